Background: an optimization exercise with open tools, aiming at small area, a short achievable clock period and few clock cycles. Do not read the settings as production practice. At most, simulation tests tie the RTL to the original design; equivalence was not proved. The runs stand in the order in which they began. Some may have run side by side, so a run need not build on the results above it, and the first need not be the original design. The series may have gaps, and a smaller design here may also do less where the tests do not look. For runs 10, 13 to 16, 21, 22 and 27, only the layout was checked, not whether the RTL still works.

`flow/design.v`:
```
typedef enum logic [2:0] {
	S_IDLE,
	S_ENABLE_UART_RX,
	S_WAIT_UART_RX,
	S_M1,
	S_M2
} top_state_type;
typedef enum logic [1:0] {
	S_RXC_IDLE,
	S_RXC_SYNC,
	S_RXC_ASSEMBLE_DATA,
	S_RXC_STOP_BIT
} RX_Controller_state_type;
typedef enum logic [2:0] {
	S_US_IDLE,
	S_US_STRIP_FILE_HEADER_1,
	S_US_STRIP_FILE_HEADER_2,
	S_US_START_FIRST_BYTE_RECEIVE,
	S_US_WRITE_FIRST_BYTE,
	S_US_START_SECOND_BYTE_RECEIVE,
	S_US_WRITE_SECOND_BYTE
} UART_SRAM_state_type;
typedef enum logic [3:0] {
	S_VS_WAIT_NEW_PIXEL_ROW,
	S_VS_NEW_PIXEL_ROW_DELAY_1,
	S_VS_NEW_PIXEL_ROW_DELAY_2,
	S_VS_NEW_PIXEL_ROW_DELAY_3,
	S_VS_NEW_PIXEL_ROW_DELAY_4,
	S_VS_NEW_PIXEL_ROW_DELAY_5,
	S_VS_FETCH_PIXEL_DATA_0,
	S_VS_FETCH_PIXEL_DATA_1,
	S_VS_FETCH_PIXEL_DATA_2,
	S_VS_FETCH_PIXEL_DATA_3
} VGA_SRAM_state_type;
typedef enum logic [5:0] {
	STATE_IDLE,
	STATE_00,
	STATE_01,
	STATE_02,
	STATE_03,
	STATE_04,
	STATE_05,
	STATE_06,
	STATE_07,
	STATE_08,
	STATE_09,
	STATE_10,
	STATE_11,
	STATE_12,
	STATE_13,
	STATE_14,
	STATE_15,
	STATE_16,
	STATE_17,
	STATE_18,
	STATE_19,
	STATE_20,
	STATE_21,
	STATE_22
} M1_STATE_type;
typedef enum logic [5:0] {
	STATE_2_IDLE,
	S_INIT_00,
	S_INIT_01,
	S_INIT_02,
	S_FETCH_S,
	S_COMPUTE_T,
	S_COMMON_1,
	S_COMMON_2,
	S_COMPUTE_S,
	S_WRITE_S,
	S_PRE_IDLE,
	STATE_PRE_IDLE
} M2_STATE_type;
`timescale 1ns/100ps
`default_nettype none
module fundamental_milestone (
		input logic Clock_50,
		input logic Resetn,
		input logic m1_enable,
		input logic [15:0] SRAM_read_data,
		output logic [15:0] SRAM_write_data,
		output logic SRAM_we_n,
		output logic [17:0] SRAM_address,
		output logic m1_disable
		);
parameter OFFSET_U = 18'd38400,
		  OFFSET_V = 18'd57600,
		  OFFSET_RGB = 18'd146944;
logic [17:0] counter_uv;
logic [17:0] counter_y;
logic [17:0] counter_rgb; 
logic [9:0] counter_pixel;
logic [9:0] counter_row;
logic signed [31:0] operator_0a, operator_0b, operator_1a, operator_1b, operator_2a, operator_2b;
logic signed [63:0] product_generator0, product_generator1, product_generator2;
logic signed [31:0] interpolating_sum_compiler;
logic signed [31:0] convertable_red_even_sum_compiler, convertable_green_even_sum_compiler, convertable_blue_even_sum_compiler;
logic signed [31:0] convertable_red_odd_sum_compiler, convertable_green_odd_sum_compiler, convertable_blue_odd_sum_compiler;
M1_STATE_type M1_STATE;
logic [15:0] YVAL_sram_data[1:0];
logic [15:0] UVAL_sram_data[3:0];
logic [15:0] VVAL_sram_data[3:0];
logic [39:0] Uprimez;  
logic [39:0] Vprimez;  
logic [63:0] RGB_even_terms[4:0];
logic [7:0] RGB_even_data[2:0];
logic [63:0] RGB_odd_terms[4:0];
logic [7:0] RGB_odd_data[2:0];
always_ff @ (posedge Clock_50 or negedge Resetn) begin
    if (Resetn == 1'b0) begin
        M1_STATE <= STATE_IDLE;
		counter_uv <= 18'd0;
		counter_y <= 18'd0;
		counter_rgb <= 18'd0;
		counter_pixel <= 10'd0;
		counter_row <= 10'd0;
		SRAM_address <= 18'd0;
		SRAM_we_n <= 1'b1;
		SRAM_write_data <= 16'd0;
		m1_disable <= 1'b0;
		YVAL_sram_data[1] <= 16'd0;
		YVAL_sram_data[0] <= 16'd0;	
		UVAL_sram_data[3] <= 16'd0;
		UVAL_sram_data[2] <= 16'd0;
		UVAL_sram_data[1] <= 16'd0;
		UVAL_sram_data[0] <= 16'd0;
		VVAL_sram_data[3] <= 16'd0;
		VVAL_sram_data[2] <= 16'd0;
		VVAL_sram_data[1] <= 16'd0;
		VVAL_sram_data[0] <= 16'd0;
		Uprimez <= 40'd0;
		Vprimez <= 40'd0;
		RGB_even_terms[4] <= 64'd0;
		RGB_even_terms[3] <= 64'd0;
		RGB_even_terms[2] <= 64'd0;
		RGB_even_terms[1] <= 64'd0;
		RGB_even_terms[0] <= 64'd0;
		RGB_odd_terms[4] <= 64'd0;
		RGB_odd_terms[3] <= 64'd0;
		RGB_odd_terms[2] <= 64'd0;
		RGB_odd_terms[1] <= 64'd0;
		RGB_odd_terms[0] <= 64'd0;
    end else begin
        case (M1_STATE)
			STATE_IDLE: begin
			counter_uv <= 18'd0;
			counter_y <= 18'd0;
			counter_rgb <= 18'd0;
			counter_pixel <= 10'd0;
			counter_row <= 10'd0;
			SRAM_address <= 18'd0;
			SRAM_we_n <= 1'b1;
			SRAM_write_data <= 16'd0;
			m1_disable <= 1'b0;
			YVAL_sram_data[1] <= 16'd0;
			YVAL_sram_data[0] <= 16'd0;	
			UVAL_sram_data[3] <= 16'd0;
			UVAL_sram_data[2] <= 16'd0;
			UVAL_sram_data[1] <= 16'd0;
			UVAL_sram_data[0] <= 16'd0;
			VVAL_sram_data[3] <= 16'd0;
			VVAL_sram_data[2] <= 16'd0;
			VVAL_sram_data[1] <= 16'd0;
			VVAL_sram_data[0] <= 16'd0;
			Uprimez <= 40'd0;
			Vprimez <= 40'd0;
			RGB_even_terms[4] <= 64'd0;
			RGB_even_terms[3] <= 64'd0;
			RGB_even_terms[2] <= 64'd0;
			RGB_even_terms[1] <= 64'd0;
			RGB_even_terms[0] <= 64'd0;
			RGB_odd_terms[4] <= 64'd0;
			RGB_odd_terms[3] <= 64'd0;
			RGB_odd_terms[2] <= 64'd0;
			RGB_odd_terms[1] <= 64'd0;
			RGB_odd_terms[0] <= 64'd0;
               if (m1_enable == 1'b1) begin
					M1_STATE  <= STATE_00;
					m1_disable <= 1'b0;
					counter_row <= 10'd0;
				end  
			end
            STATE_00: begin
				SRAM_we_n <= 1'b1;  
                SRAM_address <= OFFSET_U + counter_uv;  
				counter_pixel <= 10'd0;
                M1_STATE <= STATE_01; 
            end
            STATE_01: begin
                SRAM_address <= OFFSET_U + counter_uv +  18'd1 ;  
				M1_STATE <= STATE_02; 
            end
            STATE_02: begin
                SRAM_address <= OFFSET_V + counter_uv;  
				counter_uv <= counter_uv + 18'd1;  
				M1_STATE <= STATE_03; 
            end
            STATE_03: begin
                SRAM_address <= OFFSET_V + counter_uv;  
				counter_uv <= counter_uv + 18'd1;  
				UVAL_sram_data[3] <= {SRAM_read_data[15:8], SRAM_read_data[15:8]};  
				UVAL_sram_data[2] <= SRAM_read_data;  
				Uprimez[39:32] <= SRAM_read_data[15:8];  
				M1_STATE <= STATE_04;
            end
            STATE_04: begin
                SRAM_address <= counter_y;  
				counter_y <= counter_y + 18'd1;  
				UVAL_sram_data[1] <= SRAM_read_data;  
				Uprimez[31:0] <= interpolating_sum_compiler >>> 8; 
				M1_STATE <= STATE_05;
            end
            STATE_05: begin
                SRAM_address <= OFFSET_U + counter_uv;  
				VVAL_sram_data[3] <= {SRAM_read_data[15:8], SRAM_read_data[15:8]};  
				VVAL_sram_data[2] <= SRAM_read_data;  
				Vprimez[39:32] <= SRAM_read_data[15:8];  
				M1_STATE <= STATE_06;
            end
            STATE_06: begin
                SRAM_address <= OFFSET_V + counter_uv;  
				counter_uv <= counter_uv + 18'd1;  
				VVAL_sram_data[1] <= SRAM_read_data;  
				Vprimez[31:0] <= interpolating_sum_compiler >>> 8; 
				M1_STATE <= STATE_07;
            end
            STATE_07: begin
				YVAL_sram_data[0] <= SRAM_read_data;  
				RGB_even_terms[0] <= product_generator0;
				RGB_even_terms[1] <= product_generator1;
				RGB_even_terms[2] <= product_generator2;				
				M1_STATE <= STATE_08;
            end
            STATE_08: begin
                SRAM_address <= counter_y;  
				counter_y <= counter_y + 18'd1;  
				UVAL_sram_data[0] <= SRAM_read_data;  
				RGB_even_terms[3] <= product_generator0;
				RGB_even_terms[4] <= product_generator1;
				M1_STATE <= STATE_09;
            end
            STATE_09: begin
				VVAL_sram_data[0] <= SRAM_read_data;  
				RGB_odd_terms[0] <= product_generator0;
				RGB_odd_terms[1] <= product_generator1;
				RGB_odd_terms[2] <= product_generator2;	
				M1_STATE <= STATE_10;
            end
            STATE_10: begin
				RGB_odd_terms[3] <= product_generator0;
				RGB_odd_terms[4] <= product_generator1;
				M1_STATE <= STATE_11;
            end
            STATE_11: begin  
				YVAL_sram_data[1] <= YVAL_sram_data[0];  
				YVAL_sram_data[0] <= SRAM_read_data;  
				SRAM_we_n <= 1'b0;  
                SRAM_address <= OFFSET_RGB + counter_rgb;  
				counter_rgb <= counter_rgb + 18'd1;  
				SRAM_write_data <= {RGB_even_data[0],RGB_even_data[1]};	
				counter_pixel <= counter_pixel+ 10'd1;  
				Uprimez <= {UVAL_sram_data[2][7:0], (interpolating_sum_compiler >>> 8)};  
				M1_STATE <= STATE_12;
            end
            STATE_12: begin
                SRAM_address <= OFFSET_RGB + counter_rgb;  
				counter_rgb <= counter_rgb + 18'd1;  
				SRAM_write_data <= {RGB_even_data[2],RGB_odd_data[0]};						
				Vprimez <= {VVAL_sram_data[2][7:0], (interpolating_sum_compiler >>> 8)};  
				M1_STATE <= STATE_13;
            end
            STATE_13: begin
                SRAM_address <= OFFSET_RGB + counter_rgb;  
				counter_rgb <= counter_rgb + 18'd1;  
				SRAM_write_data <= {RGB_odd_data[1],RGB_odd_data[2]};	
				counter_pixel <= counter_pixel+ 10'd1;	 
				RGB_even_terms[0] <= product_generator0;
				RGB_even_terms[1] <= product_generator1;
				RGB_even_terms[2] <= product_generator2;					
				M1_STATE <= STATE_14;
            end
            STATE_14: begin
				SRAM_we_n <= 1'b1;  
				SRAM_address <= counter_y;  
				if ( counter_pixel < 10'd316) counter_y <= counter_y + 18'd1;  
				RGB_even_terms[3] <= product_generator0;
				RGB_even_terms[4] <= product_generator1;
				M1_STATE <= STATE_15;
            end
            STATE_15: begin
                SRAM_address <= OFFSET_U + counter_uv;  
				RGB_odd_terms[0] <= product_generator0;
				RGB_odd_terms[1] <= product_generator1;
				RGB_odd_terms[2] <= product_generator2;		
				M1_STATE <= STATE_16;
            end
            STATE_16: begin
                SRAM_address <= OFFSET_V + counter_uv;  
				if(counter_pixel < 10'd308) counter_uv <= counter_uv + 18'd1;  
				RGB_odd_terms[3] <= product_generator0;
				RGB_odd_terms[4] <= product_generator1;
				M1_STATE <= STATE_17;
            end
            STATE_17: begin
				if (counter_pixel >= 10'd318) begin
					YVAL_sram_data[1] <= YVAL_sram_data[0];  
				end
				else begin
					YVAL_sram_data[1] <= YVAL_sram_data[0];  
					YVAL_sram_data[0] <= SRAM_read_data;  
				end
				SRAM_we_n <= 1'b0;  
                SRAM_address <= OFFSET_RGB + counter_rgb;  
				counter_rgb <= counter_rgb + 18'd1;  
				SRAM_write_data <= {RGB_even_data[0],RGB_even_data[1]};
				counter_pixel <= counter_pixel+ 10'd1;
				Uprimez <= {UVAL_sram_data[1][15:8], (interpolating_sum_compiler >>> 8)};  
				M1_STATE <= STATE_18;
			end
            STATE_18: begin
				if (counter_pixel >= 10'd308) begin
					UVAL_sram_data[3] <= UVAL_sram_data[2];  
					UVAL_sram_data[2] <= UVAL_sram_data[1];
					UVAL_sram_data[1] <= UVAL_sram_data[0];
					UVAL_sram_data[0] <= {UVAL_sram_data[0][7:0],UVAL_sram_data[0][7:0]};					
				end else begin 
					UVAL_sram_data[3] <= UVAL_sram_data[2];  
					UVAL_sram_data[2] <= UVAL_sram_data[1];
					UVAL_sram_data[1] <= UVAL_sram_data[0];
					UVAL_sram_data[0] <= SRAM_read_data;  
				end 
                SRAM_address <= OFFSET_RGB + counter_rgb;  
				counter_rgb <= counter_rgb + 18'd1;  
				SRAM_write_data <= {RGB_even_data[2],RGB_odd_data[0]};
				Vprimez <= {VVAL_sram_data[1][15:8], (interpolating_sum_compiler >>> 8)};  
				M1_STATE <= STATE_19;
            end
            STATE_19: begin
				if (counter_pixel >= 10'd308) begin
					VVAL_sram_data[3] <= VVAL_sram_data[2];  
					VVAL_sram_data[2] <= VVAL_sram_data[1];
					VVAL_sram_data[1] <= VVAL_sram_data[0];
					VVAL_sram_data[0] <= {VVAL_sram_data[0][7:0],VVAL_sram_data[0][7:0]};	
				end else begin 
					VVAL_sram_data[3] <= VVAL_sram_data[2];
					VVAL_sram_data[2] <= VVAL_sram_data[1];
					VVAL_sram_data[1] <= VVAL_sram_data[0];
					VVAL_sram_data[0] <= SRAM_read_data;  
				end 
                SRAM_address <= OFFSET_RGB + counter_rgb;  
				counter_rgb <= counter_rgb + 18'd1;  
				SRAM_write_data <= {RGB_odd_data[1],RGB_odd_data[2]};
				counter_pixel <= counter_pixel+ 10'd1;
				RGB_even_terms[0] <= product_generator0;
				RGB_even_terms[1] <= product_generator1;
				RGB_even_terms[2] <= product_generator2;
				M1_STATE <= STATE_20;
            end
			STATE_20: begin
				SRAM_we_n <= 1'b1;  
				SRAM_address <= counter_y;  
				if ( counter_pixel < 10'd318) counter_y <= counter_y + 18'd1;  
				RGB_even_terms[3] <= product_generator0;
				RGB_even_terms[4] <= product_generator1;
				M1_STATE <= STATE_21;
            end
            STATE_21: begin
				RGB_odd_terms[0] <= product_generator0;
				RGB_odd_terms[1] <= product_generator1;
				RGB_odd_terms[2] <= product_generator2;		
				M1_STATE <= STATE_22;
            end
            STATE_22: begin
				RGB_odd_terms[3] <= product_generator0;
				RGB_odd_terms[4] <= product_generator1;
				if(counter_pixel == 10'd320) begin
					if(counter_row == 10'd239)  begin
						m1_disable <= 1'b1;
						M1_STATE <= STATE_IDLE;					
					end
					else begin
						M1_STATE <= STATE_00;
						counter_row <=  counter_row + 10'd1;
					end
				end 
				else M1_STATE <= STATE_11;  
			end
			default: M1_STATE <= STATE_IDLE;
			endcase
		end
	end
always_comb begin
	if	(M1_STATE == STATE_14 || M1_STATE == STATE_20 || M1_STATE == STATE_16 || M1_STATE == STATE_22) begin  
		operator_0a = 32'd104595;
		operator_1a = 32'd53281;
		operator_2a = 32'd0;  
		operator_2b = 32'd0;	
		if(M1_STATE == STATE_14 || M1_STATE == STATE_20) begin  
			operator_0b = {24'd0,Vprimez[39:32]} - 32'd128;  
			operator_1b = {24'd0,Vprimez[39:32]} - 32'd128;  
		end else begin		
			operator_0b = Vprimez[31:0] - 32'd128;  
			operator_1b = Vprimez[31:0] - 32'd128;  
		end
	end else begin	
		if (M1_STATE == STATE_13 || M1_STATE == STATE_19 || M1_STATE == STATE_15 || M1_STATE == STATE_21) begin  
			operator_0a = 32'd76284;
			operator_1a = 32'd25624;
			operator_2a = 32'd132251;	
			if(M1_STATE == STATE_13 || M1_STATE == STATE_19) begin  
				operator_0b =  {24'd0,YVAL_sram_data[0][15:8]} - 32'd16  ;  
				operator_1b =  {24'd0,Uprimez[39:32]} - 32'd128;  
				operator_2b =  {24'd0,Uprimez[39:32]} - 32'd128;  
			end else begin  
				operator_0b =  {24'd0,YVAL_sram_data[0][7:0]} - 32'd16  ;  
				operator_1b =  Uprimez[31:0] - 32'd128;  
				operator_2b =  Uprimez[31:0] - 32'd128;  
			end
		end 
		else begin
			if (M1_STATE == STATE_11 || M1_STATE == STATE_17 || M1_STATE == STATE_12 || M1_STATE == STATE_18) begin  
				operator_0a = 32'd21;
				operator_1a = 32'd52;
				operator_2a = 32'd159;
				if(M1_STATE == STATE_11 || M1_STATE == STATE_17) begin  
				operator_0b = M1_STATE == STATE_11 ? {24'd0,UVAL_sram_data[3][7:0]}  + {24'd0,UVAL_sram_data[0][15:8]} : {24'd0,UVAL_sram_data[2][15:8]} + {24'd0,UVAL_sram_data[0][7:0]};
				operator_1b = M1_STATE == STATE_11 ? {24'd0,UVAL_sram_data[2][15:8]} + {24'd0,UVAL_sram_data[1][7:0]}  : {24'd0,UVAL_sram_data[2][7:0]}  + {24'd0,UVAL_sram_data[0][15:8]};
				operator_2b = M1_STATE == STATE_11 ? {24'd0,UVAL_sram_data[2][7:0]}  + {24'd0,UVAL_sram_data[1][15:8]} : {24'd0,UVAL_sram_data[1][15:8]} + {24'd0,UVAL_sram_data[1][7:0]};
				end else begin  
				operator_0b = M1_STATE == STATE_12 ? {24'd0,VVAL_sram_data[3][7:0]}  + {24'd0,VVAL_sram_data[0][15:8]} : {24'd0,VVAL_sram_data[2][15:8]} + {24'd0,VVAL_sram_data[0][7:0]};
				operator_1b = M1_STATE == STATE_12 ? {24'd0,VVAL_sram_data[2][15:8]} + {24'd0,VVAL_sram_data[1][7:0]}  : {24'd0,VVAL_sram_data[2][7:0]}  + {24'd0,VVAL_sram_data[0][15:8]};
				operator_2b = M1_STATE == STATE_12 ? {24'd0,VVAL_sram_data[2][7:0]}  + {24'd0,VVAL_sram_data[1][15:8]} : {24'd0,VVAL_sram_data[1][15:8]} + {24'd0,VVAL_sram_data[1][7:0]};		
				end
			end
			else begin
				if(M1_STATE == STATE_10) begin  
					operator_0a = Vprimez[31:0] - 32'd128;  
					operator_0b = 32'd104595;
					operator_1a = Vprimez[31:0] - 32'd128;  
					operator_1b = 32'd53281;
					operator_2a = 32'd0;  
					operator_2b = 32'd0;			
				end else begin
					if(M1_STATE == STATE_09) begin  
						operator_0a = {24'd0,YVAL_sram_data[0][7:0]} - 32'd16;  
						operator_0b = 32'd76284;
						operator_1a = Uprimez[31:0] - 32'd128;  
						operator_1b = 32'd25624;
						operator_2a = Uprimez[31:0] - 32'd128;  
						operator_2b = 32'd132251;	
					end
					else begin
						if (M1_STATE == STATE_08) begin  
							operator_0a = {24'd0,Vprimez[39:32]} - 32'd128;  
							operator_0b = 32'd104595;
							operator_1a = {24'd0,Vprimez[39:32]} - 32'd128;  
							operator_1b = 32'd53281;
							operator_2a = 32'd0;  
							operator_2b = 32'd0;
						end
						else begin
							if (M1_STATE == STATE_07) begin  
								operator_0a = {24'd0,SRAM_read_data[15:8]} - 32'd16;  
								operator_0b = 32'd76284;
								operator_1a = {24'd0,Uprimez[39:32]} - 32'd128;  
								operator_1b = 32'd25624;
								operator_2a = {24'd0,Uprimez[39:32]} - 32'd128;  
								operator_2b = 32'd132251;
							end
							else begin 
								if (M1_STATE == STATE_06) begin  
									operator_0a = 32'd21;
									operator_1a = 32'd52;
									operator_2a = 32'd159;
									operator_0b = {24'd0,SRAM_read_data[7:0]} + {24'd0,VVAL_sram_data[3][7:0]};
									operator_1b = {24'd0,SRAM_read_data[15:8]} + {24'd0,VVAL_sram_data[3][7:0]};
									operator_2b = {24'd0,VVAL_sram_data[3][7:0]} + {24'd0,VVAL_sram_data[2][7:0]};		
								end else begin
									if (M1_STATE == STATE_04) begin  
										operator_0a = 32'd21;
										operator_1a = 32'd52;
										operator_2a = 32'd159;
										operator_0b = {24'd0,SRAM_read_data[7:0]} + {24'd0,UVAL_sram_data[3][7:0]};
										operator_1b = {24'd0,SRAM_read_data[15:8]} + {24'd0,UVAL_sram_data[3][7:0]};
										operator_2b = {24'd0,UVAL_sram_data[3][7:0]} + {24'd0,UVAL_sram_data[2][7:0]};
									end
									else begin
										operator_0a = 32'd0;
										operator_1a = 32'd0;
										operator_2a = 32'd0;
										operator_0b = 32'd0;
										operator_1b = 32'd0;
										operator_2b = 32'd0;						
									end
								end
							end
						end
					end	
				end
			end
		end
	end
end
assign product_generator0 = operator_0a * operator_0b;
assign product_generator1 = operator_1a * operator_1b;
assign product_generator2 = operator_2a * operator_2b;
assign interpolating_sum_compiler = 32'd128 + product_generator0[31:0] - product_generator1[31:0] + product_generator2[31:0];
assign convertable_red_even_sum_compiler = RGB_even_terms[0] + RGB_even_terms[3];  
assign convertable_green_even_sum_compiler = RGB_even_terms[0] - RGB_even_terms[1] - RGB_even_terms[4];  
assign convertable_blue_even_sum_compiler = RGB_even_terms[0] + RGB_even_terms[2];  
assign convertable_red_odd_sum_compiler = RGB_odd_terms[0] + RGB_odd_terms[3];
assign convertable_green_odd_sum_compiler = RGB_odd_terms[0] - RGB_odd_terms[1] - RGB_odd_terms[4];
assign convertable_blue_odd_sum_compiler = RGB_odd_terms[0] + RGB_odd_terms[2];
assign RGB_even_data[0] = convertable_red_even_sum_compiler[31] == 1'b1 ? 8'd0 : |convertable_red_even_sum_compiler[30:24] ? 8'd255 : convertable_red_even_sum_compiler[23:16];  
assign RGB_even_data[1] = convertable_green_even_sum_compiler[31] == 1'b1 ? 8'd0 : |convertable_green_even_sum_compiler[30:24] ? 8'd255 : convertable_green_even_sum_compiler[23:16];  
assign RGB_even_data[2] = convertable_blue_even_sum_compiler[31] == 1'b1 ? 8'd0 : |convertable_blue_even_sum_compiler[30:24] ? 8'd255 : convertable_blue_even_sum_compiler[23:16];  
assign RGB_odd_data[0] = convertable_red_odd_sum_compiler[31] == 1'b1 ? 8'd0 : |convertable_red_odd_sum_compiler[30:24] ? 8'd255 : convertable_red_odd_sum_compiler[23:16];  
assign RGB_odd_data[1] = convertable_green_odd_sum_compiler[31] == 1'b1 ? 8'd0 : |convertable_green_odd_sum_compiler[30:24] ? 8'd255 : convertable_green_odd_sum_compiler[23:16];  
assign RGB_odd_data[2] = convertable_blue_odd_sum_compiler[31] == 1'b1 ? 8'd0 : |convertable_blue_odd_sum_compiler[30:24] ? 8'd255 : convertable_blue_odd_sum_compiler[23:16];  
endmodule
```
`flow/run.sh`:
```
#!/bin/bash
# synth_recipe.tcl (not shown) runs the flow's synth.tcl, then flattens the netlist and writes it again
# the make line also repeats each setting of config.mk as NAME=value (left out here)
make -C /OpenROAD-flow-scripts/flow DESIGN_CONFIG=/design/flow/config.mk WORK_HOME=/design/flow/orfs CLKGATE_MAP_FILE= SYNTH_SCRIPT=/design/flow/synth_recipe.tcl finish
```
`flow/config.mk`:
```
export PLATFORM = sky130hd
export DESIGN_NAME = fundamental_milestone
export DESIGN_NICKNAME = fundamental_milestone
export VERILOG_FILES = /design/flow/design.v
export SDC_FILE = /design/flow/constraint.sdc
export NUM_CORES = 4
export LEC_CHECK = 0
export CAP_MARGIN = 20
export CORE_MARGIN = 2
export CORE_UTILIZATION = 40
export PLACE_DENSITY = 0.6
export SLEW_MARGIN = 20
```
`flow/constraint.sdc`:
```
create_clock -name core_clock -period 16.0 [get_ports {Clock_50}]
set_input_delay 3.2000 -clock core_clock [delete_from_list [all_inputs] [get_ports {Clock_50}]]
set_output_delay 3.2000 -clock core_clock [all_outputs]
set_load 0.01 [all_outputs]
```
==> results by group, run 1 <==
Floorplanning
  – Initial Utilization: 40.2%
  – DIE HEIGHT: roughly 470 um
  – I/O pin count: 55
  – Die X-Extent: 473 um
  – Die footprint: 224000 sq um
  – Core Region: 219000 sq um
  – # rows: between 150 and 200

Flow run
  – Max Cap Violations: 0

Yosys
  – Most common cell in the netlist: inv_1
  – Avg Cell Area, Syn: 9.13 sq um
  – Cell Area, Synth: 88100 sq um
  – Dominant synthesized flop cell: dfrtp_1
  – Cells after Synth: 9650
  – Commonest cells in the synthesized netlist: inv_1, fa_1, ha_1, nor2_1, dfrtp_1
  – Area contributors post-synth: fa_1, dfrtp_1, ha_1
  – Post-synth EDFFs: 0
  – Top cell type's share of synthesized area: 30.2%
  – Yosys top cell by area: fa_1
  – #FFs+latches synth: about 630
  – Seq/Total Area, Yosys: 17.8%
  – Synth cell types: 124
  – Share of synthesized registers carrying an async set or reset: 100%
  – Yosys warns: 8

Timing
  – Worst-Margin Slew: 1.25 ns
  – Pins over their slew limit: 0
  – Fin crit period: 14.92 ns
  – Setup Skew: 0.0532 ns
  – Final setup vio count: 0
  – RSZ-0062 raised after global routing: no
  – Fmax: between 60 and 70 MHz
  – Final worst-path cycle share: 93.2%
  – Slew headroom: around 16%
  – Setup_tns: 0 ns
  – Count of final hold-check violations: 0

Clocking
  – Clock Pin Slew Worst Setup and Hold Paths: ~0.060 ns
  – CTS HTree Levels: 3
  – CTS Hold Bufs: 0
  – CTS root buf: clkbuf_16
  – Total CTS buffers: 75
  – TritonCTS clock tree: built
  – Clock Latency Late Sink: ~0.73 ns
  – Post-cts resize count: 0
  – Maximum clock path buffer count: 3
  – Setup bufs post-CTS: 0
  – Clock sink total: between 600 and 700

Global routing
  – Global Route met1 Usage: 39.3%
  – Initial antenna violation count: 11
  – First-pass GRT wire length: 473 mm
  – Vias in the first global route: 74239
  – GR Layer Usage met3: 6.75%
  – GR Util met2: 42.8%
  – GR Util All Layers: 28.3%
  – Busiest layer in global routing: met2
  – GRT overflow: 0
  – Largest net degree at the start of global routing: 176

Worst setup path
  – Critical path class: primary input to flop
  – Crit path top cell by count: fa_1
  – Crit path DAT: approximately 16 ns
  – Crit-path max cell delay: 0.67 ns
  – Worst Path Buf+Inv: 9
  – Worst Path Required: about 17 ns
  – Slowest CP cell: clkdlybuf4s50_1
  – CP Capture Type: flop
  – CP Max Fanout: 8
  – Type of origin of the critical path: primary input
  – Cell family with most CP delay: adder cells

Placement
  – GP Congestion: about 1.0
  – Detailed Place HPWL: 252 mm
  – Port Buffer Count: 54

Detailed routing
  – Routed WL: 315 mm
  – ANT nets after route: 0
  – Detailed-route via count: just over 70000
  – Wire length per cell: 24.2 um
  – DRC violations left: 0
  – Number of vias per cell: 5.53
  – Drt pass-1 iters: 7
  – Drt initial violations: 7631

Worst hold path
  – Min-Delay Path Class: flop to flop

Layout
  – P&R area growth vs syn: 10.5%
  – Nets@finish: 12279
  – Layout cells sized above 1: 6.29%

Outcome
  – Status: finished clean
==> stage by stage <==
stage	worst slack [ns]	utilization (%)	instances	instance area [sq um]	hold WS (ns)
after floorplan	1.90	-	10031	89500	0.456
after global placement	0.380	43.2	12885	94800	0.480
after detailed placement	0.446	43.2	12886	94800	0.489
after CTS	1.19	44.4	13021	97300	0.501
after global routing	0.390	44.4	13021	97300	0.523
final	1.08	44.4	13024	97300	0.495
==> final timing paths <==
| path | slack [ns] | endpoint | from | cells after the start |
|---|---|---|---|---|
| setup / recovery | 1.08 | Vprimez[30]$_DFFE_PN0P_ | SRAM_read_data[0] | 54 |
| hold / removal | 0.49 | RGB_even_terms[1][30]$_DFFE_PN0P_ | RGB_even_terms[1][30]$_DFFE_PN0P_ | 2 |
| setup reg to reg | 2.02 | Vprimez[30]$_DFFE_PN0P_ | M1_STATE[1]$_DFFE_PN0P_ | 54 |
| hold reg to reg | 0.49 | RGB_even_terms[1][30]$_DFFE_PN0P_ | RGB_even_terms[1][30]$_DFFE_PN0P_ | 2 |
| max in group asynchronous | 10.38 | RGB_even_terms[2][22]$_DFFE_PN0P_ | Resetn | 4 |
| min in group asynchronous | 2.61 | UVAL_sram_data[2][9]$_DFFE_PN0P_ | Resetn | 1 |
==> area by class of cell <==
cell class,instances,area [sq um]
Antenna cell,3,7.51
Clock buffer,111,2170
Clock inverter,24,338
Fill cell,21328,122000
Inverter,1912,7180
Multi-Input combinational cell,7113,65400
Sequential cell,627,15700
Tap cell,2871,3590
Timing Repair Buffer,363,2930
==> worst register-to-register path: cells and delay by family, from the launching register on <==
family / cells / cell delay (ns)
adders and majority gates: 13 / 5.41
buffers and inverters: 10 / 1.13
AOI/OAI and AO/OA: 20 / 4.43
xor gates and xnor gates: 3 / 0.63
and+or+nand+nor: 8 / 1.91
DFF: 1 / 0.36
==> cells by family (layout without fill, tap and decap cells) <==
group	count (synthesis)	after routing	share of synthesized area, %
flip-flops	627	627	17.8
AO/OA/AOI/OAI	1779	1779	13.0
multiplexers	31	31	0.362
adder cells (fa/ha/maj)	2169	2169	42.1
buffers and inverters	2291	2410	9.85
other	2	386	0.00853
XOR/XNOR	426	426	4.35
AND/OR/NAND/NOR	2325	2325	12.4
==> sequential cells by signal, indices dropped and copies added (netlist names), 16 cells and up <==
| register | flops |
|---|---|
| SRAM_write_data | 16 |
| RGB_even_terms | 160 |
| VVAL_sram_data | 56 |
| Vprimez | 32 |
| counter_y | 18 |
| Uprimez | 32 |
| YVAL_sram_data | 16 |
| RGB_odd_terms | 160 |
| UVAL_sram_data | 56 |
| SRAM_address | 18 |
| counter_uv | 18 |
| counter_rgb | 18 |
==> routing by layer <==
| layer | wire, um | vias up |
|---|---|---|
| met4 | 13500 | 8 |
| met2 | 135000 | 3175 |
| met3 | 31700 | 642 |
| li1 | - | 31792 |
| met1 | 135000 | 36441 |
| met5 | 54 | - |
==> cell usage in the layout, fill, tap and decap left out, types with 155 or more instances in the layout <==
master	n
xnor2_1	261
dfrtp_1	625
o21ai_0	605
nor2_1	757
fa_1	1329
a21oi_1	364
conb_1	383
nand2_1	510
xor2_1	155
ha_1	839
inv_1	1904
buf_4	303
nand3_1	441
Testbench counts, summed over its fixed seeds: cycles 1,864,336.
Power of run 1 is left out: the tool's default activity adds up to more than one toggle a clock period on the data nets, which glitch-free logic cannot reach.
==> run 2: changes to the inputs <==
==> flow/design.v (replaced) <==
typedef enum logic [2:0] {
	S_IDLE,
	S_ENABLE_UART_RX,
	S_WAIT_UART_RX,
	S_M1,
	S_M2
} top_state_type;
typedef enum logic [1:0] {
	S_RXC_IDLE,
	S_RXC_SYNC,
	S_RXC_ASSEMBLE_DATA,
	S_RXC_STOP_BIT
} RX_Controller_state_type;
typedef enum logic [2:0] {
	S_US_IDLE,
	S_US_STRIP_FILE_HEADER_1,
	S_US_STRIP_FILE_HEADER_2,
	S_US_START_FIRST_BYTE_RECEIVE,
	S_US_WRITE_FIRST_BYTE,
	S_US_START_SECOND_BYTE_RECEIVE,
	S_US_WRITE_SECOND_BYTE
} UART_SRAM_state_type;
typedef enum logic [3:0] {
	S_VS_WAIT_NEW_PIXEL_ROW,
	S_VS_NEW_PIXEL_ROW_DELAY_1,
	S_VS_NEW_PIXEL_ROW_DELAY_2,
	S_VS_NEW_PIXEL_ROW_DELAY_3,
	S_VS_NEW_PIXEL_ROW_DELAY_4,
	S_VS_NEW_PIXEL_ROW_DELAY_5,
	S_VS_FETCH_PIXEL_DATA_0,
	S_VS_FETCH_PIXEL_DATA_1,
	S_VS_FETCH_PIXEL_DATA_2,
	S_VS_FETCH_PIXEL_DATA_3
} VGA_SRAM_state_type;
typedef enum logic [5:0] {
	STATE_IDLE,
	STATE_00,
	STATE_01,
	STATE_02,
	STATE_03,
	STATE_04,
	STATE_05,
	STATE_06,
	STATE_07,
	STATE_08,
	STATE_09,
	STATE_10,
	STATE_11,
	STATE_12,
	STATE_13,
	STATE_14,
	STATE_15,
	STATE_16,
	STATE_17,
	STATE_18,
	STATE_19,
	STATE_20,
	STATE_21,
	STATE_22
} M1_STATE_type;
typedef enum logic [5:0] {
	STATE_2_IDLE,
	S_INIT_00,
	S_INIT_01,
	S_INIT_02,
	S_FETCH_S,
	S_COMPUTE_T,
	S_COMMON_1,
	S_COMMON_2,
	S_COMPUTE_S,
	S_WRITE_S,
	S_PRE_IDLE,
	STATE_PRE_IDLE
} M2_STATE_type;
`timescale 1ns/100ps
`default_nettype none
module fundamental_milestone (
		input logic Clock_50,
		input logic Resetn,
		input logic m1_enable,
		input logic [15:0] SRAM_read_data,
		output logic [15:0] SRAM_write_data,
		output logic SRAM_we_n,
		output logic [17:0] SRAM_address,
		output logic m1_disable
		);
localparam [17:0] OFFSET_U = 18'd38400,
                  OFFSET_V = 18'd57600,
                  OFFSET_RGB = 18'd146944;
localparam [16:0] LAST_RGB = 17'd115199;
logic        running;
logic [3:0]  ph;         
logic [1:0]  warm;       
logic [6:0]  col;        
logic [14:0] uvp;        
logic [15:0] yp;         
logic [16:0] wp;         
logic [7:0]  us [0:6];   
logic [7:0]  vs [0:6];   
logic [15:0] ybuf;
logic signed [9:0] fu, fv;
logic [7:0]  px_y;
logic signed [9:0] px_u, px_v;
logic [7:0]  q_r, q_g, q_b;
logic [15:0] hold;
logic        f_isv, f_pre;
logic [7:0]  t [0:5];
logic [7:0]  c [0:5];
logic        first_col, col78, last_col;
always_comb begin
	f_isv = (ph == 4'd2) || (ph == 4'd7);
	f_pre = (ph == 4'd6) || (ph == 4'd7);
	for (int i = 0; i < 6; i++) begin
		if (f_isv) t[i] = f_pre ? vs[i+1] : vs[i];
		else       t[i] = f_pre ? us[i+1] : us[i];
	end
	if (f_pre) begin
		first_col = (col == 7'd79);
		col78     = 1'b0;
		last_col  = (col == 7'd78);
	end else begin
		first_col = (col == 7'd0);
		col78     = (col == 7'd78);
		last_col  = (col == 7'd79);
	end
	for (int i = 0; i < 6; i++) c[i] = t[i];
	if (f_pre) begin
		if (first_col) begin c[0] = t[2]; c[1] = t[2]; end
		if (last_col)  begin c[4] = t[3]; c[5] = t[3]; end
	end else begin
		if (first_col) c[0] = t[1];
		if (col78)     c[5] = t[4];
		if (last_col)  begin c[3] = t[2]; c[4] = t[2]; c[5] = t[2]; end
	end
end
logic [8:0]  p1, p2, p3;
logic signed [18:0] fsum;
logic signed [9:0]  fout;
assign p1 = {1'b0, c[0]} + {1'b0, c[5]};
assign p2 = {1'b0, c[1]} + {1'b0, c[4]};
assign p3 = {1'b0, c[2]} + {1'b0, c[3]};
logic signed [18:0] sp1, sp2, sp3;
assign sp1 = {10'd0, p1};
assign sp2 = {10'd0, p2};
assign sp3 = {10'd0, p3};
assign fsum = sp1 * 19'sd21 - sp2 * 19'sd52 + sp3 * 19'sd159 + 19'sd128;
assign fout = fsum[17:8];
logic signed [8:0]  yd;
logic signed [9:0]  ud, vd;
logic signed [26:0] yt, sr, sg, sb;
assign yd = {1'b0, px_y} - 9'd16;
assign ud = px_u - 10'sd128;
assign vd = px_v - 10'sd128;
assign yt = yd * 27'sd76284;
assign sr = yt + vd * 27'sd104595;
assign sg = yt - ud * 27'sd25624 - vd * 27'sd53281;
assign sb = yt + ud * 27'sd132251;
function automatic [7:0] clip(input logic signed [26:0] x);
	clip = x[26] ? 8'd0 : (|x[25:24]) ? 8'd255 : x[23:16];
endfunction
logic wr_en;
assign wr_en = (warm == 2'd3);
always_ff @(posedge Clock_50 or negedge Resetn) begin
	if (!Resetn) begin
		running <= 1'b0;
		SRAM_we_n <= 1'b1;
		m1_disable <= 1'b0;
		ph <= 4'd0;
		warm <= 2'd0;
		col <= 7'd0;
	end else begin
		m1_disable <= 1'b0;
		if (!running) begin
			SRAM_we_n <= 1'b1;
			if (m1_enable) begin
				running <= 1'b1;
				ph <= 4'd6;
				warm <= 2'd0;
				col <= 7'd77;
			end
		end else begin
			ph <= (ph == 4'd9) ? 4'd0 : ph + 4'd1;
			if (ph == 4'd9) begin
				if (warm != 2'd3) warm <= warm + 2'd1;
				col <= (col == 7'd79) ? 7'd0 : col + 7'd1;
			end
			case (ph)
				4'd1, 4'd2, 4'd3, 4'd6, 4'd7, 4'd8: SRAM_we_n <= ~wr_en;
				default: SRAM_we_n <= 1'b1;
			endcase
			if (ph == 4'd8 && wr_en && wp == LAST_RGB) begin
				m1_disable <= 1'b1;
				running <= 1'b0;
			end
		end
	end
end
always_ff @(posedge Clock_50) begin
	if (!running) begin
		uvp <= 15'd0;
		yp <= 16'hFFFD;
		wp <= 17'd0;
		SRAM_address <= OFFSET_V;
	end else begin
		case (ph)
			4'd9, 4'd4: begin
				SRAM_address <= {2'b00, yp};
				yp <= yp + 16'd1;
			end
			4'd0: begin
				SRAM_address <= OFFSET_U + {3'b000, uvp};
				uvp <= uvp + 15'd1;
			end
			4'd5: SRAM_address <= OFFSET_V + {3'b000, uvp};
			default: begin
				SRAM_address <= OFFSET_RGB + {1'b0, wp};
				if (wr_en) wp <= wp + 17'd1;
			end
		endcase
	end
	if (ph == 4'd2 || ph == 4'd7) ybuf <= SRAM_read_data;
	if (ph == 4'd3) begin
		for (int i = 0; i < 5; i++) us[i] <= us[i+2];
		us[5] <= SRAM_read_data[15:8];
		us[6] <= SRAM_read_data[7:0];
	end
	if (ph == 4'd8) begin
		for (int i = 0; i < 5; i++) vs[i] <= vs[i+2];
		vs[5] <= SRAM_read_data[15:8];
		vs[6] <= SRAM_read_data[7:0];
	end
	if (ph == 4'd4 || ph == 4'd6) fu <= fout;
	if (ph == 4'd2 || ph == 4'd7) fv <= fout;
	case (ph)
		4'd9: begin px_y <= ybuf[15:8]; px_u <= {2'b00, us[3]}; px_v <= {2'b00, vs[1]}; end
		4'd0: begin px_y <= ybuf[7:0];  px_u <= fu;             px_v <= fv;             end
		4'd4: begin px_y <= ybuf[15:8]; px_u <= {2'b00, us[2]}; px_v <= {2'b00, vs[2]}; end
		default: begin px_y <= ybuf[7:0]; px_u <= fu;           px_v <= fv;             end
	endcase
	q_r <= clip(sr);
	q_g <= clip(sg);
	q_b <= clip(sb);
	case (ph)
		4'd1, 4'd6: begin SRAM_write_data <= {q_r, q_g}; hold <= {8'd0, q_b}; end
		4'd2, 4'd7: begin SRAM_write_data <= {hold[7:0], q_r}; hold <= {q_g, q_b}; end
		default:    SRAM_write_data <= hold;
	endcase
end
endmodule
==> run 2 against run 1 <==
  * Register-to-register slack better by 3.4 ns
  * Synthesized cell count decreased by 66%
  * Final cell count fell by 66%
  * Worst setup slack improved by 4.3 ns
  * First-iteration DRC count down 83%
  * Hold slack got worse by 0.10 ns
  * Via count is 69% lower
  * Critical path depth down 16
  * Largest cell class unchanged
  * Core utilization decreased by 0.56 points
  * Area after synthesis down 64%
  * Flip-flop and latch count is 313 lower
  * Clock-buffer cell count fell by 66
  * Critical endpoint is now fv[9]$_DFFE_PN_
==> results by group, run 2 <==
Detailed routing
  – Wire length per cell: 16.8 um
  – Number of vias per cell: 5.10
  – ANT nets after route: 0
  – Drt pass-1 iters: 5
  – Drt initial violations: 1293
  – Routed WL: approximately 74 mm
  – DRC violations left: 0
  – Detailed-route via count: 22325

Yosys
  – Yosys warns: 5
  – Post-synth EDFFs: 164
  – Commonest cells in the synthesized netlist: inv_1, ha_1, nand2_1, fa_1, edfxtp_1
  – Synth cell types: 80
  – Most common cell in the netlist: inv_1
  – Top cell type's share of synthesized area: 22.9%
  – Area contributors post-synth: ha_1, edfxtp_1, fa_1
  – Cells after Synth: 3263
  – Share of synthesized registers carrying an async set or reset: 5.10%
  – Seq/Total Area, Yosys: 25.4%
  – Dominant synthesized flop cell: edfxtp_1
  – #FFs+latches synth: roughly 310
  – Avg Cell Area, Syn: 9.68 sq um
  – Yosys top cell by area: ha_1
  – Cell Area, Synth: 31600 sq um

Layout
  – Layout cells sized above 1: 3.55%
  – Most frequent cells in the layout: inv_1, ha_1, nand2_1
  – P&R area growth vs syn: 9.10%
  – Largest regs: us: 56 flops, vs: 56 flops, SRAM_address: 18 flops
  – Commonest non-fill, non-tap cell in the layout: inv_1
  – Nets@finish: 4142

Timing
  – Setup Skew: 0.0290 ns
  – RSZ-0062 raised after global routing: no
  – Fin crit period: 10.62 ns
  – Slew headroom: 32.9%
  – Pins over their slew limit: 0
  – Final worst-path cycle share: 66.4%
  – Setup_tns: 0 ns
  – Fmax: 94.1 MHz
  – Count of final hold-check violations: 0
  – Worst-Margin Slew: about 1.0 ns
  – Final setup vio count: 0

Clocking
  – CTS root buf: clkbuf_16
  – CTS HTree Levels: 2
  – Setup bufs post-CTS: 0
  – Clock sink total: 314
  – Total CTS buffers: 34
  – Post-cts resize count: 0
  – Clock Latency Late Sink: 0.54 ns
  – Clock Pin Slew Worst Setup and Hold Paths: 0.08 ns
  – CTS Hold Bufs: 0
  – Maximum clock path buffer count: 3
  – TritonCTS clock tree: built

Worst setup path
  – Crit path DAT: approximately 11 ns
  – Type of origin of the critical path: flop
  – Worst Path Required: 16.26 ns
  – Worst Setup SP: ph[1]$_DFFE_PN0P_
  – Slowest CP cell: buf_4
  – CP Capture Type: flop
  – Critical path class: flop to flop
  – Reg-to-reg startpoint: ph[1]$_DFFE_PN0P_
  – Crit path top cell by count: ha_1
  – Crit-path max cell delay: 0.83 ns
  – CP Max Fanout: 80

Floorplanning
  – Initial Utilization: 40.2%
  – I/O pin count: 55
  – Die X-Extent: 285 um
  – Core Region: 78600 sq um
  – # rows: between 100 and 150
  – DIE HEIGHT: 285 um
  – Die footprint: 81200 sq um

Flow run
  – Max Cap Violations: 0

Global routing
  – Initial antenna violation count: 2
  – Vias in the first global route: 22122
  – First-pass GRT wire length: 118 mm
  – GRT overflow: 0
  – GR Util All Layers: 18.2%
  – Largest net degree at the start of global routing: 83

Placement
  – GP Congestion: 0.867
  – Detailed Place HPWL: 59.7 mm
  – Port Buffer Count: 54

Worst hold path
  – Min-Delay Path Class: flop to flop
  – Min-delay src: q_b[6]$_SDFF_PP0_

Outcome
  – Status: finished clean
-- run 2: worst paths after layout --
check / depth (start not counted) / endpoint / slack (ns)
max in group asynchronous: 1 / col[1]$_DFFE_PN0P_ / 12.31
max: 38 / fv[9]$_DFFE_PN_ / 5.38
min: 0 / hold[6]$_DFFE_PN_ / 0.39
max reg2reg: 38 / fv[9]$_DFFE_PN_ / 5.38
min in group asynchronous: 1 / m1_disable$_DFF_PN0_ / 3.15
min reg2reg: 0 / hold[6]$_DFFE_PN_ / 0.39
-- run 2: metal layers --
metal / wire length [um] / global-route usage (%) / part of all wire, % / vias to the layer above
li1: - / - / - / 11122
met1: 34900 / 25.5 / 47 / 10707
met2: 34100 / 29.9 / 46 / 407
met3: 3000 / 2.02 / 4.1 / 89
met4: 1770 / 4.84 / 2.4 / 0
met5: 0 / 0 / 0 / -
-- run 2: layout make-up --
class                   instances  area [sq um]
diodes                          2          5.00
clock buffers                  45           913
clock inverters                17           184
fillers                      7677         44200
inverters                     588          2210
multi-input cells            2287         21100
flip-flops and latches        314          8010
well taps                    1050          1310
repair buffers                 75           698
-- run 2: logic make-up (layout without fill, tap and decap cells) --
family                     count (synthesis)  after routing  share of synthesized area, %
xor gates and xnor gates                 172            172                          4.79
AOI/OAI and AO/OA                        570            570                          11.8
buffers and inverters                    662            725                          7.94
and+or+nand+nor                          687            687                          10.3
other                                      0              2                             0
DFF                                      314            314                          25.4
muxes                                     35             35                          1.47
adders and majority gates                823            823                          38.4
-- run 2: worst max-delay path, delay by kind of cell, from the launching register on --
kind            cells  cell delay (ns)
compound gates     11             2.37
simple gates        4             0.66
xor+xnor            4             0.62
mux                 1             0.46
flops               1             0.71
buf+inv             8             1.84
fa+ha+maj          10             3.62
-- run 2: metrics by stage --
stage / setup slack [ns] / hold WS [ns] / utilization (%) / std cells / area [sq um]
CTS: 5.35 / 0.398 / 43.8 / 4376 / 34400
global placement: 5.52 / 0.387 / 42.4 / 4314 / 33300
detailed placement: 5.41 / 0.391 / 42.4 / 4314 / 33300
floorplan: 6.99 / 0.386 / - / 3263 / 31600
finish: 5.38 / 0.394 / 43.8 / 4378 / 34500
global route: 4.57 / 0.410 / 43.8 / 4377 / 34500
Testbench counts for the RTL of run 2, summed over its fixed seeds: cycles 1,536,200.
Power of run 2 is left out for the same reason.
==> run 3: changes to the inputs <==
==> flow/design.v (replaced) <==
typedef enum logic [2:0] {
	S_IDLE,
	S_ENABLE_UART_RX,
	S_WAIT_UART_RX,
	S_M1,
	S_M2
} top_state_type;
typedef enum logic [1:0] {
	S_RXC_IDLE,
	S_RXC_SYNC,
	S_RXC_ASSEMBLE_DATA,
	S_RXC_STOP_BIT
} RX_Controller_state_type;
typedef enum logic [2:0] {
	S_US_IDLE,
	S_US_STRIP_FILE_HEADER_1,
	S_US_STRIP_FILE_HEADER_2,
	S_US_START_FIRST_BYTE_RECEIVE,
	S_US_WRITE_FIRST_BYTE,
	S_US_START_SECOND_BYTE_RECEIVE,
	S_US_WRITE_SECOND_BYTE
} UART_SRAM_state_type;
typedef enum logic [3:0] {
	S_VS_WAIT_NEW_PIXEL_ROW,
	S_VS_NEW_PIXEL_ROW_DELAY_1,
	S_VS_NEW_PIXEL_ROW_DELAY_2,
	S_VS_NEW_PIXEL_ROW_DELAY_3,
	S_VS_NEW_PIXEL_ROW_DELAY_4,
	S_VS_NEW_PIXEL_ROW_DELAY_5,
	S_VS_FETCH_PIXEL_DATA_0,
	S_VS_FETCH_PIXEL_DATA_1,
	S_VS_FETCH_PIXEL_DATA_2,
	S_VS_FETCH_PIXEL_DATA_3
} VGA_SRAM_state_type;
typedef enum logic [5:0] {
	STATE_IDLE,
	STATE_00,
	STATE_01,
	STATE_02,
	STATE_03,
	STATE_04,
	STATE_05,
	STATE_06,
	STATE_07,
	STATE_08,
	STATE_09,
	STATE_10,
	STATE_11,
	STATE_12,
	STATE_13,
	STATE_14,
	STATE_15,
	STATE_16,
	STATE_17,
	STATE_18,
	STATE_19,
	STATE_20,
	STATE_21,
	STATE_22
} M1_STATE_type;
typedef enum logic [5:0] {
	STATE_2_IDLE,
	S_INIT_00,
	S_INIT_01,
	S_INIT_02,
	S_FETCH_S,
	S_COMPUTE_T,
	S_COMMON_1,
	S_COMMON_2,
	S_COMPUTE_S,
	S_WRITE_S,
	S_PRE_IDLE,
	STATE_PRE_IDLE
} M2_STATE_type;
`timescale 1ns/100ps
`default_nettype none
module fundamental_milestone (
		input logic Clock_50,
		input logic Resetn,
		input logic m1_enable,
		input logic [15:0] SRAM_read_data,
		output logic [15:0] SRAM_write_data,
		output logic SRAM_we_n,
		output logic [17:0] SRAM_address,
		output logic m1_disable
		);
logic        running;
logic [3:0]  ph;         
logic [1:0]  warm;       
logic [6:0]  col;        
logic        wr_en;
assign wr_en = (warm == 2'd3);
logic [15:0] yp;
logic [16:0] up, vp;
logic [17:0] wp;
logic [17:0] inc;
logic [7:0]  us0, us1, us2, us3, us4, us5, us6;    
logic [7:0]  vs0, vs1, vs2, vs3, vs4, vs5, vs6;    
logic [15:0] ybuf;
logic [9:0]  fu, fv;            
logic [7:0]  px_y;
logic [9:0]  px_u, px_v;        
logic [10:0] r_a, r_b, g_a, g_b, b_a, b_b;
logic        r_c, g_c, b_c;
logic [9:0]  f_a, f_b;
logic        f_c;
logic [15:0] hold;
logic [17:0] icy;
always_comb begin
	icy[0] = 1'b1;
	for (int i = 1; i < 18; i++) icy[i] = icy[i-1] & SRAM_address[i-1];
	inc = SRAM_address ^ icy;
end
logic        f_isv, f_pre, first_col, col78, last_col;
logic [7:0]  t0, t1, t2, t3, t4, t5;
logic [7:0]  s0, s1, s2, s3, s4, s5;
always_comb begin
	f_isv = ph[0] & (ph[1] ~^ ph[2]);    
	f_pre = ph[2];                       
	if (f_isv) begin s0 = vs0; s1 = vs1; s2 = vs2; s3 = vs3; s4 = vs4; s5 = vs5; end
	else       begin s0 = us0; s1 = us1; s2 = us2; s3 = us3; s4 = us4; s5 = us5; end
	if (f_pre) begin
		first_col = (col == 7'd79);
		col78     = 1'b0;
		last_col  = (col == 7'd78);
	end else begin
		first_col = (col == 7'd0);
		col78     = (col == 7'd78);
		last_col  = (col == 7'd79);
	end
	t0 = s0; t1 = s1; t2 = s2; t3 = s3; t4 = s4; t5 = s5;
	if (f_pre) begin
		if (first_col) begin t0 = s2; t1 = s2; end
		if (last_col)  begin t4 = s3; t5 = s3; end
	end else begin
		if (first_col) t0 = s1;
		if (col78)     t5 = s4;
		if (last_col)  begin t3 = s2; t4 = s2; t5 = s2; end
	end
end
logic [9:0] f_a_d, f_b_d;
logic       f_c_d;
wire fi_0 = t0[5] ^ t0[3];
wire fi_1 = t0[5] & t0[3];
wire fi_2 = t0[6] ^ t0[4] ^ t0[2];
wire fi_3 = (t0[6] & t0[4]) | (t0[6] & t0[2]) | (t0[4] & t0[2]);
wire fi_4 = t5[6] ^ t5[4] ^ t5[2];
wire fi_5 = (t5[6] & t5[4]) | (t5[6] & t5[2]) | (t5[4] & t5[2]);
wire fi_6 = t0[7] ^ t0[5] ^ t0[3];
wire fi_7 = (t0[7] & t0[5]) | (t0[7] & t0[3]) | (t0[5] & t0[3]);
wire fi_8 = t5[7] ^ t5[5] ^ t5[3];
wire fi_9 = (t5[7] & t5[5]) | (t5[7] & t5[3]) | (t5[5] & t5[3]);
wire fi_10 = ~t1[5] ^ t1[3] ^ ~t1[1];
wire fi_11 = (~t1[5] & t1[3]) | (~t1[5] & ~t1[1]) | (t1[3] & ~t1[1]);
wire fi_12 = ~t4[5] ^ t4[3];
wire fi_13 = ~t4[5] & t4[3];
wire fi_14 = t0[6] ^ t0[4] ^ t5[6];
wire fi_15 = (t0[6] & t0[4]) | (t0[6] & t5[6]) | (t0[4] & t5[6]);
wire fi_16 = t5[4] ^ ~t1[6] ^ t1[4];
wire fi_17 = (t5[4] & ~t1[6]) | (t5[4] & t1[4]) | (~t1[6] & t1[4]);
wire fi_18 = ~t1[2] ^ ~t4[6] ^ t4[4];
wire fi_19 = (~t1[2] & ~t4[6]) | (~t1[2] & t4[4]) | (~t4[6] & t4[4]);
wire fi_20 = t0[7] ^ t0[5] ^ t5[7];
wire fi_21 = (t0[7] & t0[5]) | (t0[7] & t5[7]) | (t0[5] & t5[7]);
wire fi_22 = t5[5] ^ ~t1[7] ^ t1[5];
wire fi_23 = (t5[5] & ~t1[7]) | (t5[5] & t1[5]) | (~t1[7] & t1[5]);
wire fi_24 = ~t1[3] ^ ~t4[7];
wire fi_25 = ~t1[3] & ~t4[7];
wire fi_26 = t0[6] ^ t5[6];
wire fi_27 = t0[6] & t5[6];
wire fi_28 = t0[4] ^ t0[2] ^ t0[0];
wire fi_29 = (t0[4] & t0[2]) | (t0[4] & t0[0]) | (t0[2] & t0[0]);
wire fi_30 = t5[4] ^ t5[2];
wire fi_31 = t5[4] & t5[2];
wire fi_32 = fi_0 ^ t0[1] ^ t5[5];
wire fi_33 = (fi_0 & t0[1]) | (fi_0 & t5[5]) | (t0[1] & t5[5]);
wire fi_34 = t5[3] ^ t5[1] ^ ~t1[3];
wire fi_35 = (t5[3] & t5[1]) | (t5[3] & ~t1[3]) | (t5[1] & ~t1[3]);
wire fi_36 = t1[1] ^ ~t4[3] ^ t4[1];
wire fi_37 = (t1[1] & ~t4[3]) | (t1[1] & t4[1]) | (~t4[3] & t4[1]);
wire fi_38 = fi_1 ^ fi_2 ^ fi_4;
wire fi_39 = (fi_1 & fi_2) | (fi_1 & fi_4) | (fi_2 & fi_4);
wire fi_40 = ~t1[4] ^ t1[2] ^ ~t1[0];
wire fi_41 = (~t1[4] & t1[2]) | (~t1[4] & ~t1[0]) | (t1[2] & ~t1[0]);
wire fi_42 = ~t4[4] ^ t4[2] ^ ~t4[0];
wire fi_43 = (~t4[4] & t4[2]) | (~t4[4] & ~t4[0]) | (t4[2] & ~t4[0]);
wire fi_44 = ~t2[6] ^ t2[1];
wire fi_45 = ~t2[6] & t2[1];
wire fi_46 = fi_3 ^ fi_5 ^ fi_6;
wire fi_47 = (fi_3 & fi_5) | (fi_3 & fi_6) | (fi_5 & fi_6);
wire fi_48 = fi_8 ^ fi_10 ^ fi_12;
wire fi_49 = (fi_8 & fi_10) | (fi_8 & fi_12) | (fi_10 & fi_12);
wire fi_50 = ~t4[1] ^ ~t2[7] ^ t2[2];
wire fi_51 = (~t4[1] & ~t2[7]) | (~t4[1] & t2[2]) | (~t2[7] & t2[2]);
wire fi_52 = t2[0] ^ ~t3[7] ^ t3[2];
wire fi_53 = (t2[0] & ~t3[7]) | (t2[0] & t3[2]) | (~t3[7] & t3[2]);
wire fi_54 = fi_7 ^ fi_9 ^ fi_11;
wire fi_55 = (fi_7 & fi_9) | (fi_7 & fi_11) | (fi_9 & fi_11);
wire fi_56 = fi_13 ^ fi_14 ^ fi_16;
wire fi_57 = (fi_13 & fi_14) | (fi_13 & fi_16) | (fi_14 & fi_16);
wire fi_58 = fi_18 ^ ~t4[2] ^ t2[3];
wire fi_59 = (fi_18 & ~t4[2]) | (fi_18 & t2[3]) | (~t4[2] & t2[3]);
wire fi_60 = t2[1] ^ t3[3] ^ t3[1];
wire fi_61 = (t2[1] & t3[3]) | (t2[1] & t3[1]) | (t3[3] & t3[1]);
wire fi_62 = fi_15 ^ fi_17 ^ fi_19;
wire fi_63 = (fi_15 & fi_17) | (fi_15 & fi_19) | (fi_17 & fi_19);
wire fi_64 = fi_20 ^ fi_22 ^ fi_24;
wire fi_65 = (fi_20 & fi_22) | (fi_20 & fi_24) | (fi_22 & fi_24);
wire fi_66 = t4[5] ^ ~t4[3] ^ t2[4];
wire fi_67 = (t4[5] & ~t4[3]) | (t4[5] & t2[4]) | (~t4[3] & t2[4]);
wire fi_68 = t2[2] ^ t3[4] ^ t3[2];
wire fi_69 = (t2[2] & t3[4]) | (t2[2] & t3[2]) | (t3[4] & t3[2]);
wire fi_70 = fi_21 ^ fi_23 ^ fi_25;
wire fi_71 = (fi_21 & fi_23) | (fi_21 & fi_25) | (fi_23 & fi_25);
wire fi_72 = fi_26 ^ t1[6] ^ ~t1[4];
wire fi_73 = (fi_26 & t1[6]) | (fi_26 & ~t1[4]) | (t1[6] & ~t1[4]);
wire fi_74 = t4[6] ^ ~t4[4] ^ t2[5];
wire fi_75 = (t4[6] & ~t4[4]) | (t4[6] & t2[5]) | (~t4[4] & t2[5]);
wire fi_76 = t2[3] ^ t3[5] ^ t3[3];
wire fi_77 = (t2[3] & t3[5]) | (t2[3] & t3[3]) | (t3[5] & t3[3]);
wire fi_78 = fi_27 ^ t0[7] ^ t5[7];
wire fi_79 = (fi_27 & t0[7]) | (fi_27 & t5[7]) | (t0[7] & t5[7]);
wire fi_80 = t1[7] ^ ~t1[5] ^ t4[7];
wire fi_81 = (t1[7] & ~t1[5]) | (t1[7] & t4[7]) | (~t1[5] & t4[7]);
wire fi_82 = ~t4[5] ^ t2[6] ^ t2[4];
wire fi_83 = (~t4[5] & t2[6]) | (~t4[5] & t2[4]) | (t2[6] & t2[4]);
wire fi_84 = ~t1[6] ^ ~t4[6];
wire fi_85 = ~t1[6] & ~t4[6];
wire fi_86 = t0[2] ^ t0[0] ^ t5[2];
wire fi_87 = (t0[2] & t0[0]) | (t0[2] & t5[2]) | (t0[0] & t5[2]);
wire fi_88 = t0[3] ^ t0[1] ^ t5[3];
wire fi_89 = (t0[3] & t0[1]) | (t0[3] & t5[3]) | (t0[1] & t5[3]);
wire fi_90 = t5[1] ^ ~t1[1] ^ ~t4[1];
wire fi_91 = (t5[1] & ~t1[1]) | (t5[1] & ~t4[1]) | (~t1[1] & ~t4[1]);
wire fi_92 = fi_28 ^ fi_30 ^ t5[0];
wire fi_93 = (fi_28 & fi_30) | (fi_28 & t5[0]) | (fi_30 & t5[0]);
wire fi_94 = ~t1[2] ^ t1[0] ^ ~t4[2];
wire fi_95 = (~t1[2] & t1[0]) | (~t1[2] & ~t4[2]) | (t1[0] & ~t4[2]);
wire fi_96 = t4[0] ^ ~t2[4];
wire fi_97 = t4[0] & ~t2[4];
wire fi_98 = fi_29 ^ fi_31 ^ fi_32;
wire fi_99 = (fi_29 & fi_31) | (fi_29 & fi_32) | (fi_31 & fi_32);
wire fi_100 = fi_34 ^ fi_36 ^ ~t2[5];
wire fi_101 = (fi_34 & fi_36) | (fi_34 & ~t2[5]) | (fi_36 & ~t2[5]);
wire fi_102 = t2[0] ^ ~t3[5] ^ t3[0];
wire fi_103 = (t2[0] & ~t3[5]) | (t2[0] & t3[0]) | (~t3[5] & t3[0]);
wire fi_104 = fi_33 ^ fi_35 ^ fi_37;
wire fi_105 = (fi_33 & fi_35) | (fi_33 & fi_37) | (fi_35 & fi_37);
wire fi_106 = fi_38 ^ fi_40 ^ fi_42;
wire fi_107 = (fi_38 & fi_40) | (fi_38 & fi_42) | (fi_40 & fi_42);
wire fi_108 = fi_44 ^ ~t3[6] ^ t3[1];
wire fi_109 = (fi_44 & ~t3[6]) | (fi_44 & t3[1]) | (~t3[6] & t3[1]);
wire fi_110 = fi_39 ^ fi_41 ^ fi_43;
wire fi_111 = (fi_39 & fi_41) | (fi_39 & fi_43) | (fi_41 & fi_43);
wire fi_112 = fi_45 ^ fi_46 ^ fi_48;
wire fi_113 = (fi_45 & fi_46) | (fi_45 & fi_48) | (fi_46 & fi_48);
wire fi_114 = fi_50 ^ fi_52 ^ t3[0];
wire fi_115 = (fi_50 & fi_52) | (fi_50 & t3[0]) | (fi_52 & t3[0]);
wire fi_116 = fi_47 ^ fi_49 ^ fi_51;
wire fi_117 = (fi_47 & fi_49) | (fi_47 & fi_51) | (fi_49 & fi_51);
wire fi_118 = fi_53 ^ fi_54 ^ fi_56;
wire fi_119 = (fi_53 & fi_54) | (fi_53 & fi_56) | (fi_54 & fi_56);
wire fi_120 = ~(fi_58 ^ fi_60);
wire fi_121 = fi_58 | fi_60;
wire fi_122 = fi_55 ^ fi_57 ^ fi_59;
wire fi_123 = (fi_55 & fi_57) | (fi_55 & fi_59) | (fi_57 & fi_59);
wire fi_124 = fi_61 ^ fi_62 ^ fi_64;
wire fi_125 = (fi_61 & fi_62) | (fi_61 & fi_64) | (fi_62 & fi_64);
wire fi_126 = ~(fi_66 ^ fi_68);
wire fi_127 = fi_66 | fi_68;
wire fi_128 = fi_63 ^ fi_65 ^ fi_67;
wire fi_129 = (fi_63 & fi_65) | (fi_63 & fi_67) | (fi_65 & fi_67);
wire fi_130 = fi_69 ^ fi_70 ^ fi_72;
wire fi_131 = (fi_69 & fi_70) | (fi_69 & fi_72) | (fi_70 & fi_72);
wire fi_132 = ~(fi_74 ^ fi_76);
wire fi_133 = fi_74 | fi_76;
wire fi_134 = fi_71 ^ fi_73 ^ fi_75;
wire fi_135 = (fi_71 & fi_73) | (fi_71 & fi_75) | (fi_73 & fi_75);
wire fi_136 = fi_77 ^ fi_78 ^ fi_80;
wire fi_137 = (fi_77 & fi_78) | (fi_77 & fi_80) | (fi_78 & fi_80);
wire fi_138 = fi_82 ^ t3[6] ^ t3[4];
wire fi_139 = (fi_82 & t3[6]) | (fi_82 & t3[4]) | (t3[6] & t3[4]);
wire fi_140 = fi_79 ^ fi_81 ^ fi_83;
wire fi_141 = (fi_79 & fi_81) | (fi_79 & fi_83) | (fi_81 & fi_83);
wire fi_142 = fi_84 ^ t2[7] ^ t2[5];
wire fi_143 = (fi_84 & t2[7]) | (fi_84 & t2[5]) | (t2[7] & t2[5]);
wire fi_144 = ~(t3[7] ^ t3[5]);
wire fi_145 = t3[7] | t3[5];
wire fi_146 = fi_85 ^ ~t1[7] ^ ~t4[7];
wire fi_147 = (fi_85 & ~t1[7]) | (fi_85 & ~t4[7]) | (~t1[7] & ~t4[7]);
wire fi_148 = t2[6] ^ t3[6];
wire fi_149 = t2[6] & t3[6];
wire fi_150 = t0[1] ^ t5[1];
wire fi_151 = t0[1] & t5[1];
wire fi_152 = fi_86 ^ t5[0] ^ ~t1[0];
wire fi_153 = (fi_86 & t5[0]) | (fi_86 & ~t1[0]) | (t5[0] & ~t1[0]);
wire fi_154 = ~t4[0] ^ ~t2[2];
wire fi_155 = ~t4[0] & ~t2[2];
wire fi_156 = fi_87 ^ fi_88 ^ fi_90;
wire fi_157 = (fi_87 & fi_88) | (fi_87 & fi_90) | (fi_88 & fi_90);
wire fi_158 = ~(~t2[3] ^ ~t3[3]);
wire fi_159 = ~t2[3] | ~t3[3];
wire fi_160 = fi_89 ^ fi_91 ^ fi_92;
wire fi_161 = (fi_89 & fi_91) | (fi_89 & fi_92) | (fi_91 & fi_92);
wire fi_162 = fi_94 ^ fi_96 ^ ~t3[4];
wire fi_163 = (fi_94 & fi_96) | (fi_94 & ~t3[4]) | (fi_96 & ~t3[4]);
wire fi_164 = fi_93 ^ fi_95 ^ fi_97;
wire fi_165 = (fi_93 & fi_95) | (fi_93 & fi_97) | (fi_95 & fi_97);
wire fi_166 = fi_98 ^ fi_100 ^ fi_102;
wire fi_167 = (fi_98 & fi_100) | (fi_98 & fi_102) | (fi_100 & fi_102);
wire fi_168 = fi_99 ^ fi_101 ^ fi_103;
wire fi_169 = (fi_99 & fi_101) | (fi_99 & fi_103) | (fi_101 & fi_103);
wire fi_170 = fi_104 ^ fi_106 ^ fi_108;
wire fi_171 = (fi_104 & fi_106) | (fi_104 & fi_108) | (fi_106 & fi_108);
wire fi_172 = fi_105 ^ fi_107 ^ fi_109;
wire fi_173 = (fi_105 & fi_107) | (fi_105 & fi_109) | (fi_107 & fi_109);
wire fi_174 = fi_110 ^ fi_112 ^ fi_114;
wire fi_175 = (fi_110 & fi_112) | (fi_110 & fi_114) | (fi_112 & fi_114);
wire fi_176 = fi_111 ^ fi_113 ^ fi_115;
wire fi_177 = (fi_111 & fi_113) | (fi_111 & fi_115) | (fi_113 & fi_115);
wire fi_178 = fi_116 ^ fi_118 ^ fi_120;
wire fi_179 = (fi_116 & fi_118) | (fi_116 & fi_120) | (fi_118 & fi_120);
wire fi_180 = fi_117 ^ fi_119 ^ fi_121;
wire fi_181 = (fi_117 & fi_119) | (fi_117 & fi_121) | (fi_119 & fi_121);
wire fi_182 = fi_122 ^ fi_124 ^ fi_126;
wire fi_183 = (fi_122 & fi_124) | (fi_122 & fi_126) | (fi_124 & fi_126);
wire fi_184 = fi_123 ^ fi_125 ^ fi_127;
wire fi_185 = (fi_123 & fi_125) | (fi_123 & fi_127) | (fi_125 & fi_127);
wire fi_186 = fi_128 ^ fi_130 ^ fi_132;
wire fi_187 = (fi_128 & fi_130) | (fi_128 & fi_132) | (fi_130 & fi_132);
wire fi_188 = fi_129 ^ fi_131 ^ fi_133;
wire fi_189 = (fi_129 & fi_131) | (fi_129 & fi_133) | (fi_131 & fi_133);
wire fi_190 = fi_134 ^ fi_136 ^ fi_138;
wire fi_191 = (fi_134 & fi_136) | (fi_134 & fi_138) | (fi_136 & fi_138);
wire fi_192 = fi_135 ^ fi_137 ^ fi_139;
wire fi_193 = (fi_135 & fi_137) | (fi_135 & fi_139) | (fi_137 & fi_139);
wire fi_194 = fi_140 ^ fi_142 ^ fi_144;
wire fi_195 = (fi_140 & fi_142) | (fi_140 & fi_144) | (fi_142 & fi_144);
wire fi_196 = fi_141 ^ fi_143 ^ fi_145;
wire fi_197 = (fi_141 & fi_143) | (fi_141 & fi_145) | (fi_143 & fi_145);
wire fi_198 = ~(fi_146 ^ fi_148);
wire fi_199 = fi_146 | fi_148;
wire fi_200 = fi_147 ^ fi_149 ^ t2[7];
wire fi_201 = (fi_147 & fi_149) | (fi_147 & t2[7]) | (fi_149 & t2[7]);
wire fi_202 = ~t3[7];
wire fi_203 = t0[0] ^ t5[0];
wire fi_204 = t0[0] & t5[0];
wire fi_205 = fi_150 ^ ~t2[1] ^ ~t3[1];
wire fi_206 = (fi_150 & ~t2[1]) | (fi_150 & ~t3[1]) | (~t2[1] & ~t3[1]);
wire fi_207 = fi_151 ^ fi_152 ^ fi_154;
wire fi_208 = (fi_151 & fi_152) | (fi_151 & fi_154) | (fi_152 & fi_154);
wire fi_209 = fi_153 ^ fi_155 ^ fi_156;
wire fi_210 = (fi_153 & fi_155) | (fi_153 & fi_156) | (fi_155 & fi_156);
wire fi_211 = fi_157 ^ fi_159 ^ fi_160;
wire fi_212 = (fi_157 & fi_159) | (fi_157 & fi_160) | (fi_159 & fi_160);
wire fi_213 = fi_161 ^ fi_163 ^ fi_164;
wire fi_214 = (fi_161 & fi_163) | (fi_161 & fi_164) | (fi_163 & fi_164);
wire fi_215 = fi_165 ^ fi_167 ^ fi_168;
wire fi_216 = (fi_165 & fi_167) | (fi_165 & fi_168) | (fi_167 & fi_168);
wire fi_217 = fi_169 ^ fi_171 ^ fi_172;
wire fi_218 = (fi_169 & fi_171) | (fi_169 & fi_172) | (fi_171 & fi_172);
wire fi_219 = fi_173 ^ fi_175 ^ fi_176;
wire fi_220 = (fi_173 & fi_175) | (fi_173 & fi_176) | (fi_175 & fi_176);
wire fi_221 = fi_177 ^ fi_179 ^ fi_180;
wire fi_222 = (fi_177 & fi_179) | (fi_177 & fi_180) | (fi_179 & fi_180);
wire fi_223 = fi_181 ^ fi_183 ^ fi_184;
wire fi_224 = (fi_181 & fi_183) | (fi_181 & fi_184) | (fi_183 & fi_184);
wire fi_225 = fi_185 ^ fi_187 ^ fi_188;
wire fi_226 = (fi_185 & fi_187) | (fi_185 & fi_188) | (fi_187 & fi_188);
wire fi_227 = fi_189 ^ fi_191 ^ fi_192;
wire fi_228 = (fi_189 & fi_191) | (fi_189 & fi_192) | (fi_191 & fi_192);
wire fi_229 = fi_193 ^ fi_195 ^ fi_196;
wire fi_230 = (fi_193 & fi_195) | (fi_193 & fi_196) | (fi_195 & fi_196);
wire fi_231 = fi_197 ^ fi_199 ^ fi_200;
wire fi_232 = (fi_197 & fi_199) | (fi_197 & fi_200) | (fi_199 & fi_200);
wire fi_233 = fi_203 ^ ~t2[0];
wire fi_234 = fi_203 & ~t2[0];
wire fi_235 = ~(fi_204 ^ fi_205);
wire fi_236 = fi_204 | fi_205;
wire fi_237 = fi_206 ^ fi_207 ^ ~t3[2];
wire fi_238 = (fi_206 & fi_207) | (fi_206 & ~t3[2]) | (fi_207 & ~t3[2]);
wire fi_239 = fi_208 ^ fi_209 ^ fi_158;
wire fi_240 = (fi_208 & fi_209) | (fi_208 & fi_158) | (fi_209 & fi_158);
wire fi_241 = fi_210 ^ fi_211 ^ fi_162;
wire fi_242 = (fi_210 & fi_211) | (fi_210 & fi_162) | (fi_211 & fi_162);
wire fi_243 = fi_212 ^ fi_213 ^ fi_166;
wire fi_244 = (fi_212 & fi_213) | (fi_212 & fi_166) | (fi_213 & fi_166);
wire fi_245 = fi_214 ^ fi_215 ^ fi_170;
wire fi_246 = (fi_214 & fi_215) | (fi_214 & fi_170) | (fi_215 & fi_170);
wire fi_247 = fi_216 ^ fi_217 ^ fi_174;
wire fi_248 = (fi_216 & fi_217) | (fi_216 & fi_174) | (fi_217 & fi_174);
wire fi_249 = fi_218 ^ fi_219 ^ fi_178;
wire fi_250 = (fi_218 & fi_219) | (fi_218 & fi_178) | (fi_219 & fi_178);
wire fi_251 = fi_220 ^ fi_221 ^ fi_182;
wire fi_252 = (fi_220 & fi_221) | (fi_220 & fi_182) | (fi_221 & fi_182);
wire fi_253 = fi_222 ^ fi_223 ^ fi_186;
wire fi_254 = (fi_222 & fi_223) | (fi_222 & fi_186) | (fi_223 & fi_186);
wire fi_255 = fi_224 ^ fi_225 ^ fi_190;
wire fi_256 = (fi_224 & fi_225) | (fi_224 & fi_190) | (fi_225 & fi_190);
wire fi_257 = fi_226 ^ fi_227 ^ fi_194;
wire fi_258 = (fi_226 & fi_227) | (fi_226 & fi_194) | (fi_227 & fi_194);
wire fi_259 = fi_228 ^ fi_229 ^ fi_198;
wire fi_260 = (fi_228 & fi_229) | (fi_228 & fi_198) | (fi_229 & fi_198);
wire fi_261 = fi_230 ^ fi_231 ^ fi_202;
wire fi_262 = (fi_230 & fi_231) | (fi_230 & fi_202) | (fi_231 & fi_202);
wire fi_263 = fi_232 ^ fi_201 ^ t3[7];
wire fi_264 = (fi_232 & fi_201) | (fi_232 & t3[7]) | (fi_201 & t3[7]);
wire fi_265 = fi_233 & ~t3[0];
wire fi_266 = fi_233 | ~t3[0];
wire fi_267 = fi_234 & fi_235;
wire fi_268 = fi_234 | fi_235;
wire fi_269 = fi_236 & fi_237;
wire fi_270 = fi_236 | fi_237;
wire fi_271 = fi_238 & fi_239;
wire fi_272 = fi_238 | fi_239;
wire fi_273 = fi_240 & fi_241;
wire fi_274 = fi_240 | fi_241;
wire fi_275 = fi_242 & fi_243;
wire fi_276 = fi_242 | fi_243;
wire fi_277 = fi_244 & fi_245;
wire fi_278 = fi_244 | fi_245;
wire fi_279 = fi_246 & fi_247;
wire fi_280 = fi_246 | fi_247;
wire fi_281 = fi_267 | (fi_268 & fi_265);
wire fi_282 = fi_268 & fi_266;
wire fi_283 = fi_271 | (fi_272 & fi_269);
wire fi_284 = fi_272 & fi_270;
wire fi_285 = fi_283 | (fi_284 & fi_281);
wire fi_286 = fi_284 & fi_282;
wire fi_287 = fi_275 | (fi_276 & fi_273);
wire fi_288 = fi_276 & fi_274;
wire fi_289 = fi_279 | (fi_280 & fi_277);
wire fi_290 = fi_280 & fi_278;
wire fi_291 = fi_289 | (fi_290 & fi_287);
wire fi_292 = fi_290 & fi_288;
wire fi_293 = fi_291 | (fi_292 & fi_285);
wire fi_294 = fi_292 & fi_286;
assign f_a_d = {1'b1, fi_264, fi_262, fi_260, fi_258, fi_256, fi_254, fi_252, fi_250, fi_248};
assign f_b_d = {1'b0, 1'b1, fi_263, fi_261, fi_259, fi_257, fi_255, fi_253, fi_251, fi_249};
assign f_c_d = fi_293;
logic [9:0] fout;
wire fj_0 = f_a[0] ^ f_b[0];
wire fj_1 = f_a[0] & f_b[0];
wire fj_2 = f_a[0] | f_b[0];
wire fj_3 = f_a[1] ^ f_b[1];
wire fj_4 = f_a[1] & f_b[1];
wire fj_5 = f_a[1] | f_b[1];
wire fj_6 = f_a[2] ^ f_b[2];
wire fj_7 = f_a[2] & f_b[2];
wire fj_8 = f_a[2] | f_b[2];
wire fj_9 = f_a[3] ^ f_b[3];
wire fj_10 = f_a[3] & f_b[3];
wire fj_11 = f_a[3] | f_b[3];
wire fj_12 = f_a[4] ^ f_b[4];
wire fj_13 = f_a[4] & f_b[4];
wire fj_14 = f_a[4] | f_b[4];
wire fj_15 = f_a[5] ^ f_b[5];
wire fj_16 = f_a[5] & f_b[5];
wire fj_17 = f_a[5] | f_b[5];
wire fj_18 = f_a[6] ^ f_b[6];
wire fj_19 = f_a[6] & f_b[6];
wire fj_20 = f_a[6] | f_b[6];
wire fj_21 = f_a[7] ^ f_b[7];
wire fj_22 = f_a[7] & f_b[7];
wire fj_23 = f_a[7] | f_b[7];
wire fj_24 = f_a[8] ^ f_b[8];
wire fj_25 = f_a[8] & f_b[8];
wire fj_26 = f_a[8] | f_b[8];
wire fj_27 = f_a[9] ^ f_b[9];
wire fj_28 = f_a[9] & f_b[9];
wire fj_29 = f_a[9] | f_b[9];
wire fj_30 = fj_1 | (fj_2 & f_c);
wire fj_31 = fj_7 | (fj_8 & fj_4);
wire fj_32 = fj_8 & fj_5;
wire fj_33 = fj_13 | (fj_14 & fj_10);
wire fj_34 = fj_14 & fj_11;
wire fj_35 = fj_19 | (fj_20 & fj_16);
wire fj_36 = fj_20 & fj_17;
wire fj_37 = fj_25 | (fj_26 & fj_22);
wire fj_38 = fj_26 & fj_23;
wire fj_39 = fj_4 | (fj_5 & fj_30);
wire fj_40 = fj_31 | (fj_32 & fj_30);
wire fj_41 = fj_16 | (fj_17 & fj_33);
wire fj_42 = fj_17 & fj_34;
wire fj_43 = fj_35 | (fj_36 & fj_33);
wire fj_44 = fj_36 & fj_34;
wire fj_45 = fj_28 | (fj_29 & fj_37);
wire fj_46 = fj_29 & fj_38;
wire fj_47 = fj_10 | (fj_11 & fj_40);
wire fj_48 = fj_33 | (fj_34 & fj_40);
wire fj_49 = fj_41 | (fj_42 & fj_40);
wire fj_50 = fj_43 | (fj_44 & fj_40);
wire fj_51 = fj_22 | (fj_23 & fj_50);
wire fj_52 = fj_37 | (fj_38 & fj_50);
wire fj_53 = fj_45 | (fj_46 & fj_50);
wire fj_54 = fj_0 ^ f_c;
wire fj_55 = fj_3 ^ fj_30;
wire fj_56 = fj_6 ^ fj_39;
wire fj_57 = fj_9 ^ fj_40;
wire fj_58 = fj_12 ^ fj_47;
wire fj_59 = fj_15 ^ fj_48;
wire fj_60 = fj_18 ^ fj_49;
wire fj_61 = fj_21 ^ fj_50;
wire fj_62 = fj_24 ^ fj_51;
wire fj_63 = fj_27 ^ fj_52;
assign fout = {fj_63, fj_62, fj_61, fj_60, fj_59, fj_58, fj_57, fj_56, fj_55, fj_54};
logic [10:0] r_a_d, r_b_d, g_a_d, g_b_d, b_a_d, b_b_d;
logic        r_c_d, g_c_d, b_c_d;
wire cr_0 = px_y[4] ^ px_y[2] ^ px_y[0];
wire cr_1 = (px_y[4] & px_y[2]) | (px_y[4] & px_y[0]) | (px_y[2] & px_y[0]);
wire cr_2 = px_y[5] ^ px_y[3] ^ px_y[1];
wire cr_3 = (px_y[5] & px_y[3]) | (px_y[5] & px_y[1]) | (px_y[3] & px_y[1]);
wire cr_4 = px_y[6] ^ px_y[4] ^ px_y[2];
wire cr_5 = (px_y[6] & px_y[4]) | (px_y[6] & px_y[2]) | (px_y[4] & px_y[2]);
wire cr_6 = px_y[7] ^ px_y[5] ^ px_y[3];
wire cr_7 = (px_y[7] & px_y[5]) | (px_y[7] & px_y[3]) | (px_y[5] & px_y[3]);
wire cr_8 = px_y[0] ^ ~px_v[9];
wire cr_9 = px_y[0] & ~px_v[9];
wire cr_10 = px_y[6] ^ px_y[4] ^ px_y[1];
wire cr_11 = (px_y[6] & px_y[4]) | (px_y[6] & px_y[1]) | (px_y[4] & px_y[1]);
wire cr_12 = ~px_v[6] ^ px_v[4];
wire cr_13 = ~px_v[6] & px_v[4];
wire cr_14 = px_y[7] ^ px_y[5] ^ px_y[2];
wire cr_15 = (px_y[7] & px_y[5]) | (px_y[7] & px_y[2]) | (px_y[5] & px_y[2]);
wire cr_16 = ~px_v[7] ^ px_v[5];
wire cr_17 = ~px_v[7] & px_v[5];
wire cr_18 = px_y[6] ^ px_y[3] ^ ~px_v[8];
wire cr_19 = (px_y[6] & px_y[3]) | (px_y[6] & ~px_v[8]) | (px_y[3] & ~px_v[8]);
wire cr_20 = px_y[7] ^ px_y[4] ^ px_v[9];
wire cr_21 = (px_y[7] & px_y[4]) | (px_y[7] & px_v[9]) | (px_y[4] & px_v[9]);
wire cr_22 = ~px_y[4] ^ ~px_v[6];
wire cr_23 = ~px_y[4] & ~px_v[6];
wire cr_24 = ~px_y[5] ^ ~px_v[7] ^ px_v[5];
wire cr_25 = (~px_y[5] & ~px_v[7]) | (~px_y[5] & px_v[5]) | (~px_v[7] & px_v[5]);
wire cr_26 = px_v[3] ^ px_v[0];
wire cr_27 = px_v[3] & px_v[0];
wire cr_28 = ~px_y[6] ^ ~px_v[8] ^ px_v[6];
wire cr_29 = (~px_y[6] & ~px_v[8]) | (~px_y[6] & px_v[6]) | (~px_v[8] & px_v[6]);
wire cr_30 = px_v[4] ^ px_v[1];
wire cr_31 = px_v[4] & px_v[1];
wire cr_32 = ~px_y[7] ^ px_y[0] ^ px_v[9];
wire cr_33 = (~px_y[7] & px_y[0]) | (~px_y[7] & px_v[9]) | (px_y[0] & px_v[9]);
wire cr_34 = px_v[7] ^ px_v[5] ^ px_v[2];
wire cr_35 = (px_v[7] & px_v[5]) | (px_v[7] & px_v[2]) | (px_v[5] & px_v[2]);
wire cr_36 = px_y[1] ^ px_v[8] ^ px_v[6];
wire cr_37 = (px_y[1] & px_v[8]) | (px_y[1] & px_v[6]) | (px_v[8] & px_v[6]);
wire cr_38 = px_y[2] ^ px_y[0] ^ ~px_v[9];
wire cr_39 = (px_y[2] & px_y[0]) | (px_y[2] & ~px_v[9]) | (px_y[0] & ~px_v[9]);
wire cr_40 = px_v[7] ^ px_v[4];
wire cr_41 = px_v[7] & px_v[4];
wire cr_42 = px_y[3] ^ px_y[1] ^ px_v[8];
wire cr_43 = (px_y[3] & px_y[1]) | (px_y[3] & px_v[8]) | (px_y[1] & px_v[8]);
wire cr_44 = ~(px_v[5] ^ ~px_v[1]);
wire cr_45 = px_v[5] | ~px_v[1];
wire cr_46 = cr_0 ^ ~px_v[9] ^ px_v[6];
wire cr_47 = (cr_0 & ~px_v[9]) | (cr_0 & px_v[6]) | (~px_v[9] & px_v[6]);
wire cr_48 = ~(~px_v[2] ^ px_v[0]);
wire cr_49 = ~px_v[2] | px_v[0];
wire cr_50 = cr_1 ^ cr_2 ^ px_v[7];
wire cr_51 = (cr_1 & cr_2) | (cr_1 & px_v[7]) | (cr_2 & px_v[7]);
wire cr_52 = ~(~px_v[3] ^ px_v[1]);
wire cr_53 = ~px_v[3] | px_v[1];
wire cr_54 = cr_3 ^ cr_4 ^ px_v[8];
wire cr_55 = (cr_3 & cr_4) | (cr_3 & px_v[8]) | (cr_4 & px_v[8]);
wire cr_56 = ~px_v[4] ^ px_v[2] ^ ~px_v[0];
wire cr_57 = (~px_v[4] & px_v[2]) | (~px_v[4] & ~px_v[0]) | (px_v[2] & ~px_v[0]);
wire cr_58 = cr_5 ^ cr_6 ^ cr_8;
wire cr_59 = (cr_5 & cr_6) | (cr_5 & cr_8) | (cr_6 & cr_8);
wire cr_60 = ~px_v[5] ^ px_v[3] ^ ~px_v[1];
wire cr_61 = (~px_v[5] & px_v[3]) | (~px_v[5] & ~px_v[1]) | (px_v[3] & ~px_v[1]);
wire cr_62 = cr_7 ^ cr_9 ^ cr_10;
wire cr_63 = (cr_7 & cr_9) | (cr_7 & cr_10) | (cr_9 & cr_10);
wire cr_64 = cr_12 ^ ~px_v[2] ^ px_v[0];
wire cr_65 = (cr_12 & ~px_v[2]) | (cr_12 & px_v[0]) | (~px_v[2] & px_v[0]);
wire cr_66 = cr_11 ^ cr_13 ^ cr_14;
wire cr_67 = (cr_11 & cr_13) | (cr_11 & cr_14) | (cr_13 & cr_14);
wire cr_68 = cr_16 ^ ~px_v[3] ^ px_v[1];
wire cr_69 = (cr_16 & ~px_v[3]) | (cr_16 & px_v[1]) | (~px_v[3] & px_v[1]);
wire cr_70 = cr_15 ^ cr_17 ^ cr_18;
wire cr_71 = (cr_15 & cr_17) | (cr_15 & cr_18) | (cr_17 & cr_18);
wire cr_72 = px_v[6] ^ ~px_v[4] ^ px_v[2];
wire cr_73 = (px_v[6] & ~px_v[4]) | (px_v[6] & px_v[2]) | (~px_v[4] & px_v[2]);
wire cr_74 = cr_19 ^ cr_20 ^ px_v[7];
wire cr_75 = (cr_19 & cr_20) | (cr_19 & px_v[7]) | (cr_20 & px_v[7]);
wire cr_76 = ~(~px_v[5] ^ px_v[3]);
wire cr_77 = ~px_v[5] | px_v[3];
wire cr_78 = cr_21 ^ px_y[5] ^ px_v[8];
wire cr_79 = (cr_21 & px_y[5]) | (cr_21 & px_v[8]) | (px_y[5] & px_v[8]);
wire cr_80 = ~px_v[6] ^ px_v[4];
wire cr_81 = ~px_v[6] & px_v[4];
wire cr_82 = px_y[6] ^ ~px_v[9] ^ ~px_v[7];
wire cr_83 = (px_y[6] & ~px_v[9]) | (px_y[6] & ~px_v[7]) | (~px_v[9] & ~px_v[7]);
wire cr_84 = ~px_v[5];
wire cr_85 = px_y[7] ^ ~px_v[8] ^ px_v[6];
wire cr_86 = (px_y[7] & ~px_v[8]) | (px_y[7] & px_v[6]) | (~px_v[8] & px_v[6]);
wire cr_87 = ~px_y[0] ^ ~px_v[2];
wire cr_88 = ~px_y[0] & ~px_v[2];
wire cr_89 = ~px_y[1] ^ ~px_v[3];
wire cr_90 = ~px_y[1] & ~px_v[3];
wire cr_91 = ~px_y[2] ^ ~px_v[4] ^ px_v[2];
wire cr_92 = (~px_y[2] & ~px_v[4]) | (~px_y[2] & px_v[2]) | (~px_v[4] & px_v[2]);
wire cr_93 = ~px_y[3] ^ ~px_v[5] ^ px_v[3];
wire cr_94 = (~px_y[3] & ~px_v[5]) | (~px_y[3] & px_v[3]) | (~px_v[5] & px_v[3]);
wire cr_95 = cr_22 ^ px_v[4] ^ px_v[2];
wire cr_96 = (cr_22 & px_v[4]) | (cr_22 & px_v[2]) | (px_v[4] & px_v[2]);
wire cr_97 = cr_23 ^ cr_24 ^ cr_26;
wire cr_98 = (cr_23 & cr_24) | (cr_23 & cr_26) | (cr_24 & cr_26);
wire cr_99 = cr_25 ^ cr_27 ^ cr_28;
wire cr_100 = (cr_25 & cr_27) | (cr_25 & cr_28) | (cr_27 & cr_28);
wire cr_101 = cr_29 ^ cr_31 ^ cr_32;
wire cr_102 = (cr_29 & cr_31) | (cr_29 & cr_32) | (cr_31 & cr_32);
wire cr_103 = cr_33 ^ cr_35 ^ cr_36;
wire cr_104 = (cr_33 & cr_35) | (cr_33 & cr_36) | (cr_35 & cr_36);
wire cr_105 = cr_37 ^ cr_38 ^ cr_40;
wire cr_106 = (cr_37 & cr_38) | (cr_37 & cr_40) | (cr_38 & cr_40);
wire cr_107 = cr_39 ^ cr_41 ^ cr_42;
wire cr_108 = (cr_39 & cr_41) | (cr_39 & cr_42) | (cr_41 & cr_42);
wire cr_109 = cr_43 ^ cr_45 ^ cr_46;
wire cr_110 = (cr_43 & cr_45) | (cr_43 & cr_46) | (cr_45 & cr_46);
wire cr_111 = cr_47 ^ cr_49 ^ cr_50;
wire cr_112 = (cr_47 & cr_49) | (cr_47 & cr_50) | (cr_49 & cr_50);
wire cr_113 = cr_51 ^ cr_53 ^ cr_54;
wire cr_114 = (cr_51 & cr_53) | (cr_51 & cr_54) | (cr_53 & cr_54);
wire cr_115 = cr_55 ^ cr_57 ^ cr_58;
wire cr_116 = (cr_55 & cr_57) | (cr_55 & cr_58) | (cr_57 & cr_58);
wire cr_117 = cr_59 ^ cr_61 ^ cr_62;
wire cr_118 = (cr_59 & cr_61) | (cr_59 & cr_62) | (cr_61 & cr_62);
wire cr_119 = cr_63 ^ cr_65 ^ cr_66;
wire cr_120 = (cr_63 & cr_65) | (cr_63 & cr_66) | (cr_65 & cr_66);
wire cr_121 = cr_67 ^ cr_69 ^ cr_70;
wire cr_122 = (cr_67 & cr_69) | (cr_67 & cr_70) | (cr_69 & cr_70);
wire cr_123 = cr_71 ^ cr_73 ^ cr_74;
wire cr_124 = (cr_71 & cr_73) | (cr_71 & cr_74) | (cr_73 & cr_74);
wire cr_125 = cr_75 ^ cr_77 ^ cr_78;
wire cr_126 = (cr_75 & cr_77) | (cr_75 & cr_78) | (cr_77 & cr_78);
wire cr_127 = cr_79 ^ cr_81 ^ cr_82;
wire cr_128 = (cr_79 & cr_81) | (cr_79 & cr_82) | (cr_81 & cr_82);
wire cr_129 = cr_83 ^ px_v[5] ^ cr_85;
wire cr_130 = (cr_83 & px_v[5]) | (cr_83 & cr_85) | (px_v[5] & cr_85);
wire cr_131 = cr_86 ^ px_v[9] ^ px_v[7];
wire cr_132 = (cr_86 & px_v[9]) | (cr_86 & px_v[7]) | (px_v[9] & px_v[7]);
wire cr_133 = cr_87 ^ px_v[0];
wire cr_134 = cr_87 & px_v[0];
wire cr_135 = cr_88 ^ cr_89 ^ px_v[1];
wire cr_136 = (cr_88 & cr_89) | (cr_88 & px_v[1]) | (cr_89 & px_v[1]);
wire cr_137 = cr_90 ^ cr_91 ^ px_v[0];
wire cr_138 = (cr_90 & cr_91) | (cr_90 & px_v[0]) | (cr_91 & px_v[0]);
wire cr_139 = cr_92 ^ cr_93 ^ px_v[1];
wire cr_140 = (cr_92 & cr_93) | (cr_92 & px_v[1]) | (cr_93 & px_v[1]);
wire cr_141 = ~(cr_94 ^ cr_95);
wire cr_142 = cr_94 | cr_95;
wire cr_143 = ~(cr_96 ^ cr_97);
wire cr_144 = cr_96 | cr_97;
wire cr_145 = cr_98 ^ cr_99 ^ cr_30;
wire cr_146 = (cr_98 & cr_99) | (cr_98 & cr_30) | (cr_99 & cr_30);
wire cr_147 = cr_100 ^ cr_101 ^ cr_34;
wire cr_148 = (cr_100 & cr_101) | (cr_100 & cr_34) | (cr_101 & cr_34);
wire cr_149 = cr_102 ^ cr_103 ^ px_v[3];
wire cr_150 = (cr_102 & cr_103) | (cr_102 & px_v[3]) | (cr_103 & px_v[3]);
wire cr_151 = cr_104 ^ cr_105 ^ ~px_v[0];
wire cr_152 = (cr_104 & cr_105) | (cr_104 & ~px_v[0]) | (cr_105 & ~px_v[0]);
wire cr_153 = cr_106 ^ cr_107 ^ cr_44;
wire cr_154 = (cr_106 & cr_107) | (cr_106 & cr_44) | (cr_107 & cr_44);
wire cr_155 = cr_108 ^ cr_109 ^ cr_48;
wire cr_156 = (cr_108 & cr_109) | (cr_108 & cr_48) | (cr_109 & cr_48);
wire cr_157 = cr_110 ^ cr_111 ^ cr_52;
wire cr_158 = (cr_110 & cr_111) | (cr_110 & cr_52) | (cr_111 & cr_52);
wire cr_159 = cr_112 ^ cr_113 ^ cr_56;
wire cr_160 = (cr_112 & cr_113) | (cr_112 & cr_56) | (cr_113 & cr_56);
wire cr_161 = cr_114 ^ cr_115 ^ cr_60;
wire cr_162 = (cr_114 & cr_115) | (cr_114 & cr_60) | (cr_115 & cr_60);
wire cr_163 = cr_116 ^ cr_117 ^ cr_64;
wire cr_164 = (cr_116 & cr_117) | (cr_116 & cr_64) | (cr_117 & cr_64);
wire cr_165 = cr_118 ^ cr_119 ^ cr_68;
wire cr_166 = (cr_118 & cr_119) | (cr_118 & cr_68) | (cr_119 & cr_68);
wire cr_167 = cr_120 ^ cr_121 ^ cr_72;
wire cr_168 = (cr_120 & cr_121) | (cr_120 & cr_72) | (cr_121 & cr_72);
wire cr_169 = cr_122 ^ cr_123 ^ cr_76;
wire cr_170 = (cr_122 & cr_123) | (cr_122 & cr_76) | (cr_123 & cr_76);
wire cr_171 = cr_124 ^ cr_125 ^ cr_80;
wire cr_172 = (cr_124 & cr_125) | (cr_124 & cr_80) | (cr_125 & cr_80);
wire cr_173 = cr_126 ^ cr_127 ^ cr_84;
wire cr_174 = (cr_126 & cr_127) | (cr_126 & cr_84) | (cr_127 & cr_84);
wire cr_175 = ~(cr_128 ^ cr_129);
wire cr_176 = cr_128 | cr_129;
wire cr_177 = ~(cr_130 ^ cr_131);
wire cr_178 = cr_130 | cr_131;
wire cr_179 = cr_132 ^ px_v[8];
wire cr_180 = cr_132 & px_v[8];
wire cr_181 = ~px_v[0] & 1'b1;
wire cr_182 = ~px_v[0] | 1'b1;
wire cr_183 = cr_133 & 1'b1;
wire cr_184 = cr_133 | 1'b1;
wire cr_185 = cr_134 & cr_135;
wire cr_186 = cr_134 | cr_135;
wire cr_187 = cr_136 & cr_137;
wire cr_188 = cr_136 | cr_137;
wire cr_189 = cr_138 & cr_139;
wire cr_190 = cr_138 | cr_139;
wire cr_191 = cr_140 & cr_141;
wire cr_192 = cr_140 | cr_141;
wire cr_193 = cr_142 & cr_143;
wire cr_194 = cr_142 | cr_143;
wire cr_195 = cr_144 & cr_145;
wire cr_196 = cr_144 | cr_145;
wire cr_197 = cr_146 & cr_147;
wire cr_198 = cr_146 | cr_147;
wire cr_199 = cr_148 & cr_149;
wire cr_200 = cr_148 | cr_149;
wire cr_201 = cr_150 & cr_151;
wire cr_202 = cr_150 | cr_151;
wire cr_203 = cr_152 & cr_153;
wire cr_204 = cr_152 | cr_153;
wire cr_205 = cr_154 & cr_155;
wire cr_206 = cr_154 | cr_155;
wire cr_207 = cr_156 & cr_157;
wire cr_208 = cr_156 | cr_157;
wire cr_209 = cr_158 & cr_159;
wire cr_210 = cr_158 | cr_159;
wire cr_211 = ~px_v[1] & cr_181;
wire cr_212 = ~px_v[1] & cr_182;
wire cr_213 = cr_185 | (cr_186 & cr_183);
wire cr_214 = cr_186 & cr_184;
wire cr_215 = cr_213 | (cr_214 & cr_211);
wire cr_216 = cr_214 & cr_212;
wire cr_217 = cr_189 | (cr_190 & cr_187);
wire cr_218 = cr_190 & cr_188;
wire cr_219 = cr_193 | (cr_194 & cr_191);
wire cr_220 = cr_194 & cr_192;
wire cr_221 = cr_219 | (cr_220 & cr_217);
wire cr_222 = cr_220 & cr_218;
wire cr_223 = cr_221 | (cr_222 & cr_215);
wire cr_224 = cr_222 & cr_216;
wire cr_225 = cr_197 | (cr_198 & cr_195);
wire cr_226 = cr_198 & cr_196;
wire cr_227 = cr_201 | (cr_202 & cr_199);
wire cr_228 = cr_202 & cr_200;
wire cr_229 = cr_227 | (cr_228 & cr_225);
wire cr_230 = cr_228 & cr_226;
wire cr_231 = cr_205 | (cr_206 & cr_203);
wire cr_232 = cr_206 & cr_204;
wire cr_233 = cr_209 | (cr_210 & cr_207);
wire cr_234 = cr_210 & cr_208;
wire cr_235 = cr_233 | (cr_234 & cr_231);
wire cr_236 = cr_234 & cr_232;
wire cr_237 = cr_235 | (cr_236 & cr_229);
wire cr_238 = cr_236 & cr_230;
wire cr_239 = cr_237 | (cr_238 & cr_223);
wire cr_240 = cr_238 & cr_224;
assign r_a_d = {cr_180, cr_178, cr_176, cr_174, cr_172, cr_170, cr_168, cr_166, cr_164, cr_162, cr_160};
assign r_b_d = {~px_v[9], cr_179, cr_177, cr_175, cr_173, cr_171, cr_169, cr_167, cr_165, cr_163, cr_161};
assign r_c_d = cr_239;
wire cg_0 = px_y[5] ^ px_y[3];
wire cg_1 = px_y[5] & px_y[3];
wire cg_2 = px_y[7] ^ px_y[5];
wire cg_3 = px_y[7] & px_y[5];
wire cg_4 = px_y[6] ^ px_y[4];
wire cg_5 = px_y[6] & px_y[4];
wire cg_6 = px_y[7] ^ px_y[5];
wire cg_7 = px_y[7] & px_y[5];
wire cg_8 = ~px_y[7] ^ px_y[0];
wire cg_9 = ~px_y[7] & px_y[0];
wire cg_10 = px_y[2] ^ px_y[0];
wire cg_11 = px_y[2] & px_y[0];
wire cg_12 = px_y[3] ^ px_y[1] ^ ~px_u[9];
wire cg_13 = (px_y[3] & px_y[1]) | (px_y[3] & ~px_u[9]) | (px_y[1] & ~px_u[9]);
wire cg_14 = ~px_u[7] ^ ~px_u[2];
wire cg_15 = ~px_u[7] & ~px_u[2];
wire cg_16 = px_y[4] ^ px_y[2] ^ px_y[0];
wire cg_17 = (px_y[4] & px_y[2]) | (px_y[4] & px_y[0]) | (px_y[2] & px_y[0]);
wire cg_18 = ~px_u[8] ^ ~px_u[3] ^ px_u[0];
wire cg_19 = (~px_u[8] & ~px_u[3]) | (~px_u[8] & px_u[0]) | (~px_u[3] & px_u[0]);
wire cg_20 = ~px_v[8] ^ ~px_v[1];
wire cg_21 = ~px_v[8] & ~px_v[1];
wire cg_22 = cg_0 ^ px_y[1] ^ px_u[9];
wire cg_23 = (cg_0 & px_y[1]) | (cg_0 & px_u[9]) | (px_y[1] & px_u[9]);
wire cg_24 = ~px_u[4] ^ px_u[1] ^ px_v[9];
wire cg_25 = (~px_u[4] & px_u[1]) | (~px_u[4] & px_v[9]) | (px_u[1] & px_v[9]);
wire cg_26 = ~(~px_v[2] ^ px_v[0]);
wire cg_27 = ~px_v[2] | px_v[0];
wire cg_28 = cg_1 ^ px_y[6] ^ px_y[4];
wire cg_29 = (cg_1 & px_y[6]) | (cg_1 & px_y[4]) | (px_y[6] & px_y[4]);
wire cg_30 = px_y[2] ^ ~px_u[5] ^ px_u[2];
wire cg_31 = (px_y[2] & ~px_u[5]) | (px_y[2] & px_u[2]) | (~px_u[5] & px_u[2]);
wire cg_32 = ~px_u[0] ^ ~px_v[3] ^ px_v[1];
wire cg_33 = (~px_u[0] & ~px_v[3]) | (~px_u[0] & px_v[1]) | (~px_v[3] & px_v[1]);
wire cg_34 = cg_2 ^ px_y[3] ^ px_y[0];
wire cg_35 = (cg_2 & px_y[3]) | (cg_2 & px_y[0]) | (px_y[3] & px_y[0]);
wire cg_36 = ~px_u[6] ^ px_u[3] ^ ~px_u[1];
wire cg_37 = (~px_u[6] & px_u[3]) | (~px_u[6] & ~px_u[1]) | (px_u[3] & ~px_u[1]);
wire cg_38 = ~px_v[4] ^ px_v[2] ^ ~px_v[0];
wire cg_39 = (~px_v[4] & px_v[2]) | (~px_v[4] & ~px_v[0]) | (px_v[2] & ~px_v[0]);
wire cg_40 = cg_3 ^ cg_4 ^ px_y[1];
wire cg_41 = (cg_3 & cg_4) | (cg_3 & px_y[1]) | (cg_4 & px_y[1]);
wire cg_42 = ~px_u[7] ^ px_u[4] ^ ~px_u[2];
wire cg_43 = (~px_u[7] & px_u[4]) | (~px_u[7] & ~px_u[2]) | (px_u[4] & ~px_u[2]);
wire cg_44 = ~px_v[5] ^ px_v[3] ^ ~px_v[1];
wire cg_45 = (~px_v[5] & px_v[3]) | (~px_v[5] & ~px_v[1]) | (px_v[3] & ~px_v[1]);
wire cg_46 = cg_5 ^ cg_6 ^ px_y[2];
wire cg_47 = (cg_5 & cg_6) | (cg_5 & px_y[2]) | (cg_6 & px_y[2]);
wire cg_48 = ~px_u[8] ^ px_u[5] ^ ~px_u[3];
wire cg_49 = (~px_u[8] & px_u[5]) | (~px_u[8] & ~px_u[3]) | (px_u[5] & ~px_u[3]);
wire cg_50 = ~px_v[6] ^ px_v[4] ^ ~px_v[2];
wire cg_51 = (~px_v[6] & px_v[4]) | (~px_v[6] & ~px_v[2]) | (px_v[4] & ~px_v[2]);
wire cg_52 = cg_7 ^ px_y[6] ^ px_y[3];
wire cg_53 = (cg_7 & px_y[6]) | (cg_7 & px_y[3]) | (px_y[6] & px_y[3]);
wire cg_54 = px_u[9] ^ px_u[6] ^ ~px_u[4];
wire cg_55 = (px_u[9] & px_u[6]) | (px_u[9] & ~px_u[4]) | (px_u[6] & ~px_u[4]);
wire cg_56 = ~px_v[7] ^ px_v[5] ^ ~px_v[3];
wire cg_57 = (~px_v[7] & px_v[5]) | (~px_v[7] & ~px_v[3]) | (px_v[5] & ~px_v[3]);
wire cg_58 = px_y[7] ^ px_y[4] ^ px_u[7];
wire cg_59 = (px_y[7] & px_y[4]) | (px_y[7] & px_u[7]) | (px_y[4] & px_u[7]);
wire cg_60 = ~px_u[5] ^ ~px_v[8] ^ px_v[6];
wire cg_61 = (~px_u[5] & ~px_v[8]) | (~px_u[5] & px_v[6]) | (~px_v[8] & px_v[6]);
wire cg_62 = px_y[5] ^ px_u[8] ^ ~px_u[6];
wire cg_63 = (px_y[5] & px_u[8]) | (px_y[5] & ~px_u[6]) | (px_u[8] & ~px_u[6]);
wire cg_64 = px_v[9] ^ px_v[7];
wire cg_65 = px_v[9] & px_v[7];
wire cg_66 = px_y[6] ^ ~px_u[9];
wire cg_67 = px_y[6] & ~px_u[9];
wire cg_68 = ~px_y[3] ^ px_u[2];
wire cg_69 = ~px_y[3] & px_u[2];
wire cg_70 = ~px_y[4] ^ px_u[3] ^ ~px_u[1];
wire cg_71 = (~px_y[4] & px_u[3]) | (~px_y[4] & ~px_u[1]) | (px_u[3] & ~px_u[1]);
wire cg_72 = ~px_y[5] ^ px_u[4] ^ ~px_u[2];
wire cg_73 = (~px_y[5] & px_u[4]) | (~px_y[5] & ~px_u[2]) | (px_u[4] & ~px_u[2]);
wire cg_74 = ~px_y[6] ^ px_u[5] ^ ~px_u[3];
wire cg_75 = (~px_y[6] & px_u[5]) | (~px_y[6] & ~px_u[3]) | (px_u[5] & ~px_u[3]);
wire cg_76 = ~px_v[8] ^ ~px_v[3];
wire cg_77 = ~px_v[8] & ~px_v[3];
wire cg_78 = cg_8 ^ px_u[6] ^ ~px_u[4];
wire cg_79 = (cg_8 & px_u[6]) | (cg_8 & ~px_u[4]) | (px_u[6] & ~px_u[4]);
wire cg_80 = ~(px_v[9] ^ ~px_v[4]);
wire cg_81 = px_v[9] | ~px_v[4];
wire cg_82 = cg_9 ^ px_y[1] ^ px_u[7];
wire cg_83 = (cg_9 & px_y[1]) | (cg_9 & px_u[7]) | (px_y[1] & px_u[7]);
wire cg_84 = ~px_u[5] ^ ~px_u[0] ^ ~px_v[5];
wire cg_85 = (~px_u[5] & ~px_u[0]) | (~px_u[5] & ~px_v[5]) | (~px_u[0] & ~px_v[5]);
wire cg_86 = cg_10 ^ px_u[8] ^ ~px_u[6];
wire cg_87 = (cg_10 & px_u[8]) | (cg_10 & ~px_u[6]) | (px_u[8] & ~px_u[6]);
wire cg_88 = ~(~px_u[1] ^ ~px_v[6]);
wire cg_89 = ~px_u[1] | ~px_v[6];
wire cg_90 = cg_11 ^ cg_12 ^ cg_14;
wire cg_91 = (cg_11 & cg_12) | (cg_11 & cg_14) | (cg_12 & cg_14);
wire cg_92 = ~(~px_v[7] ^ ~px_v[0]);
wire cg_93 = ~px_v[7] | ~px_v[0];
wire cg_94 = cg_13 ^ cg_15 ^ cg_16;
wire cg_95 = (cg_13 & cg_15) | (cg_13 & cg_16) | (cg_15 & cg_16);
wire cg_96 = ~(cg_18 ^ cg_20);
wire cg_97 = cg_18 | cg_20;
wire cg_98 = cg_17 ^ cg_19 ^ cg_21;
wire cg_99 = (cg_17 & cg_19) | (cg_17 & cg_21) | (cg_19 & cg_21);
wire cg_100 = cg_22 ^ cg_24 ^ cg_26;
wire cg_101 = (cg_22 & cg_24) | (cg_22 & cg_26) | (cg_24 & cg_26);
wire cg_102 = cg_23 ^ cg_25 ^ cg_27;
wire cg_103 = (cg_23 & cg_25) | (cg_23 & cg_27) | (cg_25 & cg_27);
wire cg_104 = cg_28 ^ cg_30 ^ cg_32;
wire cg_105 = (cg_28 & cg_30) | (cg_28 & cg_32) | (cg_30 & cg_32);
wire cg_106 = cg_29 ^ cg_31 ^ cg_33;
wire cg_107 = (cg_29 & cg_31) | (cg_29 & cg_33) | (cg_31 & cg_33);
wire cg_108 = cg_34 ^ cg_36 ^ cg_38;
wire cg_109 = (cg_34 & cg_36) | (cg_34 & cg_38) | (cg_36 & cg_38);
wire cg_110 = cg_35 ^ cg_37 ^ cg_39;
wire cg_111 = (cg_35 & cg_37) | (cg_35 & cg_39) | (cg_37 & cg_39);
wire cg_112 = cg_40 ^ cg_42 ^ cg_44;
wire cg_113 = (cg_40 & cg_42) | (cg_40 & cg_44) | (cg_42 & cg_44);
wire cg_114 = cg_41 ^ cg_43 ^ cg_45;
wire cg_115 = (cg_41 & cg_43) | (cg_41 & cg_45) | (cg_43 & cg_45);
wire cg_116 = cg_46 ^ cg_48 ^ cg_50;
wire cg_117 = (cg_46 & cg_48) | (cg_46 & cg_50) | (cg_48 & cg_50);
wire cg_118 = cg_47 ^ cg_49 ^ cg_51;
wire cg_119 = (cg_47 & cg_49) | (cg_47 & cg_51) | (cg_49 & cg_51);
wire cg_120 = cg_52 ^ cg_54 ^ cg_56;
wire cg_121 = (cg_52 & cg_54) | (cg_52 & cg_56) | (cg_54 & cg_56);
wire cg_122 = cg_53 ^ cg_55 ^ cg_57;
wire cg_123 = (cg_53 & cg_55) | (cg_53 & cg_57) | (cg_55 & cg_57);
wire cg_124 = cg_58 ^ cg_60 ^ ~px_v[4];
wire cg_125 = (cg_58 & cg_60) | (cg_58 & ~px_v[4]) | (cg_60 & ~px_v[4]);
wire cg_126 = cg_59 ^ cg_61 ^ cg_62;
wire cg_127 = (cg_59 & cg_61) | (cg_59 & cg_62) | (cg_61 & cg_62);
wire cg_128 = ~(cg_64 ^ ~px_v[5]);
wire cg_129 = cg_64 | ~px_v[5];
wire cg_130 = cg_63 ^ cg_65 ^ cg_66;
wire cg_131 = (cg_63 & cg_65) | (cg_63 & cg_66) | (cg_65 & cg_66);
wire cg_132 = ~px_u[7] ^ px_v[8] ^ ~px_v[6];
wire cg_133 = (~px_u[7] & px_v[8]) | (~px_u[7] & ~px_v[6]) | (px_v[8] & ~px_v[6]);
wire cg_134 = cg_67 ^ px_y[7] ^ ~px_u[8];
wire cg_135 = (cg_67 & px_y[7]) | (cg_67 & ~px_u[8]) | (px_y[7] & ~px_u[8]);
wire cg_136 = ~(~px_v[9] ^ ~px_v[7]);
wire cg_137 = ~px_v[9] | ~px_v[7];
wire cg_138 = cg_68 ^ ~px_u[0];
wire cg_139 = cg_68 & ~px_u[0];
wire cg_140 = cg_69 ^ cg_70 ^ ~px_v[6];
wire cg_141 = (cg_69 & cg_70) | (cg_69 & ~px_v[6]) | (cg_70 & ~px_v[6]);
wire cg_142 = cg_71 ^ cg_72 ^ ~px_v[7];
wire cg_143 = (cg_71 & cg_72) | (cg_71 & ~px_v[7]) | (cg_72 & ~px_v[7]);
wire cg_144 = cg_73 ^ cg_74 ^ cg_76;
wire cg_145 = (cg_73 & cg_74) | (cg_73 & cg_76) | (cg_74 & cg_76);
wire cg_146 = cg_75 ^ cg_77 ^ cg_78;
wire cg_147 = (cg_75 & cg_77) | (cg_75 & cg_78) | (cg_77 & cg_78);
wire cg_148 = cg_79 ^ cg_81 ^ cg_82;
wire cg_149 = (cg_79 & cg_81) | (cg_79 & cg_82) | (cg_81 & cg_82);
wire cg_150 = cg_83 ^ cg_85 ^ cg_86;
wire cg_151 = (cg_83 & cg_85) | (cg_83 & cg_86) | (cg_85 & cg_86);
wire cg_152 = cg_87 ^ cg_89 ^ cg_90;
wire cg_153 = (cg_87 & cg_89) | (cg_87 & cg_90) | (cg_89 & cg_90);
wire cg_154 = cg_91 ^ cg_93 ^ cg_94;
wire cg_155 = (cg_91 & cg_93) | (cg_91 & cg_94) | (cg_93 & cg_94);
wire cg_156 = cg_95 ^ cg_97 ^ cg_98;
wire cg_157 = (cg_95 & cg_97) | (cg_95 & cg_98) | (cg_97 & cg_98);
wire cg_158 = cg_99 ^ cg_101 ^ cg_102;
wire cg_159 = (cg_99 & cg_101) | (cg_99 & cg_102) | (cg_101 & cg_102);
wire cg_160 = cg_103 ^ cg_105 ^ cg_106;
wire cg_161 = (cg_103 & cg_105) | (cg_103 & cg_106) | (cg_105 & cg_106);
wire cg_162 = cg_107 ^ cg_109 ^ cg_110;
wire cg_163 = (cg_107 & cg_109) | (cg_107 & cg_110) | (cg_109 & cg_110);
wire cg_164 = cg_111 ^ cg_113 ^ cg_114;
wire cg_165 = (cg_111 & cg_113) | (cg_111 & cg_114) | (cg_113 & cg_114);
wire cg_166 = cg_115 ^ cg_117 ^ cg_118;
wire cg_167 = (cg_115 & cg_117) | (cg_115 & cg_118) | (cg_117 & cg_118);
wire cg_168 = cg_119 ^ cg_121 ^ cg_122;
wire cg_169 = (cg_119 & cg_121) | (cg_119 & cg_122) | (cg_121 & cg_122);
wire cg_170 = cg_123 ^ cg_125 ^ cg_126;
wire cg_171 = (cg_123 & cg_125) | (cg_123 & cg_126) | (cg_125 & cg_126);
wire cg_172 = cg_127 ^ cg_129 ^ cg_130;
wire cg_173 = (cg_127 & cg_129) | (cg_127 & cg_130) | (cg_129 & cg_130);
wire cg_174 = cg_131 ^ cg_133 ^ cg_134;
wire cg_175 = (cg_131 & cg_133) | (cg_131 & cg_134) | (cg_133 & cg_134);
wire cg_176 = cg_135 ^ cg_137 ^ px_u[9];
wire cg_177 = (cg_135 & cg_137) | (cg_135 & px_u[9]) | (cg_137 & px_u[9]);
wire cg_178 = ~px_y[0] ^ ~px_v[2];
wire cg_179 = ~px_y[0] & ~px_v[2];
wire cg_180 = ~px_y[1] ^ px_u[0] ^ ~px_v[3];
wire cg_181 = (~px_y[1] & px_u[0]) | (~px_y[1] & ~px_v[3]) | (px_u[0] & ~px_v[3]);
wire cg_182 = ~px_y[2] ^ px_u[1] ^ ~px_v[4];
wire cg_183 = (~px_y[2] & px_u[1]) | (~px_y[2] & ~px_v[4]) | (px_u[1] & ~px_v[4]);
wire cg_184 = cg_138 ^ ~px_v[5] ^ ~px_v[0];
wire cg_185 = (cg_138 & ~px_v[5]) | (cg_138 & ~px_v[0]) | (~px_v[5] & ~px_v[0]);
wire cg_186 = cg_139 ^ cg_140 ^ ~px_v[1];
wire cg_187 = (cg_139 & cg_140) | (cg_139 & ~px_v[1]) | (cg_140 & ~px_v[1]);
wire cg_188 = cg_141 ^ cg_142 ^ ~px_v[2];
wire cg_189 = (cg_141 & cg_142) | (cg_141 & ~px_v[2]) | (cg_142 & ~px_v[2]);
wire cg_190 = ~(cg_143 ^ cg_144);
wire cg_191 = cg_143 | cg_144;
wire cg_192 = cg_145 ^ cg_146 ^ cg_80;
wire cg_193 = (cg_145 & cg_146) | (cg_145 & cg_80) | (cg_146 & cg_80);
wire cg_194 = cg_147 ^ cg_148 ^ cg_84;
wire cg_195 = (cg_147 & cg_148) | (cg_147 & cg_84) | (cg_148 & cg_84);
wire cg_196 = cg_149 ^ cg_150 ^ cg_88;
wire cg_197 = (cg_149 & cg_150) | (cg_149 & cg_88) | (cg_150 & cg_88);
wire cg_198 = cg_151 ^ cg_152 ^ cg_92;
wire cg_199 = (cg_151 & cg_152) | (cg_151 & cg_92) | (cg_152 & cg_92);
wire cg_200 = cg_153 ^ cg_154 ^ cg_96;
wire cg_201 = (cg_153 & cg_154) | (cg_153 & cg_96) | (cg_154 & cg_96);
wire cg_202 = cg_155 ^ cg_156 ^ cg_100;
wire cg_203 = (cg_155 & cg_156) | (cg_155 & cg_100) | (cg_156 & cg_100);
wire cg_204 = cg_157 ^ cg_158 ^ cg_104;
wire cg_205 = (cg_157 & cg_158) | (cg_157 & cg_104) | (cg_158 & cg_104);
wire cg_206 = cg_159 ^ cg_160 ^ cg_108;
wire cg_207 = (cg_159 & cg_160) | (cg_159 & cg_108) | (cg_160 & cg_108);
wire cg_208 = cg_161 ^ cg_162 ^ cg_112;
wire cg_209 = (cg_161 & cg_162) | (cg_161 & cg_112) | (cg_162 & cg_112);
wire cg_210 = cg_163 ^ cg_164 ^ cg_116;
wire cg_211 = (cg_163 & cg_164) | (cg_163 & cg_116) | (cg_164 & cg_116);
wire cg_212 = cg_165 ^ cg_166 ^ cg_120;
wire cg_213 = (cg_165 & cg_166) | (cg_165 & cg_120) | (cg_166 & cg_120);
wire cg_214 = cg_167 ^ cg_168 ^ cg_124;
wire cg_215 = (cg_167 & cg_168) | (cg_167 & cg_124) | (cg_168 & cg_124);
wire cg_216 = cg_169 ^ cg_170 ^ cg_128;
wire cg_217 = (cg_169 & cg_170) | (cg_169 & cg_128) | (cg_170 & cg_128);
wire cg_218 = cg_171 ^ cg_172 ^ cg_132;
wire cg_219 = (cg_171 & cg_172) | (cg_171 & cg_132) | (cg_172 & cg_132);
wire cg_220 = cg_173 ^ cg_174 ^ cg_136;
wire cg_221 = (cg_173 & cg_174) | (cg_173 & cg_136) | (cg_174 & cg_136);
wire cg_222 = cg_175 ^ cg_176 ^ ~px_v[8];
wire cg_223 = (cg_175 & cg_176) | (cg_175 & ~px_v[8]) | (cg_176 & ~px_v[8]);
wire cg_224 = cg_177 ^ px_v[9];
wire cg_225 = cg_177 & px_v[9];
wire cg_226 = ~px_v[0] & 1'b1;
wire cg_227 = ~px_v[0] | 1'b1;
wire cg_228 = cg_178 & 1'b1;
wire cg_229 = cg_178 | 1'b1;
wire cg_230 = cg_179 & cg_180;
wire cg_231 = cg_179 | cg_180;
wire cg_232 = cg_181 & cg_182;
wire cg_233 = cg_181 | cg_182;
wire cg_234 = cg_183 & cg_184;
wire cg_235 = cg_183 | cg_184;
wire cg_236 = cg_185 & cg_186;
wire cg_237 = cg_185 | cg_186;
wire cg_238 = cg_187 & cg_188;
wire cg_239 = cg_187 | cg_188;
wire cg_240 = cg_189 & cg_190;
wire cg_241 = cg_189 | cg_190;
wire cg_242 = cg_191 & cg_192;
wire cg_243 = cg_191 | cg_192;
wire cg_244 = cg_193 & cg_194;
wire cg_245 = cg_193 | cg_194;
wire cg_246 = cg_195 & cg_196;
wire cg_247 = cg_195 | cg_196;
wire cg_248 = cg_197 & cg_198;
wire cg_249 = cg_197 | cg_198;
wire cg_250 = cg_199 & cg_200;
wire cg_251 = cg_199 | cg_200;
wire cg_252 = cg_201 & cg_202;
wire cg_253 = cg_201 | cg_202;
wire cg_254 = cg_203 & cg_204;
wire cg_255 = cg_203 | cg_204;
wire cg_256 = ~px_v[1] & cg_226;
wire cg_257 = ~px_v[1] & cg_227;
wire cg_258 = cg_230 | (cg_231 & cg_228);
wire cg_259 = cg_231 & cg_229;
wire cg_260 = cg_258 | (cg_259 & cg_256);
wire cg_261 = cg_259 & cg_257;
wire cg_262 = cg_234 | (cg_235 & cg_232);
wire cg_263 = cg_235 & cg_233;
wire cg_264 = cg_238 | (cg_239 & cg_236);
wire cg_265 = cg_239 & cg_237;
wire cg_266 = cg_264 | (cg_265 & cg_262);
wire cg_267 = cg_265 & cg_263;
wire cg_268 = cg_266 | (cg_267 & cg_260);
wire cg_269 = cg_267 & cg_261;
wire cg_270 = cg_242 | (cg_243 & cg_240);
wire cg_271 = cg_243 & cg_241;
wire cg_272 = cg_246 | (cg_247 & cg_244);
wire cg_273 = cg_247 & cg_245;
wire cg_274 = cg_272 | (cg_273 & cg_270);
wire cg_275 = cg_273 & cg_271;
wire cg_276 = cg_250 | (cg_251 & cg_248);
wire cg_277 = cg_251 & cg_249;
wire cg_278 = cg_254 | (cg_255 & cg_252);
wire cg_279 = cg_255 & cg_253;
wire cg_280 = cg_278 | (cg_279 & cg_276);
wire cg_281 = cg_279 & cg_277;
wire cg_282 = cg_280 | (cg_281 & cg_274);
wire cg_283 = cg_281 & cg_275;
wire cg_284 = cg_282 | (cg_283 & cg_268);
wire cg_285 = cg_283 & cg_269;
assign g_a_d = {cg_225, cg_223, cg_221, cg_219, cg_217, cg_215, cg_213, cg_211, cg_209, cg_207, cg_205};
assign g_b_d = {1'b1, cg_224, cg_222, cg_220, cg_218, cg_216, cg_214, cg_212, cg_210, cg_208, cg_206};
assign g_c_d = cg_284;
wire cb_0 = px_y[5] ^ px_y[3];
wire cb_1 = px_y[5] & px_y[3];
wire cb_2 = px_y[6] ^ px_y[4];
wire cb_3 = px_y[6] & px_y[4];
wire cb_4 = px_y[7] ^ px_y[5] ^ px_y[3];
wire cb_5 = (px_y[7] & px_y[5]) | (px_y[7] & px_y[3]) | (px_y[5] & px_y[3]);
wire cb_6 = ~px_y[4] ^ ~px_u[6];
wire cb_7 = ~px_y[4] & ~px_u[6];
wire cb_8 = ~px_y[5] ^ ~px_u[7] ^ ~px_u[5];
wire cb_9 = (~px_y[5] & ~px_u[7]) | (~px_y[5] & ~px_u[5]) | (~px_u[7] & ~px_u[5]);
wire cb_10 = px_u[2] ^ px_u[0];
wire cb_11 = px_u[2] & px_u[0];
wire cb_12 = ~px_y[6] ^ ~px_u[8] ^ ~px_u[6];
wire cb_13 = (~px_y[6] & ~px_u[8]) | (~px_y[6] & ~px_u[6]) | (~px_u[8] & ~px_u[6]);
wire cb_14 = px_u[3] ^ px_u[1];
wire cb_15 = px_u[3] & px_u[1];
wire cb_16 = ~px_y[7] ^ px_y[0] ^ px_u[9];
wire cb_17 = (~px_y[7] & px_y[0]) | (~px_y[7] & px_u[9]) | (px_y[0] & px_u[9]);
wire cb_18 = ~px_u[7] ^ px_u[4] ^ px_u[2];
wire cb_19 = (~px_u[7] & px_u[4]) | (~px_u[7] & px_u[2]) | (px_u[4] & px_u[2]);
wire cb_20 = px_y[1] ^ ~px_u[8] ^ px_u[5];
wire cb_21 = (px_y[1] & ~px_u[8]) | (px_y[1] & px_u[5]) | (~px_u[8] & px_u[5]);
wire cb_22 = ~(px_u[3] ^ px_u[0]);
wire cb_23 = px_u[3] | px_u[0];
wire cb_24 = px_y[2] ^ px_y[0] ^ px_u[9];
wire cb_25 = (px_y[2] & px_y[0]) | (px_y[2] & px_u[9]) | (px_y[0] & px_u[9]);
wire cb_26 = px_u[6] ^ px_u[4] ^ px_u[1];
wire cb_27 = (px_u[6] & px_u[4]) | (px_u[6] & px_u[1]) | (px_u[4] & px_u[1]);
wire cb_28 = px_y[3] ^ px_y[1] ^ px_u[7];
wire cb_29 = (px_y[3] & px_y[1]) | (px_y[3] & px_u[7]) | (px_y[1] & px_u[7]);
wire cb_30 = px_u[5] ^ px_u[2];
wire cb_31 = px_u[5] & px_u[2];
wire cb_32 = px_y[4] ^ px_y[2] ^ px_y[0];
wire cb_33 = (px_y[4] & px_y[2]) | (px_y[4] & px_y[0]) | (px_y[2] & px_y[0]);
wire cb_34 = px_u[8] ^ px_u[6] ^ px_u[3];
wire cb_35 = (px_u[8] & px_u[6]) | (px_u[8] & px_u[3]) | (px_u[6] & px_u[3]);
wire cb_36 = cb_0 ^ px_y[1] ^ ~px_u[9];
wire cb_37 = (cb_0 & px_y[1]) | (cb_0 & ~px_u[9]) | (px_y[1] & ~px_u[9]);
wire cb_38 = ~(px_u[7] ^ px_u[4]);
wire cb_39 = px_u[7] | px_u[4];
wire cb_40 = cb_1 ^ cb_2 ^ px_y[2];
wire cb_41 = (cb_1 & cb_2) | (cb_1 & px_y[2]) | (cb_2 & px_y[2]);
wire cb_42 = ~(px_u[8] ^ px_u[5]);
wire cb_43 = px_u[8] | px_u[5];
wire cb_44 = cb_3 ^ cb_4 ^ px_y[0];
wire cb_45 = (cb_3 & cb_4) | (cb_3 & px_y[0]) | (cb_4 & px_y[0]);
wire cb_46 = ~(~px_u[9] ^ px_u[6]);
wire cb_47 = ~px_u[9] | px_u[6];
wire cb_48 = cb_5 ^ px_y[6] ^ px_y[4];
wire cb_49 = (cb_5 & px_y[6]) | (cb_5 & px_y[4]) | (px_y[6] & px_y[4]);
wire cb_50 = px_y[1] ^ px_u[7] ^ px_u[0];
wire cb_51 = (px_y[1] & px_u[7]) | (px_y[1] & px_u[0]) | (px_u[7] & px_u[0]);
wire cb_52 = px_y[7] ^ px_y[5] ^ px_y[2];
wire cb_53 = (px_y[7] & px_y[5]) | (px_y[7] & px_y[2]) | (px_y[5] & px_y[2]);
wire cb_54 = px_u[8] ^ px_u[1];
wire cb_55 = px_u[8] & px_u[1];
wire cb_56 = px_y[6] ^ px_y[3] ^ ~px_u[9];
wire cb_57 = (px_y[6] & px_y[3]) | (px_y[6] & ~px_u[9]) | (px_y[3] & ~px_u[9]);
wire cb_58 = ~px_y[1] ^ ~px_u[3];
wire cb_59 = ~px_y[1] & ~px_u[3];
wire cb_60 = ~px_y[2] ^ ~px_u[4];
wire cb_61 = ~px_y[2] & ~px_u[4];
wire cb_62 = ~px_y[3] ^ ~px_u[5] ^ ~px_u[3];
wire cb_63 = (~px_y[3] & ~px_u[5]) | (~px_y[3] & ~px_u[3]) | (~px_u[5] & ~px_u[3]);
wire cb_64 = cb_6 ^ ~px_u[4] ^ px_u[1];
wire cb_65 = (cb_6 & ~px_u[4]) | (cb_6 & px_u[1]) | (~px_u[4] & px_u[1]);
wire cb_66 = cb_7 ^ cb_8 ^ cb_10;
wire cb_67 = (cb_7 & cb_8) | (cb_7 & cb_10) | (cb_8 & cb_10);
wire cb_68 = cb_9 ^ cb_11 ^ cb_12;
wire cb_69 = (cb_9 & cb_11) | (cb_9 & cb_12) | (cb_11 & cb_12);
wire cb_70 = cb_13 ^ cb_15 ^ cb_16;
wire cb_71 = (cb_13 & cb_15) | (cb_13 & cb_16) | (cb_15 & cb_16);
wire cb_72 = cb_17 ^ cb_19 ^ cb_20;
wire cb_73 = (cb_17 & cb_19) | (cb_17 & cb_20) | (cb_19 & cb_20);
wire cb_74 = cb_21 ^ cb_23 ^ cb_24;
wire cb_75 = (cb_21 & cb_23) | (cb_21 & cb_24) | (cb_23 & cb_24);
wire cb_76 = cb_25 ^ cb_27 ^ cb_28;
wire cb_77 = (cb_25 & cb_27) | (cb_25 & cb_28) | (cb_27 & cb_28);
wire cb_78 = cb_29 ^ cb_31 ^ cb_32;
wire cb_79 = (cb_29 & cb_31) | (cb_29 & cb_32) | (cb_31 & cb_32);
wire cb_80 = cb_33 ^ cb_35 ^ cb_36;
wire cb_81 = (cb_33 & cb_35) | (cb_33 & cb_36) | (cb_35 & cb_36);
wire cb_82 = cb_37 ^ cb_39 ^ cb_40;
wire cb_83 = (cb_37 & cb_39) | (cb_37 & cb_40) | (cb_39 & cb_40);
wire cb_84 = cb_41 ^ cb_43 ^ cb_44;
wire cb_85 = (cb_41 & cb_43) | (cb_41 & cb_44) | (cb_43 & cb_44);
wire cb_86 = cb_45 ^ cb_47 ^ cb_48;
wire cb_87 = (cb_45 & cb_47) | (cb_45 & cb_48) | (cb_47 & cb_48);
wire cb_88 = cb_49 ^ cb_51 ^ cb_52;
wire cb_89 = (cb_49 & cb_51) | (cb_49 & cb_52) | (cb_51 & cb_52);
wire cb_90 = cb_53 ^ cb_55 ^ cb_56;
wire cb_91 = (cb_53 & cb_55) | (cb_53 & cb_56) | (cb_55 & cb_56);
wire cb_92 = cb_57 ^ px_y[7] ^ px_y[4];
wire cb_93 = (cb_57 & px_y[7]) | (cb_57 & px_y[4]) | (px_y[7] & px_y[4]);
wire cb_94 = px_y[5] ^ px_u[4];
wire cb_95 = px_y[5] & px_u[4];
wire cb_96 = px_y[6] ^ px_u[5];
wire cb_97 = px_y[6] & px_u[5];
wire cb_98 = px_y[7] ^ px_u[6];
wire cb_99 = px_y[7] & px_u[6];
wire cb_100 = ~px_y[0] ^ ~px_u[2];
wire cb_101 = ~px_y[0] & ~px_u[2];
wire cb_102 = ~(cb_58 ^ ~px_u[1]);
wire cb_103 = cb_58 | ~px_u[1];
wire cb_104 = cb_59 ^ cb_60 ^ ~px_u[2];
wire cb_105 = (cb_59 & cb_60) | (cb_59 & ~px_u[2]) | (cb_60 & ~px_u[2]);
wire cb_106 = cb_61 ^ cb_62 ^ px_u[0];
wire cb_107 = (cb_61 & cb_62) | (cb_61 & px_u[0]) | (cb_62 & px_u[0]);
wire cb_108 = ~(cb_63 ^ cb_64);
wire cb_109 = cb_63 | cb_64;
wire cb_110 = ~(cb_65 ^ cb_66);
wire cb_111 = cb_65 | cb_66;
wire cb_112 = cb_67 ^ cb_68 ^ cb_14;
wire cb_113 = (cb_67 & cb_68) | (cb_67 & cb_14) | (cb_68 & cb_14);
wire cb_114 = cb_69 ^ cb_70 ^ cb_18;
wire cb_115 = (cb_69 & cb_70) | (cb_69 & cb_18) | (cb_70 & cb_18);
wire cb_116 = cb_71 ^ cb_72 ^ cb_22;
wire cb_117 = (cb_71 & cb_72) | (cb_71 & cb_22) | (cb_72 & cb_22);
wire cb_118 = cb_73 ^ cb_74 ^ cb_26;
wire cb_119 = (cb_73 & cb_74) | (cb_73 & cb_26) | (cb_74 & cb_26);
wire cb_120 = cb_75 ^ cb_76 ^ cb_30;
wire cb_121 = (cb_75 & cb_76) | (cb_75 & cb_30) | (cb_76 & cb_30);
wire cb_122 = cb_77 ^ cb_78 ^ cb_34;
wire cb_123 = (cb_77 & cb_78) | (cb_77 & cb_34) | (cb_78 & cb_34);
wire cb_124 = cb_79 ^ cb_80 ^ cb_38;
wire cb_125 = (cb_79 & cb_80) | (cb_79 & cb_38) | (cb_80 & cb_38);
wire cb_126 = cb_81 ^ cb_82 ^ cb_42;
wire cb_127 = (cb_81 & cb_82) | (cb_81 & cb_42) | (cb_82 & cb_42);
wire cb_128 = cb_83 ^ cb_84 ^ cb_46;
wire cb_129 = (cb_83 & cb_84) | (cb_83 & cb_46) | (cb_84 & cb_46);
wire cb_130 = cb_85 ^ cb_86 ^ cb_50;
wire cb_131 = (cb_85 & cb_86) | (cb_85 & cb_50) | (cb_86 & cb_50);
wire cb_132 = cb_87 ^ cb_88 ^ cb_54;
wire cb_133 = (cb_87 & cb_88) | (cb_87 & cb_54) | (cb_88 & cb_54);
wire cb_134 = cb_89 ^ cb_90 ^ px_u[2];
wire cb_135 = (cb_89 & cb_90) | (cb_89 & px_u[2]) | (cb_90 & px_u[2]);
wire cb_136 = cb_91 ^ cb_92 ^ px_u[3];
wire cb_137 = (cb_91 & cb_92) | (cb_91 & px_u[3]) | (cb_92 & px_u[3]);
wire cb_138 = ~(cb_93 ^ cb_94);
wire cb_139 = cb_93 | cb_94;
wire cb_140 = ~(cb_95 ^ cb_96);
wire cb_141 = cb_95 | cb_96;
wire cb_142 = ~(cb_97 ^ cb_98);
wire cb_143 = cb_97 | cb_98;
wire cb_144 = cb_99 ^ px_u[7];
wire cb_145 = cb_99 & px_u[7];
wire cb_146 = ~px_u[8];
wire cb_147 = ~px_u[0] & 1'b1;
wire cb_148 = ~px_u[0] | 1'b1;
wire cb_149 = cb_100 & ~px_u[0];
wire cb_150 = cb_100 | ~px_u[0];
wire cb_151 = cb_101 & cb_102;
wire cb_152 = cb_101 | cb_102;
wire cb_153 = cb_103 & cb_104;
wire cb_154 = cb_103 | cb_104;
wire cb_155 = cb_105 & cb_106;
wire cb_156 = cb_105 | cb_106;
wire cb_157 = cb_107 & cb_108;
wire cb_158 = cb_107 | cb_108;
wire cb_159 = cb_109 & cb_110;
wire cb_160 = cb_109 | cb_110;
wire cb_161 = cb_111 & cb_112;
wire cb_162 = cb_111 | cb_112;
wire cb_163 = cb_113 & cb_114;
wire cb_164 = cb_113 | cb_114;
wire cb_165 = cb_115 & cb_116;
wire cb_166 = cb_115 | cb_116;
wire cb_167 = cb_117 & cb_118;
wire cb_168 = cb_117 | cb_118;
wire cb_169 = cb_119 & cb_120;
wire cb_170 = cb_119 | cb_120;
wire cb_171 = cb_121 & cb_122;
wire cb_172 = cb_121 | cb_122;
wire cb_173 = cb_123 & cb_124;
wire cb_174 = cb_123 | cb_124;
wire cb_175 = cb_125 & cb_126;
wire cb_176 = cb_125 | cb_126;
wire cb_177 = ~px_u[1] & cb_147;
wire cb_178 = ~px_u[1] & cb_148;
wire cb_179 = cb_151 | (cb_152 & cb_149);
wire cb_180 = cb_152 & cb_150;
wire cb_181 = cb_179 | (cb_180 & cb_177);
wire cb_182 = cb_180 & cb_178;
wire cb_183 = cb_155 | (cb_156 & cb_153);
wire cb_184 = cb_156 & cb_154;
wire cb_185 = cb_159 | (cb_160 & cb_157);
wire cb_186 = cb_160 & cb_158;
wire cb_187 = cb_185 | (cb_186 & cb_183);
wire cb_188 = cb_186 & cb_184;
wire cb_189 = cb_187 | (cb_188 & cb_181);
wire cb_190 = cb_188 & cb_182;
wire cb_191 = cb_163 | (cb_164 & cb_161);
wire cb_192 = cb_164 & cb_162;
wire cb_193 = cb_167 | (cb_168 & cb_165);
wire cb_194 = cb_168 & cb_166;
wire cb_195 = cb_193 | (cb_194 & cb_191);
wire cb_196 = cb_194 & cb_192;
wire cb_197 = cb_171 | (cb_172 & cb_169);
wire cb_198 = cb_172 & cb_170;
wire cb_199 = cb_175 | (cb_176 & cb_173);
wire cb_200 = cb_176 & cb_174;
wire cb_201 = cb_199 | (cb_200 & cb_197);
wire cb_202 = cb_200 & cb_198;
wire cb_203 = cb_201 | (cb_202 & cb_195);
wire cb_204 = cb_202 & cb_196;
wire cb_205 = cb_203 | (cb_204 & cb_189);
wire cb_206 = cb_204 & cb_190;
assign b_a_d = {px_u[8], cb_145, cb_143, cb_141, cb_139, cb_137, cb_135, cb_133, cb_131, cb_129, cb_127};
assign b_b_d = {~px_u[9], cb_146, cb_144, cb_142, cb_140, cb_138, cb_136, cb_134, cb_132, cb_130, cb_128};
assign b_c_d = cb_205;
logic [10:0] r_s, g_s, b_s;
wire dr_0 = r_a[0] ^ r_b[0];
wire dr_1 = r_a[0] & r_b[0];
wire dr_2 = r_a[0] | r_b[0];
wire dr_3 = r_a[1] ^ r_b[1];
wire dr_4 = r_a[1] & r_b[1];
wire dr_5 = r_a[1] | r_b[1];
wire dr_6 = r_a[2] ^ r_b[2];
wire dr_7 = r_a[2] & r_b[2];
wire dr_8 = r_a[2] | r_b[2];
wire dr_9 = r_a[3] ^ r_b[3];
wire dr_10 = r_a[3] & r_b[3];
wire dr_11 = r_a[3] | r_b[3];
wire dr_12 = r_a[4] ^ r_b[4];
wire dr_13 = r_a[4] & r_b[4];
wire dr_14 = r_a[4] | r_b[4];
wire dr_15 = r_a[5] ^ r_b[5];
wire dr_16 = r_a[5] & r_b[5];
wire dr_17 = r_a[5] | r_b[5];
wire dr_18 = r_a[6] ^ r_b[6];
wire dr_19 = r_a[6] & r_b[6];
wire dr_20 = r_a[6] | r_b[6];
wire dr_21 = r_a[7] ^ r_b[7];
wire dr_22 = r_a[7] & r_b[7];
wire dr_23 = r_a[7] | r_b[7];
wire dr_24 = r_a[8] ^ r_b[8];
wire dr_25 = r_a[8] & r_b[8];
wire dr_26 = r_a[8] | r_b[8];
wire dr_27 = r_a[9] ^ r_b[9];
wire dr_28 = r_a[9] & r_b[9];
wire dr_29 = r_a[9] | r_b[9];
wire dr_30 = r_a[10] ^ r_b[10];
wire dr_31 = r_a[10] & r_b[10];
wire dr_32 = r_a[10] | r_b[10];
wire dr_33 = dr_1 | (dr_2 & r_c);
wire dr_34 = dr_7 | (dr_8 & dr_4);
wire dr_35 = dr_8 & dr_5;
wire dr_36 = dr_13 | (dr_14 & dr_10);
wire dr_37 = dr_14 & dr_11;
wire dr_38 = dr_19 | (dr_20 & dr_16);
wire dr_39 = dr_20 & dr_17;
wire dr_40 = dr_25 | (dr_26 & dr_22);
wire dr_41 = dr_26 & dr_23;
wire dr_42 = dr_31 | (dr_32 & dr_28);
wire dr_43 = dr_32 & dr_29;
wire dr_44 = dr_4 | (dr_5 & dr_33);
wire dr_45 = dr_34 | (dr_35 & dr_33);
wire dr_46 = dr_16 | (dr_17 & dr_36);
wire dr_47 = dr_17 & dr_37;
wire dr_48 = dr_38 | (dr_39 & dr_36);
wire dr_49 = dr_39 & dr_37;
wire dr_50 = dr_28 | (dr_29 & dr_40);
wire dr_51 = dr_29 & dr_41;
wire dr_52 = dr_42 | (dr_43 & dr_40);
wire dr_53 = dr_43 & dr_41;
wire dr_54 = dr_10 | (dr_11 & dr_45);
wire dr_55 = dr_36 | (dr_37 & dr_45);
wire dr_56 = dr_46 | (dr_47 & dr_45);
wire dr_57 = dr_48 | (dr_49 & dr_45);
wire dr_58 = dr_22 | (dr_23 & dr_57);
wire dr_59 = dr_40 | (dr_41 & dr_57);
wire dr_60 = dr_50 | (dr_51 & dr_57);
wire dr_61 = dr_52 | (dr_53 & dr_57);
wire dr_62 = dr_0 ^ r_c;
wire dr_63 = dr_3 ^ dr_33;
wire dr_64 = dr_6 ^ dr_44;
wire dr_65 = dr_9 ^ dr_45;
wire dr_66 = dr_12 ^ dr_54;
wire dr_67 = dr_15 ^ dr_55;
wire dr_68 = dr_18 ^ dr_56;
wire dr_69 = dr_21 ^ dr_57;
wire dr_70 = dr_24 ^ dr_58;
wire dr_71 = dr_27 ^ dr_59;
wire dr_72 = dr_30 ^ dr_60;
assign r_s = {dr_72, dr_71, dr_70, dr_69, dr_68, dr_67, dr_66, dr_65, dr_64, dr_63, dr_62};
wire dg_0 = g_a[0] ^ g_b[0];
wire dg_1 = g_a[0] & g_b[0];
wire dg_2 = g_a[0] | g_b[0];
wire dg_3 = g_a[1] ^ g_b[1];
wire dg_4 = g_a[1] & g_b[1];
wire dg_5 = g_a[1] | g_b[1];
wire dg_6 = g_a[2] ^ g_b[2];
wire dg_7 = g_a[2] & g_b[2];
wire dg_8 = g_a[2] | g_b[2];
wire dg_9 = g_a[3] ^ g_b[3];
wire dg_10 = g_a[3] & g_b[3];
wire dg_11 = g_a[3] | g_b[3];
wire dg_12 = g_a[4] ^ g_b[4];
wire dg_13 = g_a[4] & g_b[4];
wire dg_14 = g_a[4] | g_b[4];
wire dg_15 = g_a[5] ^ g_b[5];
wire dg_16 = g_a[5] & g_b[5];
wire dg_17 = g_a[5] | g_b[5];
wire dg_18 = g_a[6] ^ g_b[6];
wire dg_19 = g_a[6] & g_b[6];
wire dg_20 = g_a[6] | g_b[6];
wire dg_21 = g_a[7] ^ g_b[7];
wire dg_22 = g_a[7] & g_b[7];
wire dg_23 = g_a[7] | g_b[7];
wire dg_24 = g_a[8] ^ g_b[8];
wire dg_25 = g_a[8] & g_b[8];
wire dg_26 = g_a[8] | g_b[8];
wire dg_27 = g_a[9] ^ g_b[9];
wire dg_28 = g_a[9] & g_b[9];
wire dg_29 = g_a[9] | g_b[9];
wire dg_30 = g_a[10] ^ g_b[10];
wire dg_31 = g_a[10] & g_b[10];
wire dg_32 = g_a[10] | g_b[10];
wire dg_33 = dg_1 | (dg_2 & g_c);
wire dg_34 = dg_7 | (dg_8 & dg_4);
wire dg_35 = dg_8 & dg_5;
wire dg_36 = dg_13 | (dg_14 & dg_10);
wire dg_37 = dg_14 & dg_11;
wire dg_38 = dg_19 | (dg_20 & dg_16);
wire dg_39 = dg_20 & dg_17;
wire dg_40 = dg_25 | (dg_26 & dg_22);
wire dg_41 = dg_26 & dg_23;
wire dg_42 = dg_31 | (dg_32 & dg_28);
wire dg_43 = dg_32 & dg_29;
wire dg_44 = dg_4 | (dg_5 & dg_33);
wire dg_45 = dg_34 | (dg_35 & dg_33);
wire dg_46 = dg_16 | (dg_17 & dg_36);
wire dg_47 = dg_17 & dg_37;
wire dg_48 = dg_38 | (dg_39 & dg_36);
wire dg_49 = dg_39 & dg_37;
wire dg_50 = dg_28 | (dg_29 & dg_40);
wire dg_51 = dg_29 & dg_41;
wire dg_52 = dg_42 | (dg_43 & dg_40);
wire dg_53 = dg_43 & dg_41;
wire dg_54 = dg_10 | (dg_11 & dg_45);
wire dg_55 = dg_36 | (dg_37 & dg_45);
wire dg_56 = dg_46 | (dg_47 & dg_45);
wire dg_57 = dg_48 | (dg_49 & dg_45);
wire dg_58 = dg_22 | (dg_23 & dg_57);
wire dg_59 = dg_40 | (dg_41 & dg_57);
wire dg_60 = dg_50 | (dg_51 & dg_57);
wire dg_61 = dg_52 | (dg_53 & dg_57);
wire dg_62 = dg_0 ^ g_c;
wire dg_63 = dg_3 ^ dg_33;
wire dg_64 = dg_6 ^ dg_44;
wire dg_65 = dg_9 ^ dg_45;
wire dg_66 = dg_12 ^ dg_54;
wire dg_67 = dg_15 ^ dg_55;
wire dg_68 = dg_18 ^ dg_56;
wire dg_69 = dg_21 ^ dg_57;
wire dg_70 = dg_24 ^ dg_58;
wire dg_71 = dg_27 ^ dg_59;
wire dg_72 = dg_30 ^ dg_60;
assign g_s = {dg_72, dg_71, dg_70, dg_69, dg_68, dg_67, dg_66, dg_65, dg_64, dg_63, dg_62};
wire db_0 = b_a[0] ^ b_b[0];
wire db_1 = b_a[0] & b_b[0];
wire db_2 = b_a[0] | b_b[0];
wire db_3 = b_a[1] ^ b_b[1];
wire db_4 = b_a[1] & b_b[1];
wire db_5 = b_a[1] | b_b[1];
wire db_6 = b_a[2] ^ b_b[2];
wire db_7 = b_a[2] & b_b[2];
wire db_8 = b_a[2] | b_b[2];
wire db_9 = b_a[3] ^ b_b[3];
wire db_10 = b_a[3] & b_b[3];
wire db_11 = b_a[3] | b_b[3];
wire db_12 = b_a[4] ^ b_b[4];
wire db_13 = b_a[4] & b_b[4];
wire db_14 = b_a[4] | b_b[4];
wire db_15 = b_a[5] ^ b_b[5];
wire db_16 = b_a[5] & b_b[5];
wire db_17 = b_a[5] | b_b[5];
wire db_18 = b_a[6] ^ b_b[6];
wire db_19 = b_a[6] & b_b[6];
wire db_20 = b_a[6] | b_b[6];
wire db_21 = b_a[7] ^ b_b[7];
wire db_22 = b_a[7] & b_b[7];
wire db_23 = b_a[7] | b_b[7];
wire db_24 = b_a[8] ^ b_b[8];
wire db_25 = b_a[8] & b_b[8];
wire db_26 = b_a[8] | b_b[8];
wire db_27 = b_a[9] ^ b_b[9];
wire db_28 = b_a[9] & b_b[9];
wire db_29 = b_a[9] | b_b[9];
wire db_30 = b_a[10] ^ b_b[10];
wire db_31 = b_a[10] & b_b[10];
wire db_32 = b_a[10] | b_b[10];
wire db_33 = db_1 | (db_2 & b_c);
wire db_34 = db_7 | (db_8 & db_4);
wire db_35 = db_8 & db_5;
wire db_36 = db_13 | (db_14 & db_10);
wire db_37 = db_14 & db_11;
wire db_38 = db_19 | (db_20 & db_16);
wire db_39 = db_20 & db_17;
wire db_40 = db_25 | (db_26 & db_22);
wire db_41 = db_26 & db_23;
wire db_42 = db_31 | (db_32 & db_28);
wire db_43 = db_32 & db_29;
wire db_44 = db_4 | (db_5 & db_33);
wire db_45 = db_34 | (db_35 & db_33);
wire db_46 = db_16 | (db_17 & db_36);
wire db_47 = db_17 & db_37;
wire db_48 = db_38 | (db_39 & db_36);
wire db_49 = db_39 & db_37;
wire db_50 = db_28 | (db_29 & db_40);
wire db_51 = db_29 & db_41;
wire db_52 = db_42 | (db_43 & db_40);
wire db_53 = db_43 & db_41;
wire db_54 = db_10 | (db_11 & db_45);
wire db_55 = db_36 | (db_37 & db_45);
wire db_56 = db_46 | (db_47 & db_45);
wire db_57 = db_48 | (db_49 & db_45);
wire db_58 = db_22 | (db_23 & db_57);
wire db_59 = db_40 | (db_41 & db_57);
wire db_60 = db_50 | (db_51 & db_57);
wire db_61 = db_52 | (db_53 & db_57);
wire db_62 = db_0 ^ b_c;
wire db_63 = db_3 ^ db_33;
wire db_64 = db_6 ^ db_44;
wire db_65 = db_9 ^ db_45;
wire db_66 = db_12 ^ db_54;
wire db_67 = db_15 ^ db_55;
wire db_68 = db_18 ^ db_56;
wire db_69 = db_21 ^ db_57;
wire db_70 = db_24 ^ db_58;
wire db_71 = db_27 ^ db_59;
wire db_72 = db_30 ^ db_60;
assign b_s = {db_72, db_71, db_70, db_69, db_68, db_67, db_66, db_65, db_64, db_63, db_62};
logic [7:0] q_r, q_g, q_b;
assign q_r = r_s[10] ? 8'd0 : (r_s[9] | r_s[8]) ? 8'd255 : r_s[7:0];
assign q_g = g_s[10] ? 8'd0 : (g_s[9] | g_s[8]) ? 8'd255 : g_s[7:0];
assign q_b = b_s[10] ? 8'd0 : (b_s[9] | b_s[8]) ? 8'd255 : b_s[7:0];
always_ff @(posedge Clock_50 or negedge Resetn) begin
	if (!Resetn) begin
		running <= 1'b0;
		SRAM_we_n <= 1'b1;
		m1_disable <= 1'b0;
		ph <= 4'd0;
		warm <= 2'd0;
		col <= 7'd0;
	end else begin
		m1_disable <= 1'b0;
		if (!running) begin
			SRAM_we_n <= 1'b1;
			if (m1_enable) begin
				running <= 1'b1;
				ph <= 4'd6;
				warm <= 2'd0;
				col <= 7'd77;
			end
		end else begin
			ph <= (ph == 4'd9) ? 4'd0 : ph + 4'd1;
			if (ph == 4'd9) begin
				if (!wr_en) warm <= warm + 2'd1;
				col <= (col == 7'd79) ? 7'd0 : col + 7'd1;
			end
			case (ph)
				4'd1, 4'd2, 4'd3, 4'd6, 4'd7, 4'd8: SRAM_we_n <= ~wr_en;
				default: SRAM_we_n <= 1'b1;
			endcase
			if (ph == 4'd8 && wr_en && (&inc)) begin
				m1_disable <= 1'b1;
				running <= 1'b0;
			end
		end
	end
end
always_ff @(posedge Clock_50) begin
	if (!running) begin
		yp <= 16'hFFFD;
		up <= 17'd38400;
		wp <= 18'd146944;
		SRAM_address <= 18'd57600;
	end else begin
		case (ph)
			4'd9: SRAM_address <= {1'b0, up};
			4'd0, 4'd4: SRAM_address <= {2'b00, yp};
			4'd5: SRAM_address <= {1'b0, vp};
			4'd1, 4'd6: SRAM_address <= wp;
			default: SRAM_address <= inc;
		endcase
		if (ph == 4'd0) up <= inc[16:0];
		if (ph == 4'd1 || ph == 4'd5) yp <= inc[15:0];
		if ((ph == 4'd4 || ph == 4'd9) && wr_en) wp <= inc;
	end
	if (running && ph == 4'd6) vp <= inc[16:0];
	else if (!running) vp <= 17'd57600;
	if (ph == 4'd3 || ph == 4'd7) ybuf <= SRAM_read_data;
	if (ph == 4'd2 || ph == 4'd3) begin
		us0 <= us1; us1 <= us2; us2 <= us3; us3 <= us4; us4 <= us5;
		us5 <= (ph == 4'd2) ? SRAM_read_data[15:8] : us6;
		us6 <= SRAM_read_data[7:0];
	end
	if (ph == 4'd1 || ph == 4'd8) begin
		vs0 <= vs1; vs1 <= vs2; vs2 <= vs3; vs3 <= vs4; vs4 <= vs5;
		vs5 <= (ph == 4'd8) ? SRAM_read_data[15:8] : vs6;
		vs6 <= SRAM_read_data[7:0];
	end
	f_a <= f_a_d; f_b <= f_b_d; f_c <= f_c_d;
	if (ph == 4'd4 || ph == 4'd6) fu <= fout;
	if (ph == 4'd2 || ph == 4'd8) fv <= fout;
	case (ph)
		4'd9: begin px_y <= ybuf[15:8]; px_u <= {2'b00, us2}; px_v <= {2'b00, vs1}; end
		4'd4: begin px_y <= ybuf[15:8]; px_u <= {2'b00, us1}; px_v <= {2'b00, vs1}; end
		default: begin px_y <= ybuf[7:0]; px_u <= fu; px_v <= fv; end
	endcase
	r_a <= r_a_d; r_b <= r_b_d; r_c <= r_c_d;
	g_a <= g_a_d; g_b <= g_b_d; g_c <= g_c_d;
	b_a <= b_a_d; b_b <= b_b_d; b_c <= b_c_d;
	case (ph)
		4'd1, 4'd6: begin SRAM_write_data <= {q_r, q_g}; hold[7:0] <= q_b; end
		4'd2, 4'd7: begin SRAM_write_data <= {hold[7:0], q_r}; hold <= {q_g, q_b}; end
		default:    SRAM_write_data <= hold;
	endcase
end
endmodule
==> run 3 against run 2 <==
  * Still clean
  * Worst setup slack improved by 3.9 ns
  * Largest cell class unchanged
  * Wire length fell by 11%
  * Via count fell by 24%
  * Area after synthesis fell by 16%
==> results by group, run 3 <==
Layout
  – Layout cells sized above 1: between 7 and 8%
  – Largest regs: SRAM_address: 18 flops, wp: 18 flops
  – Non-Filler Instances: approximately 3400
  – Commonest non-fill, non-tap cell in the layout: inv_1
  – Fillers: 6102
  – Most frequent cells in the layout: inv_1, fa_1, nand2_1
  – Nets@finish: 2988
  – P&R area growth vs syn: 11.9%

Timing
  – Fin crit period: 6.75 ns
  – Final setup vio count: 0
  – Worst-Margin Slew: 1.07 ns
  – Pins over their slew limit: 0
  – Slew headroom: 28.2%
  – Count of final hold-check violations: 0
  – Fmax: 148 MHz
  – Final worst-path cycle share: 42.2%
  – Setup_tns: 0 ns
  – RSZ-0062 raised after global routing: no
  – Setup Skew: 0.0408 ns

Flow run
  – Max Cap Violations: 0

Detailed routing
  – Drt initial violations: 1278
  – Wire length per cell: 19.5 um
  – ANT nets after route: 0
  – Detailed-route via count: 17061
  – Routed WL: 65.5 mm
  – DRC violations left: 0
  – Drt pass-1 iters: 7
  – Number of vias per cell: 5.07

Clocking
  – CTS Hold Bufs: 0
  – Post-cts resize count: 0
  – Total CTS buffers: 45
  – Clock sink total: between 300 and 400
  – Clock Latency Late Sink: a little over 0.6 ns
  – Maximum clock path buffer count: 3
  – TritonCTS clock tree: built
  – CTS root buf: clkbuf_16
  – CTS HTree Levels: 2
  – Setup bufs post-CTS: 0
  – Clock Pin Slew Worst Setup and Hold Paths: 0.07 ns

Floorplanning
  – Die footprint: just under 70000 sq um
  – DIE HEIGHT: 261 um
  – I/O pin count: between 50 and 60
  – Core Region: 65600 sq um
  – Die X-Extent: 261 um
  – # rows: 94
  – Initial Utilization: 40.3%

Worst setup path
  – Type of origin of the critical path: flop
  – Worst Path Required: 16.50 ns
  – Crit path DAT: 7.25 ns
  – Critical path class: flop to flop
  – CP Capture Type: flop
  – CP Max Fanout: 30

Yosys
  – Post-synth EDFFs: ~180
  – Yosys warns: 1
  – Dominant synthesized flop cell: dfxtp_1
  – Avg Cell Area, Syn: 11.0 sq um
  – Yosys top cell by area: fa_1
  – Synth cell types: 93
  – Commonest cells in the synthesized netlist: inv_1, fa_1, nand2_1, dfxtp_1, ha_1
  – Area contributors post-synth: fa_1, edfxtp_1, dfxtp_1
  – Cells after Synth: 2396
  – Share of synthesized registers carrying an async set or reset: approximately 4%
  – Cell Area, Synth: between 20000 and 30000 sq um
  – Top cell type's share of synthesized area: 24.3%
  – #FFs+latches synth: between 300 and 400
  – Most common cell in the netlist: inv_1
  – Seq/Total Area, Yosys: 37.1%

Outcome
  – Status: finished clean

Global routing
  – Largest net degree at the start of global routing: 57
  – First-pass GRT wire length: approximately 100 mm
  – GRT overflow: 0
  – Initial antenna violation count: 4
  – GR Util All Layers: 19.7%
  – Vias in the first global route: around 18000

Worst hold path
  – Min-Delay Path Class: flop to flop

Placement
  – Detailed Place HPWL: 50.0 mm
  – Port Buffer Count: 54
  – Placed instance count: 3281
  – GP Congestion: 0.915
==> run 3: area by class of cell <==
class,instances,area (sq um),area share [%]
multi-input combinational,1403,14400,48.6
tap,864,1080,3.65
timing repair buffer,79,728,2.46
clock inverter,24,299,1.01
sequential,396,9820,33.2
antenna,2,5.00,0.0169
inverter,539,2020,6.83
clock buffer,59,1270,4.29
==> run 3: metal layers <==
| layer | up-vias | track usage (%) | wire, um |
|---|---|---|---|
| met5 | - | 0 | 0 |
| met4 | 0 | 7.77 | 2380 |
| met3 | 128 | 2.66 | 3460 |
| met2 | 505 | 33.4 | 32100 |
| met1 | 8549 | 25.7 | 27600 |
| li1 | 7879 | - | - |
==> run 3: metrics by stage <==
step	instance area [sq um]	util (%)	setup slack, ns	hold WS (ns)
4_1_cts	29600	45.1	9.19	0.446
3_5_place_dp	28000	42.7	9.23	0.431
5_1_grt	29600	45.1	8.81	0.454
2_1_floorplan	26500	-	10.12	0.416
6_report	29600	45.1	9.25	0.442
3_3_place_gp	28000	42.7	9.28	0.431
==> run 3: logic make-up after synthesis <==
group                      after synthesis  share of synthesized area (%)
and+or+nand+nor                        443                           7.64
AOI/OAI and AO/OA                      329                           8.67
muxes                                   79                           3.31
DFF                                    396                           37.1
buffers and inverters                  597                           8.66
adders and majority gates              515                           33.4
xor gates and xnor gates                37                           1.22
==> run 3: path summary, 6_finish.rpt <==
check,endpoint,startpoint,slack [ns],cells after the start
hold reg to reg,px_u[9]$_DFF_P_,fu[9]$_DFFE_PP_,0.44,1
setup / recovery,f_c$_DFF_P_,ph[1]$_DFFE_PN0P_,9.25,19
min in group asynchronous,m1_disable$_DFF_PN0_,Resetn,3.08,1
max in group asynchronous,ph[2]$_DFFE_PN0P_,Resetn,12.40,1
hold / removal,px_u[9]$_DFF_P_,fu[9]$_DFFE_PP_,0.44,1
setup reg to reg,f_c$_DFF_P_,ph[1]$_DFFE_PN0P_,9.25,19
==> run 3: worst max-delay path, stage by stage, from the launching register on <==
cell,delay (ns)
dfrtp_1,0.59
ha_1,0.31
and2b_4,0.61
mux2i_1,0.84
mux2i_1,0.15
o21ai_0,0.42
inv_1,0.18
ha_1,0.31
inv_1,0.05
fa_1,0.55
fa_1,0.44
fa_1,0.45
fa_1,0.51
inv_1,0.05
fa_1,0.50
a31oi_1,0.19
o22ai_1,0.12
nor3b_1,0.19
nor3_1,0.07
o31a_1,0.10
Testbench counts for the RTL of run 3, summed over its fixed seeds: cycles 1,536,200.
Power of run 3 is left out for the same reason.
==> run 4: too many edits to list; what changed since run 3 <==
flow/design.v: 1562 -> 1582 lines; modules unchanged: 0
  fundamental_milestone: edited, 1486 -> 1498 lines, not shown
  m1_fa: new, 4 lines
  m1_ha: new, 4 lines
==> module m1_fa as of run 4 <==
module m1_fa (input logic a, input logic b, input logic c, output logic s, output logic co);
assign s = a ^ b ^ c;
assign co = (a & b) | (a & c) | (b & c);
endmodule
==> module m1_ha as of run 4 <==
module m1_ha (input logic a, input logic b, output logic s, output logic co);
assign s = a ^ b;
assign co = a & b;
endmodule
--- a/flow/config.mk
+++ b/flow/config.mk
@@ -10,3 +10,5 @@
 export CORE_UTILIZATION = 40
 export PLACE_DENSITY = 0.6
 export SLEW_MARGIN = 20
+export SYNTH_HIERARCHICAL = 1
+export SYNTH_MINIMUM_KEEP_SIZE = 0
==> run 4 against run 3 <==
  * Clock-buffer cell count up 6
  * Core utilization about the same
  * Die area down 8.6%
  * Hold slack better by 0.0030 ns
  * Global-route usage down 0.84 points
  * Clock skew down 0.015 ns
  * Non-clock buffer count up 2
  * Critical path depth down 7
==> results by group, run 4 <==
Outcome
  – Status: finished clean

Timing
  – Fin crit period: 5.64 ns
  – Worst-Margin Slew: 1.02 ns
  – Final setup vio count: 0
  – Final worst-path cycle share: 35.2%
  – RSZ-0062 raised after global routing: no
  – Pins over their slew limit: 0
  – Count of final hold-check violations: 0
  – Setup Skew: 0.0254 ns
  – Setup_tns: 0 ns
  – Fmax: 177 MHz
  – Slew headroom: 32.2%

Global routing
  – First-pass GRT wire length: between 90 and 100 mm
  – GRT overflow: 0
  – GR Util All Layers: 18.9%
  – Initial antenna violation count: 2
  – Vias in the first global route: between 15000 and 20000
  – Largest net degree at the start of global routing: 92

Clocking
  – TritonCTS clock tree: built
  – Clock Latency Late Sink: approximately 0.58 ns
  – Maximum clock path buffer count: 3
  – Post-cts resize count: 0
  – Setup bufs post-CTS: 0
  – CTS root buf: clkbuf_16
  – Clock sink total: 353
  – Total CTS buffers: 40
  – CTS Hold Bufs: 0
  – CTS HTree Levels: 2
  – Clock Pin Slew Worst Setup and Hold Paths: 0.06 ns

Yosys
  – Area contributors post-synth: fa_1, edfxtp_1, dfxtp_1
  – Synth cell types: 67
  – Yosys warns: 7
  – Top cell type's share of synthesized area: 23.6%
  – Yosys top cell by area: fa_1
  – Post-synth EDFFs: 156
  – #FFs+latches synth: 353
  – Avg Cell Area, Syn: 11.4 sq um
  – Cell Area, Synth: 24200 sq um
  – Most common cell in the netlist: inv_1
  – Commonest cells in the synthesized netlist: inv_1, fa_1, ha_1, nand2_1, dfxtp_1
  – Seq/Total Area, Yosys: 36.1%
  – Cells after Synth: ~2100
  – Dominant synthesized flop cell: dfxtp_1
  – Share of synthesized registers carrying an async set or reset: ~4.5%

Worst setup path
  – Slowest CP cell: dfxtp_2
  – Crit path to: r_c$_DFF_P_
  – Worst Path Buf+Inv: 1
  – CP Capture Type: flop
  – Crit-path max cell delay: 0.92 ns
  – CP Max Fanout: 36
  – Reg-to-reg startpoint: ev$_DFF_P_
  – Reg2Reg Depth: 12
  – Critical path depth: 12
  – Critical path class: flop to flop
  – Worst Setup SP: ev$_DFF_P_
  – Crit path DAT: 6.11 ns
  – Slack of the worst reg-to-reg path: 10.36 ns
  – Worst Path Required: 16.47 ns
  – RR Endpoint: r_c$_DFF_P_
  – Type of origin of the critical path: flop
  – Cell family with most CP delay: adder cells
  – Crit path top cell by count: fa_1
  – Critical-path cell list: mux2i_1 > inv_1 > fa_1 > fa_1 > fa_1 > fa_1 > a222oi_1 > o21ai_0 > a31oi_1 > a21oi_1 > maj3_1 > maj3_1

Floorplanning
  – Core Region: approximately 60000 sq um
  – I/O pin count: 55
  – Die footprint: about 62000 sq um
  – DIE HEIGHT: 250 um
  – Initial Utilization: 40.2%
  – # rows: 90
  – Die X-Extent: 250 um

Layout
  – Nets@finish: 2708
  – Commonest non-fill, non-tap cell in the layout: inv_1
  – Layout cells sized above 1: 6.26%
  – P&R area growth vs syn: 12.0%
  – Most frequent cells in the layout: inv_1, fa_1, ha_1
  – Multi-input gate area: 14000 sq um
  – Diodes inserted: 0
  – Fillers: 5521
  – Largest regs: SRAM_address: 18 flops, wp: 18 flops, up: 17 flops
  – Reg area: 8710 sq um

Worst hold path
  – Min-Delay Path Class: flop to flop

Detailed routing
  – Routed WL: about 58 mm
  – Detailed-route via count: 15367
  – ANT nets after route: 0
  – Number of vias per cell: 5.12
  – DRC violations left: 0
  – Drt initial violations: just under 900
  – Drt pass-1 iters: 5
  – Wire length per cell: approximately 19 um

Placement
  – Detailed Place HPWL: 43.7 mm
  – GP Congestion: 0.883
  – Port Buffer Count: 54

Flow run
  – Max Cap Violations: 0
==> run 4: area by class of cell <==
| type | count | share of cell area (%) |
|---|---|---|
| tap | 782 | 3.62 |
| timing repair buffer | 81 | 2.75 |
| sequential | 353 | 32.2 |
| clock inverter | 8 | 0.319 |
| inverter | 340 | 4.72 |
| multi-input combinational | 1374 | 51.6 |
| clock buffer | 65 | 4.77 |
==> run 4: Yosys stat by module (local to each module, per instance) <==
module                 area, sq um  times used  cells inside
fundamental_milestone        18600           1          1838
m1_fa                         20.0         260             1
m1_ha                         12.5          27             1
==> run 4: how the worst min path moves through the flow <==
| stage | start | end | slack (ns) | cells past startpoint |
|---|---|---|---|---|
| 2_1_floorplan | vs5[7]$_DFFE_PP_ | vs4[7]$_DFFE_PP_ | 0.42 | 0 |
| 3_3_place_gp | vs2[0]$_DFFE_PP_ | vs1[0]$_DFFE_PP_ | 0.43 | 0 |
| 3_5_place_dp | vs2[7]$_DFFE_PP_ | vs1[7]$_DFFE_PP_ | 0.43 | 0 |
| 4_1_cts | us3[5]$_DFFE_PN_ | us2[5]$_DFFE_PN_ | 0.44 | 0 |
| 5_1_grt | us4[0]$_DFFE_PN_ | us3[0]$_DFFE_PN_ | 0.45 | 0 |
| 6_report | vs3[5]$_DFFE_PP_ | vs2[5]$_DFFE_PP_ | 0.44 | 0 |
==> run 4: cells by family (layout without fill, tap and decap cells) <==
family | after synthesis | in the layout | synth area share, %
adders and majority gates | 514 | 514 | 35.4
buffers and inverters | 398 | 494 | 6.26
and+or+nand+nor | 392 | 392 | 6.87
DFF | 353 | 353 | 36.1
AOI/OAI and AO/OA | 298 | 298 | 8.43
muxes | 118 | 118 | 5.14
xor gates and xnor gates | 52 | 52 | 1.89
==> run 4: layer usage <==
metal / part of all wire, % / up-vias / track usage, % / routed length [um]
met5: 0 / - / 0 / 0
met4: 2.5 / 0 / 5.54 / 1430
met3: 5.0 / 84 / 2.91 / 2860
met2: 48 / 374 / 31.7 / 27700
met1: 44 / 7771 / 25.3 / 25500
li1: - / 7138 / - / -
==> run 4: through the flow <==
| step | cell area (sq um) | setup WS, ns | utilization [%] | cells | hold WS [ns] |
|---|---|---|---|---|---|
| detailed placement | 25700 | 10.36 | 42.8 | 2930 | 0.434 |
| global placement | 25700 | 10.40 | 42.8 | 2930 | 0.426 |
| CTS | 27100 | 10.34 | 45.1 | 3003 | 0.441 |
| global route | 27100 | 10.05 | 45.1 | 3003 | 0.452 |
| finish | 27100 | 10.36 | 45.1 | 3003 | 0.445 |
| floorplan | 24200 | 11.08 | - | 2125 | 0.419 |
Testbench counts for the RTL of run 4, summed over its fixed seeds: cycles 1,536,200.
Power of run 4 is left out for the same reason.
==> run 5: changes to the inputs <==
--- a/flow/design.v
+++ b/flow/design.v
@@ -100,7 +100,6 @@
 logic [9:0]  fu, fv;            
 logic [7:0]  px_y;
 logic [9:0]  px_u, px_v;        
-logic        ev, ev0;           
 logic [10:0] r_a, r_b, g_a, g_b, b_a, b_b;
 logic        r_c, g_c, b_c;
 logic [8:0]  p1, p2, p3;        
@@ -111,32 +110,46 @@
 	for (int i = 1; i < 18; i++) icy[i] = icy[i-1] & SRAM_address[i-1];
 	inc = SRAM_address ^ icy;
 end
-logic        f_isv, f_pre, first_col, col78, last_col;
+logic        f_isv, f_pre;
+logic        c01, c02, c12, c32, c43, c42, c54, c53, c52;    
+logic [3:0]  nph;
+logic        n_isv, n_pre, n_first, n_78, n_last;
 logic [7:0]  t0, t1, t2, t3, t4, t5;
 logic [7:0]  s0, s1, s2, s3, s4, s5;
 always_comb begin
-	f_isv = (ph == 4'd1) || (ph == 4'd7);
-	f_pre = (ph == 4'd6) || (ph == 4'd7);
-	if (f_isv) begin s0 = vs0; s1 = vs1; s2 = vs2; s3 = vs3; s4 = vs4; s5 = vs5; end
-	else       begin s0 = us0; s1 = us1; s2 = us2; s3 = us3; s4 = us4; s5 = us5; end
-	if (f_pre) begin
-		first_col = (col == 7'd79);
-		col78     = 1'b0;
-		last_col  = (col == 7'd78);
-	end else begin
-		first_col = (col == 7'd0);
-		col78     = (col == 7'd78);
-		last_col  = (col == 7'd79);
-	end
-	t0 = s0; t1 = s1; t2 = s2; t3 = s3; t4 = s4; t5 = s5;
-	if (f_pre) begin
-		if (first_col) begin t0 = s2; t1 = s2; end
-		if (last_col)  begin t4 = s3; t5 = s3; end
+	nph = ph + 4'd1;
+	n_isv = (nph == 4'd1) || (nph == 4'd7);
+	n_pre = (nph == 4'd5) || (nph == 4'd7);
+	if (n_pre) begin
+		n_first = (col == 7'd79);
+		n_78    = 1'b0;
+		n_last  = (col == 7'd78);
 	end else begin
-		if (first_col) t0 = s1;
-		if (col78)     t5 = s4;
-		if (last_col)  begin t3 = s2; t4 = s2; t5 = s2; end
+		n_first = (col == 7'd0);
+		n_78    = (col == 7'd78);
+		n_last  = (col == 7'd79);
 	end
+	if (f_isv) begin s0 = vs0; s1 = vs1; s2 = vs2; s3 = vs3; s4 = vs4; s5 = vs5; end
+	else       begin s0 = us0; s1 = us1; s2 = us2; s3 = us3; s4 = us4; s5 = us5; end
+	t0 = c02 ? s2 : c01 ? s1 : s0;
+	t1 = c12 ? s2 : s1;
+	t2 = s2;
+	t3 = c32 ? s2 : s3;
+	t4 = c42 ? s2 : c43 ? s3 : s4;
+	t5 = c52 ? s2 : c53 ? s3 : c54 ? s4 : s5;
+end
+always_ff @(posedge Clock_50) begin
+	f_isv <= n_isv;
+	f_pre <= n_pre;
+	c02 <= n_pre & n_first;
+	c12 <= n_pre & n_first;
+	c01 <= ~n_pre & n_first;
+	c43 <= n_pre & n_last;
+	c53 <= n_pre & n_last;
+	c54 <= ~n_pre & n_78;
+	c32 <= ~n_pre & n_last;
+	c42 <= ~n_pre & n_last;
+	c52 <= ~n_pre & n_last;
 end
 logic [8:0] p1_d, p2_d, p3_d;
 wire fp_0 = t0[0] ^ t5[0];
@@ -485,44 +498,56 @@
 wire fi_192 = fi_137 ^ 1'b1;
 wire fi_193 = fi_137 & 1'b1;
 wire fi_194 = fi_137 | 1'b1;
-wire fi_195 = fi_169 | (fi_170 & fi_166);
-wire fi_196 = fi_175 | (fi_176 & fi_172);
-wire fi_197 = fi_176 & fi_173;
-wire fi_198 = fi_181 | (fi_182 & fi_178);
-wire fi_199 = fi_182 & fi_179;
-wire fi_200 = fi_187 | (fi_188 & fi_184);
-wire fi_201 = fi_188 & fi_185;
-wire fi_202 = fi_193 | (fi_194 & fi_190);
-wire fi_203 = fi_194 & fi_191;
-wire fi_204 = fi_172 | (fi_173 & fi_195);
-wire fi_205 = fi_196 | (fi_197 & fi_195);
-wire fi_206 = fi_184 | (fi_185 & fi_198);
-wire fi_207 = fi_185 & fi_199;
-wire fi_208 = fi_200 | (fi_201 & fi_198);
-wire fi_209 = fi_201 & fi_199;
-wire fi_210 = 1'b1 & fi_202;
-wire fi_211 = 1'b1 & fi_203;
-wire fi_212 = fi_178 | (fi_179 & fi_205);
-wire fi_213 = fi_198 | (fi_199 & fi_205);
-wire fi_214 = fi_206 | (fi_207 & fi_205);
-wire fi_215 = fi_208 | (fi_209 & fi_205);
-wire fi_216 = fi_190 | (fi_191 & fi_215);
-wire fi_217 = fi_202 | (fi_203 & fi_215);
-wire fi_218 = fi_210 | (fi_211 & fi_215);
-wire fi_219 = fi_168 ^ fi_166;
-wire fi_220 = fi_171 ^ fi_195;
-wire fi_221 = fi_174 ^ fi_204;
-wire fi_222 = fi_177 ^ fi_205;
-wire fi_223 = fi_180 ^ fi_212;
-wire fi_224 = fi_183 ^ fi_213;
-wire fi_225 = fi_186 ^ fi_214;
-wire fi_226 = fi_189 ^ fi_215;
-wire fi_227 = fi_192 ^ fi_216;
-wire fi_228 = 1'b1 ^ fi_217;
-assign fout = {fi_228, fi_227, fi_226, fi_225, fi_224, fi_223, fi_222, fi_221, fi_220, fi_219};
-assign px_y = ev ? ybuf[15:8] : ybuf[7:0];
-assign px_u = ev ? {2'b00, (ev0 ? us2 : us1)} : fu;
-assign px_v = ev ? {2'b00, vs1} : fv;
+wire fi_195 = fi_172 | (fi_173 & fi_169);
+wire fi_196 = fi_173 & fi_170;
+wire fi_197 = fi_178 | (fi_179 & fi_175);
+wire fi_198 = fi_179 & fi_176;
+wire fi_199 = fi_184 | (fi_185 & fi_181);
+wire fi_200 = fi_185 & fi_182;
+wire fi_201 = fi_190 | (fi_191 & fi_187);
+wire fi_202 = fi_191 & fi_188;
+wire fi_203 = 1'b1 & fi_193;
+wire fi_204 = 1'b1 & fi_194;
+wire fi_205 = fi_175 | (fi_176 & fi_195);
+wire fi_206 = fi_176 & fi_196;
+wire fi_207 = fi_197 | (fi_198 & fi_195);
+wire fi_208 = fi_198 & fi_196;
+wire fi_209 = fi_187 | (fi_188 & fi_199);
+wire fi_210 = fi_188 & fi_200;
+wire fi_211 = fi_201 | (fi_202 & fi_199);
+wire fi_212 = fi_202 & fi_200;
+wire fi_213 = fi_181 | (fi_182 & fi_207);
+wire fi_214 = fi_182 & fi_208;
+wire fi_215 = fi_199 | (fi_200 & fi_207);
+wire fi_216 = fi_200 & fi_208;
+wire fi_217 = fi_209 | (fi_210 & fi_207);
+wire fi_218 = fi_210 & fi_208;
+wire fi_219 = fi_211 | (fi_212 & fi_207);
+wire fi_220 = fi_212 & fi_208;
+wire fi_221 = fi_193 | (fi_194 & fi_219);
+wire fi_222 = fi_194 & fi_220;
+wire fi_223 = fi_203 | (fi_204 & fi_219);
+wire fi_224 = fi_204 & fi_220;
+wire fi_225 = fi_168 ^ fi_166;
+wire fi_226 = fi_169 | (fi_170 & fi_166);
+wire fi_227 = fi_171 ^ fi_226;
+wire fi_228 = fi_195 | (fi_196 & fi_166);
+wire fi_229 = fi_174 ^ fi_228;
+wire fi_230 = fi_205 | (fi_206 & fi_166);
+wire fi_231 = fi_177 ^ fi_230;
+wire fi_232 = fi_207 | (fi_208 & fi_166);
+wire fi_233 = fi_180 ^ fi_232;
+wire fi_234 = fi_213 | (fi_214 & fi_166);
+wire fi_235 = fi_183 ^ fi_234;
+wire fi_236 = fi_215 | (fi_216 & fi_166);
+wire fi_237 = fi_186 ^ fi_236;
+wire fi_238 = fi_217 | (fi_218 & fi_166);
+wire fi_239 = fi_189 ^ fi_238;
+wire fi_240 = fi_219 | (fi_220 & fi_166);
+wire fi_241 = fi_192 ^ fi_240;
+wire fi_242 = fi_221 | (fi_222 & fi_166);
+wire fi_243 = 1'b1 ^ fi_242;
+assign fout = {fi_243, fi_241, fi_239, fi_237, fi_235, fi_233, fi_231, fi_229, fi_227, fi_225};
 logic [10:0] r_a_d, r_b_d, g_a_d, g_b_d, b_a_d, b_b_d;
 logic        r_c_d, g_c_d, b_c_d;
 wire cr_0, cr_1;
@@ -1521,7 +1546,7 @@
 				4'd1, 4'd2, 4'd3, 4'd6, 4'd7, 4'd8: SRAM_we_n <= ~wr_en;
 				default: SRAM_we_n <= 1'b1;
 			endcase
-			if (ph == 4'd8 && wr_en && (&inc)) begin
+			if (ph == 4'd8 && wr_en && SRAM_address == 18'h3FFFE) begin
 				m1_disable <= 1'b1;
 				running <= 1'b0;
 			end
@@ -1558,10 +1583,13 @@
 		vs6 <= SRAM_read_data[7:0];
 	end
 	p1 <= p1_d; p2 <= p2_d; p3 <= p3_d;
-	if (ph == 4'd4 || ph == 4'd7) fu <= fout;
+	if (ph == 4'd4 || ph == 4'd6) fu <= fout;
 	if (ph == 4'd2 || ph == 4'd8) fv <= fout;
-	ev <= (ph == 4'd9) || (ph == 4'd4);
-	ev0 <= (ph == 4'd9);
+	case (ph)
+		4'd9: begin px_y <= ybuf[15:8]; px_u <= {2'b00, us2}; px_v <= {2'b00, vs1}; end
+		4'd4: begin px_y <= ybuf[15:8]; px_u <= {2'b00, us1}; px_v <= {2'b00, vs1}; end
+		default: begin px_y <= ybuf[7:0]; px_u <= fu; px_v <= fv; end
+	endcase
 	r_a <= r_a_d; r_b <= r_b_d; r_c <= r_c_d;
 	g_a <= g_a_d; g_b <= g_b_d; g_c <= g_c_d;
 	b_a <= b_a_d; b_b <= b_b_d; b_c <= b_c_d;
==> run 5 against run 4 <==
  * Fmax increased by 13%
  * Global-route usage decreased by 0.89 points
  * Core utilization increased by 0.37 points
  * Flip-flop and latch count increased by 32
  * Register-to-register slack improved by 0.67 ns
==> results by group, run 5 <==
Yosys
  – Dominant synthesized flop cell: dfxtp_1
  – Seq/Total Area, Yosys: 37.7%
  – Area contributors post-synth: fa_1, edfxtp_1, dfxtp_1
  – Yosys top cell by area: fa_1
  – Commonest cells in the synthesized netlist: inv_1, fa_1, ha_1, dfxtp_1, nand2_1
  – Yosys warns: 7
  – Cell Area, Synth: between 20000 and 25000 sq um
  – Cells after Synth: 2155
  – Synth cell types: 67
  – Avg Cell Area, Syn: 11.5 sq um
  – #FFs+latches synth: 385
  – Top cell type's share of synthesized area: 22.7%
  – Post-synth EDFFs: 156
  – Share of synthesized registers carrying an async set or reset: 4.16%
  – Most common cell in the netlist: inv_1

Global routing
  – GR Layer Usage met3: 2.87%
  – Global Route met1 Usage: between 20% and 30%
  – GR Util met2: 30.8%
  – GRT overflow: 0
  – Largest net degree at the start of global routing: 57
  – Vias in the first global route: 16798
  – Busiest layer in global routing: met2
  – GR Util All Layers: 18.0%
  – First-pass GRT wire length: roughly 90 mm
  – Initial antenna violation count: 3

Timing
  – Final setup vio count: 0
  – Fin crit period: 4.97 ns
  – Count of final hold-check violations: 0
  – Setup_tns: 0 ns
  – RSZ-0062 raised after global routing: no
  – Slew headroom: 30.2%
  – Final worst-path cycle share: 31.1%
  – Worst-Margin Slew: 1.04 ns
  – Setup Skew: 0.0320 ns
  – Pins over their slew limit: 0
  – Fmax: about 200 MHz

Placement
  – Detailed Place HPWL: 41.7 mm
  – GP Congestion: between 0.8 and 0.9
  – Port Buffer Count: 54

Worst setup path
  – Crit path top cell by count: fa_1
  – CP Capture Type: flop
  – Critical path class: flop to flop
  – Critical-path cell list: ha_1 > fa_1 > fa_1 > fa_1 > fa_1 > o21a_1 > nor2_1 > o41ai_1 > a211o_1 > a21oi_2 > o21bai_1 > a221o_1 > a21oi_2 > xor2_1
  – Slowest CP cell: o41ai_1
  – Crit path DAT: around 5.3 ns
  – Crit-path max cell delay: 0.70 ns
  – Type of origin of the critical path: flop
  – CP Max Fanout: 3
  – Worst Path Required: ~16 ns

Clocking
  – CTS HTree Levels: 2
  – Clock Latency Late Sink: 0.59 ns
  – Total CTS buffers: 44
  – Maximum clock path buffer count: 3
  – CTS Hold Bufs: 0
  – Post-cts resize count: 0
  – Clock Pin Slew Worst Setup and Hold Paths: approximately 0.070 ns
  – Setup bufs post-CTS: 0
  – CTS root buf: clkbuf_16
  – TritonCTS clock tree: built
  – Clock sink total: around 390

Layout
  – P&R area growth vs syn: 12.6%
  – Commonest non-fill, non-tap cell in the layout: inv_1
  – Nets@finish: 2746
  – Layout cells sized above 1: 7.86%
  – Most frequent cells in the layout: inv_1, fa_1, ha_1
  – Largest regs: SRAM_address: 18 flops, wp: 18 flops, up: 17 flops
  – Diodes inserted: 0

Worst hold path
  – Min-Delay Path Class: flop to flop

Detailed routing
  – DRC violations left: 0
  – ANT nets after route: 0
  – Drt initial violations: 938
  – Routed WL: 55.7 mm
  – Number of vias per cell: between 5 and 6
  – Detailed-route via count: between 15000 and 20000
  – Drt pass-1 iters: 5
  – Wire length per cell: 18.2 um

Floorplanning
  – Initial Utilization: 40.4%
  – Core Region: roughly 60000 sq um
  – Die X-Extent: 253 um
  – DIE HEIGHT: 253 um
  – # rows: a little over 90
  – Die footprint: 64100 sq um
  – I/O pin count: 55

Outcome
  – Status: finished clean

Flow run
  – Max Cap Violations: 0
[run 5: changes by cell type in the layout (fill, tap and decap cells not counted), moves of 15 or more]
cell and delta:
a21boi_0 +29, a21boi_1 -38, dfxtp_1 +32, inv_1 +17
mux2_1 -15, mux2_2 +27, mux2i_1 -57, nor2_1 -27
nor3_1 +21, o21ai_0 +36, o21ai_1 -36, o311ai_0 +19
[run 5: cells by family after synthesis]
family / synth area share (%)
xor gates and xnor gates: 1.73
and+or+nand+nor: 7.44
buffers and inverters: 6.19
AOI/OAI and AO/OA: 8.94
DFF: 37.7
muxes: 4.13
adders and majority gates: 33.9
[run 5: Yosys stat by module, one instance, submodules excluded]
module | area (sq um) | flip-flops and latches
fundamental_milestone | 19300 | 385
m1_ha | 12.5 | 0
m1_fa | 20.0 | 0
[run 5: worst paths after layout]
| check | startpoint | endpoint | slack [ns] | depth (start not counted) |
|---|---|---|---|---|
| worst min register to register | fu[8]$_DFFE_PP_ | px_u[8]$_DFF_P_ | 0.43 | 1 |
| worst max-delay path | p1[7]$_DFF_P_ | fu[8]$_DFFE_PP_ | 11.03 | 14 |
| worst min-delay path | fu[8]$_DFFE_PP_ | px_u[8]$_DFF_P_ | 0.43 | 1 |
| worst max register to register | p1[7]$_DFF_P_ | fu[8]$_DFFE_PP_ | 11.03 | 14 |
| min in group asynchronous | Resetn | col[3]$_DFFE_PN0P_ | 3.06 | 1 |
| max in group asynchronous | Resetn | running$_DFF_PN0_ | 12.40 | 1 |
[run 5: through the flow]
stage	instance area, sq um	instances	worst slack, ns	utilization, %	hold slack (ns)
2_1_floorplan	24800	2155	11.48	-	0.416
3_3_place_gp	26400	2973	11.06	43.0	0.424
3_5_place_dp	26400	2973	10.99	43.0	0.426
4_1_cts	28000	3055	10.99	45.5	0.437
5_1_grt	28000	3055	10.72	45.5	0.453
6_report	28000	3055	11.03	45.5	0.430
[run 5: critical path, delay by kind of cell, from the launching register on]
| family | cells | cell delay [ns] |
|---|---|---|
| AOI/OAI and AO/OA | 7 | 1.81 |
| xor gates and xnor gates | 1 | 0.15 |
| adders and majority gates | 5 | 2.30 |
| DFF | 1 | 0.41 |
| and+or+nand+nor | 1 | 0.03 |
[run 5: final cells by class]
cell class | instances | area, sq um
well taps | 790 | 988
multi-input cells | 1362 | 14000
clock buffers | 57 | 1180
repair buffers | 87 | 788
fillers | 5688 | 33500
clock inverters | 25 | 332
flip-flops and latches | 385 | 9350
inverters | 349 | 1310
[run 5: metal layers]
metal	part of all wire (%)	vias to the layer above
met5	0.023	-
met4	2.4	2
met3	4.2	103
met2	49	303
met1	44	7965
li1	-	7335
Testbench counts for the RTL of run 5, summed over its fixed seeds: cycles 1,536,200.
Power of run 5 is left out for the same reason.
==> run 6: changes to the inputs <==
--- a/flow/config.mk
+++ b/flow/config.mk
@@ -8,6 +8,8 @@
 export CAP_MARGIN = 20
 export CORE_MARGIN = 2
 export CORE_UTILIZATION = 40
+export CTS_BUF_LIST = sky130_fd_sc_hd__clkbuf_4
+export CTS_CLUSTER_SIZE = 30
 export PLACE_DENSITY = 0.6
 export SLEW_MARGIN = 20
 export SYNTH_HIERARCHICAL = 1
==> run 6 against run 5 <==
  * Still clean
  * Clock-buffer cell count grew 94
  * Synthesized cell count is the same
  * Via count grew 2.3%
  * Flip-flop and latch count is the same
  * Critical endpoint is now SRAM_we_n
  * Largest cell class unchanged
  * Highest routed layer unchanged
==> results by group, run 6 <==
Outcome
  – Status: finished clean

Worst setup path
  – Slowest CP cell: dfstp_2
  – Crit-path max cell delay: 0.55 ns
  – CP Max Fanout: 1
  – Worst Path Required: 12.80 ns
  – Critical path depth: 1
  – Cell family with most CP delay: flip-flops
  – Slack of the worst reg-to-reg path: 10.99 ns
  – Crit path DAT: slightly below 2 ns
  – RR Endpoint: fu[8]$_DFFE_PP_
  – Type of origin of the critical path: flop
  – Reg2Reg Depth: 14
  – CP Capture Type: output pin
  – Critical path class: flop to output pin
  – Worst Setup SP: SRAM_we_n$_DFF_PN1_
  – Critical-path cell list: clkdlybuf4s50_1
  – Reg-to-reg startpoint: p1[7]$_DFF_P_
  – Worst Path Buf+Inv: 1

Global routing
  – GR Util All Layers: 18.3%
  – GRT overflow: 0
  – Largest net degree at the start of global routing: 57
  – Initial antenna violation count: 6
  – Vias in the first global route: 17274
  – First-pass GRT wire length: 91.0 mm

Clocking
  – TritonCTS clock tree: built
  – Clock Latency Late Sink: 0.88 ns
  – Maximum clock path buffer count: 3
  – CTS root buf: clkbuf_4
  – Clock Pin Slew Worst Setup and Hold Paths: ~0.070 ns
  – CTS HTree Levels: 3
  – Total CTS buffers: 102
  – CTS Hold Bufs: 0
  – Clock sink total: 385
  – Setup bufs post-CTS: 0
  – Post-cts resize count: 0

Placement
  – DP Area: 26400 sq um
  – GP Congestion: 0.836
  – Port Buffer Count: 54
  – Detailed Place HPWL: around 42 mm

Yosys
  – Avg Cell Area, Syn: 11.5 sq um
  – Cell Area, Synth: 24800 sq um
  – Seq/Total Area, Yosys: a little under two fifths
  – XOR/XNOR share of the synthesized area: approximately 1.7%
  – Cells after Synth: 2155
  – Top cell type's share of synthesized area: 22.7%
  – Compound-cell area share of the yosys netlist: 8.94%
  – Area contributors post-synth: fa_1, edfxtp_1, dfxtp_1
  – Mux cell area share after synthesis: 4.13%
  – Synth cell types: 67
  – Share of synthesized registers carrying an async set or reset: under 10%
  – Post-synth EDFFs: 156
  – Most common cell in the netlist: inv_1
  – Yosys top cell by area: fa_1
  – Yosys warns: 7
  – Dominant synthesized flop cell: dfxtp_1
  – #FFs+latches synth: about 390
  – Commonest cells in the synthesized netlist: inv_1, fa_1, ha_1, dfxtp_1, nand2_1
  – Adder-cell share of the synthesized area: 33.9%
  – Post-Synth Simple-Gate Area: under 10%
  – Largest family of logic cells by synthesized area: adder cells

Layout
  – Final instance area: 27800 sq um
  – Fillers: 5778
  – Largest regs: SRAM_address: 18 flops, wp: 18 flops, up: 17 flops
  – Reg area: 9350 sq um
  – Commonest non-fill, non-tap cell in the layout: inv_1
  – Final core utilization: 45.2%
  – Nets@finish: ~2800
  – Multi-input gate area: ~14000 sq um
  – Most frequent cells in the layout: inv_1, fa_1, ha_1
  – P&R area growth vs syn: 12.0%
  – Layout cells sized above 1: 11.7%

Timing
  – Setup_tns: 0 ns
  – Worst-Margin Slew: 1.04 ns
  – Setup Skew: between 0.06 and 0.07 ns
  – Final setup vio count: 0
  – Final worst-path cycle share: approximately 32%
  – Fin crit period: 5.13 ns
  – Fmax: between 150 and 200 MHz
  – Pins over their slew limit: 0
  – RSZ-0062 raised after global routing: no
  – Count of final hold-check violations: 0
  – Hold slack: between 0.4 and 0.5 ns
  – Slew headroom: 30.3%

Detailed routing
  – DRC violations left: 0
  – Detailed-route via count: 16071
  – Drt pass-1 iters: 6
  – Wire length per cell: 17.7 um
  – Routed WL: 56.0 mm
  – ANT nets after route: 0
  – Drt initial violations: slightly below 1000
  – Number of vias per cell: 5.08

Floorplanning
  – Die X-Extent: 253 um
  – DIE HEIGHT: 253 um
  – Initial Utilization: 40.4%
  – I/O pin count: 55
  – Die footprint: about 64000 sq um
  – Core Region: about 61000 sq um
  – # rows: 91

Worst hold path
  – Min-delay src: fu[8]$_DFFE_PP_
  – Min-Delay Path Class: flop to flop
  – Hold Path Stages: 1
  – Hold Crit Endpoint: px_u[8]$_DFF_P_

Flow run
  – Max Cap Violations: 0
-- run 6: cell counts after synthesis --
Identical to the previous run, type by type.
-- run 6: cell families (layout without fill, tap and decap cells) --
logic type,Yosys count,in the layout
mux,82,82
other cells,0,5
compound gates,313,313
buf+inv,408,621
simple gates,413,413
flops,385,385
xor+xnor,49,49
fa+ha+maj,505,505
-- run 6: routing by layer --
layer | vias up | share of wire, % | track usage, %
met4 | 2 | 2.3 | 6.09
met5 | - | 0.025 | 0
met2 | 348 | 50 | 31.0
met3 | 109 | 4.7 | 3.81
met1 | 8079 | 43 | 23.2
li1 | 7533 | - | -
-- run 6: worst max-delay path by stage --
stage | end | slack, ns
floorplan | fu[8]$_DFFE_PP_ | 11.48
global placement | fu[8]$_DFFE_PP_ | 11.06
detailed placement | fu[8]$_DFFE_PP_ | 10.99
CTS | SRAM_we_n | 10.77
global route | fu[8]$_DFFE_PP_ | 10.64
finish | SRAM_we_n | 10.87
-- run 6: metrics by stage --
step,instances,setup slack [ns]
2_1_floorplan,2155,11.48
3_3_place_gp,2973,11.06
3_5_place_dp,2973,10.99
4_1_cts,3158,10.77
5_1_grt,3162,10.64
6_report,3163,10.87
-- run 6: final cells by class --
cell class | instances | area share (%)
Clock inverter | 34 | 0.828
Inverter | 349 | 4.71
Sequential cell | 385 | 33.6
Multi-Input combinational cell | 1362 | 50.3
Tap cell | 790 | 3.55
Antenna cell | 5 | 0.0450
Clock buffer | 151 | 4.08
Timing Repair Buffer | 87 | 2.83
-- run 6: Yosys stat by module, one instance, submodules excluded --
module | cells inside | flops+latches | cell area (sq um) | times used
fundamental_milestone | 1868 | 385 | 19300 | 1
m1_fa | 1 | 0 | 20.0 | 260
m1_ha | 1 | 0 | 12.5 | 27
Power of run 6 is left out for the same reason.
==> run 7: changes to the inputs <==
==> flow/flow/run.sh (new file) <==
#!/bin/bash
set -euo pipefail
cat >> config.mk <<'EOC'
export SETUP_SLACK_MARGIN = 11.3
EOC
bash standard.sh > standard.log 2>&1
==> flow/standard.sh (new file) <==
#!/bin/bash
# synth_recipe.tcl (not shown) runs the flow's synth.tcl, then flattens the netlist and writes it again
# the make line also repeats each setting of config.mk as NAME=value (left out here)
make -C /OpenROAD-flow-scripts/flow DESIGN_CONFIG=/design/flow/config.mk WORK_HOME=/design/flow/orfs CLKGATE_MAP_FILE= SYNTH_SCRIPT=/design/flow/synth_recipe.tcl "${@:-finish}"
--- a/flow/config.mk
+++ b/flow/config.mk
@@ -8,9 +8,8 @@
 export CAP_MARGIN = 20
 export CORE_MARGIN = 2
 export CORE_UTILIZATION = 40
-export CTS_BUF_LIST = sky130_fd_sc_hd__clkbuf_4
-export CTS_CLUSTER_SIZE = 30
 export PLACE_DENSITY = 0.6
 export SLEW_MARGIN = 20
 export SYNTH_HIERARCHICAL = 1
 export SYNTH_MINIMUM_KEEP_SIZE = 0
+export SETUP_SLACK_MARGIN = 11.3
removed: flow/run.sh
==> run 7 against run 6 <==
  * Area after synthesis unchanged
  * Clock skew down 0.036 ns
  * Critical path type unchanged
  * Largest cell class unchanged
  * Die area unchanged
  * Sequential share of layout area down 0.24 points
  * Final cell count down 3.3%
  * Wire length down 0.43%
==> results by group, run 7 <==
Yosys
  – Commonest cells in the synthesized netlist: inv_1, fa_1, ha_1, dfxtp_1, nand2_1
  – Share of synthesized registers carrying an async set or reset: 4.16%
  – Avg Cell Area, Syn: 11.5 sq um
  – Seq/Total Area, Yosys: a little under two fifths
  – Yosys top cell by area: fa_1
  – Dominant synthesized flop cell: dfxtp_1
  – Mux cell area share after synthesis: 4.13%
  – Post-synth EDFFs: 156
  – XOR/XNOR share of the synthesized area: 1.73%
  – Adder-cell share of the synthesized area: 33.9%
  – Most common cell in the netlist: inv_1
  – Top cell type's share of synthesized area: between 20% and 30%
  – #FFs+latches synth: 385
  – Post-Synth Simple-Gate Area: 7.44%
  – Yosys warns: 7
  – Synth cell types: 67
  – Cell Area, Synth: 24800 sq um
  – Largest family of logic cells by synthesized area: adder cells
  – Compound-cell area share of the yosys netlist: 8.94%
  – Area contributors post-synth: fa_1, edfxtp_1, dfxtp_1
  – Cells after Synth: 2155

Detailed routing
  – Drt pass-1 iters: 5
  – DRC violations left: 0
  – Routed WL: 55.8 mm
  – Detailed-route via count: 15744
  – Drt initial violations: 947
  – ANT nets after route: 0
  – Wire length per cell: 18.2 um
  – Number of vias per cell: 5.15

Layout
  – Final instance area: 28100 sq um
  – Nets@finish: 2750
  – Commonest non-fill, non-tap cell in the layout: inv_1
  – Layout cells sized above 1: a little under a tenth
  – Largest regs: SRAM_address: 18 flops, wp: 18 flops, up: 17 flops
  – P&R area growth vs syn: 13.0%
  – Diodes inserted: 0
  – Most frequent cells in the layout: inv_1, fa_1, ha_1
  – Non-Filler Instances: 3059

Worst setup path
  – CP Capture Type: output pin
  – Critical-path cell list: clkdlybuf4s50_1
  – Type of origin of the critical path: flop
  – CP Max Fanout: 1
  – Cell family with most CP delay: buffers and inverters
  – Slowest CP cell: clkdlybuf4s50_1
  – Worst Path Required: ~13 ns
  – Crit path DAT: 1.41 ns
  – Worst Path Buf+Inv: 1
  – Slack of the worst reg-to-reg path: between 10 and 15 ns
  – Reg2Reg Depth: 14
  – Reg-to-reg startpoint: p1[7]$_DFF_P_
  – Critical path class: flop to output pin
  – Crit-path max cell delay: 0.54 ns
  – RR Endpoint: fu[8]$_DFFE_PP_

Floorplanning
  – # rows: 91
  – Initial Utilization: 40.4%
  – DIE HEIGHT: approximately 250 um
  – Die X-Extent: 253 um
  – Core Region: 61500 sq um
  – Die footprint: 64100 sq um
  – I/O pin count: 55

Timing
  – RSZ-0062 raised after global routing: no
  – Fmax: 217 MHz
  – Final worst-path cycle share: 28.8%
  – Fin crit period: 4.61 ns
  – Count of final hold-check violations: 0
  – Setup Skew: 0.0297 ns
  – Slew headroom: 29.2%
  – Setup_tns: 0 ns
  – Pins over their slew limit: 0
  – Worst-Margin Slew: about 1.1 ns
  – Final setup vio count: 0

Worst hold path
  – Min-Delay Path Class: flop to flop
  – Hold Path Stages: 1
  – Hold Crit Endpoint: px_u[8]$_DFF_P_
  – Min-delay src: fu[8]$_DFFE_PP_

Global routing
  – Initial antenna violation count: 3
  – GRT overflow: 0
  – Busiest layer in global routing: met2
  – Global Route met1 Usage: 23.7%
  – First-pass GRT wire length: 90.3 mm
  – GR Layer Usage met3: 2.87%
  – Largest net degree at the start of global routing: 57
  – GR Util All Layers: a little under a fifth
  – GR Util met2: 30.8%
  – Vias in the first global route: between 15000 and 20000

Outcome
  – Status: finished clean

Clocking
  – CTS Hold Bufs: 0
  – Clock Pin Slew Worst Setup and Hold Paths: 0.07 ns
  – Total CTS buffers: 44
  – CTS HTree Levels: 2
  – Clock Latency Late Sink: 0.59 ns
  – CTS root buf: clkbuf_16
  – TritonCTS clock tree: built
  – Maximum clock path buffer count: 3
  – Clock sink total: 385

Placement
  – GP Congestion: 0.836
  – Placed instance count: 2973
  – Port Buffer Count: 54
  – DP Area: 26400 sq um
  – Detailed Place HPWL: 41.7 mm

Flow run
  – Max Cap Violations: 0
==> run 7: kinds of logic after synthesis <==
| family | after synthesis |
|---|---|
| DFF | 385 |
| buffers and inverters | 408 |
| muxes | 82 |
| adders and majority gates | 505 |
| and+or+nand+nor | 413 |
| xor gates and xnor gates | 49 |
| AOI/OAI and AO/OA | 313 |
==> run 7: metrics by stage <==
stage                     utilization [%]  hold slack [ns]  setup slack (ns)
final                                45.6            0.430             11.39
after global placement               43.0            0.424             11.06
after detailed placement             43.0            0.426             10.99
after global routing                 45.6            0.453             11.29
after CTS                            45.5            0.437             11.33
after floorplan                         -            0.416             11.48
==> run 7: area by class of cell <==
class                   count  area, sq um
well taps                 790          988
clock inverters            25          332
repair buffers             91          793
multi-input cells        1362        14100
inverters                 349         1310
clock buffers              57         1180
fillers                  5677        33400
flip-flops and latches    385         9370
==> run 7: per-module statistics from Yosys, one instance, submodules excluded <==
module | times used | flops+latches | area [sq um] | cells inside
m1_fa | 260 | 0 | 20.0 | 1
m1_ha | 27 | 0 | 12.5 | 1
fundamental_milestone | 1 | 385 | 19300 | 1868
==> run 7: what timing repair did <==
item                       CTS  global route
pin swaps                    0            15
setup buffers                0             4
resized for setup           31            19
setup endpoints to repair   29             7
==> run 7: worst max-delay path by stage <==
stage,from,to,slack (ns),cells past startpoint
floorplan,p1[7]$_DFF_P_,fu[8]$_DFFE_PP_,11.48,14
global placement,p1[7]$_DFF_P_,fu[8]$_DFFE_PP_,11.06,14
detailed placement,p1[7]$_DFF_P_,fu[8]$_DFFE_PP_,10.99,14
CTS,p1[7]$_DFF_P_,fu[8]$_DFFE_PP_,11.33,16
global route,p1[7]$_DFF_P_,fu[8]$_DFFE_PP_,11.29,14
finish,SRAM_write_data[7]$_DFF_P_,SRAM_write_data[7],11.39,1
==> run 7: per-layer routing <==
metal / vias to the layer above / routed length (um)
li1: 7345 / -
met1: 8003 / 24600
met2: 298 / 27700
met3: 96 / 2240
met4: 2 / 1270
met5: - / 13
Power of run 7 is left out for the same reason.
==> run 8: changes to the inputs <==
==> flow/flow/run.sh (replaced) <==
#!/bin/bash
set -euo pipefail
cat >> config.mk <<'EOC'
export SETUP_SLACK_MARGIN = 11.8
EOC
bash standard.sh > standard.log 2>&1
--- a/flow/config.mk
+++ b/flow/config.mk
@@ -12,4 +12,4 @@
 export SLEW_MARGIN = 20
 export SYNTH_HIERARCHICAL = 1
 export SYNTH_MINIMUM_KEEP_SIZE = 0
-export SETUP_SLACK_MARGIN = 11.3
+export SETUP_SLACK_MARGIN = 11.8
==> run 8 against run 7 <==
  * Highest routed layer is now met4
  * Core utilization rose by 0.56 points
  * Die area did not move
  * Still clean
  * Largest cell class unchanged
  * Critical path depth rose by 13
==> results by group, run 8 <==
Clocking
  – Total CTS buffers: between 40 and 50
  – Maximum clock path buffer count: 3
  – Clock sink total: 385
  – TritonCTS clock tree: built
  – CTS HTree Levels: 2
  – CTS Hold Bufs: 0
  – Clock Latency Late Sink: between 0.5 and 0.6 ns
  – Clock Pin Slew Worst Setup and Hold Paths: roughly 0.060 ns
  – CTS root buf: clkbuf_16

Timing
  – Pins over their slew limit: 0
  – Count of final hold-check violations: 0
  – Fmax: 225 MHz
  – RSZ-0062 raised after global routing: yes
  – Final setup vio count: 0
  – PnR worst setup slack: 11.55 ns
  – Hold slack: 0.424 ns
  – Final worst-path cycle share: 27.8%
  – Setup_tns: 0 ns
  – Fin crit period: 4.45 ns
  – Slew headroom: about 29%
  – Setup Skew: around 0.026 ns
  – Worst-Margin Slew: 1.07 ns

Worst setup path
  – Crit path DAT: 4.78 ns
  – Slowest CP cell: fa_2
  – Critical path class: flop to flop
  – Critical-path cell list: ha_4 > fa_2 > fa_2 > fa_2 > fa_2 > ha_4 > a21oi_1 > nor2_1 > a211o_1 > a21oi_2 > o21bai_2 > a221o_1 > a21oi_2 > xor2_1
  – CP Capture Type: flop
  – Crit path top cell by count: fa_2
  – Worst Path Required: 16.33 ns
  – CP Max Fanout: 3
  – Type of origin of the critical path: flop
  – Crit-path max cell delay: 0.55 ns

Detailed routing
  – Number of vias per cell: ~5.1
  – Drt pass-1 iters: 8
  – DRC violations left: 0
  – Detailed-route via count: ~16000
  – Wire length per cell: between 15 and 20 um
  – Routed WL: approximately 56 mm
  – Drt initial violations: 1158
  – ANT nets after route: 0

Yosys
  – Yosys top cell by area: fa_1
  – Most common cell in the netlist: inv_1
  – Share of synthesized registers carrying an async set or reset: 4.16%
  – Commonest cells in the synthesized netlist: inv_1, fa_1, ha_1, dfxtp_1, nand2_1
  – Cells after Synth: 2155
  – Avg Cell Area, Syn: 11.5 sq um
  – Dominant synthesized flop cell: dfxtp_1
  – #FFs+latches synth: 385
  – Synth cell types: 67
  – Top cell type's share of synthesized area: 22.7%
  – Seq/Total Area, Yosys: 37.7%
  – Cell Area, Synth: 24800 sq um
  – Yosys warns: 7
  – Post-synth EDFFs: 156
  – Area contributors post-synth: fa_1, edfxtp_1, dfxtp_1

Layout
  – Nets@finish: 2773
  – Most frequent cells in the layout: inv_1, fa_1, ha_1
  – Final core utilization: 46.2%
  – Largest regs: SRAM_address: 18 flops, wp: 18 flops, up: 17 flops
  – Commonest non-fill, non-tap cell in the layout: inv_1
  – Diodes inserted: 0
  – P&R area growth vs syn: 14.4%
  – Layout cells sized above 1: 13.7%
  – Fillers: 5642

Placement
  – Detailed Place HPWL: 41.4 mm
  – Port Buffer Count: 54
  – Place WS: 11.38 ns
  – GP Congestion: slightly below 0.9

Flow run
  – Max Cap Violations: 0

Floorplanning
  – Initial Utilization: 40.4%
  – Die X-Extent: roughly 250 um
  – Die footprint: 64100 sq um
  – Core Region: 61500 sq um
  – DIE HEIGHT: 253 um
  – I/O pin count: 55
  – # rows: 91

Global routing
  – First-pass GRT wire length: about 90 mm
  – GR Util All Layers: 18.1%
  – Initial antenna violation count: 2
  – Vias in the first global route: 16757
  – Largest net degree at the start of global routing: 72
  – GRT overflow: 0

Outcome
  – Status: finished clean

Worst hold path
  – Min-Delay Path Class: flop to flop
run 8: per-stage QoR:
step	area (sq um)	cells
floorplan	24900	2155
global placement	26500	2971
detailed placement	26500	2971
CTS	28200	3072
global route	28400	3081
finish	28400	3081
run 8: final cells by class:
type	count	area (sq um)	share of cell area, %
inverters	349	1310	4.61
multi-input cells	1362	14100	49.8
repair buffers	115	982	3.46
well taps	790	988	3.48
clock inverters	21	352	1.24
clock buffers	59	1190	4.18
flip-flops and latches	385	9430	33.2
run 8: routing by layer:
| layer | share of wire [%] | routed length [um] | global-route usage (%) |
|---|---|---|---|
| met5 | 0 | 0 | 0 |
| met4 | 2.7 | 1510 | 5.39 |
| met3 | 4.5 | 2530 | 3.08 |
| met2 | 49 | 27600 | 30.8 |
| met1 | 43 | 24300 | 23.5 |
run 8: repair_timing:
item | 4_1_cts | 5_1_grt
buffers inserted | 21 | 9
endpoints found under the hold margin | 0 | 0
endpoints found under the setup margin | 48 | 53
pin swaps | 11 | 9
gates resized for setup | 211 | 29
run 8: cell families after synthesis:
kind of cell	after synthesis	share of synthesized area [%]
XOR/XNOR	49	1.73
adder cells (fa/ha/maj)	505	33.9
AO/OA/AOI/OAI	313	8.94
buffers and inverters	408	6.19
AND/OR/NAND/NOR	413	7.44
multiplexers	82	4.13
flip-flops	385	37.7
run 8: Yosys stat by module, one instance, submodules excluded:
module | flip-flops and latches | cell area (sq um) | cells | copies in the design
m1_fa | 0 | 20.0 | 1 | 260
m1_ha | 0 | 12.5 | 1 | 27
fundamental_milestone | 385 | 19300 | 1868 | 1
run 8: worst paths after layout:
kind / cells past startpoint / from / slack [ns] / end
min in group asynchronous: 1 / Resetn / 3.09 / col[4]$_DFFE_PN0P_
max in group asynchronous: 1 / Resetn / 12.35 / running$_DFF_PN0_
worst max-delay path: 14 / p1[6]$_DFF_P_ / 11.55 / fv[8]$_DFFE_PP_
worst min-delay path: 0 / us5[5]$_DFFE_PP_ / 0.42 / us4[5]$_DFFE_PP_
worst min register to register: 0 / us5[5]$_DFFE_PP_ / 0.42 / us4[5]$_DFFE_PP_
worst max register to register: 14 / p1[6]$_DFF_P_ / 11.55 / fv[8]$_DFFE_PP_
run 8: critical path: cells and delay by family (launching register included):
family / cells / cell delay, ns
adders and majority gates: 6 / 2.44
AOI/OAI and AO/OA: 6 / 1.22
DFF: 1 / 0.37
xor gates and xnor gates: 1 / 0.09
and+or+nand+nor: 1 / 0.06
Power of run 8 is left out for the same reason.
==> run 9: changes to the inputs <==
==> flow/flow/run.sh (replaced) <==
#!/bin/bash
set -euo pipefail
cat >> config.mk <<'EOC'
export SETUP_SLACK_MARGIN = 12.2
EOC
bash standard.sh > standard.log 2>&1
--- a/flow/config.mk
+++ b/flow/config.mk
@@ -12,4 +12,4 @@
 export SLEW_MARGIN = 20
 export SYNTH_HIERARCHICAL = 1
 export SYNTH_MINIMUM_KEEP_SIZE = 0
-export SETUP_SLACK_MARGIN = 11.8
+export SETUP_SLACK_MARGIN = 12.2
==> run 9 against run 8 <==
  * Wire length is 3.1% higher
  * Clock skew is 0.016 ns higher
  * Highest routed layer unchanged
  * Core utilization is 0.85 points higher
  * Sequential share of layout area is 0.43 points lower
  * Critical path depth is 13 lower
==> results by group, run 9 <==
Outcome
  – Status: finished clean

Clocking
  – Maximum clock path buffer count: 3
  – CTS HTree Levels: 2
  – Clock Pin Slew Worst Setup and Hold Paths: 0.06 ns
  – Clock Latency Late Sink: 0.59 ns
  – Clock sink total: 385
  – TritonCTS clock tree: built
  – CTS root buf: clkbuf_16
  – CTS Hold Bufs: 0
  – Total CTS buffers: 44

Detailed routing
  – Highest Signal Layer: met4
  – Wire length per cell: between 15 and 20 um
  – Detailed-route via count: 16048
  – DRC violations left: 0
  – Drt initial violations: 950
  – Number of vias per cell: 5.16
  – Met2 WL: just under 30 mm
  – Met3 WL post-DR: 2.66 mm
  – DRT met1 WL: approximately 25 mm
  – ANT nets after route: 0
  – Drt pass-1 iters: 8
  – Routed WL: 57.6 mm

Global routing
  – GR Util All Layers: 18.7%
  – GRT overflow: 0
  – Initial antenna violation count: 0
  – Largest net degree at the start of global routing: around 70
  – First-pass GRT wire length: 93.6 mm
  – Vias in the first global route: 17156

Layout
  – Fillers: approximately 5500
  – Nets@finish: roughly 2800
  – Layout cells sized above 1: 16.8%
  – Non-Filler Instances: 3112
  – Diodes inserted: 0
  – P&R area growth vs syn: 16.5%
  – Commonest non-fill, non-tap cell in the layout: inv_1
  – Largest regs: SRAM_address: 18 flops, wp: 18 flops, up: 17 flops
  – Most frequent cells in the layout: inv_1, fa_1, ha_1

Worst setup path
  – Type of origin of the critical path: flop
  – Worst Path Required: roughly 13 ns
  – Crit path DAT: around 1.3 ns
  – Critical-path cell list: buf_6
  – Critical path class: flop to output pin
  – Cell family with most CP delay: flip-flops
  – Reg2Reg Depth: 14
  – Slowest CP cell: dfstp_2
  – Crit-path max cell delay: ~0.57 ns
  – CP Capture Type: output pin
  – Worst Path Buf+Inv: 1
  – CP Max Fanout: 1
  – Critical path depth: 1

Timing
  – Final worst-path cycle share: 27.9%
  – Fmax: 224 MHz
  – Slew headroom: 24.2%
  – Count of final hold-check violations: 0
  – Setup_tns: 0 ns
  – Hold slack: about 0.44 ns
  – Fin crit period: 4.47 ns
  – Worst-Margin Slew: 1.13 ns
  – Final setup vio count: 0
  – RSZ-0062 raised after global routing: yes
  – PnR worst setup slack: 11.53 ns
  – Pins over their slew limit: 0
  – Setup Skew: 0.0420 ns

Floorplanning
  – Core Region: 61500 sq um
  – I/O pin count: 55
  – Die footprint: ~64000 sq um
  – Initial Utilization: approximately 40%
  – Die X-Extent: between 200 and 300 um
  – DIE HEIGHT: between 200 and 300 um
  – # rows: 91

Placement
  – Placed instance count: 2965
  – Port Buffer Count: 54
  – Place WS: 11.43 ns
  – GP Congestion: between 0.8 and 0.9
  – Detailed Place HPWL: 41.3 mm

Yosys
  – Avg Cell Area, Syn: 11.5 sq um
  – Post-synth EDFFs: approximately 160
  – Area contributors post-synth: fa_1, edfxtp_1, dfxtp_1
  – #FFs+latches synth: 385
  – Dominant synthesized flop cell: dfxtp_1
  – Cell Area, Synth: 24800 sq um
  – Seq/Total Area, Yosys: a little under two fifths
  – Yosys top cell by area: fa_1
  – Most common cell in the netlist: inv_1
  – Top cell type's share of synthesized area: 22.7%
  – Share of synthesized registers carrying an async set or reset: 4.16%
  – Commonest cells in the synthesized netlist: inv_1, fa_1, ha_1, dfxtp_1, nand2_1
  – Cells after Synth: 2155
  – Synth cell types: 67
  – Yosys warns: 7

Flow run
  – Max Cap Violations: 0

Worst hold path
  – Min-Delay Path Class: flop to flop
  – Hold Path Stages: 1
[run 9: cell counts after synthesis]
Identical to the previous run, type by type.
[run 9: per-stage QoR]
step	area, sq um	util [%]
floorplan	24900	-
global placement	26500	43.0
detailed placement	26500	43.0
CTS	28600	46.5
global route	28900	47.0
finish	28900	47.0
[run 9: cell type report]
type                       instances  area, sq um  area share (%)
clock buffer                      68         1350            4.67
timing repair buffer             145         1240            4.27
inverter                         349         1330            4.58
tap                              790          988            3.42
multi-input combinational       1362        14400            49.7
clock inverter                    13          156           0.541
sequential                       385         9480            32.8
[run 9: cell families (layout without fill, tap and decap cells)]
family | Yosys count | count (layout) | share of synthesized area (%)
AO/OA/AOI/OAI | 313 | 313 | 8.94
XOR/XNOR | 49 | 49 | 1.73
adder cells (fa/ha/maj) | 505 | 505 | 33.9
buffers and inverters | 408 | 575 | 6.19
flip-flops | 385 | 385 | 37.7
multiplexers | 82 | 82 | 4.13
AND/OR/NAND/NOR | 413 | 413 | 7.44
[run 9: per-layer routing]
metal	GRT usage, %	vias to the layer above
met2	32.6	351
met1	24.3	8143
met3	2.66	85
li1	-	7469
met5	0	-
met4	5.05	0
[run 9: path summary, 6_finish.rpt]
path                                      from            endpoint  slack [ns]
max                        SRAM_we_n$_DFF_PN1_           SRAM_we_n       11.53
max reg2reg                      p1[5]$_DFF_P_     fv[7]$_DFFE_PP_       11.56
min reg2reg                    fv[9]$_DFFE_PP_  px_v[9]$_SDFF_PN0_        0.44
min in group asynchronous               Resetn  col[5]$_DFFE_PN0P_        3.06
min                            fv[9]$_DFFE_PP_  px_v[9]$_SDFF_PN0_        0.44
max in group asynchronous               Resetn   running$_DFF_PN0_       12.41
[run 9: per-module statistics from Yosys, one instance, submodules excluded]
module                 flops+latches  area (sq um)  times used
fundamental_milestone            385         19300           1
m1_fa                              0          20.0         260
m1_ha                              0          12.5          27
[run 9: timing repair]
action                     4_1_cts  5_1_grt
resized for setup              255       49
hold endpoints to repair         0        0
buffers inserted                56       10
pin swaps                       38       24
setup endpoints to repair       68       79
Power of run 9 is left out for the same reason.
==> run 10: changes to the inputs <==
--- a/flow/design.v
+++ b/flow/design.v
@@ -154,154 +154,130 @@
 logic [8:0] p1_d, p2_d, p3_d;
 wire fp_0 = t0[0] ^ t5[0];
 wire fp_1 = t0[0] & t5[0];
-wire fp_2 = t0[0] | t5[0];
-wire fp_3 = t0[1] ^ t5[1];
-wire fp_4 = t0[1] & t5[1];
-wire fp_5 = t0[1] | t5[1];
-wire fp_6 = t0[2] ^ t5[2];
-wire fp_7 = t0[2] & t5[2];
-wire fp_8 = t0[2] | t5[2];
-wire fp_9 = t0[3] ^ t5[3];
-wire fp_10 = t0[3] & t5[3];
-wire fp_11 = t0[3] | t5[3];
-wire fp_12 = t0[4] ^ t5[4];
-wire fp_13 = t0[4] & t5[4];
-wire fp_14 = t0[4] | t5[4];
-wire fp_15 = t0[5] ^ t5[5];
-wire fp_16 = t0[5] & t5[5];
-wire fp_17 = t0[5] | t5[5];
-wire fp_18 = t0[6] ^ t5[6];
-wire fp_19 = t0[6] & t5[6];
-wire fp_20 = t0[6] | t5[6];
-wire fp_21 = t0[7] ^ t5[7];
-wire fp_22 = t0[7] & t5[7];
-wire fp_23 = t0[7] | t5[7];
-wire fp_24 = fp_7 | (fp_8 & fp_4);
-wire fp_25 = fp_8 & fp_5;
-wire fp_26 = fp_13 | (fp_14 & fp_10);
-wire fp_27 = fp_14 & fp_11;
-wire fp_28 = fp_19 | (fp_20 & fp_16);
-wire fp_29 = fp_20 & fp_17;
-wire fp_30 = fp_4 | (fp_5 & fp_1);
-wire fp_31 = fp_24 | (fp_25 & fp_1);
-wire fp_32 = fp_16 | (fp_17 & fp_26);
-wire fp_33 = fp_17 & fp_27;
-wire fp_34 = fp_28 | (fp_29 & fp_26);
-wire fp_35 = fp_29 & fp_27;
-wire fp_36 = fp_10 | (fp_11 & fp_31);
-wire fp_37 = fp_26 | (fp_27 & fp_31);
-wire fp_38 = fp_32 | (fp_33 & fp_31);
-wire fp_39 = fp_34 | (fp_35 & fp_31);
-wire fp_40 = fp_22 | (fp_23 & fp_39);
-wire fp_41 = fp_3 ^ fp_1;
-wire fp_42 = fp_6 ^ fp_30;
-wire fp_43 = fp_9 ^ fp_31;
-wire fp_44 = fp_12 ^ fp_36;
-wire fp_45 = fp_15 ^ fp_37;
-wire fp_46 = fp_18 ^ fp_38;
-wire fp_47 = fp_21 ^ fp_39;
-wire fp_48 = 1'b0 ^ fp_40;
-assign p1_d = {fp_48, fp_47, fp_46, fp_45, fp_44, fp_43, fp_42, fp_41, fp_0};
-wire fp_49 = t1[0] ^ t4[0];
-wire fp_50 = t1[0] & t4[0];
-wire fp_51 = t1[0] | t4[0];
-wire fp_52 = t1[1] ^ t4[1];
-wire fp_53 = t1[1] & t4[1];
-wire fp_54 = t1[1] | t4[1];
-wire fp_55 = t1[2] ^ t4[2];
-wire fp_56 = t1[2] & t4[2];
-wire fp_57 = t1[2] | t4[2];
-wire fp_58 = t1[3] ^ t4[3];
-wire fp_59 = t1[3] & t4[3];
-wire fp_60 = t1[3] | t4[3];
-wire fp_61 = t1[4] ^ t4[4];
-wire fp_62 = t1[4] & t4[4];
-wire fp_63 = t1[4] | t4[4];
-wire fp_64 = t1[5] ^ t4[5];
-wire fp_65 = t1[5] & t4[5];
-wire fp_66 = t1[5] | t4[5];
-wire fp_67 = t1[6] ^ t4[6];
-wire fp_68 = t1[6] & t4[6];
-wire fp_69 = t1[6] | t4[6];
-wire fp_70 = t1[7] ^ t4[7];
-wire fp_71 = t1[7] & t4[7];
-wire fp_72 = t1[7] | t4[7];
-wire fp_73 = fp_56 | (fp_57 & fp_53);
-wire fp_74 = fp_57 & fp_54;
-wire fp_75 = fp_62 | (fp_63 & fp_59);
-wire fp_76 = fp_63 & fp_60;
-wire fp_77 = fp_68 | (fp_69 & fp_65);
-wire fp_78 = fp_69 & fp_66;
-wire fp_79 = fp_53 | (fp_54 & fp_50);
-wire fp_80 = fp_73 | (fp_74 & fp_50);
-wire fp_81 = fp_65 | (fp_66 & fp_75);
-wire fp_82 = fp_66 & fp_76;
-wire fp_83 = fp_77 | (fp_78 & fp_75);
-wire fp_84 = fp_78 & fp_76;
-wire fp_85 = fp_59 | (fp_60 & fp_80);
-wire fp_86 = fp_75 | (fp_76 & fp_80);
-wire fp_87 = fp_81 | (fp_82 & fp_80);
-wire fp_88 = fp_83 | (fp_84 & fp_80);
-wire fp_89 = fp_71 | (fp_72 & fp_88);
-wire fp_90 = fp_52 ^ fp_50;
-wire fp_91 = fp_55 ^ fp_79;
-wire fp_92 = fp_58 ^ fp_80;
-wire fp_93 = fp_61 ^ fp_85;
-wire fp_94 = fp_64 ^ fp_86;
-wire fp_95 = fp_67 ^ fp_87;
-wire fp_96 = fp_70 ^ fp_88;
-wire fp_97 = 1'b0 ^ fp_89;
-assign p2_d = {fp_97, fp_96, fp_95, fp_94, fp_93, fp_92, fp_91, fp_90, fp_49};
-wire fp_98 = t2[0] ^ t3[0];
-wire fp_99 = t2[0] & t3[0];
-wire fp_100 = t2[0] | t3[0];
-wire fp_101 = t2[1] ^ t3[1];
-wire fp_102 = t2[1] & t3[1];
-wire fp_103 = t2[1] | t3[1];
-wire fp_104 = t2[2] ^ t3[2];
-wire fp_105 = t2[2] & t3[2];
-wire fp_106 = t2[2] | t3[2];
-wire fp_107 = t2[3] ^ t3[3];
-wire fp_108 = t2[3] & t3[3];
-wire fp_109 = t2[3] | t3[3];
-wire fp_110 = t2[4] ^ t3[4];
-wire fp_111 = t2[4] & t3[4];
-wire fp_112 = t2[4] | t3[4];
-wire fp_113 = t2[5] ^ t3[5];
-wire fp_114 = t2[5] & t3[5];
-wire fp_115 = t2[5] | t3[5];
-wire fp_116 = t2[6] ^ t3[6];
-wire fp_117 = t2[6] & t3[6];
-wire fp_118 = t2[6] | t3[6];
-wire fp_119 = t2[7] ^ t3[7];
-wire fp_120 = t2[7] & t3[7];
-wire fp_121 = t2[7] | t3[7];
-wire fp_122 = fp_105 | (fp_106 & fp_102);
-wire fp_123 = fp_106 & fp_103;
-wire fp_124 = fp_111 | (fp_112 & fp_108);
-wire fp_125 = fp_112 & fp_109;
-wire fp_126 = fp_117 | (fp_118 & fp_114);
-wire fp_127 = fp_118 & fp_115;
-wire fp_128 = fp_102 | (fp_103 & fp_99);
-wire fp_129 = fp_122 | (fp_123 & fp_99);
-wire fp_130 = fp_114 | (fp_115 & fp_124);
-wire fp_131 = fp_115 & fp_125;
-wire fp_132 = fp_126 | (fp_127 & fp_124);
-wire fp_133 = fp_127 & fp_125;
-wire fp_134 = fp_108 | (fp_109 & fp_129);
-wire fp_135 = fp_124 | (fp_125 & fp_129);
-wire fp_136 = fp_130 | (fp_131 & fp_129);
-wire fp_137 = fp_132 | (fp_133 & fp_129);
-wire fp_138 = fp_120 | (fp_121 & fp_137);
-wire fp_139 = fp_101 ^ fp_99;
-wire fp_140 = fp_104 ^ fp_128;
-wire fp_141 = fp_107 ^ fp_129;
-wire fp_142 = fp_110 ^ fp_134;
-wire fp_143 = fp_113 ^ fp_135;
-wire fp_144 = fp_116 ^ fp_136;
-wire fp_145 = fp_119 ^ fp_137;
-wire fp_146 = 1'b0 ^ fp_138;
-assign p3_d = {fp_146, fp_145, fp_144, fp_143, fp_142, fp_141, fp_140, fp_139, fp_98};
+wire fp_2 = t0[1] ^ t5[1];
+wire fp_3 = t0[1] & t5[1];
+wire fp_4 = t0[2] ^ t5[2];
+wire fp_5 = t0[2] & t5[2];
+wire fp_6 = t0[3] ^ t5[3];
+wire fp_7 = t0[3] & t5[3];
+wire fp_8 = t0[4] ^ t5[4];
+wire fp_9 = t0[4] & t5[4];
+wire fp_10 = t0[5] ^ t5[5];
+wire fp_11 = t0[5] & t5[5];
+wire fp_12 = t0[6] ^ t5[6];
+wire fp_13 = t0[6] & t5[6];
+wire fp_14 = t0[7] ^ t5[7];
+wire fp_15 = t0[7] & t5[7];
+wire fp_16 = fp_5 | (fp_4 & fp_3);
+wire fp_17 = fp_4 & fp_2;
+wire fp_18 = fp_9 | (fp_8 & fp_7);
+wire fp_19 = fp_8 & fp_6;
+wire fp_20 = fp_13 | (fp_12 & fp_11);
+wire fp_21 = fp_12 & fp_10;
+wire fp_22 = fp_3 | (fp_2 & fp_1);
+wire fp_23 = fp_16 | (fp_17 & fp_1);
+wire fp_24 = fp_11 | (fp_10 & fp_18);
+wire fp_25 = fp_10 & fp_19;
+wire fp_26 = fp_20 | (fp_21 & fp_18);
+wire fp_27 = fp_21 & fp_19;
+wire fp_28 = fp_7 | (fp_6 & fp_23);
+wire fp_29 = fp_18 | (fp_19 & fp_23);
+wire fp_30 = fp_24 | (fp_25 & fp_23);
+wire fp_31 = fp_26 | (fp_27 & fp_23);
+wire fp_32 = fp_15 | (fp_14 & fp_31);
+wire fp_33 = fp_2 ^ fp_1;
+wire fp_34 = fp_4 ^ fp_22;
+wire fp_35 = fp_6 ^ fp_23;
+wire fp_36 = fp_8 ^ fp_28;
+wire fp_37 = fp_10 ^ fp_29;
+wire fp_38 = fp_12 ^ fp_30;
+wire fp_39 = fp_14 ^ fp_31;
+wire fp_40 = 1'b0 ^ fp_32;
+assign p1_d = {fp_40, fp_39, fp_38, fp_37, fp_36, fp_35, fp_34, fp_33, fp_0};
+wire fp_41 = t1[0] ^ t4[0];
+wire fp_42 = t1[0] & t4[0];
+wire fp_43 = t1[1] ^ t4[1];
+wire fp_44 = t1[1] & t4[1];
+wire fp_45 = t1[2] ^ t4[2];
+wire fp_46 = t1[2] & t4[2];
+wire fp_47 = t1[3] ^ t4[3];
+wire fp_48 = t1[3] & t4[3];
+wire fp_49 = t1[4] ^ t4[4];
+wire fp_50 = t1[4] & t4[4];
+wire fp_51 = t1[5] ^ t4[5];
+wire fp_52 = t1[5] & t4[5];
+wire fp_53 = t1[6] ^ t4[6];
+wire fp_54 = t1[6] & t4[6];
+wire fp_55 = t1[7] ^ t4[7];
+wire fp_56 = t1[7] & t4[7];
+wire fp_57 = fp_46 | (fp_45 & fp_44);
+wire fp_58 = fp_45 & fp_43;
+wire fp_59 = fp_50 | (fp_49 & fp_48);
+wire fp_60 = fp_49 & fp_47;
+wire fp_61 = fp_54 | (fp_53 & fp_52);
+wire fp_62 = fp_53 & fp_51;
+wire fp_63 = fp_44 | (fp_43 & fp_42);
+wire fp_64 = fp_57 | (fp_58 & fp_42);
+wire fp_65 = fp_52 | (fp_51 & fp_59);
+wire fp_66 = fp_51 & fp_60;
+wire fp_67 = fp_61 | (fp_62 & fp_59);
+wire fp_68 = fp_62 & fp_60;
+wire fp_69 = fp_48 | (fp_47 & fp_64);
+wire fp_70 = fp_59 | (fp_60 & fp_64);
+wire fp_71 = fp_65 | (fp_66 & fp_64);
+wire fp_72 = fp_67 | (fp_68 & fp_64);
+wire fp_73 = fp_56 | (fp_55 & fp_72);
+wire fp_74 = fp_43 ^ fp_42;
+wire fp_75 = fp_45 ^ fp_63;
+wire fp_76 = fp_47 ^ fp_64;
+wire fp_77 = fp_49 ^ fp_69;
+wire fp_78 = fp_51 ^ fp_70;
+wire fp_79 = fp_53 ^ fp_71;
+wire fp_80 = fp_55 ^ fp_72;
+wire fp_81 = 1'b0 ^ fp_73;
+assign p2_d = {fp_81, fp_80, fp_79, fp_78, fp_77, fp_76, fp_75, fp_74, fp_41};
+wire fp_82 = t2[0] ^ t3[0];
+wire fp_83 = t2[0] & t3[0];
+wire fp_84 = t2[1] ^ t3[1];
+wire fp_85 = t2[1] & t3[1];
+wire fp_86 = t2[2] ^ t3[2];
+wire fp_87 = t2[2] & t3[2];
+wire fp_88 = t2[3] ^ t3[3];
+wire fp_89 = t2[3] & t3[3];
+wire fp_90 = t2[4] ^ t3[4];
+wire fp_91 = t2[4] & t3[4];
+wire fp_92 = t2[5] ^ t3[5];
+wire fp_93 = t2[5] & t3[5];
+wire fp_94 = t2[6] ^ t3[6];
+wire fp_95 = t2[6] & t3[6];
+wire fp_96 = t2[7] ^ t3[7];
+wire fp_97 = t2[7] & t3[7];
+wire fp_98 = fp_87 | (fp_86 & fp_85);
+wire fp_99 = fp_86 & fp_84;
+wire fp_100 = fp_91 | (fp_90 & fp_89);
+wire fp_101 = fp_90 & fp_88;
+wire fp_102 = fp_95 | (fp_94 & fp_93);
+wire fp_103 = fp_94 & fp_92;
+wire fp_104 = fp_85 | (fp_84 & fp_83);
+wire fp_105 = fp_98 | (fp_99 & fp_83);
+wire fp_106 = fp_93 | (fp_92 & fp_100);
+wire fp_107 = fp_92 & fp_101;
+wire fp_108 = fp_102 | (fp_103 & fp_100);
+wire fp_109 = fp_103 & fp_101;
+wire fp_110 = fp_89 | (fp_88 & fp_105);
+wire fp_111 = fp_100 | (fp_101 & fp_105);
+wire fp_112 = fp_106 | (fp_107 & fp_105);
+wire fp_113 = fp_108 | (fp_109 & fp_105);
+wire fp_114 = fp_97 | (fp_96 & fp_113);
+wire fp_115 = fp_84 ^ fp_83;
+wire fp_116 = fp_86 ^ fp_104;
+wire fp_117 = fp_88 ^ fp_105;
+wire fp_118 = fp_90 ^ fp_110;
+wire fp_119 = fp_92 ^ fp_111;
+wire fp_120 = fp_94 ^ fp_112;
+wire fp_121 = fp_96 ^ fp_113;
+wire fp_122 = 1'b0 ^ fp_114;
+assign p3_d = {fp_122, fp_121, fp_120, fp_119, fp_118, fp_117, fp_116, fp_115, fp_82};
 logic [9:0] fout;
 wire fi_0, fi_1;
 m1_ha u_fi_0 (.a(p1[7]), .b(p1[5]), .s(fi_0), .co(fi_1));
@@ -473,81 +449,72 @@
 wire fi_167 = fi_165 & fi_159;
 wire fi_168 = fi_121 ^ fi_122;
 wire fi_169 = fi_121 & fi_122;
-wire fi_170 = fi_121 | fi_122;
-wire fi_171 = fi_123 ^ fi_124;
-wire fi_172 = fi_123 & fi_124;
-wire fi_173 = fi_123 | fi_124;
-wire fi_174 = fi_125 ^ fi_126;
-wire fi_175 = fi_125 & fi_126;
-wire fi_176 = fi_125 | fi_126;
-wire fi_177 = fi_127 ^ fi_128;
-wire fi_178 = fi_127 & fi_128;
-wire fi_179 = fi_127 | fi_128;
-wire fi_180 = fi_129 ^ fi_130;
-wire fi_181 = fi_129 & fi_130;
-wire fi_182 = fi_129 | fi_130;
-wire fi_183 = fi_131 ^ fi_132;
-wire fi_184 = fi_131 & fi_132;
-wire fi_185 = fi_131 | fi_132;
-wire fi_186 = fi_133 ^ fi_134;
-wire fi_187 = fi_133 & fi_134;
-wire fi_188 = fi_133 | fi_134;
-wire fi_189 = fi_135 ^ fi_136;
-wire fi_190 = fi_135 & fi_136;
-wire fi_191 = fi_135 | fi_136;
-wire fi_192 = fi_137 ^ 1'b1;
-wire fi_193 = fi_137 & 1'b1;
-wire fi_194 = fi_137 | 1'b1;
-wire fi_195 = fi_172 | (fi_173 & fi_169);
-wire fi_196 = fi_173 & fi_170;
-wire fi_197 = fi_178 | (fi_179 & fi_175);
-wire fi_198 = fi_179 & fi_176;
-wire fi_199 = fi_184 | (fi_185 & fi_181);
-wire fi_200 = fi_185 & fi_182;
-wire fi_201 = fi_190 | (fi_191 & fi_187);
-wire fi_202 = fi_191 & fi_188;
-wire fi_203 = 1'b1 & fi_193;
-wire fi_204 = 1'b1 & fi_194;
-wire fi_205 = fi_175 | (fi_176 & fi_195);
-wire fi_206 = fi_176 & fi_196;
-wire fi_207 = fi_197 | (fi_198 & fi_195);
-wire fi_208 = fi_198 & fi_196;
-wire fi_209 = fi_187 | (fi_188 & fi_199);
-wire fi_210 = fi_188 & fi_200;
-wire fi_211 = fi_201 | (fi_202 & fi_199);
-wire fi_212 = fi_202 & fi_200;
-wire fi_213 = fi_181 | (fi_182 & fi_207);
-wire fi_214 = fi_182 & fi_208;
-wire fi_215 = fi_199 | (fi_200 & fi_207);
-wire fi_216 = fi_200 & fi_208;
-wire fi_217 = fi_209 | (fi_210 & fi_207);
-wire fi_218 = fi_210 & fi_208;
-wire fi_219 = fi_211 | (fi_212 & fi_207);
-wire fi_220 = fi_212 & fi_208;
-wire fi_221 = fi_193 | (fi_194 & fi_219);
-wire fi_222 = fi_194 & fi_220;
-wire fi_223 = fi_203 | (fi_204 & fi_219);
-wire fi_224 = fi_204 & fi_220;
-wire fi_225 = fi_168 ^ fi_166;
-wire fi_226 = fi_169 | (fi_170 & fi_166);
-wire fi_227 = fi_171 ^ fi_226;
-wire fi_228 = fi_195 | (fi_196 & fi_166);
-wire fi_229 = fi_174 ^ fi_228;
-wire fi_230 = fi_205 | (fi_206 & fi_166);
-wire fi_231 = fi_177 ^ fi_230;
-wire fi_232 = fi_207 | (fi_208 & fi_166);
-wire fi_233 = fi_180 ^ fi_232;
-wire fi_234 = fi_213 | (fi_214 & fi_166);
-wire fi_235 = fi_183 ^ fi_234;
-wire fi_236 = fi_215 | (fi_216 & fi_166);
-wire fi_237 = fi_186 ^ fi_236;
-wire fi_238 = fi_217 | (fi_218 & fi_166);
-wire fi_239 = fi_189 ^ fi_238;
-wire fi_240 = fi_219 | (fi_220 & fi_166);
-wire fi_241 = fi_192 ^ fi_240;
-wire fi_242 = fi_221 | (fi_222 & fi_166);
-wire fi_243 = 1'b1 ^ fi_242;
-assign fout = {fi_243, fi_241, fi_239, fi_237, fi_235, fi_233, fi_231, fi_229, fi_227, fi_225};
+wire fi_170 = fi_123 ^ fi_124;
+wire fi_171 = fi_123 & fi_124;
+wire fi_172 = fi_125 ^ fi_126;
+wire fi_173 = fi_125 & fi_126;
+wire fi_174 = fi_127 ^ fi_128;
+wire fi_175 = fi_127 & fi_128;
+wire fi_176 = fi_129 ^ fi_130;
+wire fi_177 = fi_129 & fi_130;
+wire fi_178 = fi_131 ^ fi_132;
+wire fi_179 = fi_131 & fi_132;
+wire fi_180 = fi_133 ^ fi_134;
+wire fi_181 = fi_133 & fi_134;
+wire fi_182 = fi_135 ^ fi_136;
+wire fi_183 = fi_135 & fi_136;
+wire fi_184 = fi_137 ^ 1'b1;
+wire fi_185 = fi_137 & 1'b1;
+wire fi_186 = fi_171 | (fi_170 & fi_169);
+wire fi_187 = fi_170 & fi_168;
+wire fi_188 = fi_175 | (fi_174 & fi_173);
+wire fi_189 = fi_174 & fi_172;
+wire fi_190 = fi_179 | (fi_178 & fi_177);
+wire fi_191 = fi_178 & fi_176;
+wire fi_192 = fi_183 | (fi_182 & fi_181);
+wire fi_193 = fi_182 & fi_180;
+wire fi_194 = 1'b1 & fi_185;
+wire fi_195 = 1'b1 & fi_184;
+wire fi_196 = fi_173 | (fi_172 & fi_186);
+wire fi_197 = fi_172 & fi_187;
+wire fi_198 = fi_188 | (fi_189 & fi_186);
+wire fi_199 = fi_189 & fi_187;
+wire fi_200 = fi_181 | (fi_180 & fi_190);
+wire fi_201 = fi_180 & fi_191;
+wire fi_202 = fi_192 | (fi_193 & fi_190);
+wire fi_203 = fi_193 & fi_191;
+wire fi_204 = fi_177 | (fi_176 & fi_198);
+wire fi_205 = fi_176 & fi_199;
+wire fi_206 = fi_190 | (fi_191 & fi_198);
+wire fi_207 = fi_191 & fi_199;
+wire fi_208 = fi_200 | (fi_201 & fi_198);
+wire fi_209 = fi_201 & fi_199;
+wire fi_210 = fi_202 | (fi_203 & fi_198);
+wire fi_211 = fi_203 & fi_199;
+wire fi_212 = fi_185 | (fi_184 & fi_210);
+wire fi_213 = fi_184 & fi_211;
+wire fi_214 = fi_194 | (fi_195 & fi_210);
+wire fi_215 = fi_195 & fi_211;
+wire fi_216 = fi_168 ^ fi_166;
+wire fi_217 = fi_169 | (fi_168 & fi_166);
+wire fi_218 = fi_170 ^ fi_217;
+wire fi_219 = fi_186 | (fi_187 & fi_166);
+wire fi_220 = fi_172 ^ fi_219;
+wire fi_221 = fi_196 | (fi_197 & fi_166);
+wire fi_222 = fi_174 ^ fi_221;
+wire fi_223 = fi_198 | (fi_199 & fi_166);
+wire fi_224 = fi_176 ^ fi_223;
+wire fi_225 = fi_204 | (fi_205 & fi_166);
+wire fi_226 = fi_178 ^ fi_225;
+wire fi_227 = fi_206 | (fi_207 & fi_166);
+wire fi_228 = fi_180 ^ fi_227;
+wire fi_229 = fi_208 | (fi_209 & fi_166);
+wire fi_230 = fi_182 ^ fi_229;
+wire fi_231 = fi_210 | (fi_211 & fi_166);
+wire fi_232 = fi_184 ^ fi_231;
+wire fi_233 = fi_212 | (fi_213 & fi_166);
+wire fi_234 = 1'b1 ^ fi_233;
+assign fout = {fi_234, fi_232, fi_230, fi_228, fi_226, fi_224, fi_222, fi_220, fi_218, fi_216};
 logic [10:0] r_a_d, r_b_d, g_a_d, g_b_d, b_a_d, b_b_d;
 logic        r_c_d, g_c_d, b_c_d;
 wire cr_0, cr_1;
@@ -1294,226 +1261,193 @@
 logic [10:0] r_s, g_s, b_s;
 wire dr_0 = r_a[0] ^ r_b[0];
 wire dr_1 = r_a[0] & r_b[0];
-wire dr_2 = r_a[0] | r_b[0];
-wire dr_3 = r_a[1] ^ r_b[1];
-wire dr_4 = r_a[1] & r_b[1];
-wire dr_5 = r_a[1] | r_b[1];
-wire dr_6 = r_a[2] ^ r_b[2];
-wire dr_7 = r_a[2] & r_b[2];
-wire dr_8 = r_a[2] | r_b[2];
-wire dr_9 = r_a[3] ^ r_b[3];
-wire dr_10 = r_a[3] & r_b[3];
-wire dr_11 = r_a[3] | r_b[3];
-wire dr_12 = r_a[4] ^ r_b[4];
-wire dr_13 = r_a[4] & r_b[4];
-wire dr_14 = r_a[4] | r_b[4];
-wire dr_15 = r_a[5] ^ r_b[5];
-wire dr_16 = r_a[5] & r_b[5];
-wire dr_17 = r_a[5] | r_b[5];
-wire dr_18 = r_a[6] ^ r_b[6];
-wire dr_19 = r_a[6] & r_b[6];
-wire dr_20 = r_a[6] | r_b[6];
-wire dr_21 = r_a[7] ^ ~r_b[7];
-wire dr_22 = r_a[7] & ~r_b[7];
-wire dr_23 = r_a[7] | ~r_b[7];
-wire dr_24 = r_a[8] ^ ~r_b[8];
-wire dr_25 = r_a[8] & ~r_b[8];
-wire dr_26 = r_a[8] | ~r_b[8];
-wire dr_27 = r_a[9] ^ r_b[9];
-wire dr_28 = r_a[9] & r_b[9];
-wire dr_29 = r_a[9] | r_b[9];
-wire dr_30 = r_a[10] ^ ~r_b[10];
-wire dr_31 = r_a[10] & ~r_b[10];
-wire dr_32 = r_a[10] | ~r_b[10];
-wire dr_33 = dr_1 | (dr_2 & r_c);
-wire dr_34 = dr_7 | (dr_8 & dr_4);
-wire dr_35 = dr_8 & dr_5;
-wire dr_36 = dr_13 | (dr_14 & dr_10);
-wire dr_37 = dr_14 & dr_11;
-wire dr_38 = dr_19 | (dr_20 & dr_16);
-wire dr_39 = dr_20 & dr_17;
-wire dr_40 = dr_25 | (dr_26 & dr_22);
-wire dr_41 = dr_26 & dr_23;
-wire dr_42 = dr_31 | (dr_32 & dr_28);
-wire dr_43 = dr_32 & dr_29;
-wire dr_44 = dr_4 | (dr_5 & dr_33);
-wire dr_45 = dr_34 | (dr_35 & dr_33);
-wire dr_46 = dr_16 | (dr_17 & dr_36);
-wire dr_47 = dr_17 & dr_37;
-wire dr_48 = dr_38 | (dr_39 & dr_36);
-wire dr_49 = dr_39 & dr_37;
-wire dr_50 = dr_28 | (dr_29 & dr_40);
-wire dr_51 = dr_29 & dr_41;
-wire dr_52 = dr_42 | (dr_43 & dr_40);
-wire dr_53 = dr_43 & dr_41;
-wire dr_54 = dr_10 | (dr_11 & dr_45);
-wire dr_55 = dr_36 | (dr_37 & dr_45);
-wire dr_56 = dr_46 | (dr_47 & dr_45);
-wire dr_57 = dr_48 | (dr_49 & dr_45);
-wire dr_58 = dr_22 | (dr_23 & dr_57);
-wire dr_59 = dr_40 | (dr_41 & dr_57);
-wire dr_60 = dr_50 | (dr_51 & dr_57);
-wire dr_61 = dr_52 | (dr_53 & dr_57);
-wire dr_62 = dr_0 ^ r_c;
-wire dr_63 = dr_3 ^ dr_33;
-wire dr_64 = dr_6 ^ dr_44;
-wire dr_65 = dr_9 ^ dr_45;
-wire dr_66 = dr_12 ^ dr_54;
-wire dr_67 = dr_15 ^ dr_55;
-wire dr_68 = dr_18 ^ dr_56;
-wire dr_69 = dr_21 ^ dr_57;
-wire dr_70 = dr_24 ^ dr_58;
-wire dr_71 = dr_27 ^ dr_59;
-wire dr_72 = dr_30 ^ dr_60;
-assign r_s = {dr_72, dr_71, dr_70, dr_69, dr_68, dr_67, dr_66, dr_65, dr_64, dr_63, dr_62};
+wire dr_2 = r_a[1] ^ r_b[1];
+wire dr_3 = r_a[1] & r_b[1];
+wire dr_4 = r_a[2] ^ r_b[2];
+wire dr_5 = r_a[2] & r_b[2];
+wire dr_6 = r_a[3] ^ r_b[3];
+wire dr_7 = r_a[3] & r_b[3];
+wire dr_8 = r_a[4] ^ r_b[4];
+wire dr_9 = r_a[4] & r_b[4];
+wire dr_10 = r_a[5] ^ r_b[5];
+wire dr_11 = r_a[5] & r_b[5];
+wire dr_12 = r_a[6] ^ r_b[6];
+wire dr_13 = r_a[6] & r_b[6];
+wire dr_14 = r_a[7] ^ ~r_b[7];
+wire dr_15 = r_a[7] & ~r_b[7];
+wire dr_16 = r_a[8] ^ ~r_b[8];
+wire dr_17 = r_a[8] & ~r_b[8];
+wire dr_18 = r_a[9] ^ r_b[9];
+wire dr_19 = r_a[9] & r_b[9];
+wire dr_20 = r_a[10] ^ ~r_b[10];
+wire dr_21 = r_a[10] & ~r_b[10];
+wire dr_22 = dr_1 | (dr_0 & r_c);
+wire dr_23 = dr_5 | (dr_4 & dr_3);
+wire dr_24 = dr_4 & dr_2;
+wire dr_25 = dr_9 | (dr_8 & dr_7);
+wire dr_26 = dr_8 & dr_6;
+wire dr_27 = dr_13 | (dr_12 & dr_11);
+wire dr_28 = dr_12 & dr_10;
+wire dr_29 = dr_17 | (dr_16 & dr_15);
+wire dr_30 = dr_16 & dr_14;
+wire dr_31 = dr_21 | (dr_20 & dr_19);
+wire dr_32 = dr_20 & dr_18;
+wire dr_33 = dr_3 | (dr_2 & dr_22);
+wire dr_34 = dr_23 | (dr_24 & dr_22);
+wire dr_35 = dr_11 | (dr_10 & dr_25);
+wire dr_36 = dr_10 & dr_26;
+wire dr_37 = dr_27 | (dr_28 & dr_25);
+wire dr_38 = dr_28 & dr_26;
+wire dr_39 = dr_19 | (dr_18 & dr_29);
+wire dr_40 = dr_18 & dr_30;
+wire dr_41 = dr_31 | (dr_32 & dr_29);
+wire dr_42 = dr_32 & dr_30;
+wire dr_43 = dr_7 | (dr_6 & dr_34);
+wire dr_44 = dr_25 | (dr_26 & dr_34);
+wire dr_45 = dr_35 | (dr_36 & dr_34);
+wire dr_46 = dr_37 | (dr_38 & dr_34);
+wire dr_47 = dr_15 | (dr_14 & dr_46);
+wire dr_48 = dr_29 | (dr_30 & dr_46);
+wire dr_49 = dr_39 | (dr_40 & dr_46);
+wire dr_50 = dr_41 | (dr_42 & dr_46);
+wire dr_51 = dr_0 ^ r_c;
+wire dr_52 = dr_2 ^ dr_22;
+wire dr_53 = dr_4 ^ dr_33;
+wire dr_54 = dr_6 ^ dr_34;
+wire dr_55 = dr_8 ^ dr_43;
+wire dr_56 = dr_10 ^ dr_44;
+wire dr_57 = dr_12 ^ dr_45;
+wire dr_58 = dr_14 ^ dr_46;
+wire dr_59 = dr_16 ^ dr_47;
+wire dr_60 = dr_18 ^ dr_48;
+wire dr_61 = dr_20 ^ dr_49;
+assign r_s = {dr_61, dr_60, dr_59, dr_58, dr_57, dr_56, dr_55, dr_54, dr_53, dr_52, dr_51};
 wire dg_0 = g_a[0] ^ g_b[0];
 wire dg_1 = g_a[0] & g_b[0];
-wire dg_2 = g_a[0] | g_b[0];
-wire dg_3 = g_a[1] ^ g_b[1];
-wire dg_4 = g_a[1] & g_b[1];
-wire dg_5 = g_a[1] | g_b[1];
-wire dg_6 = g_a[2] ^ g_b[2];
-wire dg_7 = g_a[2] & g_b[2];
-wire dg_8 = g_a[2] | g_b[2];
-wire dg_9 = g_a[3] ^ g_b[3];
-wire dg_10 = g_a[3] & g_b[3];
-wire dg_11 = g_a[3] | g_b[3];
-wire dg_12 = g_a[4] ^ g_b[4];
-wire dg_13 = g_a[4] & g_b[4];
-wire dg_14 = g_a[4] | g_b[4];
-wire dg_15 = g_a[5] ^ g_b[5];
-wire dg_16 = g_a[5] & g_b[5];
-wire dg_17 = g_a[5] | g_b[5];
-wire dg_18 = g_a[6] ^ g_b[6];
-wire dg_19 = g_a[6] & g_b[6];
-wire dg_20 = g_a[6] | g_b[6];
-wire dg_21 = g_a[7] ^ g_b[7];
-wire dg_22 = g_a[7] & g_b[7];
-wire dg_23 = g_a[7] | g_b[7];
-wire dg_24 = g_a[8] ^ g_b[8];
-wire dg_25 = g_a[8] & g_b[8];
-wire dg_26 = g_a[8] | g_b[8];
-wire dg_27 = g_a[9] ^ g_b[9];
-wire dg_28 = g_a[9] & g_b[9];
-wire dg_29 = g_a[9] | g_b[9];
-wire dg_30 = g_a[10] ^ 1'b1;
-wire dg_31 = g_a[10] & 1'b1;
-wire dg_32 = g_a[10] | 1'b1;
-wire dg_33 = dg_1 | (dg_2 & g_c);
-wire dg_34 = dg_7 | (dg_8 & dg_4);
-wire dg_35 = dg_8 & dg_5;
-wire dg_36 = dg_13 | (dg_14 & dg_10);
-wire dg_37 = dg_14 & dg_11;
-wire dg_38 = dg_19 | (dg_20 & dg_16);
-wire dg_39 = dg_20 & dg_17;
-wire dg_40 = dg_25 | (dg_26 & dg_22);
-wire dg_41 = dg_26 & dg_23;
-wire dg_42 = dg_31 | (dg_32 & dg_28);
-wire dg_43 = dg_32 & dg_29;
-wire dg_44 = dg_4 | (dg_5 & dg_33);
-wire dg_45 = dg_34 | (dg_35 & dg_33);
-wire dg_46 = dg_16 | (dg_17 & dg_36);
-wire dg_47 = dg_17 & dg_37;
-wire dg_48 = dg_38 | (dg_39 & dg_36);
-wire dg_49 = dg_39 & dg_37;
-wire dg_50 = dg_28 | (dg_29 & dg_40);
-wire dg_51 = dg_29 & dg_41;
-wire dg_52 = dg_42 | (dg_43 & dg_40);
-wire dg_53 = dg_43 & dg_41;
-wire dg_54 = dg_10 | (dg_11 & dg_45);
-wire dg_55 = dg_36 | (dg_37 & dg_45);
-wire dg_56 = dg_46 | (dg_47 & dg_45);
-wire dg_57 = dg_48 | (dg_49 & dg_45);
-wire dg_58 = dg_22 | (dg_23 & dg_57);
-wire dg_59 = dg_40 | (dg_41 & dg_57);
-wire dg_60 = dg_50 | (dg_51 & dg_57);
-wire dg_61 = dg_52 | (dg_53 & dg_57);
-wire dg_62 = dg_0 ^ g_c;
-wire dg_63 = dg_3 ^ dg_33;
-wire dg_64 = dg_6 ^ dg_44;
-wire dg_65 = dg_9 ^ dg_45;
-wire dg_66 = dg_12 ^ dg_54;
-wire dg_67 = dg_15 ^ dg_55;
-wire dg_68 = dg_18 ^ dg_56;
-wire dg_69 = dg_21 ^ dg_57;
-wire dg_70 = dg_24 ^ dg_58;
-wire dg_71 = dg_27 ^ dg_59;
-wire dg_72 = dg_30 ^ dg_60;
-assign g_s = {dg_72, dg_71, dg_70, dg_69, dg_68, dg_67, dg_66, dg_65, dg_64, dg_63, dg_62};
+wire dg_2 = g_a[1] ^ g_b[1];
+wire dg_3 = g_a[1] & g_b[1];
+wire dg_4 = g_a[2] ^ g_b[2];
+wire dg_5 = g_a[2] & g_b[2];
+wire dg_6 = g_a[3] ^ g_b[3];
+wire dg_7 = g_a[3] & g_b[3];
+wire dg_8 = g_a[4] ^ g_b[4];
+wire dg_9 = g_a[4] & g_b[4];
+wire dg_10 = g_a[5] ^ g_b[5];
+wire dg_11 = g_a[5] & g_b[5];
+wire dg_12 = g_a[6] ^ g_b[6];
+wire dg_13 = g_a[6] & g_b[6];
+wire dg_14 = g_a[7] ^ g_b[7];
+wire dg_15 = g_a[7] & g_b[7];
+wire dg_16 = g_a[8] ^ g_b[8];
+wire dg_17 = g_a[8] & g_b[8];
+wire dg_18 = g_a[9] ^ g_b[9];
+wire dg_19 = g_a[9] & g_b[9];
+wire dg_20 = g_a[10] ^ 1'b1;
+wire dg_21 = g_a[10] & 1'b1;
+wire dg_22 = dg_1 | (dg_0 & g_c);
+wire dg_23 = dg_5 | (dg_4 & dg_3);
+wire dg_24 = dg_4 & dg_2;
+wire dg_25 = dg_9 | (dg_8 & dg_7);
+wire dg_26 = dg_8 & dg_6;
+wire dg_27 = dg_13 | (dg_12 & dg_11);
+wire dg_28 = dg_12 & dg_10;
+wire dg_29 = dg_17 | (dg_16 & dg_15);
+wire dg_30 = dg_16 & dg_14;
+wire dg_31 = dg_21 | (dg_20 & dg_19);
+wire dg_32 = dg_20 & dg_18;
+wire dg_33 = dg_3 | (dg_2 & dg_22);
+wire dg_34 = dg_23 | (dg_24 & dg_22);
+wire dg_35 = dg_11 | (dg_10 & dg_25);
+wire dg_36 = dg_10 & dg_26;
+wire dg_37 = dg_27 | (dg_28 & dg_25);
+wire dg_38 = dg_28 & dg_26;
+wire dg_39 = dg_19 | (dg_18 & dg_29);
+wire dg_40 = dg_18 & dg_30;
+wire dg_41 = dg_31 | (dg_32 & dg_29);
+wire dg_42 = dg_32 & dg_30;
+wire dg_43 = dg_7 | (dg_6 & dg_34);
+wire dg_44 = dg_25 | (dg_26 & dg_34);
+wire dg_45 = dg_35 | (dg_36 & dg_34);
+wire dg_46 = dg_37 | (dg_38 & dg_34);
+wire dg_47 = dg_15 | (dg_14 & dg_46);
+wire dg_48 = dg_29 | (dg_30 & dg_46);
+wire dg_49 = dg_39 | (dg_40 & dg_46);
+wire dg_50 = dg_41 | (dg_42 & dg_46);
+wire dg_51 = dg_0 ^ g_c;
+wire dg_52 = dg_2 ^ dg_22;
+wire dg_53 = dg_4 ^ dg_33;
+wire dg_54 = dg_6 ^ dg_34;
+wire dg_55 = dg_8 ^ dg_43;
+wire dg_56 = dg_10 ^ dg_44;
+wire dg_57 = dg_12 ^ dg_45;
+wire dg_58 = dg_14 ^ dg_46;
+wire dg_59 = dg_16 ^ dg_47;
+wire dg_60 = dg_18 ^ dg_48;
+wire dg_61 = dg_20 ^ dg_49;
+assign g_s = {dg_61, dg_60, dg_59, dg_58, dg_57, dg_56, dg_55, dg_54, dg_53, dg_52, dg_51};
 wire db_0 = b_a[0] ^ b_b[0];
 wire db_1 = b_a[0] & b_b[0];
-wire db_2 = b_a[0] | b_b[0];
-wire db_3 = b_a[1] ^ b_b[1];
-wire db_4 = b_a[1] & b_b[1];
-wire db_5 = b_a[1] | b_b[1];
-wire db_6 = b_a[2] ^ b_b[2];
-wire db_7 = b_a[2] & b_b[2];
-wire db_8 = b_a[2] | b_b[2];
-wire db_9 = b_a[3] ^ b_b[3];
-wire db_10 = b_a[3] & b_b[3];
-wire db_11 = b_a[3] | b_b[3];
-wire db_12 = b_a[4] ^ b_b[4];
-wire db_13 = b_a[4] & b_b[4];
-wire db_14 = b_a[4] | b_b[4];
-wire db_15 = b_a[5] ^ ~b_b[5];
-wire db_16 = b_a[5] & ~b_b[5];
-wire db_17 = b_a[5] | ~b_b[5];
-wire db_18 = b_a[6] ^ ~b_b[6];
-wire db_19 = b_a[6] & ~b_b[6];
-wire db_20 = b_a[6] | ~b_b[6];
-wire db_21 = b_a[7] ^ ~b_b[7];
-wire db_22 = b_a[7] & ~b_b[7];
-wire db_23 = b_a[7] | ~b_b[7];
-wire db_24 = b_a[8] ^ b_b[8];
-wire db_25 = b_a[8] & b_b[8];
-wire db_26 = b_a[8] | b_b[8];
-wire db_27 = b_a[9] ^ ~b_b[9];
-wire db_28 = b_a[9] & ~b_b[9];
-wire db_29 = b_a[9] | ~b_b[9];
-wire db_30 = b_a[10] ^ ~b_b[10];
-wire db_31 = b_a[10] & ~b_b[10];
-wire db_32 = b_a[10] | ~b_b[10];
-wire db_33 = db_1 | (db_2 & b_c);
-wire db_34 = db_7 | (db_8 & db_4);
-wire db_35 = db_8 & db_5;
-wire db_36 = db_13 | (db_14 & db_10);
-wire db_37 = db_14 & db_11;
-wire db_38 = db_19 | (db_20 & db_16);
-wire db_39 = db_20 & db_17;
-wire db_40 = db_25 | (db_26 & db_22);
-wire db_41 = db_26 & db_23;
-wire db_42 = db_31 | (db_32 & db_28);
-wire db_43 = db_32 & db_29;
-wire db_44 = db_4 | (db_5 & db_33);
-wire db_45 = db_34 | (db_35 & db_33);
-wire db_46 = db_16 | (db_17 & db_36);
-wire db_47 = db_17 & db_37;
-wire db_48 = db_38 | (db_39 & db_36);
-wire db_49 = db_39 & db_37;
-wire db_50 = db_28 | (db_29 & db_40);
-wire db_51 = db_29 & db_41;
-wire db_52 = db_42 | (db_43 & db_40);
-wire db_53 = db_43 & db_41;
-wire db_54 = db_10 | (db_11 & db_45);
-wire db_55 = db_36 | (db_37 & db_45);
-wire db_56 = db_46 | (db_47 & db_45);
-wire db_57 = db_48 | (db_49 & db_45);
-wire db_58 = db_22 | (db_23 & db_57);
-wire db_59 = db_40 | (db_41 & db_57);
-wire db_60 = db_50 | (db_51 & db_57);
-wire db_61 = db_52 | (db_53 & db_57);
-wire db_62 = db_0 ^ b_c;
-wire db_63 = db_3 ^ db_33;
-wire db_64 = db_6 ^ db_44;
-wire db_65 = db_9 ^ db_45;
-wire db_66 = db_12 ^ db_54;
-wire db_67 = db_15 ^ db_55;
-wire db_68 = db_18 ^ db_56;
-wire db_69 = db_21 ^ db_57;
-wire db_70 = db_24 ^ db_58;
-wire db_71 = db_27 ^ db_59;
-wire db_72 = db_30 ^ db_60;
-assign b_s = {db_72, db_71, db_70, db_69, db_68, db_67, db_66, db_65, db_64, db_63, db_62};
+wire db_2 = b_a[1] ^ b_b[1];
+wire db_3 = b_a[1] & b_b[1];
+wire db_4 = b_a[2] ^ b_b[2];
+wire db_5 = b_a[2] & b_b[2];
+wire db_6 = b_a[3] ^ b_b[3];
+wire db_7 = b_a[3] & b_b[3];
+wire db_8 = b_a[4] ^ b_b[4];
+wire db_9 = b_a[4] & b_b[4];
+wire db_10 = b_a[5] ^ ~b_b[5];
+wire db_11 = b_a[5] & ~b_b[5];
+wire db_12 = b_a[6] ^ ~b_b[6];
+wire db_13 = b_a[6] & ~b_b[6];
+wire db_14 = b_a[7] ^ ~b_b[7];
+wire db_15 = b_a[7] & ~b_b[7];
+wire db_16 = b_a[8] ^ b_b[8];
+wire db_17 = b_a[8] & b_b[8];
+wire db_18 = b_a[9] ^ ~b_b[9];
+wire db_19 = b_a[9] & ~b_b[9];
+wire db_20 = b_a[10] ^ ~b_b[10];
+wire db_21 = b_a[10] & ~b_b[10];
+wire db_22 = db_1 | (db_0 & b_c);
+wire db_23 = db_5 | (db_4 & db_3);
+wire db_24 = db_4 & db_2;
+wire db_25 = db_9 | (db_8 & db_7);
+wire db_26 = db_8 & db_6;
+wire db_27 = db_13 | (db_12 & db_11);
+wire db_28 = db_12 & db_10;
+wire db_29 = db_17 | (db_16 & db_15);
+wire db_30 = db_16 & db_14;
+wire db_31 = db_21 | (db_20 & db_19);
+wire db_32 = db_20 & db_18;
+wire db_33 = db_3 | (db_2 & db_22);
+wire db_34 = db_23 | (db_24 & db_22);
+wire db_35 = db_11 | (db_10 & db_25);
+wire db_36 = db_10 & db_26;
+wire db_37 = db_27 | (db_28 & db_25);
+wire db_38 = db_28 & db_26;
+wire db_39 = db_19 | (db_18 & db_29);
+wire db_40 = db_18 & db_30;
+wire db_41 = db_31 | (db_32 & db_29);
+wire db_42 = db_32 & db_30;
+wire db_43 = db_7 | (db_6 & db_34);
+wire db_44 = db_25 | (db_26 & db_34);
+wire db_45 = db_35 | (db_36 & db_34);
+wire db_46 = db_37 | (db_38 & db_34);
+wire db_47 = db_15 | (db_14 & db_46);
+wire db_48 = db_29 | (db_30 & db_46);
+wire db_49 = db_39 | (db_40 & db_46);
+wire db_50 = db_41 | (db_42 & db_46);
+wire db_51 = db_0 ^ b_c;
+wire db_52 = db_2 ^ db_22;
+wire db_53 = db_4 ^ db_33;
+wire db_54 = db_6 ^ db_34;
+wire db_55 = db_8 ^ db_43;
+wire db_56 = db_10 ^ db_44;
+wire db_57 = db_12 ^ db_45;
+wire db_58 = db_14 ^ db_46;
+wire db_59 = db_16 ^ db_47;
+wire db_60 = db_18 ^ db_48;
+wire db_61 = db_20 ^ db_49;
+assign b_s = {db_61, db_60, db_59, db_58, db_57, db_56, db_55, db_54, db_53, db_52, db_51};
 logic [7:0] q_r, q_g, q_b;
 assign q_r = r_s[10] ? 8'd0 : (r_s[9] | r_s[8]) ? 8'd255 : r_s[7:0];
 assign q_g = g_s[10] ? 8'd0 : (g_s[9] | g_s[8]) ? 8'd255 : g_s[7:0];
==> flow/flow/run.sh (replaced) <==
#!/bin/bash
set -euo pipefail
cat >> config.mk <<'EOC'
export SETUP_SLACK_MARGIN = 11.8
EOC
bash standard.sh > standard.log 2>&1
--- a/flow/config.mk
+++ b/flow/config.mk
@@ -12,4 +12,4 @@
 export SLEW_MARGIN = 20
 export SYNTH_HIERARCHICAL = 1
 export SYNTH_MINIMUM_KEEP_SIZE = 0
-export SETUP_SLACK_MARGIN = 12.2
+export SETUP_SLACK_MARGIN = 11.8
==> run 10 against run 9 <==
  * Register-to-register slack about the same
  * Hold slack got worse by 0.0080 ns
  * Non-clock buffer count fell by 29
  * Core utilization shrank 0.79 points
  * Critical path depth grew 13
  * Clock skew shrank 0.023 ns
  * Clock-buffer cell count is 3 lower
  * Global-route usage down 0.35 points
  * Largest cell class unchanged
==> results by group, run 10 <==
Floorplanning
  – I/O pin count: 55
  – Initial Utilization: slightly above 40%
  – DIE HEIGHT: ~250 um
  – # rows: 89
  – Die footprint: between 60000 and 70000 sq um
  – Core Region: 59100 sq um
  – Die X-Extent: roughly 250 um

Clocking
  – CTS HTree Levels: 2
  – Clock Pin Slew Worst Setup and Hold Paths: 0.07 ns
  – Clock sink total: 385
  – CTS root buf: clkbuf_16
  – Maximum clock path buffer count: 3
  – Clock Latency Late Sink: 0.58 ns
  – TritonCTS clock tree: built
  – Total CTS buffers: 43

Yosys
  – Cell Area, Synth: approximately 24000 sq um
  – #FFs+latches synth: around 390
  – Most common cell in the netlist: fa_1
  – Area contributors post-synth: fa_1, edfxtp_1, dfxtp_1
  – Top cell type's share of synthesized area: a little under a quarter
  – Seq/Total Area, Yosys: 39.1%
  – Avg Cell Area, Syn: ~12 sq um
  – Yosys warns: 7
  – Post-synth EDFFs: roughly 160
  – Share of synthesized registers carrying an async set or reset: ~4.2%
  – Commonest cells in the synthesized netlist: fa_1, inv_1, dfxtp_1, nand2_1, ha_1
  – Synth cell types: 77
  – Cells after Synth: 2019
  – Dominant synthesized flop cell: dfxtp_1
  – Yosys top cell by area: fa_1

Detailed routing
  – Number of vias per cell: about 5.2
  – Drt initial violations: 1088
  – ANT nets after route: 0
  – Drt pass-1 iters: 17
  – Wire length per cell: 18.8 um
  – DRC violations left: 0
  – Routed WL: 55.1 mm
  – Detailed-route via count: 15393

Worst setup path
  – Slowest CP cell: fa_2
  – Crit path DAT: ~4.8 ns
  – Critical path class: flop to flop
  – Crit-path max cell delay: 0.54 ns
  – Type of origin of the critical path: flop
  – Critical-path cell list: ha_4 > fa_2 > fa_2 > fa_1 > fa_1 > ha_1 > and2_4 > a221o_1 > o21ai_4 > a31oi_4 > o21ai_2 > a21boi_4 > a31oi_2 > xor2_1
  – Worst Path Required: around 16 ns
  – CP Max Fanout: 4
  – Worst Setup SP: p1[6]$_DFF_P_
  – Slack of the worst reg-to-reg path: roughly 12 ns
  – Reg-to-reg startpoint: p1[6]$_DFF_P_
  – CP Capture Type: flop

Timing
  – Count of final hold-check violations: 0
  – Fmax: 224 MHz
  – Setup Skew: 0.0186 ns
  – RSZ-0062 raised after global routing: yes
  – Setup_tns: 0 ns
  – Worst-Margin Slew: 1.08 ns
  – Final worst-path cycle share: 27.8%
  – Slew headroom: 27.8%
  – Pins over their slew limit: 0
  – Fin crit period: between 4 and 5 ns
  – Final setup vio count: 0

Placement
  – Detailed Place HPWL: approximately 40 mm
  – Port Buffer Count: 54
  – GP Congestion: about 0.84

Worst hold path
  – Min-delay src: fu[5]$_DFFE_PP_
  – Min-Delay Path Class: flop to flop

Global routing
  – Vias in the first global route: between 15000 and 20000
  – First-pass GRT wire length: 89.6 mm
  – GRT overflow: 0
  – Largest net degree at the start of global routing: 57
  – GR Util All Layers: 18.3%
  – Initial antenna violation count: 1

Layout
  – Final core utilization: a little under half
  – Layout cells sized above 1: 13.7%
  – P&R area growth vs syn: 14.3%
  – Nets@finish: 2589
  – Most frequent cells in the layout: fa_1, inv_1, nand2_1
  – Commonest non-fill, non-tap cell in the layout: fa_1
  – Largest regs: SRAM_address: 18 flops, wp: 18 flops, up: 17 flops
  – Diodes inserted: 0

Outcome
  – Status: finished clean

Flow run
  – Max Cap Violations: 0
-- run 10: per-module statistics from Yosys, one instance, submodules excluded --
module                 copies in the design  cells
fundamental_milestone                     1   1732
m1_fa                                   260      1
m1_ha                                    27      1
-- run 10: path summary, 6_finish.rpt --
check                      cells after the start                   to
max                                           14      fu[8]$_DFFE_PP_
min                                            2      px_u[5]$_DFF_P_
max reg2reg                                   14      fu[8]$_DFFE_PP_
min reg2reg                                    2      px_u[5]$_DFF_P_
max in group asynchronous                      1  warm[1]$_DFFE_PN0P_
min in group asynchronous                      1    ph[0]$_DFFE_PN0P_
-- run 10: final cells by class --
cell class | instances | area, sq um
Multi-Input combinational cell | 1323 | 13700
Clock buffer | 65 | 1200
Tap cell | 773 | 967
Fill cell | 5338 | 31800
Inverter | 256 | 961
Sequential cell | 385 | 9410
Timing Repair Buffer | 116 | 987
Clock inverter | 15 | 165
-- run 10: logic make-up after synthesis --
family / Yosys count / synth area share (%)
AOI/OAI and AO/OA: 319 / 9.14
xor gates and xnor gates: 42 / 1.54
adders and majority gates: 456 / 32.6
buffers and inverters: 311 / 4.93
DFF: 385 / 39.1
muxes: 93 / 4.88
and+or+nand+nor: 413 / 7.86
-- run 10: per-layer routing --
layer  track usage (%)  up-vias  wire (um)
met5                 0        -          0
met2              31.9      362      27600
li1                  -     7116          -
met3              2.56       96       2300
met4              5.63        0       1380
met1              23.7     7819      23800
-- run 10: through the flow --
step / cells / hold slack, ns / worst slack [ns] / cell area [sq um]
detailed placement: 2820 / 0.424 / 11.39 / 25500
global route: 2933 / 0.440 / 11.40 / 27400
global placement: 2820 / 0.427 / 11.46 / 25500
finish: 2933 / 0.428 / 11.55 / 27400
floorplan: 2019 / 0.416 / 11.68 / 24000
CTS: 2927 / 0.426 / 11.46 / 27200
-- run 10: worst max-delay path: cells and delay by family (launching register included) --
family	cells	cell delay [ns]
AOI/OAI and AO/OA	6	1.10
xor gates and xnor gates	1	0.10
adders and majority gates	6	2.48
DFF	1	0.36
and+or+nand+nor	1	0.17
-- run 10: timing repair --
item | in CTS | in global routing
endpoints found under the setup margin | 54 | 62
buffers inserted | 27 | 6
pin swaps | 15 | 8
resized for setup | 209 | 39
hold buffers | 0 | 0
Power of run 10 is left out for the same reason.
==> run 11: changes to the inputs <==
--- a/flow/design.v
+++ b/flow/design.v
@@ -449,72 +449,81 @@
 wire fi_167 = fi_165 & fi_159;
 wire fi_168 = fi_121 ^ fi_122;
 wire fi_169 = fi_121 & fi_122;
-wire fi_170 = fi_123 ^ fi_124;
-wire fi_171 = fi_123 & fi_124;
-wire fi_172 = fi_125 ^ fi_126;
-wire fi_173 = fi_125 & fi_126;
-wire fi_174 = fi_127 ^ fi_128;
-wire fi_175 = fi_127 & fi_128;
-wire fi_176 = fi_129 ^ fi_130;
-wire fi_177 = fi_129 & fi_130;
-wire fi_178 = fi_131 ^ fi_132;
-wire fi_179 = fi_131 & fi_132;
-wire fi_180 = fi_133 ^ fi_134;
-wire fi_181 = fi_133 & fi_134;
-wire fi_182 = fi_135 ^ fi_136;
-wire fi_183 = fi_135 & fi_136;
-wire fi_184 = fi_137 ^ 1'b1;
-wire fi_185 = fi_137 & 1'b1;
-wire fi_186 = fi_171 | (fi_170 & fi_169);
-wire fi_187 = fi_170 & fi_168;
-wire fi_188 = fi_175 | (fi_174 & fi_173);
-wire fi_189 = fi_174 & fi_172;
-wire fi_190 = fi_179 | (fi_178 & fi_177);
-wire fi_191 = fi_178 & fi_176;
-wire fi_192 = fi_183 | (fi_182 & fi_181);
-wire fi_193 = fi_182 & fi_180;
-wire fi_194 = 1'b1 & fi_185;
-wire fi_195 = 1'b1 & fi_184;
-wire fi_196 = fi_173 | (fi_172 & fi_186);
-wire fi_197 = fi_172 & fi_187;
-wire fi_198 = fi_188 | (fi_189 & fi_186);
-wire fi_199 = fi_189 & fi_187;
-wire fi_200 = fi_181 | (fi_180 & fi_190);
-wire fi_201 = fi_180 & fi_191;
-wire fi_202 = fi_192 | (fi_193 & fi_190);
-wire fi_203 = fi_193 & fi_191;
-wire fi_204 = fi_177 | (fi_176 & fi_198);
-wire fi_205 = fi_176 & fi_199;
-wire fi_206 = fi_190 | (fi_191 & fi_198);
-wire fi_207 = fi_191 & fi_199;
-wire fi_208 = fi_200 | (fi_201 & fi_198);
-wire fi_209 = fi_201 & fi_199;
-wire fi_210 = fi_202 | (fi_203 & fi_198);
-wire fi_211 = fi_203 & fi_199;
-wire fi_212 = fi_185 | (fi_184 & fi_210);
-wire fi_213 = fi_184 & fi_211;
-wire fi_214 = fi_194 | (fi_195 & fi_210);
-wire fi_215 = fi_195 & fi_211;
-wire fi_216 = fi_168 ^ fi_166;
-wire fi_217 = fi_169 | (fi_168 & fi_166);
-wire fi_218 = fi_170 ^ fi_217;
-wire fi_219 = fi_186 | (fi_187 & fi_166);
-wire fi_220 = fi_172 ^ fi_219;
-wire fi_221 = fi_196 | (fi_197 & fi_166);
-wire fi_222 = fi_174 ^ fi_221;
-wire fi_223 = fi_198 | (fi_199 & fi_166);
-wire fi_224 = fi_176 ^ fi_223;
-wire fi_225 = fi_204 | (fi_205 & fi_166);
-wire fi_226 = fi_178 ^ fi_225;
-wire fi_227 = fi_206 | (fi_207 & fi_166);
-wire fi_228 = fi_180 ^ fi_227;
-wire fi_229 = fi_208 | (fi_209 & fi_166);
-wire fi_230 = fi_182 ^ fi_229;
-wire fi_231 = fi_210 | (fi_211 & fi_166);
-wire fi_232 = fi_184 ^ fi_231;
-wire fi_233 = fi_212 | (fi_213 & fi_166);
-wire fi_234 = 1'b1 ^ fi_233;
-assign fout = {fi_234, fi_232, fi_230, fi_228, fi_226, fi_224, fi_222, fi_220, fi_218, fi_216};
+wire fi_170 = fi_121 | fi_122;
+wire fi_171 = fi_123 ^ fi_124;
+wire fi_172 = fi_123 & fi_124;
+wire fi_173 = fi_123 | fi_124;
+wire fi_174 = fi_125 ^ fi_126;
+wire fi_175 = fi_125 & fi_126;
+wire fi_176 = fi_125 | fi_126;
+wire fi_177 = fi_127 ^ fi_128;
+wire fi_178 = fi_127 & fi_128;
+wire fi_179 = fi_127 | fi_128;
+wire fi_180 = fi_129 ^ fi_130;
+wire fi_181 = fi_129 & fi_130;
+wire fi_182 = fi_129 | fi_130;
+wire fi_183 = fi_131 ^ fi_132;
+wire fi_184 = fi_131 & fi_132;
+wire fi_185 = fi_131 | fi_132;
+wire fi_186 = fi_133 ^ fi_134;
+wire fi_187 = fi_133 & fi_134;
+wire fi_188 = fi_133 | fi_134;
+wire fi_189 = fi_135 ^ fi_136;
+wire fi_190 = fi_135 & fi_136;
+wire fi_191 = fi_135 | fi_136;
+wire fi_192 = fi_137 ^ 1'b1;
+wire fi_193 = fi_137 & 1'b1;
+wire fi_194 = fi_137 | 1'b1;
+wire fi_195 = fi_172 | (fi_173 & fi_169);
+wire fi_196 = fi_173 & fi_170;
+wire fi_197 = fi_178 | (fi_179 & fi_175);
+wire fi_198 = fi_179 & fi_176;
+wire fi_199 = fi_184 | (fi_185 & fi_181);
+wire fi_200 = fi_185 & fi_182;
+wire fi_201 = fi_190 | (fi_191 & fi_187);
+wire fi_202 = fi_191 & fi_188;
+wire fi_203 = 1'b1 & fi_193;
+wire fi_204 = 1'b1 & fi_194;
+wire fi_205 = fi_175 | (fi_176 & fi_195);
+wire fi_206 = fi_176 & fi_196;
+wire fi_207 = fi_197 | (fi_198 & fi_195);
+wire fi_208 = fi_198 & fi_196;
+wire fi_209 = fi_187 | (fi_188 & fi_199);
+wire fi_210 = fi_188 & fi_200;
+wire fi_211 = fi_201 | (fi_202 & fi_199);
+wire fi_212 = fi_202 & fi_200;
+wire fi_213 = fi_181 | (fi_182 & fi_207);
+wire fi_214 = fi_182 & fi_208;
+wire fi_215 = fi_199 | (fi_200 & fi_207);
+wire fi_216 = fi_200 & fi_208;
+wire fi_217 = fi_209 | (fi_210 & fi_207);
+wire fi_218 = fi_210 & fi_208;
+wire fi_219 = fi_211 | (fi_212 & fi_207);
+wire fi_220 = fi_212 & fi_208;
+wire fi_221 = fi_193 | (fi_194 & fi_219);
+wire fi_222 = fi_194 & fi_220;
+wire fi_223 = fi_203 | (fi_204 & fi_219);
+wire fi_224 = fi_204 & fi_220;
+wire fi_225 = fi_168 ^ fi_166;
+wire fi_226 = fi_169 | (fi_170 & fi_166);
+wire fi_227 = fi_171 ^ fi_226;
+wire fi_228 = fi_195 | (fi_196 & fi_166);
+wire fi_229 = fi_174 ^ fi_228;
+wire fi_230 = fi_205 | (fi_206 & fi_166);
+wire fi_231 = fi_177 ^ fi_230;
+wire fi_232 = fi_207 | (fi_208 & fi_166);
+wire fi_233 = fi_180 ^ fi_232;
+wire fi_234 = fi_213 | (fi_214 & fi_166);
+wire fi_235 = fi_183 ^ fi_234;
+wire fi_236 = fi_215 | (fi_216 & fi_166);
+wire fi_237 = fi_186 ^ fi_236;
+wire fi_238 = fi_217 | (fi_218 & fi_166);
+wire fi_239 = fi_189 ^ fi_238;
+wire fi_240 = fi_219 | (fi_220 & fi_166);
+wire fi_241 = fi_192 ^ fi_240;
+wire fi_242 = fi_221 | (fi_222 & fi_166);
+wire fi_243 = 1'b1 ^ fi_242;
+assign fout = {fi_243, fi_241, fi_239, fi_237, fi_235, fi_233, fi_231, fi_229, fi_227, fi_225};
 logic [10:0] r_a_d, r_b_d, g_a_d, g_b_d, b_a_d, b_b_d;
 logic        r_c_d, g_c_d, b_c_d;
 wire cr_0, cr_1;
==> run 11 against run 10 <==
  * Still clean on timing, DRC and antenna
  * Worst setup slack gained 0.037 ns
  * Sequential share of layout area is 0.56 points lower
  * Hold slack improved by 0.013 ns
  * Flip-flop and latch count did not move
  * Non-clock buffer count decreased by 9
  * Area after synthesis rose by 1.8%
==> results by group, run 11 <==
Outcome
  – Status: finished clean

Detailed routing
  – ANT nets after route: 0
  – Routed WL: 56.9 mm
  – Drt pass-1 iters: 5
  – DRC violations left: 0
  – Wire length per cell: 19.0 um
  – Number of vias per cell: between 5 and 6
  – Drt initial violations: 915
  – Detailed-route via count: 15790

Worst setup path
  – Worst Path Required: 12.80 ns
  – Cell family with most CP delay: flip-flops
  – CP Capture Type: output pin
  – Crit-path max cell delay: 0.54 ns
  – Slowest CP cell: dfstp_2
  – RR Endpoint: fv[8]$_DFFE_PP_
  – Critical path depth: 1
  – Worst Path Buf+Inv: 1
  – Critical-path cell list: buf_6
  – Critical path class: flop to output pin
  – Reg2Reg Depth: 14
  – Type of origin of the critical path: flop
  – Crit path DAT: roughly 1.2 ns
  – CP Max Fanout: 1
  – Slack of the worst reg-to-reg path: 11.78 ns
  – Reg-to-reg startpoint: p1[6]$_DFF_P_
  – Worst Setup SP: SRAM_we_n$_DFF_PN1_

Worst hold path
  – Hold Crit Endpoint: px_u[4]$_DFF_P_
  – Min-delay src: fu[4]$_DFFE_PP_
  – Min-Delay Path Class: flop to flop
  – Hold Path Stages: 2

Floorplanning
  – I/O pin count: 55
  – Die footprint: 62900 sq um
  – Die X-Extent: 251 um
  – # rows: 90
  – Initial Utilization: roughly 40%
  – Core Region: 60400 sq um
  – DIE HEIGHT: 251 um

Yosys
  – Cell Area, Synth: 24400 sq um
  – Commonest cells in the synthesized netlist: fa_1, inv_1, dfxtp_1, nand2_1, ha_1
  – Synth cell types: 70
  – Seq/Total Area, Yosys: 38.4%
  – Top cell type's share of synthesized area: between 20% and 30%
  – #FFs+latches synth: 385
  – Yosys warns: 7
  – Share of synthesized registers carrying an async set or reset: 4.16%
  – Cells after Synth: 2092
  – Post-synth EDFFs: 156
  – Area contributors post-synth: fa_1, edfxtp_1, dfxtp_1
  – Dominant synthesized flop cell: dfxtp_1
  – Most common cell in the netlist: fa_1
  – Avg Cell Area, Syn: 11.7 sq um
  – Yosys top cell by area: fa_1

Timing
  – Final setup vio count: 0
  – Slew headroom: 30.5%
  – Pins over their slew limit: 0
  – Fin crit period: 4.42 ns
  – Count of final hold-check violations: 0
  – Final worst-path cycle share: 27.6%
  – Worst-Margin Slew: a little over 1 ns
  – Fmax: between 200 and 250 MHz
  – Setup Skew: 0.0358 ns
  – RSZ-0062 raised after global routing: yes
  – Setup_tns: 0 ns

Placement
  – Detailed Place HPWL: 42.0 mm
  – Port Buffer Count: 54
  – GP Congestion: 0.867

Global routing
  – GRT overflow: 0
  – Initial antenna violation count: 0
  – First-pass GRT wire length: about 91 mm
  – Vias in the first global route: 16651
  – Largest net degree at the start of global routing: 57
  – GR Util All Layers: 18.4%

Layout
  – Commonest non-fill, non-tap cell in the layout: fa_1
  – Nets@finish: 2657
  – Layout cells sized above 1: 14.5%
  – Diodes inserted: 0
  – P&R area growth vs syn: 14.2%
  – Most frequent cells in the layout: fa_1, inv_1, nand2_1
  – Fillers: about 5500
  – Largest regs: SRAM_address: 18 flops, wp: 18 flops, up: 17 flops

Clocking
  – CTS root buf: clkbuf_16
  – Clock Pin Slew Worst Setup and Hold Paths: 0.06 ns
  – Clock sink total: 385
  – CTS HTree Levels: 2
  – CTS Hold Bufs: 0
  – TritonCTS clock tree: built
  – Clock Latency Late Sink: 0.58 ns
  – Maximum clock path buffer count: 3
  – Total CTS buffers: 43

Flow run
  – Max Cap Violations: 0
run 11: changes by cell type after synthesis, moves of 7 or more:
cell,before,now
ha_1,163,171
o211ai_1,14,25
inv_1,254,272
nand2b_1,18,11
a21boi_0,1,36
o21ai_0,65,81
a21oi_1,69,58
mux2_1,16,0
nor3_1,20,31
mux2_2,24,43
run 11: how the worst max path moves through the flow:
| stage | endpoint | slack, ns |
|---|---|---|
| after global routing | SRAM_we_n | 11.54 |
| after detailed placement | fv[7]$_DFFE_PP_ | 11.41 |
| after global placement | fu[7]$_DFFE_PP_ | 11.48 |
| after CTS | SRAM_we_n | 11.54 |
| after floorplan | b_c$_DFF_P_ | 11.81 |
| final | SRAM_we_n | 11.58 |
run 11: repair_timing:
| item | 4_1_cts | 5_1_grt |
|---|---|---|
| pin swaps | 5 | 8 |
| setup buffers | 21 | 4 |
| gates resized for setup | 227 | 46 |
| endpoints found under the setup margin | 56 | 56 |
run 11: kinds of logic after synthesis:
family	after synthesis	synth area share (%)
adders and majority gates	462	32.3
and+or+nand+nor	419	7.76
DFF	385	38.4
AOI/OAI and AO/OA	355	9.95
buffers and inverters	331	5.14
muxes	97	4.92
xor gates and xnor gates	43	1.54
run 11: metal layers:
layer,vias to the layer above,wire [um],global-route usage [%]
met1,8031,25100,24.7
met2,321,28400,31.5
met4,0,1220,5.07
met3,84,2210,2.23
li1,7354,-,-
met5,-,0,0
run 11: modules after synthesis, one instance, submodules excluded:
| module | area, sq um | copies in the design | cells inside | flip-flops and latches |
|---|---|---|---|---|
| fundamental_milestone | 18800 | 1 | 1805 | 385 |
| m1_fa | 20.0 | 260 | 1 | 0 |
| m1_ha | 12.5 | 27 | 1 | 0 |
run 11: per-stage QoR:
step / worst slack, ns / hold WS (ns) / cell area, sq um / std cells / util, %
global route: 11.54 / 0.452 / 27800 / 3002 / 46.1
floorplan: 11.81 / 0.416 / 24400 / 2092 / -
CTS: 11.54 / 0.439 / 27600 / 2998 / 45.8
global placement: 11.48 / 0.428 / 25900 / 2897 / 43.0
finish: 11.58 / 0.441 / 27800 / 3002 / 46.1
detailed placement: 11.41 / 0.427 / 25900 / 2897 / 43.0
run 11: cell type report:
cell class | count | area, sq um | area share [%]
Sequential cell | 385 | 9420 | 33.9
Clock inverter | 23 | 205 | 0.737
Tap cell | 782 | 978 | 3.52
Multi-Input combinational cell | 1376 | 14000 | 50.4
Clock buffer | 57 | 1200 | 4.31
Inverter | 272 | 1020 | 3.67
Timing Repair Buffer | 107 | 972 | 3.49
Testbench counts for the RTL of run 11, summed over its fixed seeds: cycles 1,536,200.
Power of run 11 is left out for the same reason.
==> run 12: changes to the inputs <==
--- a/flow/config.mk
+++ b/flow/config.mk
@@ -7,8 +7,8 @@
 export LEC_CHECK = 0
 export CAP_MARGIN = 20
 export CORE_MARGIN = 2
-export CORE_UTILIZATION = 40
-export PLACE_DENSITY = 0.6
+export CORE_UTILIZATION = 55
+export PLACE_DENSITY = 0.75
 export SLEW_MARGIN = 20
 export SYNTH_HIERARCHICAL = 1
 export SYNTH_MINIMUM_KEEP_SIZE = 0
==> run 12 against run 11 <==
  * Still clean on timing, DRC and antenna
  * Die area down 27%
  * Non-clock buffer count shrank 4
  * Register-to-register slack worse by 0.02 ns
  * Sequential share of layout area up 0.26 points
  * Final cell count down 6.5%
  * Global-route usage is 6.5 points higher
  * Area after synthesis stayed put
  * Hold slack about the same
  * Design area is 0.71% lower
  * Critical endpoint unchanged
==> results by group, run 12 <==
Clocking
  – Maximum clock path buffer count: 3
  – Total CTS buffers: 43
  – Clock sink total: 385
  – CTS root buf: clkbuf_16
  – Clock Latency Late Sink: 0.58 ns
  – TritonCTS clock tree: built
  – CTS HTree Levels: 2
  – Clock Pin Slew Worst Setup and Hold Paths: 0.07 ns

Detailed routing
  – ANT nets after route: 0
  – Drt pass-1 iters: 5
  – Wire length per cell: 20.0 um
  – DRC violations left: 0
  – Routed WL: 56.1 mm
  – Detailed-route via count: about 16000
  – Drt initial violations: 1129
  – Number of vias per cell: 5.74

Layout
  – Layout cells sized above 1: 14.7%
  – Fillers: 3305
  – Most frequent cells in the layout: fa_1, inv_1, nand2_1
  – P&R area growth vs syn: 13.4%
  – Nets@finish: 2653
  – Commonest non-fill, non-tap cell in the layout: fa_1
  – Diodes inserted: 0
  – Largest regs: SRAM_address: 18 flops, wp: 18 flops, up: 17 flops

Worst setup path
  – Worst Path Required: 12.80 ns
  – Reg-to-reg startpoint: p1[6]$_DFF_P_
  – Reg2Reg Depth: 14
  – Slowest CP cell: dfstp_2
  – Worst Path Buf+Inv: 1
  – CP Capture Type: output pin
  – Slack of the worst reg-to-reg path: between 10 and 15 ns
  – CP Max Fanout: 1
  – Critical path class: flop to output pin
  – Crit-path max cell delay: 0.56 ns
  – Critical-path cell list: buf_6
  – Type of origin of the critical path: flop
  – RR Endpoint: fu[8]$_DFFE_PP_
  – Cell family with most CP delay: flip-flops
  – Crit path DAT: 1.24 ns

Yosys
  – Yosys top cell by area: fa_1
  – Dominant synthesized flop cell: dfxtp_1
  – Commonest cells in the synthesized netlist: fa_1, inv_1, dfxtp_1, nand2_1, ha_1
  – Post-synth EDFFs: 156
  – #FFs+latches synth: 385
  – Most common cell in the netlist: fa_1
  – Synth cell types: 70
  – Share of synthesized registers carrying an async set or reset: 4.16%
  – Cells after Synth: 2092
  – Avg Cell Area, Syn: 11.7 sq um
  – Seq/Total Area, Yosys: a little under two fifths
  – Area contributors post-synth: fa_1, edfxtp_1, dfxtp_1
  – Yosys warns: 7
  – Cell Area, Synth: 24400 sq um
  – Top cell type's share of synthesized area: 23.2%

Timing
  – Final worst-path cycle share: between 20% and 30%
  – Fin crit period: between 4 and 5 ns
  – PnR worst setup slack: ~12 ns
  – Hold slack: 0.441 ns
  – RSZ-0062 raised after global routing: yes
  – Fmax: 225 MHz
  – Setup_tns: 0 ns
  – Count of final hold-check violations: 0
  – Slew headroom: roughly a third
  – Setup Skew: about 0.018 ns
  – Worst-Margin Slew: 1.02 ns
  – Final setup vio count: 0
  – Pins over their slew limit: 0

Floorplanning
  – I/O pin count: 55
  – Die footprint: 46000 sq um
  – Die X-Extent: 215 um
  – # rows: 77
  – Core Region: 44000 sq um
  – DIE HEIGHT: 215 um
  – Initial Utilization: 55.4%

Worst hold path
  – Hold Path Stages: 1
  – Hold Crit Endpoint: px_u[9]$_DFF_P_
  – Min-Delay Path Class: flop to flop
  – Min-delay src: fu[9]$_DFFE_PP_

Global routing
  – First-pass GRT wire length: 90.2 mm
  – GR Util All Layers: 24.9%
  – Largest net degree at the start of global routing: 57
  – Initial antenna violation count: 0
  – GRT overflow: 0
  – Vias in the first global route: 16880

Flow run
  – Max Cap Violations: 0

Placement
  – Detailed Place HPWL: 40.2 mm
  – Port Buffer Count: 54
  – GP Congestion: 0.889
  – Place WS: 11.44 ns

Outcome
  – Status: finished clean
[run 12: logic make-up after synthesis]
kind of cell,Yosys count,share of synthesized area [%]
AO/OA/AOI/OAI,355,9.95
AND/OR/NAND/NOR,419,7.76
multiplexers,97,4.92
adder cells (fa/ha/maj),462,32.3
buffers and inverters,331,5.14
flip-flops,385,38.4
XOR/XNOR,43,1.54
[run 12: how the worst max path moves through the flow]
stage / slack, ns / startpoint / depth (start not counted) / end
2_1_floorplan: 11.81 / px_y[6]$_DFF_P_ / 10 / b_c$_DFF_P_
3_3_place_gp: 11.51 / m1_enable / 4 / ph[2]$_DFFE_PN0P_
3_5_place_dp: 11.44 / p1[6]$_DFF_P_ / 14 / fu[8]$_DFFE_PP_
4_1_cts: 11.54 / SRAM_we_n$_DFF_PN1_ / 1 / SRAM_we_n
5_1_grt: 11.55 / SRAM_we_n$_DFF_PN1_ / 1 / SRAM_we_n
6_report: 11.56 / SRAM_we_n$_DFF_PN1_ / 1 / SRAM_we_n
[run 12: stage by stage]
step	area (sq um)	cells	util [%]
finish	27600	2808	62.8
global route	27600	2808	62.8
CTS	27400	2805	62.3
detailed placement	25700	2705	58.3
global placement	25700	2705	58.3
floorplan	24400	2092	-
[run 12: final cells by class]
type	instances	area, sq um	area share (%)
Timing Repair Buffer	103	923	3.34
Multi-Input combinational cell	1376	14000	50.8
Inverter	272	1020	3.69
Sequential cell	385	9430	34.1
Tap cell	592	741	2.68
Clock inverter	20	269	0.974
Clock buffer	60	1220	4.42
[run 12: layer usage]
metal	routed length [um]	track usage, %	vias up
met5	0	0	-
met4	1380	7.94	0
met3	3190	2.94	85
met2	27800	41.7	500
met1	23800	34.1	8158
li1	-	-	7366
[run 12: modules after synthesis, one instance, submodules excluded]
| module | cells inside | flops+latches | copies in the design |
|---|---|---|---|
| fundamental_milestone | 1805 | 385 | 1 |
| m1_ha | 1 | 0 | 27 |
| m1_fa | 1 | 0 | 260 |
[run 12: what timing repair did]
| item | CTS | global route |
|---|---|---|
| buffers inserted | 20 | 3 |
| endpoints found under the setup margin | 54 | 60 |
| hold buffers | 0 | 0 |
| pin swaps | 5 | 11 |
| resized for setup | 226 | 50 |
Power of run 12 is left out for the same reason.
## Run 13: large edit since run 12, in outline
flow/design.v: 1553 -> 1557 lines; modules unchanged: 2
  fundamental_milestone: edited, 1469 -> 1473 lines, not shown
--- a/flow/config.mk
+++ b/flow/config.mk
@@ -7,8 +7,8 @@
 export LEC_CHECK = 0
 export CAP_MARGIN = 20
 export CORE_MARGIN = 2
-export CORE_UTILIZATION = 55
-export PLACE_DENSITY = 0.75
+export CORE_UTILIZATION = 40
+export PLACE_DENSITY = 0.6
 export SLEW_MARGIN = 20
 export SYNTH_HIERARCHICAL = 1
 export SYNTH_MINIMUM_KEEP_SIZE = 0
==> run 13 against run 12 <==
  * Still clean on timing, DRC and antenna
  * Hold slack worse by 0.033 ns
  * Worst setup slack gained 0.0071 ns
  * Die area grew 33%
  * First-iteration DRC count fell by 18%
  * Global-route usage down 6.5 points
  * Core utilization shrank 16 points
  * Clock skew rose by 0.019 ns
  * Design area fell by 1.2%
  * Critical path depth unchanged
  * Critical path type unchanged
==> results by group, run 13 <==
Outcome
  – Status: finished clean

Worst setup path
  – Crit-path max cell delay: 0.54 ns
  – CP Max Fanout: 1
  – CP Capture Type: output pin
  – Cell family with most CP delay: flip-flops
  – Slack of the worst reg-to-reg path: 11.66 ns
  – Slowest CP cell: dfstp_2
  – Critical path class: flop to output pin
  – Crit path DAT: 1.23 ns
  – Worst Path Buf+Inv: 1
  – Critical-path cell list: buf_6
  – Type of origin of the critical path: flop
  – Worst Path Required: 12.80 ns

Layout
  – Diodes inserted: 0
  – Nets@finish: approximately 2600
  – Largest regs: SRAM_address: 18 flops, wp: 18 flops, up: 17 flops
  – Commonest non-fill, non-tap cell in the layout: fa_1
  – Most frequent cells in the layout: fa_1, inv_1, nand2_1
  – Fillers: about 5200
  – P&R area growth vs syn: 14.9%
  – Multi-input gate area: 13500 sq um
  – Reg area: around 9500 sq um
  – Final core utilization: 46.3%
  – Layout cells sized above 1: 16.7%

Clocking
  – Clock sink total: 386
  – CTS root buf: clkbuf_16
  – Clock Latency Late Sink: 0.59 ns
  – CTS Hold Bufs: 0
  – Total CTS buffers: 44
  – Clock Pin Slew Worst Setup and Hold Paths: 0.06 ns
  – TritonCTS clock tree: built
  – CTS HTree Levels: 2
  – Maximum clock path buffer count: 3

Timing
  – Pins over their slew limit: 0
  – Setup Skew: 0.0370 ns
  – Fmax: 226 MHz
  – RSZ-0062 raised after global routing: yes
  – Final setup vio count: 0
  – Fin crit period: 4.43 ns
  – Count of final hold-check violations: 0
  – Final worst-path cycle share: around 28%
  – Worst-Margin Slew: 1.04 ns
  – Hold slack: 0.408 ns
  – Setup_tns: 0 ns
  – Slew headroom: a little under a third

Detailed routing
  – Detailed-route via count: 15018
  – DRT met1 WL: ~24 mm
  – Routed WL: 54.7 mm
  – Met3 WL post-DR: roughly 1.9 mm
  – ANT nets after route: 0
  – Met2 WL: 27.3 mm
  – Highest Signal Layer: met4
  – Drt initial violations: 930
  – DRC violations left: 0
  – Drt pass-1 iters: 7
  – Number of vias per cell: 5.19
  – Wire length per cell: about 19 um

Flow run
  – Max Cap Violations: 0

Yosys
  – Commonest cells in the synthesized netlist: fa_1, inv_1, dfxtp_1, nand2_1, ha_1
  – Cells after Synth: a little under 2000
  – Dominant synthesized flop cell: dfxtp_1
  – Avg Cell Area, Syn: 12.1 sq um
  – Share of synthesized registers carrying an async set or reset: 4.15%
  – Yosys top cell by area: fa_1
  – Seq/Total Area, Yosys: 39.4%
  – Yosys warns: 7
  – #FFs+latches synth: 386
  – Cell Area, Synth: 23800 sq um
  – Synth cell types: 76
  – Post-synth EDFFs: about 160
  – Area contributors post-synth: fa_1, edfxtp_1, dfxtp_1
  – Top cell type's share of synthesized area: 23.8%
  – Most common cell in the netlist: fa_1

Floorplanning
  – Core Region: 58900 sq um
  – Die footprint: 61400 sq um
  – # rows: 89
  – DIE HEIGHT: between 200 and 250 um
  – I/O pin count: 55
  – Die X-Extent: 248 um
  – Initial Utilization: 40.3%

Placement
  – Detailed Place HPWL: 40.7 mm
  – Port Buffer Count: 54
  – GP Congestion: between 0.8 and 0.9

Global routing
  – GRT overflow: 0
  – First-pass GRT wire length: 87.6 mm
  – GR Util All Layers: a little under a fifth
  – Initial antenna violation count: 0
  – Largest net degree at the start of global routing: 57
  – Vias in the first global route: 15945

Worst hold path
  – Min-Delay Path Class: flop to flop
## run 13: cell count changes in the layout (fill, tap and decap cells not counted), moves of 8 or more
cell	before	now
clkbuf_1	10	21
buf_4	46	71
inv_1	271	206
dfxtp_2	43	35
o211ai_1	25	12
nor3_1	29	16
a21boi_0	36	3
clkinvlp_4	0	11
## run 13: path summary, 6_finish.rpt
kind | start | to | cells after the start
worst min-delay path | fv[9]$_DFFE_PP_ | px_v[9]$_SDFF_PN0_ | 1
min in group asynchronous | Resetn | col[6]$_DFFE_PN0P_ | 1
worst max register to register | p1[5]$_DFF_P_ | fv[8]$_DFFE_PP_ | 12
worst min register to register | fv[9]$_DFFE_PP_ | px_v[9]$_SDFF_PN0_ | 1
worst max-delay path | SRAM_we_n$_DFF_PN1_ | SRAM_we_n | 1
max in group asynchronous | Resetn | m1_disable$_DFF_PN0_ | 1
## run 13: stage by stage
stage / setup WS (ns) / std cells / cell area [sq um]
after floorplan: 11.80 / 1970 / 23800
after global placement: 11.47 / 2757 / 25200
after detailed placement: 11.42 / 2757 / 25200
after CTS: 11.52 / 2862 / 26900
after global routing: 11.52 / 2895 / 27300
final: 11.57 / 2895 / 27300
## run 13: per-layer routing
layer / up-vias / track usage (%)
li1: 6978 / -
met1: 7654 / 24.4
met2: 303 / 31.8
met3: 83 / 2.38
met4: 0 / 4.51
met5: - / 0
## run 13: final cells by class
class / instances / share of cell area (%)
multi-input combinational: 1305 / 49.5
sequential: 386 / 34.7
clock buffer: 71 / 4.63
timing repair buffer: 130 / 4.06
tap: 773 / 3.54
inverter: 219 / 3.15
clock inverter: 11 / 0.399
## run 13: repair_timing
item / 4_1_cts / 5_1_grt
setup endpoints to repair: 53 / 55
pin swaps: 19 / 10
buffers inserted: 23 / 33
resized for setup: 226 / 52
## run 13: cells by family after synthesis
kind of cell | after synthesis | share of synthesized area, %
fa+ha+maj | 467 | 33.4
simple gates | 397 | 7.41
xor+xnor | 45 | 1.69
mux | 94 | 4.91
buf+inv | 279 | 4.48
compound gates | 302 | 8.67
flops | 386 | 39.4
## run 13: Yosys stat by module, one instance, submodules excluded
module / flip-flops and latches / area, sq um / cells
fundamental_milestone: 386 / 17900 / 1657
m1_fa: 0 / 20.0 / 1
m1_ha: 0 / 12.5 / 1
Power of run 13 is left out for the same reason.
==> run 14: changes to the inputs <==
--- a/flow/design.v
+++ b/flow/design.v
@@ -90,13 +90,14 @@
 logic [6:0]  col;        
 logic        wr_en;
 assign wr_en = (warm == 2'd3);
-logic [15:0] yp;
 logic [16:0] up;
+logic [16:0] ya;       
 logic [17:0] wp;
 logic [17:0] inc;
 logic [7:0]  us0, us1, us2, us3, us4, us5, us6;    
 logic [7:0]  vs0, vs1, vs2, vs3, vs4, vs5, vs6;    
 logic [15:0] ybuf;
+logic        u_en, u_ld, v_en, v_ld;    
 logic [9:0]  fu, fv;            
 logic [7:0]  px_y;
 logic [9:0]  px_u, px_v;        
@@ -104,6 +105,94 @@
 logic        r_c, g_c, b_c;
 logic [8:0]  p1, p2, p3;        
 logic [7:0]  hold;
+wire ya_0 = up[1] ^ 1'b1;
+wire ya_1 = up[1] & 1'b1;
+wire ya_2 = up[2] ^ 1'b1;
+wire ya_3 = up[2] & 1'b1;
+wire ya_4 = up[3] ^ 1'b1;
+wire ya_5 = up[3] & 1'b1;
+wire ya_6 = up[4] ^ 1'b1;
+wire ya_7 = up[4] & 1'b1;
+wire ya_8 = up[5] ^ 1'b1;
+wire ya_9 = up[5] & 1'b1;
+wire ya_10 = up[6] ^ 1'b1;
+wire ya_11 = up[6] & 1'b1;
+wire ya_12 = up[7] ^ 1'b1;
+wire ya_13 = up[7] & 1'b1;
+wire ya_14 = up[8] ^ 1'b1;
+wire ya_15 = up[8] & 1'b1;
+wire ya_16 = up[11] ^ 1'b1;
+wire ya_17 = up[11] & 1'b1;
+wire ya_18 = up[13] ^ 1'b1;
+wire ya_19 = up[13] & 1'b1;
+wire ya_20 = up[14] ^ 1'b1;
+wire ya_21 = up[14] & 1'b1;
+wire ya_22 = up[16] ^ 1'b1;
+wire ya_23 = up[16] & 1'b1;
+wire ya_24 = ya_3 | (ya_2 & ya_1);
+wire ya_25 = ya_2 & ya_0;
+wire ya_26 = ya_7 | (ya_6 & ya_5);
+wire ya_27 = ya_6 & ya_4;
+wire ya_28 = ya_11 | (ya_10 & ya_9);
+wire ya_29 = ya_10 & ya_8;
+wire ya_30 = ya_15 | (ya_14 & ya_13);
+wire ya_31 = ya_14 & ya_12;
+wire ya_32 = up[10] & up[9];
+wire ya_33 = up[12] & ya_17;
+wire ya_34 = up[12] & ya_16;
+wire ya_35 = ya_21 | (ya_20 & ya_19);
+wire ya_36 = ya_20 & ya_18;
+wire ya_37 = ya_22 & up[15];
+wire ya_38 = ya_9 | (ya_8 & ya_26);
+wire ya_39 = ya_8 & ya_27;
+wire ya_40 = ya_28 | (ya_29 & ya_26);
+wire ya_41 = ya_29 & ya_27;
+wire ya_42 = up[9] & ya_30;
+wire ya_43 = up[9] & ya_31;
+wire ya_44 = ya_32 & ya_30;
+wire ya_45 = ya_32 & ya_31;
+wire ya_46 = ya_19 | (ya_18 & ya_33);
+wire ya_47 = ya_18 & ya_34;
+wire ya_48 = ya_35 | (ya_36 & ya_33);
+wire ya_49 = ya_36 & ya_34;
+wire ya_50 = ya_5 | (ya_4 & ya_24);
+wire ya_51 = ya_26 | (ya_27 & ya_24);
+wire ya_52 = ya_38 | (ya_39 & ya_24);
+wire ya_53 = ya_40 | (ya_41 & ya_24);
+wire ya_54 = ya_17 | (ya_16 & ya_44);
+wire ya_55 = ya_16 & ya_45;
+wire ya_56 = ya_33 | (ya_34 & ya_44);
+wire ya_57 = ya_34 & ya_45;
+wire ya_58 = ya_46 | (ya_47 & ya_44);
+wire ya_59 = ya_47 & ya_45;
+wire ya_60 = ya_48 | (ya_49 & ya_44);
+wire ya_61 = ya_49 & ya_45;
+wire ya_62 = ya_13 | (ya_12 & ya_53);
+wire ya_63 = ya_30 | (ya_31 & ya_53);
+wire ya_64 = ya_42 | (ya_43 & ya_53);
+wire ya_65 = ya_44 | (ya_45 & ya_53);
+wire ya_66 = ya_54 | (ya_55 & ya_53);
+wire ya_67 = ya_56 | (ya_57 & ya_53);
+wire ya_68 = ya_58 | (ya_59 & ya_53);
+wire ya_69 = ya_60 | (ya_61 & ya_53);
+wire ya_70 = up[15] & ya_69;
+wire ya_71 = ya_23 | (ya_37 & ya_69);
+wire ya_72 = ya_2 ^ ya_1;
+wire ya_73 = ya_4 ^ ya_24;
+wire ya_74 = ya_6 ^ ya_50;
+wire ya_75 = ya_8 ^ ya_51;
+wire ya_76 = ya_10 ^ ya_52;
+wire ya_77 = ya_12 ^ ya_53;
+wire ya_78 = ya_14 ^ ya_62;
+wire ya_79 = up[9] ^ ya_63;
+wire ya_80 = up[10] ^ ya_64;
+wire ya_81 = ya_16 ^ ya_65;
+wire ya_82 = up[12] ^ ya_66;
+wire ya_83 = ya_18 ^ ya_67;
+wire ya_84 = ya_20 ^ ya_68;
+wire ya_85 = up[15] ^ ya_69;
+wire ya_86 = ya_22 ^ ya_70;
+assign ya = {ya_86, ya_85, ya_84, ya_83, ya_82, ya_81, ya_80, ya_79, ya_78, ya_77, ya_76, ya_75, ya_74, ya_73, ya_72, ya_0, up[0]};
 logic [17:0] icy;
 always_comb begin
 	icy[0] = 1'b1;
@@ -1502,31 +1591,33 @@
 end
 always_ff @(posedge Clock_50) begin
 	if (!running) begin
-		yp <= 16'hFFFD;
 		up <= 17'd38400;
 		wp <= 18'd146944;
 		SRAM_address <= 18'd57600;
 	end else begin
 		case (ph)
 			4'd9: SRAM_address <= {1'b0, up};
-			4'd0, 4'd4: SRAM_address <= {2'b00, yp};
+			4'd0, 4'd4: SRAM_address <= {ya, (ph == 4'd0)};    
 			4'd5: SRAM_address <= {1'b0, up[16:8] + 9'h4B, up[7:0]};    
 			4'd1, 4'd6: SRAM_address <= wp;
 			default: SRAM_address <= inc;
 		endcase
 		if (ph == 4'd0) up <= inc[16:0];
-		if (ph == 4'd1 || ph == 4'd5) yp <= inc[15:0];
 		if ((ph == 4'd4 || ph == 4'd9) && wr_en) wp <= inc;
 	end
 	if (ph == 4'd3 || ph == 4'd7) ybuf <= SRAM_read_data;
-	if (ph == 4'd2 || ph == 4'd3) begin
+	u_en <= (ph == 4'd1) || (ph == 4'd2);
+	u_ld <= (ph == 4'd1);
+	v_en <= (ph == 4'd0) || (ph == 4'd7);
+	v_ld <= (ph == 4'd7);
+	if (u_en) begin
 		us0 <= us1; us1 <= us2; us2 <= us3; us3 <= us4; us4 <= us5;
-		us5 <= (ph == 4'd2) ? SRAM_read_data[15:8] : us6;
+		us5 <= u_ld ? SRAM_read_data[15:8] : us6;
 		us6 <= SRAM_read_data[7:0];
 	end
-	if (ph == 4'd1 || ph == 4'd8) begin
+	if (v_en) begin
 		vs0 <= vs1; vs1 <= vs2; vs2 <= vs3; vs3 <= vs4; vs4 <= vs5;
-		vs5 <= (ph == 4'd8) ? SRAM_read_data[15:8] : vs6;
+		vs5 <= v_ld ? SRAM_read_data[15:8] : vs6;
 		vs6 <= SRAM_read_data[7:0];
 	end
 	p1 <= p1_d; p2 <= p2_d; p3 <= p3_d;
==> run 14 against run 13 <==
  * Worst setup slack better by 0.018 ns
  * Non-clock buffer count is 12 higher
  * Synthesized cell count is 0.25% higher
  * First-iteration DRC count is 13% higher
  * Fmax is 0.40% higher
==> results by group, run 14 <==
Clocking
  – Total CTS buffers: 44
  – Maximum clock path buffer count: 3
  – Clock sink total: 374
  – TritonCTS clock tree: built
  – CTS root buf: clkbuf_16
  – Clock Pin Slew Worst Setup and Hold Paths: 0.06 ns
  – Clock Latency Late Sink: around 0.58 ns
  – CTS HTree Levels: 2

Yosys
  – Avg Cell Area, Syn: between 10 and 15 sq um
  – Share of synthesized registers carrying an async set or reset: 4.28%
  – Post-synth EDFFs: 156
  – Area contributors post-synth: fa_1, edfxtp_1, dfxtp_1
  – Commonest cells in the synthesized netlist: fa_1, inv_1, dfxtp_1, ha_1, nand2_1
  – Dominant synthesized flop cell: dfxtp_1
  – Yosys warns: 7
  – Cell Area, Synth: 23600 sq um
  – Seq/Total Area, Yosys: 38.8%
  – Yosys top cell by area: fa_1
  – #FFs+latches synth: 374
  – Most common cell in the netlist: fa_1
  – Top cell type's share of synthesized area: 24.0%
  – Cells after Synth: 1975
  – Synth cell types: 69

Floorplanning
  – I/O pin count: 55
  – Die X-Extent: ~250 um
  – Die footprint: 60800 sq um
  – # rows: 88
  – DIE HEIGHT: 247 um
  – Core Region: 57900 sq um
  – Initial Utilization: 40.7%

Timing
  – Fin crit period: 4.42 ns
  – Setup Skew: between 0.02 and 0.03 ns
  – Slew headroom: 30.4%
  – Pins over their slew limit: 0
  – Worst-Margin Slew: 1.04 ns
  – Final worst-path cycle share: 27.6%
  – Count of final hold-check violations: 0
  – RSZ-0062 raised after global routing: yes
  – Fmax: 226 MHz
  – Final setup vio count: 0
  – Setup_tns: 0 ns

Global routing
  – GRT overflow: 0
  – GR Util All Layers: 18.4%
  – Largest net degree at the start of global routing: 57
  – Vias in the first global route: 16045
  – Initial antenna violation count: 0
  – First-pass GRT wire length: approximately 87 mm

Worst setup path
  – Worst Path Buf+Inv: 1
  – Critical path class: flop to output pin
  – CP Capture Type: output pin
  – Worst Path Required: about 13 ns
  – Type of origin of the critical path: flop
  – Slack of the worst reg-to-reg path: 11.78 ns
  – Crit-path max cell delay: about 0.53 ns
  – Crit path DAT: 1.22 ns
  – Slowest CP cell: dfstp_2
  – CP Max Fanout: 1
  – Critical-path cell list: buf_6
  – Cell family with most CP delay: flip-flops

Layout
  – Nets@finish: 2581
  – Most frequent cells in the layout: fa_1, inv_1, ha_1
  – Reg area: 9250 sq um
  – P&R area growth vs syn: 15.4%
  – Layout cells sized above 1: 17.0%
  – Multi-input gate area: 13500 sq um
  – Commonest non-fill, non-tap cell in the layout: fa_1
  – Largest regs: SRAM_address: 18 flops, wp: 18 flops, up: 17 flops
  – Fillers: 5271

Placement
  – Port Buffer Count: 54
  – Detailed Place HPWL: around 41 mm
  – GP Congestion: just under 0.9

Worst hold path
  – Min-Delay Path Class: flop to flop

Detailed routing
  – Detailed-route via count: 15149
  – ANT nets after route: 0
  – Wire length per cell: 19.1 um
  – DRC violations left: 0
  – Drt pass-1 iters: 6
  – Drt initial violations: 1052
  – Routed WL: between 50 and 60 mm
  – Number of vias per cell: between 5 and 6

Flow run
  – Max Cap Violations: 0

Outcome
  – Status: finished clean
-- run 14: changes by cell type after synthesis, sizes merged, moves of 5 or more --
cell	delta
nand2	-24
a21oi	+16
dfxtp	-12
o211ai	+12
nand3	-11
xnor2	+10
inv	+9
o21ai	+9
o221ai	-8
a31oi	+6
buf	-6
a222oi	-5
-- run 14: per-stage QoR --
stage / worst slack, ns / instances / area (sq um) / util (%) / hold slack [ns]
floorplan: 11.82 / 1975 / 23600 / - / 0.416
global placement: 11.45 / 2755 / 25000 / 43.2 / 0.424
detailed placement: 11.39 / 2755 / 25000 / 43.2 / 0.425
CTS: 11.55 / 2864 / 26700 / 46.0 / 0.421
global route: 11.55 / 2905 / 27200 / 46.9 / 0.434
finish: 11.58 / 2906 / 27200 / 47.0 / 0.417
-- run 14: worst register-to-register path: cells and delay by family (launching register included) --
kind / cells / cell delay (ns)
adders and majority gates: 5 / 2.19
AOI/OAI and AO/OA: 5 / 1.01
DFF: 1 / 0.36
buffers and inverters: 2 / 0.28
xor gates and xnor gates: 1 / 0.14
-- run 14: cells by family after synthesis --
group                    Yosys count  share of synthesized area, %
AND/OR/NAND/NOR                  371                          7.03
adder cells (fa/ha/maj)          473                          34.0
buffers and inverters            285                          4.57
flip-flops                       374                          38.8
multiplexers                      94                          4.96
XOR/XNOR                          54                          2.01
AO/OA/AOI/OAI                    324                          8.72
-- run 14: cell type report --
class,count,area share [%]
repair buffers,142,4.44
inverters,228,3.23
clock inverters,30,0.819
well taps,765,3.52
diodes,1,0.00920
flip-flops and latches,374,34.0
clock buffers,50,4.21
multi-input cells,1316,49.8
-- run 14: what timing repair did --
item | in CTS | in global routing
pin swaps | 4 | 33
setup endpoints to repair | 53 | 64
setup buffers | 29 | 41
hold buffers | 0 | 0
hold endpoints to repair | 0 | 0
gates resized for setup | 219 | 64
gates cloned | 0 | 0
-- run 14: path summary, 6_finish.rpt --
check	startpoint	endpoint	cells after the start
setup / recovery	SRAM_we_n$_DFF_PN1_	SRAM_we_n	1
hold / removal	fv[9]$_DFFE_PP_	px_v[9]$_SDFF_PN0_	1
max in group asynchronous	Resetn	ph[3]$_DFFE_PN0P_	1
min in group asynchronous	Resetn	col[0]$_DFFE_PN0P_	1
hold reg to reg	fv[9]$_DFFE_PP_	px_v[9]$_SDFF_PN0_	1
setup reg to reg	p1[7]$_DFF_P_	fu[8]$_DFFE_PP_	13
-- run 14: layer usage --
metal | track usage, % | up-vias | part of all wire (%)
met1 | 23.9 | 7673 | 43
met3 | 3.02 | 87 | 4.3
met2 | 32.0 | 355 | 50
li1 | - | 7034 | -
met5 | 0 | - | 0
met4 | 4.71 | 0 | 2.1
-- run 14: per-module statistics from Yosys, one instance, submodules excluded --
module                 area [sq um]  flops+latches
m1_ha                          12.5              0
m1_fa                          20.0              0
fundamental_milestone         17700            374
Power of run 14 is left out for the same reason.
==> run 15: changes to the inputs <==
--- a/flow/config.mk
+++ b/flow/config.mk
@@ -8,6 +8,8 @@
 export CAP_MARGIN = 20
 export CORE_MARGIN = 2
 export CORE_UTILIZATION = 40
+export CTS_CLUSTER_DIAMETER = 50
+export CTS_CLUSTER_SIZE = 24
 export PLACE_DENSITY = 0.6
 export SLEW_MARGIN = 20
 export SYNTH_HIERARCHICAL = 1
==> run 15 against run 14 <==
  * Clock skew grew 0.021 ns
  * Wire length fell by 0.65%
  * Hold slack got worse by 0.011 ns
  * Synthesized cell count did not move
  * Still clean
  * First-iteration DRC count fell by 2.6%
  * Critical path depth unchanged
  * Design area barely moved
==> results by group, run 15 <==
Detailed routing
  – Number of vias per cell: 5.20
  – Wire length per cell: 19.0 um
  – Drt pass-1 iters: 6
  – DRC violations left: 0
  – Routed WL: 55.0 mm
  – ANT nets after route: 0
  – Drt initial violations: 1025
  – Detailed-route via count: ~15000

Clocking
  – Clock Pin Slew Worst Setup and Hold Paths: around 0.080 ns
  – CTS Hold Bufs: 0
  – CTS root buf: clkbuf_16
  – Maximum clock path buffer count: 3
  – Clock sink total: ~370
  – Clock Latency Late Sink: ~0.58 ns
  – TritonCTS clock tree: built
  – CTS HTree Levels: 2
  – Total CTS buffers: 41

Worst setup path
  – Cell family with most CP delay: flip-flops
  – Type of origin of the critical path: flop
  – Critical path class: flop to output pin
  – CP Max Fanout: 1
  – Critical-path cell list: buf_6
  – CP Capture Type: output pin
  – Crit-path max cell delay: 0.54 ns
  – Slowest CP cell: dfstp_2
  – Worst Path Buf+Inv: 1
  – Crit path DAT: between 1 and 1.5 ns
  – Worst Path Required: roughly 13 ns
  – Slack of the worst reg-to-reg path: 11.79 ns

Yosys
  – Post-synth EDFFs: ~160
  – Cells after Synth: 1975
  – Seq/Total Area, Yosys: 38.8%
  – Synth cell types: 69
  – Cell Area, Synth: 23600 sq um
  – #FFs+latches synth: 374
  – Commonest cells in the synthesized netlist: fa_1, inv_1, dfxtp_1, ha_1, nand2_1
  – Adder-cell share of the synthesized area: 34.0%
  – Compound-cell area share of the yosys netlist: 8.72%
  – Share of synthesized registers carrying an async set or reset: roughly 4.3%
  – Post-Synth Simple-Gate Area: approximately 7%
  – Largest family of logic cells by synthesized area: adder cells
  – Dominant synthesized flop cell: dfxtp_1
  – Most common cell in the netlist: fa_1
  – Avg Cell Area, Syn: 11.9 sq um
  – Yosys top cell by area: fa_1
  – Mux cell area share after synthesis: 4.96%
  – Top cell type's share of synthesized area: 24.0%
  – XOR/XNOR share of the synthesized area: 2.01%
  – Area contributors post-synth: fa_1, edfxtp_1, dfxtp_1
  – Yosys warns: 7

Floorplanning
  – # rows: between 80 and 90
  – Die footprint: 60800 sq um
  – Die X-Extent: 247 um
  – Initial Utilization: 40.7%
  – DIE HEIGHT: 247 um
  – Core Region: 57900 sq um
  – I/O pin count: 55

Global routing
  – Vias in the first global route: 15988
  – GR Util met2: 32.2%
  – GR Layer Usage met3: between 2 and 3%
  – GR Util All Layers: 18.4%
  – Busiest layer in global routing: met2
  – Largest net degree at the start of global routing: between 50 and 60
  – Initial antenna violation count: 0
  – First-pass GRT wire length: 87.5 mm
  – Global Route met1 Usage: 23.9%
  – GRT overflow: 0

Placement
  – Detailed Place HPWL: around 40 mm
  – Placed instance count: 2755
  – Port Buffer Count: between 50 and 60
  – GP Congestion: 0.871

Layout
  – Most frequent cells in the layout: fa_1, inv_1, ha_1
  – Nets@finish: 2574
  – Non-Filler Instances: slightly below 3000
  – Largest regs: SRAM_address: 18 flops, wp: 18 flops, up: 17 flops
  – Fillers: 5279
  – Commonest non-fill, non-tap cell in the layout: fa_1
  – P&R area growth vs syn: 15.5%
  – Layout cells sized above 1: between 15 and 20%

Timing
  – Setup Skew: 0.0463 ns
  – Final worst-path cycle share: 27.7%
  – RSZ-0062 raised after global routing: yes
  – Fin crit period: 4.42 ns
  – Slew headroom: about a third
  – Pins over their slew limit: 0
  – Final setup vio count: 0
  – Setup_tns: 0 ns
  – Worst-Margin Slew: 0.993 ns
  – Count of final hold-check violations: 0
  – Fmax: 226 MHz

Outcome
  – Status: finished clean

Worst hold path
  – Min-Delay Path Class: flop to flop

Flow run
  – Max Cap Violations: 0
-- run 15: cell families (layout without fill, tap and decap cells) --
kind of cell	Yosys count	count (layout)
flip-flops	374	374
multiplexers	94	94
adder cells (fa/ha/maj)	473	473
buffers and inverters	285	442
AO/OA/AOI/OAI	324	324
AND/OR/NAND/NOR	371	371
XOR/XNOR	54	54
other	0	1
-- run 15: final timing paths --
path                                         to                 from  depth (start not counted)
max in group asynchronous     ph[2]$_DFFE_PN0P_               Resetn                          1
hold / removal               px_v[9]$_SDFF_PN0_      fv[9]$_DFFE_PP_                          1
hold reg to reg              px_v[9]$_SDFF_PN0_      fv[9]$_DFFE_PP_                          1
setup reg to reg                fv[8]$_DFFE_PP_        p1[5]$_DFF_P_                         13
setup / recovery                      SRAM_we_n  SRAM_we_n$_DFF_PN1_                          1
min in group asynchronous  m1_disable$_DFF_PN0_               Resetn                          1
-- run 15: final cells by class --
type	count	area, sq um	area share (%)
antenna	1	2.50	0.00920
clock buffer	42	1050	3.86
sequential	374	9230	33.9
inverter	228	878	3.23
tap	765	957	3.52
clock inverter	34	423	1.55
timing repair buffer	138	1170	4.30
multi-input combinational	1316	13500	49.6
-- run 15: per-layer routing --
metal  vias to the layer above  routed length (um)
met5                         -                   0
met4                         0                1160
met3                        83                2450
met2                       320               28000
met1                      7630               23400
li1                       7031                   -
-- run 15: metrics by stage --
stage                     utilization, %  setup WS [ns]  instance area [sq um]  hold WS [ns]
after floorplan                        -          11.82                  23600         0.416
after global placement              43.2          11.45                  25000         0.424
after detailed placement            43.2          11.39                  25000         0.425
after CTS                           46.2          11.55                  26800         0.404
after global routing                47.0          11.56                  27200         0.431
final                               47.0          11.58                  27200         0.406
-- run 15: what timing repair did --
action,CTS,global route
gates resized for setup,221,44
setup buffers,29,37
pin swaps,10,20
endpoints found under the setup margin,51,62
-- run 15: per-module statistics from Yosys, one instance, submodules excluded --
module	cells	cell area [sq um]
m1_ha	1	12.5
fundamental_milestone	1662	17700
m1_fa	1	20.0
Power of run 15 is left out for the same reason.
==> run 16: changes to the inputs <==
--- a/flow/config.mk
+++ b/flow/config.mk
@@ -8,8 +8,8 @@
 export CAP_MARGIN = 20
 export CORE_MARGIN = 2
 export CORE_UTILIZATION = 40
-export CTS_CLUSTER_DIAMETER = 50
-export CTS_CLUSTER_SIZE = 24
+export CTS_CLUSTER_DIAMETER = 60
+export CTS_CLUSTER_SIZE = 30
 export PLACE_DENSITY = 0.6
 export SLEW_MARGIN = 20
 export SYNTH_HIERARCHICAL = 1
==> run 16 against run 15 <==
  * Via count is 0.36% lower
  * Synthesized cell count unchanged
  * Critical path type unchanged
  * Flip-flop and latch count is the same
  * Critical endpoint unchanged
  * Area after synthesis did not move
  * Clock skew decreased by 0.021 ns
  * Design area is 1.1% lower
  * Sequential share of layout area is 0.41 points higher
  * Worst setup slack gained 0.0079 ns
  * Non-clock buffer count shrank 4
  * First-iteration DRC count is 2.9% higher
==> results by group, run 16 <==
Layout
  – Largest regs: SRAM_address: 18 flops, wp: 18 flops, up: 17 flops
  – Fillers: 5298
  – Commonest non-fill, non-tap cell in the layout: fa_1
  – Most frequent cells in the layout: fa_1, inv_1, ha_1
  – P&R area growth vs syn: 14.3%
  – Nets@finish: 2563
  – Layout cells sized above 1: 16.0%

Worst setup path
  – Cell family with most CP delay: flip-flops
  – Critical path depth: 1
  – Critical path class: flop to output pin
  – Slowest CP cell: dfstp_2
  – Worst Path Buf+Inv: 1
  – Worst Setup SP: SRAM_we_n$_DFF_PN1_
  – RR Endpoint: fv[7]$_DFFE_PP_
  – Crit-path max cell delay: between 0.5 and 0.6 ns
  – Crit path to: SRAM_we_n
  – Worst Path Required: 12.80 ns
  – Reg2Reg Depth: 12
  – CP Max Fanout: 1
  – Reg-to-reg startpoint: p1[6]$_DFF_P_
  – Crit path DAT: 1.22 ns
  – Slack of the worst reg-to-reg path: between 10 and 15 ns
  – Type of origin of the critical path: flop
  – CP Capture Type: output pin
  – Critical-path cell list: buf_6

Yosys
  – Share of synthesized registers carrying an async set or reset: 4.28%
  – Dominant synthesized flop cell: dfxtp_1
  – Yosys warns: 7
  – Top cell type's share of synthesized area: 24.0%
  – Post-synth EDFFs: 156
  – Avg Cell Area, Syn: roughly 12 sq um
  – Area contributors post-synth: fa_1, edfxtp_1, dfxtp_1
  – #FFs+latches synth: 374
  – Most common cell in the netlist: fa_1
  – Seq/Total Area, Yosys: 38.8%
  – Synth cell types: 69
  – Cell Area, Synth: 23600 sq um
  – Yosys top cell by area: fa_1
  – Cells after Synth: 1975
  – Commonest cells in the synthesized netlist: fa_1, inv_1, dfxtp_1, ha_1, nand2_1

Placement
  – Place WS: roughly 11 ns
  – Detailed Place HPWL: 40.9 mm
  – Port Buffer Count: 54
  – GP Congestion: roughly 0.87

Floorplanning
  – Die X-Extent: approximately 250 um
  – I/O pin count: 55
  – Initial Utilization: 40.7%
  – Die footprint: 60800 sq um
  – Core Region: 57900 sq um
  – DIE HEIGHT: 247 um
  – # rows: 88

Timing
  – PnR worst setup slack: 11.58 ns
  – Final setup vio count: 0
  – Pins over their slew limit: 0
  – Worst-Margin Slew: 0.989 ns
  – Count of final hold-check violations: 0
  – Slew headroom: 33.8%
  – Final worst-path cycle share: 27.6%
  – RSZ-0062 raised after global routing: yes
  – Setup Skew: 0.0251 ns
  – Setup_tns: 0 ns
  – Fin crit period: 4.42 ns
  – Fmax: 226 MHz

Clocking
  – CTS HTree Levels: 2
  – Total CTS buffers: 34
  – TritonCTS clock tree: built
  – CTS Hold Bufs: 0
  – Clock sink total: approximately 370
  – Clock Latency Late Sink: 0.57 ns
  – Maximum clock path buffer count: 3
  – Clock Pin Slew Worst Setup and Hold Paths: ~0.09 ns
  – CTS root buf: clkbuf_16

Detailed routing
  – ANT nets after route: 0
  – Drt pass-1 iters: 6
  – DRC violations left: 0
  – Number of vias per cell: 5.21
  – Detailed-route via count: 15010
  – Routed WL: 55.1 mm
  – Wire length per cell: ~19 um
  – Drt initial violations: 1055

Outcome
  – Status: finished clean

Global routing
  – GRT overflow: 0
  – First-pass GRT wire length: 87.3 mm
  – GR Util met2: 32.3%
  – GR Layer Usage met3: 2.81%
  – Largest net degree at the start of global routing: 57
  – Vias in the first global route: approximately 16000
  – Global Route met1 Usage: 23.9%
  – Busiest layer in global routing: met2
  – GR Util All Layers: 18.4%
  – Initial antenna violation count: 1

Flow run
  – Max Cap Violations: 0

Worst hold path
  – Min-Delay Path Class: flop to flop
-- run 16: cell counts after synthesis --
No cell type changed its count.
-- run 16: through the flow --
step | std cells | hold slack (ns) | util, % | cell area [sq um]
finish | 2880 | 0.441 | 46.5 | 26900
global route | 2879 | 0.451 | 46.5 | 26900
CTS | 2846 | 0.442 | 45.7 | 26500
detailed placement | 2755 | 0.425 | 43.2 | 25000
global placement | 2755 | 0.424 | 43.2 | 25000
floorplan | 1975 | 0.416 | - | 23600
-- run 16: final cells by class --
| class | count | area, sq um | area share [%] |
|---|---|---|---|
| timing repair buffer | 134 | 1130 | 4.20 |
| inverter | 228 | 878 | 3.26 |
| sequential | 374 | 9250 | 34.3 |
| tap | 765 | 957 | 3.56 |
| multi-input combinational | 1316 | 13500 | 50.2 |
| clock buffer | 37 | 893 | 3.32 |
| clock inverter | 25 | 299 | 1.11 |
| antenna | 1 | 2.50 | 0.00930 |
-- run 16: how the worst min path moves through the flow --
stage                                start  cells past startpoint          endpoint  slack, ns
after floorplan            fu[7]$_DFFE_PP_                      2   px_u[7]$_DFF_P_       0.42
after global placement    vs3[7]$_DFFE_PP_                      0  vs2[7]$_DFFE_PP_       0.42
after detailed placement   fu[5]$_DFFE_PP_                      2   px_u[5]$_DFF_P_       0.43
after CTS                  fu[5]$_DFFE_PP_                      2   px_u[5]$_DFF_P_       0.44
after global routing      us3[2]$_DFFE_PP_                      0  us2[2]$_DFFE_PP_       0.45
final                      fu[5]$_DFFE_PP_                      2   px_u[5]$_DFF_P_       0.44
-- run 16: cells by family after synthesis --
| family | Yosys count | share of synthesized area (%) |
|---|---|---|
| compound gates | 324 | 8.72 |
| xor+xnor | 54 | 2.01 |
| fa+ha+maj | 473 | 34.0 |
| buf+inv | 285 | 4.57 |
| flops | 374 | 38.8 |
| mux | 94 | 4.96 |
| simple gates | 371 | 7.03 |
-- run 16: per-module statistics from Yosys (local to each module, per instance) --
module	flops+latches	cell area, sq um	cells inside
m1_ha	0	12.5	1
fundamental_milestone	374	17700	1662
m1_fa	0	20.0	1
-- run 16: routing by layer --
layer / routed length [um] / part of all wire [%]
met3: 2530 / 4.6
met4: 952 / 1.7
met1: 23500 / 43
met5: 0 / 0
met2: 28100 / 51
-- run 16: what timing repair did --
item                                   CTS  global route
endpoints found under the hold margin    0             0
setup endpoints to repair               53            63
resized for setup                      223            47
pin swaps                                4            19
buffers inserted                        29            33
gates cloned                             0             0
-- run 16: worst register-to-register path, stage by stage (launching register included) --
cell and delay [ns]:
dfxtp_4 0.38, ha_4 0.16, fa_1 0.44, fa_1 0.46, fa_1 0.51, fa_1 0.59
inv_1 0.06, ha_1 0.21, or3_4 0.42, o211ai_1 0.17, buf_4 0.17, a31oi_2 0.11
xnor2_2 0.17
Power of run 16 is left out for the same reason.
==> run 17: changes to the inputs <==
--- a/flow/design.v
+++ b/flow/design.v
@@ -98,7 +98,7 @@
 logic [7:0]  vs0, vs1, vs2, vs3, vs4, vs5, vs6;    
 logic [15:0] ybuf;
 logic        u_en, u_ld, v_en, v_ld;    
-logic [9:0]  fu, fv;            
+logic [9:0]  fv;                
 logic [7:0]  px_y;
 logic [9:0]  px_u, px_v;        
 logic [10:0] r_a, r_b, g_a, g_b, b_a, b_b;
@@ -208,7 +208,7 @@
 always_comb begin
 	nph = ph + 4'd1;
 	n_isv = (nph == 4'd1) || (nph == 4'd7);
-	n_pre = (nph == 4'd5) || (nph == 4'd7);
+	n_pre = (nph == 4'd7) || (nph == 4'd9);
 	if (n_pre) begin
 		n_first = (col == 7'd79);
 		n_78    = 1'b0;
@@ -1554,30 +1554,30 @@
 assign q_r = r_s[10] ? 8'd0 : (r_s[9] | r_s[8]) ? 8'd255 : r_s[7:0];
 assign q_g = g_s[10] ? 8'd0 : (g_s[9] | g_s[8]) ? 8'd255 : g_s[7:0];
 assign q_b = b_s[10] ? 8'd0 : (b_s[9] | b_s[8]) ? 8'd255 : b_s[7:0];
+always_ff @(posedge Clock_50) begin
+	if (!running) begin
+		ph <= 4'd6;
+		warm <= 2'd0;
+		col <= 7'd77;
+	end else begin
+		ph <= (ph == 4'd9) ? 4'd0 : ph + 4'd1;
+		if (ph == 4'd9) begin
+			if (!wr_en) warm <= warm + 2'd1;
+			col <= (col == 7'd79) ? 7'd0 : col + 7'd1;
+		end
+	end
+end
 always_ff @(posedge Clock_50 or negedge Resetn) begin
 	if (!Resetn) begin
 		running <= 1'b0;
 		SRAM_we_n <= 1'b1;
 		m1_disable <= 1'b0;
-		ph <= 4'd0;
-		warm <= 2'd0;
-		col <= 7'd0;
 	end else begin
 		m1_disable <= 1'b0;
 		if (!running) begin
 			SRAM_we_n <= 1'b1;
-			if (m1_enable) begin
-				running <= 1'b1;
-				ph <= 4'd6;
-				warm <= 2'd0;
-				col <= 7'd77;
-			end
+			if (m1_enable) running <= 1'b1;
 		end else begin
-			ph <= (ph == 4'd9) ? 4'd0 : ph + 4'd1;
-			if (ph == 4'd9) begin
-				if (!wr_en) warm <= warm + 2'd1;
-				col <= (col == 7'd79) ? 7'd0 : col + 7'd1;
-			end
 			case (ph)
 				4'd1, 4'd2, 4'd3, 4'd6, 4'd7, 4'd8: SRAM_we_n <= ~wr_en;
 				default: SRAM_we_n <= 1'b1;
@@ -1606,7 +1606,7 @@
 		if ((ph == 4'd4 || ph == 4'd9) && wr_en) wp <= inc;
 	end
 	if (ph == 4'd3 || ph == 4'd7) ybuf <= SRAM_read_data;
-	u_en <= (ph == 4'd1) || (ph == 4'd2);
+	u_en <= (ph == 4'd1) || (ph == 4'd3);
 	u_ld <= (ph == 4'd1);
 	v_en <= (ph == 4'd0) || (ph == 4'd7);
 	v_ld <= (ph == 4'd7);
@@ -1621,12 +1621,11 @@
 		vs6 <= SRAM_read_data[7:0];
 	end
 	p1 <= p1_d; p2 <= p2_d; p3 <= p3_d;
-	if (ph == 4'd4 || ph == 4'd6) fu <= fout;
 	if (ph == 4'd2 || ph == 4'd8) fv <= fout;
 	case (ph)
-		4'd9: begin px_y <= ybuf[15:8]; px_u <= {2'b00, us2}; px_v <= {2'b00, vs1}; end
-		4'd4: begin px_y <= ybuf[15:8]; px_u <= {2'b00, us1}; px_v <= {2'b00, vs1}; end
-		default: begin px_y <= ybuf[7:0]; px_u <= fu; px_v <= fv; end
+		4'd9, 4'd4: begin px_y <= ybuf[15:8]; px_u <= {2'b00, us2}; px_v <= {2'b00, vs1}; end
+		4'd0, 4'd5: begin px_y <= ybuf[7:0];  px_u <= fout;          px_v <= fv; end
+		default:    begin px_y <= ybuf[7:0];                          px_v <= fv; end
 	endcase
 	r_a <= r_a_d; r_b <= r_b_d; r_c <= r_c_d;
 	g_a <= g_a_d; g_b <= g_b_d; g_c <= g_c_d;
==> run 17 against run 16 <==
  * Design area shrank 0.95%
  * Wire length grew 3.5%
  * Critical endpoint unchanged
  * Non-clock buffer count shrank 11
  * Fmax grew 0.70%
  * Synthesized cell count shrank 1.5%
  * Still clean
  * Via count shrank 0.30%
  * Largest cell class unchanged
==> results by group, run 17 <==
Worst setup path
  – Type of origin of the critical path: flop
  – Cell family with most CP delay: flip-flops
  – Worst Path Required: 12.80 ns
  – CP Max Fanout: 1
  – Crit-path max cell delay: about 0.53 ns
  – CP Capture Type: output pin
  – Critical path class: flop to output pin
  – Worst Path Buf+Inv: 1
  – Slowest CP cell: dfstp_2
  – Crit path DAT: approximately 1.2 ns
  – Critical-path cell list: buf_6

Timing
  – Fin crit period: between 4 and 5 ns
  – Setup Skew: 0.0451 ns
  – Count of final hold-check violations: 0
  – Setup_tns: 0 ns
  – Pins over their slew limit: 0
  – Final worst-path cycle share: 27.4%
  – Final setup vio count: 0
  – Fmax: about 230 MHz
  – Worst-Margin Slew: ~1.0 ns
  – Slew headroom: 32.1%
  – RSZ-0062 raised after global routing: yes

Layout
  – Largest regs: SRAM_address: 18 flops, wp: 18 flops, up: 17 flops
  – Diodes inserted: 0
  – Most frequent cells in the layout: fa_1, inv_1, dfxtp_1
  – P&R area growth vs syn: 14.3%
  – Fillers: 5251
  – Commonest non-fill, non-tap cell in the layout: fa_1
  – Layout cells sized above 1: ~16%
  – Nets@finish: 2525

Detailed routing
  – Number of vias per cell: 5.27
  – DRC violations left: 0
  – Drt initial violations: 914
  – Routed WL: between 50 and 60 mm
  – Detailed-route via count: 14965
  – Drt pass-1 iters: 5
  – Wire length per cell: 20.1 um
  – ANT nets after route: 0

Yosys
  – Commonest cells in the synthesized netlist: fa_1, inv_1, dfxtp_1, ha_1, edfxtp_1
  – Yosys warns: 7
  – Cell Area, Synth: 23300 sq um
  – Yosys top cell by area: fa_1
  – Post-synth EDFFs: about 160
  – Adder-cell share of the synthesized area: 33.8%
  – Area contributors post-synth: fa_1, edfxtp_1, dfxtp_1
  – #FFs+latches synth: 364
  – Synth cell types: between 70 and 80
  – Mux cell area share after synthesis: between 5 and 6%
  – Compound-cell area share of the yosys netlist: under 10%
  – Post-Synth Simple-Gate Area: 7.25%
  – Most common cell in the netlist: fa_1
  – Cells after Synth: 1945
  – Share of synthesized registers carrying an async set or reset: 0.824%
  – XOR/XNOR share of the synthesized area: approximately 2%
  – Avg Cell Area, Syn: 12.0 sq um
  – Seq/Total Area, Yosys: about two fifths
  – Largest family of logic cells by synthesized area: adder cells
  – Top cell type's share of synthesized area: about a quarter
  – Dominant synthesized flop cell: dfxtp_1

Clocking
  – CTS HTree Levels: 2
  – TritonCTS clock tree: built
  – Maximum clock path buffer count: 3
  – CTS root buf: clkbuf_16
  – Clock sink total: 364
  – Clock Pin Slew Worst Setup and Hold Paths: 0.08 ns
  – CTS Hold Bufs: 0
  – Total CTS buffers: 34
  – Clock Latency Late Sink: 0.58 ns

Placement
  – Detailed Place HPWL: 42.2 mm
  – Port Buffer Count: 54
  – GP Congestion: 0.896

Global routing
  – GRT overflow: 0
  – Initial antenna violation count: 0
  – Largest net degree at the start of global routing: 57
  – Vias in the first global route: between 15000 and 20000
  – First-pass GRT wire length: between 90 and 100 mm
  – GR Util All Layers: 19.4%

Floorplanning
  – Core Region: 57700 sq um
  – I/O pin count: 55
  – Die X-Extent: 245 um
  – Initial Utilization: 40.4%
  – DIE HEIGHT: 245 um
  – # rows: 88
  – Die footprint: 60200 sq um

Flow run
  – Max Cap Violations: 0

Outcome
  – Status: finished clean

Worst hold path
  – Min-Delay Path Class: flop to flop
## run 17: modules after synthesis, one instance, submodules excluded
module / cell area [sq um] / times used / flip-flops and latches
fundamental_milestone: 17500 / 1 / 364
m1_fa: 20.0 / 260 / 0
m1_ha: 12.5 / 53 / 0
## run 17: area by class of cell
cell class	instances	area, sq um	share of cell area, %
clock buffer	37	915	3.43
clock inverter	24	288	1.08
inverter	227	866	3.25
multi-input combinational	1300	13700	51.3
sequential	364	8940	33.5
tap	765	957	3.59
timing repair buffer	123	1020	3.83
## run 17: cell families (layout without fill, tap and decap cells)
family | Yosys count | count (layout)
compound gates | 320 | 320
xor+xnor | 52 | 52
fa+ha+maj | 461 | 461
buf+inv | 281 | 411
flops | 364 | 364
mux | 102 | 102
simple gates | 365 | 365
## run 17: routing by layer
metal	part of all wire, %	global-route usage, %	vias to the layer above	wire length, um
met4	2.9	6.10	0	1650
met5	0	0	-	0
met1	44	25.5	7645	25100
li1	-	-	6897	-
met2	49	33.3	330	28200
met3	3.8	2.55	93	2190
## run 17: final timing paths
check                                     from  cells after the start             endpoint  slack, ns
setup / recovery           SRAM_we_n$_DFF_PN1_                      1            SRAM_we_n      11.61
hold / removal                us3[5]$_DFFE_PP_                      0     us2[5]$_DFFE_PP_       0.45
setup reg to reg                 p1[5]$_DFF_P_                     14    px_u[6]$_DFFE_PP_      11.62
hold reg to reg               us3[5]$_DFFE_PP_                      0     us2[5]$_DFFE_PP_       0.45
max in group asynchronous               Resetn                      1  SRAM_we_n$_DFF_PN1_      12.95
min in group asynchronous               Resetn                      1    running$_DFF_PN0_       2.82
## run 17: through the flow
step / setup WS, ns / hold WS [ns] / util, % / area (sq um) / instances
final: 11.61 / 0.448 / 46.2 / 26700 / 2840
after global routing: 11.52 / 0.459 / 46.2 / 26700 / 2840
after CTS: 11.58 / 0.444 / 45.7 / 26300 / 2819
after detailed placement: 11.48 / 0.429 / 43.0 / 24800 / 2726
after global placement: 11.52 / 0.433 / 43.0 / 24800 / 2726
after floorplan: 11.72 / 0.418 / - / 23400 / 1945
## run 17: what timing repair did
item | 4_1_cts | 5_1_grt
pin swaps | 15 | 13
gates resized for setup | 221 | 38
buffers inserted | 32 | 21
setup endpoints to repair | 50 | 55
Testbench counts for the RTL of run 17, summed over its fixed seeds: cycles 1,536,200.
Power of run 17 is left out for the same reason.
==> run 18: changes to the inputs <==
--- a/flow/config.mk
+++ b/flow/config.mk
@@ -8,8 +8,8 @@
 export CAP_MARGIN = 20
 export CORE_MARGIN = 2
 export CORE_UTILIZATION = 40
-export CTS_CLUSTER_DIAMETER = 60
-export CTS_CLUSTER_SIZE = 30
+export CTS_CLUSTER_DIAMETER = 70
+export CTS_CLUSTER_SIZE = 36
 export PLACE_DENSITY = 0.6
 export SLEW_MARGIN = 20
 export SYNTH_HIERARCHICAL = 1
==> run 18 against run 17 <==
  * Still clean on timing, DRC and antenna
  * Register-to-register slack gained 0.02 ns
  * Fmax down 0.34%
  * Die area unchanged
  * Wire length is 0.32% lower
  * Critical path depth unchanged
  * Area after synthesis unchanged
  * Global-route usage is 0.21 points lower
  * First-iteration DRC count increased by 18%
  * Critical path type unchanged
==> results by group, run 18 <==
Worst setup path
  – Cell family with most CP delay: flip-flops
  – Crit path DAT: between 1 and 1.5 ns
  – Worst Path Required: 12.80 ns
  – CP Max Fanout: 1
  – Crit-path max cell delay: 0.53 ns
  – Slowest CP cell: dfstp_2
  – Worst Path Buf+Inv: 1
  – Critical-path cell list: buf_6
  – CP Capture Type: output pin
  – Critical path class: flop to output pin
  – Type of origin of the critical path: flop

Floorplanning
  – Die footprint: between 60000 and 70000 sq um
  – Die X-Extent: 245 um
  – # rows: 88
  – DIE HEIGHT: ~250 um
  – I/O pin count: 55
  – Core Region: 57700 sq um
  – Initial Utilization: between 40% and 50%

Clocking
  – Clock Latency Late Sink: 0.59 ns
  – CTS root buf: clkbuf_16
  – Clock Pin Slew Worst Setup and Hold Paths: 0.09 ns
  – TritonCTS clock tree: built
  – CTS HTree Levels: 1
  – Clock sink total: 364
  – Total CTS buffers: 28
  – Maximum clock path buffer count: 3

Layout
  – Diodes inserted: 0
  – Largest regs: SRAM_address: 18 flops, wp: 18 flops, up: 17 flops
  – Nets@finish: 2518
  – Fillers: 5259
  – Most frequent cells in the layout: fa_1, inv_1, dfxtp_1
  – Commonest non-fill, non-tap cell in the layout: fa_1
  – Non-Filler Instances: 2830
  – P&R area growth vs syn: 13.8%
  – Final core utilization: between 40% and 50%
  – Layout cells sized above 1: 15.8%

Yosys
  – Dominant synthesized flop cell: dfxtp_1
  – Post-Synth Simple-Gate Area: 7.25%
  – Top cell type's share of synthesized area: 24.2%
  – Synth cell types: slightly below 80
  – Adder-cell share of the synthesized area: 33.8%
  – Area contributors post-synth: fa_1, edfxtp_1, dfxtp_1
  – Compound-cell area share of the yosys netlist: 9.07%
  – Cells after Synth: between 1500 and 2000
  – Commonest cells in the synthesized netlist: fa_1, inv_1, dfxtp_1, ha_1, edfxtp_1
  – XOR/XNOR share of the synthesized area: 1.95%
  – Cell Area, Synth: between 20000 and 25000 sq um
  – Most common cell in the netlist: fa_1
  – Mux cell area share after synthesis: around 5.4%
  – Seq/Total Area, Yosys: 38.0%
  – Yosys top cell by area: fa_1
  – Largest family of logic cells by synthesized area: adder cells
  – #FFs+latches synth: 364
  – Yosys warns: 7
  – Share of synthesized registers carrying an async set or reset: 0.824%
  – Avg Cell Area, Syn: 12.0 sq um
  – Post-synth EDFFs: 156

Timing
  – Final worst-path cycle share: 27.5%
  – Count of final hold-check violations: 0
  – Worst-Margin Slew: approximately 1.0 ns
  – Setup Skew: 0.0246 ns
  – RSZ-0062 raised after global routing: yes
  – Fmax: 227 MHz
  – Pins over their slew limit: 0
  – Slew headroom: 31.7%
  – Final setup vio count: 0
  – Fin crit period: around 4.4 ns
  – Setup_tns: 0 ns

Global routing
  – Largest net degree at the start of global routing: 57
  – First-pass GRT wire length: 89.7 mm
  – Vias in the first global route: 15949
  – Initial antenna violation count: 0
  – GRT overflow: 0
  – GR Util All Layers: 19.2%

Detailed routing
  – Routed WL: 56.9 mm
  – Drt pass-1 iters: 7
  – Number of vias per cell: roughly 5.3
  – Wire length per cell: between 20 and 25 um
  – Detailed-route via count: roughly 15000
  – Drt initial violations: 1081
  – DRC violations left: 0
  – ANT nets after route: 0

Placement
  – Detailed Place HPWL: 42.2 mm
  – Port Buffer Count: 54
  – Placed instance count: 2726
  – GP Congestion: 0.896

Worst hold path
  – Min-Delay Path Class: flop to flop

Flow run
  – Max Cap Violations: 0

Outcome
  – Status: finished clean
## run 18: Yosys stat by module (local to each module, per instance)
module	copies in the design	area, sq um	flops+latches
m1_fa	260	20.0	0
fundamental_milestone	1	17500	364
m1_ha	53	12.5	0
## run 18: area by class of cell
type,count,area [sq um],share of cell area [%]
clock buffer,29,726,2.74
clock inverter,23,362,1.36
inverter,227,860,3.24
multi-input combinational,1300,13700,51.5
sequential,364,8940,33.7
tap,765,957,3.61
timing repair buffer,122,1010,3.82
## run 18: per-stage QoR
step	hold slack (ns)	cell area, sq um	setup slack (ns)
floorplan	0.418	23400	11.72
global route	0.466	26500	11.54
CTS	0.451	26200	11.56
global placement	0.433	24800	11.52
detailed placement	0.429	24800	11.48
finish	0.456	26500	11.60
## run 18: cells by family after synthesis
logic type,count (synthesis)
xor gates and xnor gates,52
AOI/OAI and AO/OA,320
buffers and inverters,281
and+or+nand+nor,365
muxes,102
adders and majority gates,461
DFF,364
## run 18: layer usage
metal	up-vias	track usage, %	part of all wire (%)
met4	0	6.29	3.3
met3	103	2.22	4.2
met1	7555	25.7	44
met2	365	32.5	49
met5	-	0	0
li1	6880	-	-
## run 18: repair_timing
item,4_1_cts,5_1_grt
pin swaps,16,10
endpoints found under the hold margin,0,0
endpoints found under the setup margin,50,54
hold buffers,0,0
resized for setup,215,49
buffers inserted,33,19
## run 18: final timing paths
path                                     start  slack, ns             endpoint  depth (start not counted)
min reg2reg                   vs3[1]$_DFFE_PP_       0.46     vs2[1]$_DFFE_PP_                          0
max in group asynchronous               Resetn      12.96  SRAM_we_n$_DFF_PN1_                          1
max                        SRAM_we_n$_DFF_PN1_      11.60            SRAM_we_n                          1
max reg2reg                      p1[5]$_DFF_P_      11.64    px_u[6]$_DFFE_PP_                         14
min in group asynchronous               Resetn       2.81    running$_DFF_PN0_                          1
min                           vs3[1]$_DFFE_PP_       0.46     vs2[1]$_DFFE_PP_                          0
Power of run 18 is left out for the same reason.
==> run 19: changes to the inputs <==
==> flow/flow/run.sh (replaced) <==
#!/bin/bash
set -euo pipefail
cat >> config.mk <<'EOC'
export SETUP_SLACK_MARGIN = 12.0
EOC
bash standard.sh > standard.log 2>&1
--- a/flow/config.mk
+++ b/flow/config.mk
@@ -14,4 +14,4 @@
 export SLEW_MARGIN = 20
 export SYNTH_HIERARCHICAL = 1
 export SYNTH_MINIMUM_KEEP_SIZE = 0
-export SETUP_SLACK_MARGIN = 11.8
+export SETUP_SLACK_MARGIN = 12.0
==> run 19 against run 18 <==
  * Fmax down 0.68%
  * First-iteration DRC count decreased by 9.9%
  * Flip-flop and latch count is the same
  * Die area stayed put
  * Critical path depth unchanged
  * Register-to-register slack got worse by 0.03 ns
  * Final cell count up 0.11%
  * Clock-buffer cell count is 5 higher
  * Critical path type unchanged
  * Synthesized cell count stayed put
  * Hold slack worse by 0.0014 ns
==> results by group, run 19 <==
Outcome
  – Status: finished clean

Yosys
  – Cells after Synth: 1945
  – Avg Cell Area, Syn: 12.0 sq um
  – #FFs+latches synth: ~360
  – Yosys top cell by area: fa_1
  – Most common cell in the netlist: fa_1
  – Cell Area, Synth: ~23000 sq um
  – Commonest cells in the synthesized netlist: fa_1, inv_1, dfxtp_1, ha_1, edfxtp_1
  – Post-synth EDFFs: roughly 160
  – Top cell type's share of synthesized area: approximately a quarter
  – Yosys warns: 7
  – Share of synthesized registers carrying an async set or reset: less than 1%
  – Dominant synthesized flop cell: dfxtp_1
  – Area contributors post-synth: fa_1, edfxtp_1, dfxtp_1
  – Seq/Total Area, Yosys: 38.0%
  – Synth cell types: 79

Floorplanning
  – # rows: 88
  – Die footprint: between 60000 and 70000 sq um
  – DIE HEIGHT: 245 um
  – Initial Utilization: 40.4%
  – Die X-Extent: around 250 um
  – I/O pin count: 55
  – Core Region: 57700 sq um

Layout
  – Largest regs: SRAM_address: 18 flops, wp: 18 flops, up: 17 flops
  – Fillers: between 5000 and 6000
  – Diodes inserted: 0
  – Layout cells sized above 1: 17.3%
  – Commonest non-fill, non-tap cell in the layout: fa_1
  – Final core utilization: 46.3%
  – Nets@finish: between 2000 and 3000
  – Non-Filler Instances: 2833
  – Most frequent cells in the layout: fa_1, inv_1, dfxtp_1
  – P&R area growth vs syn: 14.5%

Timing
  – Fin crit period: 4.43 ns
  – Pins over their slew limit: 0
  – Fmax: 226 MHz
  – Setup_tns: 0 ns
  – Count of final hold-check violations: 0
  – Worst-Margin Slew: 1.06 ns
  – RSZ-0062 raised after global routing: yes
  – Final worst-path cycle share: between 20% and 30%
  – Slew headroom: approximately 30%
  – Final setup vio count: 0
  – Setup Skew: between 0.02 and 0.025 ns

Placement
  – GP Congestion: 0.848
  – Detailed Place HPWL: 42.5 mm
  – Placed instance count: 2725
  – Port Buffer Count: 54

Clocking
  – TritonCTS clock tree: built
  – CTS HTree Levels: 1
  – Clock sink total: 364
  – Clock Latency Late Sink: 0.61 ns
  – Total CTS buffers: 30
  – CTS Hold Bufs: 0
  – Maximum clock path buffer count: 3
  – CTS root buf: clkbuf_16
  – Clock Pin Slew Worst Setup and Hold Paths: 0.09 ns

Worst setup path
  – Crit path DAT: roughly 1.2 ns
  – Worst Path Required: 12.80 ns
  – Crit-path max cell delay: 0.53 ns
  – Critical-path cell list: buf_6
  – Cell family with most CP delay: flip-flops
  – CP Capture Type: output pin
  – Type of origin of the critical path: flop
  – CP Max Fanout: 1
  – Slowest CP cell: dfstp_2
  – Critical path class: flop to output pin
  – Worst Path Buf+Inv: 1

Global routing
  – Initial antenna violation count: 0
  – GR Util All Layers: 19.3%
  – GRT overflow: 0
  – Largest net degree at the start of global routing: 57
  – Vias in the first global route: 15766
  – First-pass GRT wire length: 89.7 mm

Detailed routing
  – Number of vias per cell: 5.22
  – Drt initial violations: 974
  – Wire length per cell: 20.1 um
  – Drt pass-1 iters: 5
  – Routed WL: 57.0 mm
  – Detailed-route via count: 14779
  – DRC violations left: 0
  – ANT nets after route: 0

Worst hold path
  – Min-Delay Path Class: flop to flop

Flow run
  – Max Cap Violations: 0
run 19: cell counts after synthesis:
No cell type changed its count.
run 19: per-layer routing:
layer | routed length, um | up-vias | GRT usage (%) | share of wire, %
met4 | 1490 | 0 | 5.17 | 2.6
met3 | 2410 | 81 | 2.92 | 4.2
li1 | - | 6893 | - | -
met2 | 28600 | 304 | 34.0 | 50
met1 | 24500 | 7501 | 24.6 | 43
met5 | 0 | - | 0 | 0
run 19: repair_timing:
item	in CTS	in global routing
setup endpoints to repair	61	56
setup buffers	38	14
pin swaps	19	32
gates resized for setup	228	63
run 19: modules after synthesis, one instance, submodules excluded:
module                 flops+latches  times used  area, sq um  cells inside
fundamental_milestone            364           1        17500          1632
m1_fa                              0         260         20.0             1
m1_ha                              0          53         12.5             1
run 19: layout make-up:
class	instances	area, sq um	share of cell area [%]
clock buffer	34	797	2.98
clock inverter	22	337	1.26
inverter	227	875	3.28
multi-input combinational	1300	13800	51.5
sequential	364	8950	33.5
tap	765	957	3.58
timing repair buffer	121	1040	3.88
run 19: final timing paths:
check                      slack, ns  cells past startpoint             endpoint                start
hold reg to reg                 0.45                      0     vs1[0]$_DFFE_PP_     vs2[0]$_DFFE_PP_
max in group asynchronous      12.98                      1  SRAM_we_n$_DFF_PN1_               Resetn
setup / recovery               11.57                      1            SRAM_we_n  SRAM_we_n$_DFF_PN1_
hold / removal                  0.45                      0     vs1[0]$_DFFE_PP_     vs2[0]$_DFFE_PP_
min in group asynchronous       2.79                      1    running$_DFF_PN0_               Resetn
setup reg to reg               11.61                     14    px_u[5]$_DFFE_PP_        p1[5]$_DFF_P_
run 19: cell families (layout without fill, tap and decap cells):
group	Yosys count	count (layout)	share of synthesized area, %
compound gates	320	320	9.07
xor+xnor	52	52	1.95
fa+ha+maj	461	461	33.8
buf+inv	281	404	4.54
flops	364	364	38.0
mux	102	102	5.40
simple gates	365	365	7.25
run 19: through the flow:
stage               cell area [sq um]  setup WS [ns]  hold slack, ns
floorplan                       23400          11.74           0.418
global placement                24800          11.60           0.429
detailed placement              24800          11.55           0.432
CTS                             26400          11.54           0.454
global route                    26700          11.50           0.461
finish                          26700          11.57           0.454
Power of run 19 is left out for the same reason.
==> run 20: changes to the inputs <==
==> flow/flow/run.sh (replaced) <==
#!/bin/bash
set -euo pipefail
cat >> config.mk <<'EOC'
export SETUP_SLACK_MARGIN = 11.6
EOC
bash standard.sh > standard.log 2>&1
--- a/flow/config.mk
+++ b/flow/config.mk
@@ -14,4 +14,4 @@
 export SLEW_MARGIN = 20
 export SYNTH_HIERARCHICAL = 1
 export SYNTH_MINIMUM_KEEP_SIZE = 0
-export SETUP_SLACK_MARGIN = 12.0
+export SETUP_SLACK_MARGIN = 11.6
==> run 20 against run 19 <==
  * Still clean on timing, DRC and antenna
  * Fmax down 0.99%
  * Register-to-register slack lost 0.09 ns
  * Design area decreased by 1.8%
  * Worst setup slack got worse by 0.044 ns
  * Wire length decreased by 1.8%
  * Hold slack lost 0.0042 ns
==> results by group, run 20 <==
Timing
  – Worst-Margin Slew: 1.09 ns
  – RSZ-0062 raised after global routing: yes
  – Final setup vio count: 0
  – Slew headroom: 27.4%
  – Fin crit period: 4.48 ns
  – Pins over their slew limit: 0
  – Setup_tns: 0 ns
  – Setup Skew: 0.0182 ns
  – Final worst-path cycle share: roughly 28%
  – Fmax: 223 MHz
  – Count of final hold-check violations: 0

Worst setup path
  – CP Max Fanout: 4
  – Crit path DAT: just under 5 ns
  – Cell family with most CP delay: adder cells
  – Critical path class: flop to flop
  – Critical-path cell list: ha_4 > fa_2 > fa_2 > fa_2 > fa_1 > inv_2 > ha_4 > nor3_1 > a32o_1 > a31o_2 > o41ai_4 > buf_4 > o21bai_2 > xor2_1 > mux2_2
  – Worst Path Buf+Inv: 2
  – Slowest CP cell: fa_2
  – Crit-path max cell delay: 0.58 ns
  – Crit path top cell by count: fa_2
  – Type of origin of the critical path: flop
  – CP Capture Type: flop
  – Worst Path Required: between 15 and 20 ns

Yosys
  – Mux cell area share after synthesis: under 10%
  – #FFs+latches synth: 364
  – Adder-cell share of the synthesized area: 33.8%
  – Area contributors post-synth: fa_1, edfxtp_1, dfxtp_1
  – Most common cell in the netlist: fa_1
  – Post-synth EDFFs: 156
  – XOR/XNOR share of the synthesized area: 1.95%
  – Yosys warns: 7
  – Yosys top cell by area: fa_1
  – Top cell type's share of synthesized area: 24.2%
  – Cell Area, Synth: 23300 sq um
  – Share of synthesized registers carrying an async set or reset: 0.824%
  – Cells after Synth: 1945
  – Commonest cells in the synthesized netlist: fa_1, inv_1, dfxtp_1, ha_1, edfxtp_1
  – Synth cell types: 79
  – Post-Synth Simple-Gate Area: roughly 7.3%
  – Compound-cell area share of the yosys netlist: just over 9%
  – Dominant synthesized flop cell: dfxtp_1
  – Avg Cell Area, Syn: 12.0 sq um
  – Largest family of logic cells by synthesized area: adder cells
  – Seq/Total Area, Yosys: approximately two fifths

Clocking
  – CTS root buf: clkbuf_16
  – Clock sink total: 364
  – Clock Pin Slew Worst Setup and Hold Paths: ~0.1 ns
  – TritonCTS clock tree: built
  – CTS HTree Levels: 1
  – Maximum clock path buffer count: 3
  – Clock Latency Late Sink: 0.59 ns
  – Total CTS buffers: 27
  – CTS Hold Bufs: 0

Layout
  – Fillers: 5290
  – Commonest non-fill, non-tap cell in the layout: fa_1
  – Layout cells sized above 1: about 13%
  – Reg area: 8930 sq um
  – Nets@finish: 2501
  – Largest regs: SRAM_address: 18 flops, wp: 18 flops, up: 17 flops
  – P&R area growth vs syn: 12.4%
  – Multi-input gate area: roughly 14000 sq um
  – Most frequent cells in the layout: fa_1, inv_1, dfxtp_1
  – Diodes inserted: 0
  – Final instance area: 26200 sq um

Floorplanning
  – # rows: 88
  – Core Region: 57700 sq um
  – Die footprint: 60200 sq um
  – Die X-Extent: 245 um
  – DIE HEIGHT: 245 um
  – Initial Utilization: 40.4%
  – I/O pin count: 55

Detailed routing
  – Drt initial violations: 1008
  – Routed WL: 56.0 mm
  – Detailed-route via count: 14722
  – DRC violations left: 0
  – Drt pass-1 iters: 5
  – Wire length per cell: 19.9 um
  – Number of vias per cell: 5.24
  – ANT nets after route: 0

Global routing
  – Initial antenna violation count: 1
  – GRT overflow: 0
  – First-pass GRT wire length: 88.3 mm
  – Largest net degree at the start of global routing: 57
  – GR Util All Layers: 18.9%
  – Vias in the first global route: 15815

Flow run
  – Max Cap Violations: 0

Placement
  – Port Buffer Count: 54
  – GP Congestion: ~0.86
  – DP Area: 24800 sq um
  – Detailed Place HPWL: 42.1 mm

Worst hold path
  – Min-Delay Path Class: flop to flop

Outcome
  – Status: finished clean
[run 20: cell counts after synthesis]
Identical to the previous run, type by type.
[run 20: metal layers]
metal  vias up  share of wire, %  track usage (%)
li1       6847                 -                -
met1      7455                43             24.4
met2       330                49             33.1
met3        90               4.3             2.67
met4         0               2.9             5.17
met5         -                 0                0
[run 20: kinds of logic (layout without fill, tap and decap cells)]
logic type                 count (synthesis)  after routing
muxes                                    102            102
and+or+nand+nor                          365            365
DFF                                      364            364
AOI/OAI and AO/OA                        320            320
xor gates and xnor gates                  52             52
adders and majority gates                461            461
buffers and inverters                    281            382
[run 20: repair_timing]
| action | in CTS | in global routing |
|---|---|---|
| pin swaps | 15 | 15 |
| endpoints found under the setup margin | 46 | 32 |
| resized for setup | 131 | 37 |
| setup buffers | 14 | 20 |
[run 20: layout make-up]
| type | instances | area share, % |
|---|---|---|
| well taps | 765 | 3.65 |
| clock inverters | 22 | 1.34 |
| repair buffers | 106 | 3.36 |
| flip-flops and latches | 364 | 34.1 |
| multi-input cells | 1300 | 51.8 |
| clock buffers | 27 | 2.58 |
| inverters | 227 | 3.25 |
[run 20: through the flow]
step / setup WS [ns] / instances / util, % / hold WS, ns
after floorplan: 11.63 / 1945 / - / 0.418
after global placement: 11.39 / 2728 / 42.9 / 0.427
after detailed placement: 11.31 / 2728 / 42.9 / 0.432
after CTS: 11.37 / 2791 / 45.1 / 0.453
after global routing: 11.43 / 2811 / 45.4 / 0.471
final: 11.52 / 2811 / 45.4 / 0.450
[run 20: final timing paths]
| kind | from | to | slack, ns | cells past startpoint |
|---|---|---|---|---|
| min in group asynchronous | Resetn | running$_DFF_PN0_ | 2.80 | 1 |
| max in group asynchronous | Resetn | SRAM_we_n$_DFF_PN1_ | 12.96 | 1 |
| hold reg to reg | us3[5]$_DFFE_PP_ | us2[5]$_DFFE_PP_ | 0.45 | 0 |
| hold / removal | us3[5]$_DFFE_PP_ | us2[5]$_DFFE_PP_ | 0.45 | 0 |
| setup / recovery | p1[8]$_DFF_P_ | px_u[7]$_DFFE_PP_ | 11.52 | 15 |
| setup reg to reg | p1[8]$_DFF_P_ | px_u[7]$_DFFE_PP_ | 11.52 | 15 |
[run 20: Yosys stat by module, one instance, submodules excluded]
module | area [sq um] | flip-flops and latches
fundamental_milestone | 17500 | 364
m1_fa | 20.0 | 0
m1_ha | 12.5 | 0
[run 20: worst reg2reg max path: stages (launching register included)]
cell and delay, ns:
dfxtp_4 0.37, ha_4 0.24, fa_2 0.36, fa_2 0.58, fa_2 0.46, fa_1 0.51, inv_2 0.10, ha_4 0.16
nor3_1 0.06, a32o_1 0.25, a31o_2 0.25, o41ai_4 0.21, buf_4 0.20, o21bai_2 0.07, xor2_1 0.15, mux2_2 0.26
Power of run 20 is left out for the same reason.
==> run 21: changes to the inputs <==
--- a/flow/design.v
+++ b/flow/design.v
@@ -341,280 +341,275 @@
 wire fp_95 = t2[6] & t3[6];
 wire fp_96 = t2[7] ^ t3[7];
 wire fp_97 = t2[7] & t3[7];
-wire fp_98 = fp_87 | (fp_86 & fp_85);
-wire fp_99 = fp_86 & fp_84;
-wire fp_100 = fp_91 | (fp_90 & fp_89);
-wire fp_101 = fp_90 & fp_88;
-wire fp_102 = fp_95 | (fp_94 & fp_93);
-wire fp_103 = fp_94 & fp_92;
-wire fp_104 = fp_85 | (fp_84 & fp_83);
-wire fp_105 = fp_98 | (fp_99 & fp_83);
-wire fp_106 = fp_93 | (fp_92 & fp_100);
-wire fp_107 = fp_92 & fp_101;
-wire fp_108 = fp_102 | (fp_103 & fp_100);
-wire fp_109 = fp_103 & fp_101;
-wire fp_110 = fp_89 | (fp_88 & fp_105);
-wire fp_111 = fp_100 | (fp_101 & fp_105);
-wire fp_112 = fp_106 | (fp_107 & fp_105);
-wire fp_113 = fp_108 | (fp_109 & fp_105);
-wire fp_114 = fp_97 | (fp_96 & fp_113);
-wire fp_115 = fp_84 ^ fp_83;
-wire fp_116 = fp_86 ^ fp_104;
-wire fp_117 = fp_88 ^ fp_105;
-wire fp_118 = fp_90 ^ fp_110;
-wire fp_119 = fp_92 ^ fp_111;
-wire fp_120 = fp_94 ^ fp_112;
-wire fp_121 = fp_96 ^ fp_113;
-wire fp_122 = 1'b0 ^ fp_114;
-assign p3_d = {fp_122, fp_121, fp_120, fp_119, fp_118, fp_117, fp_116, fp_115, fp_82};
+wire fp_98 = fp_83 | (fp_82 & 1'b1);
+wire fp_99 = fp_87 | (fp_86 & fp_85);
+wire fp_100 = fp_86 & fp_84;
+wire fp_101 = fp_91 | (fp_90 & fp_89);
+wire fp_102 = fp_90 & fp_88;
+wire fp_103 = fp_95 | (fp_94 & fp_93);
+wire fp_104 = fp_94 & fp_92;
+wire fp_105 = fp_85 | (fp_84 & fp_98);
+wire fp_106 = fp_99 | (fp_100 & fp_98);
+wire fp_107 = fp_93 | (fp_92 & fp_101);
+wire fp_108 = fp_92 & fp_102;
+wire fp_109 = fp_103 | (fp_104 & fp_101);
+wire fp_110 = fp_104 & fp_102;
+wire fp_111 = fp_89 | (fp_88 & fp_106);
+wire fp_112 = fp_101 | (fp_102 & fp_106);
+wire fp_113 = fp_107 | (fp_108 & fp_106);
+wire fp_114 = fp_109 | (fp_110 & fp_106);
+wire fp_115 = fp_97 | (fp_96 & fp_114);
+wire fp_116 = fp_82 ^ 1'b1;
+wire fp_117 = fp_84 ^ fp_98;
+wire fp_118 = fp_86 ^ fp_105;
+wire fp_119 = fp_88 ^ fp_106;
+wire fp_120 = fp_90 ^ fp_111;
+wire fp_121 = fp_92 ^ fp_112;
+wire fp_122 = fp_94 ^ fp_113;
+wire fp_123 = fp_96 ^ fp_114;
+wire fp_124 = 1'b0 ^ fp_115;
+assign p3_d = {fp_124, fp_123, fp_122, fp_121, fp_120, fp_119, fp_118, fp_117, fp_116};
 logic [9:0] fout;
 wire fi_0, fi_1;
-m1_ha u_fi_0 (.a(p1[7]), .b(p1[5]), .s(fi_0), .co(fi_1));
+m1_fa u_fi_0 (.a(p1[5]), .b(p1[3]), .c(p1[1]), .s(fi_0), .co(fi_1));
 wire fi_2, fi_3;
-m1_ha u_fi_2 (.a(p1[8]), .b(p1[6]), .s(fi_2), .co(fi_3));
+m1_fa u_fi_2 (.a(p1[6]), .b(p1[4]), .c(p1[2]), .s(fi_2), .co(fi_3));
 wire fi_4, fi_5;
-m1_ha u_fi_4 (.a(p1[5]), .b(p1[3]), .s(fi_4), .co(fi_5));
+m1_ha u_fi_4 (.a(~p2[4]), .b(p2[2]), .s(fi_4), .co(fi_5));
 wire fi_6, fi_7;
-m1_fa u_fi_6 (.a(p1[6]), .b(p1[4]), .c(p1[2]), .s(fi_6), .co(fi_7));
+m1_fa u_fi_6 (.a(p1[7]), .b(p1[5]), .c(p1[3]), .s(fi_6), .co(fi_7));
 wire fi_8, fi_9;
-m1_fa u_fi_8 (.a(~p2[4]), .b(p2[2]), .c(~p2[0]), .s(fi_8), .co(fi_9));
+m1_fa u_fi_8 (.a(~p2[5]), .b(p2[3]), .c(~p2[1]), .s(fi_8), .co(fi_9));
 wire fi_10, fi_11;
-m1_fa u_fi_10 (.a(fi_0), .b(p1[3]), .c(~p2[5]), .s(fi_10), .co(fi_11));
+m1_ha u_fi_10 (.a(~p3[7]), .b(p3[2]), .s(fi_10), .co(fi_11));
 wire fi_12, fi_13;
-m1_fa u_fi_12 (.a(p2[3]), .b(~p2[1]), .c(~p3[7]), .s(fi_12), .co(fi_13));
+m1_fa u_fi_12 (.a(p1[8]), .b(p1[6]), .c(p1[4]), .s(fi_12), .co(fi_13));
 wire fi_14, fi_15;
-m1_ha u_fi_14 (.a(p3[2]), .b(p3[0]), .s(fi_14), .co(fi_15));
+m1_fa u_fi_14 (.a(~p2[6]), .b(p2[4]), .c(~p2[2]), .s(fi_14), .co(fi_15));
 wire fi_16, fi_17;
-m1_fa u_fi_16 (.a(fi_1), .b(fi_2), .c(p1[4]), .s(fi_16), .co(fi_17));
+m1_fa u_fi_16 (.a(~p3[8]), .b(p3[3]), .c(p3[1]), .s(fi_16), .co(fi_17));
 wire fi_18, fi_19;
-m1_fa u_fi_18 (.a(~p2[6]), .b(p2[4]), .c(~p2[2]), .s(fi_18), .co(fi_19));
+m1_fa u_fi_18 (.a(p1[7]), .b(p1[5]), .c(~p2[7]), .s(fi_18), .co(fi_19));
 wire fi_20, fi_21;
-m1_fa u_fi_20 (.a(~p3[8]), .b(p3[3]), .c(p3[1]), .s(fi_20), .co(fi_21));
-wire fi_22, fi_23;
-m1_fa u_fi_22 (.a(fi_3), .b(p1[7]), .c(p1[5]), .s(fi_22), .co(fi_23));
-wire fi_24, fi_25;
-m1_fa u_fi_24 (.a(~p2[7]), .b(p2[5]), .c(~p2[3]), .s(fi_24), .co(fi_25));
-wire fi_26 = ~(p3[4] ^ p3[2]);
-wire fi_27 = p3[4] | p3[2];
+m1_fa u_fi_20 (.a(p2[5]), .b(~p2[3]), .c(p3[4]), .s(fi_20), .co(fi_21));
+wire fi_22 = ~p3[2];
+wire fi_23, fi_24;
+m1_fa u_fi_23 (.a(p1[8]), .b(p1[6]), .c(~p2[8]), .s(fi_23), .co(fi_24));
+wire fi_25, fi_26;
+m1_fa u_fi_25 (.a(p2[6]), .b(~p2[4]), .c(p3[5]), .s(fi_25), .co(fi_26));
+wire fi_27 = ~p3[3];
 wire fi_28, fi_29;
-m1_fa u_fi_28 (.a(p1[8]), .b(p1[6]), .c(~p2[8]), .s(fi_28), .co(fi_29));
+m1_fa u_fi_28 (.a(p1[7]), .b(p2[7]), .c(~p2[5]), .s(fi_28), .co(fi_29));
 wire fi_30, fi_31;
-m1_fa u_fi_30 (.a(p2[6]), .b(~p2[4]), .c(p3[5]), .s(fi_30), .co(fi_31));
-wire fi_32 = ~p3[3];
-wire fi_33, fi_34;
-m1_fa u_fi_33 (.a(p1[7]), .b(p2[7]), .c(~p2[5]), .s(fi_33), .co(fi_34));
-wire fi_35, fi_36;
-m1_ha u_fi_35 (.a(p1[8]), .b(p2[8]), .s(fi_35), .co(fi_36));
-wire fi_37, fi_38;
-m1_ha u_fi_37 (.a(p1[2]), .b(p1[0]), .s(fi_37), .co(fi_38));
-wire fi_39, fi_40;
-m1_ha u_fi_39 (.a(p1[3]), .b(p1[1]), .s(fi_39), .co(fi_40));
-wire fi_41, fi_42;
-m1_fa u_fi_41 (.a(p1[4]), .b(p1[2]), .c(p1[0]), .s(fi_41), .co(fi_42));
-wire fi_43, fi_44;
-m1_ha u_fi_43 (.a(~p2[2]), .b(p2[0]), .s(fi_43), .co(fi_44));
-wire fi_45, fi_46;
-m1_fa u_fi_45 (.a(fi_4), .b(p1[1]), .c(~p2[3]), .s(fi_45), .co(fi_46));
-wire fi_47, fi_48;
-m1_fa u_fi_47 (.a(p2[1]), .b(~p3[5]), .c(p3[0]), .s(fi_47), .co(fi_48));
-wire fi_49, fi_50;
-m1_fa u_fi_49 (.a(fi_5), .b(fi_6), .c(fi_8), .s(fi_49), .co(fi_50));
-wire fi_51 = ~(~p3[6] ^ p3[1]);
-wire fi_52 = ~p3[6] | p3[1];
-wire fi_53, fi_54;
-m1_fa u_fi_53 (.a(fi_7), .b(fi_9), .c(fi_10), .s(fi_53), .co(fi_54));
-wire fi_55 = ~(fi_12 ^ fi_14);
-wire fi_56 = fi_12 | fi_14;
-wire fi_57, fi_58;
-m1_fa u_fi_57 (.a(fi_11), .b(fi_13), .c(fi_15), .s(fi_57), .co(fi_58));
-wire fi_59, fi_60;
-m1_fa u_fi_59 (.a(fi_16), .b(fi_18), .c(fi_20), .s(fi_59), .co(fi_60));
-wire fi_61, fi_62;
-m1_fa u_fi_61 (.a(fi_17), .b(fi_19), .c(fi_21), .s(fi_61), .co(fi_62));
-wire fi_63, fi_64;
-m1_fa u_fi_63 (.a(fi_22), .b(fi_24), .c(fi_26), .s(fi_63), .co(fi_64));
-wire fi_65, fi_66;
-m1_fa u_fi_65 (.a(fi_23), .b(fi_25), .c(fi_27), .s(fi_65), .co(fi_66));
-wire fi_67, fi_68;
-m1_fa u_fi_67 (.a(fi_28), .b(fi_30), .c(fi_32), .s(fi_67), .co(fi_68));
-wire fi_69, fi_70;
-m1_fa u_fi_69 (.a(fi_29), .b(fi_31), .c(p3[3]), .s(fi_69), .co(fi_70));
-wire fi_71, fi_72;
-m1_fa u_fi_71 (.a(fi_33), .b(p3[6]), .c(p3[4]), .s(fi_71), .co(fi_72));
-wire fi_73, fi_74;
-m1_fa u_fi_73 (.a(fi_34), .b(fi_35), .c(~p2[6]), .s(fi_73), .co(fi_74));
-wire fi_75 = ~(p3[7] ^ p3[5]);
-wire fi_76 = p3[7] | p3[5];
+m1_ha u_fi_30 (.a(p1[8]), .b(p2[8]), .s(fi_30), .co(fi_31));
+wire fi_32, fi_33;
+m1_ha u_fi_32 (.a(p1[2]), .b(p1[0]), .s(fi_32), .co(fi_33));
+wire fi_34, fi_35;
+m1_ha u_fi_34 (.a(p1[3]), .b(p1[1]), .s(fi_34), .co(fi_35));
+wire fi_36, fi_37;
+m1_fa u_fi_36 (.a(p1[4]), .b(p1[2]), .c(p1[0]), .s(fi_36), .co(fi_37));
+wire fi_38, fi_39;
+m1_ha u_fi_38 (.a(~p2[2]), .b(p2[0]), .s(fi_38), .co(fi_39));
+wire fi_40, fi_41;
+m1_fa u_fi_40 (.a(fi_0), .b(~p2[3]), .c(p2[1]), .s(fi_40), .co(fi_41));
+wire fi_42 = ~(~p3[5] ^ p3[0]);
+wire fi_43 = ~p3[5] | p3[0];
+wire fi_44, fi_45;
+m1_fa u_fi_44 (.a(fi_1), .b(fi_2), .c(fi_4), .s(fi_44), .co(fi_45));
+wire fi_46, fi_47;
+m1_fa u_fi_46 (.a(~p2[0]), .b(~p3[6]), .c(p3[1]), .s(fi_46), .co(fi_47));
+wire fi_48, fi_49;
+m1_fa u_fi_48 (.a(fi_3), .b(fi_5), .c(fi_6), .s(fi_48), .co(fi_49));
+wire fi_50, fi_51;
+m1_fa u_fi_50 (.a(fi_8), .b(fi_10), .c(p3[0]), .s(fi_50), .co(fi_51));
+wire fi_52, fi_53;
+m1_fa u_fi_52 (.a(fi_7), .b(fi_9), .c(fi_11), .s(fi_52), .co(fi_53));
+wire fi_54, fi_55;
+m1_fa u_fi_54 (.a(fi_12), .b(fi_14), .c(fi_16), .s(fi_54), .co(fi_55));
+wire fi_56, fi_57;
+m1_fa u_fi_56 (.a(fi_13), .b(fi_15), .c(fi_17), .s(fi_56), .co(fi_57));
+wire fi_58, fi_59;
+m1_fa u_fi_58 (.a(fi_18), .b(fi_20), .c(fi_22), .s(fi_58), .co(fi_59));
+wire fi_60, fi_61;
+m1_fa u_fi_60 (.a(fi_19), .b(fi_21), .c(p3[2]), .s(fi_60), .co(fi_61));
+wire fi_62, fi_63;
+m1_fa u_fi_62 (.a(fi_23), .b(fi_25), .c(fi_27), .s(fi_62), .co(fi_63));
+wire fi_64, fi_65;
+m1_fa u_fi_64 (.a(fi_24), .b(fi_26), .c(p3[3]), .s(fi_64), .co(fi_65));
+wire fi_66, fi_67;
+m1_fa u_fi_66 (.a(fi_28), .b(p3[6]), .c(p3[4]), .s(fi_66), .co(fi_67));
+wire fi_68, fi_69;
+m1_fa u_fi_68 (.a(fi_29), .b(fi_30), .c(~p2[6]), .s(fi_68), .co(fi_69));
+wire fi_70 = ~(p3[7] ^ p3[5]);
+wire fi_71 = p3[7] | p3[5];
+wire fi_72, fi_73;
+m1_fa u_fi_72 (.a(fi_31), .b(~p2[7]), .c(p3[8]), .s(fi_72), .co(fi_73));
+wire fi_74 = ~p3[6];
+wire fi_75, fi_76;
+m1_ha u_fi_75 (.a(~p2[8]), .b(p3[7]), .s(fi_75), .co(fi_76));
 wire fi_77, fi_78;
-m1_fa u_fi_77 (.a(fi_36), .b(~p2[7]), .c(p3[8]), .s(fi_77), .co(fi_78));
-wire fi_79 = ~p3[6];
-wire fi_80, fi_81;
-m1_ha u_fi_80 (.a(~p2[8]), .b(p3[7]), .s(fi_80), .co(fi_81));
-wire fi_82, fi_83;
-m1_ha u_fi_82 (.a(fi_37), .b(~p2[0]), .s(fi_82), .co(fi_83));
-wire fi_84, fi_85;
-m1_fa u_fi_84 (.a(fi_38), .b(fi_39), .c(~p2[1]), .s(fi_84), .co(fi_85));
-wire fi_86, fi_87;
-m1_fa u_fi_86 (.a(fi_40), .b(fi_41), .c(fi_43), .s(fi_86), .co(fi_87));
-wire fi_88, fi_89;
-m1_fa u_fi_88 (.a(fi_42), .b(fi_44), .c(fi_45), .s(fi_88), .co(fi_89));
-wire fi_90, fi_91;
-m1_fa u_fi_90 (.a(fi_46), .b(fi_48), .c(fi_49), .s(fi_90), .co(fi_91));
-wire fi_92, fi_93;
-m1_fa u_fi_92 (.a(fi_50), .b(fi_52), .c(fi_53), .s(fi_92), .co(fi_93));
-wire fi_94, fi_95;
-m1_fa u_fi_94 (.a(fi_54), .b(fi_56), .c(fi_57), .s(fi_94), .co(fi_95));
-wire fi_96, fi_97;
-m1_fa u_fi_96 (.a(fi_58), .b(fi_60), .c(fi_61), .s(fi_96), .co(fi_97));
-wire fi_98, fi_99;
-m1_fa u_fi_98 (.a(fi_62), .b(fi_64), .c(fi_65), .s(fi_98), .co(fi_99));
-wire fi_100, fi_101;
-m1_fa u_fi_100 (.a(fi_66), .b(fi_68), .c(fi_69), .s(fi_100), .co(fi_101));
-wire fi_102, fi_103;
-m1_fa u_fi_102 (.a(fi_70), .b(fi_72), .c(fi_73), .s(fi_102), .co(fi_103));
-wire fi_104, fi_105;
-m1_fa u_fi_104 (.a(fi_74), .b(fi_76), .c(fi_77), .s(fi_104), .co(fi_105));
-wire fi_106, fi_107;
-m1_fa u_fi_106 (.a(fi_78), .b(p3[6]), .c(fi_80), .s(fi_106), .co(fi_107));
-wire fi_108, fi_109;
-m1_ha u_fi_108 (.a(p1[0]), .b(~p3[0]), .s(fi_108), .co(fi_109));
-wire fi_110, fi_111;
-m1_ha u_fi_110 (.a(p1[1]), .b(~p3[1]), .s(fi_110), .co(fi_111));
-wire fi_112 = ~(fi_82 ^ ~p3[2]);
-wire fi_113 = fi_82 | ~p3[2];
-wire fi_114, fi_115;
-m1_fa u_fi_114 (.a(fi_83), .b(fi_84), .c(~p3[3]), .s(fi_114), .co(fi_115));
-wire fi_116, fi_117;
-m1_fa u_fi_116 (.a(fi_85), .b(fi_86), .c(~p3[4]), .s(fi_116), .co(fi_117));
-wire fi_118, fi_119;
-m1_fa u_fi_118 (.a(fi_87), .b(fi_88), .c(fi_47), .s(fi_118), .co(fi_119));
-wire fi_120, fi_121;
-m1_fa u_fi_120 (.a(fi_89), .b(fi_90), .c(fi_51), .s(fi_120), .co(fi_121));
-wire fi_122, fi_123;
-m1_fa u_fi_122 (.a(fi_91), .b(fi_92), .c(fi_55), .s(fi_122), .co(fi_123));
-wire fi_124, fi_125;
-m1_fa u_fi_124 (.a(fi_93), .b(fi_94), .c(fi_59), .s(fi_124), .co(fi_125));
-wire fi_126, fi_127;
-m1_fa u_fi_126 (.a(fi_95), .b(fi_96), .c(fi_63), .s(fi_126), .co(fi_127));
-wire fi_128, fi_129;
-m1_fa u_fi_128 (.a(fi_97), .b(fi_98), .c(fi_67), .s(fi_128), .co(fi_129));
-wire fi_130, fi_131;
-m1_fa u_fi_130 (.a(fi_99), .b(fi_100), .c(fi_71), .s(fi_130), .co(fi_131));
-wire fi_132, fi_133;
-m1_fa u_fi_132 (.a(fi_101), .b(fi_102), .c(fi_75), .s(fi_132), .co(fi_133));
-wire fi_134, fi_135;
-m1_fa u_fi_134 (.a(fi_103), .b(fi_104), .c(fi_79), .s(fi_134), .co(fi_135));
-wire fi_136 = ~(fi_105 ^ fi_106);
-wire fi_137 = fi_105 | fi_106;
-wire fi_138, fi_139;
-m1_fa u_fi_138 (.a(fi_107), .b(fi_81), .c(p3[8]), .s(fi_138), .co(fi_139));
-wire fi_140 = fi_108 & 1'b1;
-wire fi_141 = fi_108 | 1'b1;
-wire fi_142 = fi_109 & fi_110;
-wire fi_143 = fi_109 | fi_110;
-wire fi_144 = fi_111 & fi_112;
-wire fi_145 = fi_111 | fi_112;
-wire fi_146 = fi_113 & fi_114;
-wire fi_147 = fi_113 | fi_114;
-wire fi_148 = fi_115 & fi_116;
-wire fi_149 = fi_115 | fi_116;
-wire fi_150 = fi_117 & fi_118;
-wire fi_151 = fi_117 | fi_118;
-wire fi_152 = fi_119 & fi_120;
-wire fi_153 = fi_119 | fi_120;
-wire fi_154 = fi_121 & fi_122;
-wire fi_155 = fi_121 | fi_122;
-wire fi_156 = fi_142 | (fi_143 & fi_140);
-wire fi_157 = fi_143 & fi_141;
-wire fi_158 = fi_146 | (fi_147 & fi_144);
-wire fi_159 = fi_147 & fi_145;
-wire fi_160 = fi_158 | (fi_159 & fi_156);
-wire fi_161 = fi_159 & fi_157;
-wire fi_162 = fi_150 | (fi_151 & fi_148);
-wire fi_163 = fi_151 & fi_149;
-wire fi_164 = fi_154 | (fi_155 & fi_152);
-wire fi_165 = fi_155 & fi_153;
-wire fi_166 = fi_164 | (fi_165 & fi_162);
-wire fi_167 = fi_165 & fi_163;
-wire fi_168 = fi_166 | (fi_167 & fi_160);
-wire fi_169 = fi_167 & fi_161;
-wire fi_170 = fi_123 ^ fi_124;
-wire fi_171 = fi_123 & fi_124;
-wire fi_172 = fi_123 | fi_124;
-wire fi_173 = fi_125 ^ fi_126;
-wire fi_174 = fi_125 & fi_126;
-wire fi_175 = fi_125 | fi_126;
-wire fi_176 = fi_127 ^ fi_128;
-wire fi_177 = fi_127 & fi_128;
-wire fi_178 = fi_127 | fi_128;
-wire fi_179 = fi_129 ^ fi_130;
-wire fi_180 = fi_129 & fi_130;
-wire fi_181 = fi_129 | fi_130;
-wire fi_182 = fi_131 ^ fi_132;
-wire fi_183 = fi_131 & fi_132;
-wire fi_184 = fi_131 | fi_132;
-wire fi_185 = fi_133 ^ fi_134;
-wire fi_186 = fi_133 & fi_134;
-wire fi_187 = fi_133 | fi_134;
-wire fi_188 = fi_135 ^ fi_136;
-wire fi_189 = fi_135 & fi_136;
-wire fi_190 = fi_135 | fi_136;
-wire fi_191 = fi_137 ^ fi_138;
-wire fi_192 = fi_137 & fi_138;
-wire fi_193 = fi_137 | fi_138;
-wire fi_194 = fi_139 ^ 1'b1;
-wire fi_195 = fi_139 & 1'b1;
-wire fi_196 = fi_139 | 1'b1;
-wire fi_197 = fi_174 | (fi_175 & fi_171);
-wire fi_198 = fi_175 & fi_172;
-wire fi_199 = fi_180 | (fi_181 & fi_177);
-wire fi_200 = fi_181 & fi_178;
-wire fi_201 = fi_186 | (fi_187 & fi_183);
-wire fi_202 = fi_187 & fi_184;
-wire fi_203 = fi_192 | (fi_193 & fi_189);
-wire fi_204 = fi_193 & fi_190;
-wire fi_205 = 1'b1 & fi_195;
-wire fi_206 = 1'b1 & fi_196;
-wire fi_207 = fi_177 | (fi_178 & fi_197);
-wire fi_208 = fi_178 & fi_198;
-wire fi_209 = fi_199 | (fi_200 & fi_197);
-wire fi_210 = fi_200 & fi_198;
-wire fi_211 = fi_189 | (fi_190 & fi_201);
-wire fi_212 = fi_190 & fi_202;
-wire fi_213 = fi_203 | (fi_204 & fi_201);
-wire fi_214 = fi_204 & fi_202;
-wire fi_215 = fi_183 | (fi_184 & fi_209);
-wire fi_216 = fi_184 & fi_210;
-wire fi_217 = fi_201 | (fi_202 & fi_209);
-wire fi_218 = fi_202 & fi_210;
-wire fi_219 = fi_211 | (fi_212 & fi_209);
-wire fi_220 = fi_212 & fi_210;
-wire fi_221 = fi_213 | (fi_214 & fi_209);
-wire fi_222 = fi_214 & fi_210;
-wire fi_223 = fi_195 | (fi_196 & fi_221);
-wire fi_224 = fi_196 & fi_222;
-wire fi_225 = fi_205 | (fi_206 & fi_221);
-wire fi_226 = fi_206 & fi_222;
-wire fi_227 = fi_170 ^ fi_168;
-wire fi_228 = fi_171 | (fi_172 & fi_168);
-wire fi_229 = fi_173 ^ fi_228;
-wire fi_230 = fi_197 | (fi_198 & fi_168);
-wire fi_231 = fi_176 ^ fi_230;
-wire fi_232 = fi_207 | (fi_208 & fi_168);
-wire fi_233 = fi_179 ^ fi_232;
-wire fi_234 = fi_209 | (fi_210 & fi_168);
-wire fi_235 = fi_182 ^ fi_234;
-wire fi_236 = fi_215 | (fi_216 & fi_168);
-wire fi_237 = fi_185 ^ fi_236;
-wire fi_238 = fi_217 | (fi_218 & fi_168);
-wire fi_239 = fi_188 ^ fi_238;
-wire fi_240 = fi_219 | (fi_220 & fi_168);
-wire fi_241 = fi_191 ^ fi_240;
-wire fi_242 = fi_221 | (fi_222 & fi_168);
-wire fi_243 = fi_194 ^ fi_242;
-wire fi_244 = fi_223 | (fi_224 & fi_168);
-wire fi_245 = 1'b1 ^ fi_244;
-assign fout = {fi_245, fi_243, fi_241, fi_239, fi_237, fi_235, fi_233, fi_231, fi_229, fi_227};
+m1_ha u_fi_77 (.a(fi_32), .b(~p2[0]), .s(fi_77), .co(fi_78));
+wire fi_79, fi_80;
+m1_fa u_fi_79 (.a(fi_33), .b(fi_34), .c(~p2[1]), .s(fi_79), .co(fi_80));
+wire fi_81, fi_82;
+m1_fa u_fi_81 (.a(fi_35), .b(fi_36), .c(fi_38), .s(fi_81), .co(fi_82));
+wire fi_83, fi_84;
+m1_fa u_fi_83 (.a(fi_37), .b(fi_39), .c(fi_40), .s(fi_83), .co(fi_84));
+wire fi_85, fi_86;
+m1_fa u_fi_85 (.a(fi_41), .b(fi_43), .c(fi_44), .s(fi_85), .co(fi_86));
+wire fi_87, fi_88;
+m1_fa u_fi_87 (.a(fi_45), .b(fi_47), .c(fi_48), .s(fi_87), .co(fi_88));
+wire fi_89, fi_90;
+m1_fa u_fi_89 (.a(fi_49), .b(fi_51), .c(fi_52), .s(fi_89), .co(fi_90));
+wire fi_91, fi_92;
+m1_fa u_fi_91 (.a(fi_53), .b(fi_55), .c(fi_56), .s(fi_91), .co(fi_92));
+wire fi_93, fi_94;
+m1_fa u_fi_93 (.a(fi_57), .b(fi_59), .c(fi_60), .s(fi_93), .co(fi_94));
+wire fi_95, fi_96;
+m1_fa u_fi_95 (.a(fi_61), .b(fi_63), .c(fi_64), .s(fi_95), .co(fi_96));
+wire fi_97, fi_98;
+m1_fa u_fi_97 (.a(fi_65), .b(fi_67), .c(fi_68), .s(fi_97), .co(fi_98));
+wire fi_99, fi_100;
+m1_fa u_fi_99 (.a(fi_69), .b(fi_71), .c(fi_72), .s(fi_99), .co(fi_100));
+wire fi_101, fi_102;
+m1_fa u_fi_101 (.a(fi_73), .b(p3[6]), .c(fi_75), .s(fi_101), .co(fi_102));
+wire fi_103, fi_104;
+m1_ha u_fi_103 (.a(p1[1]), .b(~p3[1]), .s(fi_103), .co(fi_104));
+wire fi_105 = ~(fi_77 ^ ~p3[2]);
+wire fi_106 = fi_77 | ~p3[2];
+wire fi_107, fi_108;
+m1_fa u_fi_107 (.a(fi_78), .b(fi_79), .c(~p3[3]), .s(fi_107), .co(fi_108));
+wire fi_109, fi_110;
+m1_fa u_fi_109 (.a(fi_80), .b(fi_81), .c(~p3[4]), .s(fi_109), .co(fi_110));
+wire fi_111, fi_112;
+m1_fa u_fi_111 (.a(fi_82), .b(fi_83), .c(fi_42), .s(fi_111), .co(fi_112));
+wire fi_113, fi_114;
+m1_fa u_fi_113 (.a(fi_84), .b(fi_85), .c(fi_46), .s(fi_113), .co(fi_114));
+wire fi_115, fi_116;
+m1_fa u_fi_115 (.a(fi_86), .b(fi_87), .c(fi_50), .s(fi_115), .co(fi_116));
+wire fi_117, fi_118;
+m1_fa u_fi_117 (.a(fi_88), .b(fi_89), .c(fi_54), .s(fi_117), .co(fi_118));
+wire fi_119, fi_120;
+m1_fa u_fi_119 (.a(fi_90), .b(fi_91), .c(fi_58), .s(fi_119), .co(fi_120));
+wire fi_121, fi_122;
+m1_fa u_fi_121 (.a(fi_92), .b(fi_93), .c(fi_62), .s(fi_121), .co(fi_122));
+wire fi_123, fi_124;
+m1_fa u_fi_123 (.a(fi_94), .b(fi_95), .c(fi_66), .s(fi_123), .co(fi_124));
+wire fi_125, fi_126;
+m1_fa u_fi_125 (.a(fi_96), .b(fi_97), .c(fi_70), .s(fi_125), .co(fi_126));
+wire fi_127, fi_128;
+m1_fa u_fi_127 (.a(fi_98), .b(fi_99), .c(fi_74), .s(fi_127), .co(fi_128));
+wire fi_129 = ~(fi_100 ^ fi_101);
+wire fi_130 = fi_100 | fi_101;
+wire fi_131, fi_132;
+m1_fa u_fi_131 (.a(fi_102), .b(fi_76), .c(p3[8]), .s(fi_131), .co(fi_132));
+wire fi_133 = p1[0] & ~p3[0];
+wire fi_134 = p1[0] | ~p3[0];
+wire fi_135 = fi_103 & 1'b1;
+wire fi_136 = fi_103 | 1'b1;
+wire fi_137 = fi_104 & fi_105;
+wire fi_138 = fi_104 | fi_105;
+wire fi_139 = fi_106 & fi_107;
+wire fi_140 = fi_106 | fi_107;
+wire fi_141 = fi_108 & fi_109;
+wire fi_142 = fi_108 | fi_109;
+wire fi_143 = fi_110 & fi_111;
+wire fi_144 = fi_110 | fi_111;
+wire fi_145 = fi_112 & fi_113;
+wire fi_146 = fi_112 | fi_113;
+wire fi_147 = fi_114 & fi_115;
+wire fi_148 = fi_114 | fi_115;
+wire fi_149 = fi_135 | (fi_136 & fi_133);
+wire fi_150 = fi_136 & fi_134;
+wire fi_151 = fi_139 | (fi_140 & fi_137);
+wire fi_152 = fi_140 & fi_138;
+wire fi_153 = fi_151 | (fi_152 & fi_149);
+wire fi_154 = fi_152 & fi_150;
+wire fi_155 = fi_143 | (fi_144 & fi_141);
+wire fi_156 = fi_144 & fi_142;
+wire fi_157 = fi_147 | (fi_148 & fi_145);
+wire fi_158 = fi_148 & fi_146;
+wire fi_159 = fi_157 | (fi_158 & fi_155);
+wire fi_160 = fi_158 & fi_156;
+wire fi_161 = fi_159 | (fi_160 & fi_153);
+wire fi_162 = fi_160 & fi_154;
+wire fi_163 = fi_116 ^ fi_117;
+wire fi_164 = fi_116 & fi_117;
+wire fi_165 = fi_116 | fi_117;
+wire fi_166 = fi_118 ^ fi_119;
+wire fi_167 = fi_118 & fi_119;
+wire fi_168 = fi_118 | fi_119;
+wire fi_169 = fi_120 ^ fi_121;
+wire fi_170 = fi_120 & fi_121;
+wire fi_171 = fi_120 | fi_121;
+wire fi_172 = fi_122 ^ fi_123;
+wire fi_173 = fi_122 & fi_123;
+wire fi_174 = fi_122 | fi_123;
+wire fi_175 = fi_124 ^ fi_125;
+wire fi_176 = fi_124 & fi_125;
+wire fi_177 = fi_124 | fi_125;
+wire fi_178 = fi_126 ^ fi_127;
+wire fi_179 = fi_126 & fi_127;
+wire fi_180 = fi_126 | fi_127;
+wire fi_181 = fi_128 ^ fi_129;
+wire fi_182 = fi_128 & fi_129;
+wire fi_183 = fi_128 | fi_129;
+wire fi_184 = fi_130 ^ fi_131;
+wire fi_185 = fi_130 & fi_131;
+wire fi_186 = fi_130 | fi_131;
+wire fi_187 = fi_132 ^ 1'b1;
+wire fi_188 = fi_132 & 1'b1;
+wire fi_189 = fi_132 | 1'b1;
+wire fi_190 = fi_167 | (fi_168 & fi_164);
+wire fi_191 = fi_168 & fi_165;
+wire fi_192 = fi_173 | (fi_174 & fi_170);
+wire fi_193 = fi_174 & fi_171;
+wire fi_194 = fi_179 | (fi_180 & fi_176);
+wire fi_195 = fi_180 & fi_177;
+wire fi_196 = fi_185 | (fi_186 & fi_182);
+wire fi_197 = fi_186 & fi_183;
+wire fi_198 = 1'b1 & fi_188;
+wire fi_199 = 1'b1 & fi_189;
+wire fi_200 = fi_170 | (fi_171 & fi_190);
+wire fi_201 = fi_171 & fi_191;
+wire fi_202 = fi_192 | (fi_193 & fi_190);
+wire fi_203 = fi_193 & fi_191;
+wire fi_204 = fi_182 | (fi_183 & fi_194);
+wire fi_205 = fi_183 & fi_195;
+wire fi_206 = fi_196 | (fi_197 & fi_194);
+wire fi_207 = fi_197 & fi_195;
+wire fi_208 = fi_176 | (fi_177 & fi_202);
+wire fi_209 = fi_177 & fi_203;
+wire fi_210 = fi_194 | (fi_195 & fi_202);
+wire fi_211 = fi_195 & fi_203;
+wire fi_212 = fi_204 | (fi_205 & fi_202);
+wire fi_213 = fi_205 & fi_203;
+wire fi_214 = fi_206 | (fi_207 & fi_202);
+wire fi_215 = fi_207 & fi_203;
+wire fi_216 = fi_188 | (fi_189 & fi_214);
+wire fi_217 = fi_189 & fi_215;
+wire fi_218 = fi_198 | (fi_199 & fi_214);
+wire fi_219 = fi_199 & fi_215;
+wire fi_220 = fi_163 ^ fi_161;
+wire fi_221 = fi_164 | (fi_165 & fi_161);
+wire fi_222 = fi_166 ^ fi_221;
+wire fi_223 = fi_190 | (fi_191 & fi_161);
+wire fi_224 = fi_169 ^ fi_223;
+wire fi_225 = fi_200 | (fi_201 & fi_161);
+wire fi_226 = fi_172 ^ fi_225;
+wire fi_227 = fi_202 | (fi_203 & fi_161);
+wire fi_228 = fi_175 ^ fi_227;
+wire fi_229 = fi_208 | (fi_209 & fi_161);
+wire fi_230 = fi_178 ^ fi_229;
+wire fi_231 = fi_210 | (fi_211 & fi_161);
+wire fi_232 = fi_181 ^ fi_231;
+wire fi_233 = fi_212 | (fi_213 & fi_161);
+wire fi_234 = fi_184 ^ fi_233;
+wire fi_235 = fi_214 | (fi_215 & fi_161);
+wire fi_236 = fi_187 ^ fi_235;
+wire fi_237 = fi_216 | (fi_217 & fi_161);
+wire fi_238 = 1'b1 ^ fi_237;
+assign fout = {fi_238, fi_236, fi_234, fi_232, fi_230, fi_228, fi_226, fi_224, fi_222, fi_220};
 logic [10:0] r_a_d, r_b_d, g_a_d, g_b_d, b_a_d, b_b_d;
 logic        r_c_d, g_c_d, b_c_d;
 wire cr_0, cr_1;
==> flow/flow/run.sh (replaced) <==
#!/bin/bash
set -euo pipefail
cat >> config.mk <<'EOC'
export SETUP_SLACK_MARGIN = 11.8
EOC
bash standard.sh > standard.log 2>&1
--- a/flow/config.mk
+++ b/flow/config.mk
@@ -14,4 +14,4 @@
 export SLEW_MARGIN = 20
 export SYNTH_HIERARCHICAL = 1
 export SYNTH_MINIMUM_KEEP_SIZE = 0
-export SETUP_SLACK_MARGIN = 11.6
+export SETUP_SLACK_MARGIN = 11.8
==> run 21 against run 20 <==
  * Critical path depth shrank 14
  * Die area fell by 0.47%
  * Flip-flop and latch count unchanged
  * Synthesized cell count decreased by 1.9%
  * Core utilization grew 0.21 points
  * Global-route usage shrank 0.87 points
  * Critical endpoint is now SRAM_we_n
  * Clock skew up 0.018 ns
  * Design area hardly changed
  * Largest cell class unchanged
==> results by group, run 21 <==
Yosys
  – Post-synth EDFFs: 156
  – Cells after Synth: 1908
  – Post-Synth Simple-Gate Area: 7.11%
  – Synth cell types: 85
  – Yosys top cell by area: fa_1
  – Largest family of logic cells by synthesized area: adder cells
  – Adder-cell share of the synthesized area: approximately a third
  – Share of synthesized registers carrying an async set or reset: 0.824%
  – Commonest cells in the synthesized netlist: fa_1, inv_1, dfxtp_1, ha_1, edfxtp_1
  – Yosys warns: 7
  – Dominant synthesized flop cell: dfxtp_1
  – Cell Area, Synth: between 20000 and 25000 sq um
  – Top cell type's share of synthesized area: 24.4%
  – Compound-cell area share of the yosys netlist: 9.03%
  – Avg Cell Area, Syn: 12.2 sq um
  – XOR/XNOR share of the synthesized area: 2.10%
  – Most common cell in the netlist: fa_1
  – Mux cell area share after synthesis: under 10%
  – Area contributors post-synth: fa_1, edfxtp_1, dfxtp_1
  – #FFs+latches synth: 364
  – Seq/Total Area, Yosys: 38.2%

Clocking
  – TritonCTS clock tree: built
  – Clock Pin Slew Worst Setup and Hold Paths: ~0.1 ns
  – CTS Hold Bufs: 0
  – CTS root buf: clkbuf_16
  – Total CTS buffers: 28
  – Maximum clock path buffer count: 3
  – Clock Latency Late Sink: 0.59 ns
  – Clock sink total: 364
  – CTS HTree Levels: 1

Worst setup path
  – Worst Path Required: 12.80 ns
  – Type of origin of the critical path: flop
  – Slowest CP cell: dfstp_2
  – CP Max Fanout: 1
  – Critical path class: flop to output pin
  – CP Capture Type: output pin
  – Critical-path cell list: buf_6
  – Crit path DAT: around 1.2 ns
  – Worst Setup SP: SRAM_we_n$_DFF_PN1_
  – Cell family with most CP delay: flip-flops
  – Worst Path Buf+Inv: 1
  – Reg-to-reg startpoint: p1[7]$_DFF_P_
  – Crit-path max cell delay: about 0.53 ns

Detailed routing
  – Drt pass-1 iters: 7
  – ANT nets after route: 0
  – Detailed-route via count: around 14000
  – Routed WL: 53.2 mm
  – Number of vias per cell: 5.17
  – DRC violations left: 0
  – Wire length per cell: 19.1 um
  – Drt initial violations: 859

Timing
  – Fmax: 228 MHz
  – Count of final hold-check violations: 0
  – Fin crit period: around 4.4 ns
  – Final setup vio count: 0
  – Setup_tns: 0 ns
  – Worst-Margin Slew: 1.09 ns
  – Pins over their slew limit: 0
  – Slew headroom: 27.1%
  – Hold slack: 0.449 ns
  – RSZ-0062 raised after global routing: yes
  – Final worst-path cycle share: 27.5%
  – Setup Skew: between 0.03 and 0.04 ns

Layout
  – Most frequent cells in the layout: fa_1, inv_1, ha_1
  – Layout cells sized above 1: 16.2%
  – P&R area growth vs syn: 13.1%
  – Largest regs: SRAM_address: 18 flops, wp: 18 flops, up: 17 flops
  – Final core utilization: 45.7%
  – Fillers: 5264
  – Commonest non-fill, non-tap cell in the layout: fa_1
  – Nets@finish: 2470
  – Diodes inserted: 0

Flow run
  – Max Cap Violations: 0

Floorplanning
  – # rows: 88
  – Core Region: 57500 sq um
  – Initial Utilization: 40.4%
  – I/O pin count: 55
  – Die X-Extent: 245 um
  – DIE HEIGHT: approximately 240 um
  – Die footprint: 60000 sq um

Global routing
  – GR Util met2: 31.4%
  – Busiest layer in global routing: met2
  – GR Layer Usage met3: 2.46%
  – First-pass GRT wire length: 84.6 mm
  – GR Util All Layers: between 15 and 20%
  – Global Route met1 Usage: 23.5%
  – Largest net degree at the start of global routing: between 50 and 60
  – Initial antenna violation count: 2
  – GRT overflow: 0
  – Vias in the first global route: ~15000

Worst hold path
  – Min-delay src: us5[7]$_DFFE_PP_
  – Min-Delay Path Class: flop to flop

Placement
  – GP Congestion: 0.876
  – Detailed Place HPWL: 40.3 mm
  – Port Buffer Count: 54

Outcome
  – Status: finished clean
==> run 21: logic make-up (layout without fill, tap and decap cells) <==
logic type               after synthesis  in the layout
flip-flops                           364            364
XOR/XNOR                              54             54
multiplexers                          98             98
adder cells (fa/ha/maj)              459            459
buffers and inverters                267            380
AO/OA/AOI/OAI                        311            311
AND/OR/NAND/NOR                      355            355
==> run 21: path summary, 6_finish.rpt <==
path                                         to  slack (ns)  depth (start not counted)
setup reg to reg              px_u[7]$_DFFE_PP_       11.89                         12
min in group asynchronous  m1_disable$_DFF_PN0_        2.80                          1
hold reg to reg                us4[7]$_DFFE_PP_        0.45                          0
hold / removal                 us4[7]$_DFFE_PP_        0.45                          0
setup / recovery                      SRAM_we_n       11.60                          1
max in group asynchronous   SRAM_we_n$_DFF_PN1_       12.98                          1
==> run 21: cell type report <==
type | count | area (sq um) | share of cell area, %
Timing Repair Buffer | 115 | 1000 | 3.83
Inverter | 213 | 803 | 3.06
Multi-Input combinational cell | 1277 | 13500 | 51.4
Tap cell | 765 | 957 | 3.65
Clock inverter | 20 | 289 | 1.10
Clock buffer | 32 | 737 | 2.81
Sequential cell | 364 | 8950 | 34.1
==> run 21: timing repair <==
action | CTS | global route
setup endpoints to repair | 45 | 51
cloned | 0 | 0
gates resized for setup | 218 | 57
buffers inserted | 27 | 15
pin swaps | 15 | 27
==> run 21: per-layer routing <==
metal	up-vias	wire length, um
met2	305	26500
met4	2	1410
met1	7285	22900
li1	6730	-
met3	83	2370
met5	-	13
==> run 21: stage by stage <==
stage | setup slack [ns] | instance area [sq um] | std cells
after global placement | 11.56 | 24600 | 2692
after CTS | 11.58 | 25900 | 2771
after detailed placement | 11.57 | 24600 | 2692
after floorplan | 11.81 | 23200 | 1908
final | 11.60 | 26200 | 2786
after global routing | 11.57 | 26200 | 2786
==> run 21: Yosys stat by module (local to each module, per instance) <==
| module | area, sq um | cells | copies in the design |
|---|---|---|---|
| m1_fa | 20.0 | 1 | 261 |
| m1_ha | 12.5 | 1 | 50 |
| fundamental_milestone | 17400 | 1597 | 1 |
Power of run 21 is left out for the same reason.
==> run 22: changes to the inputs <==
--- a/flow/config.mk
+++ b/flow/config.mk
@@ -10,6 +10,7 @@
 export CORE_UTILIZATION = 40
 export CTS_CLUSTER_DIAMETER = 70
 export CTS_CLUSTER_SIZE = 36
+export GPL_TIMING_DRIVEN = 1
 export PLACE_DENSITY = 0.6
 export SLEW_MARGIN = 20
 export SYNTH_HIERARCHICAL = 1
==> run 22 against run 21 <==
  * Worst setup slack unchanged
  * Register-to-register slack about the same
  * Area after synthesis unchanged
  * Clock skew unchanged
  * Highest routed layer unchanged
  * Final cell count unchanged
  * Critical path type unchanged
  * Core utilization unchanged
  * Largest cell class unchanged
  * Critical endpoint unchanged
==> results by group, run 22 <==
Outcome
  – Status: finished clean

Yosys
  – Avg Cell Area, Syn: 12.2 sq um
  – Share of synthesized registers carrying an async set or reset: 0.824%
  – Most common cell in the netlist: fa_1
  – Top cell type's share of synthesized area: roughly a quarter
  – Area contributors post-synth: fa_1, edfxtp_1, dfxtp_1
  – Synth cell types: 85
  – Yosys warns: 7
  – #FFs+latches synth: 364
  – Dominant synthesized flop cell: dfxtp_1
  – Yosys top cell by area: fa_1
  – Seq/Total Area, Yosys: 38.2%
  – Post-synth EDFFs: 156
  – Cells after Synth: 1908
  – Commonest cells in the synthesized netlist: fa_1, inv_1, dfxtp_1, ha_1, edfxtp_1
  – Cell Area, Synth: 23200 sq um

Floorplanning
  – Die X-Extent: 245 um
  – I/O pin count: 55
  – Initial Utilization: 40.4%
  – Die footprint: between 50000 and 60000 sq um
  – Core Region: 57500 sq um
  – DIE HEIGHT: ~240 um
  – # rows: 88

Detailed routing
  – Routed WL: 53.2 mm
  – ANT nets after route: 0
  – Number of vias per cell: 5.17
  – Highest Signal Layer: met5
  – Drt pass-1 iters: 7
  – Met3 WL post-DR: about 2.4 mm
  – Met2 WL: 26.5 mm
  – DRT met1 WL: roughly 23 mm
  – DRC violations left: 0
  – Detailed-route via count: 14405
  – Drt initial violations: between 800 and 900
  – Wire length per cell: 19.1 um

Clocking
  – CTS HTree Levels: 1
  – TritonCTS clock tree: built
  – CTS root buf: clkbuf_16
  – Total CTS buffers: 28
  – Clock sink total: ~360
  – Clock Latency Late Sink: 0.59 ns
  – CTS Hold Bufs: 0
  – Maximum clock path buffer count: 3
  – Clock Pin Slew Worst Setup and Hold Paths: 0.10 ns

Timing
  – Final worst-path cycle share: between 20 and 30%
  – Fin crit period: around 4.4 ns
  – Final setup vio count: 0
  – Setup Skew: roughly 0.036 ns
  – PnR worst setup slack: around 12 ns
  – Pins over their slew limit: 0
  – Fmax: 228 MHz
  – RSZ-0062 raised after global routing: yes
  – Setup_tns: 0 ns
  – Slew headroom: 27.1%
  – Count of final hold-check violations: 0
  – Worst-Margin Slew: roughly 1.1 ns

Layout
  – Commonest non-fill, non-tap cell in the layout: fa_1
  – Reg area: 8950 sq um
  – Nets@finish: 2470
  – Diodes inserted: 0
  – Largest regs: SRAM_address: 18 flops, wp: 18 flops, up: 17 flops
  – P&R area growth vs syn: 13.1%
  – Most frequent cells in the layout: fa_1, inv_1, ha_1
  – Fillers: 5264
  – Layout cells sized above 1: approximately 16%
  – Final instance area: 26200 sq um
  – Multi-input gate area: 13500 sq um

Global routing
  – GRT overflow: 0
  – GR Util All Layers: 18.0%
  – Largest net degree at the start of global routing: 57
  – Vias in the first global route: roughly 15000
  – First-pass GRT wire length: 84.6 mm
  – Initial antenna violation count: 2

Worst setup path
  – Worst Path Buf+Inv: 1
  – Type of origin of the critical path: flop
  – Crit path DAT: between 1 and 1.5 ns
  – Critical-path cell list: buf_6
  – Slowest CP cell: dfstp_2
  – Critical path class: flop to output pin
  – Cell family with most CP delay: flip-flops
  – Worst Path Required: 12.80 ns
  – Crit-path max cell delay: 0.53 ns
  – CP Capture Type: output pin
  – CP Max Fanout: 1

Worst hold path
  – Min-Delay Path Class: flop to flop

Placement
  – GP Congestion: 0.876
  – Place WS: 11.57 ns
  – Detailed Place HPWL: approximately 40 mm
  – Port Buffer Count: 54
  – DP Area: 24600 sq um

Flow run
  – Max Cap Violations: 0
## run 22: cell counts after synthesis
No cell type changed its count.
## run 22: logic make-up (layout without fill, tap and decap cells)
kind of cell,after synthesis,in the layout,synth area share (%)
compound gates,311,311,9.03
xor+xnor,54,54,2.10
fa+ha+maj,459,459,33.8
buf+inv,267,380,4.44
flops,364,364,38.2
mux,98,98,5.28
simple gates,355,355,7.11
## run 22: layer usage
metal  vias to the layer above  GRT usage [%]
met5                         -              0
met4                         2           4.81
met3                        83           2.46
met2                       305           31.4
met1                      7285           23.5
li1                       6730              -
## run 22: timing repair
item	in CTS	in global routing
pin swaps	15	27
resized for setup	218	57
hold endpoints to repair	0	0
endpoints found under the setup margin	45	51
buffers inserted	27	15
## run 22: final cells by class
class,instances,share of cell area (%)
Tap cell,765,3.65
Clock inverter,20,1.10
Timing Repair Buffer,115,3.83
Inverter,213,3.06
Multi-Input combinational cell,1277,51.4
Clock buffer,32,2.81
Sequential cell,364,34.1
## run 22: worst paths after layout
| path | from | end | slack (ns) | cells past startpoint |
|---|---|---|---|---|
| setup / recovery | SRAM_we_n$_DFF_PN1_ | SRAM_we_n | 11.60 | 1 |
| hold / removal | us5[7]$_DFFE_PP_ | us4[7]$_DFFE_PP_ | 0.45 | 0 |
| setup reg to reg | p1[7]$_DFF_P_ | px_u[7]$_DFFE_PP_ | 11.89 | 12 |
| hold reg to reg | us5[7]$_DFFE_PP_ | us4[7]$_DFFE_PP_ | 0.45 | 0 |
| max in group asynchronous | Resetn | SRAM_we_n$_DFF_PN1_ | 12.98 | 1 |
| min in group asynchronous | Resetn | m1_disable$_DFF_PN0_ | 2.80 | 1 |
## run 22: stage by stage
stage	hold WS [ns]	instances	utilization [%]
3_3_place_gp	0.426	2692	42.9
6_report	0.449	2786	45.7
4_1_cts	0.449	2771	45.1
2_1_floorplan	0.418	1908	-
3_5_place_dp	0.425	2692	42.9
5_1_grt	0.456	2786	45.7
## run 22: per-module statistics from Yosys, one instance, submodules excluded
| module | copies in the design | flip-flops and latches | cell area [sq um] |
|---|---|---|---|
| m1_ha | 50 | 0 | 12.5 |
| m1_fa | 261 | 0 | 20.0 |
| fundamental_milestone | 1 | 364 | 17400 |
Power of run 22 is left out for the same reason.
==> run 23: changes to the inputs <==
--- a/flow/design.v
+++ b/flow/design.v
@@ -90,6 +90,8 @@
 logic [6:0]  col;        
 logic        wr_en;
 assign wr_en = (warm == 2'd3);
+logic        we;         
+assign SRAM_we_n = ~we;
 logic [16:0] up;
 logic [16:0] ya;       
 logic [17:0] wp;
@@ -1565,17 +1567,17 @@
 always_ff @(posedge Clock_50 or negedge Resetn) begin
 	if (!Resetn) begin
 		running <= 1'b0;
-		SRAM_we_n <= 1'b1;
+		we <= 1'b0;
 		m1_disable <= 1'b0;
 	end else begin
 		m1_disable <= 1'b0;
 		if (!running) begin
-			SRAM_we_n <= 1'b1;
+			we <= 1'b0;
 			if (m1_enable) running <= 1'b1;
 		end else begin
 			case (ph)
-				4'd1, 4'd2, 4'd3, 4'd6, 4'd7, 4'd8: SRAM_we_n <= ~wr_en;
-				default: SRAM_we_n <= 1'b1;
+				4'd1, 4'd2, 4'd3, 4'd6, 4'd7, 4'd8: we <= wr_en;
+				default: we <= 1'b0;
 			endcase
 			if (ph == 4'd8 && wr_en && SRAM_address == 18'h3FFFE) begin
 				m1_disable <= 1'b1;
--- a/flow/config.mk
+++ b/flow/config.mk
@@ -10,7 +10,6 @@
 export CORE_UTILIZATION = 40
 export CTS_CLUSTER_DIAMETER = 70
 export CTS_CLUSTER_SIZE = 36
-export GPL_TIMING_DRIVEN = 1
 export PLACE_DENSITY = 0.6
 export SLEW_MARGIN = 20
 export SYNTH_HIERARCHICAL = 1
==> run 23 against run 22 <==
  * Critical path depth is 1 higher
  * Area after synthesis fell by 0.16%
  * Worst setup slack improved by 0.12 ns
  * Still clean
  * Critical endpoint unchanged
  * Clock-buffer cell count did not move
  * Core utilization decreased by 0.12 points
  * Hold slack worse by 0.0022 ns
  * Highest routed layer is now met4
  * Sequential share of layout area about the same
  * Flip-flop and latch count unchanged
  * Wire length rose by 5.3%
==> results by group, run 23 <==
Outcome
  – Status: finished clean

Yosys
  – Dominant synthesized flop cell: dfxtp_1
  – Share of synthesized registers carrying an async set or reset: 0.824%
  – Yosys warns: 7
  – Synth cell types: 78
  – Cells after Synth: around 1900
  – Avg Cell Area, Syn: 12.1 sq um
  – Commonest cells in the synthesized netlist: fa_1, inv_1, dfxtp_1, ha_1, edfxtp_1
  – Most common cell in the netlist: fa_1
  – Seq/Total Area, Yosys: roughly two fifths
  – Top cell type's share of synthesized area: 24.5%
  – #FFs+latches synth: 364
  – Area contributors post-synth: fa_1, edfxtp_1, dfxtp_1
  – Cell Area, Synth: 23200 sq um
  – Yosys top cell by area: fa_1
  – Post-synth EDFFs: 156

Timing
  – Pins over their slew limit: 0
  – Worst-Margin Slew: 1.08 ns
  – Hold slack: 0.447 ns
  – Fmax: 234 MHz
  – Setup_tns: 0 ns
  – Count of final hold-check violations: 0
  – Slew headroom: 27.7%
  – Setup Skew: 0.0487 ns
  – Fin crit period: 4.27 ns
  – RSZ-0062 raised after global routing: yes
  – Final worst-path cycle share: 26.7%
  – Final setup vio count: 0

Worst setup path
  – CP Capture Type: output pin
  – Type of origin of the critical path: flop
  – Crit path DAT: 1.07 ns
  – Worst Path Required: 12.80 ns
  – CP Max Fanout: 1
  – Slack of the worst reg-to-reg path: 11.74 ns
  – Critical path class: flop to output pin
  – Reg2Reg Depth: 15

Flow run
  – Max Cap Violations: 0

Detailed routing
  – DRC violations left: 0
  – Drt initial violations: between 800 and 900
  – Wire length per cell: 20.0 um
  – Number of vias per cell: 5.19
  – Detailed-route via count: roughly 15000
  – Routed WL: 56.0 mm
  – Drt pass-1 iters: 5
  – ANT nets after route: 0

Global routing
  – Vias in the first global route: 15599
  – GRT overflow: 0
  – First-pass GRT wire length: ~89 mm
  – GR Util All Layers: between 10% and 20%
  – Initial antenna violation count: 0
  – Largest net degree at the start of global routing: 57

Placement
  – GP Congestion: 0.909
  – Detailed Place HPWL: roughly 42 mm
  – Port Buffer Count: 54
  – DP Area: 24600 sq um

Layout
  – P&R area growth vs syn: 13.0%
  – Commonest non-fill, non-tap cell in the layout: fa_1
  – Nets@finish: approximately 2500
  – Largest regs: SRAM_address: 18 flops, wp: 18 flops, up: 17 flops
  – Final instance area: about 26000 sq um
  – Most frequent cells in the layout: fa_1, inv_1, dfxtp_1, ha_1, edfxtp_1
  – Layout cells sized above 1: 15.9%
  – Final core utilization: 45.5%
  – Fillers: 5213
  – Diodes inserted: 0

Clocking
  – Total CTS buffers: 29
  – Maximum clock path buffer count: 3
  – Clock Latency Late Sink: roughly 0.6 ns
  – Clock sink total: about 360
  – CTS HTree Levels: 1
  – Clock Pin Slew Worst Setup and Hold Paths: about 0.080 ns
  – CTS root buf: clkbuf_16
  – TritonCTS clock tree: built

Floorplanning
  – Die X-Extent: 245 um
  – # rows: 88
  – Die footprint: 59900 sq um
  – DIE HEIGHT: about 240 um
  – Core Region: about 57000 sq um
  – Initial Utilization: 40.3%
  – I/O pin count: 55

Worst hold path
  – Min-Delay Path Class: flop to flop
  – Hold Path Stages: 1
==> run 23: routing by layer <==
layer / track usage (%) / vias to the layer above / wire (um) / part of all wire, %
met5: 0 / - / 0 / 0
li1: - / 6769 / - / -
met4: 4.88 / 0 / 1380 / 2.5
met1: 24.4 / 7400 / 24100 / 43
met2: 34.1 / 253 / 28600 / 51
met3: 2.39 / 88 / 1870 / 3.3
==> run 23: cell type report <==
type                    instances  area [sq um]  area share (%)
clock buffers                  32           767            2.93
flip-flops and latches        364          8940            34.2
clock inverters                22           304            1.16
repair buffers                112           935            3.57
well taps                     765           957            3.66
inverters                     217           828            3.16
multi-input cells            1285         13400            51.3
==> run 23: worst max-delay path, stage by stage (launching register included) <==
cell     delay (ns)
dfrtp_1        0.36
inv_1          0.04
buf_2          0.12
==> run 23: final timing paths <==
path / from / end
setup reg to reg: p2[5]$_DFF_P_ / px_u[5]$_DFFE_PP_
max in group asynchronous: Resetn / we$_DFF_PN0_
hold reg to reg: fv[8]$_DFFE_PP_ / px_v[8]$_SDFF_PN0_
hold / removal: fv[8]$_DFFE_PP_ / px_v[8]$_SDFF_PN0_
setup / recovery: we$_DFF_PN0_ / SRAM_we_n
min in group asynchronous: Resetn / m1_disable$_DFF_PN0_
==> run 23: per-stage QoR <==
step / instances / setup WS [ns]
final: 2797 / 11.73
after global routing: 2797 / 11.56
after CTS: 2781 / 11.52
after detailed placement: 2703 / 11.39
after global placement: 2703 / 11.45
after floorplan: 1920 / 11.81
==> run 23: modules after synthesis (local to each module, per instance) <==
module                 cells  flip-flops and latches  area (sq um)  copies in the design
fundamental_milestone   1609                     364         17300                     1
m1_fa                      1                       0          20.0                   261
m1_ha                      1                       0          12.5                    50
==> run 23: cell families (layout without fill, tap and decap cells) <==
group / Yosys count / count (layout) / share of synthesized area [%]
flops: 364 / 364 / 38.3
simple gates: 343 / 343 / 6.84
compound gates: 328 / 328 / 9.05
buf+inv: 271 / 383 / 4.48
xor+xnor: 52 / 52 / 1.97
fa+ha+maj: 462 / 462 / 34.0
mux: 100 / 100 / 5.40
==> run 23: repair_timing <==
item                       4_1_cts  5_1_grt
hold buffers                     0        0
gates resized for setup        223       43
pin swaps                       11       21
setup endpoints to repair       47       55
buffers inserted                24       16
Testbench counts for the RTL of run 23, summed over its fixed seeds: cycles 1,536,200.
Power of run 23 is left out for the same reason.
==> run 24: changes to the inputs <==
==> flow/flow/run.sh (replaced) <==
#!/bin/bash
set -euo pipefail
cat >> config.mk <<'EOC'
export SETUP_SLACK_MARGIN = 11.95
EOC
bash standard.sh > standard.log 2>&1
--- a/flow/config.mk
+++ b/flow/config.mk
@@ -14,4 +14,4 @@
 export SLEW_MARGIN = 20
 export SYNTH_HIERARCHICAL = 1
 export SYNTH_MINIMUM_KEEP_SIZE = 0
-export SETUP_SLACK_MARGIN = 11.8
+export SETUP_SLACK_MARGIN = 11.95
==> run 24 against run 23 <==
  * Still clean
  * Wire length shrank 0.56%
  * Synthesized cell count stayed put
  * Die area unchanged
  * Clock skew fell by 0.020 ns
  * Via count rose by 1.8%
  * Global-route usage down 0.28 points
  * Critical endpoint unchanged
  * Highest routed layer unchanged
==> results by group, run 24 <==
Worst setup path
  – Slowest CP cell: dfrtp_1
  – Critical path class: flop to output pin
  – Worst Path Buf+Inv: 2
  – Worst Path Required: 12.80 ns
  – CP Capture Type: output pin
  – Cell family with most CP delay: flip-flops
  – Critical-path cell list: inv_1 > buf_2
  – CP Max Fanout: 1
  – Type of origin of the critical path: flop
  – Crit path DAT: 1.13 ns
  – Crit-path max cell delay: 0.37 ns

Outcome
  – Status: finished clean

Yosys
  – Area contributors post-synth: fa_1, edfxtp_1, dfxtp_1
  – XOR/XNOR share of the synthesized area: 1.97%
  – Yosys warns: 7
  – Dominant synthesized flop cell: dfxtp_1
  – #FFs+latches synth: 364
  – Largest family of logic cells by synthesized area: adder cells
  – Compound-cell area share of the yosys netlist: 9.05%
  – Cells after Synth: between 1500 and 2000
  – Mux cell area share after synthesis: 5.40%
  – Top cell type's share of synthesized area: about 24%
  – Commonest cells in the synthesized netlist: fa_1, inv_1, dfxtp_1, ha_1, edfxtp_1
  – Share of synthesized registers carrying an async set or reset: 0.824%
  – Cell Area, Synth: 23200 sq um
  – Adder-cell share of the synthesized area: 34.0%
  – Synth cell types: 78
  – Seq/Total Area, Yosys: 38.3%
  – Avg Cell Area, Syn: 12.1 sq um
  – Post-synth EDFFs: roughly 160
  – Most common cell in the netlist: fa_1
  – Yosys top cell by area: fa_1
  – Post-Synth Simple-Gate Area: 6.84%

Placement
  – GP Congestion: 0.916
  – Port Buffer Count: 54
  – Detailed Place HPWL: 41.5 mm
  – Place WS: 11.45 ns
  – Placed instance count: 2704

Layout
  – Commonest non-fill, non-tap cell in the layout: fa_1
  – Non-Filler Instances: ~2800
  – Most frequent cells in the layout: fa_1, inv_1, dfxtp_1
  – Nets@finish: 2521
  – Fillers: 5208
  – Diodes inserted: 0
  – P&R area growth vs syn: 15.3%
  – Layout cells sized above 1: 18.9%
  – Largest regs: SRAM_address: 18 flops, wp: 18 flops, up: 17 flops

Clocking
  – CTS root buf: clkbuf_16
  – Total CTS buffers: 29
  – Maximum clock path buffer count: 3
  – Clock Pin Slew Worst Setup and Hold Paths: 0.10 ns
  – CTS HTree Levels: 1
  – TritonCTS clock tree: built
  – Clock sink total: about 360
  – Clock Latency Late Sink: 0.61 ns
  – CTS Hold Bufs: 0

Detailed routing
  – Drt pass-1 iters: 5
  – Number of vias per cell: 5.21
  – Detailed-route via count: approximately 15000
  – DRC violations left: 0
  – Routed WL: 55.7 mm
  – Drt initial violations: 836
  – ANT nets after route: 0
  – Wire length per cell: 19.6 um

Global routing
  – GR Util All Layers: 18.8%
  – GRT overflow: 0
  – Largest net degree at the start of global routing: 57
  – Vias in the first global route: about 15000
  – First-pass GRT wire length: 87.5 mm
  – Initial antenna violation count: 1

Floorplanning
  – Core Region: 57500 sq um
  – I/O pin count: between 50 and 60
  – # rows: 88
  – Initial Utilization: 40.3%
  – DIE HEIGHT: 245 um
  – Die footprint: 59900 sq um
  – Die X-Extent: 245 um

Timing
  – Count of final hold-check violations: 0
  – RSZ-0062 raised after global routing: yes
  – Final worst-path cycle share: 27.1%
  – Fin crit period: 4.33 ns
  – Fmax: 231 MHz
  – Final setup vio count: 0
  – Slew headroom: slightly above 30%
  – Pins over their slew limit: 0
  – Setup_tns: 0 ns
  – Setup Skew: 0.0291 ns
  – PnR worst setup slack: between 10 and 15 ns
  – Worst-Margin Slew: between 1 and 1.5 ns

Flow run
  – Max Cap Violations: 0

Worst hold path
  – Min-Delay Path Class: flop to flop
## run 24: cell counts after synthesis
No cell type changed its count.
## run 24: cells by family after synthesis
logic type               after synthesis
AO/OA/AOI/OAI                        328
adder cells (fa/ha/maj)              462
AND/OR/NAND/NOR                      343
XOR/XNOR                              52
multiplexers                         100
buffers and inverters                271
flip-flops                           364
## run 24: worst paths after layout
check                           slack, ns             start  cells after the start              endpoint
max in group asynchronous           13.08            Resetn                      1  m1_disable$_DFF_PN0_
worst min-delay path                 0.45  vs3[1]$_DFFE_PP_                      0      vs2[1]$_DFFE_PP_
worst max-delay path                11.67      we$_DFF_PN0_                      2             SRAM_we_n
worst max register to register      11.75     p1[4]$_DFF_P_                     13     px_u[6]$_DFFE_PP_
min in group asynchronous            2.77            Resetn                      1          we$_DFF_PN0_
worst min register to register       0.45  vs3[1]$_DFFE_PP_                      0      vs2[1]$_DFFE_PP_
## run 24: Yosys stat by module, one instance, submodules excluded
module,cells,flops+latches
m1_fa,1,0
m1_ha,1,0
fundamental_milestone,1609,364
## run 24: repair_timing
item,in CTS,in global routing
resized for setup,240,58
endpoints found under the hold margin,0,0
buffers inserted,40,40
pin swaps,26,44
endpoints found under the setup margin,52,65
## run 24: final cells by class
cell class	instances	area, sq um	area share, %
Inverter	217	826	3.09
Multi-Input combinational cell	1285	13600	50.8
Tap cell	765	957	3.58
Clock inverter	25	423	1.58
Clock buffer	29	726	2.72
Sequential cell	364	8950	33.5
Timing Repair Buffer	153	1270	4.74
## run 24: routing by layer
metal / GRT usage (%) / routed length, um / part of all wire (%)
met3: 1.73 / 1760 / 3.2
met2: 32.8 / 28000 / 50
met5: 0 / 0 / 0
met4: 6.53 / 2110 / 3.8
met1: 24.5 / 23800 / 43
## run 24: metrics by stage
step | util (%) | hold WS, ns | cell area [sq um]
after CTS | 45.6 | 0.450 | 26200
after floorplan | - | 0.418 | 23200
after global placement | 42.9 | 0.432 | 24600
final | 46.5 | 0.448 | 26700
after detailed placement | 42.9 | 0.434 | 24600
after global routing | 46.5 | 0.461 | 26700
Power of run 24 is left out for the same reason.
==> run 25: changes to the inputs <==
==> flow/flow/run.sh (replaced) <==
#!/bin/bash
set -euo pipefail
cat >> config.mk <<'EOC'
export SETUP_SLACK_MARGIN = 11.8
EOC
bash standard.sh > standard.log 2>&1
--- a/flow/config.mk
+++ b/flow/config.mk
@@ -8,10 +8,10 @@
 export CAP_MARGIN = 20
 export CORE_MARGIN = 2
 export CORE_UTILIZATION = 40
-export CTS_CLUSTER_DIAMETER = 70
-export CTS_CLUSTER_SIZE = 36
+export CTS_CLUSTER_DIAMETER = 80
+export CTS_CLUSTER_SIZE = 40
 export PLACE_DENSITY = 0.6
 export SLEW_MARGIN = 20
 export SYNTH_HIERARCHICAL = 1
 export SYNTH_MINIMUM_KEEP_SIZE = 0
-export SETUP_SLACK_MARGIN = 11.95
+export SETUP_SLACK_MARGIN = 11.8
==> run 25 against run 24 <==
  * Global-route usage grew 0.29 points
  * Highest routed layer unchanged
  * Area after synthesis is the same
  * Critical path type unchanged
  * Via count fell by 1.2%
  * Design area shrank 2.1%
  * Wire length is 0.88% higher
  * Fmax is 0.72% higher
  * Final cell count shrank 1.5%
==> results by group, run 25 <==
Detailed routing
  – Drt pass-1 iters: 5
  – Number of vias per cell: between 5 and 6
  – DRC violations left: 0
  – Drt initial violations: 782
  – Routed WL: 56.2 mm
  – ANT nets after route: 0
  – Detailed-route via count: 14599
  – Wire length per cell: around 20 um

Clocking
  – Total CTS buffers: 25
  – CTS root buf: clkbuf_16
  – CTS HTree Levels: 1
  – Clock Latency Late Sink: roughly 0.6 ns
  – TritonCTS clock tree: built
  – Clock sink total: around 360
  – Maximum clock path buffer count: 3
  – Clock Pin Slew Worst Setup and Hold Paths: 0.09 ns
  – CTS Hold Bufs: 0

Global routing
  – Largest net degree at the start of global routing: 57
  – GRT overflow: 0
  – First-pass GRT wire length: around 89 mm
  – Initial antenna violation count: 0
  – Vias in the first global route: ~16000
  – GR Util All Layers: a little under a fifth

Layout
  – Fillers: 5189
  – Commonest non-fill, non-tap cell in the layout: fa_1
  – Largest regs: SRAM_address: 18 flops, wp: 18 flops, up: 17 flops
  – Final instance area: between 20000 and 30000 sq um
  – Most frequent cells in the layout: fa_1, inv_1, dfxtp_1
  – Reg area: slightly below 9000 sq um
  – Layout cells sized above 1: 16.3%
  – Non-Filler Instances: 2796
  – P&R area growth vs syn: 12.9%
  – Multi-input gate area: 13500 sq um
  – Diodes inserted: 0
  – Nets@finish: between 2000 and 2500

Timing
  – Count of final hold-check violations: 0
  – Final setup vio count: 0
  – Fmax: 233 MHz
  – Pins over their slew limit: 0
  – Final worst-path cycle share: a little over a quarter
  – Hold slack: about 0.45 ns
  – Slew headroom: 26.6%
  – Fin crit period: ~4.3 ns
  – Worst-Margin Slew: 1.10 ns
  – RSZ-0062 raised after global routing: yes
  – Setup Skew: 0.0287 ns
  – Setup_tns: 0 ns

Worst setup path
  – Worst Path Required: roughly 13 ns
  – Critical-path cell list: inv_1 > buf_2
  – Worst Path Buf+Inv: 2
  – Crit path DAT: 1.10 ns
  – Crit-path max cell delay: 0.37 ns
  – Type of origin of the critical path: flop
  – Slowest CP cell: dfrtp_1
  – CP Max Fanout: 1
  – Cell family with most CP delay: flip-flops
  – Critical path class: flop to output pin
  – CP Capture Type: output pin

Placement
  – Port Buffer Count: 54
  – Detailed Place HPWL: 42.0 mm
  – Placed instance count: 2703
  – GP Congestion: between 0.9 and 1
  – DP Area: 24600 sq um

Floorplanning
  – Initial Utilization: 40.3%
  – # rows: 88
  – Die X-Extent: 245 um
  – DIE HEIGHT: roughly 240 um
  – Core Region: 57500 sq um
  – I/O pin count: 55
  – Die footprint: 59900 sq um

Yosys
  – #FFs+latches synth: 364
  – Avg Cell Area, Syn: 12.1 sq um
  – Cells after Synth: 1920
  – Dominant synthesized flop cell: dfxtp_1
  – Post-synth EDFFs: 156
  – Synth cell types: 78
  – Top cell type's share of synthesized area: 24.5%
  – Commonest cells in the synthesized netlist: fa_1, inv_1, dfxtp_1, ha_1, edfxtp_1
  – Share of synthesized registers carrying an async set or reset: less than 1%
  – Cell Area, Synth: 23200 sq um
  – Most common cell in the netlist: fa_1
  – Yosys top cell by area: fa_1
  – Area contributors post-synth: fa_1, edfxtp_1, dfxtp_1
  – Seq/Total Area, Yosys: 38.3%
  – Yosys warns: 7

Worst hold path
  – Min-Delay Path Class: flop to flop

Flow run
  – Max Cap Violations: 0

Outcome
  – Status: finished clean
run 25: cell counts after synthesis:
Identical to the previous run, type by type.
run 25: modules after synthesis, one instance, submodules excluded:
module,area (sq um),flops+latches,copies in the design
fundamental_milestone,17300,364,1
m1_fa,20.0,0,261
m1_ha,12.5,0,50
run 25: per-layer routing:
layer	up-vias	part of all wire [%]	GRT usage, %	routed length (um)
met5	-	0	0	0
met4	0	3.3	5.83	1840
met3	96	3.9	2.34	2170
met2	328	51	33.7	28500
met1	7418	42	24.5	23600
li1	6757	-	-	-
run 25: cells by family (layout without fill, tap and decap cells):
| family | after synthesis | after routing | share of synthesized area [%] |
|---|---|---|---|
| flops | 364 | 364 | 38.3 |
| compound gates | 328 | 328 | 9.05 |
| buf+inv | 271 | 382 | 4.48 |
| simple gates | 343 | 343 | 6.84 |
| xor+xnor | 52 | 52 | 1.97 |
| mux | 100 | 100 | 5.40 |
| fa+ha+maj | 462 | 462 | 34.0 |
run 25: layout make-up:
| class | count | area share [%] |
|---|---|---|
| Clock inverter | 17 | 1.04 |
| Tap cell | 765 | 3.66 |
| Sequential cell | 364 | 34.2 |
| Multi-Input combinational cell | 1285 | 51.6 |
| Timing Repair Buffer | 120 | 3.82 |
| Clock buffer | 28 | 2.55 |
| Inverter | 217 | 3.16 |
run 25: final timing paths:
check | startpoint | end | slack, ns | cells after the start
setup / recovery | we$_DFF_PN0_ | SRAM_we_n | 11.70 | 2
hold / removal | fv[8]$_DFFE_PP_ | px_v[8]$_SDFF_PN0_ | 0.45 | 1
setup reg to reg | p1[5]$_DFF_P_ | px_u[5]$_DFFE_PP_ | 11.74 | 14
hold reg to reg | fv[8]$_DFFE_PP_ | px_v[8]$_SDFF_PN0_ | 0.45 | 1
max in group asynchronous | Resetn | running$_DFF_PN0_ | 13.07 | 1
min in group asynchronous | Resetn | m1_disable$_DFF_PN0_ | 2.79 | 1
run 25: through the flow:
step / setup WS [ns] / utilization [%]
detailed placement: 11.39 / 42.8
finish: 11.70 / 45.5
floorplan: 11.81 / -
global route: 11.58 / 45.5
global placement: 11.45 / 42.8
CTS: 11.66 / 44.9
run 25: worst reg2reg max path, cell delays in order, from the launching register on:
cell      delay, ns
dfxtp_4        0.38
fa_1           0.50
fa_1           0.48
fa_1           0.48
fa_2           0.47
ha_4           0.20
a311oi_2       0.26
o21ai_2        0.11
a31oi_2        0.24
o31ai_4        0.13
a21oi_4        0.21
buf_4          0.15
buf_6          0.09
xnor2_2        0.08
mux2_2         0.26
run 25: what timing repair did:
action | 4_1_cts | 5_1_grt
setup buffers | 28 | 20
setup endpoints to repair | 47 | 55
pin swaps | 16 | 27
gates cloned | 0 | 0
resized for setup | 225 | 52
Power of run 25 is left out for the same reason.
==> run 26: changes to the inputs <==
--- a/flow/config.mk
+++ b/flow/config.mk
@@ -8,8 +8,9 @@
 export CAP_MARGIN = 20
 export CORE_MARGIN = 2
 export CORE_UTILIZATION = 40
-export CTS_CLUSTER_DIAMETER = 80
-export CTS_CLUSTER_SIZE = 40
+export CTS_BUF_LIST = sky130_fd_sc_hd__clkbuf_8 sky130_fd_sc_hd__clkbuf_16
+export CTS_CLUSTER_DIAMETER = 70
+export CTS_CLUSTER_SIZE = 36
 export PLACE_DENSITY = 0.6
 export SLEW_MARGIN = 20
 export SYNTH_HIERARCHICAL = 1
==> run 26 against run 25 <==
  * Die area unchanged
  * Clock-buffer cell count increased by 4
  * Area after synthesis unchanged
  * Design area about the same
  * Critical endpoint unchanged
  * Largest cell class unchanged
==> results by group, run 26 <==
Detailed routing
  – Drt initial violations: 845
  – Drt pass-1 iters: 5
  – Detailed-route via count: 14510
  – Number of vias per cell: between 5 and 6
  – ANT nets after route: 0
  – Wire length per cell: 20.0 um
  – DRC violations left: 0
  – Routed WL: 56.0 mm

Floorplanning
  – Die X-Extent: between 200 and 250 um
  – Die footprint: roughly 60000 sq um
  – I/O pin count: 55
  – DIE HEIGHT: roughly 240 um
  – Initial Utilization: between 40% and 50%
  – Core Region: 57500 sq um
  – # rows: 88

Yosys
  – Share of synthesized registers carrying an async set or reset: 0.824%
  – Area contributors post-synth: fa_1, edfxtp_1, dfxtp_1
  – Yosys top cell by area: fa_1
  – Synth cell types: 78
  – Top cell type's share of synthesized area: between 20% and 30%
  – Most common cell in the netlist: fa_1
  – Post-synth EDFFs: 156
  – Dominant synthesized flop cell: dfxtp_1
  – Cells after Synth: 1920
  – Cell Area, Synth: 23200 sq um
  – Avg Cell Area, Syn: 12.1 sq um
  – Seq/Total Area, Yosys: about two fifths
  – #FFs+latches synth: 364
  – Commonest cells in the synthesized netlist: fa_1, inv_1, dfxtp_1, ha_1, edfxtp_1
  – Yosys warns: 7

Clocking
  – Clock Latency Late Sink: 0.60 ns
  – TritonCTS clock tree: built
  – CTS HTree Levels: 1
  – CTS Hold Bufs: 0
  – Total CTS buffers: 29
  – Clock sink total: 364
  – CTS root buf: clkbuf_16
  – Clock Pin Slew Worst Setup and Hold Paths: 0.08 ns
  – Maximum clock path buffer count: 3

Worst setup path
  – Worst Path Required: 12.80 ns
  – Critical path class: flop to output pin
  – Crit path DAT: 1.07 ns
  – Slowest CP cell: dfrtp_1
  – CP Capture Type: output pin
  – Type of origin of the critical path: flop
  – Cell family with most CP delay: flip-flops
  – Critical-path cell list: inv_1 > buf_2
  – CP Max Fanout: 1
  – Worst Path Buf+Inv: 2
  – Crit-path max cell delay: approximately 0.36 ns

Global routing
  – Largest net degree at the start of global routing: 57
  – First-pass GRT wire length: 88.7 mm
  – Initial antenna violation count: 0
  – Vias in the first global route: 15599
  – GR Util All Layers: between 10% and 20%
  – GRT overflow: 0

Timing
  – Final worst-path cycle share: 26.7%
  – Slew headroom: 27.7%
  – Worst-Margin Slew: approximately 1.1 ns
  – Setup_tns: 0 ns
  – Setup Skew: 0.0487 ns
  – Final setup vio count: 0
  – RSZ-0062 raised after global routing: yes
  – Fmax: 234 MHz
  – Pins over their slew limit: 0
  – Count of final hold-check violations: 0
  – Fin crit period: 4.27 ns

Layout
  – Largest regs: SRAM_address: 18 flops, wp: 18 flops, up: 17 flops
  – P&R area growth vs syn: 13.0%
  – Fillers: 5213
  – Multi-input gate area: 13400 sq um
  – Nets@finish: roughly 2500
  – Reg area: ~8900 sq um
  – Diodes inserted: 0
  – Layout cells sized above 1: about 16%
  – Commonest non-fill, non-tap cell in the layout: fa_1
  – Most frequent cells in the layout: fa_1, inv_1, dfxtp_1, ha_1, edfxtp_1

Placement
  – Detailed Place HPWL: ~42 mm
  – Port Buffer Count: 54
  – GP Congestion: 0.909

Flow run
  – Max Cap Violations: 0

Outcome
  – Status: finished clean

Worst hold path
  – Min-Delay Path Class: flop to flop
run 26: worst reg2reg max path, stage by stage, from the launching register on:
cell and delay, ns:
dfxtp_4 0.38, inv_4 0.04, fa_2 0.37, fa_2 0.58, fa_1 0.44, fa_2 0.50, ha_2 0.23, a311oi_1 0.19
o21ai_1 0.15, a31oi_2 0.20, o31ai_4 0.12, a21oi_4 0.24, buf_4 0.16, buf_6 0.09, xnor2_2 0.08, mux2_2 0.27
run 26: worst paths after layout:
path	from	to	slack, ns	cells past startpoint
min in group asynchronous	Resetn	m1_disable$_DFF_PN0_	2.81	1
hold / removal	fv[8]$_DFFE_PP_	px_v[8]$_SDFF_PN0_	0.45	1
hold reg to reg	fv[8]$_DFFE_PP_	px_v[8]$_SDFF_PN0_	0.45	1
max in group asynchronous	Resetn	we$_DFF_PN0_	13.04	1
setup reg to reg	p2[5]$_DFF_P_	px_u[5]$_DFFE_PP_	11.74	15
setup / recovery	we$_DFF_PN0_	SRAM_we_n	11.73	2
run 26: timing repair:
item	CTS	global route
cloned	0	0
resized for setup	223	43
endpoints found under the hold margin	0	0
setup buffers	24	16
endpoints found under the setup margin	47	55
pin swaps	11	21
run 26: area by class of cell:
cell class                      count  share of cell area, %
Clock buffer                       32                   2.93
Clock inverter                     22                   1.16
Inverter                          217                   3.16
Multi-Input combinational cell   1285                   51.3
Sequential cell                   364                   34.2
Tap cell                          765                   3.66
Timing Repair Buffer              112                   3.57
run 26: logic make-up (layout without fill, tap and decap cells):
kind of cell / Yosys count / in the layout / synth area share [%]
AO/OA/AOI/OAI: 328 / 328 / 9.05
XOR/XNOR: 52 / 52 / 1.97
adder cells (fa/ha/maj): 462 / 462 / 34.0
buffers and inverters: 271 / 383 / 4.48
flip-flops: 364 / 364 / 38.3
multiplexers: 100 / 100 / 5.40
AND/OR/NAND/NOR: 343 / 343 / 6.84
run 26: stage by stage:
stage / instances / hold WS (ns) / setup WS, ns / util [%] / instance area [sq um]
after floorplan: 1920 / 0.418 / 11.81 / - / 23200
after global placement: 2703 / 0.431 / 11.45 / 42.8 / 24600
after detailed placement: 2703 / 0.431 / 11.39 / 42.8 / 24600
after CTS: 2781 / 0.446 / 11.52 / 45.1 / 25900
after global routing: 2797 / 0.453 / 11.56 / 45.5 / 26200
final: 2797 / 0.447 / 11.73 / 45.5 / 26200
run 26: layer usage:
metal  up-vias  GRT usage (%)  part of all wire [%]
met5         -              0                     0
met4         0           4.88                   2.5
met3        88           2.39                   3.3
met2       253           34.1                    51
met1      7400           24.4                    43
li1       6769              -                     -
run 26: Yosys stat by module (local to each module, per instance):
| module | area, sq um | cells | flops+latches |
|---|---|---|---|
| m1_ha | 12.5 | 1 | 0 |
| m1_fa | 20.0 | 1 | 0 |
| fundamental_milestone | 17300 | 1609 | 364 |
Power of run 26 is left out for the same reason.
==> run 27: changes to the inputs <==
--- a/flow/design.v
+++ b/flow/design.v
@@ -98,10 +98,10 @@
 logic [17:0] inc;
 logic [7:0]  us0, us1, us2, us3, us4, us5, us6;    
 logic [7:0]  vs0, vs1, vs2, vs3, vs4, vs5, vs6;    
-logic [15:0] ybuf;
+logic [15:0] ybuf;       
 logic        u_en, u_ld, v_en, v_ld;    
 logic [9:0]  fv;                
-logic [7:0]  px_y;
+logic [7:0]  px_y;       
 logic [9:0]  px_u, px_v;        
 logic [10:0] r_a, r_b, g_a, g_b, b_a, b_b;
 logic        r_c, g_c, b_c;
@@ -612,6 +612,7 @@
 wire fi_237 = fi_216 | (fi_217 & fi_161);
 wire fi_238 = 1'b1 ^ fi_237;
 assign fout = {fi_238, fi_236, fi_234, fi_232, fi_230, fi_228, fi_226, fi_224, fi_222, fi_220};
+assign px_y = ybuf[15:8];
 logic [10:0] r_a_d, r_b_d, g_a_d, g_b_d, b_a_d, b_b_d;
 logic        r_c_d, g_c_d, b_c_d;
 wire cr_0, cr_1;
@@ -1603,6 +1604,7 @@
 		if ((ph == 4'd4 || ph == 4'd9) && wr_en) wp <= inc;
 	end
 	if (ph == 4'd3 || ph == 4'd7) ybuf <= SRAM_read_data;
+	else if (ph == 4'd0 || ph == 4'd5) ybuf[15:8] <= ybuf[7:0];
 	u_en <= (ph == 4'd1) || (ph == 4'd3);
 	u_ld <= (ph == 4'd1);
 	v_en <= (ph == 4'd0) || (ph == 4'd7);
@@ -1620,9 +1622,9 @@
 	p1 <= p1_d; p2 <= p2_d; p3 <= p3_d;
 	if (ph == 4'd2 || ph == 4'd8) fv <= fout;
 	case (ph)
-		4'd9, 4'd4: begin px_y <= ybuf[15:8]; px_u <= {2'b00, us2}; px_v <= {2'b00, vs1}; end
-		4'd0, 4'd5: begin px_y <= ybuf[7:0];  px_u <= fout;          px_v <= fv; end
-		default:    begin px_y <= ybuf[7:0];                          px_v <= fv; end
+		4'd9, 4'd4: begin px_u <= {2'b00, us2}; px_v <= {2'b00, vs1}; end
+		4'd0, 4'd5: begin px_u <= fout;          px_v <= fv; end
+		default:    begin                        px_v <= fv; end
 	endcase
 	r_a <= r_a_d; r_b <= r_b_d; r_c <= r_c_d;
 	g_a <= g_a_d; g_b <= g_b_d; g_c <= g_c_d;
--- a/flow/config.mk
+++ b/flow/config.mk
@@ -8,7 +8,6 @@
 export CAP_MARGIN = 20
 export CORE_MARGIN = 2
 export CORE_UTILIZATION = 40
-export CTS_BUF_LIST = sky130_fd_sc_hd__clkbuf_8 sky130_fd_sc_hd__clkbuf_16
 export CTS_CLUSTER_DIAMETER = 70
 export CTS_CLUSTER_SIZE = 36
 export PLACE_DENSITY = 0.6
==> run 27 against run 26 <==
  * Clock-buffer cell count down 3
  * Critical path depth stayed put
  * First-iteration DRC count is 0.24% lower
  * Flip-flop and latch count decreased by 8
  * Hold slack got worse by 0.0050 ns
  * Via count increased by 2.6%
  * Worst setup slack got worse by 0.046 ns
  * Final cell count rose by 1.9%
  * Core utilization up 0.43 points
  * Fmax fell by 1.1%
  * Critical endpoint unchanged
==> results by group, run 27 <==
Outcome
  – Status: finished clean

Clocking
  – Total CTS buffers: 27
  – CTS Hold Bufs: 0
  – Clock sink total: 356
  – Clock Pin Slew Worst Setup and Hold Paths: 0.12 ns
  – Clock Latency Late Sink: approximately 0.6 ns
  – TritonCTS clock tree: built
  – Maximum clock path buffer count: 3
  – CTS HTree Levels: 1
  – CTS root buf: clkbuf_16

Yosys
  – Avg Cell Area, Syn: 11.9 sq um
  – Top cell type's share of synthesized area: 24.2%
  – Most common cell in the netlist: fa_1
  – Yosys top cell by area: fa_1
  – Cells after Synth: around 2000
  – Yosys warns: 7
  – #FFs+latches synth: 356
  – Commonest cells in the synthesized netlist: fa_1, inv_1, dfxtp_1, ha_1, edfxtp_1
  – Dominant synthesized flop cell: dfxtp_1
  – Seq/Total Area, Yosys: between 30% and 40%
  – Synth cell types: 84
  – Cell Area, Synth: ~23000 sq um
  – Area contributors post-synth: fa_1, edfxtp_1, dfxtp_1
  – Share of synthesized registers carrying an async set or reset: 0.843%
  – Post-synth EDFFs: 156

Global routing
  – GRT overflow: 0
  – Vias in the first global route: 15761
  – Largest net degree at the start of global routing: 57
  – Initial antenna violation count: 1
  – GR Util All Layers: a little under a fifth
  – First-pass GRT wire length: 86.0 mm

Timing
  – Final setup vio count: 0
  – PnR worst setup slack: 11.68 ns
  – Pins over their slew limit: 0
  – RSZ-0062 raised after global routing: yes
  – Slew headroom: 32.1%
  – Fmax: ~230 MHz
  – Count of final hold-check violations: 0
  – Final worst-path cycle share: 27.0%
  – Fin crit period: 4.32 ns
  – Setup_tns: 0 ns
  – Setup Skew: 0.0390 ns
  – Worst-Margin Slew: 1.01 ns

Floorplanning
  – Initial Utilization: 40.5%
  – Die X-Extent: 246 um
  – DIE HEIGHT: 246 um
  – Die footprint: between 60000 and 70000 sq um
  – # rows: 88
  – I/O pin count: 55
  – Core Region: 57800 sq um

Detailed routing
  – Drt initial violations: 843
  – Routed WL: 54.1 mm
  – Drt pass-1 iters: 5
  – Number of vias per cell: around 5.2
  – Detailed-route via count: around 15000
  – Wire length per cell: 19.0 um
  – ANT nets after route: 0
  – DRC violations left: 0

Worst hold path
  – Min-Delay Path Class: flop to flop

Layout
  – P&R area growth vs syn: 13.5%
  – Final core utilization: between 40% and 50%
  – Layout cells sized above 1: 16.0%
  – Diodes inserted: 0
  – Final instance area: 26600 sq um
  – Most frequent cells in the layout: fa_1, inv_1, ha_1
  – Commonest non-fill, non-tap cell in the layout: fa_1
  – Nets@finish: 2534
  – Largest regs: SRAM_address: 18 flops, wp: 18 flops, up: 17 flops

Worst setup path
  – CP Capture Type: output pin
  – Type of origin of the critical path: flop
  – Worst Path Required: approximately 13 ns
  – Critical path class: flop to output pin
  – Crit path DAT: 1.12 ns
  – CP Max Fanout: 1

Placement
  – Detailed Place HPWL: 40.8 mm
  – DP Area: 24900 sq um
  – Place WS: between 10 and 15 ns
  – Port Buffer Count: 54
  – GP Congestion: 0.856

Flow run
  – Max Cap Violations: 0
## run 27: cell count changes after synthesis, sizes merged, moves of 8 or more
cell    change
a21oi      -39
inv        +15
a211oi     +14
o221ai     +12
xor2       -11
nand2      +10
nor3        +9
o211ai      +9
and2        +8
buf         +8
dfxtp       -8
xnor2       +8
## run 27: per-stage QoR
stage | hold slack (ns) | std cells
2_1_floorplan | 0.418 | 1975
3_3_place_gp | 0.428 | 2757
3_5_place_dp | 0.430 | 2757
4_1_cts | 0.435 | 2828
5_1_grt | 0.443 | 2849
6_report | 0.442 | 2849
## run 27: path summary, 6_finish.rpt
kind	from	endpoint	slack (ns)	cells past startpoint
worst max-delay path	we$_DFF_PN0_	SRAM_we_n	11.68	2
worst min-delay path	us5[4]$_DFFE_PP_	us4[4]$_DFFE_PP_	0.44	0
worst max register to register	p2[5]$_DFF_P_	px_u[6]$_DFFE_PP_	11.71	15
worst min register to register	us5[4]$_DFFE_PP_	us4[4]$_DFFE_PP_	0.44	0
max in group asynchronous	Resetn	m1_disable$_DFF_PN0_	13.07	1
min in group asynchronous	Resetn	we$_DFF_PN0_	2.79	1
## run 27: repair_timing
action                     in CTS  in global routing
setup endpoints to repair      46                 54
setup buffers                  21                 21
pin swaps                      13                 25
gates resized for setup       230                 58
## run 27: area by class of cell
cell class,count,area (sq um)
multi-input combinational,1328,13800
fill,5273,31200
tap,765,957
sequential,356,8780
clock inverter,21,380
timing repair buffer,118,1020
inverter,232,877
clock buffer,29,714
## run 27: Yosys stat by module (local to each module, per instance)
module                 times used  flops+latches
m1_fa                         261              0
m1_ha                          50              0
fundamental_milestone           1            356
## run 27: per-layer routing
| layer | GRT usage (%) | wire (um) | vias up | share of wire, % |
|---|---|---|---|---|
| met5 | 0 | 0 | - | 0 |
| met4 | 4.92 | 1310 | 0 | 2.4 |
| met3 | 2.42 | 2330 | 85 | 4.3 |
| met2 | 31.2 | 26900 | 325 | 50 |
| met1 | 24.1 | 23500 | 7492 | 44 |
| li1 | - | - | 6991 | - |
## run 27: logic make-up (layout without fill, tap and decap cells)
kind of cell             count (synthesis)  after routing  synth area share (%)
flip-flops                             356            356                  37.2
AND/OR/NAND/NOR                        387            387                  7.77
buffers and inverters                  291            400                  4.77
AO/OA/AOI/OAI                          338            338                  9.84
adder cells (fa/ha/maj)                458            458                  33.5
XOR/XNOR                                49             49                  1.83
multiplexers                            96             96                  5.14
## run 27: critical path, stage by stage (launching register included)
cell	delay, ns
dfrtp_1	0.37
inv_1	0.05
buf_2	0.12
Power of run 27 is left out for the same reason.
==> run 28: changes to the inputs <==
--- a/flow/design.v
+++ b/flow/design.v
@@ -98,10 +98,10 @@
 logic [17:0] inc;
 logic [7:0]  us0, us1, us2, us3, us4, us5, us6;    
 logic [7:0]  vs0, vs1, vs2, vs3, vs4, vs5, vs6;    
-logic [15:0] ybuf;       
+logic [15:0] ybuf;
 logic        u_en, u_ld, v_en, v_ld;    
 logic [9:0]  fv;                
-logic [7:0]  px_y;       
+logic [7:0]  px_y;
 logic [9:0]  px_u, px_v;        
 logic [10:0] r_a, r_b, g_a, g_b, b_a, b_b;
 logic        r_c, g_c, b_c;
@@ -612,7 +612,6 @@
 wire fi_237 = fi_216 | (fi_217 & fi_161);
 wire fi_238 = 1'b1 ^ fi_237;
 assign fout = {fi_238, fi_236, fi_234, fi_232, fi_230, fi_228, fi_226, fi_224, fi_222, fi_220};
-assign px_y = ybuf[15:8];
 logic [10:0] r_a_d, r_b_d, g_a_d, g_b_d, b_a_d, b_b_d;
 logic        r_c_d, g_c_d, b_c_d;
 wire cr_0, cr_1;
@@ -1604,7 +1603,6 @@
 		if ((ph == 4'd4 || ph == 4'd9) && wr_en) wp <= inc;
 	end
 	if (ph == 4'd3 || ph == 4'd7) ybuf <= SRAM_read_data;
-	else if (ph == 4'd0 || ph == 4'd5) ybuf[15:8] <= ybuf[7:0];
 	u_en <= (ph == 4'd1) || (ph == 4'd3);
 	u_ld <= (ph == 4'd1);
 	v_en <= (ph == 4'd0) || (ph == 4'd7);
@@ -1622,9 +1620,9 @@
 	p1 <= p1_d; p2 <= p2_d; p3 <= p3_d;
 	if (ph == 4'd2 || ph == 4'd8) fv <= fout;
 	case (ph)
-		4'd9, 4'd4: begin px_u <= {2'b00, us2}; px_v <= {2'b00, vs1}; end
-		4'd0, 4'd5: begin px_u <= fout;          px_v <= fv; end
-		default:    begin                        px_v <= fv; end
+		4'd9, 4'd4: begin px_y <= ybuf[15:8]; px_u <= {2'b00, us2}; px_v <= {2'b00, vs1}; end
+		4'd0, 4'd5: begin px_y <= ybuf[7:0];  px_u <= fout;          px_v <= fv; end
+		default:    begin px_y <= ybuf[7:0];                          px_v <= fv; end
 	endcase
 	r_a <= r_a_d; r_b <= r_b_d; r_c <= r_c_d;
 	g_a <= g_a_d; g_b <= g_b_d; g_c <= g_c_d;
--- a/flow/config.mk
+++ b/flow/config.mk
@@ -7,10 +7,10 @@
 export LEC_CHECK = 0
 export CAP_MARGIN = 20
 export CORE_MARGIN = 2
-export CORE_UTILIZATION = 40
+export CORE_UTILIZATION = 50
 export CTS_CLUSTER_DIAMETER = 70
 export CTS_CLUSTER_SIZE = 36
-export PLACE_DENSITY = 0.6
+export PLACE_DENSITY = 0.65
 export SLEW_MARGIN = 20
 export SYNTH_HIERARCHICAL = 1
 export SYNTH_MINIMUM_KEEP_SIZE = 0
==> run 28 against run 27 <==
  * Hold slack improved by 0.011 ns
  * Design area fell by 2.5%
  * Worst setup slack improved by 0.023 ns
  * Flip-flop and latch count rose by 8
  * Largest cell class unchanged
  * Final cell count fell by 7.4%
  * Critical path depth did not move
  * Clock skew fell by 0.024 ns
  * Global-route usage rose by 5.1 points
  * First-iteration DRC count rose by 19%
  * Register-to-register slack improved by 0.03 ns
  * Still clean on timing, DRC and antenna
  * Non-clock buffer count rose by 4
  * Sequential share of layout area rose by 1.5 points
==> results by group, run 28 <==
Yosys
  – Top cell type's share of synthesized area: between 20% and 30%
  – Dominant synthesized flop cell: dfxtp_1
  – Avg Cell Area, Syn: 12.1 sq um
  – #FFs+latches synth: 364
  – Cells after Synth: between 1500 and 2000
  – Cell Area, Synth: 23200 sq um
  – Seq/Total Area, Yosys: 38.3%
  – Share of synthesized registers carrying an async set or reset: 0.824%
  – Most common cell in the netlist: fa_1
  – Area contributors post-synth: fa_1, edfxtp_1, dfxtp_1
  – Synth cell types: 78
  – Commonest cells in the synthesized netlist: fa_1, inv_1, dfxtp_1, ha_1, edfxtp_1
  – Yosys warns: 7
  – Yosys top cell by area: fa_1
  – Post-synth EDFFs: 156

Global routing
  – First-pass GRT wire length: approximately 86 mm
  – Initial antenna violation count: 0
  – Largest net degree at the start of global routing: 57
  – GR Util All Layers: 23.3%
  – Vias in the first global route: 15511
  – GRT overflow: 0

Detailed routing
  – Routed WL: approximately 54 mm
  – ANT nets after route: 0
  – Number of vias per cell: between 5 and 6
  – DRC violations left: 0
  – Drt initial violations: 1001
  – Drt pass-1 iters: 8
  – Wire length per cell: roughly 21 um
  – Detailed-route via count: 14596

Layout
  – Layout cells sized above 1: 15.9%
  – Commonest non-fill, non-tap cell in the layout: fa_1
  – Nets@finish: 2488
  – Fillers: ~3700
  – P&R area growth vs syn: 11.8%
  – Most frequent cells in the layout: fa_1, inv_1, dfxtp_1
  – Diodes inserted: 0
  – Largest regs: SRAM_address: 18 flops, wp: 18 flops, up: 17 flops

Clocking
  – CTS Hold Bufs: 0
  – Total CTS buffers: 27
  – Maximum clock path buffer count: 3
  – Clock sink total: roughly 360
  – CTS root buf: clkbuf_16
  – TritonCTS clock tree: built
  – Clock Latency Late Sink: 0.58 ns
  – Clock Pin Slew Worst Setup and Hold Paths: 0.09 ns
  – CTS HTree Levels: 1

Worst setup path
  – Slack of the worst reg-to-reg path: between 10 and 15 ns
  – Crit-path max cell delay: 0.37 ns
  – Cell family with most CP delay: flip-flops
  – Crit path DAT: 1.09 ns
  – Reg-to-reg startpoint: p2[1]$_DFF_P_
  – Critical-path cell list: inv_1 > buf_2
  – Crit path to: SRAM_we_n
  – Critical path depth: 2
  – Reg2Reg Depth: 14
  – Worst Setup SP: we$_DFF_PN0_
  – Worst Path Buf+Inv: 2
  – Type of origin of the critical path: flop
  – Slowest CP cell: dfrtp_1
  – Worst Path Required: approximately 13 ns
  – RR Endpoint: px_u[6]$_DFFE_PP_
  – CP Capture Type: output pin
  – Critical path class: flop to output pin
  – CP Max Fanout: 1

Placement
  – GP Congestion: 0.883
  – Detailed Place HPWL: around 41 mm
  – Port Buffer Count: 54

Timing
  – Worst-Margin Slew: 1.01 ns
  – Pins over their slew limit: 0
  – Setup Skew: 0.0153 ns
  – Fmax: 233 MHz
  – Count of final hold-check violations: 0
  – Slew headroom: 32.5%
  – Final setup vio count: 0
  – Fin crit period: 4.29 ns
  – Setup_tns: 0 ns
  – Final worst-path cycle share: 26.8%
  – RSZ-0062 raised after global routing: yes

Floorplanning
  – Die X-Extent: 219 um
  – I/O pin count: between 50 and 60
  – Initial Utilization: roughly 50%
  – Die footprint: around 48000 sq um
  – DIE HEIGHT: 219 um
  – Core Region: 45600 sq um
  – # rows: between 70 and 80

Flow run
  – Max Cap Violations: 0

Outcome
  – Status: finished clean

Worst hold path
  – Min-Delay Path Class: flop to flop
  – Min-delay src: vs3[5]$_DFFE_PP_
-- run 28: layout make-up --
| class | count | area, sq um | area share, % |
|---|---|---|---|
| multi-input cells | 1285 | 13400 | 51.9 |
| flip-flops and latches | 364 | 8940 | 34.5 |
| repair buffers | 122 | 1000 | 3.88 |
| inverters | 217 | 826 | 3.19 |
| well taps | 600 | 751 | 2.90 |
| clock buffers | 30 | 718 | 2.77 |
| clock inverters | 19 | 225 | 0.870 |
-- run 28: worst min-delay path by stage --
stage	cells after the start	slack (ns)	to
floorplan	0	0.42	us4[7]$_DFFE_PP_
global placement	0	0.43	us2[5]$_DFFE_PP_
detailed placement	0	0.43	vs2[1]$_DFFE_PP_
CTS	0	0.45	vs2[5]$_DFFE_PP_
global route	0	0.46	vs2[1]$_DFFE_PP_
finish	0	0.45	vs2[5]$_DFFE_PP_
-- run 28: logic make-up after synthesis --
kind of cell	after synthesis	share of synthesized area (%)
xor gates and xnor gates	52	1.97
adders and majority gates	462	34.0
and+or+nand+nor	343	6.84
buffers and inverters	271	4.48
muxes	100	5.40
DFF	364	38.3
AOI/OAI and AO/OA	328	9.05
-- run 28: metrics by stage --
stage	instance area, sq um	hold WS, ns	std cells	util [%]	worst slack [ns]
finish	25900	0.452	2637	56.8	11.71
global route	25900	0.459	2637	56.8	11.60
CTS	25600	0.452	2616	56.2	11.67
detailed placement	24400	0.432	2538	53.5	11.44
global placement	24400	0.428	2537	53.5	11.51
floorplan	23200	0.418	1920	-	11.81
-- run 28: Yosys stat by module, one instance, submodules excluded --
module / copies in the design / flip-flops and latches / cell area (sq um)
fundamental_milestone: 1 / 364 / 17300
m1_fa: 261 / 0 / 20.0
m1_ha: 50 / 0 / 12.5
-- run 28: metal layers --
layer / part of all wire, % / global-route usage [%]
met5: 0 / 0
met1: 42 / 30.1
met3: 4.4 / 2.97
met2: 50 / 41.0
met4: 3.1 / 6.96
-- run 28: timing repair --
item                                    4_1_cts  5_1_grt
endpoints found under the hold margin         0        0
endpoints found under the setup margin       49       56
gates resized for setup                     225       34
buffers inserted                             29       21
cloned                                        0        0
pin swaps                                    21       15
Testbench counts for the RTL of run 28, summed over its fixed seeds: cycles 1,536,200.
Power of run 28 is left out for the same reason.
==> run 29: changes to the inputs <==
--- a/flow/config.mk
+++ b/flow/config.mk
@@ -7,10 +7,10 @@
 export LEC_CHECK = 0
 export CAP_MARGIN = 20
 export CORE_MARGIN = 2
-export CORE_UTILIZATION = 50
+export CORE_UTILIZATION = 40
 export CTS_CLUSTER_DIAMETER = 70
 export CTS_CLUSTER_SIZE = 36
-export PLACE_DENSITY = 0.65
+export PLACE_DENSITY = 0.5
 export SLEW_MARGIN = 20
 export SYNTH_HIERARCHICAL = 1
 export SYNTH_MINIMUM_KEEP_SIZE = 0
==> run 29 against run 28 <==
  * Still clean on timing, DRC and antenna
  * Clock skew grew 0.015 ns
  * Critical path depth is the same
  * Via count shrank 1.1%
  * Wire length grew 7.7%
  * Global-route usage shrank 3.6 points
  * First-iteration DRC count shrank 18%
  * Design area grew 1.5%
  * Worst setup slack lost 0.022 ns
  * Synthesized cell count is the same
  * Clock-buffer cell count is the same
  * Core utilization shrank 11 points
  * Largest cell class unchanged
  * Highest routed layer unchanged
==> results by group, run 29 <==
Yosys
  – Top cell type's share of synthesized area: 24.5%
  – Seq/Total Area, Yosys: roughly two fifths
  – Avg Cell Area, Syn: between 10 and 15 sq um
  – Post-synth EDFFs: 156
  – Cell Area, Synth: between 20000 and 25000 sq um
  – Share of synthesized registers carrying an async set or reset: 0.824%
  – Dominant synthesized flop cell: dfxtp_1
  – #FFs+latches synth: 364
  – Cells after Synth: 1920
  – Area contributors post-synth: fa_1, edfxtp_1, dfxtp_1
  – Yosys top cell by area: fa_1
  – Yosys warns: 7
  – Commonest cells in the synthesized netlist: fa_1, inv_1, dfxtp_1, ha_1, edfxtp_1
  – Most common cell in the netlist: fa_1
  – Synth cell types: between 70 and 80

Clocking
  – CTS Hold Bufs: 0
  – Clock Pin Slew Worst Setup and Hold Paths: 0.08 ns
  – Clock Latency Late Sink: about 0.60 ns
  – CTS root buf: clkbuf_16
  – Maximum clock path buffer count: 3
  – CTS HTree Levels: 1
  – TritonCTS clock tree: built
  – Clock sink total: 364
  – Total CTS buffers: 29

Detailed routing
  – Drt initial violations: 825
  – Number of vias per cell: 5.13
  – Drt pass-1 iters: 5
  – ANT nets after route: 0
  – Detailed-route via count: 14431
  – DRC violations left: 0
  – Wire length per cell: 20.8 um
  – Routed WL: a little under 60 mm

Timing
  – Worst-Margin Slew: approximately 0.95 ns
  – Setup Skew: 0.0301 ns
  – RSZ-0062 raised after global routing: yes
  – Pins over their slew limit: 0
  – Fin crit period: between 4 and 5 ns
  – Slew headroom: 36.3%
  – Fmax: 232 MHz
  – Final worst-path cycle share: 27.0%
  – Setup_tns: 0 ns
  – Count of final hold-check violations: 0
  – Final setup vio count: 0
  – Hold slack: 0.457 ns

Worst hold path
  – Hold Crit Endpoint: vs2[3]$_DFFE_PP_
  – Min-Delay Path Class: flop to flop
  – Hold Path Stages: 0
  – Min-delay src: vs3[3]$_DFFE_PP_

Floorplanning
  – Core Region: 57500 sq um
  – Initial Utilization: 40.3%
  – Die X-Extent: 245 um
  – DIE HEIGHT: 245 um
  – I/O pin count: 55
  – Die footprint: 59900 sq um
  – # rows: 88

Layout
  – P&R area growth vs syn: 13.4%
  – Nets@finish: approximately 2500
  – Largest regs: SRAM_address: 18 flops, wp: 18 flops, up: 17 flops
  – Most frequent cells in the layout: fa_1, inv_1, dfxtp_1
  – Fillers: 5316
  – Diodes inserted: 0
  – Layout cells sized above 1: 16.5%
  – Commonest non-fill, non-tap cell in the layout: fa_1

Global routing
  – First-pass GRT wire length: 89.9 mm
  – Largest net degree at the start of global routing: 57
  – GR Util All Layers: 19.7%
  – Vias in the first global route: 15031
  – GRT overflow: 0
  – Initial antenna violation count: 0

Worst setup path
  – Critical-path cell list: inv_1 > buf_2
  – Reg2Reg Depth: 14
  – Worst Path Buf+Inv: 2
  – Critical path class: flop to output pin
  – Crit-path max cell delay: 0.36 ns
  – Type of origin of the critical path: flop
  – CP Max Fanout: 1
  – Slack of the worst reg-to-reg path: 11.82 ns
  – Critical path depth: 2
  – RR Endpoint: px_u[8]$_SDFFCE_PP0P_
  – CP Capture Type: output pin
  – Worst Path Required: approximately 13 ns
  – Crit path DAT: 1.12 ns
  – Slowest CP cell: dfrtp_1
  – Cell family with most CP delay: flip-flops
  – Reg-to-reg startpoint: p1[7]$_DFF_P_

Placement
  – Port Buffer Count: 54
  – Detailed Place HPWL: 43.9 mm
  – GP Congestion: 0.890

Flow run
  – Max Cap Violations: 0

Outcome
  – Status: finished clean
run 29: logic make-up after synthesis:
family | synth area share [%]
AND/OR/NAND/NOR | 6.84
AO/OA/AOI/OAI | 9.05
adder cells (fa/ha/maj) | 34.0
flip-flops | 38.3
XOR/XNOR | 1.97
multiplexers | 5.40
buffers and inverters | 4.48
run 29: worst max path at each step:
stage / start / to / slack (ns)
4_1_cts: we$_DFF_PN0_ / SRAM_we_n / 11.64
2_1_floorplan: p2[5]$_DFF_P_ / px_u[6]$_DFFE_PP_ / 11.81
5_1_grt: we$_DFF_PN0_ / SRAM_we_n / 11.62
3_3_place_gp: px_y[6]$_DFF_P_ / b_c$_DFF_P_ / 11.51
3_5_place_dp: px_y[7]$_DFF_P_ / g_c$_DFF_P_ / 11.40
6_report: we$_DFF_PN0_ / SRAM_we_n / 11.68
run 29: layer usage:
metal | vias to the layer above | part of all wire [%] | track usage (%)
met5 | - | 0 | 0
met4 | 0 | 2.1 | 4.07
met3 | 56 | 3.0 | 2.01
met2 | 213 | 51 | 35.3
met1 | 7373 | 43 | 25.9
li1 | 6789 | - | -
run 29: repair_timing:
item | 4_1_cts | 5_1_grt
resized for setup | 231 | 35
gates cloned | 0 | 0
endpoints found under the setup margin | 46 | 52
buffers inserted | 26 | 22
pin swaps | 11 | 6
run 29: final cells by class:
cell class | count | area (sq um) | share of cell area (%)
Timing Repair Buffer | 126 | 1050 | 4.01
Clock buffer | 30 | 729 | 2.78
Tap cell | 765 | 957 | 3.64
Clock inverter | 24 | 325 | 1.24
Multi-Input combinational cell | 1285 | 13500 | 51.2
Inverter | 217 | 826 | 3.14
Sequential cell | 364 | 8940 | 34.0
run 29: modules after synthesis (local to each module, per instance):
module / cells / flops+latches
fundamental_milestone: 1609 / 364
m1_fa: 1 / 0
m1_ha: 1 / 0
run 29: through the flow:
step / cell area [sq um] / instances / util, % / worst slack (ns)
global placement: 24600 / 2708 / 42.9 / 11.51
floorplan: 23200 / 1920 / - / 11.81
global route: 26300 / 2811 / 45.7 / 11.62
finish: 26300 / 2811 / 45.7 / 11.68
CTS: 26000 / 2788 / 45.2 / 11.64
detailed placement: 24600 / 2708 / 42.9 / 11.40
Power of run 29 is left out for the same reason.
==> run 30: changes to the inputs <==
--- a/flow/design.v
+++ b/flow/design.v
@@ -1627,8 +1627,9 @@
 	r_a <= r_a_d; r_b <= r_b_d; r_c <= r_c_d;
 	g_a <= g_a_d; g_b <= g_b_d; g_c <= g_c_d;
 	b_a <= b_a_d; b_b <= b_b_d; b_c <= b_c_d;
+	hold <= q_b;
 	case (ph)
-		4'd1, 4'd6: begin SRAM_write_data <= {q_r, q_g}; hold <= q_b; end
+		4'd1, 4'd6: SRAM_write_data <= {q_r, q_g};
 		4'd2, 4'd7: SRAM_write_data <= {hold, q_r};
 		default:    SRAM_write_data <= {q_g, q_b};    
 	endcase
--- a/flow/config.mk
+++ b/flow/config.mk
@@ -7,10 +7,10 @@
 export LEC_CHECK = 0
 export CAP_MARGIN = 20
 export CORE_MARGIN = 2
-export CORE_UTILIZATION = 40
+export CORE_UTILIZATION = 50
 export CTS_CLUSTER_DIAMETER = 70
 export CTS_CLUSTER_SIZE = 36
-export PLACE_DENSITY = 0.5
+export PLACE_DENSITY = 0.65
 export SLEW_MARGIN = 20
 export SYNTH_HIERARCHICAL = 1
 export SYNTH_MINIMUM_KEEP_SIZE = 0
==> run 30 against run 29 <==
  * Sequential share of layout area down 0.19 points
  * Critical endpoint is now px_u[5]$_DFFE_PP_
  * Non-clock buffer count down 7
  * First-iteration DRC count increased by 26%
  * Area after synthesis increased by 1.3%
==> results by group, run 30 <==
Timing
  – RSZ-0062 raised after global routing: yes
  – Slew headroom: roughly 30%
  – Setup_tns: 0 ns
  – Pins over their slew limit: 0
  – Final worst-path cycle share: between 20% and 30%
  – Count of final hold-check violations: 0
  – Fin crit period: 4.32 ns
  – Setup Skew: 0.0200 ns
  – Fmax: 231 MHz
  – Worst-Margin Slew: 1.05 ns
  – Final setup vio count: 0

Clocking
  – TritonCTS clock tree: built
  – CTS root buf: clkbuf_16
  – Total CTS buffers: 27
  – Clock Pin Slew Worst Setup and Hold Paths: 0.08 ns
  – Maximum clock path buffer count: 3
  – CTS Hold Bufs: 0
  – CTS HTree Levels: 1
  – Clock Latency Late Sink: roughly 0.58 ns
  – Clock sink total: 364

Floorplanning
  – DIE HEIGHT: 221 um
  – I/O pin count: between 50 and 60
  – Die X-Extent: between 200 and 250 um
  – Core Region: 46500 sq um
  – # rows: 79
  – Die footprint: 48700 sq um
  – Initial Utilization: 50.5%

Yosys
  – Cells after Synth: 1957
  – #FFs+latches synth: 364
  – Most common cell in the netlist: fa_1
  – Yosys warns: 7
  – Yosys top cell by area: fa_1
  – Dominant synthesized flop cell: dfxtp_1
  – Area contributors post-synth: fa_1, edfxtp_1, dfxtp_1
  – Share of synthesized registers carrying an async set or reset: 0.824%
  – Seq/Total Area, Yosys: 37.4%
  – Top cell type's share of synthesized area: 24.1%
  – Synth cell types: 84
  – Cell Area, Synth: 23500 sq um
  – Post-synth EDFFs: roughly 150
  – Avg Cell Area, Syn: 12.0 sq um
  – Commonest cells in the synthesized netlist: fa_1, dfxtp_1, inv_1, ha_1, edfxtp_1

Worst setup path
  – Critical-path cell list: fa_1 > fa_1 > fa_1 > fa_1 > nor2_1 > or4b_1 > a211oi_2 > buf_4 > a21oi_4 > nand3b_1 > a21oi_2 > xnor2_2 > mux2_4
  – CP Max Fanout: 3
  – CP Capture Type: flop
  – Crit path DAT: 4.64 ns
  – Crit-path max cell delay: 0.55 ns
  – Critical path class: flop to flop
  – Slowest CP cell: fa_1
  – Worst Path Required: 16.32 ns
  – Slack of the worst reg-to-reg path: 11.68 ns
  – Type of origin of the critical path: flop
  – Crit path top cell by count: fa_1

Layout
  – Fillers: 3894
  – Diodes inserted: 0
  – Largest regs: SRAM_address: 18 flops, wp: 18 flops, up: 17 flops
  – Reg area: a little under 9000 sq um
  – Layout cells sized above 1: 16.0%
  – Most frequent cells in the layout: fa_1, inv_1, dfxtp_1
  – Non-Filler Instances: between 2000 and 3000
  – Multi-input gate area: 13800 sq um
  – P&R area growth vs syn: 11.8%
  – Commonest non-fill, non-tap cell in the layout: fa_1
  – Nets@finish: between 2000 and 3000

Worst hold path
  – Min-Delay Path Class: flop to flop

Detailed routing
  – Drt pass-1 iters: 6
  – DRC violations left: 0
  – Number of vias per cell: around 5.6
  – Wire length per cell: about 21 um
  – Routed WL: roughly 57 mm
  – Detailed-route via count: 14980
  – ANT nets after route: 0
  – Drt initial violations: between 1000 and 1500

Global routing
  – Vias in the first global route: 15530
  – GR Util All Layers: 24.1%
  – Busiest layer in global routing: met2
  – GR Layer Usage met3: 3.42%
  – Largest net degree at the start of global routing: 57
  – Initial antenna violation count: 1
  – GR Util met2: about two fifths
  – First-pass GRT wire length: 88.9 mm
  – GRT overflow: 0
  – Global Route met1 Usage: 32.9%

Placement
  – Detailed Place HPWL: 43.1 mm
  – Placed instance count: 2579
  – Port Buffer Count: 54
  – GP Congestion: 0.978

Flow run
  – Max Cap Violations: 0

Outcome
  – Status: finished clean
-- run 30: layout make-up --
cell class / count / area share, %
clock buffer: 29 / 2.60
clock inverter: 20 / 1.15
inverter: 213 / 3.09
multi-input combinational: 1324 / 52.6
sequential: 364 / 33.8
tap: 607 / 2.90
timing repair buffer: 119 / 3.85
-- run 30: per-module statistics from Yosys, one instance, submodules excluded --
module | cells | cell area, sq um
fundamental_milestone | 1646 | 17600
m1_fa | 1 | 20.0
m1_ha | 1 | 12.5
-- run 30: worst max-delay path, delay by kind of cell (launching register included) --
kind	cells	cell delay (ns)
mux	1	0.28
simple gates	3	0.75
xor+xnor	1	0.16
fa+ha+maj	4	1.99
buf+inv	1	0.17
compound gates	3	0.36
flops	1	0.36
-- run 30: repair_timing --
| action | CTS | global route |
|---|---|---|
| setup endpoints to repair | 57 | 63 |
| buffers inserted | 22 | 26 |
| pin swaps | 18 | 20 |
| resized for setup | 215 | 47 |
-- run 30: cells by family after synthesis --
group	count (synthesis)	share of synthesized area, %
and+or+nand+nor	385	7.89
AOI/OAI and AO/OA	324	9.27
DFF	364	37.4
xor gates and xnor gates	52	1.94
buffers and inverters	269	4.48
muxes	101	5.38
adders and majority gates	462	33.6
-- run 30: metrics by stage --
| step | worst slack, ns | cell area [sq um] | hold slack, ns | util [%] |
|---|---|---|---|---|
| floorplan | 11.79 | 23500 | 0.409 | - |
| global placement | 11.50 | 24700 | 0.424 | 53.1 |
| detailed placement | 11.44 | 24700 | 0.424 | 53.1 |
| CTS | 11.55 | 25900 | 0.448 | 55.7 |
| global route | 11.57 | 26200 | 0.466 | 56.5 |
| finish | 11.68 | 26200 | 0.451 | 56.5 |
-- run 30: final timing paths --
check / startpoint / end / cells past startpoint
min in group asynchronous: Resetn / m1_disable$_DFF_PN0_ / 1
max reg2reg: p1[7]$_DFF_P_ / px_u[5]$_DFFE_PP_ / 13
max: p1[7]$_DFF_P_ / px_u[5]$_DFFE_PP_ / 13
min reg2reg: hold[4]$_DFF_P_ / SRAM_write_data[12]$_DFF_P_ / 2
max in group asynchronous: Resetn / we$_DFF_PN0_ / 1
min: hold[4]$_DFF_P_ / SRAM_write_data[12]$_DFF_P_ / 2
-- run 30: metal layers --
metal  share of wire, %  wire, um
met1                 43     24400
met2                 49     27700
met3                5.3      3050
met4                3.4      1930
met5                  0         0
Testbench counts for the RTL of run 30, summed over its fixed seeds: cycles 1,536,200.
Power of run 30 is left out for the same reason.

==> separate check: timing with driven ports <==
The flow's constraints put no driver on any port. The routed layouts listed below were extracted and timed again, unchanged, in two steps. Step 1 sets driving cells, clkbuf_16 on the clock port and buf_2 on the other inputs (assumed; they add their load-dependent delay and slew). Step 2, shift: input delay + t, output delay - t, t = (earliest + latest rising clock arrival at the registers) / 2. This alone moves slack from input paths to output paths. a / b / c = ideal / step 1 / step 2; a / b = the first two.
run	t (ns)	setup WS [ns]	hold slack, ns	worst slew at a driven data input, ns
run 1	0.780	1.081 / 1.131 / 0.351	0.495 / 0.495 / 0.495	0.07
run 2	0.577	5.375 / 5.375 / 5.375	0.394 / 0.394 / 0.394	0.07
run 3	0.648	9.246 / 9.246 / 9.246	0.442 / 0.442 / 0.442	0.10
run 4	0.625	10.361 / 10.361 / 10.361	0.445 / 0.445 / 0.445	0.04
run 5	0.636	11.030 / 11.030 / 11.030	0.430 / 0.430 / 0.430	0.04
run 6	0.901	10.872 / 10.814 / 10.986	0.421 / 0.421 / 0.421	0.05
run 7	0.636	11.390 / 11.331 / 11.388	0.430 / 0.430 / 0.430	0.04
run 8	0.643	11.548 / 11.494 / 11.410	0.424 / 0.424 / 0.424	0.04
run 9	0.626	11.535 / 11.475 / 11.560	0.436 / 0.436 / 0.436	0.05
run 10	0.632	11.545 / 11.545 / 11.430	0.428 / 0.428 / 0.428	0.04
run 11	0.619	11.582 / 11.528 / 11.446	0.441 / 0.441 / 0.441	0.07
run 12	0.633	11.559 / 11.503 / 11.420	0.441 / 0.441 / 0.441	0.05
run 13	0.630	11.566 / 11.508 / 11.430	0.408 / 0.408 / 0.408	0.07
run 14	0.634	11.584 / 11.522 / 11.431	0.417 / 0.417 / 0.417	0.03
run 15	0.620	11.576 / 11.516 / 11.429	0.406 / 0.406 / 0.406	0.03
run 16	0.617	11.584 / 11.521 / 11.449	0.441 / 0.441 / 0.441	0.03
run 17	0.615	11.614 / 11.556 / 11.619	0.448 / 0.448 / 0.448	0.05
run 18	0.633	11.599 / 11.543 / 11.638	0.456 / 0.456 / 0.456	0.05
run 19	0.652	11.569 / 11.514 / 11.609	0.454 / 0.454 / 0.454	0.05
run 20	0.633	11.525 / 11.525 / 11.525	0.450 / 0.450 / 0.450	0.04
run 21	0.633	11.605 / 11.547 / 11.776	0.449 / 0.449 / 0.449	0.04
run 22	0.633	11.605 / 11.547 / 11.776	0.449 / 0.449 / 0.449	0.04
run 23	0.643	11.728 / 11.667 / 11.737	0.447 / 0.447 / 0.447	0.04
run 24	0.661	11.669 / 11.604 / 11.751	0.448 / 0.448 / 0.448	0.04
run 25	0.637	11.700 / 11.640 / 11.745	0.452 / 0.452 / 0.452	0.04
run 26	0.643	11.728 / 11.667 / 11.737	0.447 / 0.447 / 0.447	0.04
run 27	0.645	11.683 / 11.627 / 11.709	0.442 / 0.442 / 0.442	0.04
run 28	0.623	11.705 / 11.650 / 11.743	0.452 / 0.452 / 0.452	0.04
run 29	0.647	11.683 / 11.623 / 11.815	0.457 / 0.457 / 0.457	0.04
run 30	0.621	11.676 / 11.660 / 11.676	0.451 / 0.451 / 0.451	0.04
After both steps every run listed still meets setup and hold. The setup slack of run 1, which loses most, moves by +0.050 ns with the drivers and by -0.730 ns with both steps.
